Context: an optimization exercise on an open-source flow, tuned for small area, a short achievable clock period and few clock cycles per item. The choices shown serve that exercise and are no tape-out recipe.
At most, simulation tests tie the RTL to the original design; equivalence was not proved.
Runs are listed by start time; runs that overlapped did not see each other's results, and the first one shown may already differ from the original design.
The series may have gaps, and a smaller design here may also do less where the tests do not look.
Function not checked in runs 15, 18, 19, 25 and 27: the RTL went through the layout flow alone.
Power is estimated from default activity; no workload was simulated.

--- design.v ---
module ctrl (clk, rst, en, start, en_brch, en_add, en_mem, en_rd, ld_tbck, en_tbck, last);
    input      clk, rst, en;
    output     start;
    output reg en_brch, en_add, en_mem, en_rd, ld_tbck, en_tbck, last;
    reg        busy;
    reg [4:0]  count;
    assign start = en & ~busy;
    always @ (posedge clk or posedge rst) begin
        if (rst) begin
            busy  <= 0;
            count <= 0;
        end else begin
            if (start) begin
                busy  <= 1;
                count <= 0;
            end else if (busy) begin
                count <= count + 1;
                if (count == 5'd18)
                    busy <= 0;
            end
        end
    end
    always @(*) begin
        en_brch = busy && (count <= 5'd7);
        en_add  = busy && (count >= 5'd1)  && (count <= 5'd8);
        en_mem  = busy && (count >= 5'd2)  && (count <= 5'd9);
        en_rd   = busy && (count >= 5'd10) && (count <= 5'd17);
        ld_tbck = busy && (count == 5'd10);
        en_tbck = busy && (count >= 5'd11) && (count <= 5'd18);
        last    = busy && (count == 5'd18);
    end
endmodule
module ham_d (clk, rst, start, en_brch, data, hamd_1, hamd_2,
                                       hamd_3, hamd_4,
                                       hamd_5, hamd_6,
                                       hamd_7, hamd_8);
    input            clk, rst, start, en_brch;
    input     [15:0] data;
    output reg [1:0] hamd_1, hamd_2, hamd_3, hamd_4, hamd_5, hamd_6, hamd_7, hamd_8;
    reg [15:0]   data_reg;      
    wire [1:0]   data_rx;       
    assign data_rx = data_reg[15:14];
    always @(posedge clk or posedge rst) begin
        if (rst) begin
            data_reg <= 16'b0;
            hamd_1   <= 2'b00;
            hamd_2   <= 2'b00;
            hamd_3   <= 2'b00;
            hamd_4   <= 2'b00;
            hamd_5   <= 2'b00;
            hamd_6   <= 2'b00;
            hamd_7   <= 2'b00;
            hamd_8   <= 2'b00;
        end else begin
            if (start)
                data_reg <= data;
            else if (en_brch)
                data_reg <= {data_reg[13:0], 2'b00};
            if (en_brch) begin
                case (data_rx)
                    2'b00: begin
                        hamd_1 <= 2'd0; hamd_2 <= 2'd2; hamd_3 <= 2'd1; hamd_4 <= 2'd1;
                        hamd_5 <= 2'd2; hamd_6 <= 2'd0; hamd_7 <= 2'd1; hamd_8 <= 2'd1;
                    end
                    2'b01: begin
                        hamd_1 <= 2'd1; hamd_2 <= 2'd1; hamd_3 <= 2'd2; hamd_4 <= 2'd0;
                        hamd_5 <= 2'd1; hamd_6 <= 2'd1; hamd_7 <= 2'd0; hamd_8 <= 2'd2;
                    end
                    2'b10: begin
                        hamd_1 <= 2'd1; hamd_2 <= 2'd1; hamd_3 <= 2'd0; hamd_4 <= 2'd2;
                        hamd_5 <= 2'd1; hamd_6 <= 2'd1; hamd_7 <= 2'd2; hamd_8 <= 2'd0;
                    end
                    default: begin
                        hamd_1 <= 2'd2; hamd_2 <= 2'd0; hamd_3 <= 2'd1; hamd_4 <= 2'd1;
                        hamd_5 <= 2'd0; hamd_6 <= 2'd2; hamd_7 <= 2'd1; hamd_8 <= 2'd1;
                    end
                endcase
            end
        end
    end
endmodule
module add_comp (clk, rst, start, en_add, hamd_1, hamd_2,
                                   hamd_3, hamd_4,
                                   hamd_5, hamd_6,
                                   hamd_7, hamd_8,
                                   prv_st_00, prv_st_01,
                                   prv_st_10, prv_st_11,
                                   sel_node);
    input            clk, rst, start, en_add;
    input      [1:0] hamd_1, hamd_2, hamd_3, hamd_4, hamd_5, hamd_6, hamd_7, hamd_8;
    output reg [1:0] prv_st_00, prv_st_01, prv_st_10, prv_st_11;
    output reg [1:0] sel_node;
    reg [4:0] sum_00, sum_10, sum_01, sum_11;
    reg [4:0] min_sum;
    wire [4:0] a_00 = hamd_1 + sum_00, b_00 = hamd_5 + sum_01;
    wire [4:0] a_10 = hamd_2 + sum_00, b_10 = hamd_6 + sum_01;
    wire [4:0] a_01 = hamd_3 + sum_10, b_01 = hamd_7 + sum_11;
    wire [4:0] a_11 = hamd_4 + sum_10, b_11 = hamd_8 + sum_11;
    always @(posedge clk or posedge rst) begin
        if (rst) begin
            sum_00    <= 5'b00000;
            sum_10    <= 5'b00000;
            sum_01    <= 5'b00000;
            sum_11    <= 5'b00000;
            prv_st_00 <= 2'b00;
            prv_st_01 <= 2'b00;
            prv_st_10 <= 2'b00;
            prv_st_11 <= 2'b00;
        end else begin
            if (start) begin
                sum_00 <= 5'd0;
                sum_10 <= 5'd8;
                sum_01 <= 5'd8;
                sum_11 <= 5'd8;
            end else if (en_add) begin
                if (a_00 <= b_00) begin
                    sum_00 <= a_00;
                    prv_st_00 <= 2'b00;
                end else begin
                    sum_00 <= b_00;
                    prv_st_00 <= 2'b01;
                end
                if (a_10 <= b_10) begin
                    sum_10 <= a_10;
                    prv_st_10 <= 2'b00;
                end else begin
                    sum_10 <= b_10;
                    prv_st_10 <= 2'b01;
                end
                if (a_01 <= b_01) begin
                    sum_01 <= a_01;
                    prv_st_01 <= 2'b10;
                end else begin
                    sum_01 <= b_01;
                    prv_st_01 <= 2'b11;
                end
                if (a_11 <= b_11) begin
                    sum_11 <= a_11;
                    prv_st_11 <= 2'b10;
                end else begin
                    sum_11 <= b_11;
                    prv_st_11 <= 2'b11;
                end
            end
        end
    end
    always @(*) begin
        min_sum  = sum_00;
        sel_node = 2'b00;
        if (sum_10 < min_sum) begin
            min_sum  = sum_10;
            sel_node = 2'b10;
        end
        if (sum_01 < min_sum) begin
            min_sum  = sum_01;
            sel_node = 2'b01;
        end
        if (sum_11 < min_sum) begin
            min_sum  = sum_11;
            sel_node = 2'b11;
        end
    end
endmodule
module mem (clk, rst, start, en_mem, en_rd, prv_st_00, prv_st_01,
                              prv_st_10, prv_st_11,
                              bck_prv_st_00, bck_prv_st_01,
                              bck_prv_st_10, bck_prv_st_11);
    input            clk, rst, start, en_mem, en_rd;
    input      [1:0] prv_st_00, prv_st_01, prv_st_10, prv_st_11;
    output reg [1:0] bck_prv_st_00, bck_prv_st_01, bck_prv_st_10, bck_prv_st_11;
    reg [2:0] count;
    reg [1:0] trellis_diagr[0:3][0:7];
    reg [2:0] trace;
    integer i;
    integer k;
    always @ (posedge clk or posedge rst) begin
        if (rst) begin
            count <= 0;
            trace <= 7;
            bck_prv_st_00 <= 2'b00;
            bck_prv_st_01 <= 2'b00;
            bck_prv_st_10 <= 2'b00;
            bck_prv_st_11 <= 2'b00;
            for (i = 0; i < 4; i = i + 1) begin          
                for (k = 0; k < 8; k = k + 1) begin
                    trellis_diagr[i][k] <= 2'b00;        
                end
            end
        end else begin
            if (start) begin
                count <= 0;
                trace <= 7;
            end
            if (en_mem) begin
                trellis_diagr[0][count] <= prv_st_00;
                trellis_diagr[2][count] <= prv_st_10;
                trellis_diagr[1][count] <= prv_st_01;
                trellis_diagr[3][count] <= prv_st_11;
                count <= count + 1;
            end
            if (en_rd) begin
                bck_prv_st_00 <= trellis_diagr[0][trace];
                bck_prv_st_10 <= trellis_diagr[2][trace];
                bck_prv_st_01 <= trellis_diagr[1][trace];
                bck_prv_st_11 <= trellis_diagr[3][trace];
                trace <= trace - 1;
            end
        end
    end
endmodule
module tbck_dec (clk, rst, ld_tbck, en_tbck, last, bck_prv_st_00, bck_prv_st_01,
                               bck_prv_st_10, bck_prv_st_11,
                               sel_node, data_out, done_flag);
    input            clk, rst, ld_tbck, en_tbck, last;
    input      [1:0] bck_prv_st_00, bck_prv_st_01, bck_prv_st_10, bck_prv_st_11;
    input      [1:0] sel_node;
    output reg [7:0] data_out;
    output reg       done_flag;
    reg [7:0] sel_bit_out;
    reg       in_bit;
    localparam [1:0] s0 = 2'b00;
    localparam [1:0] s1 = 2'b01;
    localparam [1:0] s2 = 2'b10;
    localparam [1:0] s3 = 2'b11;
    reg [1:0] select_node;
    always @(*) in_bit = select_node[1];
    always @(posedge clk or posedge rst) begin
        if (rst) begin
            select_node <= s0;
            sel_bit_out <= 8'b0;
            data_out    <= 8'b0;
            done_flag   <= 0;
        end else begin
            done_flag <= last;
            if (ld_tbck)
                select_node <= sel_node;
            else if (en_tbck) begin
                case (select_node)
                    s0: select_node <= bck_prv_st_00;
                    s1: select_node <= bck_prv_st_01;
                    s2: select_node <= bck_prv_st_10;
                    s3: select_node <= bck_prv_st_11;
                endcase
                sel_bit_out <= {in_bit, sel_bit_out[7:1]};
                if (last)
                    data_out <= {in_bit, sel_bit_out[7:1]};
            end
        end
    end
endmodule
module viterbi_decoder(clk, rst, en, data, data_out, done_flag);
    input clk, rst, en;
    input [15:0] data;
    output [7:0] data_out;
    output done_flag;
    wire start, en_brch, en_add, en_mem, en_rd, ld_tbck, en_tbck, last;
    wire [1:0] hamd_1, hamd_2, hamd_3, hamd_4, hamd_5, hamd_6, hamd_7, hamd_8;
    wire [1:0] prv_st_00, prv_st_01, prv_st_10, prv_st_11;
    wire [1:0] bck_prv_st_00, bck_prv_st_01, bck_prv_st_10, bck_prv_st_11;
    wire [1:0] sel_node;
    ctrl c1 (.clk(clk),
            .rst(rst),
            .en(en),
            .start(start),
            .en_brch(en_brch),
            .en_add(en_add),
            .en_mem(en_mem),
            .en_rd(en_rd),
            .ld_tbck(ld_tbck),
            .en_tbck(en_tbck),
            .last(last));
    ham_d br1 (.clk(clk),
            .rst(rst),
            .start(start),
            .en_brch(en_brch),
            .data(data),
            .hamd_1(hamd_1),
            .hamd_2(hamd_2),
            .hamd_3(hamd_3),
            .hamd_4(hamd_4),
            .hamd_5(hamd_5),
            .hamd_6(hamd_6),
            .hamd_7(hamd_7),
            .hamd_8(hamd_8));
    add_comp add1 (.clk(clk),
            .rst(rst),
            .start(start),
            .en_add(en_add),
            .hamd_1(hamd_1),
            .hamd_2(hamd_2),
            .hamd_3(hamd_3),
            .hamd_4(hamd_4),
            .hamd_5(hamd_5),
            .hamd_6(hamd_6),
            .hamd_7(hamd_7),
            .hamd_8(hamd_8),
            .prv_st_00(prv_st_00),
            .prv_st_10(prv_st_10),
            .prv_st_01(prv_st_01),
            .prv_st_11(prv_st_11),
            .sel_node(sel_node));
    mem mem1 (.clk(clk),
            .rst(rst),
            .start(start),
            .en_mem(en_mem),
            .en_rd(en_rd),
            .prv_st_00(prv_st_00),
            .prv_st_01(prv_st_01),
            .prv_st_10(prv_st_10),
            .prv_st_11(prv_st_11),
            .bck_prv_st_00(bck_prv_st_00),
            .bck_prv_st_01(bck_prv_st_01),
            .bck_prv_st_10(bck_prv_st_10),
            .bck_prv_st_11(bck_prv_st_11));
    tbck_dec tbck1 (.clk(clk),
            .rst(rst),
            .ld_tbck(ld_tbck),
            .en_tbck(en_tbck),
            .last(last),
            .bck_prv_st_00(bck_prv_st_00),
            .bck_prv_st_01(bck_prv_st_01),
            .bck_prv_st_10(bck_prv_st_10),
            .bck_prv_st_11(bck_prv_st_11),
            .sel_node(sel_node),
            .data_out(data_out),
            .done_flag(done_flag));
endmodule
--- constraint.sdc ---
create_clock -name core_clock -period 5.0 [get_ports {clk}]
set_input_delay 1.0000 -clock core_clock [delete_from_list [all_inputs] [get_ports {clk}]]
set_output_delay 1.0000 -clock core_clock [all_outputs]
set_load 0.01 [all_outputs]
--- config.mk ---
export PLATFORM = sky130hd
export DESIGN_NAME = viterbi_decoder
export DESIGN_NICKNAME = viterbi_decoder
export VERILOG_FILES = /design/flow/design.v
export SDC_FILE = /design/flow/constraint.sdc
export NUM_CORES = 4
export LEC_CHECK = 0
export CAP_MARGIN = 20
export CORE_MARGIN = 2
export CORE_UTILIZATION = 40
export SLEW_MARGIN = 20
--- run.sh ---
#!/bin/bash
# synth_recipe.tcl (not shown) runs the flow's synth.tcl, then flattens the netlist and writes it again
# the make line also repeats each setting of config.mk as NAME=value (left out here)
make -C /OpenROAD-flow-scripts/flow DESIGN_CONFIG=/design/flow/config.mk WORK_HOME=/design/flow/orfs CLKGATE_MAP_FILE= SYNTH_SCRIPT=/design/flow/synth_recipe.tcl finish
==> results of run 1 <==
-- final cells by class --
cell class | count | area [um^2]
inverters | 24 | 92.6
repair buffers | 33 | 328
fillers | 1619 | 9570
multi-input cells | 500 | 3950
well taps | 229 | 287
clock inverters | 10 | 120
flip-flops and latches | 122 | 3060
clock buffers | 21 | 440
-- layout by cell type, fill, tap and decap left out, types with 9 or more instances in the layout --
| cell type | n |
|---|---|
| a21oi_1 | 24 |
| a22oi_1 | 18 |
| clkbuf_16 | 17 |
| clkdlybuf4s50_1 | 27 |
| dfrtp_1 | 119 |
| ha_1 | 60 |
| inv_1 | 23 |
| mux2_1 | 10 |
| mux2_2 | 44 |
| mux2_4 | 10 |
| mux2i_1 | 30 |
| nand2_1 | 64 |
| nand2b_1 | 10 |
| nand3_1 | 35 |
| nor2_1 | 27 |
| nor2b_1 | 10 |
| nor3_1 | 9 |
| o21ai_0 | 43 |
| o31ai_1 | 9 |
| xnor2_1 | 18 |
-- cells by family (layout without fill, tap and decap cells) --
group	after synthesis	after routing
compound gates	132	132
fa+ha+maj	68	68
buf+inv	58	88
simple gates	179	179
xor+xnor	26	26
flops	122	122
mux	95	95
-- worst reg2reg max path, cell delays in order (launching register included) --
cell and delay [ns]:
dfrtp_1 0.47, inv_1 0.15, ha_1 0.32, a21oi_1 0.12, o21ai_0 0.14, a21oi_1 0.50
mux2i_1 0.35, ha_1 0.29, a211oi_1 0.27, o21ai_0 0.19, o31a_1 0.43, nand2_1 0.09
o21ai_0 0.09, ha_1 0.34, a21o_1 0.18, nand3_1 0.09, a21oi_1 0.09, a21oi_1 0.15
nand2_1 0.09, a22oi_1 0.20
-- worst min path at each step --
stage / from / to / slack [ns] / depth (start not counted)
after floorplan: mem1.bck_prv_st_10[0]$_DFFE_PP0P_ / mem1.bck_prv_st_10[0]$_DFFE_PP0P_ / 0.44 / 2
after global placement: mem1.bck_prv_st_11[0]$_DFFE_PP0P_ / mem1.bck_prv_st_11[0]$_DFFE_PP0P_ / 0.47 / 2
after detailed placement: mem1.bck_prv_st_11[0]$_DFFE_PP0P_ / mem1.bck_prv_st_11[0]$_DFFE_PP0P_ / 0.48 / 2
after CTS: mem1.bck_prv_st_11[0]$_DFFE_PP0P_ / mem1.bck_prv_st_11[0]$_DFFE_PP0P_ / 0.49 / 2
after global routing: mem1.bck_prv_st_01[0]$_DFFE_PP0P_ / mem1.bck_prv_st_01[0]$_DFFE_PP0P_ / 0.51 / 2
final: mem1.bck_prv_st_11[0]$_DFFE_PP0P_ / mem1.bck_prv_st_11[0]$_DFFE_PP0P_ / 0.48 / 2
-- per-layer routing --
| metal | up-vias | wire (um) |
|---|---|---|
| li1 | 2469 | - |
| met3 | 26 | 573 |
| met4 | 0 | 359 |
| met5 | - | 0 |
| met1 | 2546 | 7300 |
| met2 | 114 | 7870 |
-- through the flow --
| step | hold WS (ns) | util | std cells | cell area (um^2) | setup slack, ns |
|---|---|---|---|---|---|
| floorplan | 0.445 | - | 680 | 7240 | 0.762 |
| global placement | 0.467 | 0.432 | 908 | 7710 | 0.819 |
| detailed placement | 0.475 | 0.432 | 908 | 7710 | 0.526 |
| CTS | 0.488 | 0.464 | 939 | 8270 | 0.508 |
| global route | 0.506 | 0.464 | 939 | 8270 | 0.0126 |
| finish | 0.483 | 0.464 | 939 | 8270 | 0.343 |
==> metrics list, run 1 <==
- Along the worst path, the maximum fanout reaches 10.
- Counting both buffers and inverters, the worst setup path holds a total of 1.
- The tree is rooted in a clkbuf_16.
- Detailed placement finished with a half-perimeter wire length of 11,300 um.
* # hold bufs at CTS: 0
- Each instance of the synthesized netlist takes up on average 10.6 um^2.
- Of all flip-flops after synthesis, the portion carrying an async set or reset was 1.00.
* Critical Path Max Stage Delay: 0.50 ns
* Flip-flop count of the largest register after layout: 40
- The critical path runs through a total of 19 cells.
- CTS tree: built
* Pin count of the biggest net entering global routing: 64
- Dividing the detail-routed wire length by the instance count gives 17.1 um.
- For this run, the register share of the synthesized area comes to 0.422.
* Number of different library cells in the post-synthesis netlist: slightly above 50
* Initial antenna violation count: 0
* Post-synthesis simple-gate area fraction: 0.123
- XOR/XNOR share of the synthesized area: 0.0315
* Starting Density: 0.406
- Met3 Usage GRT: 0.0336
* Global-route total usage across every layer: 0.175
* Weighted congestion at the end of routability-driven global placement: 0.872
- In the synthesized netlist, the number of instances is slightly below 700.
- Setup slack, reg-to-reg: 0.34 ns
- Gr ovfl total: 0
* Seq cells post-synth: 122
* Post-synth top area cell: dfrtp_1
- The routed design could run at a clock period as short as 4.66 ns.
- Dominant combinational cell family by area after synthesis: multiplexers
- The clock drives 122 sinks.
- Die X-Extent: approximately 140 um
- Cell-by-cell trace of the critical path: inv_1, ha_1, a21oi_1, o21ai_0, a21oi_1, mux2i_1, ha_1, a211oi_1, o21ai_0, o31a_1, nand2_1, o21ai_0, ha_1, a21o_1, nand3_1, a21oi_1, a21oi_1, nand2_1, a22oi_1
- When the netlist entered floorplanning its net count stood at approximately 770.
- Post-CTS sizing: 0
- The worst pin sits at a relative slew slack of 0.264.
* Cell with the largest stage delay on the worst path: a21oi_1
* Number of global-route vias before repair: 5,301
* Post-synthesis cell area: around 0.0072 mm^2
- Data on the critical path is required at its endpoint by 5.32 ns.
- The number of setup buffers added after CTS is 0.
- Setup Crit Path Kind: reg2reg
* Outcome: timing/DRC/antenna clean
- Post-detailed-route via-to-cell ratio: between 5 and 6
- Data on the critical path arrives at its endpoint at 4.98 ns.
- The die covers about 0.019 mm^2.
* DRC Markers: 0
- The number of antenna diodes in the final layout is 0.
- Measured slew at the worst slew-check pin: between 1 and 1.5 ns
- Path category of the worst min-delay check: reg2reg
* Count of input and output buffers: 27
* Crit path capture type: flop
- Setup TNS Final: 0 ns
- Once detail routing completed, the nets flagged for antenna violations numbered 0.
- From synthesis to final layout, the design area changed by 14.4%.
* Met2 track demand over resource: 0.290
- Across the run, the number of max-cap violations was 0.
* Number of synthesis warnings: 6
- I/O pin total: 28
* Most frequently used cell type in the post-synthesis netlist: dfrtp_1
* Number of levels in the clock H-tree: 4
- The complex-gate fraction of the synthesized area was 0.115.
- Number of synthesized flops with an enable pin: 0
- The later pin in the worst-skew pair is clocked with a latency of roughly 0.4 ns.
* Portion of netlist area occupied by mux cells: 0.149
* RR Startpoint: add1.sum_00[2]$_DFFE_PP0P_
- Of the total synthesized cell area, the portion taken by full adders, half adders and majority gates is 0.126.
- Number of clock buffers inserted by TritonCTS: 17
* Fraction of layout cells with a size suffix above 1: 0.149
- Of the post-synthesis cell area, the dominant cell type holds 0.412.
- Setup repair after global routing left no endpoint under its margin.
- Final period utilization: 0.931
* Highest attainable clock frequency: 215 MHz
* End point of the critical path: tbck1.select_node[0]$_DFFE_PP0P_
* Chip Height: 138 um
* DRT Pass-1 Iters: 5
- Initial DRC count: slightly above 300
- The final layout contains routed wiring with a total length of 16,100 um.
* Predominant post-synthesis flop cell: dfrtp_1
- Detailed routing inserted a total of 5,155 vias.
- CP startpoint kind: flop
* Wire length of the first global-routing pass: around 27,000 um
- Maximum buffer depth of the clock tree: 2
* Terminus of the critical flop-to-flop path: tbck1.select_node[0]$_DFFE_PP0P_
* Final setup fails: 0
* Startpoint of the most critical setup path: add1.sum_00[2]$_DFFE_PP0P_
- In this run the core area contains a little under 50 standard-cell rows.
* Number of pins with negative max-slew slack in the final report: 0
* Nets: 785
- In this design, the largest share of critical-path delay is due to compound AO/OA/AOI/OAI gates.
- By area the synthesized netlist is led by dfrtp_1, ha_1, mux2_2.
- After floorplanning, the core was sized to cover 0.0178 mm^2.
- Clock skew: around 0.0083 ns
- By count the netlist is led by dfrtp_1, nand2_1, ha_1.
- Global-route track usage on met1: 0.226
* Clock transition at path regs: 0.06 ns
- Number of hold violations in the final report: 0
- Worst Reg2Reg Path Length in Cells: 19
- The layer flagged by global routing as most heavily used is met2.
- Critical Path Most Common Cell: a21oi_1
Testbench counts, summed over its fixed seeds: cycles 25,600, blocks 1,280.
Power of run 1 is not shown: the default activity estimate is doubtful for this run.
==> inputs of run 2 (changes only) <==
==> design.v (replaced) <==
module viterbi_decoder(clk, rst, en, data, data_out, done_flag);
    input clk, rst, en;
    input [15:0] data;
    output reg [7:0] data_out;
    output reg done_flag;
    function [1:0] hd;
        input [1:0] r;
        input o1, o0;
        hd = (r[1] ^ o1) + (r[0] ^ o0);
    endfunction
    wire [1:0] r [0:7];
    genvar g;
    generate for (g = 0; g < 8; g = g + 1) begin : pairs
        assign r[g] = data[15-2*g -: 2];
    end endgenerate
    reg [3:0] pm [0:7][0:3];    
    reg       dec [2:7][0:3];   
    reg [3:0] ma, mb;
    reg [3:0] dd;
    reg [1:0] best;
    reg [7:0] u;
    integer t, n;
    always @(*) begin
        for (n = 0; n < 4; n = n + 1)
            pm[1][n] = hd(r[0], n[0], n[0]) +
                       hd(r[1], n[1] ^ n[0], n[1]);
        for (t = 2; t < 8; t = t + 1) begin
            for (n = 0; n < 4; n = n + 1) begin
                ma = pm[t-1][{n[0], 1'b0}] + hd(r[t], n[1] ^ n[0],     n[1]);
                mb = pm[t-1][{n[0], 1'b1}] + hd(r[t], n[1] ^ n[0] ^ 1'b1, n[1] ^ 1'b1);
                dd = mb - ma;           
                if (!dd[3]) begin       
                    pm[t][n] = ma;
                    dec[t][n] = 1'b0;
                end else begin
                    pm[t][n] = mb;
                    dec[t][n] = 1'b1;
                end
            end
        end
        best = 2'b00; ma = pm[7][0];
        dd = pm[7][2] - ma; if (dd[3]) begin best = 2'b10; ma = pm[7][2]; end
        dd = pm[7][1] - ma; if (dd[3]) begin best = 2'b01; ma = pm[7][1]; end
        dd = pm[7][3] - ma; if (dd[3]) begin best = 2'b11; ma = pm[7][3]; end
        u[7] = best[1];
        u[6] = best[0];
        for (t = 7; t >= 2; t = t - 1)
            u[t-2] = dec[t][{u[t], u[t-1]}];
    end
    always @(posedge clk or posedge rst)
        if (rst) done_flag <= 1'b0;
        else     done_flag <= en;
    always @(posedge clk)
        data_out <= {u[0], u[1], u[2], u[3], u[4], u[5], u[6], u[7]};
endmodule
==> run 2 against run 1 <==
The layout now fails its checks (setup timing). Maximum frequency down 76%. Routed wire length rose to 2.5 times the previous value. Flip-flop and latch count down 113. Setup slack worse by 15 ns. Final area up 130%. Sequential share of layout area down 36 points. Via count rose to 2.6 times the previous value. Clock-buffer cell count down 17. Critical path depth up 69. First-iteration DRC count up 120%. Synthesized area up 55%.
==> metrics list, run 2 <==
- For this run, the detailed router's first-pass iteration total came to 5.
- Post-synth top area cell: ha_1
- Flip-flop count of the largest register after layout: 8
* Final-layout fill cell count: 2,213
* Unrepaired setup endpoints after global routing: yes
- Most frequent standard cell in the layout excluding fill and tap cells: buf_4
- Critical Path Max Stage Delay: 0.65 ns
- Static timing analysis puts the maximum clock frequency at 50.9 MHz.
- The via count of the first global-routing pass was roughly 14,000.
- Number of sinks on the clock net: 9
- The path class of the tightest hold or removal check is in2async.
- After detailed routing, the number of remaining DRC violations is 0.
* Clock transition at path regs: 0.05 ns
* Gr ovfl total: 0
- The first global-routing pass estimated 65,100 um of wire.
* Number of synthesized flops with an enable pin: 0
* Setup Crit Path Kind: in2reg
- Failing layout criteria: setup timing
- Of the post-synthesis cell area, the dominant cell type holds 0.158.
* Detailed-route via count: about 13,000
- The initialized floorplan defines slightly above 60 standard-cell rows.
* Final setup fails: 8
* # hold bufs at CTS: 0
- Leaving out fill and tap cells, the most frequent cells in the layout are buf_4, inv_1, ha_1.
- In this run the standard cell core region covers approximately 0.028 mm^2.
- Along the worst path, the maximum fanout reaches 4.
* Chip Height: 171 um
- Measured slew at the worst slew-check pin: 0.630 ns
- For this configuration, the core starts out at a cell density of 0.405.
- Initial antenna violation count: 0
* Critical Path Most Common Cell: ha_4
- Using the TritonRoute via totals, the vias-per-cell ratio works out to around 5.4.
* Die outline area: around 0.029 mm^2
* Residual antenna-violating net count after detailed routing: 0
* Largest register by flop count: data_out
- Initial DRC count: 668
- Weighted congestion at the end of routability-driven global placement: 0.963
* Seq cells post-synth: 9
- STA classifies the critical path endpoint as a flop.
- Final period utilization: 3.93
- Entering global routing, the biggest net connects 17 pins.
- Fraction of the yosys area taken by sequential cells: 0.0165
* Global-route total usage across every layer: 0.271
- The number of max-slew violations in the final report is 0.
- Outcome: finished with violations
* Largest cells by area after synthesis: ha_1, fa_1, a21oi_1
- Arrival time at the worst endpoint: 19.78 ns
- Fraction of layout cells with a size suffix above 1: 0.513
* Number of antenna repair diodes: 0
* Routed wire length per instance: 16.2 um
- Setup TNS Final: -107.48 ns
- The worst setup path is launched from an input pin.
- Number of levels in the clock H-tree: 1
- In this run the cell area of the synthesized design comes to between 0.01 and 0.015 mm^2.
- Yosys printed 3 warnings.
- Wires add up to around 41,000 um.
- CTS tree: built
* Nets: 2,333
* Count of input and output buffers: 27
* Cell with the largest stage delay on the worst path: mux4_2
- Detailed placer's ending HPWL: 33,200 um
- For this design the top-level I/O count stands at 28.
* Endpoint required time on the critical path: 5.14 ns
- The synthesized netlist contains approximately 120 unique library cells.
* Mapped Avg Cell Area: 8.03 um^2
* Most frequently used cell type in the post-synthesis netlist: inv_1
* Leading post-synthesis cells by instance count: inv_1, ha_1, a21oi_1
- Maximum buffer depth of the clock tree: 2
* Die X-Extent: 171 um
- In the synthesized netlist the async set-or-reset flop fraction comes to 0.111.
- Subtracting the final worst setup slack from the clock period gives 19.64 ns.
- Cell count after synthesis: ~1,400
- Buffer cell driving the clock tree root: clkbuf_16
* Number of clock buffers inserted by TritonCTS: 3
* Core Util, Final: 0.681
- Area added between synthesis and finish: 68.2%
- After layout, the worst setup slack is -14.64 ns.
- The number of nets handed over by synthesis was approximately 1,600.
* Relative slew slack: 0.569
* Predominant post-synthesis flop cell: dfxtp_1
* Number of hold violations in the final report: 0
- Count of max-cap constraint violations: 0
==> run 2: cell types whose count changed in the layout (fill, tap and decap cells not counted), moves of 27 or more <==
cell,previous run,this run
mux2_2,44,12
inv_1,23,112
dfrtp_1,119,1
ha_4,0,43
xnor2_2,0,27
nor2_1,27,76
buf_4,5,709
ha_1,60,93
fa_1,8,44
a21oi_2,1,44
a21oi_1,24,77
inv_2,0,39
a21o_1,4,57
==> run 2: how the worst max path moves through the flow <==
stage / depth (start not counted) / slack, ns / endpoint / from
global placement: 92 / -15.95 / data_out[7]$_DFF_P_ / data[15]
finish: 88 / -14.64 / data_out[7]$_DFF_P_ / data[15]
detailed placement: 92 / -16.39 / data_out[7]$_DFF_P_ / data[15]
CTS: 90 / -14.64 / data_out[7]$_DFF_P_ / data[15]
floorplan: 85 / -14.77 / data_out[7]$_DFF_P_ / data[15]
global route: 101 / -15.66 / data_out[7]$_DFF_P_ / data[15]
==> run 2: area by class of cell <==
cell class | instances | area, um^2 | area share
tap | 378 | 473 | 0.0251
multi-input combinational | 1208 | 11900 | 0.628
clock buffer | 4 | 78.8 | 0.00418
timing repair buffer | 742 | 5670 | 0.301
sequential | 9 | 185 | 0.00981
inverter | 156 | 606 | 0.0321
==> run 2: kinds of logic (layout without fill, tap and decap cells) <==
group                      Yosys count  after routing  share of synthesized area
muxes                               90             90                     0.0898
AOI/OAI and AO/OA                  439            439                      0.284
adders and majority gates          214            214                      0.271
xor gates and xnor gates           120            120                      0.117
and+or+nand+nor                    345            345                      0.158
DFF                                  9              9                     0.0165
buffers and inverters              181            902                     0.0646
==> run 2: through the flow <==
step | area, um^2 | setup slack [ns] | hold WS (ns) | cells
3_3_place_gp | 16800 | -15.95 | 1.14 | 2384
5_1_grt | 18900 | -15.66 | 0.903 | 2497
6_report | 18900 | -14.64 | 0.896 | 2497
3_5_place_dp | 16800 | -16.39 | 1.14 | 2384
4_1_cts | 18200 | -14.64 | 0.890 | 2467
2_1_floorplan | 11700 | -14.77 | 0.729 | 1398
==> run 2: critical path: cells and delay by family <==
family          cells  cell delay (ns)
buf+inv            12             1.02
xor+xnor            9             1.68
simple gates        8             1.08
compound gates     20             2.82
mux                16             4.63
fa+ha+maj          23             7.51
==> run 2: layer usage <==
metal	vias up	part of all wire	GRT usage	routed length, um
met3	89	0.032	0.0205	1300
met4	0	0.033	0.0940	1350
met2	327	0.52	0.509	21000
met1	6364	0.42	0.322	16900
met5	-	0	0	0
li1	6609	-	-	-
==> run 2: repair_timing <==
action	in CTS	in global routing
pin swaps	122	73
hold endpoints to repair	0	0
setup buffers	80	30
endpoints found under the setup margin	8	8
gates resized for setup	163	86
Testbench counts for the RTL of run 2, summed over its fixed seeds: cycles 1,280, blocks 1,280.
Power of run 2 is not shown: default switching activity piles up to over one toggle a cycle in this logic, so the estimate is an artifact.
==> inputs of run 3 (changes only) <==
==> design.v (replaced) <==
module viterbi_decoder(clk, rst, en, data, data_out, done_flag);
    input clk, rst, en;
    input [15:0] data;
    output reg [7:0] data_out;
    output reg done_flag;
    wire [3:0] rr0;
    assign rr0[0] = (data[15:14] == 2'd0);
    assign rr0[1] = (data[15:14] == 2'd1);
    assign rr0[2] = (data[15:14] == 2'd2);
    assign rr0[3] = (data[15:14] == 2'd3);
    wire [3:0] rr1;
    assign rr1[0] = (data[13:12] == 2'd0);
    assign rr1[1] = (data[13:12] == 2'd1);
    assign rr1[2] = (data[13:12] == 2'd2);
    assign rr1[3] = (data[13:12] == 2'd3);
    wire [3:0] rr2;
    assign rr2[0] = (data[11:10] == 2'd0);
    assign rr2[1] = (data[11:10] == 2'd1);
    assign rr2[2] = (data[11:10] == 2'd2);
    assign rr2[3] = (data[11:10] == 2'd3);
    wire [3:0] rr3;
    assign rr3[0] = (data[9:8] == 2'd0);
    assign rr3[1] = (data[9:8] == 2'd1);
    assign rr3[2] = (data[9:8] == 2'd2);
    assign rr3[3] = (data[9:8] == 2'd3);
    wire [3:0] rr4;
    assign rr4[0] = (data[7:6] == 2'd0);
    assign rr4[1] = (data[7:6] == 2'd1);
    assign rr4[2] = (data[7:6] == 2'd2);
    assign rr4[3] = (data[7:6] == 2'd3);
    wire [3:0] rr5;
    assign rr5[0] = (data[5:4] == 2'd0);
    assign rr5[1] = (data[5:4] == 2'd1);
    assign rr5[2] = (data[5:4] == 2'd2);
    assign rr5[3] = (data[5:4] == 2'd3);
    wire [3:0] rr6;
    assign rr6[0] = (data[3:2] == 2'd0);
    assign rr6[1] = (data[3:2] == 2'd1);
    assign rr6[2] = (data[3:2] == 2'd2);
    assign rr6[3] = (data[3:2] == 2'd3);
    wire [3:0] rr7;
    assign rr7[0] = (data[1:0] == 2'd0);
    assign rr7[1] = (data[1:0] == 2'd1);
    assign rr7[2] = (data[1:0] == 2'd2);
    assign rr7[3] = (data[1:0] == 2'd3);
    wire [11:0] s1;
    assign s1[0] = (data[15:12] == 4'd2);
    assign s1[1] = (data[15:12] == 4'd4) | (data[15:12] == 4'd8);
    assign s1[2] = (data[15:12] == 4'd1);
    assign s1[3] = (data[15:12] == 4'd0);
    assign s1[4] = (data[15:12] == 4'd6) | (data[15:12] == 4'd10);
    assign s1[5] = (data[15:12] == 4'd12);
    assign s1[6] = (data[15:12] == 4'd5) | (data[15:12] == 4'd9);
    assign s1[7] = (data[15:12] == 4'd7) | (data[15:12] == 4'd11);
    assign s1[8] = (data[15:12] == 4'd3);
    assign s1[9] = (data[15:12] == 4'd15);
    assign s1[10] = (data[15:12] == 4'd14);
    assign s1[11] = (data[15:12] == 4'd13);
    wire [23:0] s2;
    assign s2[0] = (s1[1] & rr2[1]) | (s1[4] & rr2[2]);
    assign s2[1] = (s1[6] & rr2[0]) | (s1[7] & rr2[3]);
    assign s2[2] = (s1[1] & rr2[2]) | (s1[4] & rr2[1]);
    assign s2[3] = (s1[3] & rr2[2]) | (s1[10] & rr2[1]);
    assign s2[4] = (s1[0] & rr2[0]) | (s1[5] & rr2[3]);
    assign s2[5] = (s1[2] & rr2[0]) | (s1[9] & rr2[3]);
    assign s2[6] = (s1[3] & rr2[1]) | (s1[10] & rr2[2]);
    assign s2[7] = (s1[1] & rr2[0]) | (s1[4] & rr2[3]);
    assign s2[8] = (s1[3] & rr2[0]) | (s1[10] & rr2[3]);
    assign s2[9] = (s1[6] & rr2[3]) | (s1[7] & rr2[0]);
    assign s2[10] = (s1[2] & rr2[2]) | (s1[9] & rr2[1]);
    assign s2[11] = (s1[0] & rr2[2]) | (s1[5] & rr2[1]);
    assign s2[12] = (s1[8] & rr2[0]) | (s1[11] & rr2[3]);
    assign s2[13] = (s1[0] & rr2[3]) | (s1[5] & rr2[0]);
    assign s2[14] = (s1[2] & rr2[1]) | (s1[9] & rr2[2]);
    assign s2[15] = (s1[1] & rr2[3]) | (s1[4] & rr2[0]);
    assign s2[16] = (s1[0] & rr2[1]) | (s1[5] & rr2[2]);
    assign s2[17] = (s1[8] & rr2[3]) | (s1[11] & rr2[0]);
    assign s2[18] = (s1[6] & rr2[1]) | (s1[7] & rr2[2]);
    assign s2[19] = (s1[2] & rr2[3]) | (s1[9] & rr2[0]);
    assign s2[20] = (s1[6] & rr2[2]) | (s1[7] & rr2[1]);
    assign s2[21] = (s1[3] & rr2[3]) | (s1[10] & rr2[0]);
    assign s2[22] = (s1[8] & rr2[2]) | (s1[11] & rr2[1]);
    assign s2[23] = (s1[8] & rr2[1]) | (s1[11] & rr2[2]);
    wire [3:0] dec2;
    assign dec2[0] = (s1[0] & rr2[3]) | (s1[1] & rr2[3]) | (s1[4] & rr2[1]) | (s1[4] & rr2[2]) | (s1[4] & rr2[3]) | (s1[5] & rr2[1]) | (s1[5] & rr2[2]) | (s1[5] & rr2[3]) | (s1[6] & rr2[3]) | (s1[7] & rr2[1]) | (s1[7] & rr2[2]) | (s1[7] & rr2[3]) | (s1[8] & rr2[3]) | (s1[9] & rr2[0]) | (s1[9] & rr2[1]) | (s1[9] & rr2[2]) | (s1[9] & rr2[3]) | (s1[10] & rr2[0]) | (s1[10] & rr2[1]) | (s1[10] & rr2[2]) | (s1[10] & rr2[3]) | (s1[11] & rr2[1]) | (s1[11] & rr2[2]) | (s1[11] & rr2[3]);
    assign dec2[1] = (s1[1] & rr2[0]) | (s1[1] & rr2[1]) | (s1[1] & rr2[3]) | (s1[2] & rr2[1]) | (s1[3] & rr2[1]) | (s1[4] & rr2[1]) | (s1[5] & rr2[0]) | (s1[5] & rr2[1]) | (s1[5] & rr2[2]) | (s1[5] & rr2[3]) | (s1[6] & rr2[0]) | (s1[6] & rr2[1]) | (s1[6] & rr2[3]) | (s1[7] & rr2[1]) | (s1[9] & rr2[0]) | (s1[9] & rr2[1]) | (s1[9] & rr2[3]) | (s1[10] & rr2[0]) | (s1[10] & rr2[1]) | (s1[10] & rr2[3]) | (s1[11] & rr2[0]) | (s1[11] & rr2[1]) | (s1[11] & rr2[2]) | (s1[11] & rr2[3]);
    assign dec2[2] = (s1[0] & rr2[0]) | (s1[1] & rr2[0]) | (s1[4] & rr2[0]) | (s1[4] & rr2[1]) | (s1[4] & rr2[2]) | (s1[5] & rr2[0]) | (s1[5] & rr2[1]) | (s1[5] & rr2[2]) | (s1[6] & rr2[0]) | (s1[7] & rr2[0]) | (s1[7] & rr2[1]) | (s1[7] & rr2[2]) | (s1[8] & rr2[0]) | (s1[9] & rr2[0]) | (s1[9] & rr2[1]) | (s1[9] & rr2[2]) | (s1[9] & rr2[3]) | (s1[10] & rr2[0]) | (s1[10] & rr2[1]) | (s1[10] & rr2[2]) | (s1[10] & rr2[3]) | (s1[11] & rr2[0]) | (s1[11] & rr2[1]) | (s1[11] & rr2[2]);
    assign dec2[3] = (s1[1] & rr2[0]) | (s1[1] & rr2[2]) | (s1[1] & rr2[3]) | (s1[2] & rr2[2]) | (s1[3] & rr2[2]) | (s1[4] & rr2[2]) | (s1[5] & rr2[0]) | (s1[5] & rr2[1]) | (s1[5] & rr2[2]) | (s1[5] & rr2[3]) | (s1[6] & rr2[0]) | (s1[6] & rr2[2]) | (s1[6] & rr2[3]) | (s1[7] & rr2[2]) | (s1[9] & rr2[0]) | (s1[9] & rr2[2]) | (s1[9] & rr2[3]) | (s1[10] & rr2[0]) | (s1[10] & rr2[2]) | (s1[10] & rr2[3]) | (s1[11] & rr2[0]) | (s1[11] & rr2[1]) | (s1[11] & rr2[2]) | (s1[11] & rr2[3]);
    wire [30:0] s3;
    assign s3[0] = (s2[4] & rr3[1]) | (s2[4] & rr3[2]) | (s2[10] & rr3[1]) | (s2[10] & rr3[2]) | (s2[13] & rr3[0]) | (s2[13] & rr3[3]) | (s2[14] & rr3[0]) | (s2[14] & rr3[3]);
    assign s3[1] = (s2[5] & rr3[1]) | (s2[7] & rr3[2]) | (s2[11] & rr3[2]) | (s2[18] & rr3[1]);
    assign s3[2] = (s2[15] & rr3[0]) | (s2[16] & rr3[0]) | (s2[19] & rr3[3]) | (s2[20] & rr3[3]);
    assign s3[3] = (s2[5] & rr3[2]) | (s2[7] & rr3[1]) | (s2[11] & rr3[1]) | (s2[18] & rr3[2]);
    assign s3[4] = (s2[0] & rr3[0]) | (s2[0] & rr3[3]) | (s2[1] & rr3[0]) | (s2[1] & rr3[3]);
    assign s3[5] = (s2[8] & rr3[2]) | (s2[22] & rr3[1]);
    assign s3[6] = (s2[2] & rr3[0]) | (s2[3] & rr3[0]) | (s2[9] & rr3[3]) | (s2[12] & rr3[3]);
    assign s3[7] = (s2[6] & rr3[0]) | (s2[17] & rr3[3]);
    assign s3[8] = (s2[8] & rr3[1]) | (s2[22] & rr3[2]);
    assign s3[9] = (s2[4] & rr3[0]) | (s2[5] & rr3[0]) | (s2[10] & rr3[3]) | (s2[11] & rr3[3]);
    assign s3[10] = (s2[7] & rr3[0]) | (s2[18] & rr3[3]);
    assign s3[11] = (s2[8] & rr3[0]) | (s2[22] & rr3[3]);
    assign s3[12] = (s2[15] & rr3[3]) | (s2[16] & rr3[3]) | (s2[19] & rr3[0]) | (s2[20] & rr3[0]);
    assign s3[13] = (s2[2] & rr3[1]) | (s2[2] & rr3[2]) | (s2[9] & rr3[1]) | (s2[9] & rr3[2]);
    assign s3[14] = (s2[0] & rr3[2]) | (s2[1] & rr3[1]) | (s2[6] & rr3[2]) | (s2[17] & rr3[1]);
    assign s3[15] = (s2[3] & rr3[2]) | (s2[12] & rr3[1]);
    assign s3[16] = (s2[21] & rr3[0]) | (s2[23] & rr3[3]);
    assign s3[17] = (s2[2] & rr3[3]) | (s2[3] & rr3[3]) | (s2[9] & rr3[0]) | (s2[12] & rr3[0]);
    assign s3[18] = (s2[0] & rr3[1]) | (s2[1] & rr3[2]) | (s2[6] & rr3[1]) | (s2[17] & rr3[2]);
    assign s3[19] = (s2[4] & rr3[3]) | (s2[5] & rr3[3]) | (s2[10] & rr3[0]) | (s2[11] & rr3[0]);
    assign s3[20] = (s2[3] & rr3[1]) | (s2[12] & rr3[2]);
    assign s3[21] = (s2[21] & rr3[3]) | (s2[23] & rr3[0]);
    assign s3[22] = (s2[13] & rr3[2]) | (s2[14] & rr3[1]) | (s2[16] & rr3[1]) | (s2[19] & rr3[2]);
    assign s3[23] = (s2[15] & rr3[2]) | (s2[20] & rr3[1]);
    assign s3[24] = (s2[6] & rr3[3]) | (s2[17] & rr3[0]);
    assign s3[25] = (s2[13] & rr3[1]) | (s2[14] & rr3[2]) | (s2[16] & rr3[2]) | (s2[19] & rr3[1]);
    assign s3[26] = (s2[7] & rr3[3]) | (s2[18] & rr3[0]);
    assign s3[27] = (s2[15] & rr3[1]) | (s2[20] & rr3[2]);
    assign s3[28] = (s2[8] & rr3[3]) | (s2[22] & rr3[0]);
    assign s3[29] = (s2[21] & rr3[2]) | (s2[23] & rr3[1]);
    assign s3[30] = (s2[21] & rr3[1]) | (s2[23] & rr3[2]);
    wire [3:0] dec3;
    assign dec3[0] = (s2[0] & rr3[3]) | (s2[1] & rr3[3]) | (s2[2] & rr3[3]) | (s2[3] & rr3[3]) | (s2[4] & rr3[3]) | (s2[5] & rr3[3]) | (s2[9] & rr3[1]) | (s2[9] & rr3[2]) | (s2[9] & rr3[3]) | (s2[10] & rr3[1]) | (s2[10] & rr3[2]) | (s2[10] & rr3[3]) | (s2[11] & rr3[1]) | (s2[11] & rr3[2]) | (s2[11] & rr3[3]) | (s2[12] & rr3[1]) | (s2[12] & rr3[2]) | (s2[12] & rr3[3]) | (s2[13] & rr3[3]) | (s2[14] & rr3[3]) | (s2[15] & rr3[3]) | (s2[16] & rr3[3]) | (s2[17] & rr3[1]) | (s2[17] & rr3[2]) | (s2[17] & rr3[3]) | (s2[18] & rr3[1]) | (s2[18] & rr3[2]) | (s2[18] & rr3[3]) | (s2[19] & rr3[1]) | (s2[19] & rr3[2]) | (s2[19] & rr3[3]) | (s2[20] & rr3[1]) | (s2[20] & rr3[2]) | (s2[20] & rr3[3]) | (s2[21] & rr3[3]) | (s2[22] & rr3[0]) | (s2[22] & rr3[1]) | (s2[22] & rr3[2]) | (s2[22] & rr3[3]) | (s2[23] & rr3[1]) | (s2[23] & rr3[2]) | (s2[23] & rr3[3]);
    assign dec3[1] = (s2[0] & rr3[1]) | (s2[1] & rr3[0]) | (s2[1] & rr3[1]) | (s2[1] & rr3[3]) | (s2[2] & rr3[1]) | (s2[4] & rr3[1]) | (s2[5] & rr3[0]) | (s2[5] & rr3[1]) | (s2[5] & rr3[3]) | (s2[6] & rr3[1]) | (s2[7] & rr3[1]) | (s2[8] & rr3[1]) | (s2[9] & rr3[1]) | (s2[10] & rr3[1]) | (s2[11] & rr3[1]) | (s2[12] & rr3[0]) | (s2[12] & rr3[1]) | (s2[12] & rr3[3]) | (s2[13] & rr3[1]) | (s2[14] & rr3[0]) | (s2[14] & rr3[1]) | (s2[14] & rr3[3]) | (s2[16] & rr3[0]) | (s2[16] & rr3[1]) | (s2[16] & rr3[3]) | (s2[17] & rr3[0]) | (s2[17] & rr3[1]) | (s2[17] & rr3[3]) | (s2[18] & rr3[0]) | (s2[18] & rr3[1]) | (s2[18] & rr3[3]) | (s2[19] & rr3[1]) | (s2[20] & rr3[0]) | (s2[20] & rr3[1]) | (s2[20] & rr3[3]) | (s2[22] & rr3[0]) | (s2[22] & rr3[1]) | (s2[22] & rr3[3]) | (s2[23] & rr3[0]) | (s2[23] & rr3[1]) | (s2[23] & rr3[2]) | (s2[23] & rr3[3]);
    assign dec3[2] = (s2[0] & rr3[0]) | (s2[1] & rr3[0]) | (s2[2] & rr3[0]) | (s2[3] & rr3[0]) | (s2[4] & rr3[0]) | (s2[5] & rr3[0]) | (s2[9] & rr3[0]) | (s2[9] & rr3[1]) | (s2[9] & rr3[2]) | (s2[10] & rr3[0]) | (s2[10] & rr3[1]) | (s2[10] & rr3[2]) | (s2[11] & rr3[0]) | (s2[11] & rr3[1]) | (s2[11] & rr3[2]) | (s2[12] & rr3[0]) | (s2[12] & rr3[1]) | (s2[12] & rr3[2]) | (s2[13] & rr3[0]) | (s2[14] & rr3[0]) | (s2[15] & rr3[0]) | (s2[16] & rr3[0]) | (s2[17] & rr3[0]) | (s2[17] & rr3[1]) | (s2[17] & rr3[2]) | (s2[18] & rr3[0]) | (s2[18] & rr3[1]) | (s2[18] & rr3[2]) | (s2[19] & rr3[0]) | (s2[19] & rr3[1]) | (s2[19] & rr3[2]) | (s2[20] & rr3[0]) | (s2[20] & rr3[1]) | (s2[20] & rr3[2]) | (s2[21] & rr3[0]) | (s2[22] & rr3[0]) | (s2[22] & rr3[1]) | (s2[22] & rr3[2]) | (s2[22] & rr3[3]) | (s2[23] & rr3[0]) | (s2[23] & rr3[1]) | (s2[23] & rr3[2]);
    assign dec3[3] = (s2[0] & rr3[2]) | (s2[1] & rr3[0]) | (s2[1] & rr3[2]) | (s2[1] & rr3[3]) | (s2[2] & rr3[2]) | (s2[4] & rr3[2]) | (s2[5] & rr3[0]) | (s2[5] & rr3[2]) | (s2[5] & rr3[3]) | (s2[6] & rr3[2]) | (s2[7] & rr3[2]) | (s2[8] & rr3[2]) | (s2[9] & rr3[2]) | (s2[10] & rr3[2]) | (s2[11] & rr3[2]) | (s2[12] & rr3[0]) | (s2[12] & rr3[2]) | (s2[12] & rr3[3]) | (s2[13] & rr3[2]) | (s2[14] & rr3[0]) | (s2[14] & rr3[2]) | (s2[14] & rr3[3]) | (s2[16] & rr3[0]) | (s2[16] & rr3[2]) | (s2[16] & rr3[3]) | (s2[17] & rr3[0]) | (s2[17] & rr3[2]) | (s2[17] & rr3[3]) | (s2[18] & rr3[0]) | (s2[18] & rr3[2]) | (s2[18] & rr3[3]) | (s2[19] & rr3[2]) | (s2[20] & rr3[0]) | (s2[20] & rr3[2]) | (s2[20] & rr3[3]) | (s2[22] & rr3[0]) | (s2[22] & rr3[2]) | (s2[22] & rr3[3]) | (s2[23] & rr3[0]) | (s2[23] & rr3[1]) | (s2[23] & rr3[2]) | (s2[23] & rr3[3]);
    wire [30:0] s4;
    assign s4[0] = (s3[6] & rr4[1]) | (s3[6] & rr4[2]) | (s3[14] & rr4[1]) | (s3[14] & rr4[2]) | (s3[17] & rr4[0]) | (s3[17] & rr4[3]) | (s3[18] & rr4[0]) | (s3[18] & rr4[3]);
    assign s4[1] = (s3[7] & rr4[1]) | (s3[9] & rr4[2]) | (s3[15] & rr4[2]) | (s3[22] & rr4[1]);
    assign s4[2] = (s3[19] & rr4[0]) | (s3[20] & rr4[0]) | (s3[24] & rr4[3]) | (s3[25] & rr4[3]);
    assign s4[3] = (s3[7] & rr4[2]) | (s3[9] & rr4[1]) | (s3[15] & rr4[1]) | (s3[22] & rr4[2]);
    assign s4[4] = (s3[0] & rr4[0]) | (s3[0] & rr4[3]) | (s3[1] & rr4[0]) | (s3[1] & rr4[3]) | (s3[2] & rr4[0]) | (s3[2] & rr4[3]) | (s3[10] & rr4[1]) | (s3[10] & rr4[2]) | (s3[23] & rr4[1]) | (s3[23] & rr4[2]);
    assign s4[5] = (s3[11] & rr4[2]) | (s3[29] & rr4[1]);
    assign s4[6] = (s3[3] & rr4[0]) | (s3[4] & rr4[0]) | (s3[5] & rr4[0]) | (s3[12] & rr4[3]) | (s3[13] & rr4[3]) | (s3[16] & rr4[3]);
    assign s4[7] = (s3[8] & rr4[0]) | (s3[21] & rr4[3]);
    assign s4[8] = (s3[11] & rr4[1]) | (s3[29] & rr4[2]);
    assign s4[9] = (s3[6] & rr4[0]) | (s3[7] & rr4[0]) | (s3[14] & rr4[3]) | (s3[15] & rr4[3]);
    assign s4[10] = (s3[9] & rr4[0]) | (s3[22] & rr4[3]);
    assign s4[11] = (s3[10] & rr4[0]) | (s3[11] & rr4[0]) | (s3[23] & rr4[3]) | (s3[29] & rr4[3]);
    assign s4[12] = (s3[19] & rr4[3]) | (s3[20] & rr4[3]) | (s3[24] & rr4[0]) | (s3[25] & rr4[0]);
    assign s4[13] = (s3[0] & rr4[1]) | (s3[0] & rr4[2]) | (s3[3] & rr4[1]) | (s3[3] & rr4[2]) | (s3[12] & rr4[1]) | (s3[12] & rr4[2]) | (s3[26] & rr4[0]) | (s3[26] & rr4[3]) | (s3[27] & rr4[0]) | (s3[27] & rr4[3]);
    assign s4[14] = (s3[1] & rr4[2]) | (s3[2] & rr4[1]) | (s3[4] & rr4[2]) | (s3[8] & rr4[2]) | (s3[13] & rr4[1]) | (s3[21] & rr4[1]);
    assign s4[15] = (s3[5] & rr4[2]) | (s3[16] & rr4[1]);
    assign s4[16] = (s3[28] & rr4[0]) | (s3[30] & rr4[3]);
    assign s4[17] = (s3[3] & rr4[3]) | (s3[4] & rr4[3]) | (s3[5] & rr4[3]) | (s3[12] & rr4[0]) | (s3[13] & rr4[0]) | (s3[16] & rr4[0]);
    assign s4[18] = (s3[1] & rr4[1]) | (s3[2] & rr4[2]) | (s3[4] & rr4[1]) | (s3[8] & rr4[1]) | (s3[13] & rr4[2]) | (s3[21] & rr4[2]);
    assign s4[19] = (s3[6] & rr4[3]) | (s3[7] & rr4[3]) | (s3[14] & rr4[0]) | (s3[15] & rr4[0]);
    assign s4[20] = (s3[5] & rr4[1]) | (s3[16] & rr4[2]);
    assign s4[21] = (s3[28] & rr4[3]) | (s3[30] & rr4[0]);
    assign s4[22] = (s3[17] & rr4[2]) | (s3[18] & rr4[1]) | (s3[20] & rr4[1]) | (s3[24] & rr4[2]);
    assign s4[23] = (s3[19] & rr4[2]) | (s3[25] & rr4[1]);
    assign s4[24] = (s3[8] & rr4[3]) | (s3[21] & rr4[0]);
    assign s4[25] = (s3[17] & rr4[1]) | (s3[18] & rr4[2]) | (s3[20] & rr4[2]) | (s3[24] & rr4[1]);
    assign s4[26] = (s3[9] & rr4[3]) | (s3[22] & rr4[0]);
    assign s4[27] = (s3[19] & rr4[1]) | (s3[25] & rr4[2]);
    assign s4[28] = (s3[10] & rr4[3]) | (s3[11] & rr4[3]) | (s3[23] & rr4[0]) | (s3[29] & rr4[0]);
    assign s4[29] = (s3[26] & rr4[2]) | (s3[27] & rr4[1]) | (s3[28] & rr4[2]) | (s3[30] & rr4[1]);
    assign s4[30] = (s3[26] & rr4[1]) | (s3[27] & rr4[2]) | (s3[28] & rr4[1]) | (s3[30] & rr4[2]);
    wire [3:0] dec4;
    assign dec4[0] = (s3[0] & rr4[3]) | (s3[1] & rr4[3]) | (s3[2] & rr4[3]) | (s3[3] & rr4[3]) | (s3[4] & rr4[3]) | (s3[5] & rr4[3]) | (s3[6] & rr4[3]) | (s3[7] & rr4[3]) | (s3[12] & rr4[1]) | (s3[12] & rr4[2]) | (s3[12] & rr4[3]) | (s3[13] & rr4[1]) | (s3[13] & rr4[2]) | (s3[13] & rr4[3]) | (s3[14] & rr4[1]) | (s3[14] & rr4[2]) | (s3[14] & rr4[3]) | (s3[15] & rr4[1]) | (s3[15] & rr4[2]) | (s3[15] & rr4[3]) | (s3[16] & rr4[1]) | (s3[16] & rr4[2]) | (s3[16] & rr4[3]) | (s3[17] & rr4[3]) | (s3[18] & rr4[3]) | (s3[19] & rr4[3]) | (s3[20] & rr4[3]) | (s3[21] & rr4[1]) | (s3[21] & rr4[2]) | (s3[21] & rr4[3]) | (s3[22] & rr4[1]) | (s3[22] & rr4[2]) | (s3[22] & rr4[3]) | (s3[23] & rr4[1]) | (s3[23] & rr4[2]) | (s3[23] & rr4[3]) | (s3[24] & rr4[1]) | (s3[24] & rr4[2]) | (s3[24] & rr4[3]) | (s3[25] & rr4[1]) | (s3[25] & rr4[2]) | (s3[25] & rr4[3]) | (s3[26] & rr4[3]) | (s3[27] & rr4[3]) | (s3[28] & rr4[3]) | (s3[29] & rr4[0]) | (s3[29] & rr4[1]) | (s3[29] & rr4[2]) | (s3[29] & rr4[3]) | (s3[30] & rr4[1]) | (s3[30] & rr4[2]) | (s3[30] & rr4[3]);
    assign dec4[1] = (s3[0] & rr4[1]) | (s3[1] & rr4[1]) | (s3[2] & rr4[0]) | (s3[2] & rr4[1]) | (s3[2] & rr4[3]) | (s3[3] & rr4[1]) | (s3[4] & rr4[1]) | (s3[6] & rr4[1]) | (s3[7] & rr4[0]) | (s3[7] & rr4[1]) | (s3[7] & rr4[3]) | (s3[8] & rr4[1]) | (s3[9] & rr4[1]) | (s3[10] & rr4[1]) | (s3[11] & rr4[1]) | (s3[12] & rr4[1]) | (s3[13] & rr4[0]) | (s3[13] & rr4[1]) | (s3[13] & rr4[3]) | (s3[14] & rr4[1]) | (s3[15] & rr4[1]) | (s3[16] & rr4[0]) | (s3[16] & rr4[1]) | (s3[16] & rr4[3]) | (s3[17] & rr4[1]) | (s3[18] & rr4[0]) | (s3[18] & rr4[1]) | (s3[18] & rr4[3]) | (s3[20] & rr4[0]) | (s3[20] & rr4[1]) | (s3[20] & rr4[3]) | (s3[21] & rr4[0]) | (s3[21] & rr4[1]) | (s3[21] & rr4[3]) | (s3[22] & rr4[0]) | (s3[22] & rr4[1]) | (s3[22] & rr4[3]) | (s3[23] & rr4[1]) | (s3[24] & rr4[1]) | (s3[25] & rr4[0]) | (s3[25] & rr4[1]) | (s3[25] & rr4[3]) | (s3[27] & rr4[0]) | (s3[27] & rr4[1]) | (s3[27] & rr4[3]) | (s3[29] & rr4[0]) | (s3[29] & rr4[1]) | (s3[29] & rr4[3]) | (s3[30] & rr4[0]) | (s3[30] & rr4[1]) | (s3[30] & rr4[2]) | (s3[30] & rr4[3]);
    assign dec4[2] = (s3[0] & rr4[0]) | (s3[1] & rr4[0]) | (s3[2] & rr4[0]) | (s3[3] & rr4[0]) | (s3[4] & rr4[0]) | (s3[5] & rr4[0]) | (s3[6] & rr4[0]) | (s3[7] & rr4[0]) | (s3[12] & rr4[0]) | (s3[12] & rr4[1]) | (s3[12] & rr4[2]) | (s3[13] & rr4[0]) | (s3[13] & rr4[1]) | (s3[13] & rr4[2]) | (s3[14] & rr4[0]) | (s3[14] & rr4[1]) | (s3[14] & rr4[2]) | (s3[15] & rr4[0]) | (s3[15] & rr4[1]) | (s3[15] & rr4[2]) | (s3[16] & rr4[0]) | (s3[16] & rr4[1]) | (s3[16] & rr4[2]) | (s3[17] & rr4[0]) | (s3[18] & rr4[0]) | (s3[19] & rr4[0]) | (s3[20] & rr4[0]) | (s3[21] & rr4[0]) | (s3[21] & rr4[1]) | (s3[21] & rr4[2]) | (s3[22] & rr4[0]) | (s3[22] & rr4[1]) | (s3[22] & rr4[2]) | (s3[23] & rr4[0]) | (s3[23] & rr4[1]) | (s3[23] & rr4[2]) | (s3[24] & rr4[0]) | (s3[24] & rr4[1]) | (s3[24] & rr4[2]) | (s3[25] & rr4[0]) | (s3[25] & rr4[1]) | (s3[25] & rr4[2]) | (s3[26] & rr4[0]) | (s3[27] & rr4[0]) | (s3[28] & rr4[0]) | (s3[29] & rr4[0]) | (s3[29] & rr4[1]) | (s3[29] & rr4[2]) | (s3[29] & rr4[3]) | (s3[30] & rr4[0]) | (s3[30] & rr4[1]) | (s3[30] & rr4[2]);
    assign dec4[3] = (s3[0] & rr4[2]) | (s3[1] & rr4[2]) | (s3[2] & rr4[0]) | (s3[2] & rr4[2]) | (s3[2] & rr4[3]) | (s3[3] & rr4[2]) | (s3[4] & rr4[2]) | (s3[6] & rr4[2]) | (s3[7] & rr4[0]) | (s3[7] & rr4[2]) | (s3[7] & rr4[3]) | (s3[8] & rr4[2]) | (s3[9] & rr4[2]) | (s3[10] & rr4[2]) | (s3[11] & rr4[2]) | (s3[12] & rr4[2]) | (s3[13] & rr4[0]) | (s3[13] & rr4[2]) | (s3[13] & rr4[3]) | (s3[14] & rr4[2]) | (s3[15] & rr4[2]) | (s3[16] & rr4[0]) | (s3[16] & rr4[2]) | (s3[16] & rr4[3]) | (s3[17] & rr4[2]) | (s3[18] & rr4[0]) | (s3[18] & rr4[2]) | (s3[18] & rr4[3]) | (s3[20] & rr4[0]) | (s3[20] & rr4[2]) | (s3[20] & rr4[3]) | (s3[21] & rr4[0]) | (s3[21] & rr4[2]) | (s3[21] & rr4[3]) | (s3[22] & rr4[0]) | (s3[22] & rr4[2]) | (s3[22] & rr4[3]) | (s3[23] & rr4[2]) | (s3[24] & rr4[2]) | (s3[25] & rr4[0]) | (s3[25] & rr4[2]) | (s3[25] & rr4[3]) | (s3[27] & rr4[0]) | (s3[27] & rr4[2]) | (s3[27] & rr4[3]) | (s3[29] & rr4[0]) | (s3[29] & rr4[2]) | (s3[29] & rr4[3]) | (s3[30] & rr4[0]) | (s3[30] & rr4[1]) | (s3[30] & rr4[2]) | (s3[30] & rr4[3]);
    wire [30:0] s5;
    assign s5[0] = (s4[6] & rr5[1]) | (s4[6] & rr5[2]) | (s4[14] & rr5[1]) | (s4[14] & rr5[2]) | (s4[17] & rr5[0]) | (s4[17] & rr5[3]) | (s4[18] & rr5[0]) | (s4[18] & rr5[3]);
    assign s5[1] = (s4[7] & rr5[1]) | (s4[9] & rr5[2]) | (s4[15] & rr5[2]) | (s4[22] & rr5[1]);
    assign s5[2] = (s4[19] & rr5[0]) | (s4[20] & rr5[0]) | (s4[24] & rr5[3]) | (s4[25] & rr5[3]);
    assign s5[3] = (s4[7] & rr5[2]) | (s4[9] & rr5[1]) | (s4[15] & rr5[1]) | (s4[22] & rr5[2]);
    assign s5[4] = (s4[0] & rr5[0]) | (s4[0] & rr5[3]) | (s4[1] & rr5[0]) | (s4[1] & rr5[3]) | (s4[2] & rr5[0]) | (s4[2] & rr5[3]) | (s4[10] & rr5[1]) | (s4[10] & rr5[2]) | (s4[23] & rr5[1]) | (s4[23] & rr5[2]);
    assign s5[5] = (s4[11] & rr5[2]) | (s4[29] & rr5[1]);
    assign s5[6] = (s4[3] & rr5[0]) | (s4[4] & rr5[0]) | (s4[5] & rr5[0]) | (s4[12] & rr5[3]) | (s4[13] & rr5[3]) | (s4[16] & rr5[3]);
    assign s5[7] = (s4[8] & rr5[0]) | (s4[21] & rr5[3]);
    assign s5[8] = (s4[11] & rr5[1]) | (s4[29] & rr5[2]);
    assign s5[9] = (s4[6] & rr5[0]) | (s4[7] & rr5[0]) | (s4[14] & rr5[3]) | (s4[15] & rr5[3]);
    assign s5[10] = (s4[9] & rr5[0]) | (s4[22] & rr5[3]);
    assign s5[11] = (s4[10] & rr5[0]) | (s4[11] & rr5[0]) | (s4[23] & rr5[3]) | (s4[29] & rr5[3]);
    assign s5[12] = (s4[19] & rr5[3]) | (s4[20] & rr5[3]) | (s4[24] & rr5[0]) | (s4[25] & rr5[0]);
    assign s5[13] = (s4[0] & rr5[1]) | (s4[0] & rr5[2]) | (s4[3] & rr5[1]) | (s4[3] & rr5[2]) | (s4[12] & rr5[1]) | (s4[12] & rr5[2]) | (s4[26] & rr5[0]) | (s4[26] & rr5[3]) | (s4[27] & rr5[0]) | (s4[27] & rr5[3]);
    assign s5[14] = (s4[1] & rr5[2]) | (s4[2] & rr5[1]) | (s4[4] & rr5[2]) | (s4[8] & rr5[2]) | (s4[13] & rr5[1]) | (s4[21] & rr5[1]);
    assign s5[15] = (s4[5] & rr5[2]) | (s4[16] & rr5[1]);
    assign s5[16] = (s4[28] & rr5[0]) | (s4[30] & rr5[3]);
    assign s5[17] = (s4[3] & rr5[3]) | (s4[4] & rr5[3]) | (s4[5] & rr5[3]) | (s4[12] & rr5[0]) | (s4[13] & rr5[0]) | (s4[16] & rr5[0]);
    assign s5[18] = (s4[1] & rr5[1]) | (s4[2] & rr5[2]) | (s4[4] & rr5[1]) | (s4[8] & rr5[1]) | (s4[13] & rr5[2]) | (s4[21] & rr5[2]);
    assign s5[19] = (s4[6] & rr5[3]) | (s4[7] & rr5[3]) | (s4[14] & rr5[0]) | (s4[15] & rr5[0]);
    assign s5[20] = (s4[5] & rr5[1]) | (s4[16] & rr5[2]);
    assign s5[21] = (s4[28] & rr5[3]) | (s4[30] & rr5[0]);
    assign s5[22] = (s4[17] & rr5[2]) | (s4[18] & rr5[1]) | (s4[20] & rr5[1]) | (s4[24] & rr5[2]);
    assign s5[23] = (s4[19] & rr5[2]) | (s4[25] & rr5[1]);
    assign s5[24] = (s4[8] & rr5[3]) | (s4[21] & rr5[0]);
    assign s5[25] = (s4[17] & rr5[1]) | (s4[18] & rr5[2]) | (s4[20] & rr5[2]) | (s4[24] & rr5[1]);
    assign s5[26] = (s4[9] & rr5[3]) | (s4[22] & rr5[0]);
    assign s5[27] = (s4[19] & rr5[1]) | (s4[25] & rr5[2]);
    assign s5[28] = (s4[10] & rr5[3]) | (s4[11] & rr5[3]) | (s4[23] & rr5[0]) | (s4[29] & rr5[0]);
    assign s5[29] = (s4[26] & rr5[2]) | (s4[27] & rr5[1]) | (s4[28] & rr5[2]) | (s4[30] & rr5[1]);
    assign s5[30] = (s4[26] & rr5[1]) | (s4[27] & rr5[2]) | (s4[28] & rr5[1]) | (s4[30] & rr5[2]);
    wire [3:0] dec5;
    assign dec5[0] = (s4[0] & rr5[3]) | (s4[1] & rr5[3]) | (s4[2] & rr5[3]) | (s4[3] & rr5[3]) | (s4[4] & rr5[3]) | (s4[5] & rr5[3]) | (s4[6] & rr5[3]) | (s4[7] & rr5[3]) | (s4[12] & rr5[1]) | (s4[12] & rr5[2]) | (s4[12] & rr5[3]) | (s4[13] & rr5[1]) | (s4[13] & rr5[2]) | (s4[13] & rr5[3]) | (s4[14] & rr5[1]) | (s4[14] & rr5[2]) | (s4[14] & rr5[3]) | (s4[15] & rr5[1]) | (s4[15] & rr5[2]) | (s4[15] & rr5[3]) | (s4[16] & rr5[1]) | (s4[16] & rr5[2]) | (s4[16] & rr5[3]) | (s4[17] & rr5[3]) | (s4[18] & rr5[3]) | (s4[19] & rr5[3]) | (s4[20] & rr5[3]) | (s4[21] & rr5[1]) | (s4[21] & rr5[2]) | (s4[21] & rr5[3]) | (s4[22] & rr5[1]) | (s4[22] & rr5[2]) | (s4[22] & rr5[3]) | (s4[23] & rr5[1]) | (s4[23] & rr5[2]) | (s4[23] & rr5[3]) | (s4[24] & rr5[1]) | (s4[24] & rr5[2]) | (s4[24] & rr5[3]) | (s4[25] & rr5[1]) | (s4[25] & rr5[2]) | (s4[25] & rr5[3]) | (s4[26] & rr5[3]) | (s4[27] & rr5[3]) | (s4[28] & rr5[3]) | (s4[29] & rr5[0]) | (s4[29] & rr5[1]) | (s4[29] & rr5[2]) | (s4[29] & rr5[3]) | (s4[30] & rr5[1]) | (s4[30] & rr5[2]) | (s4[30] & rr5[3]);
    assign dec5[1] = (s4[0] & rr5[1]) | (s4[1] & rr5[1]) | (s4[2] & rr5[0]) | (s4[2] & rr5[1]) | (s4[2] & rr5[3]) | (s4[3] & rr5[1]) | (s4[4] & rr5[1]) | (s4[6] & rr5[1]) | (s4[7] & rr5[0]) | (s4[7] & rr5[1]) | (s4[7] & rr5[3]) | (s4[8] & rr5[1]) | (s4[9] & rr5[1]) | (s4[10] & rr5[1]) | (s4[11] & rr5[1]) | (s4[12] & rr5[1]) | (s4[13] & rr5[0]) | (s4[13] & rr5[1]) | (s4[13] & rr5[3]) | (s4[14] & rr5[1]) | (s4[15] & rr5[1]) | (s4[16] & rr5[0]) | (s4[16] & rr5[1]) | (s4[16] & rr5[3]) | (s4[17] & rr5[1]) | (s4[18] & rr5[0]) | (s4[18] & rr5[1]) | (s4[18] & rr5[3]) | (s4[20] & rr5[0]) | (s4[20] & rr5[1]) | (s4[20] & rr5[3]) | (s4[21] & rr5[0]) | (s4[21] & rr5[1]) | (s4[21] & rr5[3]) | (s4[22] & rr5[0]) | (s4[22] & rr5[1]) | (s4[22] & rr5[3]) | (s4[23] & rr5[1]) | (s4[24] & rr5[1]) | (s4[25] & rr5[0]) | (s4[25] & rr5[1]) | (s4[25] & rr5[3]) | (s4[27] & rr5[0]) | (s4[27] & rr5[1]) | (s4[27] & rr5[3]) | (s4[29] & rr5[0]) | (s4[29] & rr5[1]) | (s4[29] & rr5[3]) | (s4[30] & rr5[0]) | (s4[30] & rr5[1]) | (s4[30] & rr5[2]) | (s4[30] & rr5[3]);
    assign dec5[2] = (s4[0] & rr5[0]) | (s4[1] & rr5[0]) | (s4[2] & rr5[0]) | (s4[3] & rr5[0]) | (s4[4] & rr5[0]) | (s4[5] & rr5[0]) | (s4[6] & rr5[0]) | (s4[7] & rr5[0]) | (s4[12] & rr5[0]) | (s4[12] & rr5[1]) | (s4[12] & rr5[2]) | (s4[13] & rr5[0]) | (s4[13] & rr5[1]) | (s4[13] & rr5[2]) | (s4[14] & rr5[0]) | (s4[14] & rr5[1]) | (s4[14] & rr5[2]) | (s4[15] & rr5[0]) | (s4[15] & rr5[1]) | (s4[15] & rr5[2]) | (s4[16] & rr5[0]) | (s4[16] & rr5[1]) | (s4[16] & rr5[2]) | (s4[17] & rr5[0]) | (s4[18] & rr5[0]) | (s4[19] & rr5[0]) | (s4[20] & rr5[0]) | (s4[21] & rr5[0]) | (s4[21] & rr5[1]) | (s4[21] & rr5[2]) | (s4[22] & rr5[0]) | (s4[22] & rr5[1]) | (s4[22] & rr5[2]) | (s4[23] & rr5[0]) | (s4[23] & rr5[1]) | (s4[23] & rr5[2]) | (s4[24] & rr5[0]) | (s4[24] & rr5[1]) | (s4[24] & rr5[2]) | (s4[25] & rr5[0]) | (s4[25] & rr5[1]) | (s4[25] & rr5[2]) | (s4[26] & rr5[0]) | (s4[27] & rr5[0]) | (s4[28] & rr5[0]) | (s4[29] & rr5[0]) | (s4[29] & rr5[1]) | (s4[29] & rr5[2]) | (s4[29] & rr5[3]) | (s4[30] & rr5[0]) | (s4[30] & rr5[1]) | (s4[30] & rr5[2]);
    assign dec5[3] = (s4[0] & rr5[2]) | (s4[1] & rr5[2]) | (s4[2] & rr5[0]) | (s4[2] & rr5[2]) | (s4[2] & rr5[3]) | (s4[3] & rr5[2]) | (s4[4] & rr5[2]) | (s4[6] & rr5[2]) | (s4[7] & rr5[0]) | (s4[7] & rr5[2]) | (s4[7] & rr5[3]) | (s4[8] & rr5[2]) | (s4[9] & rr5[2]) | (s4[10] & rr5[2]) | (s4[11] & rr5[2]) | (s4[12] & rr5[2]) | (s4[13] & rr5[0]) | (s4[13] & rr5[2]) | (s4[13] & rr5[3]) | (s4[14] & rr5[2]) | (s4[15] & rr5[2]) | (s4[16] & rr5[0]) | (s4[16] & rr5[2]) | (s4[16] & rr5[3]) | (s4[17] & rr5[2]) | (s4[18] & rr5[0]) | (s4[18] & rr5[2]) | (s4[18] & rr5[3]) | (s4[20] & rr5[0]) | (s4[20] & rr5[2]) | (s4[20] & rr5[3]) | (s4[21] & rr5[0]) | (s4[21] & rr5[2]) | (s4[21] & rr5[3]) | (s4[22] & rr5[0]) | (s4[22] & rr5[2]) | (s4[22] & rr5[3]) | (s4[23] & rr5[2]) | (s4[24] & rr5[2]) | (s4[25] & rr5[0]) | (s4[25] & rr5[2]) | (s4[25] & rr5[3]) | (s4[27] & rr5[0]) | (s4[27] & rr5[2]) | (s4[27] & rr5[3]) | (s4[29] & rr5[0]) | (s4[29] & rr5[2]) | (s4[29] & rr5[3]) | (s4[30] & rr5[0]) | (s4[30] & rr5[1]) | (s4[30] & rr5[2]) | (s4[30] & rr5[3]);
    wire [30:0] s6;
    assign s6[0] = (s5[6] & rr6[1]) | (s5[6] & rr6[2]) | (s5[14] & rr6[1]) | (s5[14] & rr6[2]) | (s5[17] & rr6[0]) | (s5[17] & rr6[3]) | (s5[18] & rr6[0]) | (s5[18] & rr6[3]);
    assign s6[1] = (s5[7] & rr6[1]) | (s5[9] & rr6[2]) | (s5[15] & rr6[2]) | (s5[22] & rr6[1]);
    assign s6[2] = (s5[19] & rr6[0]) | (s5[20] & rr6[0]) | (s5[24] & rr6[3]) | (s5[25] & rr6[3]);
    assign s6[3] = (s5[7] & rr6[2]) | (s5[9] & rr6[1]) | (s5[15] & rr6[1]) | (s5[22] & rr6[2]);
    assign s6[4] = (s5[0] & rr6[0]) | (s5[0] & rr6[3]) | (s5[1] & rr6[0]) | (s5[1] & rr6[3]) | (s5[2] & rr6[0]) | (s5[2] & rr6[3]) | (s5[10] & rr6[1]) | (s5[10] & rr6[2]) | (s5[23] & rr6[1]) | (s5[23] & rr6[2]);
    assign s6[5] = (s5[11] & rr6[2]) | (s5[29] & rr6[1]);
    assign s6[6] = (s5[3] & rr6[0]) | (s5[4] & rr6[0]) | (s5[5] & rr6[0]) | (s5[12] & rr6[3]) | (s5[13] & rr6[3]) | (s5[16] & rr6[3]);
    assign s6[7] = (s5[8] & rr6[0]) | (s5[21] & rr6[3]);
    assign s6[8] = (s5[11] & rr6[1]) | (s5[29] & rr6[2]);
    assign s6[9] = (s5[6] & rr6[0]) | (s5[7] & rr6[0]) | (s5[14] & rr6[3]) | (s5[15] & rr6[3]);
    assign s6[10] = (s5[9] & rr6[0]) | (s5[22] & rr6[3]);
    assign s6[11] = (s5[10] & rr6[0]) | (s5[11] & rr6[0]) | (s5[23] & rr6[3]) | (s5[29] & rr6[3]);
    assign s6[12] = (s5[19] & rr6[3]) | (s5[20] & rr6[3]) | (s5[24] & rr6[0]) | (s5[25] & rr6[0]);
    assign s6[13] = (s5[0] & rr6[1]) | (s5[0] & rr6[2]) | (s5[3] & rr6[1]) | (s5[3] & rr6[2]) | (s5[12] & rr6[1]) | (s5[12] & rr6[2]) | (s5[26] & rr6[0]) | (s5[26] & rr6[3]) | (s5[27] & rr6[0]) | (s5[27] & rr6[3]);
    assign s6[14] = (s5[1] & rr6[2]) | (s5[2] & rr6[1]) | (s5[4] & rr6[2]) | (s5[8] & rr6[2]) | (s5[13] & rr6[1]) | (s5[21] & rr6[1]);
    assign s6[15] = (s5[5] & rr6[2]) | (s5[16] & rr6[1]);
    assign s6[16] = (s5[28] & rr6[0]) | (s5[30] & rr6[3]);
    assign s6[17] = (s5[3] & rr6[3]) | (s5[4] & rr6[3]) | (s5[5] & rr6[3]) | (s5[12] & rr6[0]) | (s5[13] & rr6[0]) | (s5[16] & rr6[0]);
    assign s6[18] = (s5[1] & rr6[1]) | (s5[2] & rr6[2]) | (s5[4] & rr6[1]) | (s5[8] & rr6[1]) | (s5[13] & rr6[2]) | (s5[21] & rr6[2]);
    assign s6[19] = (s5[6] & rr6[3]) | (s5[7] & rr6[3]) | (s5[14] & rr6[0]) | (s5[15] & rr6[0]);
    assign s6[20] = (s5[5] & rr6[1]) | (s5[16] & rr6[2]);
    assign s6[21] = (s5[28] & rr6[3]) | (s5[30] & rr6[0]);
    assign s6[22] = (s5[17] & rr6[2]) | (s5[18] & rr6[1]) | (s5[20] & rr6[1]) | (s5[24] & rr6[2]);
    assign s6[23] = (s5[19] & rr6[2]) | (s5[25] & rr6[1]);
    assign s6[24] = (s5[8] & rr6[3]) | (s5[21] & rr6[0]);
    assign s6[25] = (s5[17] & rr6[1]) | (s5[18] & rr6[2]) | (s5[20] & rr6[2]) | (s5[24] & rr6[1]);
    assign s6[26] = (s5[9] & rr6[3]) | (s5[22] & rr6[0]);
    assign s6[27] = (s5[19] & rr6[1]) | (s5[25] & rr6[2]);
    assign s6[28] = (s5[10] & rr6[3]) | (s5[11] & rr6[3]) | (s5[23] & rr6[0]) | (s5[29] & rr6[0]);
    assign s6[29] = (s5[26] & rr6[2]) | (s5[27] & rr6[1]) | (s5[28] & rr6[2]) | (s5[30] & rr6[1]);
    assign s6[30] = (s5[26] & rr6[1]) | (s5[27] & rr6[2]) | (s5[28] & rr6[1]) | (s5[30] & rr6[2]);
    wire [3:0] dec6;
    assign dec6[0] = (s5[0] & rr6[3]) | (s5[1] & rr6[3]) | (s5[2] & rr6[3]) | (s5[3] & rr6[3]) | (s5[4] & rr6[3]) | (s5[5] & rr6[3]) | (s5[6] & rr6[3]) | (s5[7] & rr6[3]) | (s5[12] & rr6[1]) | (s5[12] & rr6[2]) | (s5[12] & rr6[3]) | (s5[13] & rr6[1]) | (s5[13] & rr6[2]) | (s5[13] & rr6[3]) | (s5[14] & rr6[1]) | (s5[14] & rr6[2]) | (s5[14] & rr6[3]) | (s5[15] & rr6[1]) | (s5[15] & rr6[2]) | (s5[15] & rr6[3]) | (s5[16] & rr6[1]) | (s5[16] & rr6[2]) | (s5[16] & rr6[3]) | (s5[17] & rr6[3]) | (s5[18] & rr6[3]) | (s5[19] & rr6[3]) | (s5[20] & rr6[3]) | (s5[21] & rr6[1]) | (s5[21] & rr6[2]) | (s5[21] & rr6[3]) | (s5[22] & rr6[1]) | (s5[22] & rr6[2]) | (s5[22] & rr6[3]) | (s5[23] & rr6[1]) | (s5[23] & rr6[2]) | (s5[23] & rr6[3]) | (s5[24] & rr6[1]) | (s5[24] & rr6[2]) | (s5[24] & rr6[3]) | (s5[25] & rr6[1]) | (s5[25] & rr6[2]) | (s5[25] & rr6[3]) | (s5[26] & rr6[3]) | (s5[27] & rr6[3]) | (s5[28] & rr6[3]) | (s5[29] & rr6[0]) | (s5[29] & rr6[1]) | (s5[29] & rr6[2]) | (s5[29] & rr6[3]) | (s5[30] & rr6[1]) | (s5[30] & rr6[2]) | (s5[30] & rr6[3]);
    assign dec6[1] = (s5[0] & rr6[1]) | (s5[1] & rr6[1]) | (s5[2] & rr6[0]) | (s5[2] & rr6[1]) | (s5[2] & rr6[3]) | (s5[3] & rr6[1]) | (s5[4] & rr6[1]) | (s5[6] & rr6[1]) | (s5[7] & rr6[0]) | (s5[7] & rr6[1]) | (s5[7] & rr6[3]) | (s5[8] & rr6[1]) | (s5[9] & rr6[1]) | (s5[10] & rr6[1]) | (s5[11] & rr6[1]) | (s5[12] & rr6[1]) | (s5[13] & rr6[0]) | (s5[13] & rr6[1]) | (s5[13] & rr6[3]) | (s5[14] & rr6[1]) | (s5[15] & rr6[1]) | (s5[16] & rr6[0]) | (s5[16] & rr6[1]) | (s5[16] & rr6[3]) | (s5[17] & rr6[1]) | (s5[18] & rr6[0]) | (s5[18] & rr6[1]) | (s5[18] & rr6[3]) | (s5[20] & rr6[0]) | (s5[20] & rr6[1]) | (s5[20] & rr6[3]) | (s5[21] & rr6[0]) | (s5[21] & rr6[1]) | (s5[21] & rr6[3]) | (s5[22] & rr6[0]) | (s5[22] & rr6[1]) | (s5[22] & rr6[3]) | (s5[23] & rr6[1]) | (s5[24] & rr6[1]) | (s5[25] & rr6[0]) | (s5[25] & rr6[1]) | (s5[25] & rr6[3]) | (s5[27] & rr6[0]) | (s5[27] & rr6[1]) | (s5[27] & rr6[3]) | (s5[29] & rr6[0]) | (s5[29] & rr6[1]) | (s5[29] & rr6[3]) | (s5[30] & rr6[0]) | (s5[30] & rr6[1]) | (s5[30] & rr6[2]) | (s5[30] & rr6[3]);
    assign dec6[2] = (s5[0] & rr6[0]) | (s5[1] & rr6[0]) | (s5[2] & rr6[0]) | (s5[3] & rr6[0]) | (s5[4] & rr6[0]) | (s5[5] & rr6[0]) | (s5[6] & rr6[0]) | (s5[7] & rr6[0]) | (s5[12] & rr6[0]) | (s5[12] & rr6[1]) | (s5[12] & rr6[2]) | (s5[13] & rr6[0]) | (s5[13] & rr6[1]) | (s5[13] & rr6[2]) | (s5[14] & rr6[0]) | (s5[14] & rr6[1]) | (s5[14] & rr6[2]) | (s5[15] & rr6[0]) | (s5[15] & rr6[1]) | (s5[15] & rr6[2]) | (s5[16] & rr6[0]) | (s5[16] & rr6[1]) | (s5[16] & rr6[2]) | (s5[17] & rr6[0]) | (s5[18] & rr6[0]) | (s5[19] & rr6[0]) | (s5[20] & rr6[0]) | (s5[21] & rr6[0]) | (s5[21] & rr6[1]) | (s5[21] & rr6[2]) | (s5[22] & rr6[0]) | (s5[22] & rr6[1]) | (s5[22] & rr6[2]) | (s5[23] & rr6[0]) | (s5[23] & rr6[1]) | (s5[23] & rr6[2]) | (s5[24] & rr6[0]) | (s5[24] & rr6[1]) | (s5[24] & rr6[2]) | (s5[25] & rr6[0]) | (s5[25] & rr6[1]) | (s5[25] & rr6[2]) | (s5[26] & rr6[0]) | (s5[27] & rr6[0]) | (s5[28] & rr6[0]) | (s5[29] & rr6[0]) | (s5[29] & rr6[1]) | (s5[29] & rr6[2]) | (s5[29] & rr6[3]) | (s5[30] & rr6[0]) | (s5[30] & rr6[1]) | (s5[30] & rr6[2]);
    assign dec6[3] = (s5[0] & rr6[2]) | (s5[1] & rr6[2]) | (s5[2] & rr6[0]) | (s5[2] & rr6[2]) | (s5[2] & rr6[3]) | (s5[3] & rr6[2]) | (s5[4] & rr6[2]) | (s5[6] & rr6[2]) | (s5[7] & rr6[0]) | (s5[7] & rr6[2]) | (s5[7] & rr6[3]) | (s5[8] & rr6[2]) | (s5[9] & rr6[2]) | (s5[10] & rr6[2]) | (s5[11] & rr6[2]) | (s5[12] & rr6[2]) | (s5[13] & rr6[0]) | (s5[13] & rr6[2]) | (s5[13] & rr6[3]) | (s5[14] & rr6[2]) | (s5[15] & rr6[2]) | (s5[16] & rr6[0]) | (s5[16] & rr6[2]) | (s5[16] & rr6[3]) | (s5[17] & rr6[2]) | (s5[18] & rr6[0]) | (s5[18] & rr6[2]) | (s5[18] & rr6[3]) | (s5[20] & rr6[0]) | (s5[20] & rr6[2]) | (s5[20] & rr6[3]) | (s5[21] & rr6[0]) | (s5[21] & rr6[2]) | (s5[21] & rr6[3]) | (s5[22] & rr6[0]) | (s5[22] & rr6[2]) | (s5[22] & rr6[3]) | (s5[23] & rr6[2]) | (s5[24] & rr6[2]) | (s5[25] & rr6[0]) | (s5[25] & rr6[2]) | (s5[25] & rr6[3]) | (s5[27] & rr6[0]) | (s5[27] & rr6[2]) | (s5[27] & rr6[3]) | (s5[29] & rr6[0]) | (s5[29] & rr6[2]) | (s5[29] & rr6[3]) | (s5[30] & rr6[0]) | (s5[30] & rr6[1]) | (s5[30] & rr6[2]) | (s5[30] & rr6[3]);
    wire [3:0] dec7;
    assign dec7[0] = (s6[0] & rr7[3]) | (s6[1] & rr7[3]) | (s6[2] & rr7[3]) | (s6[3] & rr7[3]) | (s6[4] & rr7[3]) | (s6[5] & rr7[3]) | (s6[6] & rr7[3]) | (s6[7] & rr7[3]) | (s6[12] & rr7[1]) | (s6[12] & rr7[2]) | (s6[12] & rr7[3]) | (s6[13] & rr7[1]) | (s6[13] & rr7[2]) | (s6[13] & rr7[3]) | (s6[14] & rr7[1]) | (s6[14] & rr7[2]) | (s6[14] & rr7[3]) | (s6[15] & rr7[1]) | (s6[15] & rr7[2]) | (s6[15] & rr7[3]) | (s6[16] & rr7[1]) | (s6[16] & rr7[2]) | (s6[16] & rr7[3]) | (s6[17] & rr7[3]) | (s6[18] & rr7[3]) | (s6[19] & rr7[3]) | (s6[20] & rr7[3]) | (s6[21] & rr7[1]) | (s6[21] & rr7[2]) | (s6[21] & rr7[3]) | (s6[22] & rr7[1]) | (s6[22] & rr7[2]) | (s6[22] & rr7[3]) | (s6[23] & rr7[1]) | (s6[23] & rr7[2]) | (s6[23] & rr7[3]) | (s6[24] & rr7[1]) | (s6[24] & rr7[2]) | (s6[24] & rr7[3]) | (s6[25] & rr7[1]) | (s6[25] & rr7[2]) | (s6[25] & rr7[3]) | (s6[26] & rr7[3]) | (s6[27] & rr7[3]) | (s6[28] & rr7[3]) | (s6[29] & rr7[0]) | (s6[29] & rr7[1]) | (s6[29] & rr7[2]) | (s6[29] & rr7[3]) | (s6[30] & rr7[1]) | (s6[30] & rr7[2]) | (s6[30] & rr7[3]);
    assign dec7[1] = (s6[0] & rr7[1]) | (s6[1] & rr7[1]) | (s6[2] & rr7[0]) | (s6[2] & rr7[1]) | (s6[2] & rr7[3]) | (s6[3] & rr7[1]) | (s6[4] & rr7[1]) | (s6[6] & rr7[1]) | (s6[7] & rr7[0]) | (s6[7] & rr7[1]) | (s6[7] & rr7[3]) | (s6[8] & rr7[1]) | (s6[9] & rr7[1]) | (s6[10] & rr7[1]) | (s6[11] & rr7[1]) | (s6[12] & rr7[1]) | (s6[13] & rr7[0]) | (s6[13] & rr7[1]) | (s6[13] & rr7[3]) | (s6[14] & rr7[1]) | (s6[15] & rr7[1]) | (s6[16] & rr7[0]) | (s6[16] & rr7[1]) | (s6[16] & rr7[3]) | (s6[17] & rr7[1]) | (s6[18] & rr7[0]) | (s6[18] & rr7[1]) | (s6[18] & rr7[3]) | (s6[20] & rr7[0]) | (s6[20] & rr7[1]) | (s6[20] & rr7[3]) | (s6[21] & rr7[0]) | (s6[21] & rr7[1]) | (s6[21] & rr7[3]) | (s6[22] & rr7[0]) | (s6[22] & rr7[1]) | (s6[22] & rr7[3]) | (s6[23] & rr7[1]) | (s6[24] & rr7[1]) | (s6[25] & rr7[0]) | (s6[25] & rr7[1]) | (s6[25] & rr7[3]) | (s6[27] & rr7[0]) | (s6[27] & rr7[1]) | (s6[27] & rr7[3]) | (s6[29] & rr7[0]) | (s6[29] & rr7[1]) | (s6[29] & rr7[3]) | (s6[30] & rr7[0]) | (s6[30] & rr7[1]) | (s6[30] & rr7[2]) | (s6[30] & rr7[3]);
    assign dec7[2] = (s6[0] & rr7[0]) | (s6[1] & rr7[0]) | (s6[2] & rr7[0]) | (s6[3] & rr7[0]) | (s6[4] & rr7[0]) | (s6[5] & rr7[0]) | (s6[6] & rr7[0]) | (s6[7] & rr7[0]) | (s6[12] & rr7[0]) | (s6[12] & rr7[1]) | (s6[12] & rr7[2]) | (s6[13] & rr7[0]) | (s6[13] & rr7[1]) | (s6[13] & rr7[2]) | (s6[14] & rr7[0]) | (s6[14] & rr7[1]) | (s6[14] & rr7[2]) | (s6[15] & rr7[0]) | (s6[15] & rr7[1]) | (s6[15] & rr7[2]) | (s6[16] & rr7[0]) | (s6[16] & rr7[1]) | (s6[16] & rr7[2]) | (s6[17] & rr7[0]) | (s6[18] & rr7[0]) | (s6[19] & rr7[0]) | (s6[20] & rr7[0]) | (s6[21] & rr7[0]) | (s6[21] & rr7[1]) | (s6[21] & rr7[2]) | (s6[22] & rr7[0]) | (s6[22] & rr7[1]) | (s6[22] & rr7[2]) | (s6[23] & rr7[0]) | (s6[23] & rr7[1]) | (s6[23] & rr7[2]) | (s6[24] & rr7[0]) | (s6[24] & rr7[1]) | (s6[24] & rr7[2]) | (s6[25] & rr7[0]) | (s6[25] & rr7[1]) | (s6[25] & rr7[2]) | (s6[26] & rr7[0]) | (s6[27] & rr7[0]) | (s6[28] & rr7[0]) | (s6[29] & rr7[0]) | (s6[29] & rr7[1]) | (s6[29] & rr7[2]) | (s6[29] & rr7[3]) | (s6[30] & rr7[0]) | (s6[30] & rr7[1]) | (s6[30] & rr7[2]);
    assign dec7[3] = (s6[0] & rr7[2]) | (s6[1] & rr7[2]) | (s6[2] & rr7[0]) | (s6[2] & rr7[2]) | (s6[2] & rr7[3]) | (s6[3] & rr7[2]) | (s6[4] & rr7[2]) | (s6[6] & rr7[2]) | (s6[7] & rr7[0]) | (s6[7] & rr7[2]) | (s6[7] & rr7[3]) | (s6[8] & rr7[2]) | (s6[9] & rr7[2]) | (s6[10] & rr7[2]) | (s6[11] & rr7[2]) | (s6[12] & rr7[2]) | (s6[13] & rr7[0]) | (s6[13] & rr7[2]) | (s6[13] & rr7[3]) | (s6[14] & rr7[2]) | (s6[15] & rr7[2]) | (s6[16] & rr7[0]) | (s6[16] & rr7[2]) | (s6[16] & rr7[3]) | (s6[17] & rr7[2]) | (s6[18] & rr7[0]) | (s6[18] & rr7[2]) | (s6[18] & rr7[3]) | (s6[20] & rr7[0]) | (s6[20] & rr7[2]) | (s6[20] & rr7[3]) | (s6[21] & rr7[0]) | (s6[21] & rr7[2]) | (s6[21] & rr7[3]) | (s6[22] & rr7[0]) | (s6[22] & rr7[2]) | (s6[22] & rr7[3]) | (s6[23] & rr7[2]) | (s6[24] & rr7[2]) | (s6[25] & rr7[0]) | (s6[25] & rr7[2]) | (s6[25] & rr7[3]) | (s6[27] & rr7[0]) | (s6[27] & rr7[2]) | (s6[27] & rr7[3]) | (s6[29] & rr7[0]) | (s6[29] & rr7[2]) | (s6[29] & rr7[3]) | (s6[30] & rr7[0]) | (s6[30] & rr7[1]) | (s6[30] & rr7[2]) | (s6[30] & rr7[3]);
    wire [3:0] bo;
    assign bo[0] = (s6[0] & rr7[0]) | (s6[0] & rr7[3]) | (s6[1] & rr7[0]) | (s6[1] & rr7[3]) | (s6[2] & rr7[0]) | (s6[2] & rr7[3]) | (s6[3] & rr7[0]) | (s6[4] & rr7[0]) | (s6[5] & rr7[0]) | (s6[6] & rr7[0]) | (s6[6] & rr7[1]) | (s6[6] & rr7[2]) | (s6[7] & rr7[0]) | (s6[7] & rr7[1]) | (s6[7] & rr7[2]) | (s6[8] & rr7[0]) | (s6[9] & rr7[0]) | (s6[9] & rr7[1]) | (s6[9] & rr7[2]) | (s6[10] & rr7[0]) | (s6[10] & rr7[1]) | (s6[10] & rr7[2]) | (s6[11] & rr7[0]) | (s6[11] & rr7[1]) | (s6[11] & rr7[2]) | (s6[12] & rr7[3]) | (s6[13] & rr7[3]) | (s6[14] & rr7[1]) | (s6[14] & rr7[2]) | (s6[14] & rr7[3]) | (s6[15] & rr7[1]) | (s6[15] & rr7[2]) | (s6[15] & rr7[3]) | (s6[16] & rr7[3]) | (s6[17] & rr7[0]) | (s6[17] & rr7[3]) | (s6[18] & rr7[0]) | (s6[18] & rr7[3]) | (s6[19] & rr7[0]) | (s6[20] & rr7[0]) | (s6[21] & rr7[3]) | (s6[22] & rr7[1]) | (s6[22] & rr7[2]) | (s6[22] & rr7[3]) | (s6[23] & rr7[1]) | (s6[23] & rr7[2]) | (s6[23] & rr7[3]) | (s6[24] & rr7[3]) | (s6[25] & rr7[3]) | (s6[29] & rr7[1]) | (s6[29] & rr7[2]) | (s6[29] & rr7[3]);
    assign bo[1] = (s6[0] & rr7[1]) | (s6[0] & rr7[2]) | (s6[1] & rr7[2]) | (s6[2] & rr7[1]) | (s6[3] & rr7[1]) | (s6[3] & rr7[2]) | (s6[4] & rr7[2]) | (s6[5] & rr7[2]) | (s6[8] & rr7[2]) | (s6[12] & rr7[1]) | (s6[12] & rr7[2]) | (s6[13] & rr7[1]) | (s6[16] & rr7[1]) | (s6[17] & rr7[2]) | (s6[18] & rr7[1]) | (s6[19] & rr7[2]) | (s6[20] & rr7[1]) | (s6[21] & rr7[1]) | (s6[24] & rr7[2]) | (s6[25] & rr7[1]) | (s6[26] & rr7[0]) | (s6[26] & rr7[2]) | (s6[26] & rr7[3]) | (s6[27] & rr7[0]) | (s6[27] & rr7[1]) | (s6[27] & rr7[3]) | (s6[28] & rr7[0]) | (s6[28] & rr7[2]) | (s6[28] & rr7[3]) | (s6[30] & rr7[0]) | (s6[30] & rr7[1]) | (s6[30] & rr7[3]);
    assign bo[2] = (s6[3] & rr7[3]) | (s6[4] & rr7[3]) | (s6[5] & rr7[3]) | (s6[6] & rr7[3]) | (s6[7] & rr7[3]) | (s6[8] & rr7[3]) | (s6[9] & rr7[3]) | (s6[10] & rr7[3]) | (s6[11] & rr7[3]) | (s6[12] & rr7[0]) | (s6[13] & rr7[0]) | (s6[14] & rr7[0]) | (s6[15] & rr7[0]) | (s6[16] & rr7[0]) | (s6[19] & rr7[3]) | (s6[20] & rr7[3]) | (s6[21] & rr7[0]) | (s6[22] & rr7[0]) | (s6[23] & rr7[0]) | (s6[24] & rr7[0]) | (s6[25] & rr7[0]) | (s6[29] & rr7[0]);
    assign bo[3] = (s6[1] & rr7[1]) | (s6[2] & rr7[2]) | (s6[4] & rr7[1]) | (s6[5] & rr7[1]) | (s6[8] & rr7[1]) | (s6[13] & rr7[2]) | (s6[16] & rr7[2]) | (s6[17] & rr7[1]) | (s6[18] & rr7[2]) | (s6[19] & rr7[1]) | (s6[20] & rr7[2]) | (s6[21] & rr7[2]) | (s6[24] & rr7[1]) | (s6[25] & rr7[2]) | (s6[26] & rr7[1]) | (s6[27] & rr7[2]) | (s6[28] & rr7[1]) | (s6[30] & rr7[2]);
    wire [0:0] p2_0 = dec2[0];
    wire [0:0] p2_1 = dec2[1];
    wire [0:0] p2_2 = dec2[2];
    wire [0:0] p2_3 = dec2[3];
    wire [1:0] p3_0 = dec3[0] ? {1'b1, p2_1} : {1'b0, p2_0};
    wire [1:0] p3_1 = dec3[1] ? {1'b1, p2_3} : {1'b0, p2_2};
    wire [1:0] p3_2 = dec3[2] ? {1'b1, p2_1} : {1'b0, p2_0};
    wire [1:0] p3_3 = dec3[3] ? {1'b1, p2_3} : {1'b0, p2_2};
    wire [2:0] p4_0 = dec4[0] ? {1'b1, p3_1} : {1'b0, p3_0};
    wire [2:0] p4_1 = dec4[1] ? {1'b1, p3_3} : {1'b0, p3_2};
    wire [2:0] p4_2 = dec4[2] ? {1'b1, p3_1} : {1'b0, p3_0};
    wire [2:0] p4_3 = dec4[3] ? {1'b1, p3_3} : {1'b0, p3_2};
    wire [3:0] p5_0 = dec5[0] ? {1'b1, p4_1} : {1'b0, p4_0};
    wire [3:0] p5_1 = dec5[1] ? {1'b1, p4_3} : {1'b0, p4_2};
    wire [3:0] p5_2 = dec5[2] ? {1'b1, p4_1} : {1'b0, p4_0};
    wire [3:0] p5_3 = dec5[3] ? {1'b1, p4_3} : {1'b0, p4_2};
    wire [4:0] p6_0 = dec6[0] ? {1'b1, p5_1} : {1'b0, p5_0};
    wire [4:0] p6_1 = dec6[1] ? {1'b1, p5_3} : {1'b0, p5_2};
    wire [4:0] p6_2 = dec6[2] ? {1'b1, p5_1} : {1'b0, p5_0};
    wire [4:0] p6_3 = dec6[3] ? {1'b1, p5_3} : {1'b0, p5_2};
    wire [5:0] p7_0 = dec7[0] ? {1'b1, p6_1} : {1'b0, p6_0};
    wire [5:0] p7_1 = dec7[1] ? {1'b1, p6_3} : {1'b0, p6_2};
    wire [5:0] p7_2 = dec7[2] ? {1'b1, p6_1} : {1'b0, p6_0};
    wire [5:0] p7_3 = dec7[3] ? {1'b1, p6_3} : {1'b0, p6_2};
    wire [7:0] u = ({8{bo[0]}} & {2'b00, p7_0}) | ({8{bo[1]}} & {2'b01, p7_1}) | ({8{bo[2]}} & {2'b10, p7_2}) | ({8{bo[3]}} & {2'b11, p7_3});
    always @(posedge clk or posedge rst)
        if (rst) done_flag <= 1'b0;
        else     done_flag <= en;
    always @(posedge clk)
        data_out <= {u[0], u[1], u[2], u[3], u[4], u[5], u[6], u[7]};
endmodule
==> run 3 against run 2 <==
The layout still fails its checks (setup timing). Final area decreased by 31%. Via count is 3.1% lower. Core utilization grew 4.4 points. Hold slack worse by 0.0067 ns. Synthesized cell count down 19%. Global-route usage increased by 19 points. Final cell count shrank 27%. Non-clock buffer count fell by 175. Clock-buffer cell count unchanged. Highest routed layer unchanged.
==> metrics list, run 3 <==
- Number of antenna repair diodes: 0
* Top cell type's share of synthesized area: 0.0580
- After layout, the worst setup slack is -0.0546 ns.
* Fraction of the yosys area taken by sequential cells: 0.0250
- Crit-path max FO: 5
- Setup Crit Path Kind: in2reg
* Post-synthesis cell area: around 0.0074 mm^2
- In the final routed layout, each cell accounts on average for 26.3 um.
* Number of global-route vias before repair: between 10,000 and 15,000
- Seq cells post-synth: 9
- By count the netlist is led by nand2_1, nor2_1, a21oi_1.
- Largest register by flop count: data_out
- Counting both buffers and inverters, the worst setup path holds a total of 4.
* Highest attainable clock frequency: 198 MHz
* Initial DRC count: 1,641
- The first global-routing pass estimated 70,600 um of wire.
- Buffers inserted to repair hold after CTS numbered 0.
* Global-route total usage across every layer: 0.458
* Number of hold violations in the final report: 0
- The smallest clock period supported by the final layout is computed as 5.05 ns.
- Max-cap violations in this run came to 0.
* Worst hold slack: ~0.89 ns
- Input and output buffers added on the ports amount to 27.
- Path category of the worst min-delay check: in2async
* Most frequently used cell type in the post-synthesis netlist: nand2_1
* Largest cells by area after synthesis: mux2i_1, nand2_1, nor2_1
* Number of synthesized flops with an enable pin: 0
- Entering global routing, the biggest net connects 32 pins.
- For this configuration, the core starts out at a cell density of 0.410.
- Gr ovfl total: 0
* Failing layout criteria: setup timing
- CP startpoint kind: input pin
- Residual antenna-violating net count after detailed routing: 0
- Critical Path Max Stage Delay: approximately 0.49 ns
- Setup violations remaining at the end of the flow were counted as 5.
* Critical Path Most Common Cell: buf_4
- Number of pins with negative max-slew slack in the final report: 0
* Measured slew at the worst slew-check pin: 0.698 ns
- Fraction of registers with async set or reset after synthesis: 0.111
- For the worst setup path, the data required time is approximately 5.1 ns.
* Number of levels in the clock H-tree: 1
- STA puts the critical path data arrival time at approximately 5.2 ns.
* Cell count after synthesis: 1,132
- The die covers just under 0.02 mm^2.
- From synthesis to final layout, the design area changed by 76.7%.
- After floorplanning, the core was divided into 49 placement rows.
- Dividing the detail-routed via count by the number of cells gives ~7.1.
- CP delay by family, top: simple AND/OR/NAND/NOR gates
- After the last flow step, the layout net total stands at 1,619.
- Crit path capture type: flop
* Number of different library cells in the post-synthesis netlist: 101
* Outcome: finished with violations
- Weighted congestion at the end of routability-driven global placement: 1.11
* Post-synth top area cell: mux2i_1
- Wirelength, routed: 48,000 um
* Unrepaired setup endpoints after global routing: yes
- Max IR drop VDD: 141 uV
* Number of sinks on the clock net: 9
- DRC Markers: 0
- Once placement completed, the tool counted placed cells totaling 1,777.
- The HPWL after detailed placement is 35,600 um.
- After clock tree synthesis, the clock-pin slew on the worst setup and hold paths is about 0.040 ns.
- Mapped Avg Cell Area: 6.56 um^2
* Maximum buffer depth of the clock tree: 2
* PD cells: 151 mW/mm^2
* Number of clock buffers inserted by TritonCTS: 3
- The floorplan step set the die height to 140 um.
* Fraction of layout cells with a size suffix above 1: 0.487
- The core region is 0.0181 mm^2.
* Initial antenna violation count: 0
- P_leak: about 5.6 nW
* Predominant post-synthesis flop cell: dfxtp_1
- Most frequent standard cell in the layout excluding fill and tap cells: buf_4
* I/O pin total: 28
- Worst slack after detailed placement: -0.867 ns
- Detailed-route via count: roughly 13,000
- Buffer cell driving the clock tree root: clkbuf_16
- TritonCTS built the clock tree.
* Final period utilization: 1.01
- In this run the tightest slew margin relative to its limit is 0.530.
- Number of synthesis warnings: 1
- DRT Pass-1 Iters: 9
- Commonest cells after routing, fill and taps aside: buf_4, nand2_1, nor2_1
- The slowest stage of the critical path belongs to the cell mux4_2.
- The critical path goes through buf_6, buf_4, and3b_2, a22oi_4, buf_4, buf_4, o22ai_1, nor2_4, nand2_2, a22o_1, a221o_1, mux4_2, or3_4, o41ai_2, and3_4, o21ba_4, or4_1.
* Net count after synthesis: 1,151
- The die is 140 um wide.
- Cell Count, Final, Fillers Out: around 1,800
- The register with the most flip-flops in the layout has 8 of them.
==> run 3: timing repair <==
action,CTS,global route
buffers inserted,33,12
pin swaps,38,62
hold endpoints to repair,0,0
gates resized for setup,145,141
endpoints found under the setup margin,8,7
cloned,5,0
==> run 3: report_power, final <==
group          switching (W)  internal, W
clock              0.0000431     0.000107
combinational       0.000910     0.000814
sequential        0.00000868    0.0000953
total               0.000962      0.00102
==> run 3: worst paths after layout <==
check / from / end / slack [ns] / depth (start not counted)
max: data[14] / data_out[2]$_DFF_P_ / -0.05 / 17
min: rst / done_flag$_DFF_PP0_ / 0.89 / 2
max in group asynchronous: rst / done_flag$_DFF_PP0_ / 4.02 / 2
min in group core_clock: en / done_flag$_DFF_PP0_ / 1.20 / 1
==> run 3: metal layers <==
metal,global-route usage,wire [um],up-vias
li1,-,-,5516
met1,0.526,16600,5905
met2,0.776,21500,1117
met3,0.0585,4700,430
met4,0.351,5250,0
met5,0,0,-
==> run 3: kinds of logic after synthesis <==
family | count (synthesis) | synth area share
xor+xnor | 4 | 0.00573
simple gates | 463 | 0.332
mux | 58 | 0.0883
buf+inv | 125 | 0.0792
compound gates | 472 | 0.469
flops | 9 | 0.0250
fa+ha+maj | 1 | 0.00135
==> run 3: layout make-up <==
type,instances,area [um^2]
multi-input cells,998,7830
fillers,1454,4970
repair buffers,567,4650
well taps,229,287
flip-flops and latches,9,185
inverters,21,82.6
clock buffers,4,78.8
==> run 3: through the flow <==
stage / util / TNS (ns) / instance area (um^2) / power, W
3_5_place_dp: 0.623 / -5.95 / 11300 / 0.00149
3_3_place_gp: 0.623 / -6.20 / 11300 / 0.00148
6_report: 0.725 / -0.153 / 13100 / 0.00198
2_1_floorplan: - / -0.0202 / 7430 / 0.000814
5_1_grt: 0.725 / -0.896 / 13100 / 0.00205
4_1_cts: 0.682 / -0.0133 / 12300 / 0.00177
Testbench counts for the RTL of run 3, summed over its fixed seeds: cycles 1,280, blocks 1,280.
## Run 4: large edit since run 3, in outline
design.v: 277 -> 1260 lines; modules unchanged: 0
  vcomb: new, 1247 lines, shown in part
  viterbi_decoder: edited, 277 -> 13 lines
==> module vcomb as of run 4, first 26 of 1247 lines <==
module vcomb(data, dout);
  input [15:0] data;
  output [7:0] dout;
  wire new_n25, new_n26, new_n27, new_n28, new_n29, new_n30, new_n31,
    new_n32, new_n33, new_n34, new_n35, new_n36, new_n37, new_n38, new_n39,
    new_n40, new_n41, new_n42, new_n43, new_n44, new_n45, new_n46, new_n47,
    new_n48, new_n49, new_n50, new_n51, new_n52, new_n53, new_n54, new_n55,
    new_n56, new_n57, new_n58, new_n59, new_n60, new_n61, new_n62, new_n63,
    new_n64, new_n65, new_n66, new_n67, new_n68, new_n69, new_n70, new_n71,
    new_n72, new_n73, new_n74, new_n75, new_n76, new_n77, new_n78, new_n79,
    new_n80, new_n81, new_n82, new_n83, new_n84, new_n85, new_n86, new_n87,
    new_n88, new_n89, new_n90, new_n91, new_n92, new_n93, new_n94, new_n95,
    new_n96, new_n97, new_n98, new_n99, new_n100, new_n101, new_n102,
    new_n103, new_n104, new_n105, new_n106, new_n107, new_n108, new_n109,
    new_n110, new_n111, new_n112, new_n113, new_n114, new_n115, new_n116,
    new_n117, new_n118, new_n119, new_n120, new_n121, new_n122, new_n123,
    new_n124, new_n125, new_n126, new_n127, new_n128, new_n129, new_n130,
    new_n131, new_n132, new_n133, new_n134, new_n135, new_n136, new_n137,
    new_n138, new_n139, new_n140, new_n141, new_n142, new_n143, new_n144,
    new_n145, new_n146, new_n147, new_n148, new_n149, new_n150, new_n151,
    new_n152, new_n153, new_n154, new_n155, new_n156, new_n157, new_n158,
    new_n159, new_n160, new_n161, new_n162, new_n163, new_n164, new_n165,
    new_n166, new_n167, new_n168, new_n169, new_n170, new_n171, new_n172,
    new_n173, new_n174, new_n175, new_n176, new_n177, new_n178, new_n179,
    new_n180, new_n181, new_n182, new_n183, new_n184, new_n185, new_n186,
    new_n187, new_n188, new_n189, new_n190, new_n191, new_n192, new_n193,
==> module viterbi_decoder as of run 4 <==
module viterbi_decoder(clk, rst, en, data, data_out, done_flag);
    input clk, rst, en;
    input [15:0] data;
    output reg [7:0] data_out;
    output reg done_flag;
    wire [7:0] dec;
    vcomb trellis (.data(data), .dout(dec));
    always @(posedge clk or posedge rst)
        if (rst) done_flag <= 1'b0;
        else     done_flag <= en;
    always @(posedge clk)
        data_out <= dec;
endmodule
--- a/config.mk
+++ b/config.mk
@@ -5,6 +5,7 @@
 export SDC_FILE = /design/flow/constraint.sdc
 export NUM_CORES = 4
 export LEC_CHECK = 0
+export ABC_AREA = 1
 export CAP_MARGIN = 20
 export CORE_MARGIN = 2
 export CORE_UTILIZATION = 40
==> run 4 against run 3 <==
The run now finishes clean. Critical path depth grew 13. Combinational power down 58%. Synthesized area down 31%. Global-route usage down 21 points. Die area fell by 30%. Final area fell by 57%. Non-clock buffer count down 529. Clock-buffer cell count did not move. Setup slack better by 0.44 ns. Maximum frequency increased by 9.6%. Critical endpoint is now data_out[5]$_DFF_P_. Largest power group unchanged. Highest routed layer unchanged.
==> metrics list, run 4 <==
- Outcome: timing/DRC/antenna clean
- End point of the critical path: data_out[5]$_DFF_P_
- Of the post-synthesis cell area, the dominant cell type holds 0.338.
- Of the synthesized area, sequential elements account for 0.0360.
- CTS saw 9 sinks.
- For this configuration, the core starts out at a cell density of 0.410.
- Leading post-synthesis cells by instance count: nand2_1, nor2_1, inv_1
- Global-route total usage across every layer: 0.246
* Initial DRC count: 814
- Wire length of the first global-routing pass: 28,600 um
- The cell count after synthesis came out at around 1,100.
* Weighted congestion at the end of routability-driven global placement: 0.989
- Measured along the y axis, the die boundary spans about 120 um.
- For this run, the slowest stage of the critical path takes 0.63 ns.
- Detailed placer's ending HPWL: around 15,000 um
- For this run, global-route usage on met3 was measured as 0.0336.
- For this run, the number of Yosys warnings is 1.
- The core region is 0.0126 mm^2.
* Most frequently used cell type in the post-synthesis netlist: nand2_1
* Final critical-path required period: between 4 and 5 ns
* Seq cells post-synth: 9
* Largest cells by area after synthesis: nand2_1, nor2_1, nand3_1
- Buffers added to address setup during post-CTS repair amount to 0.
- Wirelength, routed: 17,800 um
- Counting buffers and inverters, the worst setup path is 30 cells deep.
- The path class of the tightest hold or removal check is in2async.
- Summed over all cells, the static leakage comes to 3.32 nW.
* I/O pin total: 28
- Gr ovfl total: 0
- After clock tree synthesis, the clock-pin slew on the worst setup and hold paths is 0.04 ns.
- Routed wire length per instance: 14.2 um
* Buffer cell driving the clock tree root: clkbuf_16
- The via count of the first global-routing pass is 5,636.
- Predominant post-synthesis flop cell: dfxtp_1
- STA classifies the critical path startpoint as an input pin.
- Count of max-cap constraint violations: 0
- Die X-Extent: 117 um
- In this run, placement finished with an instance count of 1,252.
* Most congested layer reported by global routing: met1
- CTS tree: built
* DRC Markers: 0
- Number of synthesized flops with an enable pin: 0
- Post-detailed-route via-to-cell ratio: 5.32
* Area added between synthesis and finish: 9.75%
* Nets: 1,126
- Arrival time at the worst endpoint: 4.73 ns
* Post-synthesis cell area: 0.00515 mm^2
- Pin count of the biggest net entering global routing: 19
* Number of different library cells in the post-synthesis netlist: 47
* Global-route track usage on met1: 0.376
- Die outline area: 0.0138 mm^2
* Startpoint of the most critical setup path: data[10]
- The worst setup path is of the in2reg kind.
- Port buffering added 27 buffers.
* Number of hold violations in the final report: 0
* Highest attainable clock frequency: 217 MHz
- Fraction of registers with async set or reset after synthesis: 0.111
- The worst-case IR drop observed on VDD is 102 uV.
* Final period utilization: 0.922
- Setup TNS Final: 0 ns
- The number of antenna violations at the first check in global routing was 0.
* Crit path capture type: flop
- The worst pin sits at a relative slew slack of 0.468.
- Met2 track demand over resource: 0.365
- The number of max-slew violations in the final report is 0.
- CP delay by family, top: simple AND/OR/NAND/NOR gates
- At the pin with the least slew margin, the transition time is 0.789 ns.
* Post-CTS sizing: 0
- CTS built an H-tree with a depth of 1.
* Number of buffers and inverters on the critical path: 3
- The first detailed-routing pass ran for 5 iterations.
- Number of antenna repair diodes: 0
* Residual antenna-violating net count after detailed routing: 0
* Crit-path max FO: 10
- Number of clock buffers inserted by TritonCTS: 3
- Summing over every cut layer, the via total after detailed routing is 6,677.
* # hold bufs at CTS: 0
- Counting along the longest clock path gives a buffer depth of 2.
* Unrepaired setup endpoints after global routing: no
* Post-synth top area cell: nand2_1
- Mapped Avg Cell Area: approximately 4.8 um^2
* Largest register by flop count: data_out
* Standard-cell row count: roughly 40
- The cell that appears most often on the critical path is nand2_1.
* Cell Count, Final, Fillers Out: 1,256
* Flip-flop count of the largest register after layout: 8
- PD cells: 172 mW/mm^2
- Of the cells placed in the final design, the portion with a size suffix greater than 1 is 0.118.
- The sequential cells in the finished layout cover a total of 185 um^2.
- Area of the multi-input gates: around 0.0043 mm^2
- After filler insertion, the fill cell instance count of the layout stands at between 1,000 and 1,500.
- Among all stages on the critical path, the largest delay is contributed by clkdlybuf4s50_1.
- Worst hold slack: 0.904 ns
- Endpoint required time on the critical path: 5.12 ns
* Commonest cells after routing, fill and taps aside: nand2_1, nor2_1, inv_1
- The library cell used most frequently in the layout, excluding fill and tap cells, is nand2_1.
- Net count after synthesis: 1,114
- Final setup fails: 0
-- run 4: changes by cell type in the layout (fill, tap and decap cells not counted), moves of 26 or more --
cell / before / now
inv_2: 0 / 26
nor2_1: 79 / 124
inv_1: 16 / 100
nand3_1: 47 / 77
o22ai_1: 37 / 0
buf_4: 513 / 11
nand2_1: 91 / 464
mux2i_1: 31 / 0
a21oi_1: 64 / 12
-- run 4: cells by family after synthesis --
| family | synth area share |
|---|---|
| mux | 0.0197 |
| fa+ha+maj | 0.0535 |
| buf+inv | 0.131 |
| compound gates | 0.0965 |
| flops | 0.0360 |
| simple gates | 0.662 |
| xor+xnor | 0.00170 |
-- run 4: metrics by stage --
| step | setup WS, ns | area (um^2) | power [W] | utilization |
|---|---|---|---|---|
| global placement | 0.119 | 5550 | 0.000824 | 0.442 |
| detailed placement | 0.0973 | 5550 | 0.000823 | 0.442 |
| finish | 0.388 | 5650 | 0.000974 | 0.449 |
| CTS | 0.309 | 5630 | 0.000967 | 0.448 |
| global route | 0.0210 | 5650 | 0.00107 | 0.449 |
| floorplan | 1.30 | 5150 | 0.000615 | - |
-- run 4: final cells by class --
type / count / share of cell area
inverters: 133 / 0.0897
repair buffers: 38 / 0.0633
multi-input cells: 900 / 0.762
flip-flops and latches: 9 / 0.0328
clock buffers: 4 / 0.0140
well taps: 172 / 0.0381
-- run 4: per-layer routing --
layer	part of all wire	wire length [um]
met3	0.10	1830
met1	0.47	8400
met2	0.41	7290
met4	0.016	280
met5	0	0
-- run 4: where the power goes --
part / switching, W / internal [W] / leakage (nW)
logic: 0.000456 / 0.000273 / 3.20
clock network: 0.0000307 / 0.000106 / 0.0382
registers: 0.00000631 / 0.000102 / 0.0790
total: 0.000493 / 0.000481 / 3.32
-- run 4: how the worst min path moves through the flow --
stage / slack [ns] / from / end
2_1_floorplan: 0.73 / rst / done_flag$_DFF_PP0_
3_3_place_gp: 1.15 / rst / done_flag$_DFF_PP0_
3_5_place_dp: 1.15 / rst / done_flag$_DFF_PP0_
4_1_cts: 0.90 / rst / done_flag$_DFF_PP0_
5_1_grt: 0.93 / rst / done_flag$_DFF_PP0_
6_report: 0.90 / rst / done_flag$_DFF_PP0_
Testbench counts for the RTL of run 4, summed over its fixed seeds: cycles 1,280, blocks 1,280.
==> inputs of run 5 (changes only) <==
--- a/config.mk
+++ b/config.mk
@@ -9,4 +9,5 @@
 export CAP_MARGIN = 20
 export CORE_MARGIN = 2
 export CORE_UTILIZATION = 40
+export SETUP_SLACK_MARGIN = 2
 export SLEW_MARGIN = 20
==> run 5 against run 4 <==
Non-clock buffer count rose by 49. Synthesized area did not move. Routed wire length rose by 17%. Via count rose by 8.8%. Sequential share of layout area fell by 0.79 points. Critical path depth fell by 1. Die area did not move.
==> metrics list, run 5 <==
* CP startpoint kind: input pin
* Area added between synthesis and finish: 44.4%
* Placed Instances: 1,255
* Final setup fails: 0
- Averaged over all synthesized cells, the footprint is approximately 4.8 um^2.
- Data arrives at the worst endpoint at 4.17 ns.
- Detailed placement finished with a half-perimeter wire length of 15,400 um.
* Seq cells post-synth: 9
- Number of hold violations in the final report: 0
- Final critical-path required period: 4.04 ns
* Post-detailed-route via-to-cell ratio: ~5.6
- The share of total power dissipated in the clock network is 0.115.
- Switching power as a share of total power: 0.512
- Leading post-synthesis cells by instance count: nand2_1, nor2_1, inv_1
* Overall power consumption: around 0.0012 W
- CTS tree: built
- For this design the ratio of total power to cell area is 163 mW/mm^2.
* I/O pin total: 28
- The register with the most flip-flops in the layout has 8 of them.
- Crit path capture type: flop
- Final period utilization: 0.808
- P_leak: 4.07 nW
- Combinational Power Share: 0.796
- For this run, the number of standard cells in the final layout without fillers is 1,305.
- Wirelength, routed: about 21,000 um
- The initial utilization of the core area, before any placement, comes to 0.410.
* Most frequent standard cell in the layout excluding fill and tap cells: nand2_1
* # hold bufs at CTS: 0
- Initial antenna violation count: 0
- The critical path contains buffers and inverters numbering 4 combined.
* Psw: 0.000619 W
- Number of antenna repair diodes: 0
- Endpoint required time on the critical path: 5.13 ns
* Standard-cell row count: 41
* Relative slew slack: 0.532
* Number of levels in the clock H-tree: 1
* Number of global-route vias before repair: about 6,300
- Max IR drop VDD: 94.7 uV
* Commonest cells after routing, fill and taps aside: nand2_1, nand2_2, inv_1
* Setup TNS Final: 0 ns
- Counting along the longest clock path gives a buffer depth of 2.
* DRC Markers: 0
- After filler insertion, the fill cell instance count of the layout stands at 1,232.
- Gr ovfl total: 0
- The flow ran to the end and the layout has no timing, DRC or antenna violations.
- Across the run, the number of max-cap violations was 0.
* Cell with the largest stage delay on the worst path: ha_4
- Predominant post-synthesis flop cell: dfxtp_1
- Int Pwr: 0.000591 W
- Met3 Usage GRT: 0.0277
* Setup Crit Path Kind: in2reg
- Worst hold slack: ~0.90 ns
- Wire length of the first global-routing pass: 31,600 um
* Number of synthesized flops with an enable pin: 0
- Path category of the worst min-delay check: in2async
- Die outline area: 0.0138 mm^2
- Detailed-route via count: 7,265
* Fraction of layout cells with a size suffix above 1: 0.406
- The number of max-slew violations in the final report was 0.
- Highest attainable clock frequency: 248 MHz
- Count of input and output buffers: 27
- Number of different library cells in the post-synthesis netlist: 47
* Fraction of registers with async set or reset after synthesis: 0.111
* Number of clock buffers inserted by TritonCTS: 3
* Measured slew at the worst slew-check pin: 0.702 ns
- Counting every instance in the synthesized netlist gives 1,073.
- CP delay by family, top: simple AND/OR/NAND/NOR gates
- Clock-pin slew was measured on the worst setup and hold paths at 0.04 ns.
- The final layout contains 1,175 nets.
* Chip Height: 117 um
- Entering global routing, the biggest net connects 19 pins.
- Clock tree synthesis selected as its root buffer the cell clkbuf_16.
* Number of synthesis warnings: 1
* Post-synth top area cell: nand2_1
* Post-synthesis cell area: approximately 0.0051 mm^2
* Global-route track usage on met1: 0.390
- Routed wire length per instance: 15.9 um
* Number of sinks on the clock net: 9
- In this design, the stage delay of the slowest critical-path cell is around 0.29 ns.
* Part of the power in registers: 0.089
- For this run, the detailed router's first-pass iteration total came to 5.
- Met2 track demand over resource: 0.433
- The share of synthesized area in the top cell type comes to 0.338.
* Die X-Extent: approximately 120 um
* Placeable core region: around 0.013 mm^2
- Ranked by total cell area, the synthesized netlist is headed by nand2_1, nor2_1, nand3_1.
* Weighted congestion at the end of routability-driven global placement: 1.00
- Unrepaired setup endpoints after global routing: yes
- Ranked by flip-flop count, first place goes to data_out.
* Initial DRC count: 784
* Residual antenna-violating net count after detailed routing: 0
- Most congested layer reported by global routing: met2
- The number of nets handed over by synthesis was 1,114.
- The most common cell in the synthesized netlist is nand2_1.
* Crit-path max FO: 6
* Fraction of the yosys area taken by sequential cells: 0.0360
- In the global route stage, overall resource usage came out at 0.272.
- The most numerous cell type found on the critical path is nand2_1.
[run 5: kinds of logic (layout without fill, tap and decap cells)]
group           count (synthesis)  after routing  synth area share
simple gates                  784            784             0.662
buf+inv                       164            224             0.131
mux                             9              9            0.0197
flops                           9              9            0.0360
xor+xnor                        1              1           0.00170
compound gates                 84             84            0.0965
fa+ha+maj                      22             22            0.0535
[run 5: per-layer routing]
layer	wire (um)	vias to the layer above	part of all wire
met5	0	-	0
met4	699	0	0.034
met3	1940	70	0.093
met2	9300	423	0.45
met1	8830	3264	0.42
li1	-	3508	-
[run 5: repair_timing]
item                                    in CTS  in global routing
endpoints found under the setup margin       8                  8
gates resized for setup                    177                233
cloned                                       1                  0
pin swaps                                   71                101
buffers inserted                            21                 24
endpoints found under the hold margin        0                  0
[run 5: per-stage QoR]
| step | setup slack, ns | area (um^2) | util |
|---|---|---|---|
| 2_1_floorplan | 1.46 | 5240 | - |
| 3_3_place_gp | 0.103 | 5650 | 0.450 |
| 3_5_place_dp | 0.136 | 5650 | 0.450 |
| 4_1_cts | 1.11 | 6380 | 0.508 |
| 5_1_grt | 0.765 | 7430 | 0.591 |
| 6_report | 0.960 | 7430 | 0.591 |
[run 5: final timing paths]
check	to	startpoint	cells after the start	slack (ns)
max	data_out[7]$_DFF_P_	data[14]	29	0.96
min	done_flag$_DFF_PP0_	rst	2	0.90
max in group asynchronous	done_flag$_DFF_PP0_	rst	2	4.01
min in group core_clock	done_flag$_DFF_PP0_	en	1	1.22
[run 5: cell type report]
class                           instances  area, um^2  share of cell area
Multi-Input combinational cell        900        5660               0.762
Timing Repair Buffer                   87         767               0.103
Tap cell                              172         215              0.0290
Sequential cell                         9         185              0.0249
Inverter                              133         523              0.0704
Clock buffer                            4        78.8              0.0106
[run 5: power by group through the flow]
stage,sequential (W),clock (W),combinational [W]
after floorplan,0.000125,0,0.000499
after global placement,0.000109,0,0.000741
after detailed placement,0.000109,0,0.000736
after CTS,0.000108,0.000141,0.000810
after global routing,0.000113,0.000150,0.00105
final,0.000107,0.000139,0.000963
==> inputs of run 6 (changes only) <==
--- a/config.mk
+++ b/config.mk
@@ -9,5 +9,5 @@
 export CAP_MARGIN = 20
 export CORE_MARGIN = 2
 export CORE_UTILIZATION = 40
-export SETUP_SLACK_MARGIN = 2
+export SETUP_SLACK_MARGIN = 1
 export SLEW_MARGIN = 20
==> run 6 against run 5 <==
Total power grew 4.9%. Hold slack lost 0.0013 ns. First-iteration DRC count grew 26%. Synthesized cell count is the same. Non-clock buffer count grew 17.
==> metrics list, run 6 <==
- In this run the remaining antenna-violating nets after routing total 0.
* Commonest cells after routing, fill and taps aside: nand2_1, nand2_2, inv_1
- For this run, the register share of the synthesized area comes to 0.0360.
- In this run the power density over the cells is 156 mW/mm^2.
- Number of sinks on the clock net: 9
* Final setup fails: 0
- In this run the worst setup path begins at data[14].
- Detailed placement ended at an HPWL of 15,000 um.
- CP delay by family, top: simple AND/OR/NAND/NOR gates
* Nets: between 1,000 and 1,500
- Setup Crit Path Kind: in2reg
- In this run, the number of DRC markers left after iteration 0 of detailed routing was 987.
- Final period utilization: 0.792
* Net count after synthesis: 1,114
- Number of antenna repair diodes: 0
- Mapped Avg Cell Area: 4.80 um^2
* Number of hold violations in the final report: 0
- Final-layout fill cell count: 1,080
* Portion of netlist area occupied by mux cells: 0.0197
* DRT Pass-1 Iters: 8
- I/O pin total: 28
- Detailed-route via count: around 7,500
* Clock transition at path regs: roughly 0.040 ns
* Measured slew at the worst slew-check pin: between 0.6 and 0.7 ns
* End point of the critical path: data_out[5]$_DFF_P_
- The critical path runs through a total of 29 cells.
- At the placement stage, the worst setup path has a slack of a little under 0.1 ns.
* Wire length of the first global-routing pass: approximately 30,000 um
- In the final layout, the multi-input gates occupy slightly above 0.006 mm^2.
- The worst setup path is launched from an input pin.
- For met3 alone, demand over resource in global routing was 0.0413.
- Buffers inserted during clock tree synthesis total 3.
- Synthesis inferred 9 register bits.
- Most congested layer reported by global routing: met2
- For this run, the number of Yosys warnings is 1.
- For this run, design rule violations remaining after detail routing come to 0.
- Gr ovfl total: 0
- Ranked by instance count, the synthesized netlist is headed by nand2_1, nor2_1, inv_1.
* Fraction of registers with async set or reset after synthesis: 0.111
- Count of input and output buffers: 27
- The number of antenna violations at the first check in global routing is 0.
* Arrival time at the worst endpoint: 4.08 ns
* Post-synthesis cell area: slightly above 0.005 mm^2
- Relative slew slack: 0.541
- Of the post-synthesis cell area, the dominant cell type holds 0.338.
- Global-route track usage on met1: 0.383
* Number of levels in the clock H-tree: 1
- Of the total synthesized cell area, the portion taken by XOR and XNOR cells is 0.00170.
- Across all setup checks in the final design, the least slack found is 1.04 ns.
- Area added between synthesis and finish: 57.9%
- After floorplanning, the core was sized to cover 0.0126 mm^2.
- Crit path capture type: flop
* Number of global-route vias before repair: between 6,000 and 7,000
- Flip-flop count of the largest register after layout: 8
* Die X-Extent: 117 um
- The synthesized design contains 0 enable-type register cells.
- Met2 track demand over resource: 0.402
- After detailed routing, the number of vias per cell comes to 5.70.
- Largest register by flop count: data_out
- Weighted congestion at the end of routability-driven global placement: 0.989
- Number of buffers and inverters on the critical path: 3
* Outcome: timing/DRC/antenna clean
- In the final routed layout, each cell accounts on average for 16.5 um.
* Starting Density: 0.410
- No sink is reached through more buffers than the 2 on the longest clock path.
- Buffer cell driving the clock tree root: clkbuf_16
* Fraction of layout cells with a size suffix above 1: 0.503
- Adder-cell share of the synthesized area: 0.0535
- Critical Path Max Stage Delay: 0.30 ns
- Across every metal layer, demand over resource in global routing totals 0.262.
- Max-cap violations in this run came to 0.
- Predominant post-synthesis flop cell: dfxtp_1
- Among all cell types in the netlist, the one instantiated most often is nand2_1.
- Area occupied by registers: 185 um^2
- In this design, the critical path's most frequently occurring cell is nand2_2.
* Wirelength, routed: 21,800 um
* Endpoint required time on the critical path: 5.12 ns
- Highest attainable clock frequency: 253 MHz
* Path category of the worst min-delay check: in2async
* Most frequent standard cell in the layout excluding fill and tap cells: nand2_1
- CTS tree: built
* Post-synthesis simple-gate area fraction: 0.662
- Crit-path max FO: 6
- The die covers 0.0138 mm^2.
- IR analysis of the VDD net gives a maximum drop of 107 uV.
- Cell Count, Final, Fillers Out: 1,322
* Setup TNS Final: 0 ns
* Dominant combinational cell family by area after synthesis: simple AND/OR/NAND/NOR gates
- In this run the static leakage power is approximately 4.4 nW.
* Cell with the largest stage delay on the worst path: ha_4
* Pin count of the biggest net entering global routing: 19
- Number of pins with negative max-slew slack in the final report: 0
- After clock tree synthesis, the flow added hold-fix buffers numbering 0.
- Unrepaired setup endpoints after global routing: yes
- Placed Instances: 1,252
* Cell count after synthesis: 1,073
- Largest cells by area after synthesis: nand2_1, nor2_1, nand3_1
* Chip Height: 117 um
- Counting distinct cell types in the post-synthesis netlist gives between 40 and 50.
- Final critical-path required period: 3.96 ns
- The complex-gate fraction of the synthesized area was 0.0965.
- The biggest area contributor in the post-synthesis netlist is nand2_1.
* Standard-cell row count: 41
[run 6: cell count changes in the layout (fill, tap and decap cells not counted), sizes merged, moves of 2 or more]
| cell | before | now |
|---|---|---|
| dlygate4sd2 | 0 | 2 |
| dlymetal6s2s | 2 | 0 |
| clkdlybuf4s50 | 17 | 19 |
| buf | 64 | 80 |
[run 6: cell type report]
type / instances / area share
tap: 172 / 0.0265
sequential: 9 / 0.0228
inverter: 133 / 0.0646
timing repair buffer: 104 / 0.111
clock buffer: 4 / 0.00970
multi-input combinational: 900 / 0.766
[run 6: how the worst min path moves through the flow]
| stage | from | endpoint | slack, ns | cells past startpoint |
|---|---|---|---|---|
| floorplan | rst | done_flag$_DFF_PP0_ | 0.73 | 1 |
| global placement | rst | done_flag$_DFF_PP0_ | 1.15 | 2 |
| detailed placement | rst | done_flag$_DFF_PP0_ | 1.15 | 2 |
| CTS | rst | done_flag$_DFF_PP0_ | 0.90 | 2 |
| global route | rst | done_flag$_DFF_PP0_ | 0.93 | 2 |
| finish | rst | done_flag$_DFF_PP0_ | 0.90 | 2 |
[run 6: through the flow]
stage | power [W] | area, um^2 | hold WS (ns) | util
2_1_floorplan | 0.000615 | 5150 | 0.729 | -
3_3_place_gp | 0.000824 | 5550 | 1.15 | 0.442
3_5_place_dp | 0.000823 | 5550 | 1.15 | 0.442
4_1_cts | 0.00103 | 6320 | 0.901 | 0.503
5_1_grt | 0.00136 | 8130 | 0.930 | 0.647
6_report | 0.00127 | 8130 | 0.903 | 0.647
[run 6: timing repair]
item,4_1_cts,5_1_grt
setup buffers,23,43
resized for setup,162,430
endpoints found under the setup margin,8,7
hold endpoints to repair,0,0
pin swaps,62,148
[run 6: power breakdown]
group          internal [W]  switching [W]
clock network      0.000106      0.0000312
registers          0.000102     0.00000633
logic              0.000407       0.000616
[run 6: metal layers]
| layer | wire, um | share of wire |
|---|---|---|
| met1 | 8970 | 0.41 |
| met4 | 802 | 0.037 |
| met5 | 0 | 0 |
| met3 | 2270 | 0.10 |
| met2 | 9800 | 0.45 |
[run 6: kinds of logic after synthesis]
family                   after synthesis
AND/OR/NAND/NOR                      784
buffers and inverters                164
AO/OA/AOI/OAI                         84
adder cells (fa/ha/maj)               22
multiplexers                           9
flip-flops                             9
XOR/XNOR                               1
==> inputs of run 7 (changes only) <==
==> flow/run.sh (new file) <==
#!/bin/bash
# The standard layout (standard.sh, unchanged synthesis), except that the
# port buffers inserted before global placement are sky130_fd_sc_hd__buf_2
# instead of the resizer's default pick (a clkdlybuf4s50 delay cell).
set -euo pipefail
export BUFFER_PORTS_ARGS="-buffer_cell sky130_fd_sc_hd__buf_2"
bash standard.sh finish > standard.log 2>&1
==> standard.sh (new file) <==
#!/bin/bash
# synth_recipe.tcl (not shown) runs the flow's synth.tcl, then flattens the netlist and writes it again
# the make line also repeats each setting of config.mk as NAME=value (left out here)
make -C /OpenROAD-flow-scripts/flow DESIGN_CONFIG=/design/flow/config.mk WORK_HOME=/design/flow/orfs CLKGATE_MAP_FILE= SYNTH_SCRIPT=/design/flow/synth_recipe.tcl "${@:-finish}"
--- a/config.mk
+++ b/config.mk
@@ -9,5 +9,4 @@
 export CAP_MARGIN = 20
 export CORE_MARGIN = 2
 export CORE_UTILIZATION = 40
-export SETUP_SLACK_MARGIN = 1
 export SLEW_MARGIN = 20
removed: run.sh
==> run 7 against run 6 <==
Final area fell by 33%. Synthesized area did not move. Clock power barely moved. Critical path depth rose by 4. Core utilization fell by 22 points. First-iteration DRC count fell by 8.0%. Flip-flop and latch count did not move. Combinational power fell by 33%. Non-clock buffer count fell by 76. Die area did not move.
==> metrics list, run 7 <==
- Die X-Extent: 117 um
* Cell Count, Final, Fillers Out: 1,246
- CP startpoint kind: input pin
- In this run the core area contains 41 standard-cell rows.
* Buffer cell driving the clock tree root: clkbuf_16
* Wirelength, routed: 17,400 um
- The most numerous cell type found on the critical path is nand2_1.
- Number of different library cells in the post-synthesis netlist: 47
- Number of clock buffers inserted by TritonCTS: 3
* Share of total power in the clock network: 0.146
* Number of levels in the clock H-tree: 1
- Chip Height: 117 um
- Mapped Avg Cell Area: approximately 4.8 um^2
- For this design the ratio of total power to cell area is 171 mW/mm^2.
- Clock transition at path regs: 0.04 ns
- Psw: 0.000489 W
- Number of hold violations in the final report: 0
* Outcome: timing/DRC/antenna clean
* Crit path capture type: flop
* Predominant post-synthesis flop cell: dfxtp_1
- Top cell type's share of synthesized area: 0.338
- Placed Instances: 1,242
- Placed Area: 0.00534 mm^2
* Number of setup buffers added after CTS: 0
* Wire length of the first global-routing pass: ~29,000 um
- The worst hold path belongs to the class in2async.
- Setup total negative slack on the finished layout was measured at 0 ns.
- DRT Pass-1 Iters: 6
* Post-synthesis cell area: approximately 0.005 mm^2
- The internal power of the cells totals 0.000439 W.
- Setup Crit Path Kind: in2reg
- Global-route total usage across every layer: 0.246
- The final route contains 6,627 vias.
* Crit-path max FO: 11
- I/O pin total: 28
- The final layout contains between 1,000 and 1,500 nets.
* Final std cell area, no fill: 0.00542 mm^2
- For the pin with the worst max-slew slack, the measured transition is 0.817 ns.
* # hold bufs at CTS: 0
- Initial DRC count: 908
* Weighted congestion at the end of routability-driven global placement: 1.09
* Number of pins with negative max-slew slack in the final report: 0
- More flip-flops sit in one register than any other, and that register is data_out.
- The library cell used most frequently in the layout, excluding fill and tap cells, is nand2_1.
* Gr ovfl total: 0
* Post-detailed-route via-to-cell ratio: 5.32
* Arrival time at the worst endpoint: 4.50 ns
- Of the available clock period, the critical path in the final layout requires 0.876.
- Highest attainable clock frequency: 228 MHz
* Detailed placer's ending HPWL: ~15,000 um
- Routed wire length per instance: 14.0 um
* Number of sinks on the clock net: 9
- After detailed routing, the number of remaining DRC violations is 0.
* Switching power as a share of total power: 0.527
* Post-CTS sizing: 0
* Maximum buffer depth of the clock tree: 2
* Post-synth top area cell: nand2_1
- The slowest stage of the critical path is the ha_1 cell.
* Pin count of the biggest net entering global routing: 19
* Endpoint required time on the critical path: 5.12 ns
- Unrepaired setup endpoints after global routing: no
- Commonest cells after routing, fill and taps aside: nand2_1, nor2_1, inv_1
- On the worst path, the slowest cell contributes a delay of 0.45 ns.
- Flip-flop count of the largest register after layout: 8
- TritonCTS built the clock tree.
- In the synthesized netlist, the number of instances is ~1,100.
- Starting Density: 0.410
- Relative slew slack: 0.450
* Number of synthesis warnings: 1
- Number of global-route vias before repair: 5,959
- Sorting the synthesized cells by area gives the leading types as nand2_1, nor2_1, nand3_1.
- For this run, the register share of the synthesized area comes to 0.0360.
- The count of nets left with antenna violations once routing finished came out at 0.
* Initial antenna violation count: 0
- Final critical-path required period: 4.38 ns
- Part of the power in registers: 0.115
- The total area inside the core boundary comes to roughly 0.013 mm^2.
* Net count after synthesis: between 1,000 and 1,500
* Area added between synthesis and finish: 5.27%
* Combinational Power Share: 0.739
- Final-layout fill cell count: 1,462
- Worst slack after detailed placement: 0.483 ns
* P_leak: ~3.3 nW
* Overall power consumption: slightly above 0.0009 W
- The tool flagged a number of max-cap violations equal to 0.
* Leading post-synthesis cells by instance count: nand2_1, nor2_1, inv_1
- The floorplan step defined a die boundary enclosing 0.0138 mm^2.
- Number of antenna repair diodes: 0
- Seq cells post-synth: 9
* Fraction of layout cells with a size suffix above 1: 0.133
- Input and output buffers added on the ports amount to 27.
- Fraction of registers with async set or reset after synthesis: 0.111
* Most frequently used cell type in the post-synthesis netlist: nand2_1
- Max IR drop VDD: about 97 uV
- Yosys mapped a number of flops with a built-in enable equal to 0.
- Setup violations remaining at the end of the flow were counted as 0.
- Smallest setup slack after layout: 0.622 ns
-- run 7: metrics by stage --
stage          utilization  hold WS [ns]
6_report             0.431         0.597
5_1_grt              0.431         0.605
4_1_cts              0.431         0.596
3_5_place_dp         0.425         0.837
3_3_place_gp         0.425         0.835
2_1_floorplan            -         0.729
-- run 7: metal layers --
metal  share of wire  wire [um]  GRT usage  up-vias
met4           0.027        463     0.0633        0
met5               0          0          0        -
met3           0.092       1610     0.0258       46
met1            0.48       8400      0.365     2864
met2            0.40       6970      0.376      350
li1                -          -          -     3367
-- run 7: path summary, 6_finish.rpt --
kind | cells past startpoint | end | slack [ns] | start
hold / removal | 2 | done_flag$_DFF_PP0_ | 0.60 | rst
setup / recovery | 33 | data_out[4]$_DFF_P_ | 0.62 | data[14]
max in group asynchronous | 2 | done_flag$_DFF_PP0_ | 4.31 | rst
min in group core_clock | 1 | done_flag$_DFF_PP0_ | 0.89 | en
-- run 7: area by class of cell --
cell class	count	area (um^2)	area share
clock buffer	4	78.8	0.0145
sequential	9	185	0.0342
timing repair buffer	28	143	0.0263
inverter	133	507	0.0935
multi-input combinational	900	4290	0.792
tap	172	215	0.0397
-- run 7: critical path, delay by kind of cell --
kind / cells / cell delay (ns)
AND/OR/NAND/NOR: 28 / 2.79
buffers and inverters: 4 / 0.25
adder cells (fa/ha/maj): 1 / 0.45
-- run 7: power groups by stage --
| stage | clock network [W] | registers, W | logic, W |
|---|---|---|---|
| final | 0.000136 | 0.000107 | 0.000685 |
| after global routing | 0.000144 | 0.000110 | 0.000773 |
| after CTS | 0.000139 | 0.000107 | 0.000673 |
| after detailed placement | 0 | 0.000108 | 0.000670 |
| after global placement | 0 | 0.000108 | 0.000673 |
| after floorplan | 0 | 0.000125 | 0.000489 |
-- run 7: cells by family (layout without fill, tap and decap cells) --
logic type,count (synthesis),after routing,share of synthesized area
xor+xnor,1,1,0.00170
flops,9,9,0.0360
mux,9,9,0.0197
fa+ha+maj,22,22,0.0535
simple gates,784,784,0.662
buf+inv,164,165,0.131
compound gates,84,84,0.0965
==> run 8: too many edits to list; what changed since run 7 <==
design.v: 1260 -> 820 lines; modules unchanged: 0
  vfront: new, 405 lines, shown in part
  vback: new, 400 lines, not shown
  viterbi_decoder: edited, 13 -> 15 lines
  removed: vcomb
==> module vfront as of run 8, first 26 of 405 lines <==
module vfront(data, cut);
  input [15:0] data;
  output [22:0] cut;
  wire new_n40, new_n41, new_n42, new_n43, new_n44, new_n45, new_n46,
    new_n47, new_n48, new_n49, new_n50, new_n51, new_n52, new_n53, new_n54,
    new_n55, new_n56, new_n57, new_n58, new_n59, new_n60, new_n61, new_n62,
    new_n63, new_n64, new_n65, new_n66, new_n67, new_n68, new_n69, new_n70,
    new_n71, new_n72, new_n73, new_n74, new_n75, new_n76, new_n77, new_n78,
    new_n79, new_n80, new_n81, new_n82, new_n83, new_n84, new_n85, new_n86,
    new_n87, new_n88, new_n89, new_n90, new_n91, new_n92, new_n93, new_n94,
    new_n95, new_n96, new_n97, new_n98, new_n99, new_n100, new_n101,
    new_n102, new_n103, new_n104, new_n105, new_n106, new_n107, new_n108,
    new_n109, new_n110, new_n111, new_n112, new_n113, new_n114, new_n115,
    new_n116, new_n117, new_n118, new_n119, new_n120, new_n121, new_n122,
    new_n123, new_n124, new_n125, new_n126, new_n127, new_n128, new_n129,
    new_n130, new_n131, new_n132, new_n133, new_n134, new_n135, new_n136,
    new_n137, new_n138, new_n139, new_n140, new_n141, new_n142, new_n143,
    new_n144, new_n145, new_n146, new_n148, new_n149, new_n150, new_n151,
    new_n152, new_n153, new_n154, new_n155, new_n156, new_n157, new_n158,
    new_n159, new_n160, new_n161, new_n162, new_n163, new_n164, new_n165,
    new_n166, new_n167, new_n168, new_n169, new_n170, new_n171, new_n172,
    new_n173, new_n174, new_n175, new_n176, new_n177, new_n178, new_n179,
    new_n180, new_n181, new_n182, new_n183, new_n184, new_n185, new_n186,
    new_n187, new_n188, new_n189, new_n190, new_n191, new_n192, new_n193,
    new_n194, new_n195, new_n196, new_n197, new_n198, new_n199, new_n200,
    new_n201, new_n202, new_n203, new_n204, new_n205, new_n206, new_n207,
==> module viterbi_decoder as of run 8 <==
module viterbi_decoder(clk, rst, en, data, data_out, done_flag);
    input clk, rst, en;
    input [15:0] data;
    output [7:0] data_out;
    output reg done_flag;
    wire [22:0] cut;
    reg  [22:0] cut_q;
    vfront head (.data(data), .cut(cut));
    vback  tail (.cut(cut_q), .dout(data_out));
    always @(posedge clk or posedge rst)
        if (rst) done_flag <= 1'b0;
        else     done_flag <= en;
    always @(posedge clk)
        cut_q <= cut;
endmodule
==> run 8 against run 7 <==
Via count down 33%. Still clean. Critical path type is now reg2out. Flip-flop and latch count is 15 higher. Largest power group unchanged. Final cell count fell by 34%. Clock-buffer cell count fell by 1. Combinational power up 84%. Sequential power rose to 2.9 times the previous value. Die area shrank 25%. Clock power grew 26%. Final area is 24% lower.
==> metrics list, run 8 <==
* Outcome: timing/DRC/antenna clean
* Final critical-path required period: 4.48 ns
* Cell-by-cell trace of the critical path: inv_2, ha_1, nand2_1, nand2_1, nor2_1, nand4_2, nand3_1, nand2_1, nand2_1, inv_1, nor2_2, nand3_2, a21oi_2, nand3_1, nand2_1, a21oi_1, nor2_2, nand3_1, nand2_1, inv_1, nand2_1, buf_2
* Cell count after synthesis: roughly 670
- The number of hold buffers added after CTS was 0.
- For this run, the number of Yosys warnings is 1.
* Die outline area: approximately 0.010 mm^2
- Input and output buffers added on the ports amount to 27.
- At the end of the flow, the number of nets in the layout was 750.
- The min-delay analysis places its worst path in the category in2async.
- Sorting the synthesized cells by area gives the leading types as nand2_1, dfxtp_1, ha_1.
- After synthesis, the netlist uses 50 different library cells.
- The number of max-slew violations in the final report is 0.
- Post-synthesis cell area: between 0.003 and 0.004 mm^2
- Highest attainable clock frequency: between 200 and 250 MHz
- Most frequently used cell type in the post-synthesis netlist: nand2_1
- A synthesized cell averages approximately 5.6 um^2.
* DRC Markers: 0
* Global-route total usage across every layer: 0.232
* Placeable core region: around 0.0092 mm^2
- Maximum buffer depth of the clock tree: 2
- Unrepaired setup endpoints after global routing: no
- Gr ovfl total: 0
- For this run, the register share of the synthesized area comes to 0.128.
* I/O pin total: 28
- The final count of hold timing violations was 0.
- Cell with the largest stage delay on the worst path: dfxtp_1
* Number of global-route vias before repair: 4,182
* Initial DRC count: 276
* Chip Height: 101 um
* Starting Density: 0.411
* Number of setup buffers added after CTS: 0
- Along the worst path, the maximum fanout reaches 9.
- Dividing total power by cell area gives a power density of between 400 and 500 mW/mm^2.
- The die is 101 um wide.
- Adding up every negative setup slack in the final design gives 0 ns.
- STA classifies the critical path startpoint as a flop.
- Measured against its own limit, the worst slew margin works out to 0.569.
- The largest total area in the synthesized netlist belongs to nand2_1.
- Predominant post-synthesis flop cell: dfxtp_1
- Synthesized-area fraction occupied by ao, oa, aoi and oai cells: 0.126
* DRT Pass-1 Iters: 5
* Critical Path Max Stage Delay: 0.57 ns
- Seq cells post-synth: 24
* Endpoint required time on the critical path: 4.00 ns
* Weighted congestion at the end of routability-driven global placement: 0.976
* Arrival time at the worst endpoint: 3.48 ns
- The library cell used most frequently in the layout, excluding fill and tap cells, is nand2_1.
- Row generation in the floorplan step produced 35 rows.
- Net count after synthesis: 725
- The first global-routing pass estimated 19,400 um of wire.
- After routing the design area is 0.00413 mm^2.
- Max IR drop VDD: around 130 uV
- The top cell types in the final layout, fill and taps aside, are nand2_1, inv_1, nand3_1.
* CTS tree: built
- The clock drives 24 sinks.
- Final setup fails: 0
- The register with the most flip-flops in the layout has 23 of them.
- Wires add up to 11,800 um.
* Count of max-cap constraint violations: 0
- Post-detailed-route via-to-cell ratio: 5.35
- Yosys mapped a number of flops with a built-in enable equal to 0.
- By count the netlist is led by nand2_1, inv_1, nand3_1.
- Fraction of registers with async set or reset after synthesis: 0.0417
- Pin count of the biggest net entering global routing: 15
- Detailed-route via count: 4,410
- Portion of netlist area occupied by mux cells: 0.0145
- Top cell type's share of synthesized area: 0.188
* Largest register by flop count: cut_q
- Final period utilization: 0.895
- Detailed placer's ending HPWL: 9830 um
- P_leak: 2.33 nW
- Smallest setup slack after layout: between 0.5 and 0.6 ns
- After clock tree synthesis, the repair step resized 0 gates.
* Residual antenna-violating net count after detailed routing: 0
- Of the total synthesized cell area, the portion taken by XOR and XNOR cells is 0.0155.
- In the final layout, the share of cells above drive strength 1 is 0.125.
- Number of buffers and inverters on the critical path: 4
- Post-synthesis simple-gate area fraction: 0.478
* Placed Area: 0.00406 mm^2
- The number of clock buffers added by TritonCTS is 3.
- Clock transition at path regs: 0.09 ns
* Measured slew at the worst slew-check pin: 0.639 ns
* Number of levels in the clock H-tree: 1
* Final-layout fill cell count: 1,002
- From synthesis to final layout, the design area changed by 8.70%.
- Overall power consumption: ~0.0017 W
- Among cell families on the critical path, the largest total delay comes from simple AND/OR/NAND/NOR gates.
* Critical Path Most Common Cell: nand2_1
- By startpoint and endpoint, the worst setup path is classified as reg2out.
- Number of antenna repair diodes: 0
- Initial antenna violation count: 0
* Routed wire length per instance: 14.3 um
* Buffer cell driving the clock tree root: clkbuf_8
* Crit path capture type: primary output
- Adder-cell share of the synthesized area: 0.112
* Worst slack after detailed placement: 0.841 ns
* Dominant combinational cell family by area after synthesis: simple AND/OR/NAND/NOR gates
## run 8: cell types whose count changed after synthesis, moves of 9 or more
cell	previous run	this run
inv_2	26	13
nor3_1	18	9
ha_1	22	34
nor2_1	124	62
clkbuf_1	13	2
nor2_2	18	9
nand2_2	30	9
nand2_1	464	190
dfxtp_1	8	23
## run 8: layer usage
metal  track usage  wire (um)
met1         0.291       5000
met2         0.418       5690
met3        0.0159        754
met4        0.0821        346
met5             0          0
## run 8: cells by family (layout without fill, tap and decap cells)
logic type / Yosys count / count (layout)
adders and majority gates: 34 / 34
DFF: 24 / 24
AOI/OAI and AO/OA: 81 / 81
xor gates and xnor gates: 5 / 5
and+or+nand+nor: 399 / 399
buffers and inverters: 124 / 148
muxes: 5 / 5
## run 8: power breakdown
group / internal, W / total [W] / switching [W] / leakage (nW)
Sequential: 0.000243 / 0.000308 / 0.0000652 / 0.206
Clock: 0.000107 / 0.000171 / 0.0000637 / 0.0357
Combinational: 0.000413 / 0.00126 / 0.000851 / 2.09
Total: 0.000762 / 0.00174 / 0.000980 / 2.33
## run 8: worst max path at each step
stage / startpoint / slack (ns) / end / depth (start not counted)
2_1_floorplan: cut_q[1]$_DFF_P_ / 1.40 / data_out[5] / 21
3_3_place_gp: cut_q[1]$_DFF_P_ / 0.85 / data_out[6] / 23
3_5_place_dp: cut_q[1]$_DFF_P_ / 0.84 / data_out[5] / 22
4_1_cts: cut_q[1]$_DFF_P_ / 0.53 / data_out[5] / 22
5_1_grt: cut_q[1]$_DFF_P_ / 0.16 / data_out[5] / 23
6_report: cut_q[1]$_DFF_P_ / 0.52 / data_out[5] / 22
## run 8: through the flow
step,std cells,utilization,hold WS (ns)
2_1_floorplan,672,-,0.729
3_5_place_dp,821,0.439,0.839
5_1_grt,825,0.447,0.534
6_report,825,0.447,0.540
4_1_cts,825,0.447,0.536
3_3_place_gp,821,0.439,0.832
## run 8: cell type report
type,count,area [um^2],share of cell area
clock buffer,3,41.3,0.0100
clock inverter,1,30.0,0.00728
inverter,117,442,0.107
multi-input combinational,524,2830,0.686
sequential,24,485,0.118
tap,129,161,0.0391
timing repair buffer,27,135,0.0327
Testbench counts for the RTL of run 8, summed over its fixed seeds: cycles 1,280, blocks 1,280.
==> inputs of run 9 (changes only) <==
--- a/config.mk
+++ b/config.mk
@@ -8,5 +8,5 @@
 export ABC_AREA = 1
 export CAP_MARGIN = 20
 export CORE_MARGIN = 2
-export CORE_UTILIZATION = 40
+export CORE_UTILIZATION = 65
 export SLEW_MARGIN = 20
==> run 9 against run 8 <==
First-iteration DRC count up 58%. Combinational power is essentially flat. Flip-flop and latch count unchanged. Synthesized area stayed put. Global-route usage up 12 points. Critical path depth grew 3. Sequential power barely moved. Total power grew 0.10%. Clock power fell by 3%. Core utilization is 28 points higher. Setup slack lost 0.041 ns. Largest power group unchanged. Highest routed layer unchanged.
==> metrics list, run 9 <==
- The run finished with no timing, DRC or antenna violations.
* Fraction of layout cells with a size suffix above 1: 0.125
- The library cells used most frequently in the layout, excluding fill and tap cells, are nand2_1, inv_1, nand3_1.
* Smallest setup slack after layout: 0.483 ns
- Number of clock buffers inserted by TritonCTS: 3
* CP delay by family, top: simple AND/OR/NAND/NOR gates
* Detailed placer's ending HPWL: 9120 um
* Buffer cell driving the clock tree root: clkbuf_8
- DRT Pass-1 Iters: 6
* Number of setup buffers added after CTS: 0
- Setup Crit Path Kind: reg2out
* Standard-cell row count: 27
* Seq cells post-synth: 24
- Summed over all cells, the static leakage comes to 2.33 nW.
- Gr ovfl total: 0
* Area added between synthesis and finish: 6.82%
- Detailed-route via count: between 4,000 and 5,000
- TritonCTS built the clock tree.
- Number of synthesized flops with an enable pin: 0
* Placeable core region: 0.00557 mm^2
- After detailed routing, the number of vias per cell comes to around 6.0.
- STA puts the critical path data required time at 4.00 ns.
* Nets: 750
* Predominant post-synthesis flop cell: dfxtp_1
- I/O pin total: 28
- The layout has ~500 filler cells.
- The critical path crosses 25 cells after its start point.
* Fraction of the yosys area taken by sequential cells: 0.128
* Initial antenna violation count: 0
- Max IR drop VDD: ~240 uV
- Number of global-route vias before repair: 4,372
- Count of input and output buffers: 27
- Part of the power in registers: 0.176
- The mapped netlist covers ~0.0038 mm^2.
- Of the post-synthesis cell area, the dominant cell type holds 0.188.
- Wire length of the first global-routing pass: between 15,000 and 20,000 um
- Chip Height: 80.4 um
- The critical path contains buffers and inverters numbering 5 combined.
* Largest cells by area after synthesis: nand2_1, dfxtp_1, ha_1
- Number of antenna repair diodes: 0
- Yosys instantiated no cell more often than nand2_1.
* Cell count after synthesis: 672
- For this run, the number of Yosys warnings is 1.
- Data on the critical path arrives at its endpoint at 3.52 ns.
- The register with the most flip-flops in the layout has 23 of them.
- Setup violations remaining at the end of the flow were counted as 0.
- Residual antenna-violating net count after detailed routing: 0
* Crit path capture type: primary output
- Counting flops with an async set or reset pin after synthesis yields a share of 0.0417.
* Final period utilization: 0.903
- Die X-Extent: ~80 um
* Int Pwr: 0.000762 W
* Setup TNS Final: 0 ns
- Global-route total usage across every layer: 0.354
* Maximum buffer depth of the clock tree: 2
* Combinational Power Share: 0.729
* Post-synth top area cell: nand2_1
- The number of max-slew violations in the final report was 0.
- By count the netlist is led by nand2_1, inv_1, nand3_1.
- Mapped Avg Cell Area: 5.65 um^2
- Most frequent standard cell in the layout excluding fill and tap cells: nand2_1
- Number of hold violations in the final report: 0
- Max-cap violations in this run came to 0.
* CP startpoint kind: flop
- Number of sinks on the clock net: 24
- # hold bufs at CTS: 0
* Share of total power in the clock network: 0.095
* Cell with the largest stage delay on the worst path: dfxtp_1
* Relative slew slack: 0.555
* Critical Path Most Common Cell: nand2_1
* Unrepaired setup endpoints after global routing: no
* DRC Markers: 0
- Highest attainable clock frequency: 221 MHz
- Weighted congestion at the end of routability-driven global placement: around 1.0
- Net count after synthesis: 725
- For the pin with the worst max-slew slack, the measured transition is roughly 0.66 ns.
- On the final layout, the worst hold slack is 0.545 ns.
- Largest register by flop count: cut_q
- The die covers 0.00647 mm^2.
- Pin count of the biggest net entering global routing: 15
* Routed wire length per instance: approximately 15 um
- Switching power as a share of total power: 0.563
- For this run, the slowest stage of the critical path takes 0.55 ns.
- CTS built an H-tree with a depth of 1.
* Starting Density: 0.681
* Crit-path max FO: 9
* PD cells: 430 mW/mm^2
- After detailed routing, the total wire length is 11,200 um.
- Post-CTS sizing: 0
* Final critical-path required period: 4.52 ns
* Clock transition at path regs: 0.09 ns
- Path category of the worst min-delay check: in2async
- Psw: a little under 0.001 W
- Initial DRC count: around 440
- OpenSTA, run right after detailed placement, puts the worst setup slack at 0.859 ns.
- Number of different library cells in the post-synthesis netlist: 50
[run 9: metrics by stage]
| step | area [um^2] | utilization | power, W | cells |
|---|---|---|---|---|
| floorplan | 3800 | - | 0.00123 | 672 |
| finish | 4060 | 0.727 | 0.00174 | 768 |
| CTS | 4060 | 0.727 | 0.00171 | 768 |
| global placement | 3980 | 0.715 | 0.00151 | 764 |
| global route | 4060 | 0.727 | 0.00191 | 768 |
| detailed placement | 3980 | 0.715 | 0.00154 | 764 |
[run 9: final timing paths]
check,slack (ns),from,to
setup / recovery,0.48,cut_q[1]$_DFF_P_,data_out[5]
hold / removal,0.54,rst,done_flag$_DFF_PP0_
max in group asynchronous,4.37,rst,done_flag$_DFF_PP0_
min in group core_clock,0.83,data[0],cut_q[17]$_DFF_P_
[run 9: layout make-up]
| cell class | count | area [um^2] | share of cell area |
|---|---|---|---|
| multi-input cells | 524 | 2830 | 0.698 |
| flip-flops and latches | 24 | 485 | 0.120 |
| inverters | 117 | 442 | 0.109 |
| repair buffers | 27 | 135 | 0.0333 |
| well taps | 72 | 90.1 | 0.0222 |
| clock buffers | 3 | 41.3 | 0.0102 |
| clock inverters | 1 | 30.0 | 0.00741 |
[run 9: cell families after synthesis]
group	share of synthesized area
AND/OR/NAND/NOR	0.478
adder cells (fa/ha/maj)	0.112
multiplexers	0.0145
flip-flops	0.128
buffers and inverters	0.126
AO/OA/AOI/OAI	0.126
XOR/XNOR	0.0155
[run 9: metal layers]
metal / up-vias / part of all wire / GRT usage
li1: 2231 / - / -
met1: 1974 / 0.38 / 0.402
met2: 320 / 0.48 / 0.623
met3: 75 / 0.090 / 0.0438
met4: 0 / 0.057 / 0.224
met5: - / 0 / 0
[run 9: power by group through the flow]
| stage | sequential [W] | clock (W) | combinational, W |
|---|---|---|---|
| 5_1_grt | 0.000314 | 0.000180 | 0.00142 |
| 2_1_floorplan | 0.000279 | 0 | 0.000956 |
| 6_report | 0.000306 | 0.000166 | 0.00127 |
| 3_3_place_gp | 0.000309 | 0 | 0.00120 |
| 4_1_cts | 0.000305 | 0.000169 | 0.00123 |
| 3_5_place_dp | 0.000310 | 0 | 0.00123 |
==> inputs of run 10 (changes only) <==
--- a/config.mk
+++ b/config.mk
@@ -8,5 +8,6 @@
 export ABC_AREA = 1
 export CAP_MARGIN = 20
 export CORE_MARGIN = 2
-export CORE_UTILIZATION = 65
+export CORE_UTILIZATION = 40
+export SETUP_SLACK_MARGIN = 0.7
 export SLEW_MARGIN = 20
==> run 10 against run 9 <==
Critical path depth shrank 2. Combinational power up 24%. Maximum frequency increased by 9.9%. Final area up 15%. Hold slack got worse by 0.0059 ns. Non-clock buffer count up 22. Sequential share of layout area down 0.98 points. Total power grew 18%. Global-route usage decreased by 12 points. Still clean on timing, DRC and antenna. Final cell count rose by 10%. Core utilization down 22 points.
==> metrics list, run 10 <==
- Setup violations remaining at the end of the flow were counted as 0.
- I/O pin total: 28
- The pre-antenna-repair detailed-routing pass consisted of 5 iterations.
- Routed wire length per instance: 14.7 um
- Path category of the worst min-delay check: in2async
* Final period utilization: 0.822
- Seq cells post-synth: 24
- By count the netlist is led by nand2_1, inv_1, nand3_1.
- Post-synth top area cell: nand2_1
- Wirelength, routed: 12,500 um
* Setup Crit Path Kind: reg2out
* Fraction of registers with async set or reset after synthesis: 0.0417
- P_leak: approximately 2.5 nW
- Number of sinks on the clock net: 24
- Mapped Avg Cell Area: 5.65 um^2
- Fraction of the yosys area taken by sequential cells: 0.128
- Most frequently used cell type in the post-synthesis netlist: nand2_1
* Crit-path max FO: 4
- Weighted congestion at the end of routability-driven global placement: 0.976
- In this run the vertical extent of the chip is 101 um.
* Final critical-path required period: 4.11 ns
- Number of global-route vias before repair: 4,187
- Buffer cell driving the clock tree root: clkbuf_8
- Fraction of layout cells with a size suffix above 1: 0.244
- Die X-Extent: 101 um
- # hold bufs at CTS: 0
- Headroom to the max-slew limit came out at 0.580.
- Number of clock buffers inserted by TritonCTS: 3
* Predominant post-synthesis flop cell: dfxtp_1
* Residual antenna-violating net count after detailed routing: 0
* Largest register by flop count: cut_q
- 0 antenna diodes ended up in the layout.
* Detailed-route via count: 4,566
- CTS tree: built
* Initial DRC count: 295
- Area added between synthesis and finish: 22.6%
* Arrival time at the worst endpoint: between 3 and 4 ns
- Number of synthesis warnings: 1
* Count of max-cap constraint violations: 0
- The final count of hold timing violations is 0.
- Detailed placer's ending HPWL: just under 10,000 um
* DRC Markers: 0
- Placeable core region: 0.00924 mm^2
- The number of max-slew violations in the final report came to 0.
- The synthesized design contains 0 enable-type register cells.
* Flip-flop count of the largest register after layout: 23
- The run finished with no timing, DRC or antenna violations.
* Core Util, Final: 0.504
- Top cell type's share of synthesized area: 0.188
- Counting every net in the synthesized netlist gives 725.
- Setup TNS Final: 0 ns
- The longest clock path from root to sink contains 2 buffers.
- Counting every instance in the synthesized netlist gives 672.
- Commonest cells after routing, fill and taps aside: nand2_1, inv_1, nand3_1
* Global-route track usage on met1: 0.291
- Unrepaired setup endpoints after global routing: no
* Post-detailed-route via-to-cell ratio: 5.39
* Count of input and output buffers: 27
- Most frequent standard cell in the layout excluding fill and tap cells: nand2_1
- IR analysis of the VDD net gives a maximum drop of 145 uV.
- The worst setup path is launched from a flop.
- The cell area that synthesis handed to floorplanning was 0.00380 mm^2.
- Die outline area: 0.0103 mm^2
- In this run the number of H-tree levels came out at 1.
- Initial antenna violation count: 0
- For this run, the total global-route usage over all layers was measured as 0.232.
- For this design the ratio of total power to cell area is 444 mW/mm^2.
- After the last flow step, the layout net total stands at between 700 and 800.
- Number of different library cells in the post-synthesis netlist: 50
* Clock transition at path regs: 0.09 ns
- Wire length of the first global-routing pass: 19,400 um
* Highest attainable clock frequency: 243 MHz
- Final-layout fill cell count: between 900 and 1,000
* Largest cells by area after synthesis: nand2_1, dfxtp_1, ha_1
- Measured slew at the worst slew-check pin: 0.627 ns
- Entering global routing, the biggest net connects 15 pins.
- For met2 alone, demand over resource in global routing was 0.419.
- Endpoint required time on the critical path: around 4.0 ns
- Most congested layer reported by global routing: met2
- Met3 Usage GRT: 0.0159
* Starting Density: 0.411
- STA classifies the critical path endpoint as a primary output.
- Gr ovfl total: 0
- Standard-cell row count: 35
-- run 10: logic make-up after synthesis --
group	Yosys count	synth area share
and+or+nand+nor	399	0.478
buffers and inverters	124	0.126
AOI/OAI and AO/OA	81	0.126
adders and majority gates	34	0.112
DFF	24	0.128
xor gates and xnor gates	5	0.0155
muxes	5	0.0145
-- run 10: how the worst max path moves through the flow --
stage                 startpoint           to  cells after the start
2_1_floorplan   cut_q[1]$_DFF_P_  data_out[5]                     21
3_3_place_gp    cut_q[1]$_DFF_P_  data_out[6]                     23
3_5_place_dp    cut_q[1]$_DFF_P_  data_out[5]                     22
4_1_cts        cut_q[21]$_DFF_P_  data_out[5]                     25
5_1_grt        cut_q[22]$_DFF_P_  data_out[7]                     24
6_report       cut_q[22]$_DFF_P_  data_out[5]                     23
-- run 10: where the power goes --
group / leakage (nW) / switching, W / internal [W]
Sequential: 0.207 / 0.0000632 / 0.000255
Clock: 0.0357 / 0.0000640 / 0.000107
Combinational: 2.24 / 0.000999 / 0.000578
-- run 10: what timing repair did --
| item | CTS | global route |
|---|---|---|
| setup endpoints to repair | 4 | 5 |
| buffers inserted | 0 | 22 |
| pin swaps | 1 | 20 |
| resized for setup | 9 | 87 |
-- run 10: area by class of cell --
| class | instances | area [um^2] | share of cell area |
|---|---|---|---|
| Tap cell | 129 | 161 | 0.0347 |
| Sequential cell | 24 | 512 | 0.110 |
| Multi-Input combinational cell | 524 | 3150 | 0.676 |
| Inverter | 117 | 452 | 0.0970 |
| Timing Repair Buffer | 49 | 313 | 0.0672 |
| Clock inverter | 1 | 30.0 | 0.00645 |
| Clock buffer | 3 | 41.3 | 0.00887 |
-- run 10: metrics by stage --
stage          total power [W]  std cells  area, um^2  hold slack [ns]  setup WS, ns
2_1_floorplan          0.00123        672        3800            0.729          1.40
3_3_place_gp           0.00155        821        4060            0.832         0.849
3_5_place_dp           0.00155        821        4060            0.839         0.841
4_1_cts                0.00173        825        4140            0.536         0.709
5_1_grt                0.00223        847        4650            0.534         0.622
6_report               0.00207        847        4650            0.539         0.888
-- run 10: worst max-delay path: stages, from the launching register on --
cell	delay, ns
dfxtp_4	0.37
inv_2	0.11
ha_4	0.16
inv_1	0.08
o21ai_4	0.26
nor2_4	0.07
nand3_2	0.10
nand3_1	0.10
nor2_1	0.11
nand2_1	0.07
nand2_1	0.09
nand2_1	0.09
inv_1	0.10
nand3_4	0.10
a21oi_4	0.21
nand3_2	0.12
nand2_2	0.11
a21oi_1	0.10
nor2_4	0.13
nand3_1	0.09
nand2_1	0.06
inv_1	0.04
nand2_1	0.05
buf_2	0.12
-- run 10: layer usage --
metal / vias to the layer above / share of wire / wire [um]
li1: 2261 / - / -
met1: 2076 / 0.42 / 5190
met2: 193 / 0.49 / 6130
met3: 36 / 0.059 / 739
met4: 0 / 0.034 / 420
met5: - / 0 / 0
==> inputs of run 11 (changes only) <==
--- a/config.mk
+++ b/config.mk
@@ -9,5 +9,5 @@
 export CAP_MARGIN = 20
 export CORE_MARGIN = 2
 export CORE_UTILIZATION = 40
-export SETUP_SLACK_MARGIN = 0.7
+export SETUP_SLACK_MARGIN = 1.0
 export SLEW_MARGIN = 20
==> run 11 against run 10 <==
Largest cell class unchanged. Total power up 4.0%. Via count up 1.3%. Final area up 4.1%. Die area unchanged. Sequential power down 3%. Still clean. Clock-buffer cell count unchanged. Combinational power up 6%. Global-route usage up 0.97 points. Setup slack better by 0.0070 ns.
==> metrics list, run 11 <==
- Most frequent standard cell in the layout excluding fill and tap cells: nand2_1
* Synthesized-area fraction occupied by ao, oa, aoi and oai cells: 0.126
* Relative slew slack: 0.570
- Adder-cell share of the synthesized area: 0.112
- In this run the mean area of a mapped cell was about 5.6 um^2.
- In the final layout, flip-flops and latches occupy roughly 510 um^2.
* Cell count after synthesis: 672
* Leading post-synthesis cells by instance count: nand2_1, inv_1, nand3_1
* Nets: 780
- After routing, the total negative slack on setup checks comes to 0 ns.
* Crit-path max FO: 6
- Residual antenna-violating net count after detailed routing: 0
- CP startpoint kind: flop
* Number of hold violations in the final report: 0
- The pre-antenna-repair detailed-routing pass consisted of 5 iterations.
- Largest register by flop count: cut_q
- Detailed-route via count: 4,627
- Detailed placer's ending HPWL: 9830 um
- Setup repair after global routing could not meet its margin everywhere.
- Count of max-cap constraint violations: 0
- Area added between synthesis and finish: 27.6%
- P_leak: 2.55 nW
* Number of antenna repair diodes: 0
- Final setup fails: 0
- After synthesis the cells add up to 0.00380 mm^2.
- Number of pins with negative max-slew slack in the final report: 0
* Area of the multi-input gates: approximately 0.0033 mm^2
* Number of levels in the clock H-tree: 1
- At the end of routability-driven placement, the weighted congestion stood at 0.976.
- CTS placed an instance of clkbuf_8 at the clock tree root.
- The share of total power dissipated in sequential elements is 0.143.
- Psw: between 0.001 and 0.0015 W
- Seq cells post-synth: 24
- Fill cells in the final layout number 912.
* Int Pwr: 0.000969 W
- In the layout the commonest cells are nand2_1, inv_1, nand3_1.
- Routed wire length per instance: 14.8 um
- Die X-Extent: 101 um
* Number of global-route vias before repair: 4,393
- Startpoint of the most critical setup path: cut_q[21]$_DFF_P_
* Path category of the worst min-delay check: in2async
* Number of clock buffers inserted by TritonCTS: 3
- After clock tree synthesis, the clock-pin slew on the worst setup and hold paths is 0.09 ns.
- The total area inside the core boundary comes to approximately 0.0092 mm^2.
* Maximum buffer depth of the clock tree: 2
- Flip-flop count of the largest register after layout: 23
- The run finished with no timing, DRC or antenna violations.
- The number of nets in the synthesized netlist is 725.
- Count of input and output buffers: 27
* Standard-cell row count: 35
* Predominant post-synthesis flop cell: dfxtp_1
- Gr ovfl total: 0
- The most common cell in the synthesized netlist is nand2_1.
- 28 I/O pins were placed.
* CTS tree: built
- Measured slew at the worst slew-check pin: 0.639 ns
- Post-synth top area cell: nand2_1
- Worst hold slack: 0.539 ns
- PD cells: between 400 and 500 mW/mm^2
* Portion of netlist area occupied by mux cells: 0.0145
- Highest attainable clock frequency: between 200 and 250 MHz
* Dominant combinational cell family by area after synthesis: simple AND/OR/NAND/NOR gates
- Number of sinks on the clock net: 24
- Yosys mapped a number of flops with a built-in enable equal to 0.
- By startpoint and endpoint, the worst setup path is classified as reg2out.
- Global-route total usage across every layer: 0.242
- Entering global routing, the biggest net connects 15 pins.
* Largest cells by area after synthesis: nand2_1, dfxtp_1, ha_1
- Of the total power, the share spent switching nets is 0.549.
- Arrival time at the worst endpoint: 3.10 ns
- Of the available clock period, the critical path in the final layout requires 0.821.
- The design draws approximately 0.0021 W.
- Of the total power, combinational logic draws 0.777.
- Using the TritonRoute via totals, the vias-per-cell ratio works out to 5.41.
- Fraction of layout cells with a size suffix above 1: 0.271
* Max IR drop VDD: 139 uV
* Top cell type's share of synthesized area: 0.188
* Fraction of the yosys area taken by sequential cells: 0.128
- XOR/XNOR share of the synthesized area: 0.0155
- The number of antenna violations at the first check in global routing came to 0.
- Fraction of registers with async set or reset after synthesis: 0.0417
* Starting Density: 0.411
* Endpoint required time on the critical path: 4.00 ns
- The floorplan step defined a die boundary enclosing 0.0103 mm^2.
- The share of total power dissipated in the clock network is 0.080.
* Wirelength, routed: 12,700 um
- Counting I/O delays and the setup requirement, the final critical path takes slightly above 4 ns.
- Wire length of the first global-routing pass: 20,200 um
* Chip Height: 101 um
- Post-synthesis simple-gate area fraction: 0.478
- # hold bufs at CTS: 0
- Number of different library cells in the post-synthesis netlist: 50
- DRC Markers: 0
- Initial DRC count: 301
- Number of synthesis warnings: 1
* Crit path capture type: primary output
[run 11: cell counts after synthesis]
Identical to the previous run, type by type.
[run 11: metrics by stage]
step | setup slack (ns) | area (um^2) | utilization | std cells
after floorplan | 1.40 | 3800 | - | 672
after global placement | 0.849 | 4060 | 0.439 | 821
after detailed placement | 0.841 | 4060 | 0.439 | 821
after CTS | 0.964 | 4500 | 0.487 | 840
after global routing | 0.698 | 4840 | 0.524 | 855
final | 0.895 | 4840 | 0.524 | 855
[run 11: how the worst max path moves through the flow]
| stage | to | slack (ns) |
|---|---|---|
| after floorplan | data_out[5] | 1.40 |
| after global placement | data_out[6] | 0.85 |
| after detailed placement | data_out[5] | 0.84 |
| after CTS | data_out[7] | 0.96 |
| after global routing | data_out[7] | 0.70 |
| final | data_out[5] | 0.90 |
[run 11: layout make-up]
class,count,share of cell area
clock buffer,3,0.00852
clock inverter,1,0.00620
inverter,117,0.0966
multi-input combinational,524,0.672
sequential,24,0.106
tap,129,0.0333
timing repair buffer,57,0.0778
[run 11: power groups by stage]
| stage | Sequential, W | Clock, W | Combinational [W] |
|---|---|---|---|
| after CTS | 0.000299 | 0.000175 | 0.00144 |
| after floorplan | 0.000279 | 0 | 0.000956 |
| after global placement | 0.000313 | 0 | 0.00124 |
| final | 0.000307 | 0.000172 | 0.00167 |
| after global routing | 0.000313 | 0.000184 | 0.00182 |
| after detailed placement | 0.000313 | 0 | 0.00124 |
[run 11: layer usage]
layer / global-route usage / wire length (um)
met4: 0.0946 / 414
met2: 0.443 / 6340
met5: 0 / 0
met3: 0.0152 / 782
met1: 0.295 / 5140
[run 11: timing repair]
item                       4_1_cts  5_1_grt
setup endpoints to repair        5       10
setup buffers                   15       15
gates cloned                     0        0
resized for setup               75       52
pin swaps                       17       23
[run 11: worst max-delay path, stage by stage, from the launching register on]
cell     delay (ns)
dfxtp_4        0.40
ha_2           0.27
nand2_1        0.11
o21ai_4        0.12
nor2_4         0.07
nand3_2        0.10
nand3_1        0.10
nor2_1         0.11
nand2_1        0.07
nand2_1        0.09
nand2_1        0.09
inv_1          0.10
nand3_4        0.11
a21oi_4        0.19
nand3_2        0.15
nand2_4        0.14
a21oi_4        0.07
nor2_4         0.16
nand3_2        0.09
nand2_1        0.07
inv_1          0.04
nand2_1        0.05
buf_2          0.12
[run 11: cells by family after synthesis]
logic type / Yosys count
adder cells (fa/ha/maj): 34
AO/OA/AOI/OAI: 81
buffers and inverters: 124
flip-flops: 24
multiplexers: 5
AND/OR/NAND/NOR: 399
XOR/XNOR: 5
==> inputs of run 12 (changes only) <==
==> flow/run.sh (replaced) <==
#!/bin/bash
# The standard layout (standard.sh, on the standard synthesis script) with two
# changes:
#  - ADDER_MAP_FILE is empty, so Yosys does not extract half/full adders into
#    sky130 ha/fa cells before ABC; ABC maps that logic with the rest.
#  - the port buffers inserted before global placement are sky130_fd_sc_hd__buf_2
#    instead of the resizer's default pick (a clkdlybuf4s50 delay cell).
# Registers and their names are those of the standard synthesis.
set -euo pipefail
export BUFFER_PORTS_ARGS="-buffer_cell sky130_fd_sc_hd__buf_2"
bash standard.sh ADDER_MAP_FILE= finish > standard.log 2>&1
--- a/config.mk
+++ b/config.mk
@@ -9,5 +9,4 @@
 export CAP_MARGIN = 20
 export CORE_MARGIN = 2
 export CORE_UTILIZATION = 40
-export SETUP_SLACK_MARGIN = 1.0
 export SLEW_MARGIN = 20
==> run 12 against run 11 <==
Synthesized cell count grew 0.89%. Non-clock buffer count shrank 28. Largest power group unchanged. Clock power is essentially flat. Global-route usage grew 2.0 points. First-iteration DRC count grew 6.3%. Critical path type unchanged. Largest cell class unchanged. Still clean. Core utilization shrank 8.1 points.
==> metrics list, run 12 <==
- For this run, the post-layout net count is 725.
- Fraction of the yosys area taken by sequential cells: 0.140
- Across every metal layer, demand over resource in global routing totals 0.262.
- Smallest setup slack after layout: 0.363 ns
- The slowest stage of the critical path belongs to the cell dfxtp_1.
- Number of pins with negative max-slew slack in the final report: 0
- Final critical-path required period: 4.64 ns
- Initial DRC count: 320
- The clock passes through at most 2 buffers.
- Starting Density: 0.405
- The HPWL after detailed placement is 10,300 um.
* Count of max-cap constraint violations: 0
- In this run, CTS created clock tree buffers numbering 3.
- Seq cells post-synth: 24
* Fraction of registers with async set or reset after synthesis: 0.0417
- Int Pwr: around 0.00065 W
* Wirelength, routed: around 12,000 um
- The floorplan has 34 rows.
- Placeable core region: 0.00859 mm^2
* Weighted congestion at the end of routability-driven global placement: 0.999
- Startpoint of the most critical setup path: cut_q[1]$_DFF_P_
* Number of different library cells in the post-synthesis netlist: 45
- The pre-antenna-repair detailed-routing pass consisted of 7 iterations.
- Setup repair after global routing left no endpoint under its margin.
- Of the total power, the share spent switching nets is 0.556.
- Combinational Power Share: 0.689
* Part of the power in registers: 0.194
- The worst setup path is launched from a flop.
- Count of input and output buffers: 27
- Fraction of layout cells with a size suffix above 1: 0.116
- The tree is rooted in a clkbuf_8.
* Final period utilization: 0.927
- Overall power consumption: 0.00146 W
- Routed wire length per instance: 15.1 um
- In this run the post-CTS setup repair buffer count came out at 0.
* Top cell type's share of synthesized area: 0.235
- The die is 97.3 um tall.
* I/O pin total: 28
- Endpoint required time on the critical path: 4.00 ns
- The mapped netlist covers 0.00348 mm^2.
- Initial antenna violation count: 0
* Die outline area: 0.00946 mm^2
- After global routing the overflow that remains totals 0.
* PD cells: 385 mW/mm^2
- Arrival time at the worst endpoint: 3.64 ns
* Number of synthesized flops with an enable pin: 0
- Critical Path Max Stage Delay: approximately 0.54 ns
- Crit-path max FO: 9
- After detailed routing, the number of vias per cell comes to 5.67.
- The critical path goes through clkinv_1, nand2_1, nand2_1, nand2_1, inv_1, nand3_1, nand3_1, o21ai_0, nand2_1, nor2_1, nand3_2, nand3_1, nand3_1, nand2_1, nand3_2, a21boi_2, nand4_1, nand2_1, inv_2, nand2_1, buf_2.
- Hold is met by between 0.5 and 0.6 ns.
* Setup TNS Final: 0 ns
- Measured slew at the worst slew-check pin: 0.681 ns
* CTS tree: built
* Net count after synthesis: between 600 and 700
- Residual antenna-violating net count after detailed routing: 0
* Cell Count, Final, Fillers Out: 813
- The path class of the tightest hold or removal check is in2async.
- Across the VDD grid, the largest voltage drop is around 110 uV.
- Share of total power in the clock network: 0.117
* Number of levels in the clock H-tree: 1
- Post-CTS sizing: 0
* Crit path capture type: primary output
- Timing analysis after detailed placement gives a worst setup slack of between 0.8 and 0.9 ns.
- After technology mapping, the gate count stands at between 600 and 700.
- Number of synthesis warnings: 1
- # hold bufs at CTS: 0
- Number of antenna repair diodes: 0
- The commonest cells after synthesis are nand2_1, nor2_1, nand3_1.
- Setup violations remaining at the end of the flow were counted as 0.
- Die X-Extent: ~97 um
* Relative slew slack: 0.544
* Pin count of the biggest net entering global routing: 15
* Number of hold violations in the final report: 0
- After synthesis, the mean cell area works out to 5.13 um^2.
- Of all cell types, the one taking the most synthesized area is nand2_1.
* Commonest cells after routing, fill and taps aside: nand2_1, nor2_1, nand3_1
* Detailed-route via count: roughly 4,600
* Outcome: timing/DRC/antenna clean
- Largest cells by area after synthesis: nand2_1, dfxtp_1, nand3_1
* Predominant post-synthesis flop cell: dfxtp_1
- Critical Path Most Common Cell: nand2_1
- Psw: 0.000814 W
* DRC Markers: 0
* Setup Crit Path Kind: reg2out
- Derived from the worst setup path, the maximum achievable clock frequency is 216 MHz.
- Placed Instances: 809
* Number of global-route vias before repair: 4,401
* Number of sinks on the clock net: 24
- Clock transition at path regs: 0.09 ns
- Flip-flop count of the largest register after layout: 23
* Area added between synthesis and finish: 9.35%
- Wire length of the first global-routing pass: 20,700 um
* P_leak: approximately 2.1 nW
- Most frequently used cell type in the post-synthesis netlist: nand2_1
- The register with the most flip-flops in the final layout is cut_q.
* Most frequent standard cell in the layout excluding fill and tap cells: nand2_1
==> run 12: changes by cell type in the layout (fill, tap and decap cells not counted), sizes merged, moves of 5 or more <==
cell   previous run  this run
buf              57        29
ha               34         0
inv             115        96
nand2           200       228
nand4            22        27
nor2             74       104
o21ai            41        31
==> run 12: cell type report <==
| type | instances | area, um^2 |
|---|---|---|
| fillers | 989 | 4790 |
| multi-input cells | 551 | 2600 |
| flip-flops and latches | 24 | 485 |
| inverters | 97 | 364 |
| repair buffers | 29 | 150 |
| well taps | 108 | 135 |
| clock buffers | 3 | 41.3 |
| clock inverters | 1 | 30.0 |
==> run 12: power groups by stage <==
stage	clock network, W	logic, W	registers [W]
after floorplan	0	0.000752	0.000249
after global placement	0	0.00100	0.000289
after detailed placement	0	0.000987	0.000287
after CTS	0.000176	0.000990	0.000282
after global routing	0.000183	0.00113	0.000290
final	0.000171	0.00101	0.000284
==> run 12: logic make-up (layout without fill, tap and decap cells) <==
| kind of cell | after synthesis | count (layout) | share of synthesized area |
|---|---|---|---|
| simple gates | 469 | 469 | 0.600 |
| buf+inv | 103 | 130 | 0.114 |
| compound gates | 75 | 75 | 0.127 |
| flops | 24 | 24 | 0.140 |
| xor+xnor | 4 | 4 | 0.0101 |
| mux | 3 | 3 | 0.00971 |
==> run 12: path summary, 6_finish.rpt <==
| check | slack, ns | end |
|---|---|---|
| setup / recovery | 0.36 | data_out[6] |
| hold / removal | 0.54 | done_flag$_DFF_PP0_ |
| max in group asynchronous | 4.37 | done_flag$_DFF_PP0_ |
| min in group core_clock | 0.83 | cut_q[17]$_DFF_P_ |
==> run 12: stage by stage <==
step / utilization / instance area, um^2
floorplan: - / 3480
finish: 0.443 / 3800
global route: 0.443 / 3800
global placement: 0.434 / 3730
CTS: 0.443 / 3800
detailed placement: 0.434 / 3730
==> run 12: worst max-delay path, delay by kind of cell (launching register included) <==
| kind | cells | cell delay [ns] |
|---|---|---|
| AND/OR/NAND/NOR | 15 | 1.74 |
| AO/OA/AOI/OAI | 2 | 0.59 |
| flip-flops | 1 | 0.54 |
| buffers and inverters | 4 | 0.52 |
==> run 12: layer usage <==
layer,part of all wire,up-vias,GRT usage
met2,0.49,210,0.483
met5,0,-,0
met3,0.046,58,0.0194
met4,0.064,0,0.161
li1,-,2272,-
met1,0.40,2068,0.292
==> inputs of run 13 (changes only) <==
--- a/config.mk
+++ b/config.mk
@@ -9,4 +9,5 @@
 export CAP_MARGIN = 20
 export CORE_MARGIN = 2
 export CORE_UTILIZATION = 40
+export SETUP_SLACK_MARGIN = 0.5
 export SLEW_MARGIN = 20
==> run 13 against run 12 <==
Largest cell class unchanged. First-iteration DRC count decreased by 20%. Via count up 0.46%. Maximum frequency rose by 8.0%. Core utilization up 2.2 points. Clock-buffer cell count did not move. Final cell count increased by 1.5%. Synthesized cell count stayed put.
==> metrics list, run 13 <==
* Share of total power in the clock network: 0.111
- XOR/XNOR share of the synthesized area: 0.0101
- For met2 alone, demand over resource in global routing was 0.483.
* Most congested layer reported by global routing: met2
- For this run, the slowest stage of the critical path takes 0.39 ns.
* Detailed-route via count: 4,629
* Number of pins with negative max-slew slack in the final report: 0
- I/O pin total: 28
- At the worst endpoint, the arrival time is 3.29 ns.
* Clock transition at path regs: 0.09 ns
* Standard-cell row count: 34
- For this configuration, the core starts out at a cell density of 0.405.
* Max IR drop VDD: between 100 and 150 uV
* Fraction of registers with async set or reset after synthesis: 0.0417
- Among the stages of the critical path, the cell type that occurs most often is nand2_1.
- Of the total synthesized cell area, the portion taken by AND, OR, NAND and NOR gates is 0.600.
* Path category of the worst min-delay check: in2async
- Number of global-route vias before repair: around 4,400
- Post-detailed-route via-to-cell ratio: 5.61
- The complex-gate fraction of the synthesized area is 0.127.
* Weighted congestion at the end of routability-driven global placement: 0.999
* Nets: 737
* Outcome: timing/DRC/antenna clean
- Across the run, the number of max-cap violations was 0.
- Of the total synthesized cell area, the portion taken by full adders, half adders and majority gates is 0.
* Number of levels in the clock H-tree: 1
- In the global route stage, met1 resource usage came out at 0.292.
- Post-synthesis cell area: 0.00348 mm^2
- Number of synthesized flops with an enable pin: 0
* Placeable core region: around 0.0086 mm^2
- The sequential cells in the finished layout cover a total of a little over 500 um^2.
- Of the total power, the share spent switching nets is 0.549.
* Net count after synthesis: 697
* Most frequent standard cell in the layout excluding fill and tap cells: nand2_1
- Initial antenna violation count: 0
- Unrepaired setup endpoints after global routing: no
- Count of input and output buffers: 27
- After global routing the overflow that remains totals 0.
- Worst hold slack: between 0.5 and 0.6 ns
- Fraction of the yosys area taken by sequential cells: 0.140
* Largest cells by area after synthesis: nand2_1, dfxtp_1, nand3_1
* Detailed placer's ending HPWL: 10,300 um
- Entering global routing, the biggest net connects 15 pins.
- Among all stages on the critical path, the largest delay is contributed by dfxtp_4.
* Mapped Avg Cell Area: 5.13 um^2
- TritonCTS built the clock tree.
- Portion of netlist area occupied by mux cells: 0.00971
- Combinational Power Share: 0.697
- The register with the most flip-flops in the layout has 23 of them.
* Area of the multi-input gates: 0.00268 mm^2
- Cell-by-cell trace of the critical path: inv_2, nand2_1, nand2_4, inv_2, nor2_4, nand4_1, nand3_1, nand2_1, nand2_1, nand2_1, nor2_2, nand3_2, nand3_1, nand3_1, nand2_1, nand3_2, nand2_2, nand4_1, nand2_1, inv_2, nand2_1, buf_2
- nand2_1 takes more of the synthesized area than any other cell.
- Number of clock buffers inserted by TritonCTS: 3
* Seq cells post-synth: 24
* Die X-Extent: just under 100 um
- Highest attainable clock frequency: ~230 MHz
- Int Pwr: 0.000692 W
- After detailed routing, the number of remaining DRC violations is 0.
* Number of hold violations in the final report: 0
* Cell count after synthesis: 678
- The first global-routing pass estimated 20,700 um of wire.
* Psw: about 0.00084 W
- Among all flip-flop cells after synthesis, the most frequent one is dfxtp_1.
* # hold bufs at CTS: 0
- In this run the worst path has a maximum fanout of 8.
- Of the total power, registers draw 0.192.
- For this design the ratio of total power to cell area is 384 mW/mm^2.
* Leading post-synthesis cells by instance count: nand2_1, nor2_1, nand3_1
* Cell Count, Final, Fillers Out: 825
- The worst setup path is of the reg2out kind.
* Measured slew at the worst slew-check pin: 0.695 ns
* Most frequently used cell type in the post-synthesis netlist: nand2_1
- The first TritonRoute pass finished after 5 iterations.
- Relative slew slack: 0.535
* Final-layout fill cell count: 982
- Final period utilization: 0.859
- STA classifies the critical path endpoint as a primary output.
* Global-route total usage across every layer: 0.262
* Number of different library cells in the post-synthesis netlist: 45
* Placed Instances: 809
- Number of synthesis warnings: 1
- The clock passes through at most 2 buffers.
- Number of sinks on the clock net: 24
- Buffer cell driving the clock tree root: clkbuf_8
- The design draws 0.00154 W.
- The analysis attributes to cell leakage a power of roughly 2.2 nW.
- Initial DRC count: 257
- Final setup fails: 0
- Ranked by flip-flop count, first place goes to cut_q.
- Counting I/O delays and the setup requirement, the final critical path takes 4.29 ns.
* Top cell type's share of synthesized area: 0.235
- For this block, the routed nets add up to roughly 12,000 um of wire.
- Dominant combinational cell family by area after synthesis: simple AND/OR/NAND/NOR gates
- Area added between synthesis and finish: 14.9%
- Die outline area: 0.00946 mm^2
- Endpoint required time on the critical path: 4.00 ns
- After detailed routing, the average wire length per cell comes to 15.1 um.
- From bottom edge to top edge, the die measures 97.3 um.
- Setup TNS Final: 0 ns
- Commonest cells after routing, fill and taps aside: nand2_1, nor2_1, nand3_1
- In the final layout, the share of cells above drive strength 1 is 0.163.
- Residual antenna-violating net count after detailed routing: 0
* CP startpoint kind: flop
- For this run, global-route usage on met3 was measured as 0.0194.
* Number of antenna repair diodes: 0
-- run 13: what timing repair did --
action	in CTS	in global routing
gates resized for setup	1	34
setup endpoints to repair	2	5
pin swaps	0	5
setup buffers	0	12
-- run 13: worst paths after layout --
path	from	endpoint	cells past startpoint
max in group asynchronous	rst	done_flag$_DFF_PP0_	2
setup / recovery	cut_q[21]$_DFF_P_	data_out[6]	22
hold / removal	rst	done_flag$_DFF_PP0_	2
min in group core_clock	data[0]	cut_q[17]$_DFF_P_	1
-- run 13: power by group through the flow --
| stage | combinational, W | clock [W] | sequential [W] |
|---|---|---|---|
| after global routing | 0.00120 | 0.000183 | 0.000299 |
| after floorplan | 0.000752 | 0 | 0.000249 |
| after detailed placement | 0.000987 | 0 | 0.000287 |
| after global placement | 0.00100 | 0 | 0.000289 |
| final | 0.00107 | 0.000171 | 0.000295 |
| after CTS | 0.000991 | 0.000176 | 0.000283 |
-- run 13: layout make-up --
class / count / share of cell area
clock buffer: 3 / 0.0103
clock inverter: 1 / 0.00751
inverter: 97 / 0.0924
multi-input combinational: 551 / 0.670
sequential: 24 / 0.126
tap: 108 / 0.0338
timing repair buffer: 41 / 0.0601
-- run 13: per-layer routing --
layer  up-vias  wire [um]
met4         0        825
li1       2295          -
met1      2067       4860
met5         -          0
met3        69        647
met2       198       6130
-- run 13: cell families (layout without fill, tap and decap cells) --
| group | count (synthesis) | after routing |
|---|---|---|
| AO/OA/AOI/OAI | 75 | 75 |
| XOR/XNOR | 4 | 4 |
| buffers and inverters | 103 | 142 |
| flip-flops | 24 | 24 |
| multiplexers | 3 | 3 |
| AND/OR/NAND/NOR | 469 | 469 |
-- run 13: worst max-delay path: cells and delay by family (launching register included) --
| family | cells | cell delay [ns] |
|---|---|---|
| simple gates | 18 | 2.32 |
| flops | 1 | 0.39 |
| buf+inv | 4 | 0.32 |
-- run 13: per-stage QoR --
| stage | instance area [um^2] | util | setup WS, ns |
|---|---|---|---|
| finish | 4000 | 0.465 | 0.706 |
| detailed placement | 3730 | 0.434 | 0.814 |
| CTS | 3810 | 0.443 | 0.524 |
| floorplan | 3480 | - | 1.60 |
| global placement | 3730 | 0.434 | 0.668 |
| global route | 4000 | 0.465 | 0.478 |
==> inputs of run 14 (changes only) <==
--- a/config.mk
+++ b/config.mk
@@ -9,5 +9,5 @@
 export CAP_MARGIN = 20
 export CORE_MARGIN = 2
 export CORE_UTILIZATION = 40
-export SETUP_SLACK_MARGIN = 0.5
+export SETUP_SLACK_MARGIN = 0.8
 export SLEW_MARGIN = 20
==> run 14 against run 13 <==
Clock power about the same. Largest power group unchanged. Critical path type unchanged. Setup slack improved by 0.084 ns. Still clean. Largest cell class unchanged. Hold slack about the same. Final cell count increased by 1.9%.
==> metrics list, run 14 <==
- Clock transition at path regs: 0.09 ns
- Seq cells post-synth: 24
* Count of max-cap constraint violations: 0
- Number of buffers and inverters on the critical path: 5
* Area occupied by registers: ~510 um^2
* Fraction of the yosys area taken by sequential cells: 0.140
- Post-synth top area cell: nand2_1
- Buffer cell driving the clock tree root: clkbuf_8
* Detailed-route via count: ~4,800
- CTS tree: built
- CP startpoint kind: flop
* Final setup fails: 0
* Commonest cells after routing, fill and taps aside: nand2_1, inv_1, nor2_1
- Chip Height: 97.3 um
- Placeable core region: 0.00859 mm^2
- Of the total power, the clock network draws 0.098.
- The worst path needs 4.21 ns of the cycle, external delays included.
* Die outline area: ~0.0095 mm^2
* Detailed placer's ending HPWL: ~10,000 um
- In the global route stage, met1 resource usage came out at 0.298.
* Routed wire length per instance: between 15 and 20 um
- Entering global routing, the biggest net connects 15 pins.
* Most frequently used cell type in the post-synthesis netlist: nand2_1
- Internal power comes to 0.000787 W.
* Most congested layer reported by global routing: met2
- The finished cells cover 0.00438 mm^2.
- In this run the count of I/O pins placed on the die edge is 28.
- DRC Markers: 0
- Highest attainable clock frequency: 238 MHz
- Count of input and output buffers: 27
- In this run, CTS created clock tree buffers numbering 3.
* CP delay by family, top: simple AND/OR/NAND/NOR gates
* Max IR drop VDD: around 110 uV
- For this design, the CTS-stage hold fixing added 0 buffers.
- Setup repair after global routing could not meet its margin everywhere.
- In this run, synthesis inferred 0 flip-flops with an integrated enable.
- Number of different library cells in the post-synthesis netlist: 45
- In this run the remaining antenna-violating nets after routing total 0.
- Standard-cell row count: 34
- The worst setup path is of the reg2out kind.
* Cell with the largest stage delay on the worst path: dfxtp_4
- When the netlist entered floorplanning its net count stood at 697.
* Arrival time at the worst endpoint: 3.21 ns
- Setup TNS Final: 0 ns
- Combinational Power Share: 0.728
* Die X-Extent: 97.3 um
* Crit path capture type: primary output
* Crit-path max FO: 6
- 0 antenna diodes ended up in the layout.
* Number of levels in the clock H-tree: 1
- Wire length of the first global-routing pass: about 21,000 um
- Fraction of layout cells with a size suffix above 1: 0.250
- The final count of hold timing violations was 0.
- Largest register by flop count: cut_q
- Maximum buffer depth of the clock tree: 2
- The number of max-slew violations in the final report is 0.
* Predominant post-synthesis flop cell: dfxtp_1
* Number of sinks on the clock net: 24
- The congestion estimate from routability-driven global placement came to 0.999.
* Path category of the worst min-delay check: in2async
* Switching power as a share of total power: 0.548
- DRT Pass-1 Iters: 7
- Summed over all cells, the static leakage comes to 2.33 nW.
* Critical Path Max Stage Delay: 0.40 ns
- PD cells: 397 mW/mm^2
* Area of the multi-input gates: 0.00291 mm^2
- Flip-flop count of the largest register after layout: 23
- Most frequent standard cell in the layout excluding fill and tap cells: nand2_1
* Met2 track demand over resource: 0.487
* Outcome: timing/DRC/antenna clean
- Fraction of registers with async set or reset after synthesis: 0.0417
* Initial DRC count: ~350
- In the synthesized netlist, the cells that appear most often are nand2_1, nor2_1, nand3_1.
* Post-detailed-route via-to-cell ratio: 5.70
- Largest cells by area after synthesis: nand2_1, dfxtp_1, nand3_1
- Critical Path Most Common Cell: nand2_1
* Number of global-route vias before repair: about 4,500
- Post-synthesis cell area: 0.00348 mm^2
- Each instance of the synthesized netlist takes up on average roughly 5.1 um^2.
- Number of synthesis warnings: 1
- At the pin with the least slew margin, the transition time is 0.647 ns.
- Number of stages on the worst setup path: 24
- For met3 alone, demand over resource in global routing was 0.0237.
* Placed Area: 0.00373 mm^2
* Cell count after synthesis: 678
- Dividing the final minimum period by the clock period gives 0.842.
* Startpoint of the most critical setup path: cut_q[4]$_DFF_P_
- Relative slew slack: 0.564
- At the worst endpoint, the required time is 4.00 ns.
* Cell-by-cell trace of the critical path: buf_2, buf_4, nand2_2, nor2_1, and2_1, nor2_1, nand3_1, nand2_1, nor2_1, nor2_1, nand2_1, nand2_1, nand3_2, nand3_2, nand2_1, inv_2, nand2_4, nand3_4, a21boi_4, nand4_1, nand2_1, inv_2, nand2_1, buf_2
* Nets: between 700 and 800
- Gr ovfl total: 0
* Top cell type's share of synthesized area: 0.235
- Starting Density: 0.405
- Compared with the post-synthesis result, the final layout area differs by 26.0%.
* Global-route total usage across every layer: 0.266
- Final-layout fill cell count: 926
* Initial antenna violation count: 0
* Wirelength, routed: approximately 13,000 um
- Part of the power in registers: 0.174
- In this run the power spent charging and discharging nets is 0.000955 W.
run 14: cell counts after synthesis:
No cell type changed its count.
run 14: layout make-up:
type	count	area share
timing repair buffer	57	0.0842
clock inverter	1	0.00685
tap	108	0.0308
clock buffer	3	0.00942
multi-input combinational	551	0.665
inverter	97	0.0874
sequential	24	0.117
run 14: cells by family after synthesis:
logic type	share of synthesized area
DFF	0.140
xor gates and xnor gates	0.0101
buffers and inverters	0.114
muxes	0.00971
AOI/OAI and AO/OA	0.127
and+or+nand+nor	0.600
run 14: per-layer routing:
metal	routed length, um	vias up
met5	0	-
met4	809	0
met3	741	72
met2	6540	242
met1	5070	2157
li1	-	2323
run 14: metrics by stage:
step           cells  power, W  setup WS (ns)  hold WS (ns)   util
6_report         841   0.00174          0.790         0.544  0.510
5_1_grt          841   0.00188          0.522         0.543  0.510
4_1_cts          819   0.00148          0.806         0.537  0.454
3_5_place_dp     809   0.00127          0.814         0.835  0.434
3_3_place_gp     809   0.00129          0.668         0.832  0.434
2_1_floorplan    678   0.00100           1.60         0.729      -
run 14: path summary, 6_finish.rpt:
check                                 endpoint  slack, ns
setup / recovery                   data_out[6]       0.79
hold / removal             done_flag$_DFF_PP0_       0.54
max in group asynchronous  done_flag$_DFF_PP0_       4.37
min in group core_clock      cut_q[17]$_DFF_P_       0.83
run 14: what timing repair did:
action	4_1_cts	5_1_grt
cloned	0	0
buffers inserted	6	22
pin swaps	5	37
setup endpoints to repair	5	5
endpoints found under the hold margin	0	0
resized for setup	22	92
run 14: power by group through the flow:
stage	sequential, W	clock, W	combinational [W]
floorplan	0.000249	0	0.000752
global placement	0.000289	0	0.00100
detailed placement	0.000287	0	0.000987
CTS	0.000288	0.000176	0.00102
global route	0.000307	0.000183	0.00139
finish	0.000303	0.000170	0.00127
## Run 15: large edit since run 14, in outline
design.v: 820 -> 701 lines; modules unchanged: 1
  vfront: edited, 405 -> 348 lines, shown in part
  vback: edited, 400 -> 338 lines, not shown
==> module vfront as of run 15, first 26 of 348 lines <==
module vfront(data, cut);
  input [15:0] data;
  output [22:0] cut;
  wire new_n40, new_n41, new_n42, new_n43, new_n44, new_n45, new_n46,
    new_n47, new_n48, new_n49, new_n50, new_n51, new_n52, new_n53, new_n54,
    new_n55, new_n56, new_n57, new_n58, new_n59, new_n60, new_n61, new_n62,
    new_n63, new_n64, new_n65, new_n66, new_n67, new_n68, new_n69, new_n70,
    new_n71, new_n72, new_n73, new_n74, new_n75, new_n76, new_n77, new_n78,
    new_n79, new_n80, new_n81, new_n82, new_n83, new_n84, new_n85, new_n86,
    new_n87, new_n88, new_n89, new_n90, new_n91, new_n92, new_n93, new_n94,
    new_n95, new_n96, new_n97, new_n98, new_n99, new_n100, new_n101,
    new_n102, new_n103, new_n104, new_n105, new_n106, new_n107, new_n108,
    new_n109, new_n110, new_n111, new_n112, new_n113, new_n114, new_n115,
    new_n116, new_n117, new_n118, new_n119, new_n120, new_n121, new_n122,
    new_n123, new_n124, new_n125, new_n126, new_n127, new_n128, new_n129,
    new_n130, new_n131, new_n132, new_n133, new_n134, new_n135, new_n136,
    new_n137, new_n138, new_n139, new_n140, new_n141, new_n142, new_n143,
    new_n144, new_n145, new_n146, new_n147, new_n148, new_n149, new_n150,
    new_n151, new_n152, new_n153, new_n154, new_n155, new_n156, new_n157,
    new_n159, new_n160, new_n161, new_n162, new_n163, new_n165, new_n166,
    new_n167, new_n168, new_n169, new_n170, new_n171, new_n172, new_n173,
    new_n174, new_n175, new_n176, new_n177, new_n178, new_n179, new_n180,
    new_n181, new_n182, new_n183, new_n184, new_n185, new_n186, new_n187,
    new_n188, new_n189, new_n190, new_n191, new_n192, new_n194, new_n195,
    new_n196, new_n197, new_n198, new_n199, new_n200, new_n201, new_n202,
    new_n203, new_n204, new_n205, new_n206, new_n207, new_n208, new_n209,
--- a/config.mk
+++ b/config.mk
@@ -9,5 +9,5 @@
 export CAP_MARGIN = 20
 export CORE_MARGIN = 2
 export CORE_UTILIZATION = 40
-export SETUP_SLACK_MARGIN = 0.8
+export SETUP_SLACK_MARGIN = 0.5
 export SLEW_MARGIN = 20
==> run 15 against run 14 <==
Synthesized cell count decreased by 18%. Final cell count fell by 16%. Core utilization is 0.40 points lower. Largest power group unchanged.
==> metrics list, run 15 <==
* DRT Pass-1 Iters: 5
* Area of the multi-input gates: 0.00249 mm^2
* Post-synth top area cell: nand2_1
- The register with the most flip-flops in the layout has 23 of them.
- Wire length of the first global-routing pass: 14,800 um
* Path category of the worst min-delay check: in2async
* Setup Crit Path Kind: reg2out
- The first routing iteration left between 200 and 250 violations.
- Buffer cell driving the clock tree root: clkbuf_8
- Largest cells by area after synthesis: nand2_1, dfxtp_1, inv_1
- Most frequent standard cell in the layout excluding fill and tap cells: nand2_1
* Gr ovfl total: 0
* Area added between synthesis and finish: 24.6%
* Starting Density: 0.406
- At the placement stage, the worst setup path has a slack of 0.656 ns.
- The via count of the first global-routing pass was ~3,400.
- Fraction of registers with async set or reset after synthesis: 0.0417
- Number of pins with negative max-slew slack in the final report: 0
- Post-synthesis cell area: slightly above 0.003 mm^2
- Counting every net in the synthesized netlist gives approximately 580.
* Number of different library cells in the post-synthesis netlist: 45
- cut_q holds more flip-flops than any other register.
- In this run, synthesis inferred 0 flip-flops with an integrated enable.
* Fraction of the yosys area taken by sequential cells: 0.157
- After detailed routing, the number of vias per cell comes to 5.24.
- STA classifies the critical path endpoint as a primary output.
- The final count of hold timing violations was 0.
* Endpoint required time on the critical path: ~4.0 ns
* Number of synthesis warnings: 1
- Input and output buffers added on the ports amount to 27.
- Subtracting the final worst setup slack from the clock period gives 4.47 ns.
- Chip Height: between 90 and 100 um
- Number of levels in the clock H-tree: 1
- Buffers inserted to repair hold after CTS numbered 0.
* Residual antenna-violating net count after detailed routing: 0
* CTS tree: built
- In this run the mean area of a mapped cell was 5.55 um^2.
- Highest attainable clock frequency: ~220 MHz
* Relative slew slack: 0.672
- Data arrives at the worst endpoint at about 3.5 ns.
- The most used flip-flop cell after synthesis is dfxtp_1.
- Max IR drop VDD: 210 uV
- Number of antenna repair diodes: 0
- Leading post-synthesis cells by instance count: nand2_1, inv_1, nor2_1
* Setup TNS Final: 0 ns
- Number of sinks on the clock net: 24
* P_leak: 2.00 nW
* Smallest setup slack after layout: 0.535 ns
* Maximum buffer depth of the clock tree: 2
- The detailed router placed 3,692 vias in this run.
- In the layout the commonest cells are nand2_1, inv_1, nor2_1.
* PD cells: a little over 500 mW/mm^2
- Final-layout fill cell count: 795
- Pin count of the biggest net entering global routing: 15
- The run finished with no timing, DRC or antenna violations.
* Die outline area: 0.00845 mm^2
- At the end of routability-driven placement, the weighted congestion stood at around 0.93.
- Final setup fails: 0
- Dividing the final minimum period by the clock period gives 0.893.
- For this run, design rule violations remaining after detail routing come to 0.
- Fraction of layout cells with a size suffix above 1: 0.260
- Number of clock buffers inserted by TritonCTS: 3
* Crit-path max FO: 7
- Die X-Extent: 91.9 um
- The routed design has 9350 um of wire.
- Nets: 623
- Row generation in the floorplan step produced 32 rows.
- Cell count after synthesis: 557
* Most frequently used cell type in the post-synthesis netlist: nand2_1
- Routed wire length per instance: 13.3 um
* Detailed placer's ending HPWL: 7450 um
- The number of antenna violations at the first check in global routing is 0.
- The share of synthesized area in the top cell type comes to 0.183.
- In the final layout, flip-flops and latches occupy 512 um^2.
* I/O pin total: 28
- Across all hold checks on the routed design, the worst slack comes to 0.548 ns.
- Unrepaired setup endpoints after global routing: yes
- Global-route total usage across every layer: 0.211
- Count of max-cap constraint violations: 0
* Seq cells post-synth: 24
- CP startpoint kind: flop
- For the pin with the worst max-slew slack, the measured transition is 0.489 ns.
- In this run the standard cell core region covers between 0.007 and 0.008 mm^2.
- Clock transition at path regs: 0.08 ns
[run 15: changes by cell type in the layout (fill, tap and decap cells not counted), moves of 8 or more]
cell     previous run  this run
nand2_1           197       132
nand3_2            20        10
mux2i_1             0        10
nand4_1            26        13
buf_4              26        15
nor2_2             15         4
nor2_1             77        59
o21ai_1             4        12
nand3_1            67        36
[run 15: path summary, 6_finish.rpt]
kind | start | cells past startpoint | end | slack [ns]
worst max-delay path | cut_q[2]$_DFF_P_ | 23 | data_out[5] | 0.53
worst min-delay path | rst | 2 | done_flag$_DFF_PP0_ | 0.55
max in group asynchronous | rst | 2 | done_flag$_DFF_PP0_ | 4.36
min in group core_clock | data[0] | 1 | cut_q[17]$_DFF_P_ | 0.83
[run 15: power breakdown]
part,internal [W],switching [W]
sequential,0.000244,0.0000468
clock,0.000107,0.0000613
combinational,0.000543,0.000944
total,0.000893,0.00105
[run 15: metrics by stage]
stage	std cells	power (W)	util	instance area, um^2
2_1_floorplan	557	0.00119	-	3090
3_3_place_gp	686	0.00149	0.441	3350
3_5_place_dp	686	0.00148	0.441	3350
4_1_cts	690	0.00166	0.453	3450
5_1_grt	705	0.00212	0.506	3850
6_report	705	0.00194	0.506	3850
[run 15: layout make-up]
cell class | instances | share of cell area
Clock inverter | 1 | 0.00780
Inverter | 103 | 0.102
Multi-Input combinational cell | 429 | 0.646
Timing Repair Buffer | 43 | 0.0673
Sequential cell | 24 | 0.133
Clock buffer | 3 | 0.0107
Tap cell | 102 | 0.0331
[run 15: timing repair]
item,CTS,global route
setup buffers,0,15
resized for setup,9,82
endpoints found under the setup margin,4,5
hold endpoints to repair,0,0
pin swaps,0,39
gates cloned,0,0
[run 15: cells by family after synthesis]
group | count (synthesis) | share of synthesized area
AND/OR/NAND/NOR | 325 | 0.486
buffers and inverters | 104 | 0.128
AO/OA/AOI/OAI | 85 | 0.172
flip-flops | 24 | 0.157
multiplexers | 10 | 0.0324
XOR/XNOR | 9 | 0.0255
[run 15: metal layers]
layer	part of all wire	wire (um)	up-vias	track usage
li1	-	-	1891	-
met5	0	0	-	0
met4	0.033	313	0	0.0970
met2	0.50	4720	120	0.379
met3	0.047	444	28	0.0205
met1	0.41	3880	1653	0.252
[run 15: critical path: stages (launching register included)]
cell      delay (ns)
dfxtp_4         0.39
nand2_4         0.12
nand2_8         0.07
buf_4           0.14
a21oi_2         0.23
nor2_2          0.08
nand2_1         0.16
inv_2           0.05
nand3_1         0.07
nand2_1         0.10
a22oi_1         0.27
nand3_2         0.16
nand2_1         0.10
nand3_2         0.11
o21bai_4        0.24
o21bai_4        0.25
nand2_4         0.12
nand2_2         0.09
nand3_4         0.08
nand3_1         0.09
nand2_1         0.06
inv_2           0.04
nand2_1         0.04
buf_2           0.13
==> inputs of run 16 (changes only) <==
==> design.v: back to that of run 8 <==
--- a/config.mk
+++ b/config.mk
@@ -9,5 +9,5 @@
 export CAP_MARGIN = 20
 export CORE_MARGIN = 2
 export CORE_UTILIZATION = 40
-export SETUP_SLACK_MARGIN = 0.5
+export SETUP_SLACK_MARGIN = 0.35
 export SLEW_MARGIN = 20
==> run 16 against run 15 <==
Flip-flop and latch count unchanged. Still clean on timing, DRC and antenna. Sequential power about the same. First-iteration DRC count rose by 9.0%. Maximum frequency is 2.2% higher. Routed wire length is 31% higher. Highest routed layer unchanged.
==> metrics list, run 16 <==
- Outcome: timing/DRC/antenna clean
* Unrepaired setup endpoints after global routing: no
* P_leak: around 2.1 nW
* Standard-cell row count: 34
- Max-cap violations in this run came to 0.
* DRT Pass-1 Iters: 5
- cut_q holds more flip-flops than any other register.
- I/O pin total: 28
* Endpoint required time on the critical path: 4.00 ns
- CTS placed an instance of clkbuf_8 at the clock tree root.
* Arrival time at the worst endpoint: 3.37 ns
* Gr ovfl total: 0
* End point of the critical path: data_out[6]
- 0 antenna diodes ended up in the layout.
- Number of buffers and inverters on the critical path: 4
- The via count of the first global-routing pass came to between 4,000 and 5,000.
* Measured slew at the worst slew-check pin: 0.698 ns
* Largest cells by area after synthesis: nand2_1, dfxtp_1, nand3_1
- Wire length of the first global-routing pass: 20,700 um
* Number of synthesized flops with an enable pin: 0
- The synthesized netlist contains between 40 and 50 unique library cells.
* Post-synthesis cell area: 0.00348 mm^2
- Routed wire length per instance: 15.1 um
* Starting Density: 0.405
- Measured against its own limit, the worst slew margin works out to 0.533.
- Synthesis produced 678 cells.
* Predominant post-synthesis flop cell: dfxtp_1
* CTS tree: built
* Clock transition at path regs: approximately 0.09 ns
- Yosys instantiated no cell more often than nand2_1.
- Nets: 726
- Maximum buffer depth of the clock tree: 2
* Mapped Avg Cell Area: between 5 and 6 um^2
- For this run, the total global-route usage over all layers was measured as 0.262.
- The worst setup path is of the reg2out kind.
* Die X-Extent: a little under 100 um
- Wirelength, routed: 12,300 um
* Placed Instances: 809
- Path category of the worst min-delay check: in2async
- Placeable core region: 0.00859 mm^2
- The library cells used most frequently in the layout, excluding fill and tap cells, are nand2_1, nor2_1, nand3_1.
* Chip Height: 97.3 um
* Cell Count, Final, Fillers Out: roughly 810
- Critical Path Max Stage Delay: 0.39 ns
- Final period utilization: 0.874
- Crit-path max FO: 8
- Max IR drop VDD: 106 uV
* Post-synth top area cell: nand2_1
- CP delay by family, top: simple AND/OR/NAND/NOR gates
- Crit path capture type: primary output
* DRC Markers: 0
- PD cells: 384 mW/mm^2
- The multi-input combinational cells in the finished layout cover a total of 0.00261 mm^2.
- Tracing the worst setup path back leads to its startpoint at cut_q[21]$_DFF_P_.
- Pin count of the biggest net entering global routing: 15
- Number of synthesis warnings: 1
- Initial antenna violation count: 0
* Number of pins with negative max-slew slack in the final report: 0
* Detailed placer's ending HPWL: 10,300 um
* Number of clock buffers inserted by TritonCTS: 3
- Overall power consumption: between 0.001 and 0.0015 W
- Number of levels in the clock H-tree: 1
* Number of hold violations in the final report: 0
- Final critical-path required period: 4.37 ns
- Most frequent standard cell in the layout excluding fill and tap cells: nand2_1
- Leading post-synthesis cells by instance count: nand2_1, nor2_1, nand3_1
- Fraction of layout cells with a size suffix above 1: 0.129
- For this block, the via count after detailed routing is 4,615.
* Flip-flop count of the largest register after layout: 23
- Highest attainable clock frequency: 229 MHz
- Worst hold slack: 0.544 ns
* Number of sinks on the clock net: 24
- Setup TNS Final: 0 ns
* Final-layout fill cell count: slightly below 1,000
- Of the post-synthesis cell area, the dominant cell type holds 0.235.
* Fraction of the yosys area taken by sequential cells: 0.140
- CP startpoint kind: flop
- Dividing the detail-routed via count by the number of cells gives 5.67.
* Area added between synthesis and finish: 10.1%
- Measured on the finished design, the core utilization comes to 0.446.
- Setup violations remaining at the end of the flow were counted as 0.
- Across the whole layout, storage elements account for 498 um^2.
- The critical path runs through a total of 24 cells.
- In this run, synthesis produced a sequential element count of 24.
- The die covers 0.00946 mm^2.
- The detail route stage leaves a number of antenna-violating nets equal to 0.
- Counting stages on the worst path, the most repeated cell is nand2_1.
* Fraction of registers with async set or reset after synthesis: 0.0417
* Cell-by-cell trace of the critical path: inv_2, nand2_1, nand2_4, inv_2, nor2_2, nand4_1, nand3_1, nand2_1, nand2_1, nand2_1, nor2_2, nand3_2, nand2_2, nand4_1, nand2_1, nand2_1, nand3_1, nand2_1, nor2_2, nand3_1, nand2_1, inv_1, nand2_1, buf_2
- Cell with the largest stage delay on the worst path: dfxtp_2
* Net count after synthesis: 697
- Initial DRC count: 255
- At the end of routability-driven placement, the weighted congestion stood at 0.999.
- Count of input and output buffers: 27
==> run 16: cell count changes in the layout (fill, tap and decap cells not counted), sizes merged, moves of 7 or more <==
| cell | delta |
|---|---|
| nand2 | +58 |
| o21ai | -7 |
| nand3 | +41 |
| nand4 | +12 |
| mux2i | -10 |
| buf | -13 |
| nor2 | +32 |
==> run 16: worst min-delay path by stage <==
stage / slack [ns] / end / cells past startpoint
2_1_floorplan: 0.73 / done_flag$_DFF_PP0_ / 1
3_3_place_gp: 0.83 / done_flag$_DFF_PP0_ / 2
3_5_place_dp: 0.84 / done_flag$_DFF_PP0_ / 2
4_1_cts: 0.54 / done_flag$_DFF_PP0_ / 2
5_1_grt: 0.54 / done_flag$_DFF_PP0_ / 2
6_report: 0.54 / done_flag$_DFF_PP0_ / 2
==> run 16: logic make-up after synthesis <==
family / Yosys count / share of synthesized area
AND/OR/NAND/NOR: 469 / 0.600
buffers and inverters: 103 / 0.114
AO/OA/AOI/OAI: 75 / 0.127
flip-flops: 24 / 0.140
XOR/XNOR: 4 / 0.0101
multiplexers: 3 / 0.00971
==> run 16: power breakdown <==
group	leakage (nW)	internal, W	switching [W]
Combinational	1.87	0.000312	0.000700
Sequential	0.206	0.000237	0.0000509
Clock	0.0357	0.000107	0.0000642
Total	2.11	0.000657	0.000815
==> run 16: area by class of cell <==
class	count	share of cell area
Timing Repair Buffer	30	0.0411
Multi-Input combinational cell	551	0.680
Tap cell	108	0.0353
Clock buffer	3	0.0108
Inverter	97	0.0950
Sequential cell	24	0.130
Clock inverter	1	0.00784
==> run 16: routing by layer <==
metal  vias up  global-route usage  wire length [um]
met1      2047               0.292              4710
met5         -                   0                 0
met2       231               0.483              6020
met3        68              0.0194               676
met4         0               0.161               852
li1       2269                   -                 -
==> run 16: metrics by stage <==
step / worst slack (ns) / area, um^2
6_report: 0.631 / 3830
4_1_cts: 0.484 / 3800
3_3_place_gp: 0.668 / 3730
3_5_place_dp: 0.814 / 3730
2_1_floorplan: 1.60 / 3480
5_1_grt: 0.352 / 3830
==> run 16: what timing repair did <==
item,4_1_cts,5_1_grt
setup buffers,0,1
hold buffers,0,0
resized for setup,0,12
endpoints found under the setup margin,0,4
Testbench counts for the RTL of run 16, summed over its fixed seeds: cycles 1,280, blocks 1,280.
==> inputs of run 17 (changes only) <==
--- a/config.mk
+++ b/config.mk
@@ -9,5 +9,5 @@
 export CAP_MARGIN = 20
 export CORE_MARGIN = 2
 export CORE_UTILIZATION = 40
-export SETUP_SLACK_MARGIN = 0.35
+export SETUP_SLACK_MARGIN = 0.2
 export SLEW_MARGIN = 20
==> run 17 against run 16 <==
Maximum frequency is 3.5% lower. Sequential share of layout area decreased by 0.18 points. Clock power is essentially flat. Critical path depth decreased by 3. Combinational power about the same. Routed wire length about the same. Via count fell by 0.11%. Synthesized area unchanged. Global-route usage is the same. Core utilization shrank 0.29 points. First-iteration DRC count rose by 23%. Critical path type unchanged.
==> metrics list, run 17 <==
- At the pin with the least slew margin, the transition time is 0.727 ns.
* Relative slew slack: 0.514
- In the global route stage, met1 resource usage came out at 0.292.
- The design draws ~0.0015 W.
* Die X-Extent: slightly below 100 um
* Detailed-route via count: roughly 4,600
* Cell count after synthesis: 678
- Summed over all layers, the routed wires come to 12,300 um.
- Yosys mapped the design onto 45 distinct sky130hd cell types.
* Residual antenna-violating net count after detailed routing: 0
- In the post-synthesis netlist, the cell with the most instances is nand2_1.
- Critical Path Most Common Cell: nand2_1
- Buffers placed on the I/O ports in this run total 27.
* Int Pwr: approximately 0.00065 W
- For this run, the slowest stage of the critical path takes 0.55 ns.
- Synthesis inferred 24 register bits.
- Max IR drop VDD: roughly 110 uV
- The analysis attributes to cell leakage a power of about 2.1 nW.
* Dominant combinational cell family by area after synthesis: simple AND/OR/NAND/NOR gates
- The area growth from synthesis to layout is 9.42%.
- Of all nets on the critical path, the largest fanout is 8.
- Mapped Avg Cell Area: 5.13 um^2
- The mapped netlist covers 0.00348 mm^2.
- Final critical-path required period: between 4 and 5 ns
* Met3 Usage GRT: 0.0194
* Fraction of registers with async set or reset after synthesis: 0.0417
- Portion of netlist area occupied by mux cells: 0.00971
* Leading post-synthesis cells by instance count: nand2_1, nor2_1, nand3_1
- Cell with the largest stage delay on the worst path: dfxtp_1
- Sorting the synthesized cells by area gives the leading types as nand2_1, dfxtp_1, nand3_1.
- Unrepaired setup endpoints after global routing: no
- Buffer cell driving the clock tree root: clkbuf_8
* Final-layout fill cell count: 988
- The final count of hold timing violations came to 0.
* Fraction of the yosys area taken by sequential cells: 0.140
- The library cell used most frequently in the layout, excluding fill and tap cells, is nand2_1.
- Maximum buffer depth of the clock tree: 2
- In the final layout, the share of cells above drive strength 1 is 0.121.
- The share of total power dissipated in combinational logic is 0.688.
* Initial antenna violation count: 0
- Clock transition at path regs: 0.09 ns
- Number of pins with negative max-slew slack in the final report: 0
- Of the total synthesized cell area, the portion taken by XOR and XNOR cells is 0.0101.
* Number of global-route vias before repair: 4,401
- The tightest min-delay check is of the in2async type.
- Weighted congestion at the end of routability-driven global placement: 0.999
- The share of total power dissipated in the clock network is 0.117.
- The share of total power dissipated in sequential elements is 0.195.
- In the layout the commonest cells are nand2_1, nor2_1, nand3_1.
* CP startpoint kind: flop
- The critical path goes through nand2_2, nand2_4, inv_2, nor2_2, nand4_1, nand3_1, nand2_1, nand2_1, nand2_1, nor2_1, nand3_2, nand3_1, nand3_1, nand2_1, nand3_2, a21boi_2, nand4_1, nand2_1, inv_2, nand2_1, buf_2.
* Setup Crit Path Kind: reg2out
- For met2 alone, demand over resource in global routing was 0.483.
- Number of antenna repair diodes: 0
* Count of max-cap constraint violations: 0
* CTS tree: built
- For the final routed database, the setup TNS stands at 0 ns.
- Post-synthesis simple-gate area fraction: 0.600
- Of the available clock period, the critical path in the final layout requires 0.905.
* Number of synthesized flops with an enable pin: 0
* Detailed placer's ending HPWL: slightly above 10,000 um
- Psw: 0.000813 W
- In this run, CTS created clock tree buffers numbering 3.
* Top cell type's share of synthesized area: 0.235
* Outcome: timing/DRC/antenna clean
- I/O pin total: 28
- For this design the ratio of total power to cell area is roughly 380 mW/mm^2.
- Routed wire length per instance: 15.1 um
- Synthesized-area fraction occupied by ao, oa, aoi and oai cells: 0.127
- When the netlist entered floorplanning its net count stood at 697.
- Static timing analysis puts the maximum clock frequency at roughly 220 MHz.
- Number of levels in the clock H-tree: 1
- DRT Pass-1 Iters: 5
* Arrival time at the worst endpoint: between 3 and 4 ns
- Standard-cell row count: 34
- Largest register by flop count: cut_q
- The finished layout holds 813 standard cells, fillers aside.
* Number of synthesis warnings: 1
- The core region is 0.00859 mm^2.
- met2 is the most crowded layer.
- Placed Instances: about 800
* Final setup fails: 0
- The initial utilization of the core area, before any placement, comes to 0.405.
- The first global-routing pass estimated 20,700 um of wire.
- Nets: 725
- Pin count of the biggest net entering global routing: 15
- Number of sinks on the clock net: 24
- Predominant post-synthesis flop cell: dfxtp_1
- Die outline area: 0.00946 mm^2
- The floorplan step set the die height to just under 100 um.
- The register with the most flip-flops in the layout has 23 of them.
- Initial DRC count: roughly 310
- For this run, the total global-route usage over all layers was measured as 0.262.
- Of all cell types, the one taking the most synthesized area is nand2_1.
* Crit path capture type: primary output
- DRC Markers: 0
- Switching power as a share of total power: 0.555
* Post-detailed-route via-to-cell ratio: between 5 and 6
* Gr ovfl total: 0
- Of the total synthesized cell area, the portion taken by full adders, half adders and majority gates is 0.
* Endpoint required time on the critical path: ~4.0 ns
==> run 17: cell count changes in the layout (fill, tap and decap cells not counted), sizes merged <==
cell / before / now
buf: 30 / 29
==> run 17: cell families after synthesis <==
group / Yosys count
AOI/OAI and AO/OA: 75
xor gates and xnor gates: 4
buffers and inverters: 103
DFF: 24
muxes: 3
and+or+nand+nor: 469
==> run 17: power by group through the flow <==
stage	sequential, W	clock [W]	combinational (W)
finish	0.000285	0.000171	0.00101
detailed placement	0.000287	0	0.000987
CTS	0.000282	0.000176	0.000990
global route	0.000291	0.000183	0.00113
global placement	0.000289	0	0.00100
floorplan	0.000249	0	0.000752
==> run 17: critical path, delay by kind of cell (launching register included) <==
family	cells	cell delay [ns]
and+or+nand+nor	17	2.24
DFF	1	0.55
buffers and inverters	3	0.24
AOI/OAI and AO/OA	1	0.22
==> run 17: area by class of cell <==
type | instances | area, um^2 | area share
multi-input combinational | 551 | 2600 | 0.683
timing repair buffer | 29 | 150 | 0.0394
tap | 108 | 135 | 0.0355
clock inverter | 1 | 30.0 | 0.00789
clock buffer | 3 | 41.3 | 0.0108
sequential | 24 | 488 | 0.128
inverter | 97 | 364 | 0.0956
==> run 17: worst paths after layout <==
kind | from | end | depth (start not counted)
max in group asynchronous | rst | done_flag$_DFF_PP0_ | 2
min in group core_clock | data[0] | cut_q[17]$_DFF_P_ | 1
hold / removal | rst | done_flag$_DFF_PP0_ | 2
setup / recovery | cut_q[21]$_DFF_P_ | data_out[6] | 21
==> run 17: timing repair <==
| item | in CTS | in global routing |
|---|---|---|
| endpoints found under the setup margin | 0 | 4 |
| hold buffers | 0 | 0 |
| setup buffers | 0 | 0 |
| gates resized for setup | 0 | 3 |
==> run 17: per-stage QoR <==
stage	util	hold WS, ns	cell area (um^2)	setup WS [ns]
floorplan	-	0.729	3480	1.60
global route	0.443	0.543	3810	0.225
finish	0.443	0.544	3810	0.474
global placement	0.434	0.832	3730	0.668
CTS	0.443	0.537	3800	0.484
detailed placement	0.434	0.835	3730	0.814
==> run 17: layer usage <==
| layer | vias to the layer above | routed length [um] |
|---|---|---|
| met5 | - | 0 |
| met3 | 63 | 693 |
| met4 | 0 | 819 |
| met1 | 2044 | 4740 |
| met2 | 233 | 6010 |
| li1 | 2270 | - |
## Run 18: large edit since run 17, in outline
design.v: 820 -> 827 lines; modules unchanged: 1
  vfront: edited, 405 -> 348 lines, not shown
  vback: edited, 400 -> 464 lines, shown in part
==> module vback as of run 18, first 26 of 464 lines <==
module vback(cut, dout);
  input [22:0] cut;
  output [7:0] dout;
  wire new_n32, new_n33, new_n34, new_n35, new_n36, new_n37, new_n38,
    new_n39, new_n40, new_n41, new_n42, new_n43, new_n44, new_n45, new_n46,
    new_n47, new_n48, new_n49, new_n50, new_n51, new_n52, new_n53, new_n54,
    new_n55, new_n56, new_n57, new_n58, new_n59, new_n60, new_n61, new_n62,
    new_n63, new_n64, new_n65, new_n66, new_n67, new_n68, new_n69, new_n70,
    new_n71, new_n72, new_n73, new_n74, new_n75, new_n76, new_n77, new_n78,
    new_n79, new_n80, new_n81, new_n82, new_n83, new_n84, new_n85, new_n86,
    new_n87, new_n88, new_n89, new_n90, new_n91, new_n92, new_n93, new_n94,
    new_n95, new_n96, new_n97, new_n98, new_n99, new_n100, new_n101,
    new_n102, new_n103, new_n104, new_n105, new_n106, new_n107, new_n108,
    new_n109, new_n110, new_n111, new_n112, new_n113, new_n114, new_n115,
    new_n116, new_n117, new_n118, new_n119, new_n120, new_n121, new_n122,
    new_n123, new_n124, new_n125, new_n126, new_n127, new_n128, new_n129,
    new_n130, new_n131, new_n132, new_n133, new_n134, new_n135, new_n136,
    new_n137, new_n138, new_n139, new_n140, new_n141, new_n142, new_n143,
    new_n144, new_n145, new_n146, new_n147, new_n148, new_n149, new_n150,
    new_n151, new_n152, new_n153, new_n154, new_n155, new_n156, new_n157,
    new_n158, new_n159, new_n160, new_n161, new_n162, new_n163, new_n164,
    new_n165, new_n166, new_n167, new_n168, new_n169, new_n170, new_n171,
    new_n172, new_n173, new_n174, new_n175, new_n176, new_n177, new_n178,
    new_n179, new_n180, new_n181, new_n182, new_n183, new_n184, new_n185,
    new_n186, new_n187, new_n188, new_n189, new_n190, new_n191, new_n192,
    new_n193, new_n194, new_n195, new_n196, new_n197, new_n198, new_n199,
--- a/config.mk
+++ b/config.mk
@@ -9,5 +9,5 @@
 export CAP_MARGIN = 20
 export CORE_MARGIN = 2
 export CORE_UTILIZATION = 40
-export SETUP_SLACK_MARGIN = 0.2
+export SETUP_SLACK_MARGIN = 0.35
 export SLEW_MARGIN = 20
==> run 18 against run 17 <==
Still clean on timing, DRC and antenna. Synthesized cell count up 1.3%. Maximum frequency up 5.8%. Clock power about the same. Via count down 4.7%. Clock-buffer cell count unchanged. Final area up 0.66%. Synthesized area up 0.93%. Final cell count up 0.74%. Non-clock buffer count down 1. Global-route usage down 1.7 points. Critical path depth unchanged. Largest power group unchanged.
==> metrics list, run 18 <==
* CTS tree: built
- Arrival time at the worst endpoint: between 3 and 4 ns
* Combinational Power Share: 0.671
- In the synthesized netlist the dominant register cell turns out to be dfxtp_1.
- Fraction of the yosys area taken by sequential cells: 0.138
- Number of different library cells in the post-synthesis netlist: 38
- Int Pwr: around 0.00065 W
* Final-layout fill cell count: 976
- Number of synthesis warnings: 1
* Max IR drop VDD: around 270 uV
- Number of antenna repair diodes: 0
- Endpoint required time on the critical path: 4.00 ns
* Mapped Avg Cell Area: 5.11 um^2
* Area of the multi-input gates: 0.00265 mm^2
* Setup Crit Path Kind: reg2out
* Cell-by-cell trace of the critical path: clkinvlp_4, nand2_1, nand3_1, o21ai_0, nand3_1, inv_1, nor2_1, nor2_1, nand2_1, nand3_2, nand2_1, nand2_1, nand2_2, nand2_1, nand2_2, nand3_2, nand2_1, nor2_2, nand3_1, nand3_1, buf_2
- Commonest cells after routing, fill and taps aside: nand2_1, nor2_1, inv_1
* Gr ovfl total: 0
- The congestion estimate from routability-driven global placement came to 0.979.
* Residual antenna-violating net count after detailed routing: 0
* Cell with the largest stage delay on the worst path: dfxtp_2
- Of the total power, the clock network draws 0.117.
- For this run, asynchronously set or reset flops after synthesis account for 0.0417.
* Routed wire length per instance: between 10 and 15 um
- Outcome: timing/DRC/antenna clean
- Part of the power in registers: 0.212
- Before CTS, the worst setup slack after placement is 0.880 ns.
- Initial DRC count: 306
- On the critical path the largest part of the delay comes from simple AND/OR/NAND/NOR gates.
* PD cells: 373 mW/mm^2
- Area occupied by registers: 489 um^2
- Number of pins with negative max-slew slack in the final report: 0
- Detailed-route via count: 4,394
* Chip Height: 97.7 um
* Die X-Extent: 97.7 um
* Post-CTS sizing: 0
- In this run, post-CTS hold repair placed 0 buffers.
- The cell area that synthesis handed to floorplanning was roughly 0.0035 mm^2.
- Nets: 731
- Detailed placer's ending HPWL: 9310 um
* Pin count of the biggest net entering global routing: 15
- DRC Markers: 0
* Switching power as a share of total power: 0.548
* Final std cell area, no fill: 0.00383 mm^2
- The final count of hold timing violations is 0.
- Of all cell types, the one taking the most synthesized area is nand2_1.
* Worst hold slack: between 0.5 and 0.6 ns
- The first global-routing pass estimated 19,700 um of wire.
* Fraction of layout cells with a size suffix above 1: 0.104
* Maximum buffer depth of the clock tree: 2
- After layout, the minimum clock period comes to 4.28 ns.
- The final layout contains routed wiring with a total length of between 10,000 and 15,000 um.
- Most frequently used cell type in the post-synthesis netlist: nand2_1
- Highest attainable clock frequency: 234 MHz
* Core Util, Final: 0.444
- Ranked by flip-flop count, first place goes to cut_q.
* Cell count after synthesis: 687
- Clock tree synthesis inserted a total of 3 buffers.
- Crit path capture type: primary output
- Critical Path Most Common Cell: nand2_1
- In this run the cell area measured after placement is 0.00375 mm^2.
- The worst setup path is launched from a flop.
* Number of setup buffers added after CTS: 0
- Setup slack on the critical path of the routed design comes to 0.721 ns.
* P_leak: around 2.2 nW
- DRT Pass-1 Iters: 7
* Leading post-synthesis cells by instance count: nand2_1, nor2_1, inv_1
* Standard-cell row count: 34
* Final setup fails: 0
- In the post-synthesis netlist, the biggest area contributors are nand2_1, dfxtp_1, nand3_1.
* Flip-flop count of the largest register after layout: 23
- Seq cells post-synth: 24
- Setup TNS Final: 0 ns
- The tree built by TritonCTS fans out to 24 sinks.
- Top cell type's share of synthesized area: 0.267
* Net count after synthesis: approximately 700
- In this run the clock root is driven by a clkbuf_8.
- Number of levels in the clock H-tree: 1
- Input and output buffers added on the ports amount to 27.
- In this run the tightest slew margin relative to its limit is 0.577.
- Number of synthesized flops with an enable pin: 0
- Leaving out fill and tap cells, the most frequent cell in the layout is nand2_1.
* Measured slew at the worst slew-check pin: 0.630 ns
- Clock transition at path regs: 0.09 ns
- I/O pin total: 28
- Setup repair after global routing left no endpoint under its margin.
- Dividing the final minimum period by the clock period gives 0.856.
- Post-detailed-route via-to-cell ratio: 5.37
- Starting Density: 0.407
* Initial antenna violation count: 0
* Global-route total usage across every layer: 0.246
- In this run the power spent charging and discharging nets is 0.000784 W.
* Die outline area: ~0.0095 mm^2
* Number of buffers and inverters on the critical path: 3
- Of all nets on the critical path, the largest fanout is 14.
- In this design, the stage delay of the slowest critical-path cell is 0.54 ns.
* Placeable core region: 0.00864 mm^2
- Path category of the worst min-delay check: in2async
- Count of max-cap constraint violations: 0
- Number of global-route vias before repair: approximately 4,200
* Area added between synthesis and finish: 9.12%
-- run 18: cell types whose count changed after synthesis, moves of 4 or more --
cell and delta:
o21ai_0 +4, nand3_1 -10, nand2_1 +32, a31oi_1 -4
mux2i_1 +8, inv_2 -9, nand4_1 -6, o21ai_1 +4
nor2_1 +4, o22ai_1 -5
-- run 18: layout make-up --
type / count / share of cell area
Clock buffer: 3 / 0.0108
Clock inverter: 1 / 0.00784
Inverter: 89 / 0.0891
Multi-Input combinational cell: 566 / 0.692
Sequential cell: 24 / 0.128
Tap cell: 108 / 0.0353
Timing Repair Buffer: 28 / 0.0372
-- run 18: layer usage --
metal  wire, um  global-route usage  vias to the layer above  share of wire
met1       4970               0.313                     1939           0.44
met5          0                   0                        -              0
met3        731              0.0259                       45          0.064
met4        490              0.0994                        0          0.043
li1           -                   -                     2245              -
met2       5220               0.424                      165           0.46
-- run 18: worst paths after layout --
| path | endpoint | from | slack [ns] | cells past startpoint |
|---|---|---|---|---|
| max in group asynchronous | done_flag$_DFF_PP0_ | rst | 4.36 | 2 |
| min in group core_clock | done_flag$_DFF_PP0_ | en | 0.83 | 1 |
| worst min-delay path | done_flag$_DFF_PP0_ | rst | 0.55 | 2 |
| worst max-delay path | data_out[6] | cut_q[3]$_DFF_P_ | 0.72 | 21 |
-- run 18: through the flow --
step | std cells | total power [W]
after floorplan | 687 | 0.000996
after detailed placement | 815 | 0.00124
after global routing | 819 | 0.00158
after CTS | 819 | 0.00141
after global placement | 815 | 0.00125
final | 819 | 0.00143
-- run 18: cell families (layout without fill, tap and decap cells) --
logic type,count (synthesis),count (layout),synth area share
simple gates,477,477,0.586
buf+inv,97,121,0.107
compound gates,74,74,0.121
flops,24,24,0.138
mux,8,8,0.0228
xor+xnor,7,7,0.0249
-- run 18: power by group through the flow --
stage	sequential [W]	clock (W)	combinational, W
6_report	0.000303	0.000168	0.000959
5_1_grt	0.000310	0.000181	0.00109
4_1_cts	0.000296	0.000172	0.000942
3_5_place_dp	0.000301	0	0.000937
3_3_place_gp	0.000302	0	0.000946
2_1_floorplan	0.000257	0	0.000739
==> run 19: too many edits to list; what changed since run 18 <==
design.v: 827 -> 785 lines; modules unchanged: 2
  vback: edited, 464 -> 422 lines, shown in part
==> module vback as of run 19, first 26 of 422 lines <==
module vback(cut, dout);
  input [22:0] cut;
  output [7:0] dout;
  wire new_n32, new_n33, new_n34, new_n35, new_n36, new_n37, new_n38,
    new_n39, new_n40, new_n41, new_n42, new_n43, new_n44, new_n45, new_n46,
    new_n47, new_n48, new_n49, new_n50, new_n51, new_n52, new_n53, new_n54,
    new_n55, new_n56, new_n57, new_n58, new_n59, new_n60, new_n61, new_n62,
    new_n63, new_n64, new_n65, new_n66, new_n67, new_n68, new_n69, new_n70,
    new_n71, new_n72, new_n73, new_n74, new_n75, new_n76, new_n77, new_n78,
    new_n79, new_n80, new_n81, new_n82, new_n83, new_n84, new_n85, new_n86,
    new_n87, new_n88, new_n89, new_n90, new_n91, new_n92, new_n93, new_n94,
    new_n95, new_n96, new_n97, new_n98, new_n99, new_n100, new_n101,
    new_n102, new_n103, new_n104, new_n105, new_n106, new_n107, new_n108,
    new_n109, new_n110, new_n111, new_n112, new_n113, new_n114, new_n115,
    new_n116, new_n117, new_n118, new_n119, new_n120, new_n121, new_n122,
    new_n123, new_n124, new_n125, new_n126, new_n127, new_n128, new_n129,
    new_n130, new_n131, new_n132, new_n133, new_n134, new_n135, new_n136,
    new_n137, new_n138, new_n139, new_n140, new_n141, new_n142, new_n143,
    new_n144, new_n145, new_n146, new_n147, new_n148, new_n149, new_n150,
    new_n151, new_n152, new_n153, new_n154, new_n155, new_n156, new_n157,
    new_n158, new_n159, new_n160, new_n161, new_n162, new_n163, new_n164,
    new_n165, new_n166, new_n167, new_n168, new_n169, new_n170, new_n171,
    new_n172, new_n173, new_n174, new_n175, new_n176, new_n177, new_n178,
    new_n179, new_n180, new_n181, new_n182, new_n183, new_n184, new_n185,
    new_n186, new_n187, new_n188, new_n189, new_n190, new_n191, new_n192,
    new_n193, new_n194, new_n195, new_n196, new_n197, new_n198, new_n199,
==> run 19 against run 18 <==
Critical endpoint is now data_out[7]. Critical path depth up 1. Sequential share of layout area up 0.15 points. Hold slack lost 0.0020 ns. Clock-buffer cell count unchanged. Die area down 2.0%. Critical path type unchanged. Setup slack improved by 0.057 ns. Total power up 1.6%.
==> metrics list, run 19 <==
* Outcome: timing/DRC/antenna clean
- Synthesis instantiated 45 different standard cells from the library.
- In the post-synthesis netlist, the cell with the most instances is nand2_1.
- Relative to the synthesized area, the layout overhead comes to 10.3%.
* Commonest cells after routing, fill and taps aside: nand2_1, nor2_1, nand3_1
- Smallest setup slack after layout: just under 0.8 ns
- Die X-Extent: 96.7 um
* Dominant combinational cell family by area after synthesis: simple AND/OR/NAND/NOR gates
- Relative slew slack: 0.504
* Global-route track usage on met1: 0.293
- The congestion estimate from routability-driven global placement came to 0.962.
- Post-synth top area cell: nand2_1
- On the critical path, the stage with the largest delay is an instance of dfxtp_2.
- Number of global-route vias before repair: just over 4,000
- Global-route total usage across every layer: 0.233
* Synthesized-area fraction occupied by ao, oa, aoi and oai cells: 0.124
- Of the total synthesized cell area, the portion taken by full adders, half adders and majority gates is 0.
- The critical path is of the reg2out type.
- Number of clock buffers inserted by TritonCTS: 3
- Cell-by-cell trace of the critical path: clkinvlp_4, nand2_1, nand2_1, nand2_1, nand2_1, nand3_1, inv_1, nor2_1, nand2_1, nor2_1, nor2_1, nor2_1, nand2_1, nand3_1, nand2_1, nand2_1, nand3_1, nand2_1, nor2_1, nor2_1, nand2_1, buf_2
* DRT Pass-1 Iters: 8
- Path category of the worst min-delay check: in2async
- Counting flops with an async set or reset pin after synthesis yields a share of 0.0417.
- CTS placed an instance of clkbuf_8 at the clock tree root.
- Post-detailed-route via-to-cell ratio: 5.50
- Residual antenna-violating net count after detailed routing: 0
* CP delay by family, top: simple AND/OR/NAND/NOR gates
* Highest attainable clock frequency: about 240 MHz
- The number of nets handed over by synthesis was 673.
* Unrepaired setup endpoints after global routing: no
- Number of levels in the clock H-tree: 1
- Clock transition at path regs: roughly 0.09 ns
- Number of synthesized flops with an enable pin: 0
* Crit-path max FO: 11
- Wire length of the first global-routing pass: roughly 19,000 um
* XOR/XNOR share of the synthesized area: 0.0229
- The finished layout holds 789 standard cells, fillers aside.
- For this design the ratio of total power to cell area is between 300 and 400 mW/mm^2.
- Die outline area: 0.00936 mm^2
* Fraction of layout cells with a size suffix above 1: 0.130
- Final critical-path required period: ~4.2 ns
- Initial DRC count: between 200 and 300
- Initial antenna violation count: 0
- After the last flow step, the layout net total stands at a little over 700.
* CP startpoint kind: flop
- Endpoint required time on the critical path: 4.00 ns
* Chip Height: 96.7 um
- Measured slew at the worst slew-check pin: 0.738 ns
- Number of pins with negative max-slew slack in the final report: 0
- Gr ovfl total: 0
* Wirelength, routed: 10,900 um
* Met3 Usage GRT: 0.0368
- Core Util, Final: 0.460
- Most congested layer reported by global routing: met2
- Placeable core region: 0.00826 mm^2
* Met2 track demand over resource: 0.389
* Number of hold violations in the final report: 0
- For this run, the register share of the synthesized area comes to 0.141.
- I/O pin total: 28
- The most used flip-flop cell after synthesis is dfxtp_1.
- By instance count, the cell type seen most on the critical path is nand2_1.
* CTS tree: built
- Detailed placer's ending HPWL: 8800 um
- Number of antenna repair diodes: 0
* Largest register by flop count: cut_q
* P_leak: 2.13 nW
- The initialized floorplan defines 33 standard-cell rows.
- Dividing the synthesized area by the synthesized cell count gives about 5.3 um^2.
- Post-synthesis cell area: around 0.0034 mm^2
- For this run, the number of Yosys warnings is 1.
- The clock passes through at most 2 buffers.
- After synthesis, the most frequently instantiated cells are nand2_1, nor2_1, nand3_1.
* Count of max-cap constraint violations: 0
- At the placement stage, the worst setup path has a slack of 0.796 ns.
- Routed wire length per instance: ~14 um
* Post-synthesis simple-gate area fraction: 0.583
* Max IR drop VDD: 192 uV
- Entering global routing, the biggest net connects 16 pins.
* Placed Instances: 779
- Cell count after synthesis: 654
- For this run, the slowest stage of the critical path takes 0.49 ns.
- Count of input and output buffers: 27
- Setup TNS Final: 0 ns
- Setup violations remaining at the end of the flow were counted as 0.
- Of the post-synthesis cell area, the dominant cell type holds 0.250.
- Number of buffers and inverters on the critical path: 3
- By area the synthesized netlist is led by nand2_1, dfxtp_1, nand3_1.
* Crit path capture type: primary output
- DRC Markers: 0
- After synthesis the netlist holds a flip-flop and latch count of 24.
- Dividing the final minimum period by the clock period gives 0.844.
- Arrival time at the worst endpoint: 3.22 ns
- The initial utilization of the core area, before any placement, comes to 0.417.
- The library cell used most frequently in the layout, excluding fill and tap cells, is nand2_1.
- Flip-flop count of the largest register after layout: 23
- Number of sinks on the clock net: 24
- Detailed-route via count: 4,343
* Overall power consumption: ~0.0015 W
- After synthesis, the share of cell area in mux cells is 0.0291.
==> run 19: cell count changes after synthesis, moves of 5 or more <==
cell	change
nand2_1	-21
inv_1	-14
nor2_1	-11
nand3_2	-5
nor2_2	+5
nor3_1	+5
==> run 19: cell type report <==
cell class | instances | area (um^2)
Tap cell | 105 | 131
Multi-Input combinational cell | 545 | 2620
Clock buffer | 3 | 41.3
Timing Repair Buffer | 35 | 195
Fill cell | 928 | 4460
Clock inverter | 1 | 30.0
Inverter | 76 | 293
Sequential cell | 24 | 490
==> run 19: metal layers <==
metal	vias to the layer above	part of all wire
li1	2184	-
met3	46	0.079
met1	1909	0.42
met2	204	0.46
met4	0	0.037
met5	-	0
==> run 19: how the worst max path moves through the flow <==
stage               depth (start not counted)  slack [ns]              start     endpoint
global route                               21        0.36   cut_q[4]$_DFF_P_  data_out[5]
finish                                     22        0.78   cut_q[1]$_DFF_P_  data_out[7]
CTS                                        17        0.47   cut_q[1]$_DFF_P_  data_out[7]
floorplan                                  20        1.76  cut_q[22]$_DFF_P_  data_out[5]
detailed placement                         17        0.80   cut_q[1]$_DFF_P_  data_out[7]
global placement                           17        0.70   cut_q[1]$_DFF_P_  data_out[6]
==> run 19: timing repair <==
action,CTS,global route
hold buffers,0,0
setup endpoints to repair,0,4
buffers inserted,0,6
gates resized for setup,0,7
==> run 19: per-stage QoR <==
stage | hold WS, ns | area (um^2)
2_1_floorplan | 0.729 | 3440
3_3_place_gp | 0.832 | 3660
3_5_place_dp | 0.836 | 3660
4_1_cts | 0.541 | 3740
5_1_grt | 0.528 | 3800
6_report | 0.546 | 3800
==> run 19: report_power, final <==
| group | internal [W] | switching (W) |
|---|---|---|
| Clock | 0.000107 | 0.0000613 |
| Combinational | 0.000322 | 0.000664 |
| Sequential | 0.000238 | 0.0000607 |
==> run 19: logic make-up (layout without fill, tap and decap cells) <==
kind of cell | Yosys count | in the layout
AND/OR/NAND/NOR | 457 | 457
buffers and inverters | 85 | 115
AO/OA/AOI/OAI | 72 | 72
flip-flops | 24 | 24
multiplexers | 10 | 10
XOR/XNOR | 6 | 6
--- run 20: outline of the changes from run 19 ---
design.v: 785 -> 734 lines; modules unchanged: 2
  vback: edited, 422 -> 371 lines, shown in part
==> module vback as of run 20, first 26 of 371 lines <==
module vback(cut, dout);
  input [22:0] cut;
  output [7:0] dout;
  wire new_n32, new_n33, new_n34, new_n35, new_n36, new_n37, new_n38,
    new_n39, new_n40, new_n41, new_n42, new_n43, new_n44, new_n45, new_n46,
    new_n47, new_n48, new_n49, new_n50, new_n51, new_n52, new_n53, new_n54,
    new_n55, new_n56, new_n57, new_n58, new_n59, new_n60, new_n61, new_n62,
    new_n63, new_n64, new_n65, new_n66, new_n67, new_n68, new_n69, new_n70,
    new_n71, new_n72, new_n73, new_n74, new_n75, new_n76, new_n77, new_n78,
    new_n79, new_n80, new_n81, new_n82, new_n83, new_n84, new_n85, new_n86,
    new_n87, new_n88, new_n89, new_n90, new_n91, new_n92, new_n93, new_n94,
    new_n95, new_n96, new_n97, new_n98, new_n99, new_n100, new_n101,
    new_n102, new_n103, new_n104, new_n105, new_n106, new_n107, new_n108,
    new_n109, new_n110, new_n111, new_n112, new_n113, new_n114, new_n115,
    new_n116, new_n117, new_n118, new_n119, new_n120, new_n121, new_n122,
    new_n123, new_n124, new_n125, new_n126, new_n127, new_n128, new_n129,
    new_n130, new_n131, new_n132, new_n133, new_n134, new_n135, new_n136,
    new_n137, new_n138, new_n139, new_n140, new_n141, new_n142, new_n143,
    new_n144, new_n145, new_n146, new_n147, new_n148, new_n149, new_n150,
    new_n151, new_n152, new_n153, new_n154, new_n155, new_n156, new_n157,
    new_n158, new_n159, new_n160, new_n161, new_n162, new_n163, new_n164,
    new_n165, new_n166, new_n167, new_n168, new_n169, new_n170, new_n171,
    new_n172, new_n173, new_n174, new_n175, new_n176, new_n177, new_n178,
    new_n179, new_n180, new_n181, new_n182, new_n183, new_n184, new_n185,
    new_n186, new_n187, new_n188, new_n189, new_n190, new_n191, new_n192,
    new_n193, new_n194, new_n195, new_n196, new_n197, new_n198, new_n199,
==> run 20 against run 19 <==
Total power increased by 4.9%. Sequential share of layout area increased by 0.89 points. Clock power about the same. Routed wire length decreased by 17%. Final area decreased by 6.9%. Non-clock buffer count decreased by 8. Maximum frequency decreased by 0.65%. Setup slack got worse by 0.028 ns. Sequential power decreased by 6.7%. Critical path depth decreased by 1. Synthesized cell count decreased by 11%. Die area decreased by 5.5%. Largest cell class unchanged. Highest routed layer unchanged.
==> metrics list, run 20 <==
- The run finished with no timing, DRC or antenna violations.
* Most frequent standard cell in the layout excluding fill and tap cells: nand2_1
- For the worst setup path, the data required time is around 4.0 ns.
- Gr ovfl total: 0
- The cell area that synthesis handed to floorplanning was 0.00324 mm^2.
- Summed over all layers, the routed wires come to around 9000 um.
* Number of clock buffers inserted by TritonCTS: 3
* Cell-by-cell trace of the critical path: nand2_1, nand2_1, a21oi_1, nand2_1, nand2_1, nor2_1, nand2_1, o21ai_1, a22oi_1, nand3_1, nand2_1, nand2_1, a21oi_4, nor2_1, a21oi_1, nor2_2, nor2_4, nand2_2, nand3_1, nand4_1, buf_2
- Arrival time at the worst endpoint: 3.25 ns
- Setup slack closes at 0.751 ns.
- STA classifies the critical path startpoint as a flop.
- The worst setup path is captured at a primary output.
- After detailed routing, the number of vias per cell comes to 5.18.
- Count of max-cap constraint violations: 0
* Final critical-path required period: ~4.2 ns
- Die X-Extent: roughly 94 um
* CTS tree: built
- Commonest cells after routing, fill and taps aside: nand2_1, inv_1, nor2_1
- The synthesized design contains 0 enable-type register cells.
- Number of pins with negative max-slew slack in the final report: 0
- I/O pin total: 28
- Among all cell types in the netlist, the one instantiated most often is nand2_1.
- The clock passes through at most 2 buffers.
* Standard-cell row count: 32
- Area added between synthesis and finish: 9.03%
* Predominant post-synthesis flop cell: dfxtp_1
* Die outline area: ~0.009 mm^2
- Each instance of the synthesized netlist takes up on average 5.55 um^2.
- Largest cells by area after synthesis: nand2_1, dfxtp_1, nand3_1
- Detailed placer's ending HPWL: 7700 um
- Leading post-synthesis cells by instance count: nand2_1, inv_1, nor2_1
- Setup TNS Final: 0 ns
* CP delay by family, top: simple AND/OR/NAND/NOR gates
- Number of antenna repair diodes: 0
- Global-route total usage across every layer: 0.220
* Fraction of layout cells with a size suffix above 1: 0.191
* Number of hold violations in the final report: 0
- For the pin with the worst max-slew slack, the measured transition is 0.632 ns.
- Fraction of registers with async set or reset after synthesis: 0.0417
* Final-layout fill cell count: 843
- After floorplanning, the core was sized to cover 0.00781 mm^2.
* Number of synthesis warnings: 1
- In this run, the number of DRC markers left after iteration 0 of detailed routing was 158.
* Core Util, Final: 0.453
- Flip-flop count of the largest register after layout: 23
- Of all nets on the critical path, the largest fanout is 9.
- Net count after synthesis: 603
- Seq cells post-synth: 24
- DRT Pass-1 Iters: 5
- Final period utilization: 0.850
* Weighted congestion at the end of routability-driven global placement: 0.964
* P_leak: 1.90 nW
* Number of levels in the clock H-tree: 1
- DRC Markers: 0
- Critical Path Most Common Cell: nand2_1
- Residual antenna-violating net count after detailed routing: 0
- Post-synth top area cell: nand2_1
* Number of global-route vias before repair: 3,639
- The share of the Yosys chip area taken by registers is 0.150.
- Number of different library cells in the post-synthesis netlist: 44
- Setup Crit Path Kind: reg2out
- Top cell type's share of synthesized area: 0.198
* Clock transition at path regs: 0.09 ns
- Highest attainable clock frequency: around 240 MHz
- Detailed-route via count: 3,681
- Entering global routing, the biggest net connects 15 pins.
- Timing analysis after detailed placement gives a worst setup slack of 0.924 ns.
- Number of buffers and inverters on the critical path: 1
- On the critical path, the stage with the largest delay is an instance of dfxtp_2.
- Wire length of the first global-routing pass: 15,900 um
- Buffer cell driving the clock tree root: clkbuf_8
- Path category of the worst min-delay check: in2async
* Max IR drop VDD: 144 uV
- Power comes to 0.00152 W.
- Largest register by flop count: cut_q
- After detailed routing, the average wire length per cell comes to about 13 um.
* Relative slew slack: 0.575
- Cell count after synthesis: 584
- Setup repair after global routing left no endpoint under its margin.
* Chip Height: 94.0 um
- Final setup fails: 0
- On the worst path, the slowest cell contributes a delay of about 0.39 ns.
* PD cells: 431 mW/mm^2
- After the last flow step, the layout net total stands at 628.
* Starting Density: 0.415
- For this design, the sink count on the clock tree is 24.
- The number of antenna violations at the first check in global routing was 0.
* # hold bufs at CTS: 0
- Count of input and output buffers: 27
-- run 20: cell count changes after synthesis, moves of 3 or more --
cell and delta:
buf_4 -3, inv_2 +16, nand2_1 -58, nand2_2 +17, nand3_1 -21, nand4_1 -11
nor2_1 -26, nor2_4 +3, nor3_1 -4, o21ai_0 -3, o21ai_1 +3, xor2_1 +3
-- run 20: cell families after synthesis --
family,count (synthesis),synth area share
AND/OR/NAND/NOR,362,0.518
buffers and inverters,100,0.121
AO/OA/AOI/OAI,79,0.156
flip-flops,24,0.150
multiplexers,10,0.0309
XOR/XNOR,9,0.0243
-- run 20: cell type report --
type                       instances  area [um^2]  share of cell area
timing repair buffer              27          135              0.0382
clock buffer                       3         41.3              0.0117
multi-input combinational        460         2360               0.669
tap                              102          128              0.0361
clock inverter                     1         30.0             0.00850
inverter                          93          349              0.0988
sequential                        24          488               0.138
-- run 20: timing repair --
item / in CTS / in global routing
gates resized for setup: 0 / 2
setup endpoints to repair: 0 / 4
buffers inserted: 0 / 0
endpoints found under the hold margin: 0 / 0
-- run 20: report_power, final --
part	switching (W)	internal [W]	leakage (nW)
registers	0.0000449	0.000234	0.205
clock network	0.0000607	0.000107	0.0357
logic	0.000711	0.000365	1.65
total	0.000817	0.000707	1.90
-- run 20: worst paths after layout --
kind,start,endpoint,depth (start not counted)
max in group asynchronous,rst,done_flag$_DFF_PP0_,2
hold / removal,rst,done_flag$_DFF_PP0_,2
setup / recovery,cut_q[3]$_DFF_P_,data_out[5],21
min in group core_clock,data[2],cut_q[19]$_DFF_P_,1
-- run 20: metrics by stage --
| step | cells | cell area, um^2 | hold slack [ns] |
|---|---|---|---|
| 3_5_place_dp | 706 | 3460 | 0.837 |
| 4_1_cts | 710 | 3530 | 0.546 |
| 3_3_place_gp | 706 | 3460 | 0.832 |
| 5_1_grt | 710 | 3530 | 0.538 |
| 6_report | 710 | 3530 | 0.549 |
| 2_1_floorplan | 584 | 3240 | 0.729 |
-- run 20: metal layers --
metal | vias to the layer above | global-route usage | routed length (um)
met1 | 1615 | 0.257 | 3820
met2 | 121 | 0.398 | 4520
met5 | - | 0 | 0
met4 | 0 | 0.0918 | 249
li1 | 1917 | - | -
met3 | 28 | 0.0305 | 442
Testbench counts for the RTL of run 20, summed over its fixed seeds: cycles 1,280, blocks 1,280.
==> inputs of run 21 (changes only) <==
--- a/config.mk
+++ b/config.mk
@@ -9,5 +9,8 @@
 export CAP_MARGIN = 20
 export CORE_MARGIN = 2
 export CORE_UTILIZATION = 40
+export CTS_BUF_LIST = sky130_fd_sc_hd__clkbuf_16
+export CTS_CLUSTER_DIAMETER = 300
+export CTS_CLUSTER_SIZE = 30
 export SETUP_SLACK_MARGIN = 0.35
 export SLEW_MARGIN = 20
==> run 21 against run 20 <==
Setup slack better by 0.033 ns. Combinational power hardly changed. Sequential share of layout area is 0.13 points lower. Die area stayed put. Non-clock buffer count stayed put. Still clean on timing, DRC and antenna. Synthesized area stayed put. Synthesized cell count stayed put. Critical endpoint unchanged. Critical path depth is 3 higher. Total power is 3.7% higher. Largest cell class unchanged. Final area is 0.96% higher. Flip-flop and latch count stayed put. Maximum frequency is 0.78% higher. Critical path type unchanged.
==> metrics list, run 21 <==
- Of the total synthesized cell area, the portion taken by XOR and XNOR cells is 0.0243.
- Placed Instances: 706
- Number of synthesis warnings: 1
- Worst hold slack: 0.564 ns
* Most frequently used cell type in the post-synthesis netlist: nand2_1
- After clock tree synthesis, the setup repair step added 0 buffers.
- DRC Markers: 0
- 28 I/O pins were placed.
- Entering global routing, the biggest net connects 15 pins.
* Endpoint required time on the critical path: 4.00 ns
- Of the total synthesized cell area, the portion taken by full adders, half adders and majority gates is 0.
- Gr ovfl total: 0
- Ranked by total cell area, the synthesized netlist is headed by nand2_1, dfxtp_1, nand3_1.
- Count of max-cap constraint violations: 0
- TritonCTS built the clock tree.
* Standard-cell row count: 32
- Summing all multi-input logic gate instances after layout gives 0.00236 mm^2.
* Flip-flop count of the largest register after layout: 23
- The flow ran to the end and the layout has no timing, DRC or antenna violations.
* Commonest cells after routing, fill and taps aside: nand2_1, inv_1, nor2_1
- Summing all flip-flop and latch instances after layout gives 488 um^2.
- Cell with the largest stage delay on the worst path: dfxtp_2
- In the finished design, the share of the clock period the worst path needs comes to 0.843.
- More flip-flops sit in one register than any other, and that register is cut_q.
- Final critical-path required period: 4.22 ns
* Synthesized-area fraction occupied by ao, oa, aoi and oai cells: 0.156
* Fraction of the yosys area taken by sequential cells: 0.150
- Fraction of registers with async set or reset after synthesis: 0.0417
- Detailed routing inserted a total of 3,680 vias.
- Detailed placer's ending HPWL: 7700 um
- Number of global-route vias before repair: between 3,000 and 4,000
- STA puts the critical path data arrival time at 3.22 ns.
- Cell count after synthesis: 584
* Post-synthesis simple-gate area fraction: 0.518
- Starting Density: 0.415
- Dominant combinational cell family by area after synthesis: simple AND/OR/NAND/NOR gates
- Wire length of the first global-routing pass: 15,900 um
- The worst setup path is captured at a primary output.
- Mapped Avg Cell Area: around 5.6 um^2
- In the final design database the tool counted 628 nets.
- Post-detailed-route via-to-cell ratio: 5.18
- The first detailed-routing pass took 5 iterations.
- Worst slack after detailed placement: 0.924 ns
- Final-layout fill cell count: 840
* Critical Path Max Stage Delay: 0.46 ns
- Number of hold violations in the final report: 0
* Initial antenna violation count: 0
- Most frequent standard cell in the layout excluding fill and tap cells: nand2_1
* Weighted congestion at the end of routability-driven global placement: 0.964
- Portion of netlist area occupied by mux cells: 0.0309
* Post-synth top area cell: nand2_1
- Counting instances in the post-synthesis netlist gives the leading cell types as nand2_1, inv_1, nor2_1.
- In this run, synthesis inferred 0 flip-flops with an integrated enable.
* Residual antenna-violating net count after detailed routing: 0
- Broken down by cell family, the worst path's largest delay share belongs to simple AND/OR/NAND/NOR gates.
* Setup Crit Path Kind: reg2out
- Global-route total usage across every layer: 0.221
* Cell-by-cell trace of the critical path: inv_2, nand2_1, nand2_1, nand2_1, inv_2, nand2_1, nand2_1, nor2_1, nand2_1, o21ai_1, a22oi_1, nand3_1, nand2_1, nand2_1, inv_1, nand2_1, nor2_4, a21oi_1, nor2_2, nor2_4, nand2_2, nand3_1, nand4_1, buf_2
- In this run, synthesis produced a sequential element count of 24.
- In this run the number of H-tree levels came out at 1.
- The share of synthesized area in the top cell type comes to 0.198.
- Number of antenna repair diodes: 0
- In the final routed layout, each cell accounts on average for around 13 um.
- Predominant post-synthesis flop cell: dfxtp_1
- After synthesis, the netlist uses 44 different library cells.
- Critical Path Most Common Cell: nand2_1
* Overall power consumption: 0.00158 W
- Final setup fails: 0
- Relative to the synthesized area, the layout overhead comes to 10.1%.
- The die covers 0.00884 mm^2.
- Number of clock buffers inserted by TritonCTS: 3
- Path category of the worst min-delay check: in2async
- Chip Height: 94.0 um
* Clock transition at path regs: around 0.06 ns
- The worst setup path is launched from a flop.
- Setup TNS Final: 0 ns
- Highest attainable clock frequency: approximately 240 MHz
* Relative slew slack: 0.575
- The final layout contains routed wiring with a total length of 8990 um.
* Maximum buffer depth of the clock tree: 2
- Post-CTS sizing: 0
* PD cells: around 440 mW/mm^2
- Fraction of layout cells with a size suffix above 1: 0.191
* Number of sinks on the clock net: 24
* Placeable core region: 0.00781 mm^2
- Cell Count, Final, Fillers Out: 710
* Smallest setup slack after layout: 0.783 ns
- In this run the cell area of the synthesized design comes to 0.00324 mm^2.
* Die X-Extent: 94.0 um
* Max IR drop VDD: 145 uV
* Number of buffers and inverters on the critical path: 4
- Initial DRC count: between 150 and 200
- Summed over all cells, the static leakage comes to ~1.9 nW.
* # hold bufs at CTS: 0
- Number of pins with negative max-slew slack in the final report: 0
- Buffer cell driving the clock tree root: clkbuf_16
- Of all nets on the critical path, the largest fanout is 10.
- The number of nets handed over by synthesis was between 600 and 700.
- Measured slew at the worst slew-check pin: 0.631 ns
* Unrepaired setup endpoints after global routing: no
- Port buffering added 27 buffers.
[run 21: cell counts after synthesis]
No cell type changed its count.
[run 21: layer usage]
metal / vias up / global-route usage / wire (um)
li1: 1918 / - / -
met1: 1609 / 0.256 / 3740
met2: 129 / 0.399 / 4500
met3: 24 / 0.0305 / 494
met4: 0 / 0.0990 / 255
met5: - / 0 / 0
[run 21: final cells by class]
class	count	share of cell area
multi-input combinational	460	0.662
sequential	24	0.137
inverter	93	0.0978
timing repair buffer	27	0.0379
tap	102	0.0358
clock buffer	3	0.0210
clock inverter	1	0.00842
[run 21: cells by family (layout without fill, tap and decap cells)]
kind of cell / after synthesis / count (layout)
buf+inv: 100 / 124
simple gates: 362 / 362
flops: 24 / 24
xor+xnor: 9 / 9
mux: 10 / 10
compound gates: 79 / 79
[run 21: per-stage QoR]
stage	area, um^2	util
5_1_grt	3570	0.457
6_report	3570	0.457
4_1_cts	3570	0.457
3_3_place_gp	3460	0.443
3_5_place_dp	3460	0.443
2_1_floorplan	3240	-
[run 21: final timing paths]
path                       cells after the start             start                  end  slack [ns]
setup / recovery                              24  cut_q[2]$_DFF_P_          data_out[5]        0.78
max in group asynchronous                      2               rst  done_flag$_DFF_PP0_        4.35
hold / removal                                 2               rst  done_flag$_DFF_PP0_        0.56
min in group core_clock                        1           data[5]    cut_q[22]$_DFF_P_        0.85
[run 21: power breakdown]
| group | total, W | internal [W] | switching (W) |
|---|---|---|---|
| logic | 0.00108 | 0.000365 | 0.000711 |
| registers | 0.000280 | 0.000235 | 0.0000450 |
| clock network | 0.000224 | 0.000159 | 0.0000649 |
==> inputs of run 22 (changes only) <==
--- a/design.v
+++ b/design.v
@@ -378,344 +378,322 @@
     new_n221, new_n222, new_n223, new_n224, new_n225, new_n226, new_n227,
     new_n228, new_n229, new_n230, new_n231, new_n232, new_n233, new_n234,
     new_n235, new_n236, new_n237, new_n238, new_n239, new_n240, new_n241,
-    new_n242, new_n243, new_n244, new_n245, new_n246, new_n247, new_n248,
-    new_n249, new_n250, new_n251, new_n252, new_n253, new_n254, new_n256,
-    new_n257, new_n258, new_n259, new_n260, new_n261, new_n262, new_n263,
-    new_n264, new_n265, new_n266, new_n267, new_n268, new_n269, new_n270,
-    new_n271, new_n272, new_n273, new_n275, new_n276, new_n277, new_n278,
-    new_n279, new_n280, new_n281, new_n282, new_n283, new_n284, new_n285,
-    new_n286, new_n288, new_n289, new_n290, new_n291, new_n292, new_n293,
-    new_n294, new_n295, new_n296, new_n297, new_n298, new_n299, new_n300,
-    new_n301, new_n302, new_n303, new_n304, new_n305, new_n306, new_n307,
-    new_n308, new_n310, new_n311, new_n312, new_n313, new_n314, new_n315,
-    new_n316, new_n317, new_n318, new_n319, new_n320, new_n321, new_n322,
-    new_n323, new_n324, new_n325, new_n326, new_n327, new_n328, new_n329,
-    new_n331, new_n332, new_n333, new_n334, new_n335, new_n336, new_n337,
-    new_n338, new_n339, new_n341, new_n342, new_n343, new_n344, new_n345,
-    new_n346, new_n348, new_n349, new_n350, new_n351, new_n352, new_n353;
+    new_n242, new_n243, new_n244, new_n246, new_n247, new_n248, new_n249,
+    new_n250, new_n251, new_n252, new_n253, new_n254, new_n255, new_n256,
+    new_n257, new_n259, new_n260, new_n261, new_n262, new_n263, new_n264,
+    new_n265, new_n266, new_n268, new_n269, new_n270, new_n271, new_n272,
+    new_n273, new_n274, new_n275, new_n276, new_n277, new_n278, new_n279,
+    new_n280, new_n281, new_n282, new_n283, new_n284, new_n285, new_n286,
+    new_n288, new_n289, new_n290, new_n291, new_n292, new_n293, new_n294,
+    new_n295, new_n296, new_n297, new_n298, new_n299, new_n300, new_n301,
+    new_n302, new_n303, new_n305, new_n306, new_n307, new_n308, new_n309,
+    new_n310, new_n311, new_n312, new_n313, new_n314, new_n315, new_n316,
+    new_n317, new_n318, new_n319, new_n321, new_n322, new_n323, new_n324,
+    new_n325, new_n326, new_n328, new_n329, new_n330, new_n331, new_n332,
+    new_n333;
   assign new_n32 = cut[17] & ~cut[18];
   assign new_n33 = ~cut[17] & cut[18];
   assign new_n34 = ~new_n32 & ~new_n33;
-  assign new_n35 = ~cut[2] & ~cut[4];
-  assign new_n36 = ~cut[0] & new_n35;
-  assign new_n37 = ~cut[3] & ~new_n36;
-  assign new_n38 = cut[3] & new_n36;
-  assign new_n39 = ~new_n37 & ~new_n38;
-  assign new_n40 = cut[0] & ~cut[2];
-  assign new_n41 = ~cut[0] & cut[2];
-  assign new_n42 = ~new_n40 & ~new_n41;
-  assign new_n43 = ~cut[1] & new_n42;
-  assign new_n44 = ~new_n39 & new_n43;
-  assign new_n45 = cut[2] & ~cut[4];
-  assign new_n46 = ~cut[1] & new_n45;
-  assign new_n47 = ~cut[2] & ~cut[3];
-  assign new_n48 = ~cut[4] & new_n47;
-  assign new_n49 = cut[0] & cut[1];
-  assign new_n50 = new_n48 & new_n49;
-  assign new_n51 = ~new_n46 & ~new_n50;
-  assign new_n52 = ~new_n44 & new_n51;
-  assign new_n53 = ~cut[21] & cut[22];
-  assign new_n54 = cut[21] & ~cut[22];
-  assign new_n55 = ~new_n53 & ~new_n54;
-  assign new_n56 = cut[3] & cut[4];
-  assign new_n57 = ~new_n47 & ~new_n56;
-  assign new_n58 = cut[1] & new_n57;
-  assign new_n59 = cut[2] & cut[3];
-  assign new_n60 = ~cut[4] & ~new_n59;
-  assign new_n61 = cut[0] & cut[2];
-  assign new_n62 = ~new_n60 & new_n61;
-  assign new_n63 = new_n60 & ~new_n61;
-  assign new_n64 = ~new_n62 & ~new_n63;
-  assign new_n65 = ~new_n58 & new_n64;
-  assign new_n66 = new_n55 & new_n65;
-  assign new_n67 = new_n52 & new_n66;
-  assign new_n68 = ~cut[1] & new_n60;
-  assign new_n69 = cut[0] & ~cut[3];
-  assign new_n70 = ~cut[0] & cut[3];
-  assign new_n71 = ~new_n69 & ~new_n70;
-  assign new_n72 = ~cut[2] & new_n71;
-  assign new_n73 = new_n68 & ~new_n72;
-  assign new_n74 = ~cut[1] & cut[3];
-  assign new_n75 = cut[2] & ~new_n74;
-  assign new_n76 = ~new_n71 & ~new_n75;
-  assign new_n77 = ~new_n68 & ~new_n76;
-  assign new_n78 = ~new_n73 & ~new_n77;
-  assign new_n79 = ~new_n46 & ~new_n48;
-  assign new_n80 = ~new_n55 & ~new_n79;
-  assign new_n81 = new_n78 & new_n80;
-  assign new_n82 = ~new_n67 & ~new_n81;
-  assign new_n83 = cut[20] & new_n82;
-  assign new_n84 = ~cut[19] & ~cut[20];
-  assign new_n85 = cut[21] & cut[22];
-  assign new_n86 = new_n60 & new_n85;
-  assign new_n87 = ~cut[21] & ~cut[22];
-  assign new_n88 = ~new_n60 & new_n87;
-  assign new_n89 = ~new_n86 & ~new_n88;
-  assign new_n90 = cut[1] & new_n45;
-  assign new_n91 = ~new_n89 & new_n90;
-  assign new_n92 = new_n54 & ~new_n73;
-  assign new_n93 = ~new_n44 & new_n79;
-  assign new_n94 = new_n77 & ~new_n93;
-  assign new_n95 = new_n53 & ~new_n94;
-  assign new_n96 = ~new_n92 & ~new_n95;
-  assign new_n97 = ~new_n55 & new_n64;
-  assign new_n98 = new_n96 & new_n97;
-  assign new_n99 = ~new_n91 & ~new_n98;
-  assign new_n100 = new_n84 & new_n99;
-  assign new_n101 = ~new_n83 & ~new_n100;
-  assign new_n102 = cut[0] & cut[3];
-  assign new_n103 = ~new_n75 & new_n102;
-  assign new_n104 = ~new_n64 & new_n103;
-  assign new_n105 = new_n51 & new_n104;
-  assign new_n106 = ~new_n58 & ~new_n105;
-  assign new_n107 = ~new_n42 & ~new_n106;
-  assign new_n108 = ~cut[1] & ~cut[2];
-  assign new_n109 = cut[3] & ~new_n108;
-  assign new_n110 = ~new_n55 & ~new_n109;
-  assign new_n111 = new_n107 & new_n110;
-  assign new_n112 = ~new_n55 & new_n90;
-  assign new_n113 = new_n67 & ~new_n109;
-  assign new_n114 = ~new_n112 & ~new_n113;
-  assign new_n115 = ~new_n111 & new_n114;
-  assign new_n116 = ~new_n49 & ~new_n74;
-  assign new_n117 = cut[2] & cut[4];
-  assign new_n118 = new_n116 & ~new_n117;
-  assign new_n119 = cut[3] & ~cut[22];
-  assign new_n120 = ~cut[3] & cut[22];
-  assign new_n121 = ~new_n119 & ~new_n120;
-  assign new_n122 = ~new_n118 & new_n121;
-  assign new_n123 = ~new_n115 & ~new_n122;
-  assign new_n124 = new_n52 & new_n55;
-  assign new_n125 = new_n55 & ~new_n64;
-  assign new_n126 = new_n51 & new_n125;
-  assign new_n127 = ~new_n97 & ~new_n126;
-  assign new_n128 = ~new_n124 & new_n127;
-  assign new_n129 = new_n48 & ~new_n128;
-  assign new_n130 = ~new_n55 & ~new_n106;
-  assign new_n131 = ~new_n129 & ~new_n130;
-  assign new_n132 = cut[19] & new_n131;
-  assign new_n133 = ~new_n123 & ~new_n132;
-  assign new_n134 = new_n52 & new_n65;
-  assign new_n135 = new_n54 & new_n76;
-  assign new_n136 = new_n53 & ~new_n76;
-  assign new_n137 = ~new_n135 & ~new_n136;
-  assign new_n138 = new_n134 & ~new_n137;
-  assign new_n139 = ~new_n52 & ~new_n89;
-  assign new_n140 = new_n122 & new_n139;
-  assign new_n141 = ~new_n138 & ~new_n140;
-  assign new_n142 = ~new_n133 & ~new_n141;
-  assign new_n143 = ~new_n101 & new_n142;
-  assign new_n144 = new_n101 & new_n133;
-  assign new_n145 = ~new_n143 & ~new_n144;
-  assign new_n146 = cut[20] & new_n138;
-  assign new_n147 = ~new_n89 & ~new_n106;
-  assign new_n148 = ~cut[20] & new_n147;
-  assign new_n149 = ~new_n146 & ~new_n148;
-  assign new_n150 = cut[19] & ~cut[20];
-  assign new_n151 = ~cut[19] & cut[20];
-  assign new_n152 = ~new_n150 & ~new_n151;
-  assign new_n153 = ~new_n49 & ~new_n102;
-  assign new_n154 = ~new_n109 & new_n153;
-  assign new_n155 = new_n138 & ~new_n154;
-  assign new_n156 = ~new_n45 & new_n147;
-  assign new_n157 = ~new_n155 & ~new_n156;
-  assign new_n158 = new_n152 & new_n157;
-  assign new_n159 = ~new_n55 & new_n96;
-  assign new_n160 = new_n151 & ~new_n159;
-  assign new_n161 = ~new_n139 & new_n150;
-  assign new_n162 = ~new_n160 & ~new_n161;
-  assign new_n163 = ~new_n123 & ~new_n162;
-  assign new_n164 = ~new_n158 & ~new_n163;
-  assign new_n165 = new_n149 & ~new_n164;
-  assign new_n166 = new_n145 & new_n165;
-  assign new_n167 = ~new_n34 & ~new_n166;
-  assign new_n168 = ~new_n118 & ~new_n121;
-  assign new_n169 = ~new_n115 & ~new_n168;
-  assign new_n170 = new_n55 & new_n89;
-  assign new_n171 = ~new_n52 & new_n170;
-  assign new_n172 = cut[19] & cut[20];
-  assign new_n173 = ~new_n171 & new_n172;
-  assign new_n174 = new_n92 & new_n94;
-  assign new_n175 = new_n53 & new_n73;
-  assign new_n176 = ~new_n94 & new_n175;
-  assign new_n177 = ~new_n174 & ~new_n176;
-  assign new_n178 = new_n84 & new_n177;
-  assign new_n179 = ~new_n173 & ~new_n178;
-  assign new_n180 = ~new_n169 & ~new_n179;
-  assign new_n181 = ~new_n55 & new_n137;
-  assign new_n182 = new_n134 & new_n181;
-  assign new_n183 = ~new_n154 & new_n182;
-  assign new_n184 = ~new_n106 & new_n170;
-  assign new_n185 = ~new_n45 & new_n184;
-  assign new_n186 = ~new_n183 & ~new_n185;
-  assign new_n187 = ~new_n152 & new_n186;
-  assign new_n188 = ~new_n180 & ~new_n187;
-  assign new_n189 = cut[1] & ~new_n87;
-  assign new_n190 = ~cut[1] & new_n87;
-  assign new_n191 = ~new_n189 & ~new_n190;
-  assign new_n192 = new_n59 & ~new_n191;
-  assign new_n193 = ~cut[19] & ~new_n192;
-  assign new_n194 = cut[20] & ~new_n193;
-  assign new_n195 = new_n55 & ~new_n89;
-  assign new_n196 = ~new_n106 & ~new_n195;
-  assign new_n197 = ~new_n171 & ~new_n196;
-  assign new_n198 = ~new_n129 & new_n197;
-  assign new_n199 = cut[1] & new_n105;
-  assign new_n200 = ~cut[21] & ~new_n199;
-  assign new_n201 = cut[21] & ~new_n56;
-  assign new_n202 = ~new_n200 & ~new_n201;
-  assign new_n203 = cut[19] & ~new_n202;
-  assign new_n204 = ~new_n198 & ~new_n203;
-  assign new_n205 = ~new_n194 & ~new_n204;
-  assign new_n206 = new_n177 & ~new_n182;
-  assign new_n207 = new_n83 & new_n206;
-  assign new_n208 = ~new_n205 & ~new_n207;
-  assign new_n209 = ~new_n188 & ~new_n208;
-  assign new_n210 = new_n64 & ~new_n177;
-  assign new_n211 = ~new_n184 & ~new_n210;
-  assign new_n212 = new_n150 & ~new_n211;
-  assign new_n213 = new_n168 & new_n171;
-  assign new_n214 = ~new_n182 & ~new_n213;
-  assign new_n215 = new_n151 & ~new_n214;
-  assign new_n216 = ~new_n212 & ~new_n215;
-  assign new_n217 = new_n209 & new_n216;
-  assign new_n218 = cut[18] & new_n217;
-  assign new_n219 = new_n84 & ~new_n141;
-  assign new_n220 = ~new_n99 & new_n172;
-  assign new_n221 = ~new_n219 & ~new_n220;
-  assign new_n222 = new_n82 & ~new_n138;
-  assign new_n223 = ~cut[20] & new_n222;
-  assign new_n224 = ~new_n159 & new_n223;
-  assign new_n225 = new_n76 & ~new_n200;
-  assign new_n226 = ~new_n76 & new_n200;
-  assign new_n227 = ~new_n225 & ~new_n226;
-  assign new_n228 = cut[2] & new_n56;
-  assign new_n229 = ~new_n227 & new_n228;
-  assign new_n230 = cut[21] & new_n199;
-  assign new_n231 = ~new_n229 & ~new_n230;
-  assign new_n232 = new_n152 & new_n231;
-  assign new_n233 = cut[20] & new_n131;
-  assign new_n234 = ~new_n139 & ~new_n147;
-  assign new_n235 = new_n233 & new_n234;
-  assign new_n236 = ~new_n232 & ~new_n235;
-  assign new_n237 = ~new_n224 & new_n236;
-  assign new_n238 = ~new_n164 & ~new_n237;
-  assign new_n239 = new_n221 & new_n238;
-  assign new_n240 = ~cut[17] & new_n239;
-  assign new_n241 = ~new_n218 & ~new_n240;
-  assign new_n242 = ~new_n167 & ~new_n241;
-  assign new_n243 = ~cut[19] & new_n82;
-  assign new_n244 = ~new_n233 & ~new_n243;
-  assign new_n245 = new_n211 & ~new_n244;
-  assign new_n246 = ~new_n150 & new_n209;
-  assign new_n247 = new_n214 & ~new_n246;
-  assign new_n248 = ~new_n245 & ~new_n247;
-  assign new_n249 = new_n172 & new_n184;
-  assign new_n250 = new_n84 & new_n182;
-  assign new_n251 = ~new_n249 & ~new_n250;
-  assign new_n252 = new_n32 & new_n251;
-  assign new_n253 = ~new_n188 & new_n252;
-  assign new_n254 = ~new_n248 & new_n253;
-  assign dout[0] = ~new_n242 & ~new_n254;
-  assign new_n256 = ~new_n188 & ~new_n248;
-  assign new_n257 = ~new_n34 & ~new_n256;
-  assign new_n258 = new_n96 & ~new_n171;
-  assign new_n259 = new_n152 & new_n258;
-  assign new_n260 = ~new_n171 & new_n177;
-  assign new_n261 = ~new_n152 & ~new_n260;
-  assign new_n262 = ~new_n259 & ~new_n261;
-  assign new_n263 = new_n128 & ~new_n262;
-  assign new_n264 = new_n221 & ~new_n263;
-  assign new_n265 = new_n216 & new_n264;
-  assign new_n266 = new_n33 & ~new_n265;
-  assign new_n267 = new_n251 & ~new_n266;
-  assign new_n268 = ~new_n257 & new_n267;
-  assign new_n269 = new_n253 & ~new_n265;
-  assign new_n270 = ~new_n248 & new_n269;
-  assign new_n271 = ~new_n167 & ~new_n270;
-  assign new_n272 = ~new_n149 & ~new_n152;
-  assign new_n273 = new_n271 & ~new_n272;
-  assign dout[1] = ~new_n268 | ~new_n273;
-  assign new_n275 = new_n231 & ~new_n245;
-  assign new_n276 = ~new_n247 & new_n275;
-  assign new_n277 = new_n145 & ~new_n263;
-  assign new_n278 = ~new_n276 & new_n277;
-  assign new_n279 = ~cut[18] & ~new_n278;
-  assign new_n280 = new_n239 & new_n277;
-  assign new_n281 = ~new_n276 & new_n280;
-  assign new_n282 = new_n217 & ~new_n281;
-  assign new_n283 = ~new_n279 & new_n282;
-  assign new_n284 = new_n268 & new_n283;
-  assign new_n285 = ~new_n239 & ~new_n278;
-  assign new_n286 = new_n273 & ~new_n285;
-  assign dout[2] = new_n284 | ~new_n286;
-  assign new_n288 = ~new_n82 & new_n115;
-  assign new_n289 = ~new_n159 & ~new_n288;
-  assign new_n290 = ~new_n151 & ~new_n289;
-  assign new_n291 = ~new_n147 & new_n150;
-  assign new_n292 = new_n271 & new_n291;
-  assign new_n293 = new_n151 & ~new_n271;
-  assign new_n294 = ~new_n292 & ~new_n293;
-  assign new_n295 = ~new_n290 & new_n294;
-  assign new_n296 = ~new_n138 & new_n295;
-  assign new_n297 = dout[2] & ~new_n296;
-  assign new_n298 = new_n217 & ~new_n279;
-  assign new_n299 = ~dout[1] & ~new_n298;
-  assign new_n300 = new_n84 & ~new_n299;
-  assign new_n301 = new_n206 & ~new_n288;
-  assign new_n302 = ~new_n84 & ~new_n301;
-  assign new_n303 = new_n172 & ~new_n298;
-  assign new_n304 = ~dout[1] & new_n303;
-  assign new_n305 = ~new_n302 & ~new_n304;
-  assign new_n306 = ~new_n300 & new_n305;
-  assign new_n307 = new_n268 & ~new_n299;
-  assign new_n308 = ~new_n306 & ~new_n307;
-  assign dout[3] = new_n297 | new_n308;
-  assign new_n310 = new_n54 & ~new_n297;
-  assign new_n311 = new_n53 & dout[2];
-  assign new_n312 = ~new_n296 & new_n311;
-  assign new_n313 = new_n55 & new_n77;
-  assign new_n314 = ~new_n312 & ~new_n313;
-  assign new_n315 = ~new_n310 & new_n314;
-  assign new_n316 = dout[3] & ~new_n315;
-  assign new_n317 = ~new_n84 & ~new_n268;
-  assign new_n318 = ~new_n299 & ~new_n317;
-  assign new_n319 = new_n305 & ~new_n318;
-  assign new_n320 = dout[2] & new_n296;
-  assign new_n321 = ~new_n319 & ~new_n320;
-  assign new_n322 = new_n85 & ~new_n319;
+  assign new_n35 = cut[21] & ~cut[22];
+  assign new_n36 = ~cut[21] & cut[22];
+  assign new_n37 = ~new_n35 & ~new_n36;
+  assign new_n38 = ~cut[3] & ~cut[4];
+  assign new_n39 = cut[0] & cut[1];
+  assign new_n40 = ~cut[0] & ~cut[1];
+  assign new_n41 = ~new_n39 & ~new_n40;
+  assign new_n42 = new_n38 & ~new_n41;
+  assign new_n43 = ~cut[2] & new_n42;
+  assign new_n44 = cut[2] & ~cut[4];
+  assign new_n45 = ~cut[0] & cut[3];
+  assign new_n46 = new_n44 & new_n45;
+  assign new_n47 = ~new_n43 & ~new_n46;
+  assign new_n48 = ~new_n37 & ~new_n47;
+  assign new_n49 = cut[0] & ~cut[2];
+  assign new_n50 = ~cut[0] & cut[2];
+  assign new_n51 = ~new_n49 & ~new_n50;
+  assign new_n52 = ~cut[1] & new_n51;
+  assign new_n53 = ~cut[3] & new_n52;
+  assign new_n54 = cut[4] & ~new_n53;
+  assign new_n55 = cut[1] & cut[2];
+  assign new_n56 = ~cut[3] & new_n55;
+  assign new_n57 = cut[0] & cut[2];
+  assign new_n58 = ~new_n56 & ~new_n57;
+  assign new_n59 = new_n54 & new_n58;
+  assign new_n60 = new_n37 & new_n59;
+  assign new_n61 = ~new_n48 & ~new_n60;
+  assign new_n62 = cut[20] & new_n61;
+  assign new_n63 = ~cut[19] & ~cut[20];
+  assign new_n64 = ~cut[2] & cut[4];
+  assign new_n65 = ~new_n44 & ~new_n64;
+  assign new_n66 = ~cut[1] & cut[3];
+  assign new_n67 = new_n65 & new_n66;
+  assign new_n68 = cut[0] & new_n67;
+  assign new_n69 = cut[1] & cut[3];
+  assign new_n70 = ~cut[4] & new_n69;
+  assign new_n71 = ~new_n56 & ~new_n70;
+  assign new_n72 = ~new_n68 & new_n71;
+  assign new_n73 = cut[21] & cut[22];
+  assign new_n74 = cut[3] & ~new_n65;
+  assign new_n75 = ~cut[4] & ~new_n74;
+  assign new_n76 = new_n73 & new_n75;
+  assign new_n77 = ~cut[21] & ~cut[22];
+  assign new_n78 = ~new_n75 & new_n77;
+  assign new_n79 = ~new_n76 & ~new_n78;
+  assign new_n80 = ~new_n72 & ~new_n79;
+  assign new_n81 = new_n44 & new_n80;
+  assign new_n82 = cut[0] & ~cut[3];
+  assign new_n83 = cut[2] & new_n82;
+  assign new_n84 = cut[4] & ~new_n83;
+  assign new_n85 = ~cut[4] & new_n83;
+  assign new_n86 = ~new_n84 & ~new_n85;
+  assign new_n87 = ~cut[1] & ~cut[4];
+  assign new_n88 = ~new_n49 & ~new_n87;
+  assign new_n89 = ~cut[3] & ~new_n88;
+  assign new_n90 = new_n45 & ~new_n55;
+  assign new_n91 = ~new_n89 & ~new_n90;
+  assign new_n92 = new_n35 & new_n91;
+  assign new_n93 = new_n36 & ~new_n91;
+  assign new_n94 = ~new_n92 & ~new_n93;
+  assign new_n95 = ~new_n54 & new_n72;
+  assign new_n96 = ~new_n37 & new_n47;
+  assign new_n97 = new_n95 & new_n96;
+  assign new_n98 = new_n94 & new_n97;
+  assign new_n99 = ~new_n86 & new_n98;
+  assign new_n100 = ~new_n81 & ~new_n99;
+  assign new_n101 = new_n63 & new_n100;
+  assign new_n102 = ~new_n62 & ~new_n101;
+  assign new_n103 = ~new_n37 & new_n59;
+  assign new_n104 = new_n94 & new_n103;
+  assign new_n105 = ~cut[3] & ~new_n39;
+  assign new_n106 = ~cut[2] & ~cut[4];
+  assign new_n107 = new_n105 & new_n106;
+  assign new_n108 = new_n95 & ~new_n107;
+  assign new_n109 = ~new_n79 & new_n108;
+  assign new_n110 = cut[22] & new_n45;
+  assign new_n111 = ~cut[22] & new_n82;
+  assign new_n112 = ~new_n110 & ~new_n111;
+  assign new_n113 = new_n109 & ~new_n112;
+  assign new_n114 = ~new_n104 & ~new_n113;
+  assign new_n115 = ~new_n37 & ~new_n72;
+  assign new_n116 = new_n37 & new_n107;
+  assign new_n117 = ~new_n115 & ~new_n116;
+  assign new_n118 = cut[19] & new_n117;
+  assign new_n119 = ~new_n55 & ~new_n69;
+  assign new_n120 = new_n54 & new_n119;
+  assign new_n121 = new_n37 & new_n120;
+  assign new_n122 = ~new_n44 & new_n51;
+  assign new_n123 = ~new_n72 & ~new_n122;
+  assign new_n124 = ~new_n37 & new_n123;
+  assign new_n125 = ~new_n121 & ~new_n124;
+  assign new_n126 = cut[2] & cut[4];
+  assign new_n127 = ~new_n39 & ~new_n126;
+  assign new_n128 = ~new_n74 & ~new_n127;
+  assign new_n129 = ~cut[22] & ~new_n128;
+  assign new_n130 = ~cut[0] & cut[1];
+  assign new_n131 = cut[3] & ~new_n130;
+  assign new_n132 = cut[22] & ~new_n131;
+  assign new_n133 = ~new_n129 & ~new_n132;
+  assign new_n134 = ~new_n125 & ~new_n133;
+  assign new_n135 = ~new_n118 & ~new_n134;
+  assign new_n136 = ~new_n114 & ~new_n135;
+  assign new_n137 = ~new_n102 & new_n136;
+  assign new_n138 = new_n102 & new_n135;
+  assign new_n139 = ~new_n137 & ~new_n138;
+  assign new_n140 = ~new_n52 & ~new_n105;
+  assign new_n141 = new_n104 & new_n140;
+  assign new_n142 = ~cut[19] & cut[20];
+  assign new_n143 = cut[19] & ~cut[20];
+  assign new_n144 = ~new_n142 & ~new_n143;
+  assign new_n145 = ~new_n44 & new_n80;
+  assign new_n146 = new_n144 & ~new_n145;
+  assign new_n147 = ~new_n141 & new_n146;
+  assign new_n148 = ~new_n109 & new_n143;
+  assign new_n149 = ~new_n98 & new_n142;
+  assign new_n150 = ~new_n148 & ~new_n149;
+  assign new_n151 = ~new_n134 & ~new_n150;
+  assign new_n152 = ~new_n147 & ~new_n151;
+  assign new_n153 = cut[20] & new_n104;
+  assign new_n154 = ~cut[20] & new_n80;
+  assign new_n155 = ~new_n153 & ~new_n154;
+  assign new_n156 = ~new_n152 & new_n155;
+  assign new_n157 = new_n139 & new_n156;
+  assign new_n158 = ~new_n34 & ~new_n157;
+  assign new_n159 = new_n63 & ~new_n114;
+  assign new_n160 = cut[19] & cut[20];
+  assign new_n161 = ~new_n100 & new_n160;
+  assign new_n162 = ~new_n159 & ~new_n161;
+  assign new_n163 = ~new_n152 & new_n162;
+  assign new_n164 = new_n47 & new_n95;
+  assign new_n165 = ~new_n94 & new_n164;
+  assign new_n166 = ~new_n86 & new_n165;
+  assign new_n167 = new_n37 & new_n79;
+  assign new_n168 = ~new_n72 & new_n167;
+  assign new_n169 = new_n142 & ~new_n168;
+  assign new_n170 = ~new_n166 & new_n169;
+  assign new_n171 = ~new_n118 & ~new_n170;
+  assign new_n172 = new_n59 & ~new_n94;
+  assign new_n173 = cut[22] & new_n128;
+  assign new_n174 = cut[3] & ~cut[22];
+  assign new_n175 = ~new_n173 & ~new_n174;
+  assign new_n176 = new_n108 & new_n167;
+  assign new_n177 = ~new_n175 & new_n176;
+  assign new_n178 = ~new_n172 & ~new_n177;
+  assign new_n179 = ~new_n171 & ~new_n178;
+  assign new_n180 = ~cut[20] & new_n61;
+  assign new_n181 = ~new_n152 & ~new_n180;
+  assign new_n182 = ~new_n179 & ~new_n181;
+  assign new_n183 = ~new_n171 & ~new_n180;
+  assign new_n184 = ~new_n152 & new_n183;
+  assign new_n185 = cut[3] & new_n128;
+  assign new_n186 = cut[1] & ~cut[22];
+  assign new_n187 = ~cut[1] & cut[22];
+  assign new_n188 = ~new_n186 & ~new_n187;
+  assign new_n189 = new_n185 & ~new_n188;
+  assign new_n190 = ~new_n184 & ~new_n189;
+  assign new_n191 = ~new_n182 & new_n190;
+  assign new_n192 = new_n109 & new_n112;
+  assign new_n193 = new_n86 & new_n98;
+  assign new_n194 = ~new_n192 & ~new_n193;
+  assign new_n195 = new_n144 & ~new_n194;
+  assign new_n196 = ~new_n165 & ~new_n176;
+  assign new_n197 = ~new_n144 & ~new_n196;
+  assign new_n198 = ~new_n195 & ~new_n197;
+  assign new_n199 = new_n139 & new_n198;
+  assign new_n200 = ~new_n191 & new_n199;
+  assign new_n201 = ~new_n98 & ~new_n104;
+  assign new_n202 = new_n180 & new_n201;
+  assign new_n203 = ~new_n80 & new_n117;
+  assign new_n204 = ~new_n109 & new_n203;
+  assign new_n205 = cut[20] & new_n204;
+  assign new_n206 = ~new_n202 & ~new_n205;
+  assign new_n207 = new_n200 & new_n206;
+  assign new_n208 = new_n163 & ~new_n207;
+  assign new_n209 = ~cut[17] & new_n208;
+  assign new_n210 = new_n140 & new_n172;
+  assign new_n211 = ~new_n44 & new_n168;
+  assign new_n212 = ~new_n210 & ~new_n211;
+  assign new_n213 = ~new_n144 & new_n212;
+  assign new_n214 = ~new_n125 & new_n175;
+  assign new_n215 = new_n63 & ~new_n165;
+  assign new_n216 = new_n160 & ~new_n176;
+  assign new_n217 = ~new_n215 & ~new_n216;
+  assign new_n218 = ~new_n214 & ~new_n217;
+  assign new_n219 = ~new_n213 & ~new_n218;
+  assign new_n220 = new_n142 & ~new_n178;
+  assign new_n221 = ~new_n166 & ~new_n168;
+  assign new_n222 = new_n143 & ~new_n221;
+  assign new_n223 = ~new_n220 & ~new_n222;
+  assign new_n224 = ~new_n165 & ~new_n172;
+  assign new_n225 = new_n62 & new_n224;
+  assign new_n226 = new_n185 & new_n188;
+  assign new_n227 = ~new_n144 & ~new_n226;
+  assign new_n228 = ~new_n225 & ~new_n227;
+  assign new_n229 = ~new_n168 & ~new_n176;
+  assign new_n230 = ~cut[20] & new_n117;
+  assign new_n231 = new_n229 & new_n230;
+  assign new_n232 = new_n228 & ~new_n231;
+  assign new_n233 = new_n223 & ~new_n232;
+  assign new_n234 = ~new_n219 & new_n233;
+  assign new_n235 = cut[18] & new_n234;
+  assign new_n236 = ~new_n209 & ~new_n235;
+  assign new_n237 = ~new_n158 & ~new_n236;
+  assign new_n238 = ~new_n182 & ~new_n184;
+  assign new_n239 = new_n63 & new_n172;
+  assign new_n240 = new_n160 & new_n168;
+  assign new_n241 = ~new_n239 & ~new_n240;
+  assign new_n242 = new_n32 & new_n241;
+  assign new_n243 = ~new_n219 & new_n242;
+  assign new_n244 = ~new_n238 & new_n243;
+  assign dout[0] = ~new_n237 & ~new_n244;
+  assign new_n246 = ~new_n219 & ~new_n238;
+  assign new_n247 = ~new_n34 & ~new_n246;
+  assign new_n248 = new_n162 & new_n223;
+  assign new_n249 = new_n198 & new_n248;
+  assign new_n250 = new_n33 & ~new_n249;
+  assign new_n251 = new_n241 & ~new_n250;
+  assign new_n252 = ~new_n247 & new_n251;
+  assign new_n253 = new_n243 & ~new_n249;
+  assign new_n254 = ~new_n238 & new_n253;
+  assign new_n255 = ~new_n158 & ~new_n254;
+  assign new_n256 = ~new_n144 & ~new_n155;
+  assign new_n257 = new_n255 & ~new_n256;
+  assign dout[1] = ~new_n252 | ~new_n257;
+  assign new_n259 = ~cut[18] & ~new_n200;
+  assign new_n260 = new_n234 & ~new_n259;
+  assign new_n261 = new_n257 & ~new_n260;
+  assign new_n262 = new_n252 & ~new_n261;
+  assign new_n263 = new_n200 & new_n257;
+  assign new_n264 = new_n208 & new_n263;
+  assign new_n265 = new_n262 & ~new_n264;
+  assign new_n266 = ~new_n208 & ~new_n263;
+  assign dout[2] = new_n265 | new_n266;
+  assign new_n268 = ~new_n134 & ~new_n214;
+  assign new_n269 = ~new_n61 & new_n268;
+  assign new_n270 = new_n201 & ~new_n269;
+  assign new_n271 = ~new_n104 & ~new_n144;
+  assign new_n272 = ~new_n270 & ~new_n271;
+  assign new_n273 = ~new_n142 & ~new_n255;
+  assign new_n274 = ~new_n80 & new_n143;
+  assign new_n275 = new_n255 & ~new_n274;
+  assign new_n276 = ~new_n273 & ~new_n275;
+  assign new_n277 = ~new_n272 & ~new_n276;
+  assign new_n278 = dout[2] & ~new_n277;
+  assign new_n279 = ~dout[1] & ~new_n260;
+  assign new_n280 = new_n160 & new_n279;
+  assign new_n281 = new_n63 & ~new_n279;
+  assign new_n282 = ~new_n280 & ~new_n281;
+  assign new_n283 = new_n224 & ~new_n269;
+  assign new_n284 = ~new_n63 & ~new_n283;
+  assign new_n285 = new_n282 & ~new_n284;
+  assign new_n286 = ~new_n262 & ~new_n285;
+  assign dout[3] = new_n278 | new_n286;
+  assign new_n288 = new_n35 & ~new_n278;
+  assign new_n289 = new_n36 & ~new_n277;
+  assign new_n290 = dout[2] & new_n289;
+  assign new_n291 = new_n37 & new_n91;
+  assign new_n292 = ~new_n290 & ~new_n291;
+  assign new_n293 = ~new_n288 & new_n292;
+  assign new_n294 = dout[3] & ~new_n293;
+  assign new_n295 = ~new_n37 & new_n75;
+  assign new_n296 = ~new_n262 & ~new_n284;
+  assign new_n297 = new_n282 & new_n296;
+  assign new_n298 = ~new_n77 & new_n297;
+  assign new_n299 = ~new_n73 & new_n277;
+  assign new_n300 = dout[2] & new_n299;
+  assign new_n301 = ~new_n297 & new_n300;
+  assign new_n302 = ~new_n298 & ~new_n301;
+  assign new_n303 = ~new_n295 & ~new_n302;
+  assign dout[4] = new_n294 | new_n303;
+  assign new_n305 = cut[10] & new_n303;
+  assign new_n306 = cut[16] & new_n294;
+  assign new_n307 = ~new_n305 & ~new_n306;
+  assign new_n308 = dout[3] & new_n293;
+  assign new_n309 = cut[13] & new_n308;
+  assign new_n310 = ~new_n73 & ~new_n295;
+  assign new_n311 = ~new_n297 & new_n310;
+  assign new_n312 = ~new_n77 & ~new_n295;
+  assign new_n313 = new_n297 & new_n312;
+  assign new_n314 = ~new_n311 & ~new_n313;
+  assign new_n315 = dout[2] & new_n277;
+  assign new_n316 = ~new_n297 & ~new_n315;
+  assign new_n317 = new_n314 & ~new_n316;
+  assign new_n318 = cut[7] & new_n317;
+  assign new_n319 = ~new_n309 & ~new_n318;
+  assign dout[5] = ~new_n307 | ~new_n319;
+  assign new_n321 = cut[12] & new_n308;
+  assign new_n322 = cut[9] & new_n303;
   assign new_n323 = ~new_n321 & ~new_n322;
-  assign new_n324 = ~new_n55 & new_n60;
-  assign new_n325 = new_n87 & ~new_n302;
-  assign new_n326 = ~new_n304 & new_n325;
-  assign new_n327 = ~new_n318 & new_n326;
-  assign new_n328 = ~new_n324 & ~new_n327;
-  assign new_n329 = new_n323 & new_n328;
-  assign dout[4] = new_n316 | new_n329;
-  assign new_n331 = ~new_n322 & new_n328;
-  assign new_n332 = ~new_n321 & ~new_n331;
-  assign new_n333 = cut[7] & new_n332;
-  assign new_n334 = cut[16] & new_n316;
-  assign new_n335 = ~new_n333 & ~new_n334;
-  assign new_n336 = dout[3] & new_n315;
-  assign new_n337 = cut[13] & new_n336;
-  assign new_n338 = cut[10] & new_n329;
-  assign new_n339 = ~new_n337 & ~new_n338;
-  assign dout[5] = ~new_n335 | ~new_n339;
-  assign new_n341 = cut[6] & new_n332;
-  assign new_n342 = cut[12] & new_n336;
-  assign new_n343 = ~new_n341 & ~new_n342;
-  assign new_n344 = cut[9] & new_n329;
-  assign new_n345 = cut[15] & new_n316;
-  assign new_n346 = ~new_n344 & ~new_n345;
-  assign dout[6] = ~new_n343 | ~new_n346;
-  assign new_n348 = cut[5] & new_n332;
-  assign new_n349 = cut[14] & new_n316;
-  assign new_n350 = ~new_n348 & ~new_n349;
-  assign new_n351 = cut[11] & new_n336;
-  assign new_n352 = cut[8] & new_n329;
-  assign new_n353 = ~new_n351 & ~new_n352;
-  assign dout[7] = ~new_n350 | ~new_n353;
+  assign new_n324 = cut[6] & new_n317;
+  assign new_n325 = cut[15] & new_n294;
+  assign new_n326 = ~new_n324 & ~new_n325;
+  assign dout[6] = ~new_n323 | ~new_n326;
+  assign new_n328 = cut[11] & new_n308;
+  assign new_n329 = cut[5] & new_n317;
+  assign new_n330 = ~new_n328 & ~new_n329;
+  assign new_n331 = cut[8] & new_n303;
+  assign new_n332 = cut[14] & new_n294;
+  assign new_n333 = ~new_n331 & ~new_n332;
+  assign dout[7] = ~new_n330 | ~new_n333;
 endmodule
 module viterbi_decoder(clk, rst, en, data, data_out, done_flag);
     input clk, rst, en;
--- a/config.mk
+++ b/config.mk
@@ -9,8 +9,5 @@
 export CAP_MARGIN = 20
 export CORE_MARGIN = 2
 export CORE_UTILIZATION = 40
-export CTS_BUF_LIST = sky130_fd_sc_hd__clkbuf_16
-export CTS_CLUSTER_DIAMETER = 300
-export CTS_CLUSTER_SIZE = 30
 export SETUP_SLACK_MARGIN = 0.35
 export SLEW_MARGIN = 20
==> run 22 against run 21 <==
Still clean. Total power fell by 7.3%. Synthesized area fell by 3.7%. Final area fell by 3.9%. Flip-flop and latch count did not move.
==> metrics list, run 22 <==
- Fraction of registers with async set or reset after synthesis: 0.0417
- Gr ovfl total: 0
* Highest attainable clock frequency: 235 MHz
- CTS tree: built
- Chip Height: 92.3 um
- Across every metal layer, demand over resource in global routing totals 0.215.
- The final layout contains routed wiring with a total length of 8950 um.
- Final-layout fill cell count: approximately 840
- The library cell used most frequently in the layout, excluding fill and tap cells, is nand2_1.
- For the pin with the worst max-slew slack, the measured transition is 0.534 ns.
- Post-detailed-route via-to-cell ratio: about 5.2
- Number of synthesis warnings: 1
- The share of synthesized area in the top cell type comes to 0.209.
* Buffer cell driving the clock tree root: clkbuf_8
- Initial antenna violation count: 0
- The floorplan has 32 rows.
- By instance count, the cell type seen most on the critical path is nand2_1.
- Summed over all cells, the static leakage comes to approximately 1.9 nW.
* Relative slew slack: 0.643
* Max IR drop VDD: 229 uV
- Setup repair after global routing left no endpoint under its margin.
* Die outline area: between 0.008 and 0.009 mm^2
- The area growth from synthesis to layout is 9.90%.
- Nets: ~610
* Number of pins with negative max-slew slack in the final report: 0
- Prior to clock tree synthesis, the placed netlist has a worst setup slack of 0.833 ns.
- Endpoint required time on the critical path: 4.00 ns
* Number of synthesized flops with an enable pin: 0
* Cell with the largest stage delay on the worst path: dfxtp_4
* Number of global-route vias before repair: 3,509
* Critical Path Max Stage Delay: 0.40 ns
- The netlist uses 44 different library cells.
- In the layout the commonest cells are nand2_1, inv_1, nor2_1.
* DRT Pass-1 Iters: 5
* DRC Markers: 0
- The register with the most flip-flops in the layout has 23 of them.
- Max-cap violations in this run came to 0.
- Number of clock buffers inserted by TritonCTS: 3
* Placeable core region: 0.00765 mm^2
* Number of hold violations in the final report: 0
- Setup TNS Final: 0 ns
* Detailed placer's ending HPWL: 7360 um
- Number of buffers and inverters on the critical path: 4
- Registers take 494 um^2.
* Maximum buffer depth of the clock tree: 2
- The signal on the critical path passes through clkinvlp_4, nor2_2, nand2_1, nand2_2, nand2_2, o22ai_2, nand2_1, nand2_1, nand3_1, nand2_1, nand3_1, nand2_2, nand3_2, inv_1, nand4_1, nand2_1, nand2_1, nand2_2, nand2_2, nand2_1, nand2_1, inv_1, nand3_2, buf_2.
- Data arrives at the worst endpoint at 3.26 ns.
- Number of antenna repair diodes: 0
- Mapped Avg Cell Area: 5.52 um^2
- The run finished with no timing, DRC or antenna violations.
- In the synthesized netlist, the number of instances is 565.
- Crit-path max FO: 8
- Final critical-path required period: about 4.3 ns
- Final period utilization: 0.852
- Count of input and output buffers: 27
- The register with the most flip-flops in the final layout is cut_q.
* Number of levels in the clock H-tree: 1
* Path category of the worst min-delay check: in2async
* Smallest setup slack after layout: 0.739 ns
- Pin count of the biggest net entering global routing: 15
* Wire length of the first global-routing pass: 15,200 um
- The largest total area in the synthesized netlist belongs to nand2_1.
- The critical path is of the reg2out type.
- Of the cells placed in the final design, the portion with a size suffix greater than 1 is 0.174.
* Die X-Extent: 92.3 um
- In this run the power density over the cells is roughly 430 mW/mm^2.
- Predominant post-synthesis flop cell: dfxtp_1
- Clock-pin slew was measured on the worst setup and hold paths at roughly 0.090 ns.
* Net count after synthesis: 584
- Post-synthesis cell area: 0.00312 mm^2
- Weighted congestion at the end of routability-driven global placement: 0.941
* CP startpoint kind: flop
* Seq cells post-synth: 24
- Summing all multi-input logic gate instances after layout gives 0.00222 mm^2.
* Fraction of the yosys area taken by sequential cells: 0.156
- The detailed router finished its first iteration with 152 violations.
* Residual antenna-violating net count after detailed routing: 0
- Detailed-route via count: 3,614
- Buffers inserted to repair hold after CTS numbered 0.
- Dividing the detail-routed wire length by the instance count gives approximately 13 um.
- Number of sinks on the clock net: 24
- Broken down by cell family, the worst path's largest delay share belongs to simple AND/OR/NAND/NOR gates.
- Leading post-synthesis cells by instance count: nand2_1, inv_1, nor2_1
* Largest cells by area after synthesis: nand2_1, dfxtp_1, inv_1
* Crit path capture type: primary output
* Final setup fails: 0
- Pin placement for this block handled 28 I/O pins.
- Overall power consumption: between 0.001 and 0.0015 W
- Most frequently used cell type in the post-synthesis netlist: nand2_1
* Starting Density: 0.408
-- run 22: through the flow --
stage	cells	instance area [um^2]	utilization	hold WS, ns
global placement	685	3310	0.433	0.832
global route	693	3430	0.448	0.536
CTS	689	3380	0.442	0.538
floorplan	565	3120	-	0.729
finish	693	3430	0.448	0.545
detailed placement	685	3310	0.433	0.835
-- run 22: worst max-delay path by stage --
stage	start	depth (start not counted)	to	slack (ns)
2_1_floorplan	cut_q[22]$_DFF_P_	24	data_out[6]	1.60
3_3_place_gp	cut_q[3]$_DFF_P_	25	data_out[5]	0.87
3_5_place_dp	cut_q[3]$_DFF_P_	26	data_out[6]	0.83
4_1_cts	cut_q[3]$_DFF_P_	25	data_out[6]	0.52
5_1_grt	cut_q[3]$_DFF_P_	24	data_out[6]	0.35
6_report	cut_q[3]$_DFF_P_	24	data_out[6]	0.74
-- run 22: power breakdown --
part / total, W / internal, W / switching, W / leakage (nW)
Sequential: 0.000279 / 0.000236 / 0.0000422 / 0.205
Combinational: 0.00102 / 0.000347 / 0.000669 / 1.65
Clock: 0.000170 / 0.000107 / 0.0000635 / 0.0357
-- run 22: cell type report --
| type | instances | area share |
|---|---|---|
| clock buffers | 3 | 0.0120 |
| clock inverters | 1 | 0.00876 |
| inverters | 92 | 0.103 |
| multi-input cells | 440 | 0.646 |
| flip-flops and latches | 24 | 0.144 |
| well taps | 102 | 0.0372 |
| repair buffers | 31 | 0.0482 |
-- run 22: layer usage --
metal	wire, um	track usage
met5	0	0
met4	192	0.0771
met3	463	0.0187
met2	4400	0.385
met1	3900	0.267
-- run 22: kinds of logic after synthesis --
kind of cell / synth area share
DFF: 0.156
muxes: 0.0321
AOI/OAI and AO/OA: 0.162
buffers and inverters: 0.136
xor gates and xnor gates: 0.0253
and+or+nand+nor: 0.489
-- run 22: what timing repair did --
| action | in CTS | in global routing |
|---|---|---|
| endpoints found under the setup margin | 0 | 4 |
| resized for setup | 0 | 9 |
| setup buffers | 0 | 4 |
Testbench counts for the RTL of run 22, summed over its fixed seeds: cycles 1,280, blocks 1,280.
==> inputs of run 23 (changes only) <==
--- a/config.mk
+++ b/config.mk
@@ -9,5 +9,5 @@
 export CAP_MARGIN = 20
 export CORE_MARGIN = 2
 export CORE_UTILIZATION = 40
-export SETUP_SLACK_MARGIN = 0.35
+export SETUP_SLACK_MARGIN = 0.45
 export SLEW_MARGIN = 20
==> run 23 against run 22 <==
Still clean on timing, DRC and antenna. Final area grew 0.91%. Hold slack barely moved. Final cell count is the same. Non-clock buffer count unchanged. Combinational power hardly changed. Critical path type unchanged. Largest power group unchanged. Highest routed layer unchanged.
==> metrics list, run 23 <==
- Area of the multi-input gates: around 0.0022 mm^2
- The number of antenna violations at the first check in global routing was 0.
- Of the available clock period, the critical path in the final layout requires 0.843.
* Number of antenna repair diodes: 0
- Die X-Extent: roughly 92 um
- Smallest setup slack after layout: around 0.78 ns
* Post-synth top area cell: nand2_1
- The worst setup path is of the reg2out kind.
* Routed wire length per instance: 13.0 um
- The placed instances occupy a cell area of 0.00331 mm^2.
- Traced cell by cell, the critical path runs through clkinvlp_4, nand3_1, inv_1, nand2_2, o21ai_2, or2_1, nand2_1, nand3_1, nand2_1, nand3_1, nand2_2, nand3_2, inv_1, nand4_1, nand2_1, nand2_1, nand2_2, nand2_2, nand2_1, nand2_1, inv_1, nand3_2, buf_2.
- Leading post-synthesis cells by instance count: nand2_1, inv_1, nor2_1
- Number of synthesized flops with an enable pin: 0
* P_leak: approximately 1.9 nW
- Endpoint required time on the critical path: 4.00 ns
- The final count of hold timing violations is 0.
- PD cells: 429 mW/mm^2
* Chip Height: 92.3 um
- Across the run, the number of max-cap violations was 0.
* Predominant post-synthesis flop cell: dfxtp_1
* Crit path capture type: primary output
- Highest attainable clock frequency: ~240 MHz
* Number of clock buffers inserted by TritonCTS: 3
- In the routed design, unresolved DRC markers number 0.
- Mapped Avg Cell Area: 5.52 um^2
- The initial utilization of the core area, before any placement, comes to 0.408.
- Final critical-path required period: 4.22 ns
- Of all flip-flops after synthesis, the portion carrying an async set or reset was 0.0417.
* Largest register by flop count: cut_q
* Fraction of the yosys area taken by sequential cells: 0.156
* Number of different library cells in the post-synthesis netlist: 44
* Core Util, Final: 0.453
- The number of nets in the synthesized netlist is 584.
- Of all nets on the critical path, the largest fanout is 8.
- Fill cells in the final layout number 835.
- For this block, the via count after detailed routing is 3,624.
- In the final layout, the share of cells above drive strength 1 is 0.181.
* CP startpoint kind: flop
- In the global route stage, overall resource usage came out at 0.215.
- Path category of the worst min-delay check: in2async
* Residual antenna-violating net count after detailed routing: 0
- The worst pin sits at a relative slew slack of 0.649.
- Data arrives at the worst endpoint at 3.22 ns.
* Wirelength, routed: 9020 um
* Count of input and output buffers: 27
- For this design, the sink count on the clock tree is 24.
- Power comes to 0.00148 W.
- The number of max-slew violations in the final report was 0.
* Post-synthesis cell area: 0.00312 mm^2
- Die outline area: 0.00852 mm^2
- Flip-flop count of the largest register after layout: 23
- In this run the count of I/O pins placed on the die edge is 28.
- Outcome: timing/DRC/antenna clean
- The total overflow left after global routing is 0.
* Largest cells by area after synthesis: nand2_1, dfxtp_1, inv_1
- Entering global routing, the biggest net connects 15 pins.
- The via count of the first global-routing pass was 3,509.
* Nets: between 600 and 700
- The first detailed-routing pass ran for 5 iterations.
* Critical Path Max Stage Delay: 0.41 ns
* Post-detailed-route via-to-cell ratio: 5.23
* Seq cells post-synth: 24
- The first routing iteration left 149 violations.
- For the pin with the worst max-slew slack, the measured transition is 0.524 ns.
* Area occupied by registers: ~510 um^2
- The cell sitting at the root of the clock tree is a clkbuf_8.
- In this run the deepest clock path goes through 2 buffers.
- After routing, the total negative slack on setup checks comes to 0 ns.
* Standard-cell row count: 32
* Cell count after synthesis: 565
* Wire length of the first global-routing pass: 15,200 um
- Leaving out fill and tap cells, the most frequent cell in the layout is nand2_1.
- Weighted congestion at the end of routability-driven global placement: around 0.94
* Placeable core region: ~0.0076 mm^2
* Number of levels in the clock H-tree: 1
* Worst slack after detailed placement: 0.833 ns
* Detailed placer's ending HPWL: 7360 um
- Unrepaired setup endpoints after global routing: no
- Commonest cells after routing, fill and taps aside: nand2_1, inv_1, nor2_1
- Final setup fails: 0
- The most common cell in the synthesized netlist is nand2_1.
* CTS tree: built
* Max IR drop VDD: 230 uV
- Final std cell area, no fill: 0.00346 mm^2
- The slowest stage of the critical path belongs to the cell dfxtp_4.
- After clock tree synthesis, the clock-pin slew on the worst setup and hold paths is 0.09 ns.
- For this run, the number of Yosys warnings is 1.
- Critical Path Most Common Cell: nand2_1
- Relative to the synthesized area, the layout overhead comes to 10.9%.
- Top cell type's share of synthesized area: 0.209
[run 23: logic make-up after synthesis]
family / Yosys count / synth area share
mux: 10 / 0.0321
buf+inv: 101 / 0.136
xor+xnor: 9 / 0.0253
simple gates: 339 / 0.489
compound gates: 82 / 0.162
flops: 24 / 0.156
[run 23: layout make-up]
cell class / instances / area share
clock buffer: 3 / 0.0119
timing repair buffer: 31 / 0.0477
sequential: 24 / 0.146
tap: 102 / 0.0369
inverter: 92 / 0.102
multi-input combinational: 440 / 0.646
clock inverter: 1 / 0.00868
[run 23: repair_timing]
item	CTS	global route
buffers inserted	0	4
setup endpoints to repair	0	4
hold buffers	0	0
resized for setup	0	19
[run 23: worst max-delay path by stage]
stage,start,to,slack [ns]
3_3_place_gp,cut_q[3]$_DFF_P_,data_out[5],0.87
6_report,cut_q[3]$_DFF_P_,data_out[6],0.78
2_1_floorplan,cut_q[22]$_DFF_P_,data_out[6],1.60
5_1_grt,cut_q[3]$_DFF_P_,data_out[5],0.43
3_5_place_dp,cut_q[3]$_DFF_P_,data_out[6],0.83
4_1_cts,cut_q[3]$_DFF_P_,data_out[6],0.52
[run 23: where the power goes]
| group | internal [W] | switching [W] | leakage [nW] |
|---|---|---|---|
| logic | 0.000351 | 0.000678 | 1.65 |
| clock network | 0.000107 | 0.0000656 | 0.0357 |
| registers | 0.000239 | 0.0000440 | 0.207 |
[run 23: worst max-delay path, delay by kind of cell (launching register included)]
family / cells / cell delay [ns]
AO/OA/AOI/OAI: 1 / 0.10
buffers and inverters: 5 / 0.54
flip-flops: 1 / 0.41
AND/OR/NAND/NOR: 17 / 1.90
[run 23: through the flow]
step                hold slack (ns)  std cells
floorplan                     0.729        565
global placement              0.832        685
CTS                           0.538        689
global route                  0.536        693
finish                        0.545        693
detailed placement            0.835        685
[run 23: metal layers]
metal	vias to the layer above	share of wire	track usage
met5	-	0	0
met4	0	0.024	0.0771
met3	25	0.041	0.0187
met2	120	0.49	0.385
met1	1610	0.44	0.267
li1	1869	-	-
==> inputs of run 24 (changes only) <==
--- a/config.mk
+++ b/config.mk
@@ -9,5 +9,5 @@
 export CAP_MARGIN = 20
 export CORE_MARGIN = 2
 export CORE_UTILIZATION = 40
-export SETUP_SLACK_MARGIN = 0.45
+export SETUP_SLACK_MARGIN = 0.25
 export SLEW_MARGIN = 20
==> run 24 against run 23 <==
Still clean on timing, DRC and antenna. Total power decreased by 2.8%. Sequential share of layout area decreased by 0.17 points. Global-route usage unchanged. Via count decreased by 0.91%. Largest cell class unchanged. Highest routed layer unchanged.
==> metrics list, run 24 <==
* Outcome: timing/DRC/antenna clean
* Setup TNS Final: 0 ns
- Most frequent standard cell in the layout excluding fill and tap cells: nand2_1
- The first detailed-routing pass took 5 iterations.
* Nets: 607
- Final std cell area, no fill: 0.00339 mm^2
- The wire-length estimate of the detail-placed layout is 7360 um.
* P_leak: 1.88 nW
* Count of max-cap constraint violations: 0
* Portion of netlist area occupied by mux cells: 0.0321
* Post-synthesis cell area: 0.00312 mm^2
- Clock transition at path regs: 0.09 ns
* Fraction of the yosys area taken by sequential cells: 0.156
- The final count of hold timing violations was 0.
* Net count after synthesis: 584
- Fraction of registers with async set or reset after synthesis: 0.0417
- Maximum buffer depth of the clock tree: 2
- Setup violations remaining at the end of the flow were counted as 0.
- The core region is 0.00765 mm^2.
* Post-detailed-route via-to-cell ratio: ~5.2
- Number of global-route vias before repair: 3,509
- The die covers 0.00852 mm^2.
* Setup Crit Path Kind: reg2out
- The number of antenna diodes in the final layout is 0.
- Cell count after synthesis: 565
* Dominant combinational cell family by area after synthesis: simple AND/OR/NAND/NOR gates
* Count of input and output buffers: 27
- Initial antenna violation count: 0
* Wire length of the first global-routing pass: 15,200 um
* DRC Markers: 0
- Placed Area: 0.00331 mm^2
- Overall power consumption after layout is estimated at ~0.0014 W.
- Number of pins with negative max-slew slack in the final report: 0
- For this run, the number of Yosys warnings is 1.
- Detailed-route via count: between 3,000 and 4,000
- Die X-Extent: 92.3 um
* Post-synthesis simple-gate area fraction: 0.489
- Wires add up to 8810 um.
- In this run the number of H-tree levels came out at 1.
* Final critical-path required period: between 4 and 5 ns
* Pin count of the biggest net entering global routing: 15
* Largest cells by area after synthesis: nand2_1, dfxtp_1, inv_1
- In this run, synthesis inferred 0 flip-flops with an integrated enable.
* Path category of the worst min-delay check: in2async
- The number of clock buffers added by TritonCTS is 3.
* XOR/XNOR share of the synthesized area: 0.0253
* Global-route total usage across every layer: 0.215
- In this run the core area contains 32 standard-cell rows.
* Largest register by flop count: cut_q
* Fraction of layout cells with a size suffix above 1: 0.158
- I/O pin total: 28
* Leading post-synthesis cells by instance count: nand2_1, inv_1, nor2_1
- In this run the tightest slew margin relative to its limit is 0.642.
* Most frequently used cell type in the post-synthesis netlist: nand2_1
- TritonCTS built the clock tree.
- Number of sinks on the clock net: 24
* Worst hold slack: 0.544 ns
- Setup repair after global routing left no endpoint under its margin.
* Endpoint required time on the critical path: 4.00 ns
* Area added between synthesis and finish: 8.58%
* Crit-path max FO: 8
* CP startpoint kind: flop
- Residual antenna-violating net count after detailed routing: 0
- Routed wire length per instance: 12.8 um
- The complex-gate fraction of the synthesized area came to 0.162.
- Static timing analysis puts the maximum clock frequency at 230 MHz.
* PD cells: 426 mW/mm^2
- Adder-cell share of the synthesized area: 0
- The worst setup path is captured at a primary output.
- Leaving out fill and tap cells, the most frequent cells in the layout are nand2_1, inv_1, nor2_1.
- For the pin with the worst max-slew slack, the measured transition is 0.535 ns.
- Max IR drop VDD: 230 uV
- Number of different library cells in the post-synthesis netlist: between 40 and 50
- Final period utilization: 0.870
* Mapped Avg Cell Area: 5.52 um^2
- The die is 92.3 um tall.
- Post-synth top area cell: nand2_1
- Among all flip-flop cells after synthesis, the most frequent one is dfxtp_1.
* Weighted congestion at the end of routability-driven global placement: 0.941
- Top cell type's share of synthesized area: 0.209
* Buffer cell driving the clock tree root: clkbuf_8
- Gr ovfl total: 0
* Seq cells post-synth: 24
- Core Util, Final: 0.443
- The register with the most flip-flops in the layout has 23 of them.
* Initial DRC count: 162
- For this configuration, the core starts out at a cell density of 0.408.
* Arrival time at the worst endpoint: 3.35 ns
run 24: cell count changes in the layout (fill, tap and decap cells not counted), sizes merged:
cell,previous run,this run
buf,31,27
inv,91,92
clkinvlp,1,0
run 24: where the power goes:
part	switching [W]	total, W	internal (W)
combinational	0.000660	0.000993	0.000333
sequential	0.0000438	0.000278	0.000235
clock	0.0000638	0.000171	0.000107
total	0.000768	0.00144	0.000674
run 24: cell type report:
type / count / area, um^2
clock inverters: 1 / 30.0
well taps: 102 / 128
repair buffers: 27 / 135
clock buffers: 3 / 41.3
fillers: 844 / 4260
multi-input cells: 440 / 2210
flip-flops and latches: 24 / 489
inverters: 92 / 350
run 24: cells by family after synthesis:
group	Yosys count
AOI/OAI and AO/OA	82
xor gates and xnor gates	9
buffers and inverters	101
DFF	24
muxes	10
and+or+nand+nor	339
run 24: per-layer routing:
metal	vias up	wire (um)	share of wire	track usage
met1	1602	3940	0.45	0.267
li1	1862	-	-	-
met2	110	4310	0.49	0.385
met3	17	375	0.043	0.0187
met5	-	0	0	0
met4	0	182	0.021	0.0771
run 24: critical path, cell delays in order, from the launching register on:
cell and delay (ns):
dfxtp_1 0.56, nor2_2 0.14, nor2_4 0.18, inv_2 0.12, nand2_2 0.11, o21ai_2 0.08
or2_1 0.25, nand2_1 0.10, nand3_1 0.07, nand2_1 0.12, nand3_1 0.11, nand2_2 0.11
nand3_2 0.11, inv_1 0.09, nand4_1 0.18, nand2_1 0.13, nand2_1 0.10, nand2_2 0.09
nand2_2 0.06, nand2_1 0.06, nand2_1 0.05, inv_1 0.06, nand3_2 0.07, buf_2 0.14
run 24: timing repair:
| item | in CTS | in global routing |
|---|---|---|
| hold buffers | 0 | 0 |
| setup endpoints to repair | 0 | 4 |
| resized for setup | 0 | 3 |
| setup buffers | 0 | 0 |
run 24: worst max path at each step:
stage	from	slack, ns	cells past startpoint	end
6_report	cut_q[22]$_DFF_P_	0.65	23	data_out[6]
3_3_place_gp	cut_q[3]$_DFF_P_	0.87	25	data_out[5]
3_5_place_dp	cut_q[3]$_DFF_P_	0.83	26	data_out[6]
2_1_floorplan	cut_q[22]$_DFF_P_	1.60	24	data_out[6]
5_1_grt	cut_q[4]$_DFF_P_	0.26	25	data_out[5]
4_1_cts	cut_q[3]$_DFF_P_	0.52	25	data_out[6]
run 24: metrics by stage:
step | worst slack (ns) | instances
3_3_place_gp | 0.868 | 685
3_5_place_dp | 0.833 | 685
2_1_floorplan | 1.60 | 565
4_1_cts | 0.524 | 689
6_report | 0.650 | 689
5_1_grt | 0.258 | 689
==> inputs of run 25 (changes only) <==
--- a/design.v
+++ b/design.v
@@ -378,322 +378,336 @@
     new_n221, new_n222, new_n223, new_n224, new_n225, new_n226, new_n227,
     new_n228, new_n229, new_n230, new_n231, new_n232, new_n233, new_n234,
     new_n235, new_n236, new_n237, new_n238, new_n239, new_n240, new_n241,
-    new_n242, new_n243, new_n244, new_n246, new_n247, new_n248, new_n249,
+    new_n242, new_n243, new_n244, new_n245, new_n247, new_n248, new_n249,
     new_n250, new_n251, new_n252, new_n253, new_n254, new_n255, new_n256,
-    new_n257, new_n259, new_n260, new_n261, new_n262, new_n263, new_n264,
-    new_n265, new_n266, new_n268, new_n269, new_n270, new_n271, new_n272,
-    new_n273, new_n274, new_n275, new_n276, new_n277, new_n278, new_n279,
+    new_n257, new_n258, new_n259, new_n260, new_n261, new_n263, new_n264,
+    new_n265, new_n266, new_n267, new_n268, new_n269, new_n270, new_n271,
+    new_n272, new_n273, new_n274, new_n275, new_n277, new_n278, new_n279,
     new_n280, new_n281, new_n282, new_n283, new_n284, new_n285, new_n286,
-    new_n288, new_n289, new_n290, new_n291, new_n292, new_n293, new_n294,
-    new_n295, new_n296, new_n297, new_n298, new_n299, new_n300, new_n301,
-    new_n302, new_n303, new_n305, new_n306, new_n307, new_n308, new_n309,
-    new_n310, new_n311, new_n312, new_n313, new_n314, new_n315, new_n316,
-    new_n317, new_n318, new_n319, new_n321, new_n322, new_n323, new_n324,
-    new_n325, new_n326, new_n328, new_n329, new_n330, new_n331, new_n332,
-    new_n333;
-  assign new_n32 = cut[17] & ~cut[18];
-  assign new_n33 = ~cut[17] & cut[18];
-  assign new_n34 = ~new_n32 & ~new_n33;
-  assign new_n35 = cut[21] & ~cut[22];
-  assign new_n36 = ~cut[21] & cut[22];
-  assign new_n37 = ~new_n35 & ~new_n36;
-  assign new_n38 = ~cut[3] & ~cut[4];
-  assign new_n39 = cut[0] & cut[1];
-  assign new_n40 = ~cut[0] & ~cut[1];
-  assign new_n41 = ~new_n39 & ~new_n40;
-  assign new_n42 = new_n38 & ~new_n41;
-  assign new_n43 = ~cut[2] & new_n42;
-  assign new_n44 = cut[2] & ~cut[4];
-  assign new_n45 = ~cut[0] & cut[3];
-  assign new_n46 = new_n44 & new_n45;
-  assign new_n47 = ~new_n43 & ~new_n46;
-  assign new_n48 = ~new_n37 & ~new_n47;
-  assign new_n49 = cut[0] & ~cut[2];
-  assign new_n50 = ~cut[0] & cut[2];
-  assign new_n51 = ~new_n49 & ~new_n50;
-  assign new_n52 = ~cut[1] & new_n51;
-  assign new_n53 = ~cut[3] & new_n52;
-  assign new_n54 = cut[4] & ~new_n53;
-  assign new_n55 = cut[1] & cut[2];
-  assign new_n56 = ~cut[3] & new_n55;
-  assign new_n57 = cut[0] & cut[2];
-  assign new_n58 = ~new_n56 & ~new_n57;
-  assign new_n59 = new_n54 & new_n58;
-  assign new_n60 = new_n37 & new_n59;
-  assign new_n61 = ~new_n48 & ~new_n60;
-  assign new_n62 = cut[20] & new_n61;
-  assign new_n63 = ~cut[19] & ~cut[20];
-  assign new_n64 = ~cut[2] & cut[4];
-  assign new_n65 = ~new_n44 & ~new_n64;
-  assign new_n66 = ~cut[1] & cut[3];
-  assign new_n67 = new_n65 & new_n66;
-  assign new_n68 = cut[0] & new_n67;
-  assign new_n69 = cut[1] & cut[3];
-  assign new_n70 = ~cut[4] & new_n69;
-  assign new_n71 = ~new_n56 & ~new_n70;
-  assign new_n72 = ~new_n68 & new_n71;
-  assign new_n73 = cut[21] & cut[22];
-  assign new_n74 = cut[3] & ~new_n65;
-  assign new_n75 = ~cut[4] & ~new_n74;
-  assign new_n76 = new_n73 & new_n75;
-  assign new_n77 = ~cut[21] & ~cut[22];
-  assign new_n78 = ~new_n75 & new_n77;
-  assign new_n79 = ~new_n76 & ~new_n78;
-  assign new_n80 = ~new_n72 & ~new_n79;
-  assign new_n81 = new_n44 & new_n80;
-  assign new_n82 = cut[0] & ~cut[3];
-  assign new_n83 = cut[2] & new_n82;
-  assign new_n84 = cut[4] & ~new_n83;
-  assign new_n85 = ~cut[4] & new_n83;
-  assign new_n86 = ~new_n84 & ~new_n85;
-  assign new_n87 = ~cut[1] & ~cut[4];
-  assign new_n88 = ~new_n49 & ~new_n87;
-  assign new_n89 = ~cut[3] & ~new_n88;
-  assign new_n90 = new_n45 & ~new_n55;
+    new_n287, new_n288, new_n289, new_n290, new_n291, new_n292, new_n293,
+    new_n294, new_n295, new_n296, new_n298, new_n299, new_n300, new_n301,
+    new_n302, new_n303, new_n304, new_n305, new_n306, new_n307, new_n308,
+    new_n309, new_n310, new_n311, new_n312, new_n313, new_n315, new_n316,
+    new_n317, new_n318, new_n319, new_n320, new_n321, new_n322, new_n323,
+    new_n324, new_n325, new_n326, new_n327, new_n328, new_n329, new_n330,
+    new_n332, new_n333, new_n334, new_n335, new_n336, new_n337, new_n339,
+    new_n340, new_n341, new_n342, new_n343, new_n344, new_n345, new_n346;
+  assign new_n32 = cut[21] & ~cut[22];
+  assign new_n33 = ~cut[1] & ~cut[3];
+  assign new_n34 = ~cut[4] & new_n33;
+  assign new_n35 = cut[1] & cut[2];
+  assign new_n36 = ~cut[0] & cut[3];
+  assign new_n37 = ~new_n35 & new_n36;
+  assign new_n38 = cut[0] & ~cut[3];
+  assign new_n39 = ~cut[2] & new_n38;
+  assign new_n40 = ~new_n37 & ~new_n39;
+  assign new_n41 = ~new_n34 & new_n40;
+  assign new_n42 = new_n32 & new_n41;
+  assign new_n43 = ~cut[21] & cut[22];
+  assign new_n44 = ~new_n41 & new_n43;
+  assign new_n45 = ~new_n42 & ~new_n44;
+  assign new_n46 = ~cut[0] & ~cut[2];
+  assign new_n47 = cut[0] & cut[2];
+  assign new_n48 = ~new_n46 & ~new_n47;
+  assign new_n49 = new_n33 & ~new_n48;
+  assign new_n50 = cut[4] & ~new_n49;
+  assign new_n51 = ~cut[3] & new_n35;
+  assign new_n52 = ~new_n47 & ~new_n51;
+  assign new_n53 = new_n50 & new_n52;
+  assign new_n54 = ~new_n45 & new_n53;
+  assign new_n55 = cut[21] & cut[22];
+  assign new_n56 = cut[2] & cut[3];
+  assign new_n57 = ~cut[4] & ~new_n56;
+  assign new_n58 = new_n55 & ~new_n57;
+  assign new_n59 = ~cut[21] & ~cut[22];
+  assign new_n60 = new_n57 & new_n59;
+  assign new_n61 = ~new_n58 & ~new_n60;
+  assign new_n62 = cut[0] & cut[3];
+  assign new_n63 = ~cut[2] & ~cut[4];
+  assign new_n64 = cut[2] & cut[4];
+  assign new_n65 = ~new_n63 & ~new_n64;
+  assign new_n66 = new_n62 & ~new_n65;
+  assign new_n67 = ~new_n35 & new_n66;
+  assign new_n68 = cut[1] & ~cut[4];
+  assign new_n69 = cut[3] & new_n68;
+  assign new_n70 = ~new_n51 & ~new_n69;
+  assign new_n71 = ~new_n67 & new_n70;
+  assign new_n72 = cut[0] & cut[1];
+  assign new_n73 = ~cut[3] & ~cut[4];
+  assign new_n74 = ~new_n72 & new_n73;
+  assign new_n75 = ~cut[2] & new_n74;
+  assign new_n76 = ~new_n50 & ~new_n75;
+  assign new_n77 = new_n71 & new_n76;
+  assign new_n78 = ~new_n61 & new_n77;
+  assign new_n79 = ~new_n56 & new_n72;
+  assign new_n80 = ~new_n64 & ~new_n79;
+  assign new_n81 = cut[22] & ~new_n80;
+  assign new_n82 = cut[3] & ~cut[22];
+  assign new_n83 = ~new_n81 & ~new_n82;
+  assign new_n84 = new_n78 & ~new_n83;
+  assign new_n85 = ~new_n54 & ~new_n84;
+  assign new_n86 = cut[19] & ~cut[20];
+  assign new_n87 = ~new_n85 & new_n86;
+  assign new_n88 = cut[19] & cut[20];
+  assign new_n89 = new_n55 & new_n57;
+  assign new_n90 = ~new_n57 & new_n59;
   assign new_n91 = ~new_n89 & ~new_n90;
-  assign new_n92 = new_n35 & new_n91;
-  assign new_n93 = new_n36 & ~new_n91;
-  assign new_n94 = ~new_n92 & ~new_n93;
-  assign new_n95 = ~new_n54 & new_n72;
-  assign new_n96 = ~new_n37 & new_n47;
-  assign new_n97 = new_n95 & new_n96;
-  assign new_n98 = new_n94 & new_n97;
-  assign new_n99 = ~new_n86 & new_n98;
-  assign new_n100 = ~new_n81 & ~new_n99;
-  assign new_n101 = new_n63 & new_n100;
-  assign new_n102 = ~new_n62 & ~new_n101;
-  assign new_n103 = ~new_n37 & new_n59;
-  assign new_n104 = new_n94 & new_n103;
-  assign new_n105 = ~cut[3] & ~new_n39;
-  assign new_n106 = ~cut[2] & ~cut[4];
-  assign new_n107 = new_n105 & new_n106;
-  assign new_n108 = new_n95 & ~new_n107;
-  assign new_n109 = ~new_n79 & new_n108;
-  assign new_n110 = cut[22] & new_n45;
-  assign new_n111 = ~cut[22] & new_n82;
-  assign new_n112 = ~new_n110 & ~new_n111;
-  assign new_n113 = new_n109 & ~new_n112;
-  assign new_n114 = ~new_n104 & ~new_n113;
-  assign new_n115 = ~new_n37 & ~new_n72;
-  assign new_n116 = new_n37 & new_n107;
-  assign new_n117 = ~new_n115 & ~new_n116;
-  assign new_n118 = cut[19] & new_n117;
-  assign new_n119 = ~new_n55 & ~new_n69;
-  assign new_n120 = new_n54 & new_n119;
-  assign new_n121 = new_n37 & new_n120;
-  assign new_n122 = ~new_n44 & new_n51;
-  assign new_n123 = ~new_n72 & ~new_n122;
-  assign new_n124 = ~new_n37 & new_n123;
-  assign new_n125 = ~new_n121 & ~new_n124;
-  assign new_n126 = cut[2] & cut[4];
-  assign new_n127 = ~new_n39 & ~new_n126;
-  assign new_n128 = ~new_n74 & ~new_n127;
-  assign new_n129 = ~cut[22] & ~new_n128;
-  assign new_n130 = ~cut[0] & cut[1];
-  assign new_n131 = cut[3] & ~new_n130;
-  assign new_n132 = cut[22] & ~new_n131;
-  assign new_n133 = ~new_n129 & ~new_n132;
-  assign new_n134 = ~new_n125 & ~new_n133;
-  assign new_n135 = ~new_n118 & ~new_n134;
-  assign new_n136 = ~new_n114 & ~new_n135;
-  assign new_n137 = ~new_n102 & new_n136;
-  assign new_n138 = new_n102 & new_n135;
-  assign new_n139 = ~new_n137 & ~new_n138;
-  assign new_n140 = ~new_n52 & ~new_n105;
-  assign new_n141 = new_n104 & new_n140;
-  assign new_n142 = ~cut[19] & cut[20];
-  assign new_n143 = cut[19] & ~cut[20];
-  assign new_n144 = ~new_n142 & ~new_n143;
-  assign new_n145 = ~new_n44 & new_n80;
-  assign new_n146 = new_n144 & ~new_n145;
-  assign new_n147 = ~new_n141 & new_n146;
-  assign new_n148 = ~new_n109 & new_n143;
-  assign new_n149 = ~new_n98 & new_n142;
-  assign new_n150 = ~new_n148 & ~new_n149;
-  assign new_n151 = ~new_n134 & ~new_n150;
-  assign new_n152 = ~new_n147 & ~new_n151;
-  assign new_n153 = cut[20] & new_n104;
-  assign new_n154 = ~cut[20] & new_n80;
-  assign new_n155 = ~new_n153 & ~new_n154;
-  assign new_n156 = ~new_n152 & new_n155;
-  assign new_n157 = new_n139 & new_n156;
-  assign new_n158 = ~new_n34 & ~new_n157;
-  assign new_n159 = new_n63 & ~new_n114;
-  assign new_n160 = cut[19] & cut[20];
-  assign new_n161 = ~new_n100 & new_n160;
-  assign new_n162 = ~new_n159 & ~new_n161;
-  assign new_n163 = ~new_n152 & new_n162;
-  assign new_n164 = new_n47 & new_n95;
-  assign new_n165 = ~new_n94 & new_n164;
-  assign new_n166 = ~new_n86 & new_n165;
-  assign new_n167 = new_n37 & new_n79;
-  assign new_n168 = ~new_n72 & new_n167;
-  assign new_n169 = new_n142 & ~new_n168;
-  assign new_n170 = ~new_n166 & new_n169;
-  assign new_n171 = ~new_n118 & ~new_n170;
-  assign new_n172 = new_n59 & ~new_n94;
-  assign new_n173 = cut[22] & new_n128;
-  assign new_n174 = cut[3] & ~cut[22];
-  assign new_n175 = ~new_n173 & ~new_n174;
-  assign new_n176 = new_n108 & new_n167;
-  assign new_n177 = ~new_n175 & new_n176;
-  assign new_n178 = ~new_n172 & ~new_n177;
-  assign new_n179 = ~new_n171 & ~new_n178;
-  assign new_n180 = ~cut[20] & new_n61;
-  assign new_n181 = ~new_n152 & ~new_n180;
-  assign new_n182 = ~new_n179 & ~new_n181;
-  assign new_n183 = ~new_n171 & ~new_n180;
-  assign new_n184 = ~new_n152 & new_n183;
-  assign new_n185 = cut[3] & new_n128;
-  assign new_n186 = cut[1] & ~cut[22];
-  assign new_n187 = ~cut[1] & cut[22];
-  assign new_n188 = ~new_n186 & ~new_n187;
-  assign new_n189 = new_n185 & ~new_n188;
-  assign new_n190 = ~new_n184 & ~new_n189;
-  assign new_n191 = ~new_n182 & new_n190;
-  assign new_n192 = new_n109 & new_n112;
-  assign new_n193 = new_n86 & new_n98;
-  assign new_n194 = ~new_n192 & ~new_n193;
-  assign new_n195 = new_n144 & ~new_n194;
-  assign new_n196 = ~new_n165 & ~new_n176;
-  assign new_n197 = ~new_n144 & ~new_n196;
-  assign new_n198 = ~new_n195 & ~new_n197;
-  assign new_n199 = new_n139 & new_n198;
-  assign new_n200 = ~new_n191 & new_n199;
-  assign new_n201 = ~new_n98 & ~new_n104;
-  assign new_n202 = new_n180 & new_n201;
-  assign new_n203 = ~new_n80 & new_n117;
-  assign new_n204 = ~new_n109 & new_n203;
-  assign new_n205 = cut[20] & new_n204;
-  assign new_n206 = ~new_n202 & ~new_n205;
-  assign new_n207 = new_n200 & new_n206;
-  assign new_n208 = new_n163 & ~new_n207;
-  assign new_n209 = ~cut[17] & new_n208;
-  assign new_n210 = new_n140 & new_n172;
-  assign new_n211 = ~new_n44 & new_n168;
-  assign new_n212 = ~new_n210 & ~new_n211;
-  assign new_n213 = ~new_n144 & new_n212;
-  assign new_n214 = ~new_n125 & new_n175;
-  assign new_n215 = new_n63 & ~new_n165;
-  assign new_n216 = new_n160 & ~new_n176;
-  assign new_n217 = ~new_n215 & ~new_n216;
-  assign new_n218 = ~new_n214 & ~new_n217;
-  assign new_n219 = ~new_n213 & ~new_n218;
-  assign new_n220 = new_n142 & ~new_n178;
-  assign new_n221 = ~new_n166 & ~new_n168;
-  assign new_n222 = new_n143 & ~new_n221;
-  assign new_n223 = ~new_n220 & ~new_n222;
-  assign new_n224 = ~new_n165 & ~new_n172;
-  assign new_n225 = new_n62 & new_n224;
-  assign new_n226 = new_n185 & new_n188;
-  assign new_n227 = ~new_n144 & ~new_n226;
-  assign new_n228 = ~new_n225 & ~new_n227;
-  assign new_n229 = ~new_n168 & ~new_n176;
-  assign new_n230 = ~cut[20] & new_n117;
-  assign new_n231 = new_n229 & new_n230;
-  assign new_n232 = new_n228 & ~new_n231;
-  assign new_n233 = new_n223 & ~new_n232;
-  assign new_n234 = ~new_n219 & new_n233;
-  assign new_n235 = cut[18] & new_n234;
-  assign new_n236 = ~new_n209 & ~new_n235;
-  assign new_n237 = ~new_n158 & ~new_n236;
-  assign new_n238 = ~new_n182 & ~new_n184;
-  assign new_n239 = new_n63 & new_n172;
-  assign new_n240 = new_n160 & new_n168;
-  assign new_n241 = ~new_n239 & ~new_n240;
-  assign new_n242 = new_n32 & new_n241;
-  assign new_n243 = ~new_n219 & new_n242;
-  assign new_n244 = ~new_n238 & new_n243;
-  assign dout[0] = ~new_n237 & ~new_n244;
-  assign new_n246 = ~new_n219 & ~new_n238;
-  assign new_n247 = ~new_n34 & ~new_n246;
-  assign new_n248 = new_n162 & new_n223;
-  assign new_n249 = new_n198 & new_n248;
-  assign new_n250 = new_n33 & ~new_n249;
-  assign new_n251 = new_n241 & ~new_n250;
-  assign new_n252 = ~new_n247 & new_n251;
-  assign new_n253 = new_n243 & ~new_n249;
-  assign new_n254 = ~new_n238 & new_n253;
-  assign new_n255 = ~new_n158 & ~new_n254;
-  assign new_n256 = ~new_n144 & ~new_n155;
-  assign new_n257 = new_n255 & ~new_n256;
-  assign dout[1] = ~new_n252 | ~new_n257;
-  assign new_n259 = ~cut[18] & ~new_n200;
-  assign new_n260 = new_n234 & ~new_n259;
-  assign new_n261 = new_n257 & ~new_n260;
-  assign new_n262 = new_n252 & ~new_n261;
-  assign new_n263 = new_n200 & new_n257;
-  assign new_n264 = new_n208 & new_n263;
-  assign new_n265 = new_n262 & ~new_n264;
-  assign new_n266 = ~new_n208 & ~new_n263;
-  assign dout[2] = new_n265 | new_n266;
-  assign new_n268 = ~new_n134 & ~new_n214;
-  assign new_n269 = ~new_n61 & new_n268;
-  assign new_n270 = new_n201 & ~new_n269;
-  assign new_n271 = ~new_n104 & ~new_n144;
-  assign new_n272 = ~new_n270 & ~new_n271;
-  assign new_n273 = ~new_n142 & ~new_n255;
-  assign new_n274 = ~new_n80 & new_n143;
-  assign new_n275 = new_n255 & ~new_n274;
-  assign new_n276 = ~new_n273 & ~new_n275;
-  assign new_n277 = ~new_n272 & ~new_n276;
-  assign new_n278 = dout[2] & ~new_n277;
-  assign new_n279 = ~dout[1] & ~new_n260;
-  assign new_n280 = new_n160 & new_n279;
-  assign new_n281 = new_n63 & ~new_n279;
-  assign new_n282 = ~new_n280 & ~new_n281;
-  assign new_n283 = new_n224 & ~new_n269;
-  assign new_n284 = ~new_n63 & ~new_n283;
-  assign new_n285 = new_n282 & ~new_n284;
-  assign new_n286 = ~new_n262 & ~new_n285;
-  assign dout[3] = new_n278 | new_n286;
-  assign new_n288 = new_n35 & ~new_n278;
-  assign new_n289 = new_n36 & ~new_n277;
-  assign new_n290 = dout[2] & new_n289;
-  assign new_n291 = new_n37 & new_n91;
-  assign new_n292 = ~new_n290 & ~new_n291;
-  assign new_n293 = ~new_n288 & new_n292;
-  assign new_n294 = dout[3] & ~new_n293;
-  assign new_n295 = ~new_n37 & new_n75;
-  assign new_n296 = ~new_n262 & ~new_n284;
-  assign new_n297 = new_n282 & new_n296;
-  assign new_n298 = ~new_n77 & new_n297;
-  assign new_n299 = ~new_n73 & new_n277;
-  assign new_n300 = dout[2] & new_n299;
-  assign new_n301 = ~new_n297 & new_n300;
-  assign new_n302 = ~new_n298 & ~new_n301;
-  assign new_n303 = ~new_n295 & ~new_n302;
-  assign dout[4] = new_n294 | new_n303;
-  assign new_n305 = cut[10] & new_n303;
-  assign new_n306 = cut[16] & new_n294;
-  assign new_n307 = ~new_n305 & ~new_n306;
-  assign new_n308 = dout[3] & new_n293;
-  assign new_n309 = cut[13] & new_n308;
-  assign new_n310 = ~new_n73 & ~new_n295;
-  assign new_n311 = ~new_n297 & new_n310;
-  assign new_n312 = ~new_n77 & ~new_n295;
-  assign new_n313 = new_n297 & new_n312;
-  assign new_n314 = ~new_n311 & ~new_n313;
-  assign new_n315 = dout[2] & new_n277;
-  assign new_n316 = ~new_n297 & ~new_n315;
-  assign new_n317 = new_n314 & ~new_n316;
-  assign new_n318 = cut[7] & new_n317;
-  assign new_n319 = ~new_n309 & ~new_n318;
-  assign dout[5] = ~new_n307 | ~new_n319;
-  assign new_n321 = cut[12] & new_n308;
-  assign new_n322 = cut[9] & new_n303;
-  assign new_n323 = ~new_n321 & ~new_n322;
-  assign new_n324 = cut[6] & new_n317;
-  assign new_n325 = cut[15] & new_n294;
-  assign new_n326 = ~new_n324 & ~new_n325;
-  assign dout[6] = ~new_n323 | ~new_n326;
-  assign new_n328 = cut[11] & new_n308;
-  assign new_n329 = cut[5] & new_n317;
-  assign new_n330 = ~new_n328 & ~new_n329;
-  assign new_n331 = cut[8] & new_n303;
-  assign new_n332 = cut[14] & new_n294;
-  assign new_n333 = ~new_n331 & ~new_n332;
-  assign dout[7] = ~new_n330 | ~new_n333;
+  assign new_n92 = ~new_n71 & ~new_n91;
+  assign new_n93 = ~new_n32 & ~new_n43;
+  assign new_n94 = new_n75 & new_n93;
+  assign new_n95 = new_n71 & ~new_n94;
+  assign new_n96 = ~new_n92 & ~new_n95;
+  assign new_n97 = new_n88 & new_n96;
+  assign new_n98 = ~cut[19] & ~cut[20];
+  assign new_n99 = ~new_n50 & new_n72;
+  assign new_n100 = new_n71 & new_n99;
+  assign new_n101 = ~cut[0] & ~cut[4];
+  assign new_n102 = ~new_n49 & ~new_n56;
+  assign new_n103 = new_n101 & ~new_n102;
+  assign new_n104 = ~new_n93 & ~new_n103;
+  assign new_n105 = ~new_n100 & new_n104;
+  assign new_n106 = ~new_n53 & new_n93;
+  assign new_n107 = ~new_n105 & ~new_n106;
+  assign new_n108 = new_n98 & new_n107;
+  assign new_n109 = ~new_n97 & ~new_n108;
+  assign new_n110 = ~new_n87 & new_n109;
+  assign new_n111 = ~cut[19] & cut[20];
+  assign new_n112 = ~new_n61 & ~new_n71;
+  assign new_n113 = ~cut[2] & cut[4];
+  assign new_n114 = new_n47 & new_n73;
+  assign new_n115 = ~new_n113 & ~new_n114;
+  assign new_n116 = ~new_n50 & ~new_n115;
+  assign new_n117 = ~new_n103 & new_n116;
+  assign new_n118 = new_n71 & ~new_n72;
+  assign new_n119 = new_n117 & new_n118;
+  assign new_n120 = ~new_n45 & new_n119;
+  assign new_n121 = ~new_n112 & ~new_n120;
+  assign new_n122 = new_n111 & ~new_n121;
+  assign new_n123 = new_n110 & ~new_n122;
+  assign new_n124 = cut[1] & cut[3];
+  assign new_n125 = new_n93 & ~new_n124;
+  assign new_n126 = new_n53 & new_n125;
+  assign new_n127 = cut[2] & ~cut[4];
+  assign new_n128 = new_n35 & ~new_n127;
+  assign new_n129 = cut[0] & new_n128;
+  assign new_n130 = ~new_n35 & ~new_n66;
+  assign new_n131 = ~new_n129 & ~new_n130;
+  assign new_n132 = ~new_n93 & new_n131;
+  assign new_n133 = ~new_n126 & ~new_n132;
+  assign new_n134 = new_n83 & ~new_n133;
+  assign new_n135 = ~new_n78 & new_n88;
+  assign new_n136 = new_n71 & ~new_n103;
+  assign new_n137 = ~new_n50 & ~new_n72;
+  assign new_n138 = new_n136 & new_n137;
+  assign new_n139 = ~new_n45 & new_n138;
+  assign new_n140 = new_n98 & ~new_n139;
+  assign new_n141 = ~new_n135 & ~new_n140;
+  assign new_n142 = ~new_n134 & ~new_n141;
+  assign new_n143 = ~new_n86 & ~new_n111;
+  assign new_n144 = new_n112 & ~new_n127;
+  assign new_n145 = ~new_n143 & ~new_n144;
+  assign new_n146 = ~cut[1] & ~cut[2];
+  assign new_n147 = ~cut[0] & new_n146;
+  assign new_n148 = ~cut[3] & ~new_n72;
+  assign new_n149 = ~new_n147 & ~new_n148;
+  assign new_n150 = new_n54 & new_n149;
+  assign new_n151 = new_n145 & ~new_n150;
+  assign new_n152 = ~new_n142 & ~new_n151;
+  assign new_n153 = new_n123 & ~new_n152;
+  assign new_n154 = cut[17] & ~cut[18];
+  assign new_n155 = new_n88 & new_n112;
+  assign new_n156 = new_n54 & new_n98;
+  assign new_n157 = ~new_n155 & ~new_n156;
+  assign new_n158 = new_n154 & new_n157;
+  assign new_n159 = new_n153 & new_n158;
+  assign new_n160 = ~cut[17] & cut[18];
+  assign new_n161 = ~new_n154 & ~new_n160;
+  assign new_n162 = cut[20] & ~new_n107;
+  assign new_n163 = new_n32 & ~new_n41;
+  assign new_n164 = new_n41 & new_n43;
+  assign new_n165 = ~new_n163 & ~new_n164;
+  assign new_n166 = new_n119 & ~new_n165;
+  assign new_n167 = new_n92 & new_n127;
+  assign new_n168 = new_n98 & ~new_n167;
+  assign new_n169 = ~new_n166 & new_n168;
+  assign new_n170 = ~new_n162 & ~new_n169;
+  assign new_n171 = new_n53 & ~new_n165;
+  assign new_n172 = new_n77 & ~new_n91;
+  assign new_n173 = ~cut[2] & cut[3];
+  assign new_n174 = ~new_n64 & ~new_n173;
+  assign new_n175 = new_n172 & ~new_n174;
+  assign new_n176 = ~new_n171 & ~new_n175;
+  assign new_n177 = ~cut[22] & new_n80;
+  assign new_n178 = cut[3] & ~new_n101;
+  assign new_n179 = cut[22] & ~new_n178;
+  assign new_n180 = ~new_n177 & ~new_n179;
+  assign new_n181 = ~new_n133 & ~new_n180;
+  assign new_n182 = ~new_n61 & ~new_n75;
+  assign new_n183 = ~new_n95 & ~new_n182;
+  assign new_n184 = cut[19] & ~new_n183;
+  assign new_n185 = ~new_n181 & ~new_n184;
+  assign new_n186 = ~new_n176 & ~new_n185;
+  assign new_n187 = ~new_n170 & new_n186;
+  assign new_n188 = new_n170 & new_n185;
+  assign new_n189 = ~new_n187 & ~new_n188;
+  assign new_n190 = new_n149 & new_n171;
+  assign new_n191 = new_n92 & ~new_n127;
+  assign new_n192 = new_n143 & ~new_n191;
+  assign new_n193 = ~new_n190 & new_n192;
+  assign new_n194 = new_n138 & ~new_n165;
+  assign new_n195 = new_n111 & ~new_n194;
+  assign new_n196 = new_n86 & ~new_n172;
+  assign new_n197 = ~new_n195 & ~new_n196;
+  assign new_n198 = ~new_n181 & ~new_n197;
+  assign new_n199 = ~new_n193 & ~new_n198;
+  assign new_n200 = new_n189 & ~new_n199;
+  assign new_n201 = cut[20] & new_n171;
+  assign new_n202 = new_n200 & ~new_n201;
+  assign new_n203 = ~new_n161 & ~new_n202;
+  assign new_n204 = ~new_n85 & new_n111;
+  assign new_n205 = new_n86 & ~new_n121;
+  assign new_n206 = ~new_n204 & ~new_n205;
+  assign new_n207 = cut[3] & ~new_n113;
+  assign new_n208 = ~new_n80 & new_n207;
+  assign new_n209 = cut[1] & ~cut[22];
+  assign new_n210 = ~cut[1] & cut[22];
+  assign new_n211 = ~new_n209 & ~new_n210;
+  assign new_n212 = new_n208 & new_n211;
+  assign new_n213 = ~new_n143 & ~new_n212;
+  assign new_n214 = ~new_n78 & ~new_n96;
+  assign new_n215 = ~cut[20] & new_n214;
+  assign new_n216 = ~new_n213 & ~new_n215;
+  assign new_n217 = ~new_n54 & ~new_n139;
+  assign new_n218 = new_n162 & new_n217;
+  assign new_n219 = new_n216 & ~new_n218;
+  assign new_n220 = new_n206 & ~new_n219;
+  assign new_n221 = ~new_n152 & new_n220;
+  assign new_n222 = cut[18] & new_n221;
+  assign new_n223 = ~new_n166 & ~new_n167;
+  assign new_n224 = ~new_n78 & ~new_n139;
+  assign new_n225 = new_n145 & new_n224;
+  assign new_n226 = new_n172 & new_n174;
+  assign new_n227 = ~new_n194 & ~new_n226;
+  assign new_n228 = ~new_n145 & new_n227;
+  assign new_n229 = ~new_n225 & ~new_n228;
+  assign new_n230 = new_n223 & new_n229;
+  assign new_n231 = new_n189 & ~new_n230;
+  assign new_n232 = new_n208 & ~new_n211;
+  assign new_n233 = ~new_n123 & ~new_n232;
+  assign new_n234 = new_n231 & ~new_n233;
+  assign new_n235 = ~new_n172 & ~new_n183;
+  assign new_n236 = cut[20] & new_n235;
+  assign new_n237 = ~new_n107 & new_n176;
+  assign new_n238 = ~cut[20] & new_n237;
+  assign new_n239 = ~new_n236 & ~new_n238;
+  assign new_n240 = ~new_n194 & ~new_n239;
+  assign new_n241 = new_n234 & ~new_n240;
+  assign new_n242 = ~new_n199 & ~new_n241;
+  assign new_n243 = ~cut[17] & new_n242;
+  assign new_n244 = ~new_n222 & ~new_n243;
+  assign new_n245 = ~new_n203 & ~new_n244;
+  assign dout[0] = ~new_n159 & ~new_n245;
+  assign new_n247 = new_n98 & ~new_n176;
+  assign new_n248 = new_n88 & ~new_n223;
+  assign new_n249 = ~new_n247 & ~new_n248;
+  assign new_n250 = new_n206 & new_n249;
+  assign new_n251 = ~new_n230 & new_n250;
+  assign new_n252 = new_n159 & ~new_n251;
+  assign new_n253 = ~new_n203 & ~new_n252;
+  assign new_n254 = ~new_n153 & ~new_n161;
+  assign new_n255 = new_n157 & ~new_n254;
+  assign new_n256 = new_n160 & ~new_n251;
+  assign new_n257 = new_n111 & new_n171;
+  assign new_n258 = new_n86 & new_n92;
+  assign new_n259 = ~new_n257 & ~new_n258;
+  assign new_n260 = ~new_n256 & new_n259;
+  assign new_n261 = new_n255 & new_n260;
+  assign dout[1] = ~new_n253 | ~new_n261;
+  assign new_n263 = new_n234 & new_n259;
+  assign new_n264 = new_n253 & new_n263;
+  assign new_n265 = ~new_n242 & ~new_n264;
+  assign new_n266 = ~cut[18] & ~new_n234;
+  assign new_n267 = new_n221 & ~new_n266;
+  assign new_n268 = ~dout[1] & ~new_n267;
+  assign new_n269 = new_n255 & ~new_n256;
+  assign new_n270 = ~new_n199 & new_n259;
+  assign new_n271 = new_n240 & new_n270;
+  assign new_n272 = new_n234 & new_n271;
+  assign new_n273 = new_n253 & new_n272;
+  assign new_n274 = new_n269 & ~new_n273;
+  assign new_n275 = ~new_n268 & new_n274;
+  assign dout[2] = new_n265 | new_n275;
+  assign new_n277 = new_n111 & ~new_n253;
+  assign new_n278 = new_n86 & ~new_n92;
+  assign new_n279 = new_n253 & new_n278;
+  assign new_n280 = ~new_n277 & ~new_n279;
+  assign new_n281 = ~new_n134 & ~new_n181;
+  assign new_n282 = new_n107 & new_n281;
+  assign new_n283 = ~new_n194 & ~new_n282;
+  assign new_n284 = new_n143 & ~new_n283;
+  assign new_n285 = ~new_n171 & ~new_n284;
+  assign new_n286 = new_n280 & new_n285;
+  assign new_n287 = dout[2] & ~new_n286;
+  assign new_n288 = ~new_n268 & new_n269;
+  assign new_n289 = new_n88 & ~new_n267;
+  assign new_n290 = ~dout[1] & new_n289;
+  assign new_n291 = ~new_n98 & new_n217;
+  assign new_n292 = ~new_n282 & new_n291;
+  assign new_n293 = ~new_n290 & new_n292;
+  assign new_n294 = new_n98 & new_n268;
+  assign new_n295 = ~new_n293 & ~new_n294;
+  assign new_n296 = ~new_n288 & new_n295;
+  assign dout[3] = new_n287 | new_n296;
+  assign new_n298 = new_n57 & ~new_n93;
+  assign new_n299 = new_n59 & ~new_n288;
+  assign new_n300 = ~new_n295 & new_n299;
+  assign new_n301 = ~new_n298 & ~new_n300;
+  assign new_n302 = ~new_n288 & ~new_n295;
+  assign new_n303 = ~new_n55 & new_n286;
+  assign new_n304 = dout[2] & new_n303;
+  assign new_n305 = ~new_n302 & ~new_n304;
+  assign new_n306 = new_n301 & ~new_n305;
+  assign new_n307 = new_n41 & new_n93;
+  assign new_n308 = ~new_n32 & ~new_n307;
+  assign new_n309 = ~new_n287 & new_n308;
+  assign new_n310 = ~new_n43 & ~new_n307;
+  assign new_n311 = new_n287 & new_n310;
+  assign new_n312 = ~new_n309 & ~new_n311;
+  assign new_n313 = dout[3] & new_n312;
+  assign dout[4] = new_n306 | new_n313;
+  assign new_n315 = cut[16] & new_n313;
+  assign new_n316 = cut[10] & new_n306;
+  assign new_n317 = ~new_n315 & ~new_n316;
+  assign new_n318 = new_n43 & new_n287;
+  assign new_n319 = new_n32 & ~new_n287;
+  assign new_n320 = ~new_n318 & ~new_n319;
+  assign new_n321 = dout[3] & ~new_n307;
+  assign new_n322 = new_n320 & new_n321;
+  assign new_n323 = cut[13] & new_n322;
+  assign new_n324 = new_n55 & ~new_n302;
+  assign new_n325 = new_n301 & ~new_n324;
+  assign new_n326 = dout[2] & new_n286;
+  assign new_n327 = ~new_n302 & ~new_n326;
+  assign new_n328 = ~new_n325 & ~new_n327;
+  assign new_n329 = cut[7] & new_n328;
+  assign new_n330 = ~new_n323 & ~new_n329;
+  assign dout[5] = ~new_n317 | ~new_n330;
+  assign new_n332 = cut[15] & new_n313;
+  assign new_n333 = cut[9] & new_n306;
+  assign new_n334 = ~new_n332 & ~new_n333;
+  assign new_n335 = cut[12] & new_n322;
+  assign new_n336 = cut[6] & new_n328;
+  assign new_n337 = ~new_n335 & ~new_n336;
+  assign dout[6] = ~new_n334 | ~new_n337;
+  assign new_n339 = cut[8] & new_n306;
+  assign new_n340 = cut[11] & ~new_n307;
+  assign new_n341 = dout[3] & new_n340;
+  assign new_n342 = new_n320 & new_n341;
+  assign new_n343 = ~new_n339 & ~new_n342;
+  assign new_n344 = cut[5] & new_n328;
+  assign new_n345 = new_n343 & ~new_n344;
+  assign new_n346 = cut[14] & new_n313;
+  assign dout[7] = ~new_n345 | new_n346;
 endmodule
 module viterbi_decoder(clk, rst, en, data, data_out, done_flag);
     input clk, rst, en;
--- a/config.mk
+++ b/config.mk
@@ -9,5 +9,5 @@
 export CAP_MARGIN = 20
 export CORE_MARGIN = 2
 export CORE_UTILIZATION = 40
-export SETUP_SLACK_MARGIN = 0.25
+export SETUP_SLACK_MARGIN = 0.45
 export SLEW_MARGIN = 20
==> run 25 against run 24 <==
Hold slack improved by 0.0035 ns. Synthesized area is 0.28% lower. Die area down 0.27%. Critical path depth down 1. Still clean. Critical endpoint is now data_out[7].
==> metrics list, run 25 <==
* Overall power consumption: 0.00153 W
* Buffer cell driving the clock tree root: clkbuf_8
- Gr ovfl total: 0
- Number of synthesized flops with an enable pin: 0
* Area of the multi-input gates: 0.00225 mm^2
- CP startpoint kind: flop
- Counting every net in the synthesized netlist gives 609.
- Data on the critical path is required at its endpoint by 4.00 ns.
- The via count of the first global-routing pass came to between 3,000 and 4,000.
- Setup Crit Path Kind: reg2out
- The number of antenna diodes in the final layout is 0.
* Post-detailed-route via-to-cell ratio: just over 5
- At the pin with the least slew margin, the transition time is 0.530 ns.
- Final setup fails: 0
* Detailed placer's ending HPWL: 7470 um
- The count of buffers added on input and output ports is 27.
* Starting Density: 0.407
- The routed layout has approximately 3,700 vias.
* Leading post-synthesis cells by instance count: nand2_1, inv_1, nor2_1
- Measured along the y axis, the die boundary spans between 90 and 100 um.
* Flip-flop count of the largest register after layout: 23
- In this run, post-CTS hold repair placed 0 buffers.
* Unrepaired setup endpoints after global routing: no
- Number of setup buffers added after CTS: 0
* Die X-Extent: 92.2 um
- The clock net in this run drives a total of 24 sinks.
- The most numerous cell type found on the critical path is nand2_1.
* Number of clock buffers inserted by TritonCTS: 3
* Commonest cells after routing, fill and taps aside: nand2_1, inv_1, nor2_1
* Initial DRC count: between 150 and 200
- The first TritonRoute pass finished after 5 iterations.
- Of the available clock period, the critical path in the final layout requires 0.842.
- The run finished with no timing, DRC or antenna violations.
- Die outline area: 0.00850 mm^2
* Critical Path Max Stage Delay: 0.45 ns
- The layout has between 800 and 900 filler cells.
- Cell with the largest stage delay on the worst path: dfxtp_2
- Placeable core region: 0.00765 mm^2
- Synthesis handed over a netlist of 590 instances.
- After detailed placement, the total cell area comes to roughly 0.0033 mm^2.
- Once layout is done, the placed cells without fillers occupy 0.00342 mm^2.
- For this run, the number of Yosys warnings is 1.
* Cell-by-cell trace of the critical path: nand2_2, nand3_2, nand3_2, o21ai_1, inv_2, nand2_1, nand2_1, nand2_1, nand2_1, nand2_1, nand3_1, nand2_1, nand2_2, inv_2, nand2_2, o21ai_2, nand2_1, a21oi_4, nand2_2, nand3_1, nand4_1, buf_2
- Top cell type's share of synthesized area: 0.232
- Part of the power in registers: 0.184
- Of the total power, the share spent switching nets is 0.542.
- Derived from the worst setup path, the maximum achievable clock frequency is 237 MHz.
- Standard-cell row count: 32
- Number of levels in the clock H-tree: 1
- Wire length of the first global-routing pass: between 15,000 and 20,000 um
* Crit path capture type: primary output
* Worst slack after detailed placement: around 0.95 ns
- No sink is reached through more buffers than the 2 on the longest clock path.
- Pin count of the biggest net entering global routing: 15
- Wires add up to 8800 um.
- Number of hold violations in the final report: 0
- The most used flip-flop cell after synthesis is dfxtp_1.
- Smallest setup slack after layout: 0.789 ns
* Fraction of layout cells with a size suffix above 1: 0.138
- In this run the count of I/O pins placed on the die edge is 28.
- Psw: 0.000827 W
* DRC Markers: 0
- Across the VDD grid, the largest voltage drop is 240 uV.
- Registers take 495 um^2.
- The min-delay analysis places its worst path in the category in2async.
- In the post-synthesis netlist, the biggest area contributors are nand2_1, dfxtp_1, inv_1.
* Post-synthesis cell area: between 0.003 and 0.004 mm^2
- CTS tree: built
- Routed wire length per instance: 12.3 um
- Largest register by flop count: cut_q
* Seq cells post-synth: 24
* Arrival time at the worst endpoint: 3.21 ns
- Area added between synthesis and finish: 9.93%
* Clock transition at path regs: 0.08 ns
- Nets: 634
- Relative slew slack: 0.645
- Global-route total usage across every layer: 0.215
- The most common cell in the synthesized netlist is nand2_1.
- The analysis attributes to cell leakage a power of 1.91 nW.
- The number of max-slew violations in the final report came to 0.
* Placed Instances: a little over 700
- Number of different library cells in the post-synthesis netlist: 35
* Count of max-cap constraint violations: 0
- In this run the worst path has a maximum fanout of 10.
* Combinational Power Share: 0.707
* Setup TNS Final: 0 ns
* Most frequent standard cell in the layout excluding fill and tap cells: nand2_1
- The finished layout holds 716 standard cells, fillers aside.
* Final critical-path required period: 4.21 ns
- Int Pwr: 0.000699 W
- Share of total power in the clock network: 0.109
* Fraction of the yosys area taken by sequential cells: 0.156
- Initial antenna violation count: 0
- Weighted congestion at the end of routability-driven global placement: between 0.9 and 1
- Post-synth top area cell: nand2_1
- Mapped Avg Cell Area: ~5.3 um^2
* PD cells: 446 mW/mm^2
- Residual antenna-violating net count after detailed routing: 0
- Fraction of registers with async set or reset after synthesis: 0.0417
[run 25: critical path: cells and delay by family, from the launching register on]
| kind | cells | cell delay [ns] |
|---|---|---|
| buffers and inverters | 3 | 0.36 |
| flip-flops | 1 | 0.45 |
| AO/OA/AOI/OAI | 3 | 0.62 |
| AND/OR/NAND/NOR | 16 | 1.51 |
[run 25: worst paths after layout]
check / cells after the start / start / slack, ns / endpoint
setup / recovery: 22 / cut_q[2]$_DFF_P_ / 0.79 / data_out[7]
hold / removal: 2 / rst / 0.55 / done_flag$_DFF_PP0_
min in group core_clock: 1 / data[1] / 0.83 / cut_q[18]$_DFF_P_
max in group asynchronous: 2 / rst / 4.37 / done_flag$_DFF_PP0_
[run 25: final cells by class]
type / count / share of cell area
Timing Repair Buffer: 27 / 0.0395
Tap cell: 102 / 0.0373
Sequential cell: 24 / 0.145
Multi-Input combinational cell: 468 / 0.658
Clock buffer: 3 / 0.0121
Inverter: 91 / 0.0999
Clock inverter: 1 / 0.00878
[run 25: logic make-up (layout without fill, tap and decap cells)]
group                     count (synthesis)  count (layout)  share of synthesized area
AOI/OAI and AO/OA                        80              80                      0.149
xor gates and xnor gates                  8               8                     0.0225
buffers and inverters                    98             122                      0.124
DFF                                      24              24                      0.156
muxes                                     8               8                     0.0257
and+or+nand+nor                         372             372                      0.523
[run 25: timing repair]
action                                  in CTS  in global routing
gates resized for setup                      0                 10
endpoints found under the setup margin       0                  4
endpoints found under the hold margin        0                  0
[run 25: metal layers]
metal  up-vias  GRT usage  share of wire  wire length (um)
li1       1937          -              -                 -
met2       104      0.383           0.48              4260
met5         -          0              0                 0
met1      1650      0.260           0.44              3900
met3        25     0.0255          0.042               370
met4         0     0.0896          0.030               263
[run 25: metrics by stage]
stage	util	hold WS, ns
finish	0.447	0.548
detailed placement	0.435	0.835
CTS	0.445	0.541
floorplan	-	0.729
global route	0.447	0.534
global placement	0.435	0.832
[run 25: power by group through the flow]
| stage | Combinational (W) | Sequential (W) | Clock (W) |
|---|---|---|---|
| floorplan | 0.000829 | 0.000254 | 0 |
| global placement | 0.00106 | 0.000280 | 0 |
| global route | 0.00121 | 0.000287 | 0.000180 |
| CTS | 0.00106 | 0.000276 | 0.000170 |
| detailed placement | 0.00106 | 0.000281 | 0 |
| finish | 0.00108 | 0.000281 | 0.000166 |
==> inputs of run 26 (changes only) <==
--- a/design.v
+++ b/design.v
@@ -17,30 +17,27 @@
     new_n137, new_n138, new_n139, new_n140, new_n141, new_n142, new_n143,
     new_n144, new_n145, new_n146, new_n147, new_n148, new_n149, new_n150,
     new_n151, new_n152, new_n153, new_n154, new_n155, new_n156, new_n157,
-    new_n159, new_n160, new_n161, new_n162, new_n163, new_n165, new_n166,
-    new_n167, new_n168, new_n169, new_n170, new_n171, new_n172, new_n173,
-    new_n174, new_n175, new_n176, new_n177, new_n178, new_n179, new_n180,
+    new_n158, new_n159, new_n160, new_n161, new_n162, new_n163, new_n164,
+    new_n165, new_n166, new_n167, new_n168, new_n170, new_n171, new_n172,
+    new_n173, new_n174, new_n176, new_n177, new_n178, new_n179, new_n180,
     new_n181, new_n182, new_n183, new_n184, new_n185, new_n186, new_n187,
-    new_n188, new_n189, new_n190, new_n191, new_n192, new_n194, new_n195,
+    new_n188, new_n189, new_n190, new_n191, new_n193, new_n194, new_n195,
     new_n196, new_n197, new_n198, new_n199, new_n200, new_n201, new_n202,
     new_n203, new_n204, new_n205, new_n206, new_n207, new_n208, new_n209,
-    new_n210, new_n211, new_n212, new_n213, new_n214, new_n215, new_n216,
-    new_n217, new_n218, new_n219, new_n220, new_n221, new_n222, new_n223,
-    new_n225, new_n226, new_n228, new_n229, new_n230, new_n231, new_n232,
-    new_n233, new_n235, new_n236, new_n237, new_n238, new_n239, new_n240,
+    new_n210, new_n211, new_n212, new_n213, new_n214, new_n217, new_n218,
+    new_n219, new_n220, new_n221, new_n222, new_n223, new_n224, new_n226,
+    new_n227, new_n228, new_n229, new_n230, new_n231, new_n232, new_n233,
+    new_n234, new_n235, new_n236, new_n237, new_n238, new_n239, new_n240,
     new_n241, new_n242, new_n243, new_n244, new_n245, new_n246, new_n247,
     new_n248, new_n249, new_n250, new_n251, new_n252, new_n253, new_n254,
     new_n255, new_n256, new_n257, new_n258, new_n259, new_n260, new_n261,
-    new_n262, new_n263, new_n264, new_n265, new_n266, new_n267, new_n268,
-    new_n269, new_n270, new_n271, new_n272, new_n273, new_n274, new_n275,
-    new_n276, new_n277, new_n278, new_n279, new_n280, new_n281, new_n282,
-    new_n284, new_n285, new_n286, new_n287, new_n289, new_n290, new_n291,
-    new_n292, new_n293, new_n294, new_n295, new_n297, new_n298, new_n299,
-    new_n300, new_n301, new_n302, new_n303, new_n304, new_n305, new_n306,
-    new_n307, new_n308, new_n309, new_n310, new_n311, new_n312, new_n313,
-    new_n315, new_n316, new_n317, new_n318, new_n320, new_n321, new_n322,
-    new_n324, new_n325, new_n327, new_n328, new_n330, new_n332, new_n333,
-    new_n335, new_n336;
+    new_n262, new_n263, new_n265, new_n266, new_n267, new_n268, new_n269,
+    new_n270, new_n271, new_n272, new_n273, new_n275, new_n276, new_n277,
+    new_n278, new_n279, new_n281, new_n282, new_n283, new_n284, new_n285,
+    new_n286, new_n287, new_n288, new_n289, new_n290, new_n291, new_n292,
+    new_n293, new_n294, new_n295, new_n296, new_n298, new_n299, new_n300,
+    new_n301, new_n303, new_n304, new_n305, new_n307, new_n308, new_n310,
+    new_n311, new_n313, new_n315, new_n316, new_n318, new_n319;
   assign new_n40 = data[10] & ~data[11];
   assign new_n41 = ~data[10] & data[11];
   assign new_n42 = ~new_n40 & ~new_n41;
@@ -55,290 +52,273 @@
   assign new_n51 = ~data[14] & ~data[15];
   assign new_n52 = ~new_n49 & new_n51;
   assign new_n53 = ~new_n50 & ~new_n52;
-  assign new_n54 = ~new_n45 & new_n53;
-  assign new_n55 = data[8] & ~data[9];
-  assign new_n56 = ~data[8] & data[9];
+  assign new_n54 = new_n45 & new_n53;
+  assign new_n55 = ~data[8] & ~new_n42;
+  assign new_n56 = data[8] & new_n42;
   assign new_n57 = ~new_n55 & ~new_n56;
-  assign new_n58 = data[10] & ~new_n57;
-  assign new_n59 = ~data[10] & new_n57;
-  assign new_n60 = ~new_n58 & ~new_n59;
-  assign new_n61 = new_n49 & ~new_n60;
-  assign new_n62 = ~new_n49 & new_n60;
-  assign new_n63 = ~new_n61 & ~new_n62;
-  assign new_n64 = new_n54 & ~new_n63;
-  assign new_n65 = data[8] & ~new_n42;
-  assign new_n66 = ~data[8] & new_n42;
+  assign new_n58 = ~new_n54 & ~new_n57;
+  assign new_n59 = data[8] & ~data[9];
+  assign new_n60 = ~data[8] & data[9];
+  assign new_n61 = ~new_n59 & ~new_n60;
+  assign new_n62 = data[10] & ~new_n61;
+  assign new_n63 = ~data[10] & new_n61;
+  assign new_n64 = ~new_n62 & ~new_n63;
+  assign new_n65 = new_n49 & ~new_n64;
+  assign new_n66 = ~new_n49 & new_n64;
   assign new_n67 = ~new_n65 & ~new_n66;
-  assign new_n68 = new_n64 & new_n67;
-  assign new_n69 = data[7] & ~new_n57;
-  assign new_n70 = ~data[7] & new_n57;
-  assign new_n71 = ~new_n69 & ~new_n70;
-  assign new_n72 = ~data[6] & ~data[7];
-  assign new_n73 = data[6] & data[7];
-  assign new_n74 = ~new_n72 & ~new_n73;
-  assign new_n75 = ~new_n46 & ~new_n51;
-  assign new_n76 = new_n63 & new_n75;
-  assign new_n77 = new_n45 & new_n53;
-  assign new_n78 = new_n67 & new_n77;
-  assign new_n79 = ~new_n76 & new_n78;
-  assign new_n80 = new_n71 & new_n79;
-  assign new_n81 = ~new_n74 & ~new_n80;
-  assign new_n82 = ~new_n67 & new_n77;
-  assign new_n83 = ~new_n57 & new_n82;
-  assign new_n84 = ~new_n76 & new_n83;
-  assign new_n85 = ~new_n67 & new_n75;
-  assign new_n86 = new_n67 & ~new_n75;
-  assign new_n87 = ~new_n85 & ~new_n86;
-  assign new_n88 = new_n57 & new_n87;
-  assign new_n89 = ~new_n57 & ~new_n87;
-  assign new_n90 = new_n57 & ~new_n67;
-  assign new_n91 = ~new_n89 & ~new_n90;
-  assign new_n92 = ~new_n88 & new_n91;
-  assign new_n93 = ~new_n53 & new_n63;
-  assign new_n94 = data[10] & ~new_n51;
-  assign new_n95 = ~data[10] & ~new_n46;
-  assign new_n96 = ~new_n94 & ~new_n95;
-  assign new_n97 = data[11] & data[13];
-  assign new_n98 = ~data[11] & ~data[13];
-  assign new_n99 = ~new_n97 & ~new_n98;
-  assign new_n100 = ~new_n96 & ~new_n99;
-  assign new_n101 = new_n53 & ~new_n63;
-  assign new_n102 = new_n100 & ~new_n101;
-  assign new_n103 = ~new_n93 & new_n102;
-  assign new_n104 = ~new_n92 & new_n103;
-  assign new_n105 = ~new_n84 & ~new_n104;
-  assign new_n106 = data[6] & ~data[7];
-  assign new_n107 = new_n105 & new_n106;
-  assign new_n108 = new_n82 & new_n105;
-  assign new_n109 = ~data[6] & data[7];
-  assign new_n110 = new_n57 & new_n96;
-  assign new_n111 = ~new_n76 & ~new_n110;
-  assign new_n112 = new_n99 & ~new_n111;
-  assign new_n113 = ~new_n88 & new_n112;
-  assign new_n114 = new_n109 & ~new_n113;
-  assign new_n115 = ~new_n108 & new_n114;
-  assign new_n116 = ~new_n107 & ~new_n115;
-  assign new_n117 = new_n67 & new_n93;
-  assign new_n118 = ~new_n116 & ~new_n117;
-  assign new_n119 = ~new_n81 & ~new_n118;
-  assign new_n120 = ~new_n89 & new_n103;
-  assign new_n121 = data[7] & new_n120;
-  assign new_n122 = new_n57 & ~new_n87;
-  assign new_n123 = new_n112 & ~new_n122;
-  assign new_n124 = ~data[7] & new_n123;
-  assign new_n125 = ~new_n121 & ~new_n124;
-  assign new_n126 = new_n82 & new_n125;
-  assign new_n127 = ~new_n116 & ~new_n126;
-  assign new_n128 = new_n116 & new_n125;
-  assign new_n129 = ~new_n127 & ~new_n128;
-  assign new_n130 = ~new_n119 & ~new_n129;
-  assign new_n131 = ~data[6] & new_n57;
-  assign new_n132 = new_n63 & ~new_n75;
-  assign new_n133 = ~new_n101 & ~new_n132;
-  assign new_n134 = ~new_n77 & ~new_n133;
-  assign new_n135 = new_n96 & new_n134;
-  assign new_n136 = new_n131 & new_n135;
-  assign new_n137 = new_n64 & ~new_n67;
-  assign new_n138 = ~new_n57 & new_n137;
-  assign new_n139 = ~new_n135 & ~new_n138;
-  assign new_n140 = ~data[6] & ~new_n67;
-  assign new_n141 = ~new_n139 & new_n140;
-  assign new_n142 = ~data[7] & new_n141;
-  assign new_n143 = new_n64 & new_n86;
-  assign new_n144 = new_n68 & new_n109;
-  assign new_n145 = ~new_n143 & ~new_n144;
-  assign new_n146 = ~new_n142 & new_n145;
-  assign new_n147 = ~new_n136 & new_n146;
-  assign new_n148 = new_n130 & new_n147;
-  assign new_n149 = ~new_n91 & new_n134;
-  assign new_n150 = ~new_n73 & ~new_n137;
-  assign new_n151 = ~new_n149 & ~new_n150;
-  assign new_n152 = new_n82 & new_n110;
-  assign new_n153 = ~new_n57 & new_n78;
-  assign new_n154 = ~new_n152 & ~new_n153;
-  assign new_n155 = ~new_n123 & new_n154;
-  assign new_n156 = new_n139 & new_n155;
-  assign new_n157 = ~new_n72 & ~new_n156;
-  assign cut[7] = new_n151 | new_n157;
-  assign new_n159 = new_n91 & new_n134;
-  assign new_n160 = new_n74 & ~new_n159;
-  assign new_n161 = ~new_n135 & ~new_n160;
-  assign new_n162 = ~cut[7] & new_n161;
-  assign new_n163 = data[6] & new_n162;
-  assign cut[4] = ~new_n148 | new_n163;
-  assign new_n165 = ~new_n71 & cut[4];
-  assign new_n166 = new_n68 & ~new_n165;
-  assign new_n167 = ~new_n104 & ~new_n113;
-  assign new_n168 = new_n68 & ~new_n71;
-  assign new_n169 = new_n167 & ~new_n168;
-  assign new_n170 = ~new_n116 & ~new_n169;
-  assign new_n171 = data[6] & ~new_n123;
-  assign new_n172 = ~data[6] & ~new_n120;
-  assign new_n173 = new_n116 & ~new_n172;
-  assign new_n174 = ~new_n171 & new_n173;
-  assign new_n175 = ~new_n170 & ~new_n174;
-  assign new_n176 = data[6] & ~new_n57;
-  assign new_n177 = ~new_n131 & ~new_n176;
-  assign new_n178 = new_n54 & ~new_n75;
-  assign new_n179 = new_n63 & new_n178;
-  assign new_n180 = new_n177 & new_n179;
-  assign new_n181 = ~new_n116 & ~new_n178;
-  assign new_n182 = new_n63 & new_n181;
-  assign new_n183 = ~new_n180 & ~new_n182;
-  assign new_n184 = new_n175 & ~new_n183;
-  assign new_n185 = new_n137 & ~new_n177;
-  assign new_n186 = ~new_n79 & ~new_n185;
-  assign new_n187 = ~new_n181 & ~new_n186;
-  assign new_n188 = new_n74 & new_n133;
-  assign new_n189 = new_n167 & new_n188;
-  assign new_n190 = ~new_n129 & ~new_n189;
-  assign new_n191 = ~new_n187 & new_n190;
-  assign new_n192 = ~new_n184 & new_n191;
-  assign cut[0] = new_n166 | ~new_n192;
-  assign new_n194 = new_n175 & ~new_n180;
-  assign new_n195 = ~data[7] & ~new_n96;
-  assign new_n196 = data[7] & new_n96;
-  assign new_n197 = ~new_n195 & ~new_n196;
-  assign new_n198 = new_n132 & ~new_n197;
-  assign new_n199 = ~new_n93 & ~new_n137;
-  assign new_n200 = new_n67 & ~new_n177;
-  assign new_n201 = ~new_n74 & ~new_n200;
-  assign new_n202 = ~new_n199 & new_n201;
-  assign new_n203 = ~new_n198 & ~new_n202;
-  assign new_n204 = new_n148 & new_n181;
-  assign new_n205 = ~new_n71 & ~new_n204;
-  assign new_n206 = ~new_n53 & ~new_n67;
-  assign new_n207 = new_n77 & ~new_n140;
-  assign new_n208 = new_n167 & ~new_n207;
-  assign new_n209 = new_n84 & new_n208;
-  assign new_n210 = ~new_n84 & ~new_n208;
-  assign new_n211 = ~new_n209 & ~new_n210;
-  assign new_n212 = ~new_n206 & new_n211;
-  assign new_n213 = ~new_n205 & new_n212;
-  assign new_n214 = new_n133 & new_n148;
-  assign new_n215 = ~new_n74 & ~new_n75;
-  assign new_n216 = new_n68 & ~new_n215;
-  assign new_n217 = ~new_n71 & new_n215;
-  assign new_n218 = new_n82 & new_n197;
-  assign new_n219 = new_n217 & new_n218;
-  assign new_n220 = ~new_n189 & ~new_n219;
-  assign new_n221 = ~new_n216 & new_n220;
-  assign new_n222 = ~new_n214 & new_n221;
-  assign new_n223 = new_n194 & new_n222;
-  assign cut[2] = new_n213 | ~new_n223;
-  assign new_n225 = ~new_n203 & ~cut[2];
-  assign new_n226 = new_n194 & ~new_n225;
-  assign cut[1] = new_n119 | ~new_n226;
-  assign new_n228 = ~new_n167 & new_n178;
-  assign new_n229 = ~new_n79 & new_n116;
-  assign new_n230 = ~new_n228 & new_n229;
-  assign new_n231 = new_n205 & ~new_n230;
-  assign new_n232 = ~new_n170 & ~new_n202;
-  assign new_n233 = new_n221 & new_n232;
-  assign cut[3] = new_n231 | ~new_n233;
-  assign new_n235 = ~new_n75 & new_n100;
-  assign new_n236 = ~new_n46 & ~new_n94;
-  assign new_n237 = new_n235 & ~new_n236;
-  assign new_n238 = ~new_n97 & ~new_n236;
-  assign new_n239 = new_n98 & ~new_n235;
-  assign new_n240 = ~new_n238 & ~new_n239;
-  assign new_n241 = ~new_n237 & new_n240;
-  assign new_n242 = ~new_n98 & new_n236;
-  assign new_n243 = ~new_n238 & ~new_n242;
-  assign new_n244 = ~data[8] & ~data[9];
-  assign new_n245 = data[12] & ~new_n244;
-  assign new_n246 = ~new_n235 & ~new_n245;
-  assign new_n247 = ~new_n243 & ~new_n246;
-  assign new_n248 = ~data[12] & new_n243;
-  assign new_n249 = data[8] & data[9];
-  assign new_n250 = ~new_n248 & new_n249;
-  assign new_n251 = ~new_n247 & ~new_n250;
-  assign new_n252 = new_n241 & ~new_n251;
-  assign new_n253 = ~new_n98 & ~new_n236;
-  assign new_n254 = ~new_n97 & ~new_n253;
-  assign new_n255 = new_n251 & new_n254;
-  assign new_n256 = ~new_n252 & ~new_n255;
-  assign new_n257 = ~cut[7] & new_n256;
-  assign new_n258 = new_n56 & ~new_n178;
-  assign new_n259 = new_n96 & new_n99;
-  assign new_n260 = ~data[12] & ~new_n259;
-  assign new_n261 = ~data[11] & data[13];
-  assign new_n262 = data[10] & ~new_n46;
-  assign new_n263 = ~new_n51 & ~new_n262;
-  assign new_n264 = new_n261 & new_n263;
-  assign new_n265 = data[11] & ~data[13];
-  assign new_n266 = ~new_n263 & new_n265;
-  assign new_n267 = ~new_n264 & ~new_n266;
-  assign new_n268 = ~new_n260 & new_n267;
-  assign new_n269 = ~new_n55 & ~new_n268;
-  assign new_n270 = ~data[12] & ~new_n267;
-  assign new_n271 = ~new_n269 & ~new_n270;
-  assign new_n272 = ~new_n258 & new_n271;
-  assign new_n273 = ~new_n96 & new_n265;
-  assign new_n274 = ~new_n96 & new_n261;
-  assign new_n275 = ~new_n263 & ~new_n274;
-  assign new_n276 = ~new_n273 & ~new_n275;
-  assign new_n277 = ~new_n272 & new_n276;
-  assign new_n278 = ~new_n263 & ~new_n273;
-  assign new_n279 = ~new_n274 & ~new_n278;
-  assign new_n280 = new_n272 & new_n279;
-  assign new_n281 = ~new_n277 & ~new_n280;
-  assign new_n282 = cut[7] & ~new_n281;
-  assign cut[5] = new_n257 | new_n282;
-  assign new_n284 = new_n244 & ~new_n268;
-  assign new_n285 = ~new_n251 & ~new_n284;
-  assign new_n286 = ~cut[7] & ~new_n285;
-  assign new_n287 = cut[7] & ~new_n272;
-  assign cut[6] = ~new_n286 & ~new_n287;
-  assign new_n289 = new_n109 & ~new_n143;
-  assign new_n290 = ~new_n57 & new_n68;
-  assign new_n291 = new_n78 & new_n110;
-  assign new_n292 = ~new_n83 & ~new_n291;
-  assign new_n293 = ~new_n113 & new_n292;
-  assign new_n294 = ~new_n290 & new_n293;
-  assign new_n295 = new_n161 & new_n294;
-  assign cut[10] = ~new_n289 & ~new_n295;
-  assign new_n297 = ~new_n56 & ~new_n268;
-  assign new_n298 = new_n55 & ~new_n178;
-  assign new_n299 = ~new_n270 & ~new_n298;
-  assign new_n300 = ~new_n297 & new_n299;
-  assign new_n301 = new_n276 & ~new_n300;
-  assign new_n302 = new_n279 & new_n300;
-  assign new_n303 = ~new_n301 & ~new_n302;
-  assign new_n304 = cut[10] & ~new_n303;
-  assign new_n305 = data[12] & ~new_n249;
-  assign new_n306 = ~new_n235 & ~new_n305;
-  assign new_n307 = ~new_n243 & ~new_n306;
-  assign new_n308 = new_n244 & ~new_n248;
-  assign new_n309 = ~new_n307 & ~new_n308;
-  assign new_n310 = ~new_n241 & ~new_n309;
-  assign new_n311 = ~new_n254 & new_n309;
-  assign new_n312 = ~new_n310 & ~new_n311;
-  assign new_n313 = ~cut[10] & ~new_n312;
-  assign cut[8] = new_n304 | new_n313;
-  assign new_n315 = cut[10] & ~new_n300;
-  assign new_n316 = new_n249 & ~new_n268;
-  assign new_n317 = ~new_n309 & ~new_n316;
-  assign new_n318 = ~cut[10] & ~new_n317;
-  assign cut[9] = ~new_n315 & ~new_n318;
-  assign new_n320 = ~new_n72 & ~new_n137;
-  assign new_n321 = ~new_n149 & ~new_n320;
-  assign new_n322 = ~new_n73 & ~new_n156;
-  assign cut[13] = new_n321 | new_n322;
-  assign new_n324 = new_n256 & ~cut[13];
-  assign new_n325 = ~new_n281 & cut[13];
-  assign cut[11] = new_n324 | new_n325;
-  assign new_n327 = ~new_n285 & ~cut[13];
-  assign new_n328 = ~new_n272 & cut[13];
-  assign cut[12] = ~new_n327 & ~new_n328;
-  assign new_n330 = new_n106 & ~new_n143;
-  assign cut[16] = ~new_n295 & ~new_n330;
-  assign new_n332 = ~new_n303 & cut[16];
-  assign new_n333 = ~new_n312 & ~cut[16];
-  assign cut[14] = new_n332 | new_n333;
-  assign new_n335 = ~new_n300 & cut[16];
-  assign new_n336 = ~new_n317 & ~cut[16];
-  assign cut[15] = ~new_n335 & ~new_n336;
+  assign new_n68 = new_n53 & ~new_n67;
+  assign new_n69 = new_n58 & new_n68;
+  assign new_n70 = ~new_n46 & ~new_n51;
+  assign new_n71 = new_n67 & new_n70;
+  assign new_n72 = ~new_n58 & new_n71;
+  assign new_n73 = ~data[11] & ~data[13];
+  assign new_n74 = data[11] & data[13];
+  assign new_n75 = ~new_n73 & ~new_n74;
+  assign new_n76 = ~data[10] & new_n46;
+  assign new_n77 = data[10] & new_n51;
+  assign new_n78 = ~new_n76 & ~new_n77;
+  assign new_n79 = ~new_n70 & new_n78;
+  assign new_n80 = ~new_n75 & ~new_n79;
+  assign new_n81 = ~new_n61 & new_n75;
+  assign new_n82 = new_n61 & new_n78;
+  assign new_n83 = ~new_n81 & ~new_n82;
+  assign new_n84 = ~new_n80 & new_n83;
+  assign new_n85 = ~new_n57 & new_n84;
+  assign new_n86 = ~new_n72 & ~new_n85;
+  assign new_n87 = ~new_n69 & new_n86;
+  assign new_n88 = ~data[6] & ~new_n61;
+  assign new_n89 = data[6] & new_n61;
+  assign new_n90 = ~new_n88 & ~new_n89;
+  assign new_n91 = ~data[6] & ~data[7];
+  assign new_n92 = data[6] & data[7];
+  assign new_n93 = ~new_n91 & ~new_n92;
+  assign new_n94 = new_n86 & new_n93;
+  assign new_n95 = new_n54 & new_n57;
+  assign new_n96 = new_n90 & new_n95;
+  assign new_n97 = new_n94 & ~new_n96;
+  assign new_n98 = ~data[6] & data[7];
+  assign new_n99 = ~new_n75 & new_n98;
+  assign new_n100 = data[6] & ~data[7];
+  assign new_n101 = new_n75 & new_n100;
+  assign new_n102 = ~new_n99 & ~new_n101;
+  assign new_n103 = ~new_n86 & ~new_n102;
+  assign new_n104 = ~new_n97 & ~new_n103;
+  assign new_n105 = new_n53 & ~new_n70;
+  assign new_n106 = ~new_n45 & new_n105;
+  assign new_n107 = ~new_n104 & ~new_n106;
+  assign new_n108 = ~new_n90 & ~new_n107;
+  assign new_n109 = new_n87 & ~new_n108;
+  assign new_n110 = ~new_n57 & new_n93;
+  assign new_n111 = new_n86 & ~new_n110;
+  assign new_n112 = ~new_n90 & ~new_n111;
+  assign new_n113 = ~new_n54 & new_n57;
+  assign new_n114 = new_n71 & ~new_n113;
+  assign new_n115 = new_n57 & new_n84;
+  assign new_n116 = ~new_n114 & ~new_n115;
+  assign new_n117 = ~new_n112 & ~new_n116;
+  assign new_n118 = new_n67 & ~new_n70;
+  assign new_n119 = ~new_n68 & ~new_n118;
+  assign new_n120 = new_n112 & ~new_n119;
+  assign new_n121 = ~new_n103 & ~new_n120;
+  assign new_n122 = ~new_n117 & new_n121;
+  assign new_n123 = ~new_n109 & ~new_n122;
+  assign new_n124 = new_n95 & ~new_n104;
+  assign new_n125 = ~new_n93 & ~new_n116;
+  assign new_n126 = ~new_n124 & ~new_n125;
+  assign new_n127 = ~new_n123 & ~new_n126;
+  assign new_n128 = ~data[7] & ~new_n61;
+  assign new_n129 = data[7] & new_n61;
+  assign new_n130 = ~new_n128 & ~new_n129;
+  assign new_n131 = new_n69 & ~new_n70;
+  assign new_n132 = new_n69 & new_n98;
+  assign new_n133 = ~new_n131 & ~new_n132;
+  assign new_n134 = ~new_n53 & new_n67;
+  assign new_n135 = ~new_n57 & new_n134;
+  assign new_n136 = ~new_n104 & ~new_n135;
+  assign new_n137 = new_n54 & ~new_n57;
+  assign new_n138 = ~new_n71 & new_n137;
+  assign new_n139 = ~new_n130 & new_n138;
+  assign new_n140 = ~new_n93 & ~new_n139;
+  assign new_n141 = ~new_n136 & ~new_n140;
+  assign new_n142 = ~data[9] & ~new_n42;
+  assign new_n143 = data[9] & new_n42;
+  assign new_n144 = ~new_n142 & ~new_n143;
+  assign new_n145 = ~new_n98 & new_n144;
+  assign new_n146 = ~new_n54 & ~new_n119;
+  assign new_n147 = ~new_n78 & new_n146;
+  assign new_n148 = new_n68 & new_n113;
+  assign new_n149 = ~new_n61 & new_n148;
+  assign new_n150 = ~new_n147 & ~new_n149;
+  assign new_n151 = ~new_n91 & ~new_n144;
+  assign new_n152 = ~new_n150 & ~new_n151;
+  assign new_n153 = ~new_n145 & new_n152;
+  assign new_n154 = ~new_n141 & ~new_n153;
+  assign new_n155 = new_n133 & new_n154;
+  assign new_n156 = ~new_n127 & new_n155;
+  assign new_n157 = ~new_n57 & new_n70;
+  assign new_n158 = ~new_n70 & ~new_n144;
+  assign new_n159 = ~new_n157 & ~new_n158;
+  assign new_n160 = new_n146 & new_n159;
+  assign new_n161 = ~new_n92 & ~new_n148;
+  assign new_n162 = ~new_n160 & ~new_n161;
+  assign new_n163 = new_n75 & ~new_n116;
+  assign new_n164 = new_n54 & ~new_n82;
+  assign new_n165 = new_n144 & new_n164;
+  assign new_n166 = new_n150 & ~new_n165;
+  assign new_n167 = ~new_n163 & new_n166;
+  assign new_n168 = ~new_n91 & ~new_n167;
+  assign cut[7] = new_n162 | new_n168;
+  assign new_n170 = new_n146 & ~new_n159;
+  assign new_n171 = new_n93 & ~new_n170;
+  assign new_n172 = ~new_n147 & ~new_n171;
+  assign new_n173 = ~cut[7] & new_n172;
+  assign new_n174 = data[6] & new_n173;
+  assign cut[4] = ~new_n156 | new_n174;
+  assign new_n176 = new_n130 & cut[4];
+  assign new_n177 = new_n69 & ~new_n176;
+  assign new_n178 = data[7] & new_n78;
+  assign new_n179 = ~data[7] & ~new_n79;
+  assign new_n180 = ~new_n178 & ~new_n179;
+  assign new_n181 = new_n67 & new_n180;
+  assign new_n182 = ~new_n107 & new_n181;
+  assign new_n183 = ~new_n68 & new_n94;
+  assign new_n184 = ~new_n182 & new_n183;
+  assign new_n185 = new_n90 & new_n148;
+  assign new_n186 = new_n112 & new_n181;
+  assign new_n187 = ~new_n138 & ~new_n186;
+  assign new_n188 = ~new_n185 & new_n187;
+  assign new_n189 = ~new_n107 & ~new_n188;
+  assign new_n190 = ~new_n184 & ~new_n189;
+  assign new_n191 = ~new_n177 & new_n190;
+  assign cut[0] = new_n127 | ~new_n191;
+  assign new_n193 = ~new_n107 & ~new_n119;
+  assign new_n194 = new_n156 & ~new_n193;
+  assign new_n195 = new_n86 & ~new_n130;
+  assign new_n196 = ~new_n194 & ~new_n195;
+  assign new_n197 = new_n54 & ~new_n96;
+  assign new_n198 = new_n57 & new_n134;
+  assign new_n199 = ~new_n197 & ~new_n198;
+  assign new_n200 = ~new_n196 & new_n199;
+  assign new_n201 = new_n96 & new_n118;
+  assign new_n202 = ~new_n94 & new_n201;
+  assign new_n203 = ~new_n69 & ~new_n119;
+  assign new_n204 = new_n69 & new_n70;
+  assign new_n205 = ~new_n94 & ~new_n204;
+  assign new_n206 = ~new_n203 & ~new_n205;
+  assign new_n207 = ~new_n202 & ~new_n206;
+  assign new_n208 = ~new_n200 & new_n207;
+  assign new_n209 = ~new_n90 & new_n134;
+  assign new_n210 = ~new_n148 & ~new_n209;
+  assign new_n211 = ~new_n93 & ~new_n210;
+  assign new_n212 = ~new_n181 & ~new_n211;
+  assign new_n213 = new_n208 & ~new_n212;
+  assign new_n214 = ~new_n123 & ~new_n213;
+  assign cut[1] = new_n141 | ~new_n214;
+  assign cut[2] = new_n123 | ~new_n208;
+  assign new_n217 = new_n207 & ~new_n211;
+  assign new_n218 = ~new_n103 & new_n217;
+  assign new_n219 = new_n86 & new_n199;
+  assign new_n220 = ~new_n86 & ~new_n199;
+  assign new_n221 = ~new_n219 & ~new_n220;
+  assign new_n222 = new_n104 & ~new_n221;
+  assign new_n223 = new_n130 & ~new_n222;
+  assign new_n224 = ~new_n194 & new_n223;
+  assign cut[3] = ~new_n218 | new_n224;
+  assign new_n226 = ~data[10] & ~new_n46;
+  assign new_n227 = ~new_n51 & ~new_n226;
+  assign new_n228 = ~new_n80 & new_n227;
+  assign new_n229 = ~data[8] & ~data[9];
+  assign new_n230 = data[12] & new_n61;
+  assign new_n231 = ~data[12] & ~new_n61;
+  assign new_n232 = new_n73 & ~new_n227;
+  assign new_n233 = new_n74 & new_n227;
+  assign new_n234 = ~new_n232 & ~new_n233;
+  assign new_n235 = ~new_n231 & new_n234;
+  assign new_n236 = ~new_n230 & ~new_n235;
+  assign new_n237 = ~new_n229 & ~new_n236;
+  assign new_n238 = ~new_n73 & new_n237;
+  assign new_n239 = ~new_n74 & ~new_n237;
+  assign new_n240 = ~data[10] & new_n51;
+  assign new_n241 = ~new_n239 & ~new_n240;
+  assign new_n242 = ~new_n238 & new_n241;
+  assign new_n243 = ~new_n228 & ~new_n242;
+  assign new_n244 = ~cut[7] & ~new_n243;
+  assign new_n245 = data[10] & ~new_n46;
+  assign new_n246 = ~new_n51 & ~new_n245;
+  assign new_n247 = ~new_n75 & new_n246;
+  assign new_n248 = ~new_n76 & ~new_n247;
+  assign new_n249 = ~data[11] & data[13];
+  assign new_n250 = data[11] & ~data[13];
+  assign new_n251 = ~new_n246 & new_n250;
+  assign new_n252 = new_n246 & new_n249;
+  assign new_n253 = ~new_n251 & ~new_n252;
+  assign new_n254 = new_n230 & new_n253;
+  assign new_n255 = new_n231 & ~new_n253;
+  assign new_n256 = new_n59 & ~new_n255;
+  assign new_n257 = ~new_n254 & ~new_n256;
+  assign new_n258 = new_n249 & new_n257;
+  assign new_n259 = new_n250 & ~new_n257;
+  assign new_n260 = ~new_n258 & ~new_n259;
+  assign new_n261 = ~new_n77 & ~new_n260;
+  assign new_n262 = new_n248 & ~new_n261;
+  assign new_n263 = cut[7] & ~new_n262;
+  assign cut[5] = new_n244 | new_n263;
+  assign new_n265 = ~new_n42 & ~new_n67;
+  assign new_n266 = new_n79 & new_n265;
+  assign new_n267 = ~new_n75 & new_n266;
+  assign new_n268 = ~new_n237 & ~new_n267;
+  assign new_n269 = ~cut[7] & ~new_n268;
+  assign new_n270 = new_n75 & new_n265;
+  assign new_n271 = ~new_n78 & new_n270;
+  assign new_n272 = new_n257 & ~new_n271;
+  assign new_n273 = cut[7] & ~new_n272;
+  assign cut[6] = new_n269 | new_n273;
+  assign new_n275 = new_n98 & ~new_n131;
+  assign new_n276 = new_n75 & ~new_n87;
+  assign new_n277 = ~new_n144 & new_n164;
+  assign new_n278 = new_n172 & ~new_n277;
+  assign new_n279 = ~new_n276 & new_n278;
+  assign cut[10] = ~new_n275 & ~new_n279;
+  assign new_n281 = data[8] & data[9];
+  assign new_n282 = ~new_n236 & ~new_n281;
+  assign new_n283 = new_n74 & ~new_n282;
+  assign new_n284 = new_n73 & new_n282;
+  assign new_n285 = ~new_n283 & ~new_n284;
+  assign new_n286 = ~new_n240 & ~new_n285;
+  assign new_n287 = ~new_n228 & ~new_n286;
+  assign new_n288 = ~cut[10] & new_n287;
+  assign new_n289 = new_n60 & ~new_n255;
+  assign new_n290 = ~new_n254 & ~new_n289;
+  assign new_n291 = ~new_n250 & ~new_n290;
+  assign new_n292 = ~new_n249 & new_n290;
+  assign new_n293 = ~new_n77 & ~new_n292;
+  assign new_n294 = ~new_n291 & new_n293;
+  assign new_n295 = new_n248 & ~new_n294;
+  assign new_n296 = cut[10] & new_n295;
+  assign cut[8] = ~new_n288 & ~new_n296;
+  assign new_n298 = ~new_n271 & new_n290;
+  assign new_n299 = cut[10] & ~new_n298;
+  assign new_n300 = ~new_n267 & ~new_n282;
+  assign new_n301 = ~cut[10] & ~new_n300;
+  assign cut[9] = new_n299 | new_n301;
+  assign new_n303 = ~new_n91 & ~new_n148;
+  assign new_n304 = ~new_n160 & ~new_n303;
+  assign new_n305 = ~new_n92 & ~new_n167;
+  assign cut[13] = new_n304 | new_n305;
+  assign new_n307 = ~new_n243 & ~cut[13];
+  assign new_n308 = ~new_n262 & cut[13];
+  assign cut[11] = new_n307 | new_n308;
+  assign new_n310 = ~new_n268 & ~cut[13];
+  assign new_n311 = ~new_n272 & cut[13];
+  assign cut[12] = new_n310 | new_n311;
+  assign new_n313 = new_n100 & ~new_n131;
+  assign cut[16] = ~new_n279 & ~new_n313;
+  assign new_n315 = new_n287 & ~cut[16];
+  assign new_n316 = new_n295 & cut[16];
+  assign cut[14] = ~new_n315 & ~new_n316;
+  assign new_n318 = ~new_n298 & cut[16];
+  assign new_n319 = ~new_n300 & ~cut[16];
+  assign cut[15] = new_n318 | new_n319;
   assign cut[17] = data[0];
   assign cut[18] = data[1];
   assign cut[19] = data[2];
==> run 26 against run 25 <==
Non-clock buffer count is the same. Via count shrank 1.4%. Hold slack lost 0.0070 ns. Clock-buffer cell count is the same. Final cell count shrank 2.2%. Still clean. Core utilization grew 0.26 points. Maximum frequency grew 1.1%. Global-route usage shrank 0.39 points. Final area grew 0.59%. Largest power group unchanged.
==> metrics list, run 26 <==
* Adder-cell share of the synthesized area: 0
- In this run the horizontal extent of the chip is 92.5 um.
* Smallest setup slack after layout: 0.834 ns
- Summed over all cells, the static leakage comes to 1.85 nW.
- Of the cells placed in the final design, the portion with a size suffix greater than 1 is 0.174.
- Count of input and output buffers: 27
* Nets: slightly above 600
* Standard-cell row count: 32
- PD cells: between 500 and 600 mW/mm^2
- TritonCTS created 3 clock buffers.
- Starting Density: 0.410
- Static timing analysis puts the maximum clock frequency at 240 MHz.
- Post-synthesis cell area: between 0.003 and 0.004 mm^2
- The first detailed-routing pass took 6 iterations.
* Wire length of the first global-routing pass: between 15,000 and 20,000 um
- STA classifies the critical path startpoint as a flop.
- Of the total synthesized cell area, the portion taken by AND, OR, NAND and NOR gates is 0.503.
- The die covers 0.00855 mm^2.
* Weighted congestion at the end of routability-driven global placement: 0.969
- Commonest cells after routing, fill and taps aside: nand2_1, inv_1, nor2_1
* Relative slew slack: 0.599
- At the worst endpoint, the required time is 4.00 ns.
- DRC Markers: 0
* Post-detailed-route via-to-cell ratio: 5.23
- Predominant post-synthesis flop cell: dfxtp_1
- Most frequently used cell type in the post-synthesis netlist: nand2_1
- Outcome: timing/DRC/antenna clean
- The largest total area in the synthesized netlist belongs to nand2_1.
* Cell with the largest stage delay on the worst path: dfxtp_1
- Summed over all failing endpoints, the final setup total negative slack is 0 ns.
* Cell Count, Final, Fillers Out: 700
- The routed design has between 8000 and 9000 um of wire.
* Detailed placer's ending HPWL: 7330 um
- Largest register by flop count: cut_q
* Worst slack after detailed placement: 0.903 ns
- Portion of netlist area occupied by mux cells: 0
* Arrival time at the worst endpoint: 3.17 ns
* Critical Path Most Common Cell: nand2_1
- Leading post-synthesis cells by instance count: nand2_1, inv_1, nor2_1
- Setup Crit Path Kind: reg2out
- Number of synthesized flops with an enable pin: 0
- Ranked by total cell area, the synthesized netlist is headed by nand2_1, dfxtp_1, inv_1.
* XOR/XNOR share of the synthesized area: 0.0352
* Crit-path max FO: 6
* Pin count of the biggest net entering global routing: 15
* Flip-flop count of the largest register after layout: 23
* Chip Height: just over 90 um
* Initial antenna violation count: 0
- Maximum buffer depth of the clock tree: 2
- Number of sinks on the clock net: 24
* CTS tree: built
* Core Util, Final: 0.450
- Buffer cell driving the clock tree root: clkbuf_8
* Dominant combinational cell family by area after synthesis: simple AND/OR/NAND/NOR gates
- Number of levels in the clock H-tree: 1
* Path category of the worst min-delay check: in2async
- Buffers inserted to repair hold after CTS numbered 0.
- Initial DRC count: 225
- Mapped Avg Cell Area: between 5 and 6 um^2
- The final count of hold timing violations came to 0.
- Of the available clock period, the critical path in the final layout requires 0.833.
- 0 antenna diodes ended up in the layout.
- Seq cells post-synth: 24
- Count of max-cap constraint violations: 0
- Max IR drop VDD: 262 uV
- Top cell type's share of synthesized area: 0.212
- Most frequent standard cell in the layout excluding fill and tap cells: nand2_1
- Setup violations remaining at the end of the flow were counted as 0.
* Critical Path Max Stage Delay: approximately 0.45 ns
- After global routing the overflow that remains totals 0.
- Clock transition at path regs: 0.08 ns
- Fill cells in the final layout number 850.
- Final std cell area, no fill: 0.00344 mm^2
- The synthesized netlist contains 44 unique library cells.
- Synthesized-area fraction occupied by ao, oa, aoi and oai cells: 0.187
- Dividing the detail-routed wire length by the instance count gives 12.5 um.
* Cell count after synthesis: between 500 and 600
- Placed Instances: 696
- For this run, the number of Yosys warnings is 1.
- Counting every net in the synthesized netlist gives 592.
* Residual antenna-violating net count after detailed routing: 0
- The floorplan step defined a core boundary enclosing approximately 0.0076 mm^2.
- Summing all placed instances gives a cell area of 0.00335 mm^2.
* Fraction of registers with async set or reset after synthesis: 0.0417
- The via count of the first global-routing pass is 3,529.
- Measured slew at the worst slew-check pin: 0.596 ns
- Crit path capture type: primary output
- The detailed router placed 3,664 vias in this run.
- Across every metal layer, demand over resource in global routing totals 0.211.
- The number of max-slew violations in the final report came to 0.
- Of the synthesized area, sequential elements account for 0.155.
* I/O pin total: 28
- Relative to the synthesized area, the layout overhead comes to 9.87%.
* Cell-by-cell trace of the critical path: inv_1, nor2_1, nor2_1, inv_1, nand2_1, nand3_1, nand2_1, nor2_1, nor2_4, nand2_1, nand2_1, nand2_2, nand2_1, o21ai_2, nand2_1, nand2_2, nand2_1, nand3_1, nand2_1, inv_1, nand3_2, buf_2
* Unrepaired setup endpoints after global routing: no
* Final critical-path required period: 4.17 ns
## run 26: changes by cell type in the layout (fill, tap and decap cells not counted), moves of 4 or more
cell      previous run  this run
nand2_1            191       176
mux2i_1              8         0
a31oi_1              0         6
nor2_1              68        62
inv_1               80        75
nand2_2             15        20
nand3_1             55        50
nor3_1               9         5
o211ai_1             1         5
o21ai_0             30        34
## run 26: what timing repair did
item	4_1_cts	5_1_grt
gates resized for setup	0	11
setup endpoints to repair	0	4
setup buffers	0	0
## run 26: stage by stage
stage          hold slack (ns)  total power [W]
2_1_floorplan            0.729          0.00136
4_1_cts                  0.534          0.00185
3_3_place_gp             0.832          0.00167
6_report                 0.541          0.00187
3_5_place_dp             0.834          0.00167
5_1_grt                  0.535          0.00208
## run 26: cell families (layout without fill, tap and decap cells)
group | after synthesis | in the layout
flops | 24 | 24
simple gates | 349 | 349
compound gates | 96 | 96
xor+xnor | 10 | 10
buf+inv | 94 | 119
## run 26: power by group
group / switching (W) / internal [W]
logic: 0.000938 / 0.000465
registers: 0.0000570 / 0.000243
clock network: 0.0000612 / 0.000107
total: 0.00106 / 0.000816
## run 26: cell type report
cell class | count | area [um^2] | share of cell area
Clock buffer | 3 | 41.3 | 0.0120
Clock inverter | 1 | 30.0 | 0.00873
Inverter | 88 | 330 | 0.0960
Multi-Input combinational cell | 455 | 2280 | 0.663
Sequential cell | 24 | 495 | 0.144
Tap cell | 102 | 128 | 0.0371
Timing Repair Buffer | 27 | 135 | 0.0393
## run 26: worst max-delay path, delay by kind of cell, from the launching register on
family / cells / cell delay [ns]
buf+inv: 4 / 0.43
flops: 1 / 0.45
compound gates: 1 / 0.16
simple gates: 17 / 1.85
## run 26: worst paths after layout
path / startpoint / end / slack [ns]
worst max-delay path: cut_q[20]$_DFF_P_ / data_out[6] / 0.83
worst min-delay path: rst / done_flag$_DFF_PP0_ / 0.54
max in group asynchronous: rst / done_flag$_DFF_PP0_ / 4.37
min in group core_clock: data[0] / cut_q[17]$_DFF_P_ / 0.82
## run 26: routing by layer
layer	up-vias	share of wire	global-route usage
met5	-	0	0
met4	0	0.029	0.0697
met3	28	0.057	0.0203
met2	153	0.48	0.383
met1	1587	0.43	0.259
li1	1896	-	-
Testbench counts for the RTL of run 26, summed over its fixed seeds: cycles 1,280, blocks 1,280.
==> inputs of run 27 (changes only) <==
--- a/design.v
+++ b/design.v
@@ -18,307 +18,319 @@
     new_n144, new_n145, new_n146, new_n147, new_n148, new_n149, new_n150,
     new_n151, new_n152, new_n153, new_n154, new_n155, new_n156, new_n157,
     new_n158, new_n159, new_n160, new_n161, new_n162, new_n163, new_n164,
-    new_n165, new_n166, new_n167, new_n168, new_n170, new_n171, new_n172,
-    new_n173, new_n174, new_n176, new_n177, new_n178, new_n179, new_n180,
-    new_n181, new_n182, new_n183, new_n184, new_n185, new_n186, new_n187,
-    new_n188, new_n189, new_n190, new_n191, new_n193, new_n194, new_n195,
-    new_n196, new_n197, new_n198, new_n199, new_n200, new_n201, new_n202,
-    new_n203, new_n204, new_n205, new_n206, new_n207, new_n208, new_n209,
-    new_n210, new_n211, new_n212, new_n213, new_n214, new_n217, new_n218,
-    new_n219, new_n220, new_n221, new_n222, new_n223, new_n224, new_n226,
-    new_n227, new_n228, new_n229, new_n230, new_n231, new_n232, new_n233,
-    new_n234, new_n235, new_n236, new_n237, new_n238, new_n239, new_n240,
+    new_n165, new_n166, new_n167, new_n168, new_n169, new_n170, new_n171,
+    new_n172, new_n173, new_n174, new_n175, new_n176, new_n177, new_n178,
+    new_n179, new_n180, new_n181, new_n182, new_n184, new_n185, new_n186,
+    new_n187, new_n188, new_n190, new_n191, new_n192, new_n193, new_n194,
+    new_n195, new_n196, new_n197, new_n198, new_n199, new_n200, new_n201,
+    new_n202, new_n203, new_n204, new_n205, new_n206, new_n208, new_n209,
+    new_n210, new_n211, new_n212, new_n213, new_n214, new_n215, new_n216,
+    new_n217, new_n218, new_n219, new_n220, new_n221, new_n222, new_n223,
+    new_n226, new_n227, new_n228, new_n229, new_n230, new_n231, new_n232,
+    new_n233, new_n235, new_n236, new_n237, new_n238, new_n239, new_n240,
     new_n241, new_n242, new_n243, new_n244, new_n245, new_n246, new_n247,
     new_n248, new_n249, new_n250, new_n251, new_n252, new_n253, new_n254,
     new_n255, new_n256, new_n257, new_n258, new_n259, new_n260, new_n261,
-    new_n262, new_n263, new_n265, new_n266, new_n267, new_n268, new_n269,
-    new_n270, new_n271, new_n272, new_n273, new_n275, new_n276, new_n277,
-    new_n278, new_n279, new_n281, new_n282, new_n283, new_n284, new_n285,
-    new_n286, new_n287, new_n288, new_n289, new_n290, new_n291, new_n292,
-    new_n293, new_n294, new_n295, new_n296, new_n298, new_n299, new_n300,
-    new_n301, new_n303, new_n304, new_n305, new_n307, new_n308, new_n310,
-    new_n311, new_n313, new_n315, new_n316, new_n318, new_n319;
-  assign new_n40 = data[10] & ~data[11];
-  assign new_n41 = ~data[10] & data[11];
+    new_n262, new_n263, new_n264, new_n265, new_n266, new_n267, new_n268,
+    new_n269, new_n270, new_n271, new_n272, new_n273, new_n274, new_n275,
+    new_n276, new_n277, new_n278, new_n279, new_n280, new_n282, new_n283,
+    new_n284, new_n285, new_n287, new_n288, new_n290, new_n291, new_n292,
+    new_n293, new_n294, new_n295, new_n296, new_n297, new_n298, new_n299,
+    new_n300, new_n301, new_n302, new_n303, new_n304, new_n305, new_n306,
+    new_n308, new_n309, new_n310, new_n311, new_n313, new_n314, new_n315,
+    new_n317, new_n318, new_n320, new_n321, new_n323, new_n325, new_n326,
+    new_n328, new_n329;
+  assign new_n40 = data[12] & ~data[13];
+  assign new_n41 = ~data[12] & data[13];
   assign new_n42 = ~new_n40 & ~new_n41;
-  assign new_n43 = data[12] & ~new_n42;
-  assign new_n44 = ~data[12] & new_n42;
+  assign new_n43 = ~data[8] & data[9];
+  assign new_n44 = data[8] & ~data[9];
   assign new_n45 = ~new_n43 & ~new_n44;
-  assign new_n46 = data[14] & data[15];
-  assign new_n47 = data[12] & ~data[13];
-  assign new_n48 = ~data[12] & data[13];
-  assign new_n49 = ~new_n47 & ~new_n48;
-  assign new_n50 = new_n46 & new_n49;
-  assign new_n51 = ~data[14] & ~data[15];
-  assign new_n52 = ~new_n49 & new_n51;
-  assign new_n53 = ~new_n50 & ~new_n52;
-  assign new_n54 = new_n45 & new_n53;
-  assign new_n55 = ~data[8] & ~new_n42;
-  assign new_n56 = data[8] & new_n42;
-  assign new_n57 = ~new_n55 & ~new_n56;
-  assign new_n58 = ~new_n54 & ~new_n57;
-  assign new_n59 = data[8] & ~data[9];
-  assign new_n60 = ~data[8] & data[9];
-  assign new_n61 = ~new_n59 & ~new_n60;
-  assign new_n62 = data[10] & ~new_n61;
-  assign new_n63 = ~data[10] & new_n61;
-  assign new_n64 = ~new_n62 & ~new_n63;
-  assign new_n65 = new_n49 & ~new_n64;
-  assign new_n66 = ~new_n49 & new_n64;
-  assign new_n67 = ~new_n65 & ~new_n66;
-  assign new_n68 = new_n53 & ~new_n67;
-  assign new_n69 = new_n58 & new_n68;
-  assign new_n70 = ~new_n46 & ~new_n51;
-  assign new_n71 = new_n67 & new_n70;
-  assign new_n72 = ~new_n58 & new_n71;
-  assign new_n73 = ~data[11] & ~data[13];
-  assign new_n74 = data[11] & data[13];
-  assign new_n75 = ~new_n73 & ~new_n74;
-  assign new_n76 = ~data[10] & new_n46;
-  assign new_n77 = data[10] & new_n51;
+  assign new_n46 = data[10] & ~new_n45;
+  assign new_n47 = ~data[10] & new_n45;
+  assign new_n48 = ~new_n46 & ~new_n47;
+  assign new_n49 = new_n42 & ~new_n48;
+  assign new_n50 = ~new_n42 & new_n48;
+  assign new_n51 = ~new_n49 & ~new_n50;
+  assign new_n52 = data[14] & data[15];
+  assign new_n53 = new_n42 & new_n52;
+  assign new_n54 = ~data[14] & ~data[15];
+  assign new_n55 = ~new_n42 & new_n54;
+  assign new_n56 = ~new_n53 & ~new_n55;
+  assign new_n57 = ~new_n51 & new_n56;
+  assign new_n58 = data[10] & ~data[11];
+  assign new_n59 = ~data[10] & data[11];
+  assign new_n60 = ~new_n58 & ~new_n59;
+  assign new_n61 = data[12] & ~new_n60;
+  assign new_n62 = ~data[12] & new_n60;
+  assign new_n63 = ~new_n61 & ~new_n62;
+  assign new_n64 = ~data[8] & ~new_n60;
+  assign new_n65 = data[8] & new_n60;
+  assign new_n66 = ~new_n64 & ~new_n65;
+  assign new_n67 = ~new_n63 & ~new_n66;
+  assign new_n68 = new_n57 & new_n67;
+  assign new_n69 = data[7] & ~new_n45;
+  assign new_n70 = ~data[7] & new_n45;
+  assign new_n71 = ~new_n69 & ~new_n70;
+  assign new_n72 = ~data[6] & data[7];
+  assign new_n73 = new_n68 & new_n72;
+  assign new_n74 = ~new_n52 & ~new_n54;
+  assign new_n75 = new_n68 & ~new_n74;
+  assign new_n76 = ~data[9] & ~new_n60;
+  assign new_n77 = data[9] & new_n60;
   assign new_n78 = ~new_n76 & ~new_n77;
-  assign new_n79 = ~new_n70 & new_n78;
-  assign new_n80 = ~new_n75 & ~new_n79;
-  assign new_n81 = ~new_n61 & new_n75;
-  assign new_n82 = new_n61 & new_n78;
-  assign new_n83 = ~new_n81 & ~new_n82;
-  assign new_n84 = ~new_n80 & new_n83;
-  assign new_n85 = ~new_n57 & new_n84;
-  assign new_n86 = ~new_n72 & ~new_n85;
-  assign new_n87 = ~new_n69 & new_n86;
-  assign new_n88 = ~data[6] & ~new_n61;
-  assign new_n89 = data[6] & new_n61;
-  assign new_n90 = ~new_n88 & ~new_n89;
-  assign new_n91 = ~data[6] & ~data[7];
-  assign new_n92 = data[6] & data[7];
-  assign new_n93 = ~new_n91 & ~new_n92;
-  assign new_n94 = new_n86 & new_n93;
-  assign new_n95 = new_n54 & new_n57;
-  assign new_n96 = new_n90 & new_n95;
-  assign new_n97 = new_n94 & ~new_n96;
-  assign new_n98 = ~data[6] & data[7];
-  assign new_n99 = ~new_n75 & new_n98;
-  assign new_n100 = data[6] & ~data[7];
-  assign new_n101 = new_n75 & new_n100;
-  assign new_n102 = ~new_n99 & ~new_n101;
-  assign new_n103 = ~new_n86 & ~new_n102;
-  assign new_n104 = ~new_n97 & ~new_n103;
-  assign new_n105 = new_n53 & ~new_n70;
-  assign new_n106 = ~new_n45 & new_n105;
-  assign new_n107 = ~new_n104 & ~new_n106;
-  assign new_n108 = ~new_n90 & ~new_n107;
-  assign new_n109 = new_n87 & ~new_n108;
-  assign new_n110 = ~new_n57 & new_n93;
-  assign new_n111 = new_n86 & ~new_n110;
-  assign new_n112 = ~new_n90 & ~new_n111;
-  assign new_n113 = ~new_n54 & new_n57;
-  assign new_n114 = new_n71 & ~new_n113;
-  assign new_n115 = new_n57 & new_n84;
-  assign new_n116 = ~new_n114 & ~new_n115;
-  assign new_n117 = ~new_n112 & ~new_n116;
-  assign new_n118 = new_n67 & ~new_n70;
-  assign new_n119 = ~new_n68 & ~new_n118;
-  assign new_n120 = new_n112 & ~new_n119;
-  assign new_n121 = ~new_n103 & ~new_n120;
-  assign new_n122 = ~new_n117 & new_n121;
-  assign new_n123 = ~new_n109 & ~new_n122;
-  assign new_n124 = new_n95 & ~new_n104;
-  assign new_n125 = ~new_n93 & ~new_n116;
-  assign new_n126 = ~new_n124 & ~new_n125;
-  assign new_n127 = ~new_n123 & ~new_n126;
-  assign new_n128 = ~data[7] & ~new_n61;
-  assign new_n129 = data[7] & new_n61;
-  assign new_n130 = ~new_n128 & ~new_n129;
-  assign new_n131 = new_n69 & ~new_n70;
-  assign new_n132 = new_n69 & new_n98;
-  assign new_n133 = ~new_n131 & ~new_n132;
-  assign new_n134 = ~new_n53 & new_n67;
-  assign new_n135 = ~new_n57 & new_n134;
-  assign new_n136 = ~new_n104 & ~new_n135;
-  assign new_n137 = new_n54 & ~new_n57;
-  assign new_n138 = ~new_n71 & new_n137;
-  assign new_n139 = ~new_n130 & new_n138;
-  assign new_n140 = ~new_n93 & ~new_n139;
-  assign new_n141 = ~new_n136 & ~new_n140;
-  assign new_n142 = ~data[9] & ~new_n42;
-  assign new_n143 = data[9] & new_n42;
-  assign new_n144 = ~new_n142 & ~new_n143;
-  assign new_n145 = ~new_n98 & new_n144;
-  assign new_n146 = ~new_n54 & ~new_n119;
-  assign new_n147 = ~new_n78 & new_n146;
-  assign new_n148 = new_n68 & new_n113;
-  assign new_n149 = ~new_n61 & new_n148;
-  assign new_n150 = ~new_n147 & ~new_n149;
-  assign new_n151 = ~new_n91 & ~new_n144;
-  assign new_n152 = ~new_n150 & ~new_n151;
-  assign new_n153 = ~new_n145 & new_n152;
-  assign new_n154 = ~new_n141 & ~new_n153;
-  assign new_n155 = new_n133 & new_n154;
-  assign new_n156 = ~new_n127 & new_n155;
-  assign new_n157 = ~new_n57 & new_n70;
-  assign new_n158 = ~new_n70 & ~new_n144;
-  assign new_n159 = ~new_n157 & ~new_n158;
-  assign new_n160 = new_n146 & new_n159;
-  assign new_n161 = ~new_n92 & ~new_n148;
-  assign new_n162 = ~new_n160 & ~new_n161;
-  assign new_n163 = new_n75 & ~new_n116;
-  assign new_n164 = new_n54 & ~new_n82;
-  assign new_n165 = new_n144 & new_n164;
-  assign new_n166 = new_n150 & ~new_n165;
-  assign new_n167 = ~new_n163 & new_n166;
-  assign new_n168 = ~new_n91 & ~new_n167;
-  assign cut[7] = new_n162 | new_n168;
-  assign new_n170 = new_n146 & ~new_n159;
-  assign new_n171 = new_n93 & ~new_n170;
-  assign new_n172 = ~new_n147 & ~new_n171;
-  assign new_n173 = ~cut[7] & new_n172;
-  assign new_n174 = data[6] & new_n173;
-  assign cut[4] = ~new_n156 | new_n174;
-  assign new_n176 = new_n130 & cut[4];
-  assign new_n177 = new_n69 & ~new_n176;
-  assign new_n178 = data[7] & new_n78;
-  assign new_n179 = ~data[7] & ~new_n79;
-  assign new_n180 = ~new_n178 & ~new_n179;
-  assign new_n181 = new_n67 & new_n180;
-  assign new_n182 = ~new_n107 & new_n181;
-  assign new_n183 = ~new_n68 & new_n94;
-  assign new_n184 = ~new_n182 & new_n183;
-  assign new_n185 = new_n90 & new_n148;
-  assign new_n186 = new_n112 & new_n181;
-  assign new_n187 = ~new_n138 & ~new_n186;
-  assign new_n188 = ~new_n185 & new_n187;
-  assign new_n189 = ~new_n107 & ~new_n188;
-  assign new_n190 = ~new_n184 & ~new_n189;
-  assign new_n191 = ~new_n177 & new_n190;
-  assign cut[0] = new_n127 | ~new_n191;
-  assign new_n193 = ~new_n107 & ~new_n119;
-  assign new_n194 = new_n156 & ~new_n193;
-  assign new_n195 = new_n86 & ~new_n130;
-  assign new_n196 = ~new_n194 & ~new_n195;
-  assign new_n197 = new_n54 & ~new_n96;
-  assign new_n198 = new_n57 & new_n134;
-  assign new_n199 = ~new_n197 & ~new_n198;
-  assign new_n200 = ~new_n196 & new_n199;
-  assign new_n201 = new_n96 & new_n118;
-  assign new_n202 = ~new_n94 & new_n201;
-  assign new_n203 = ~new_n69 & ~new_n119;
-  assign new_n204 = new_n69 & new_n70;
-  assign new_n205 = ~new_n94 & ~new_n204;
-  assign new_n206 = ~new_n203 & ~new_n205;
-  assign new_n207 = ~new_n202 & ~new_n206;
-  assign new_n208 = ~new_n200 & new_n207;
-  assign new_n209 = ~new_n90 & new_n134;
-  assign new_n210 = ~new_n148 & ~new_n209;
-  assign new_n211 = ~new_n93 & ~new_n210;
-  assign new_n212 = ~new_n181 & ~new_n211;
-  assign new_n213 = new_n208 & ~new_n212;
-  assign new_n214 = ~new_n123 & ~new_n213;
-  assign cut[1] = new_n141 | ~new_n214;
-  assign cut[2] = new_n123 | ~new_n208;
-  assign new_n217 = new_n207 & ~new_n211;
-  assign new_n218 = ~new_n103 & new_n217;
-  assign new_n219 = new_n86 & new_n199;
-  assign new_n220 = ~new_n86 & ~new_n199;
-  assign new_n221 = ~new_n219 & ~new_n220;
-  assign new_n222 = new_n104 & ~new_n221;
-  assign new_n223 = new_n130 & ~new_n222;
-  assign new_n224 = ~new_n194 & new_n223;
-  assign cut[3] = ~new_n218 | new_n224;
-  assign new_n226 = ~data[10] & ~new_n46;
-  assign new_n227 = ~new_n51 & ~new_n226;
-  assign new_n228 = ~new_n80 & new_n227;
-  assign new_n229 = ~data[8] & ~data[9];
-  assign new_n230 = data[12] & new_n61;
-  assign new_n231 = ~data[12] & ~new_n61;
-  assign new_n232 = new_n73 & ~new_n227;
-  assign new_n233 = new_n74 & new_n227;
-  assign new_n234 = ~new_n232 & ~new_n233;
-  assign new_n235 = ~new_n231 & new_n234;
-  assign new_n236 = ~new_n230 & ~new_n235;
-  assign new_n237 = ~new_n229 & ~new_n236;
-  assign new_n238 = ~new_n73 & new_n237;
-  assign new_n239 = ~new_n74 & ~new_n237;
-  assign new_n240 = ~data[10] & new_n51;
-  assign new_n241 = ~new_n239 & ~new_n240;
-  assign new_n242 = ~new_n238 & new_n241;
-  assign new_n243 = ~new_n228 & ~new_n242;
-  assign new_n244 = ~cut[7] & ~new_n243;
-  assign new_n245 = data[10] & ~new_n46;
-  assign new_n246 = ~new_n51 & ~new_n245;
-  assign new_n247 = ~new_n75 & new_n246;
-  assign new_n248 = ~new_n76 & ~new_n247;
-  assign new_n249 = ~data[11] & data[13];
-  assign new_n250 = data[11] & ~data[13];
-  assign new_n251 = ~new_n246 & new_n250;
-  assign new_n252 = new_n246 & new_n249;
-  assign new_n253 = ~new_n251 & ~new_n252;
-  assign new_n254 = new_n230 & new_n253;
-  assign new_n255 = new_n231 & ~new_n253;
-  assign new_n256 = new_n59 & ~new_n255;
-  assign new_n257 = ~new_n254 & ~new_n256;
-  assign new_n258 = new_n249 & new_n257;
-  assign new_n259 = new_n250 & ~new_n257;
-  assign new_n260 = ~new_n258 & ~new_n259;
-  assign new_n261 = ~new_n77 & ~new_n260;
-  assign new_n262 = new_n248 & ~new_n261;
-  assign new_n263 = cut[7] & ~new_n262;
-  assign cut[5] = new_n244 | new_n263;
-  assign new_n265 = ~new_n42 & ~new_n67;
-  assign new_n266 = new_n79 & new_n265;
-  assign new_n267 = ~new_n75 & new_n266;
-  assign new_n268 = ~new_n237 & ~new_n267;
-  assign new_n269 = ~cut[7] & ~new_n268;
-  assign new_n270 = new_n75 & new_n265;
-  assign new_n271 = ~new_n78 & new_n270;
-  assign new_n272 = new_n257 & ~new_n271;
-  assign new_n273 = cut[7] & ~new_n272;
-  assign cut[6] = new_n269 | new_n273;
-  assign new_n275 = new_n98 & ~new_n131;
-  assign new_n276 = new_n75 & ~new_n87;
-  assign new_n277 = ~new_n144 & new_n164;
-  assign new_n278 = new_n172 & ~new_n277;
-  assign new_n279 = ~new_n276 & new_n278;
-  assign cut[10] = ~new_n275 & ~new_n279;
-  assign new_n281 = data[8] & data[9];
-  assign new_n282 = ~new_n236 & ~new_n281;
-  assign new_n283 = new_n74 & ~new_n282;
-  assign new_n284 = new_n73 & new_n282;
-  assign new_n285 = ~new_n283 & ~new_n284;
-  assign new_n286 = ~new_n240 & ~new_n285;
-  assign new_n287 = ~new_n228 & ~new_n286;
-  assign new_n288 = ~cut[10] & new_n287;
-  assign new_n289 = new_n60 & ~new_n255;
-  assign new_n290 = ~new_n254 & ~new_n289;
-  assign new_n291 = ~new_n250 & ~new_n290;
-  assign new_n292 = ~new_n249 & new_n290;
-  assign new_n293 = ~new_n77 & ~new_n292;
-  assign new_n294 = ~new_n291 & new_n293;
-  assign new_n295 = new_n248 & ~new_n294;
-  assign new_n296 = cut[10] & new_n295;
-  assign cut[8] = ~new_n288 & ~new_n296;
-  assign new_n298 = ~new_n271 & new_n290;
-  assign new_n299 = cut[10] & ~new_n298;
-  assign new_n300 = ~new_n267 & ~new_n282;
-  assign new_n301 = ~cut[10] & ~new_n300;
-  assign cut[9] = new_n299 | new_n301;
-  assign new_n303 = ~new_n91 & ~new_n148;
-  assign new_n304 = ~new_n160 & ~new_n303;
-  assign new_n305 = ~new_n92 & ~new_n167;
-  assign cut[13] = new_n304 | new_n305;
-  assign new_n307 = ~new_n243 & ~cut[13];
-  assign new_n308 = ~new_n262 & cut[13];
-  assign cut[11] = new_n307 | new_n308;
-  assign new_n310 = ~new_n268 & ~cut[13];
-  assign new_n311 = ~new_n272 & cut[13];
-  assign cut[12] = new_n310 | new_n311;
-  assign new_n313 = new_n100 & ~new_n131;
-  assign cut[16] = ~new_n279 & ~new_n313;
-  assign new_n315 = new_n287 & ~cut[16];
-  assign new_n316 = new_n295 & cut[16];
-  assign cut[14] = ~new_n315 & ~new_n316;
-  assign new_n318 = ~new_n298 & cut[16];
-  assign new_n319 = ~new_n300 & ~cut[16];
-  assign cut[15] = new_n318 | new_n319;
+  assign new_n79 = ~new_n72 & new_n78;
+  assign new_n80 = ~data[6] & ~data[7];
+  assign new_n81 = ~new_n78 & ~new_n80;
+  assign new_n82 = data[10] & ~new_n54;
+  assign new_n83 = ~data[10] & ~new_n52;
+  assign new_n84 = ~new_n82 & ~new_n83;
+  assign new_n85 = new_n56 & new_n63;
+  assign new_n86 = new_n51 & ~new_n74;
+  assign new_n87 = ~new_n57 & ~new_n86;
+  assign new_n88 = ~new_n85 & ~new_n87;
+  assign new_n89 = new_n84 & new_n88;
+  assign new_n90 = ~new_n66 & ~new_n71;
+  assign new_n91 = data[6] & ~data[7];
+  assign new_n92 = ~new_n72 & ~new_n91;
+  assign new_n93 = new_n51 & ~new_n56;
+  assign new_n94 = new_n57 & ~new_n67;
+  assign new_n95 = ~new_n63 & new_n94;
+  assign new_n96 = ~new_n93 & ~new_n95;
+  assign new_n97 = new_n92 & ~new_n96;
+  assign new_n98 = ~new_n90 & new_n97;
+  assign new_n99 = ~new_n89 & ~new_n98;
+  assign new_n100 = ~new_n81 & ~new_n99;
+  assign new_n101 = ~new_n79 & new_n100;
+  assign new_n102 = ~new_n75 & ~new_n101;
+  assign new_n103 = ~new_n73 & new_n102;
+  assign new_n104 = ~data[11] & ~data[13];
+  assign new_n105 = data[11] & data[13];
+  assign new_n106 = ~new_n104 & ~new_n105;
+  assign new_n107 = ~new_n74 & ~new_n84;
+  assign new_n108 = ~new_n106 & new_n107;
+  assign new_n109 = ~new_n45 & new_n108;
+  assign new_n110 = new_n51 & new_n74;
+  assign new_n111 = new_n84 & new_n106;
+  assign new_n112 = new_n45 & new_n111;
+  assign new_n113 = ~new_n110 & ~new_n112;
+  assign new_n114 = ~new_n109 & new_n113;
+  assign new_n115 = new_n66 & new_n74;
+  assign new_n116 = ~new_n66 & ~new_n74;
+  assign new_n117 = ~new_n115 & ~new_n116;
+  assign new_n118 = ~new_n85 & ~new_n117;
+  assign new_n119 = ~new_n114 & ~new_n118;
+  assign new_n120 = data[6] & data[7];
+  assign new_n121 = new_n106 & new_n120;
+  assign new_n122 = new_n80 & ~new_n106;
+  assign new_n123 = ~new_n121 & ~new_n122;
+  assign new_n124 = new_n119 & ~new_n123;
+  assign new_n125 = new_n45 & ~new_n84;
+  assign new_n126 = new_n85 & ~new_n125;
+  assign new_n127 = ~new_n78 & new_n126;
+  assign new_n128 = ~new_n85 & new_n117;
+  assign new_n129 = ~new_n114 & ~new_n128;
+  assign new_n130 = ~new_n68 & ~new_n129;
+  assign new_n131 = new_n106 & ~new_n130;
+  assign new_n132 = ~new_n127 & ~new_n131;
+  assign new_n133 = new_n91 & new_n129;
+  assign new_n134 = ~new_n132 & ~new_n133;
+  assign new_n135 = ~new_n73 & new_n134;
+  assign new_n136 = new_n68 & new_n91;
+  assign new_n137 = new_n72 & new_n129;
+  assign new_n138 = new_n132 & ~new_n137;
+  assign new_n139 = ~new_n136 & new_n138;
+  assign new_n140 = ~new_n135 & ~new_n139;
+  assign new_n141 = ~new_n124 & ~new_n140;
+  assign new_n142 = new_n66 & new_n85;
+  assign new_n143 = ~new_n92 & ~new_n129;
+  assign new_n144 = ~new_n51 & ~new_n74;
+  assign new_n145 = ~new_n110 & ~new_n144;
+  assign new_n146 = ~new_n143 & ~new_n145;
+  assign new_n147 = ~new_n123 & new_n142;
+  assign new_n148 = new_n86 & ~new_n147;
+  assign new_n149 = ~new_n94 & ~new_n148;
+  assign new_n150 = ~new_n146 & new_n149;
+  assign new_n151 = ~new_n56 & new_n66;
+  assign new_n152 = new_n71 & ~new_n151;
+  assign new_n153 = new_n143 & new_n152;
+  assign new_n154 = new_n66 & new_n153;
+  assign new_n155 = ~new_n150 & ~new_n154;
+  assign new_n156 = new_n85 & ~new_n155;
+  assign new_n157 = new_n143 & ~new_n156;
+  assign new_n158 = new_n142 & new_n157;
+  assign new_n159 = new_n92 & new_n119;
+  assign new_n160 = ~new_n158 & ~new_n159;
+  assign new_n161 = new_n141 & ~new_n160;
+  assign new_n162 = ~new_n140 & ~new_n157;
+  assign new_n163 = ~new_n66 & new_n93;
+  assign new_n164 = ~new_n162 & ~new_n163;
+  assign new_n165 = ~new_n66 & new_n114;
+  assign new_n166 = new_n85 & new_n165;
+  assign new_n167 = new_n71 & new_n166;
+  assign new_n168 = new_n92 & ~new_n167;
+  assign new_n169 = ~new_n164 & ~new_n168;
+  assign new_n170 = ~new_n161 & ~new_n169;
+  assign new_n171 = new_n103 & new_n170;
+  assign new_n172 = ~new_n74 & new_n78;
+  assign new_n173 = ~new_n115 & ~new_n172;
+  assign new_n174 = new_n88 & ~new_n173;
+  assign new_n175 = ~new_n95 & ~new_n120;
+  assign new_n176 = ~new_n174 & ~new_n175;
+  assign new_n177 = new_n78 & new_n126;
+  assign new_n178 = ~new_n95 & ~new_n119;
+  assign new_n179 = new_n106 & ~new_n178;
+  assign new_n180 = ~new_n89 & ~new_n179;
+  assign new_n181 = ~new_n177 & new_n180;
+  assign new_n182 = ~new_n80 & ~new_n181;
+  assign cut[7] = new_n176 | new_n182;
+  assign new_n184 = new_n88 & new_n173;
+  assign new_n185 = ~new_n92 & ~new_n184;
+  assign new_n186 = ~new_n89 & ~new_n185;
+  assign new_n187 = ~cut[7] & new_n186;
+  assign new_n188 = data[6] & new_n187;
+  assign cut[4] = ~new_n171 | new_n188;
+  assign new_n190 = ~new_n71 & cut[4];
+  assign new_n191 = new_n68 & ~new_n190;
+  assign new_n192 = new_n56 & ~new_n74;
+  assign new_n193 = ~new_n63 & new_n192;
+  assign new_n194 = ~new_n162 & ~new_n193;
+  assign new_n195 = data[6] & ~new_n45;
+  assign new_n196 = ~data[6] & new_n45;
+  assign new_n197 = ~new_n195 & ~new_n196;
+  assign new_n198 = new_n193 & new_n197;
+  assign new_n199 = ~new_n194 & ~new_n198;
+  assign new_n200 = new_n141 & ~new_n199;
+  assign new_n201 = ~new_n57 & new_n200;
+  assign new_n202 = new_n95 & ~new_n197;
+  assign new_n203 = ~new_n166 & ~new_n202;
+  assign new_n204 = ~new_n200 & ~new_n203;
+  assign new_n205 = ~new_n161 & ~new_n204;
+  assign new_n206 = ~new_n201 & new_n205;
+  assign cut[0] = new_n191 | ~new_n206;
+  assign new_n208 = ~new_n129 & new_n152;
+  assign new_n209 = ~new_n85 & new_n208;
+  assign new_n210 = ~new_n92 & new_n115;
+  assign new_n211 = ~new_n87 & ~new_n210;
+  assign new_n212 = new_n171 & ~new_n211;
+  assign new_n213 = new_n155 & ~new_n212;
+  assign new_n214 = ~new_n209 & new_n213;
+  assign new_n215 = data[7] & new_n84;
+  assign new_n216 = ~data[7] & ~new_n84;
+  assign new_n217 = ~new_n215 & ~new_n216;
+  assign new_n218 = new_n86 & ~new_n217;
+  assign new_n219 = ~new_n98 & ~new_n218;
+  assign new_n220 = new_n214 & ~new_n219;
+  assign new_n221 = new_n51 & new_n198;
+  assign new_n222 = new_n141 & ~new_n221;
+  assign new_n223 = ~new_n169 & new_n222;
+  assign cut[1] = new_n220 | ~new_n223;
+  assign cut[2] = ~new_n214 | ~new_n222;
+  assign new_n226 = new_n171 & new_n194;
+  assign new_n227 = new_n129 & new_n193;
+  assign new_n228 = ~new_n166 & ~new_n227;
+  assign new_n229 = new_n162 & new_n228;
+  assign new_n230 = ~new_n71 & ~new_n229;
+  assign new_n231 = ~new_n226 & new_n230;
+  assign new_n232 = ~new_n140 & ~new_n150;
+  assign new_n233 = ~new_n98 & new_n232;
+  assign cut[3] = new_n231 | ~new_n233;
+  assign new_n235 = new_n43 & ~new_n193;
+  assign new_n236 = ~data[12] & ~new_n111;
+  assign new_n237 = data[11] & ~data[13];
+  assign new_n238 = data[10] & ~new_n52;
+  assign new_n239 = ~new_n54 & ~new_n238;
+  assign new_n240 = new_n237 & ~new_n239;
+  assign new_n241 = ~data[11] & data[13];
+  assign new_n242 = new_n239 & new_n241;
+  assign new_n243 = ~new_n240 & ~new_n242;
+  assign new_n244 = ~new_n236 & new_n243;
+  assign new_n245 = ~new_n44 & ~new_n244;
+  assign new_n246 = ~data[12] & ~new_n243;
+  assign new_n247 = ~new_n245 & ~new_n246;
+  assign new_n248 = ~new_n235 & new_n247;
+  assign new_n249 = ~new_n84 & new_n237;
+  assign new_n250 = ~new_n84 & new_n241;
+  assign new_n251 = new_n239 & ~new_n250;
+  assign new_n252 = ~new_n249 & ~new_n251;
+  assign new_n253 = new_n248 & ~new_n252;
+  assign new_n254 = new_n239 & ~new_n249;
+  assign new_n255 = ~new_n250 & ~new_n254;
+  assign new_n256 = ~new_n248 & ~new_n255;
+  assign new_n257 = ~new_n253 & ~new_n256;
+  assign new_n258 = cut[7] & new_n257;
+  assign new_n259 = ~new_n52 & ~new_n82;
+  assign new_n260 = ~new_n104 & new_n259;
+  assign new_n261 = ~new_n105 & ~new_n259;
+  assign new_n262 = ~new_n260 & ~new_n261;
+  assign new_n263 = ~data[8] & ~data[9];
+  assign new_n264 = data[12] & ~new_n263;
+  assign new_n265 = ~new_n108 & ~new_n264;
+  assign new_n266 = ~new_n262 & ~new_n265;
+  assign new_n267 = ~data[12] & new_n262;
+  assign new_n268 = data[8] & data[9];
+  assign new_n269 = ~new_n267 & new_n268;
+  assign new_n270 = ~new_n266 & ~new_n269;
+  assign new_n271 = ~new_n104 & ~new_n259;
+  assign new_n272 = ~new_n105 & ~new_n271;
+  assign new_n273 = new_n270 & new_n272;
+  assign new_n274 = ~data[10] & new_n54;
+  assign new_n275 = new_n105 & ~new_n107;
+  assign new_n276 = ~new_n260 & ~new_n275;
+  assign new_n277 = ~new_n274 & new_n276;
+  assign new_n278 = ~new_n270 & ~new_n277;
+  assign new_n279 = ~new_n273 & ~new_n278;
+  assign new_n280 = ~cut[7] & ~new_n279;
+  assign cut[5] = ~new_n258 & ~new_n280;
+  assign new_n282 = ~new_n244 & new_n263;
+  assign new_n283 = ~new_n270 & ~new_n282;
+  assign new_n284 = ~cut[7] & ~new_n283;
+  assign new_n285 = cut[7] & ~new_n248;
+  assign cut[6] = ~new_n284 & ~new_n285;
+  assign new_n287 = new_n132 & new_n186;
+  assign new_n288 = new_n72 & ~new_n75;
+  assign cut[10] = ~new_n287 & ~new_n288;
+  assign new_n290 = data[12] & ~new_n268;
+  assign new_n291 = ~new_n108 & ~new_n290;
+  assign new_n292 = ~new_n262 & ~new_n291;
+  assign new_n293 = new_n263 & ~new_n267;
+  assign new_n294 = ~new_n292 & ~new_n293;
+  assign new_n295 = new_n272 & new_n294;
+  assign new_n296 = ~new_n277 & ~new_n294;
+  assign new_n297 = ~new_n295 & ~new_n296;
+  assign new_n298 = ~cut[10] & new_n297;
+  assign new_n299 = ~new_n43 & ~new_n244;
+  assign new_n300 = new_n44 & ~new_n193;
+  assign new_n301 = ~new_n246 & ~new_n300;
+  assign new_n302 = ~new_n299 & new_n301;
+  assign new_n303 = ~new_n252 & new_n302;
+  assign new_n304 = ~new_n255 & ~new_n302;
+  assign new_n305 = ~new_n303 & ~new_n304;
+  assign new_n306 = cut[10] & ~new_n305;
+  assign cut[8] = new_n298 | new_n306;
+  assign new_n308 = cut[10] & ~new_n302;
+  assign new_n309 = ~new_n244 & new_n268;
+  assign new_n310 = ~new_n294 & ~new_n309;
+  assign new_n311 = ~cut[10] & ~new_n310;
+  assign cut[9] = ~new_n308 & ~new_n311;
+  assign new_n313 = ~new_n80 & ~new_n95;
+  assign new_n314 = ~new_n174 & ~new_n313;
+  assign new_n315 = ~new_n120 & ~new_n181;
+  assign cut[13] = new_n314 | new_n315;
+  assign new_n317 = new_n257 & cut[13];
+  assign new_n318 = ~new_n279 & ~cut[13];
+  assign cut[11] = ~new_n317 & ~new_n318;
+  assign new_n320 = ~new_n283 & ~cut[13];
+  assign new_n321 = ~new_n248 & cut[13];
+  assign cut[12] = ~new_n320 & ~new_n321;
+  assign new_n323 = ~new_n75 & new_n91;
+  assign cut[16] = ~new_n287 & ~new_n323;
+  assign new_n325 = new_n297 & ~cut[16];
+  assign new_n326 = ~new_n305 & cut[16];
+  assign cut[14] = new_n325 | new_n326;
+  assign new_n328 = ~new_n302 & cut[16];
+  assign new_n329 = ~new_n310 & ~cut[16];
+  assign cut[15] = ~new_n328 & ~new_n329;
   assign cut[17] = data[0];
   assign cut[18] = data[1];
   assign cut[19] = data[2];
==> run 27 against run 26 <==
Via count up 1.6%. Core utilization grew 0.27 points. Synthesized area increased by 1.3%. Total power shrank 5.6%. Global-route usage is 1.1 points higher. Combinational power down 6%. Still clean on timing, DRC and antenna. Flip-flop and latch count is the same. Critical endpoint is now data_out[5]. Largest power group unchanged. Sequential power fell by 4%. Synthesized cell count is 3.1% higher.
==> metrics list, run 27 <==
* Cell with the largest stage delay on the worst path: dfxtp_1
- For the worst setup path, the data required time is 4.00 ns.
* Post-detailed-route via-to-cell ratio: 5.18
- Number of global-route vias before repair: 3,366
- Leaving out fill and tap cells, the most frequent cells in the layout are nand2_1, inv_1, nand3_1.
- Post-synth top area cell: nand2_1
- Across every metal layer, demand over resource in global routing totals 0.222.
- Crit-path max FO: 6
- Critical Path Most Common Cell: nand2_1
- Setup violations remaining at the end of the flow were counted as 0.
- Int Pwr: 0.000777 W
- The critical path goes through inv_1, nor2_1, nor2_1, inv_1, nand2_1, inv_1, o21ai_1, nand2_1, nand3_1, nand2_1, nand2_1, nor2_4, nand2_2, o21ai_2, nand2_2, a21oi_4, nand2_1, nand3_1, nand3_1, buf_2.
- Count of input and output buffers: 27
* Uppermost routed layer: met4
- Share of total power in the clock network: 0.096
- Clock transition at path regs: 0.09 ns
* Largest register by flop count: cut_q
* Crit path capture type: primary output
* Unrepaired setup endpoints after global routing: no
- Initial antenna violation count: 0
* Worst hold slack: 0.544 ns
- For this run, the leading register cell type out of synthesis is dfxtp_1.
- After technology mapping, the gate count stands at 591.
- Post-CTS sizing: 0
* Number of levels in the clock H-tree: 1
* Smallest setup slack after layout: 0.808 ns
- Maximum buffer depth of the clock tree: 2
* Routed wire length per instance: roughly 13 um
* Adder-cell share of the synthesized area: 0
- The HPWL after detailed placement is 7930 um.
- Switching power as a share of total power: 0.560
* Nets: 637
- Startpoint of the most critical setup path: cut_q[20]$_DFF_P_
- Fraction of the yosys area taken by sequential cells: 0.153
- Wirelength, routed: between 9000 and 10,000 um
- The synthesized design contains 0 enable-type register cells.
* Leading post-synthesis cells by instance count: nand2_1, inv_1, nand3_1
- 28 I/O pins were placed.
- Die outline area: just under 0.009 mm^2
* DRT Pass-1 Iters: 5
* Weighted congestion at the end of routability-driven global placement: around 0.94
* Arrival time at the worst endpoint: between 3 and 4 ns
- Wire length of the first global-routing pass: 15,700 um
* Number of antenna repair diodes: 0
* P_leak: around 1.9 nW
- Highest attainable clock frequency: ~240 MHz
- PD cells: 508 mW/mm^2
- After detailed routing, the number of remaining DRC violations is 0.
* Fraction of registers with async set or reset after synthesis: 0.0417
* CP startpoint kind: flop
- Metal2 WL: slightly above 4000 um
- Number of synthesis warnings: 1
- The tool flagged a number of max-cap violations equal to 0.
- The register with the most flip-flops in the layout has 23 of them.
- Setup Crit Path Kind: reg2out
* Critical Path Max Stage Delay: 0.46 ns
* DR WL met3: 430 um
* Pin count of the biggest net entering global routing: 15
* Portion of netlist area occupied by mux cells: 0.0134
- For this configuration, the core starts out at a cell density of 0.413.
- Of the total power, combinational logic draws 0.740.
- The complex-gate fraction of the synthesized area was 0.171.
- Fill cells in the final layout number 873.
- Path category of the worst min-delay check: in2async
* Fraction of layout cells with a size suffix above 1: 0.167
* Relative slew slack: 0.567
- Max IR drop VDD: ~380 uV
* Die X-Extent: 93.1 um
* Number of sinks on the clock net: 24
- Final critical-path required period: roughly 4.2 ns
- Of the total synthesized cell area, the portion taken by AND, OR, NAND and NOR gates is 0.523.
- Top cell type's share of synthesized area: 0.245
* Net count after synthesis: 610
* Post-synthesis cell area: 0.00317 mm^2
- Gr ovfl total: 0
* Initial DRC count: 247
* Final period utilization: 0.838
* CTS tree: built
- Seq cells post-synth: 24
- The area growth from synthesis to layout is 9.66%.
- Of the total synthesized cell area, the portion taken by XOR and XNOR cells is 0.0225.
- Placeable core region: between 0.007 and 0.008 mm^2
- Leaving out fill and tap cells, the most frequent cell in the layout is nand2_1.
- In this run the core area contains 32 standard-cell rows.
- Among all cell types in the netlist, the one instantiated most often is nand2_1.
- The run finished with no timing, DRC or antenna violations.
- For this block, wires on met1 add up to between 4000 and 5000 um.
- Measured slew at the worst slew-check pin: about 0.65 ns
- Number of different library cells in the post-synthesis netlist: 43
- Largest cells by area after synthesis: nand2_1, dfxtp_1, nand3_1
* Buffer cell driving the clock tree root: clkbuf_8
- Setup TNS Final: 0 ns
- Detailed-route via count: 3,721
- Psw: 0.000990 W
- The number of clock buffers added by TritonCTS is 3.
- Prior to clock tree synthesis, the placed netlist has a worst setup slack of 0.942 ns.
- Number of setup buffers added after CTS: 0
- The share of total power dissipated in sequential elements is 0.164.
- Total power for the finished layout comes to 0.00177 W.
* # hold bufs at CTS: 0
- Mapped Avg Cell Area: 5.37 um^2
* Residual antenna-violating net count after detailed routing: 0
* Number of hold violations in the final report: 0
- The die is 93.1 um tall.
- Number of pins with negative max-slew slack in the final report: 0
* Dominant combinational cell family by area after synthesis: simple AND/OR/NAND/NOR gates
## run 27: cell count changes after synthesis, sizes merged, moves of 3 or more
cell	change
a31oi	-6
nand2	+35
a21oi	+5
xor2	-3
nor2	-15
nand3	+6
## run 27: how the worst max path moves through the flow
| stage | slack [ns] | cells after the start | end |
|---|---|---|---|
| after floorplan | 1.65 | 23 | data_out[7] |
| after global placement | 0.91 | 23 | data_out[5] |
| after detailed placement | 0.94 | 23 | data_out[5] |
| after CTS | 0.64 | 23 | data_out[5] |
| after global routing | 0.46 | 23 | data_out[5] |
| final | 0.81 | 20 | data_out[5] |
## run 27: power by group through the flow
stage	Combinational, W	Sequential [W]	Clock [W]
finish	0.00131	0.000289	0.000170
global route	0.00147	0.000296	0.000181
CTS	0.00130	0.000285	0.000173
detailed placement	0.00129	0.000289	0
global placement	0.00129	0.000291	0
floorplan	0.00101	0.000260	0
## run 27: layout make-up
type                            instances  area (um^2)  share of cell area
Multi-Input combinational cell        473         2320               0.666
Sequential cell                        24          493               0.142
Inverter                               89          337              0.0967
Timing Repair Buffer                   27          135              0.0388
Tap cell                              102          128              0.0367
Clock buffer                            3         41.3              0.0119
Clock inverter                          1         30.0             0.00863
## run 27: cell families (layout without fill, tap and decap cells)
| logic type | Yosys count | after routing |
|---|---|---|
| AND/OR/NAND/NOR | 372 | 372 |
| buffers and inverters | 94 | 120 |
| AO/OA/AOI/OAI | 91 | 91 |
| flip-flops | 24 | 24 |
| XOR/XNOR | 6 | 6 |
| multiplexers | 4 | 4 |
## run 27: metal layers
layer  vias to the layer above  track usage
li1                       1946            -
met1                      1663        0.330
met4                         0       0.0319
met2                       106        0.359
met5                         -            0
met3                         6       0.0145
## run 27: critical path: cells and delay by family (launching register included)
family | cells | cell delay, ns
buffers and inverters | 4 | 0.48
AOI/OAI and AO/OA | 3 | 0.42
DFF | 1 | 0.46
and+or+nand+nor | 13 | 1.57
## run 27: per-stage QoR
| step | instances | utilization | area, um^2 |
|---|---|---|---|
| 2_1_floorplan | 591 | - | 3170 |
| 3_3_place_gp | 715 | 0.442 | 3400 |
| 3_5_place_dp | 715 | 0.442 | 3400 |
| 4_1_cts | 719 | 0.452 | 3470 |
| 5_1_grt | 719 | 0.453 | 3480 |
| 6_report | 719 | 0.453 | 3480 |
==> inputs of run 28 (changes only) <==
==> design.v: back to that of run 26 <==
--- a/config.mk
+++ b/config.mk
@@ -9,5 +9,5 @@
 export CAP_MARGIN = 20
 export CORE_MARGIN = 2
 export CORE_UTILIZATION = 40
-export SETUP_SLACK_MARGIN = 0.45
+export SETUP_SLACK_MARGIN = 0.35
 export SLEW_MARGIN = 20
==> run 28 against run 27 <==
Synthesized area is 1.3% lower. Clock power hardly changed. Critical path depth is 3 higher. Final cell count is 2.6% lower. Global-route usage is 1.1 points lower. Sequential share of layout area is 0.13 points higher.
==> metrics list, run 28 <==
* Outcome: timing/DRC/antenna clean
* P_leak: about 1.8 nW
- The via count of the first global-routing pass is 3,529.
- Nets: between 600 and 700
- Placed Area: roughly 0.0033 mm^2
- The slowest stage of the critical path is the dfxtp_2 cell.
* Maximum buffer depth of the clock tree: 2
- After floorplanning, the core was sized to cover 0.00765 mm^2.
- Relative slew slack: 0.599
- Switching power as a share of total power: 0.565
- TritonCTS built the clock tree.
* Buffer cell driving the clock tree root: clkbuf_8
* Unrepaired setup endpoints after global routing: no
- Max IR drop VDD: 262 uV
- The floorplan step set the die height to 92.5 um.
- Final setup fails: 0
* Arrival time at the worst endpoint: between 3 and 4 ns
- Part of the power in registers: 0.160
- The internal portion of the total power is 0.000809 W.
* Path category of the worst min-delay check: in2async
* Number of hold violations in the final report: 0
- Fraction of layout cells with a size suffix above 1: 0.166
- PD cells: 543 mW/mm^2
* Core Util, Final: 0.447
- The initial utilization of the core area, before any placement, comes to 0.410.
* Count of max-cap constraint violations: 0
* Initial DRC count: 222
- Number of pins with negative max-slew slack in the final report: 0
* Post-synth top area cell: nand2_1
- Flip-flop count of the largest register after layout: 23
- Entering global routing, the biggest net connects 15 pins.
* Leading post-synthesis cells by instance count: nand2_1, inv_1, nor2_1
* Crit-path max FO: 11
- Gr ovfl total: 0
- The detail route stage leaves a number of antenna-violating nets equal to 0.
- Cell-by-cell trace of the critical path: inv_1, nand2_1, nand4_1, nand3_1, nor2_1, nand2_1, nand3_1, nand2_1, nor2_1, nor2_2, nand2_1, nand2_1, nand2_2, nand2_1, o21ai_2, nand2_1, nand2_2, nand2_1, nand3_1, nand2_1, inv_1, nand3_2, buf_2
* Fraction of the yosys area taken by sequential cells: 0.155
- CTS built an H-tree with a depth of 1.
* Detailed placer's ending HPWL: 7330 um
- CP delay by family, top: simple AND/OR/NAND/NOR gates
- Combinational Power Share: 0.750
* Top cell type's share of synthesized area: 0.212
* Seq cells post-synth: 24
- Number of synthesis warnings: 1
* Number of clock buffers inserted by TritonCTS: 3
* I/O pin total: 28
- Based on the critical path, the design can be clocked at up to 233 MHz.
* Standard-cell row count: 32
* Final std cell area, no fill: 0.00342 mm^2
* Mapped Avg Cell Area: 5.47 um^2
- Post-synthesis cell area: 0.00313 mm^2
* Number of sinks on the clock net: 24
* Critical Path Max Stage Delay: 0.39 ns
* Crit path capture type: primary output
- The number of antenna violations at the first check in global routing was 0.
- Share of total power in the clock network: 0.091
- Count of input and output buffers: 27
* Global-route total usage across every layer: 0.211
- Die X-Extent: 92.5 um
- Predominant post-synthesis flop cell: dfxtp_1
- Worst hold slack: 0.541 ns
* Endpoint required time on the critical path: about 4.0 ns
* Cell count after synthesis: 573
- Most frequently used cell type in the post-synthesis netlist: nand2_1
- After layout, the minimum clock period comes to 4.29 ns.
- Routed wire length per instance: 12.4 um
* Clock transition at path regs: 0.08 ns
* Wire length of the first global-routing pass: 15,200 um
- Ranked by flip-flop count, first place goes to cut_q.
- Number of antenna repair diodes: 0
- Measured slew at the worst slew-check pin: 0.595 ns
* Critical Path Most Common Cell: nand2_1
- Number of synthesized flops with an enable pin: 0
- Summed over all layers, the routed wires come to 8680 um.
- The synthesized netlist contains 44 unique library cells.
- Of the available clock period, the critical path in the final layout requires 0.858.
- Fraction of registers with async set or reset after synthesis: 0.0417
- Area added between synthesis and finish: 9.27%
- The critical path contains buffers and inverters numbering 3 combined.
- Sorting the synthesized cells by area gives the leading types as nand2_1, dfxtp_1, inv_1.
* DRC Markers: 0
- The number of nets in the synthesized netlist is 592.
- Number of setup buffers added after CTS: 0
- Summing over every cut layer, the via total after detailed routing is 3,653.
- Post-detailed-route via-to-cell ratio: 5.22
- The worst setup path is of the reg2out kind.
- Buffers inserted to repair hold after CTS numbered 0.
- Routability-driven placement finished with a final weighted congestion of 0.969.
- For this design the total switching power over the nets is 0.00105 W.
- CP startpoint kind: flop
- Die outline area: around 0.0086 mm^2
- Setup TNS Final: 0 ns
- The library cell used most frequently in the layout, excluding fill and tap cells, is nand2_1.
* Commonest cells after routing, fill and taps aside: nand2_1, inv_1, nor2_1
- The first TritonRoute pass finished after 5 iterations.
-- run 28: changes by cell type after synthesis, moves of 2 or more --
cell	change
mux2_2	-2
mux2i_1	-2
nand3_1	-9
nor2_1	+15
xor2_2	+3
a31oi_1	+6
nand2_1	-30
a21oi_1	-5
nand3_2	+3
or2_2	-2
nand2_2	-5
-- run 28: area by class of cell --
class | count | area, um^2
inverter | 88 | 330
clock inverter | 1 | 30.0
clock buffer | 3 | 41.3
multi-input combinational | 455 | 2270
sequential | 24 | 489
fill | 847 | 4230
tap | 102 | 128
timing repair buffer | 27 | 135
-- run 28: cell families after synthesis --
kind of cell	synth area share
simple gates	0.503
compound gates	0.187
buf+inv	0.121
flops	0.155
xor+xnor	0.0352
-- run 28: how the worst max path moves through the flow --
| stage | slack [ns] | to | cells past startpoint | startpoint |
|---|---|---|---|---|
| detailed placement | 0.90 | data_out[6] | 24 | cut_q[4]$_DFF_P_ |
| floorplan | 1.63 | data_out[5] | 24 | cut_q[3]$_DFF_P_ |
| finish | 0.71 | data_out[6] | 23 | cut_q[4]$_DFF_P_ |
| global placement | 0.90 | data_out[7] | 22 | cut_q[4]$_DFF_P_ |
| CTS | 0.59 | data_out[6] | 24 | cut_q[4]$_DFF_P_ |
| global route | 0.35 | data_out[5] | 25 | cut_q[4]$_DFF_P_ |
-- run 28: metal layers --
| metal | share of wire | track usage | wire, um |
|---|---|---|---|
| met5 | 0 | 0 | 0 |
| met4 | 0.029 | 0.0697 | 249 |
| met3 | 0.056 | 0.0203 | 484 |
| met2 | 0.48 | 0.383 | 4180 |
| met1 | 0.43 | 0.259 | 3770 |
-- run 28: timing repair --
item,CTS,global route
endpoints found under the setup margin,0,4
hold endpoints to repair,0,0
gates resized for setup,0,3
-- run 28: power groups by stage --
stage / sequential [W] / clock (W) / combinational, W
after floorplan: 0.000265 / 0 / 0.00109
after global placement: 0.000298 / 0 / 0.00137
after detailed placement: 0.000299 / 0 / 0.00137
after CTS: 0.000294 / 0.000174 / 0.00138
after global routing: 0.000304 / 0.000183 / 0.00157
final: 0.000297 / 0.000168 / 0.00139
-- run 28: metrics by stage --
step           instances  power (W)  worst slack (ns)
2_1_floorplan        573    0.00136              1.63
3_3_place_gp         696    0.00167             0.899
3_5_place_dp         696    0.00167             0.903
4_1_cts              700    0.00185             0.585
5_1_grt              700    0.00206             0.352
6_report             700    0.00186             0.711
Testbench counts for the RTL of run 28, summed over its fixed seeds: cycles 1,280, blocks 1,280.
==> inputs of run 29 (changes only) <==
--- a/config.mk
+++ b/config.mk
@@ -8,6 +8,6 @@
 export ABC_AREA = 1
 export CAP_MARGIN = 20
 export CORE_MARGIN = 2
-export CORE_UTILIZATION = 40
-export SETUP_SLACK_MARGIN = 0.35
+export CORE_UTILIZATION = 55
+export SETUP_SLACK_MARGIN = 0.45
 export SLEW_MARGIN = 20
==> run 29 against run 28 <==
Flip-flop and latch count is the same. Final cell count is 4.3% lower. Final area decreased by 0.99%. Routed wire length shrank 0.86%. Synthesized area stayed put. Largest power group unchanged.
==> metrics list, run 29 <==
- The number of max-slew violations in the final report is 0.
- Initial DRC count: 261
- Once the clock tree was built, the resizer swapped 0 gates to a different size.
- Relative slew slack: 0.601
- The final count of hold timing violations came to 0.
- Area of the multi-input gates: 0.00227 mm^2
- For this block, the routed nets add up to approximately 8600 um of wire.
* Nets: approximately 620
- Of the total power, the share spent switching nets is 0.564.
- Crit-path max FO: 11
* Wire length of the first global-routing pass: 14,900 um
- Fraction of the yosys area taken by sequential cells: 0.155
* Number of global-route vias before repair: between 3,000 and 4,000
- CP startpoint kind: flop
- Combinational Power Share: 0.747
* Final setup fails: 0
- Maximum buffer depth of the clock tree: 2
- After synthesis the cells add up to 0.00313 mm^2.
* Residual antenna-violating net count after detailed routing: 0
- The library cells used most frequently in the layout, excluding fill and tap cells, are nand2_1, inv_1, nor2_1.
- Standard-cell row count: 27
- In this run the tool buffered the top-level ports with 27 buffer cells.
- Counting every net in the synthesized netlist gives between 500 and 600.
- For this design the ratio of total power to cell area is between 500 and 600 mW/mm^2.
- Setup Crit Path Kind: reg2out
* Detailed-route via count: 3,705
- After clock tree synthesis, the clock-pin slew on the worst setup and hold paths is 0.09 ns.
- At the worst endpoint, the arrival time is 3.24 ns.
- In this run the mean area of a mapped cell was 5.47 um^2.
- Gr ovfl total: 0
- Count of max-cap constraint violations: 0
- For this run, the number of Yosys warnings is 1.
- At the pin with the least slew margin, the transition time is 0.593 ns.
- Setup repair after global routing left no endpoint under its margin.
- After routing, the total negative slack on setup checks comes to 0 ns.
* Fraction of layout cells with a size suffix above 1: 0.169
- Most frequent standard cell in the layout excluding fill and tap cells: nand2_1
- Among all cell types in the netlist, the one instantiated most often is nand2_1.
- Chip Height: 79.5 um
- Highest attainable clock frequency: 236 MHz
* # hold bufs at CTS: 0
- Detailed placer's ending HPWL: 7190 um
- Buffer cell driving the clock tree root: clkbuf_8
- Post-detailed-route via-to-cell ratio: 5.53
* CTS tree: built
* I/O pin total: 28
- Final period utilization: 0.848
- Cell internal power was estimated by the tool at 0.000810 W.
- Largest cells by area after synthesis: nand2_1, dfxtp_1, inv_1
* Area added between synthesis and finish: 8.19%
- Dividing the detail-routed wire length by the instance count gives 12.8 um.
- Initial antenna violation count: 0
- Number of sinks on the clock net: 24
- In the synthesized netlist the dominant register cell turns out to be dfxtp_1.
- Registers take roughly 490 um^2.
* Number of setup buffers added after CTS: 0
* Leading post-synthesis cells by instance count: nand2_1, inv_1, nor2_1
- DRC Markers: 0
- At the end of the flow the core is filled with cells to 0.615.
- Weighted congestion at the end of routability-driven global placement: ~1.0
- The number of clock buffers added by TritonCTS is 3.
- Seq cells post-synth: 24
- Number of different library cells in the post-synthesis netlist: 44
* Max IR drop VDD: 222 uV
* Placeable core region: 0.00551 mm^2
- The run finished with no timing, DRC or antenna violations.
* Cell count after synthesis: 573
* Die outline area: 0.00631 mm^2
- Share of total power in the clock network: 0.091
- The worst hold path belongs to the class in2async.
- Final critical-path required period: between 4 and 5 ns
- Part of the power in registers: 0.161
- The number of antenna diodes in the final layout is 0.
- After filler insertion, the fill cell instance count of the layout stands at 563.
- Endpoint required time on the critical path: about 4.0 ns
- Number of levels in the clock H-tree: 1
- Entering global routing, the biggest net connects 15 pins.
- STA classifies the critical path endpoint as a primary output.
- Starting Density: 0.569
* Fraction of registers with async set or reset after synthesis: 0.0417
- Die X-Extent: 79.5 um
* Number of synthesized flops with an enable pin: 0
- Top cell type's share of synthesized area: 0.212
- The biggest area contributor in the post-synthesis netlist is nand2_1.
* P_leak: 1.85 nW
* Global-route total usage across every layer: 0.288
- The first TritonRoute pass finished after 6 iterations.
- Flip-flop count of the largest register after layout: 23
- The register with the most flip-flops in the final layout is cut_q.
* Psw: 0.00105 W
## run 29: cell counts after synthesis
Identical to the previous run, type by type.
## run 29: metrics by stage
step | cells | total power, W | hold slack, ns | worst slack, ns | instance area, um^2
after global routing | 670 | 0.00206 | 0.548 | 0.453 | 3390
final | 670 | 0.00186 | 0.539 | 0.760 | 3390
after floorplan | 573 | 0.00136 | 0.729 | 1.63 | 3130
after detailed placement | 666 | 0.00166 | 0.835 | 1.00 | 3310
after CTS | 670 | 0.00183 | 0.533 | 0.695 | 3380
after global placement | 666 | 0.00166 | 0.832 | 1.04 | 3310
## run 29: cell type report
cell class,count,area share
Multi-Input combinational cell,455,0.670
Clock buffer,3,0.0122
Clock inverter,1,0.00886
Tap cell,72,0.0266
Sequential cell,24,0.145
Timing Repair Buffer,27,0.0399
Inverter,88,0.0975
## run 29: worst max-delay path, cell delays in order, from the launching register on
cell and delay [ns]:
dfxtp_2 0.38, inv_1 0.15, nand2_1 0.13, nand4_1 0.21, nand3_1 0.12, nor2_1 0.23, nand2_1 0.14, nand2_1 0.08
nand2_1 0.08, a21oi_1 0.18, nor2_1 0.09, nand3_1 0.08, nand2_2 0.08, inv_2 0.09, nand2_2 0.07, o21ai_2 0.13
nand2_1 0.12, a21oi_4 0.22, nand2_2 0.09, nand3_1 0.08, nand4_1 0.10, buf_2 0.16
## run 29: power groups by stage
stage               clock network [W]  registers, W  logic [W]
detailed placement                  0      0.000299    0.00136
CTS                          0.000173      0.000295    0.00137
global placement                    0      0.000298    0.00136
floorplan                           0      0.000265    0.00109
finish                       0.000169      0.000299    0.00139
global route                 0.000183      0.000309    0.00156
## run 29: kinds of logic after synthesis
family,share of synthesized area
buf+inv,0.121
flops,0.155
xor+xnor,0.0352
simple gates,0.503
compound gates,0.187
## run 29: routing by layer
metal / up-vias / wire (um) / GRT usage
met5: - / 0 / 0
met4: 0 / 320 / 0.116
met3: 34 / 550 / 0.0373
met2: 185 / 4190 / 0.528
met1: 1588 / 3550 / 0.335
li1: 1898 / - / -
## run 29: worst paths after layout
kind,from,end,slack [ns]
setup / recovery,cut_q[4]$_DFF_P_,data_out[7],0.76
hold / removal,rst,done_flag$_DFF_PP0_,0.54
min in group core_clock,data[3],cut_q[20]$_DFF_P_,0.82
max in group asynchronous,rst,done_flag$_DFF_PP0_,4.37
==> inputs of run 30 (changes only) <==
==> flow/run.sh (replaced) <==
#!/bin/bash
# The standard layout (standard.sh, on the standard synthesis script) with two
# changes:
#  - ADDER_MAP_FILE is empty, so Yosys does not extract half/full adders into
#    sky130 ha/fa cells before ABC; ABC maps that logic with the rest.
#  - the port buffers inserted before global placement are sky130_fd_sc_hd__buf_1
#    instead of the resizer's default pick (a clkdlybuf4s50 delay cell).
# Registers and their names are those of the standard synthesis.
set -euo pipefail
export BUFFER_PORTS_ARGS="-buffer_cell sky130_fd_sc_hd__buf_1"
bash standard.sh ADDER_MAP_FILE= finish > standard.log 2>&1
--- a/config.mk
+++ b/config.mk
@@ -8,6 +8,6 @@
 export ABC_AREA = 1
 export CAP_MARGIN = 20
 export CORE_MARGIN = 2
-export CORE_UTILIZATION = 55
+export CORE_UTILIZATION = 40
 export SETUP_SLACK_MARGIN = 0.45
 export SLEW_MARGIN = 20
==> run 30 against run 29 <==
Clock power is essentially flat. Global-route usage down 7.6 points. Routed wire length increased by 2.7%. Core utilization decreased by 17 points. Maximum frequency hardly changed. Clock-buffer cell count is the same. Largest cell class unchanged. Flip-flop and latch count did not move. Final cell count up 4.5%. Synthesized area did not move. Critical endpoint unchanged. Die area increased by 35%. Critical path depth unchanged. Non-clock buffer count did not move.
==> metrics list, run 30 <==
- Most frequently used cell type in the post-synthesis netlist: nand2_1
- Arrival time at the worst endpoint: ~3.2 ns
- Global-route total usage across every layer: 0.211
- CP delay by family, top: simple AND/OR/NAND/NOR gates
- Post-synth top area cell: nand2_1
* Cell count after synthesis: approximately 570
* Number of sinks on the clock net: 24
* Number of clock buffers inserted by TritonCTS: 3
* Fraction of layout cells with a size suffix above 1: 0.122
* P_leak: ~1.8 nW
- After detailed routing, the number of vias per cell comes to 5.16.
* Maximum buffer depth of the clock tree: 2
- The commonest cells after synthesis are nand2_1, inv_1, nor2_1.
- Adding up every negative setup slack in the final design gives 0 ns.
* Part of the power in registers: 0.163
- Fraction of the yosys area taken by sequential cells: 0.155
* Wire length of the first global-routing pass: 15,100 um
* CP startpoint kind: flop
- In the synthesized netlist the async set-or-reset flop fraction comes to 0.0417.
- CTS built an H-tree with a depth of 1.
- Critical Path Most Common Cell: nand2_1
- Setup Crit Path Kind: reg2out
- Area added between synthesis and finish: 8.31%
- Number of buffers and inverters on the critical path: 3
* Routed wire length per instance: 12.6 um
* Switching power as a share of total power: 0.572
- DRT Pass-1 Iters: 5
- Outcome: timing/DRC/antenna clean
* Standard-cell row count: 32
- The internal portion of the total power is 0.000785 W.
- Die X-Extent: approximately 90 um
- After synthesis, the mean cell area works out to 5.47 um^2.
- Seq cells post-synth: 24
- The min-delay analysis places its worst path in the category in2async.
- Count of input and output buffers: 27
* Highest attainable clock frequency: about 240 MHz
* Crit-path max FO: 11
* Gr ovfl total: 0
- For this run, the number of Yosys warnings is 1.
- The most used flip-flop cell after synthesis is dfxtp_1.
* Startpoint of the most critical setup path: cut_q[4]$_DFF_P_
- Relative slew slack: 0.585
- Top cell type's share of synthesized area: 0.212
* Starting Density: 0.410
* Post-synthesis cell area: 0.00313 mm^2
- The via count of the first global-routing pass came to 3,262.
- Number of antenna repair diodes: 0
- Net count after synthesis: 592
* Initial antenna violation count: 0
- Counting flops with a built-in enable in the synthesized netlist gives 0.
* Detailed-route via count: approximately 3,600
- Flip-flop count of the largest register after layout: 23
* Most frequent standard cell in the layout excluding fill and tap cells: nand2_1
- Count of max-cap constraint violations: 0
- The final count of hold timing violations came to 0.
* Clock transition at path regs: 0.08 ns
- Setup violations remaining at the end of the flow were counted as 0.
* Largest register by flop count: cut_q
* PD cells: 541 mW/mm^2
- On the worst path, the slowest cell contributes a delay of roughly 0.39 ns.
- CTS tree: built
* Largest cells by area after synthesis: nand2_1, dfxtp_1, inv_1
* Placed Area: 0.00331 mm^2
- Chip Height: ~90 um
* Weighted congestion at the end of routability-driven global placement: 1.00
- Once detail routing completed, the nets flagged for antenna violations numbered 0.
* Crit path capture type: primary output
- The tree is rooted in a clkbuf_8.
- Across the VDD grid, the largest voltage drop is approximately 270 uV.
* Wirelength, routed: 8840 um
- In this run, distinct cell masters in the synthesized netlist total 44.
* Final critical-path required period: ~4.2 ns
- Final std cell area, no fill: 0.00339 mm^2
* Placeable core region: 0.00765 mm^2
- I/O pin total: 28
* Measured slew at the worst slew-check pin: 0.616 ns
* Psw: 0.00105 W
* Final period utilization: 0.848
- In this run, the number of DRC markers left after iteration 0 of detailed routing was between 200 and 250.
- Cell with the largest stage delay on the worst path: dfxtp_4
- Number of pins with negative max-slew slack in the final report: 0
- Commonest cells after routing, fill and taps aside: nand2_1, inv_1, nor2_1
- Entering global routing, the biggest net connects 15 pins.
* Share of total power in the clock network: 0.090
- Nets: between 600 and 700
- Detailed placer's ending HPWL: 7440 um
- Endpoint required time on the critical path: approximately 4.0 ns
- The signal on the critical path passes through inv_1, nand2_1, nand4_1, nand3_1, nor2_1, nand2_1, nand2_1, nand2_1, a21oi_1, nor2_1, nand3_1, nand2_2, inv_2, nand2_2, o21ai_2, nand2_1, a21oi_4, nand2_2, nand3_1, nand4_1, buf_1.
* Combinational Power Share: 0.746
* # hold bufs at CTS: 0
- Die outline area: 0.00855 mm^2
- DRC Markers: 0
* Unrepaired setup endpoints after global routing: no
[run 30: cell counts after synthesis]
Identical to the previous run, type by type.
[run 30: logic make-up after synthesis]
logic type                Yosys count  synth area share
and+or+nand+nor                   349             0.503
AOI/OAI and AO/OA                  96             0.187
buffers and inverters              94             0.121
DFF                                24             0.155
xor gates and xnor gates           10            0.0352
[run 30: final timing paths]
path,endpoint,cells past startpoint
max in group asynchronous,done_flag$_DFF_PP0_,2
worst min-delay path,done_flag$_DFF_PP0_,2
min in group core_clock,cut_q[17]$_DFF_P_,1
worst max-delay path,data_out[7],21
[run 30: repair_timing]
action,in CTS,in global routing
endpoints found under the setup margin,0,4
gates resized for setup,0,5
setup buffers,0,0
[run 30: power groups by stage]
stage / Combinational (W) / Clock, W / Sequential (W)
after global routing: 0.00155 / 0.000178 / 0.000308
after detailed placement: 0.00136 / 0 / 0.000301
after floorplan: 0.00109 / 0 / 0.000265
final: 0.00137 / 0.000166 / 0.000300
after global placement: 0.00136 / 0 / 0.000299
after CTS: 0.00136 / 0.000172 / 0.000296
[run 30: per-stage QoR]
stage                     hold slack [ns]  std cells  setup slack (ns)   util  power [W]
after floorplan                     0.729        573              1.63      -    0.00136
after global placement              0.806        696             0.896  0.433    0.00166
after detailed placement            0.808        696             0.919  0.433    0.00166
after CTS                           0.512        700             0.607  0.443    0.00183
after global routing                0.520        700             0.458  0.444    0.00203
final                               0.523        700             0.761  0.444    0.00184
[run 30: area by class of cell]
type                    count  area, um^2
clock buffers               3        41.3
clock inverters             1        30.0
fillers                   851        4260
inverters                  88         330
multi-input cells         455        2270
flip-flops and latches     24         493
well taps                 102         128
repair buffers             27         101
[run 30: routing by layer]
| layer | part of all wire | GRT usage | vias up | wire (um) |
|---|---|---|---|---|
| met5 | 0 | 0 | - | 0 |
| met4 | 0.013 | 0.0510 | 0 | 111 |
| met3 | 0.046 | 0.0138 | 8 | 404 |
| met2 | 0.49 | 0.382 | 106 | 4320 |
| met1 | 0.45 | 0.273 | 1605 | 4000 |
| li1 | - | - | 1894 | - |

-- static timing again, ports no longer ideal --
The flow's constraints put no driver on any port. The routed layouts listed below were extracted and timed again, unchanged, in two steps. Step 1 assumes that a clkbuf_16 drives the clock port and a buf_2 every other input. Step 2 also shifts input and output timing later by t, the mid clock arrival at the registers, as if the neighbouring blocks saw the same clock. Slacks: no drivers / after step 1 / after step 2; pairs: no drivers / after step 1.
run	t (ns)	setup slack, ns	worst setup path after step 2
run 1	0.457	0.343 / 0.343 / 0.343	register to register
run 2	0.279	-14.641 / -14.669 / -14.948	input to register
run 3	0.267	-0.055 / -0.072 / -0.339	input to register
run 4	0.255	0.388 / 0.382 / 0.127	input to register
run 5	0.257	0.960 / 0.922 / 0.665	input to register
run 6	0.255	1.040 / 1.015 / 0.760	input to register
run 7	0.253	0.622 / 0.626 / 0.373	input to register
run 8	0.293	0.524 / 0.495 / 0.789	register to output
run 9	0.285	0.483 / 0.459 / 0.744	register to output
run 10	0.295	0.888 / 0.859 / 0.805	input to register
run 11	0.296	0.895 / 0.866 / 1.012	input to register
run 12	0.290	0.363 / 0.336 / 0.626	register to output
run 13	0.291	0.706 / 0.680 / 0.962	input to register
run 14	0.289	0.790 / 0.764 / 0.965	input to register
run 15	0.289	0.535 / 0.507 / 0.797	register to output
run 16	0.290	0.631 / 0.604 / 0.894	register to output
run 17	0.291	0.474 / 0.447 / 0.738	register to output
run 18	0.291	0.721 / 0.692 / 0.983	register to output
run 19	0.287	0.778 / 0.752 / 1.039	register to output
run 20	0.287	0.751 / 0.725 / 1.012	register to output
run 21	0.283	0.783 / 0.753 / 1.036	register to output
run 22	0.293	0.739 / 0.709 / 1.002	register to output
run 23	0.293	0.785 / 0.755 / 1.048	register to output
run 24	0.293	0.650 / 0.620 / 0.913	register to output
run 25	0.292	0.789 / 0.759 / 1.052	register to output
run 26	0.296	0.834 / 0.806 / 1.102	register to output
run 27	0.290	0.808 / 0.782 / 1.072	register to output
run 28	0.297	0.711 / 0.682 / 0.979	register to output
run 29	0.296	0.760 / 0.729 / 1.025	register to output
run 30	0.289	0.761 / 0.731 / 1.020	register to output
For run 2, which loses most, drivers alone change the setup slack by -0.028 ns; drivers and shift together by -0.307 ns.
